From an optimization exercise on the open Yosys and OpenROAD flow, aimed at small area and a short achievable clock period; shortcuts taken in it are not production practice.
RTL that was checked went through simulation tests only; none was proved equivalent to the original.
The runs stand in the order in which they began. Some may have run side by side, so a run need not build on the results above it, and the first need not be the original design.
The series may have gaps, and a smaller design here may also do less where the tests do not look.
Function not checked in runs 4, 5 and 11: the RTL went through the layout flow alone.
No activity file was given, so power comes from the tool's default toggle rates.

--- flow/design.v ---
`timescale 1ns/1ps
module mac(
    input wire clk,
    input wire rst,
    input wire signed [31:0] in_a,
    input wire signed [31:0] in_b,
    output wire signed [31:0] out_a,
    output wire signed [31:0] out_b,
    output wire signed [63:0] out_c
);
  wire signed [63:0] mul;
  wire signed [63:0] add;
  d_ff_32 d1 (.d(in_a), .clk(clk), .rst(rst), .q(out_a));
  d_ff_32 d2 (.d(in_b), .clk(clk), .rst(rst), .q(out_b));
  assign mul = in_a * in_b;        
  assign add = out_c + mul;        
  d_ff_64 d3 (.d(add), .clk(clk), .rst(rst), .q(out_c));
endmodule
module d_ff_32(
    input wire signed [31:0] d,
    input wire clk,
    input wire rst,
    output reg signed [31:0] q
);
    always @(posedge clk) begin
        if (rst)
            q <= 0;
        else
            q <= d;
    end
endmodule
module d_ff_64(
    input wire signed [63:0] d,
    input wire clk,
    input wire rst,
    output reg signed [63:0] q
);
    always @(posedge clk) begin
        if (rst)
            q <= 0;
        else
            q <= d;
    end
endmodule
`timescale 1ns / 1ps
module systolic_array(
    input [31:0] a1,a2,a3,
    input [31:0] b1,b2,b3,
    input rst, clk,
    output [63:0] c1,c2,c3,c4,c5,c6,c7,c8,c9
    );
    wire [31:0] m1h,m2h,m1v,m2v,m3v,m4h,m4v,m5h,m5v,m6v,m3h,m6h,m7v,m7h,m8h,m8v,m9h,m9v,b2d,b3d,b33d,a2d,a3d,a33d;
    mac m1(.clk(clk),.rst(rst),.in_a(a1),.in_b(b1),.out_a(m1h),.out_b(m1v),.out_c(c1));
    d_ff d1(.d(b2),.clk(clk),.rst(rst),.q(b2d));
    mac m2(.clk(clk),.rst(rst),.in_a(m1h),.in_b(b2d),.out_a(m2h),.out_b(m2v),.out_c(c2));
    d_ff d2(.d(b3),.clk(clk),.rst(rst),.q(b3d));
    d_ff d3(.d(b3d),.clk(clk),.rst(rst),.q(b33d));
    mac m3(.clk(clk),.rst(rst),.in_a(m2h),.in_b(b33d),.out_a(m3h),.out_b(m3v),.out_c(c3));
    d_ff d4(.d(a2),.clk(clk),.rst(rst),.q(a2d));  
    mac m4(.clk(clk),.rst(rst),.in_a(a2d),.in_b(m1v),.out_a(m4h),.out_b(m4v),.out_c(c4));    
    mac m5(.clk(clk),.rst(rst),.in_a(m4h),.in_b(m2v),.out_a(m5h),.out_b(m5v),.out_c(c5));    
    mac m6(.clk(clk),.rst(rst),.in_a(m5h),.in_b(m3v),.out_a(m6h),.out_b(m6v),.out_c(c6)); 
    d_ff d5(.d(a3),.clk(clk),.rst(rst),.q(a3d));  
    d_ff d6(.d(a3d),.clk(clk),.rst(rst),.q(a33d));  
    mac m7(.clk(clk),.rst(rst),.in_a(a33d),.in_b(m4v),.out_a(m7h),.out_b(m7v),.out_c(c7));    
    mac m8(.clk(clk),.rst(rst),.in_a(m7h),.in_b(m5v),.out_a(m8h),.out_b(m8v),.out_c(c8));    
    mac m9(.clk(clk),.rst(rst),.in_a(m8h),.in_b(m6v),.out_a(m9h),.out_b(m9v),.out_c(c9));
endmodule
module d_ff(
    input wire signed [31:0] d,
    input wire clk,
    input wire rst,
    output reg signed [31:0] q
);
    always @(posedge clk) begin
        if (rst)
            q <= 0;
        else
            q <= d;
    end
endmodule
--- flow/run.sh ---
#!/bin/bash
# synth_recipe.tcl (not shown) runs the flow's synth.tcl, then flattens the netlist and writes it again
# the make line also repeats each setting of config.mk as NAME=value (left out here)
make -C /OpenROAD-flow-scripts/flow DESIGN_CONFIG=/design/flow/config.mk WORK_HOME=/design/flow/orfs CLKGATE_MAP_FILE= SYNTH_SCRIPT=/design/flow/synth_recipe.tcl finish
--- flow/config.mk ---
export PLATFORM = sky130hd
export DESIGN_NAME = systolic_array
export DESIGN_NICKNAME = systolic_array
export VERILOG_FILES = /design/flow/design.v
export SDC_FILE = /design/flow/constraint.sdc
export NUM_CORES = 8
export LEC_CHECK = 0
export CAP_MARGIN = 20
export CORE_MARGIN = 2
export CORE_UTILIZATION = 40
export PLACE_DENSITY = 0.6
export SLEW_MARGIN = 20
--- flow/constraint.sdc ---
create_clock -name core_clock -period 12.0 [get_ports {clk}]
set_input_delay 2.4000 -clock core_clock [delete_from_list [all_inputs] [get_ports {clk}]]
set_output_delay 2.4000 -clock core_clock [all_outputs]
set_load 0.01 [all_outputs]
==> flow_summary.yaml, run 1 <==
status:
  outcome: "finished clean"
sta:
  layout_min_cycle_time_ps: 10770
  fin_crit_sh_pct: 89.8
  hold_viol: 0
  slew_violations: 0
  rsz0062_at_grt: "no"
  clock.fmax_ghz: 0.0928
  finClkSkew_ps: 105
  fin_hold_ws_ps: 434
  relSlewSlack_pct: 5.65
  setup_viol: 0
  tightest_slew_ps: 1410
cts:
  clkSinkCount: 1152
  numCtsBuffers: 187
  htree_num_levels: 4
  worstSkewPairLatency_ps: 960
  cts.hold.buffers_added: 0
  postCtsSetupBuffers: 0
  clkTransAtPathRegs_ps: 60
  cts_tree: "yes"
  cts_root_buf: "clkbuf_16"
  cts_buffer_depth: 4
  cts_resized: 0
yosys:
  synth_flop_cell: "dfxtp_1"
  yosys_warnings: 3
  synth_area_um2: 390000
  async_flop_share_pct: 0
  synth_edf_count: 0
  ys_ff_latch: 1152
  synth.distinct_cells: 99
  postSynthAreaPerCell_um2: 9.44
  syn_inst: 41400
  yosysSeqAreaShare_pct: 5.91
job:
  maxCapViolCount: 0
die:
  ios: 770
  num_rows: 362
  die-area_um2: 984000
  start_util_pct: 40.2
  core_area_um2: 972000
  die_x_um: 992
  die_height_um: 992
global_route:
  grt_use_met2_pct: 42.0
  busiest_layer: "met2"
  antenna_found_initial: 131
  grt_pass1_wl_um: 1910000
  grtUsageMet3_pct: 4.49
  grt_use_met1_pct: 32.9
  grt_usage_pct: 25.5
  gr-total-overflow: 0
  grt_pass1_vias: 313000
  grt_max_degree: 185
worst_setup_path:
  path_max_fanout: 18
  worst_setup_path_end_kind: "register"
  path_class: "in2reg"
  cp.arrival_ps: 11540
  worstPathRequired_ps: 12760
  startpoint_type: "input pin"
placement:
  routabilityCongestion: 0.928
  place_hpwl_um: 1000000
  portBuffers: 769
  dp.cells: 53800
cells_and_area:
  fin_cells: 54500
  fin_nets: 54100
  drive_gt1_share_pct: 3.11
  area_growth_pct: 7.59
drt:
  vias_per_cell: 5.02
  drc: 0
  antenna_left: 0
  drt_iter0_drc: 17900
  wirelength_um: 1220000
  wl_per_cell_um: 22.4
  first_pass_iters: 6
  vias: 274000
worst_hold_path:
  holdCritPathClass: "reg2reg"
-- registers in the layout, indices dropped and copies added, names as in the netlist, 64 cells and up --
name     count
m1.d3.q     64
m2.d3.q     64
m3.d3.q     64
m4.d3.q     64
m5.d3.q     64
m6.d3.q     64
m7.d3.q     64
m8.d3.q     64
m9.d3.q     64
-- through the flow --
| step | cell area [um2] | utilization (%) | setup slack, ps | setup TNS (ps) |
|---|---|---|---|---|
| 6_report | 420000 | 43.2 | 1230 | 0 |
| 5_1_grt | 420000 | 43.2 | 1130 | 0 |
| 4_1_cts | 419000 | 43.1 | 1390 | 0 |
| 3_5_place_dp | 412000 | 42.4 | 466 | 0 |
| 3_3_place_gp | 412000 | 42.4 | -24.3 | -24.3 |
| 2_1_floorplan | 390000 | - | 1430 | 0 |
-- cell type report --
class | count | area [um2]
Inverter | 11300 | 42200
Multi-Input combinational cell | 27000 | 318000
Clock inverter | 98 | 1390
Tap cell | 12900 | 16200
Sequential cell | 1152 | 23200
Fill cell | 94300 | 552000
Clock buffer | 242 | 5210
Timing Repair Buffer | 1479 | 13100
Antenna cell | 413 | 1030
-- synthesized netlist by cell type (all sizes together), types with 21 or more instances --
library cell  count  area, um2
dfxtp          1152      23100
nand2b           99        619
inv           11200      42200
ha             1962      24500
nor4             22        144
a31oi            77        500
and3             70        438
fa            10900     218000
nand3           113        566
a41oi            21        184
a21o            343       2570
nand4            91        576
a21boi           22        165
o21ai           331       1660
or3              27        169
mux2             46        518
xnor2           409       3580
a211oi           67        538
nor3            112        561
nor2            945       3550
a21oi           604       3040
o211ai           34        260
clkbuf         1973       7410
nor2b           705       4410
o21bai          118        886
o21a             61        458
and2           4123      25800
nand2          5196      19500
xor2            194       1700
o31ai            40        333
a221oi           21        196
-- layout by cell type, fill, tap and decap left out, types with 112 or more instances in the layout --
master / count
dfxtp_1: 1054
nand3_1: 113
clkdlybuf4s50_1: 765
o21ai_0: 304
ha_1: 1962
xor2_1: 194
nor2b_1: 698
nor2_1: 945
o21bai_1: 118
nand2_1: 5187
fa_1: 10900
a21oi_1: 599
a21o_1: 343
inv_1: 11200
xnor2_1: 409
clkbuf_16: 189
buf_4: 703
diode_2: 413
and2_1: 4123
nor3_1: 112
-- logic make-up (layout without fill, tap and decap cells) --
group,count (synthesis),in the layout,synth area share (%)
AO/OA/AOI/OAI,1905,1905,3.17
flip-flops,1152,1152,5.91
buffers and inverters,13200,13100,12.7
multiplexers,48,48,0.138
adder cells (fa/ha/maj),12900,12900,62.1
other,0,413,0
XOR/XNOR,603,603,1.35
AND/OR/NAND/NOR,11600,11600,14.6
-- critical path: stages --
cell and delay (ps):
clkdlybuf4s50_1 1100, nand2_1 180, fa_1 570, inv_1 50, fa_1 450, fa_1 540
inv_1 60, fa_1 470, fa_1 510, fa_1 540, inv_1 50, fa_1 490
inv_1 60, fa_1 490, inv_1 60, ha_1 380, o2111a_1 270, o2111a_1 360
nor4b_1 170, o311ai_1 850, a21oi_1 310, o31ai_1 700, a41oi_1 230, xor2_1 180
nor2_1 50
-- final timing paths --
kind                                               end                   start  cells after the start  slack [ps]
worst max-delay path            m1.d3.q[52]$_SDFF_PP0_                   b1[8]                     25        1230
worst min-delay path                d6.q[7]$_SDFF_PP0_      d5.q[7]$_SDFF_PP0_                      1         430
worst max register to register  m3.d3.q[58]$_SDFF_PP0_  m2.d1.q[31]$_SDFF_PP0_                     23        2070
worst min register to register      d6.q[7]$_SDFF_PP0_      d5.q[7]$_SDFF_PP0_                      1         430
-- routing by layer --
layer	vias to the layer above	routed length [um]
met5	-	204
met4	32	72500
met3	2164	90000
met2	9661	576000
met1	145000	484000
li1	116000	-
Power of run 1 is not shown: the default activity estimate is doubtful for this run.
==> run 2: too many edits to list; what changed since run 1 <==
flow/design.v: 81 -> 3391 lines; modules unchanged: 0
  mac_pe: new, 1657 lines, not shown
  mac_pe0: new, 1660 lines, shown in part
  fa: new, 4 lines
  booth_enc: new, 5 lines
  booth_enc_m: new, 5 lines
  ha: new, 4 lines
  systolic_array: edited, 23 -> 54 lines
  removed: mac, d_ff_32, d_ff_64, d_ff
==> module mac_pe0 as of run 2, first 43 of 1660 lines <==
module mac_pe0(
  input wire clk,
  input wire rst,
  input wire [31:0] a,
  input wire [31:0] b,
  output wire [63:0] c
);
  reg [232:0] pr;
  reg [63:0] r;
  wire p0, p1, p2;
  booth_enc_m up0(b[1], b[0], 1'b0, ~rst, p0, p1, p2);
  wire p3 = ((p0 & a[0]) | (p1 & 1'b0)) ^ p2;
  wire p4 = ((p0 & a[1]) | (p1 & a[0])) ^ p2;
  wire p5 = ((p0 & a[2]) | (p1 & a[1])) ^ p2;
  wire p6 = ((p0 & a[3]) | (p1 & a[2])) ^ p2;
  wire p7 = ((p0 & a[4]) | (p1 & a[3])) ^ p2;
  wire p8 = ((p0 & a[5]) | (p1 & a[4])) ^ p2;
  wire p9 = ((p0 & a[6]) | (p1 & a[5])) ^ p2;
  wire p10 = ((p0 & a[7]) | (p1 & a[6])) ^ p2;
  wire p11 = ((p0 & a[8]) | (p1 & a[7])) ^ p2;
  wire p12 = ((p0 & a[9]) | (p1 & a[8])) ^ p2;
  wire p13 = ((p0 & a[10]) | (p1 & a[9])) ^ p2;
  wire p14 = ((p0 & a[11]) | (p1 & a[10])) ^ p2;
  wire p15 = ((p0 & a[12]) | (p1 & a[11])) ^ p2;
  wire p16 = ((p0 & a[13]) | (p1 & a[12])) ^ p2;
  wire p17 = ((p0 & a[14]) | (p1 & a[13])) ^ p2;
  wire p18 = ((p0 & a[15]) | (p1 & a[14])) ^ p2;
  wire p19 = ((p0 & a[16]) | (p1 & a[15])) ^ p2;
  wire p20 = ((p0 & a[17]) | (p1 & a[16])) ^ p2;
  wire p21 = ((p0 & a[18]) | (p1 & a[17])) ^ p2;
  wire p22 = ((p0 & a[19]) | (p1 & a[18])) ^ p2;
  wire p23 = ((p0 & a[20]) | (p1 & a[19])) ^ p2;
  wire p24 = ((p0 & a[21]) | (p1 & a[20])) ^ p2;
  wire p25 = ((p0 & a[22]) | (p1 & a[21])) ^ p2;
  wire p26 = ((p0 & a[23]) | (p1 & a[22])) ^ p2;
  wire p27 = ((p0 & a[24]) | (p1 & a[23])) ^ p2;
  wire p28 = ((p0 & a[25]) | (p1 & a[24])) ^ p2;
  wire p29 = ((p0 & a[26]) | (p1 & a[25])) ^ p2;
  wire p30 = ((p0 & a[27]) | (p1 & a[26])) ^ p2;
  wire p31 = ((p0 & a[28]) | (p1 & a[27])) ^ p2;
  wire p32 = ((p0 & a[29]) | (p1 & a[28])) ^ p2;
  wire p33 = ((p0 & a[30]) | (p1 & a[29])) ^ p2;
  wire p34 = ((p0 & a[31]) | (p1 & a[30])) ^ p2;
==> module fa as of run 2 <==
module fa(input wire a, input wire b, input wire c, output wire s, output wire co);
  assign s = a ^ b ^ c;
  assign co = (a & b) | (a & c) | (b & c);
endmodule
==> module booth_enc as of run 2 <==
module booth_enc(input wire b2, input wire b1, input wire b0, output wire one, output wire two, output wire neg);
  assign one = b1 ^ b0;
  assign two = (b2 & ~b1 & ~b0) | (~b2 & b1 & b0);
  assign neg = b2;
endmodule
==> module booth_enc_m as of run 2 <==
module booth_enc_m(input wire b2, input wire b1, input wire b0, input wire en, output wire one, output wire two, output wire neg);
  assign one = (b1 ^ b0) & en;
  assign two = ((b2 & ~b1 & ~b0) | (~b2 & b1 & b0)) & en;
  assign neg = b2 & en;
endmodule
==> module ha as of run 2 <==
module ha(input wire a, input wire b, output wire s, output wire co);
  assign s = a ^ b;
  assign co = a & b;
endmodule
==> module systolic_array as of run 2 <==
module systolic_array(
    input [31:0] a1,a2,a3,
    input [31:0] b1,b2,b3,
    input rst, clk,
    output [63:0] c1,c2,c3,c4,c5,c6,c7,c8,c9
    );
    reg [31:0] a1_1;
    reg [31:0] a1_2;
    reg [31:0] a2_1;
    reg [31:0] a2_2;
    reg [31:0] a2_3;
    reg [31:0] a3_1;
    reg [31:0] a3_2;
    reg [31:0] a3_3;
    reg [31:0] a3_4;
    reg [31:0] b1_1;
    reg [31:0] b1_2;
    reg [31:0] b2_1;
    reg [31:0] b2_2;
    reg [31:0] b2_3;
    reg [31:0] b3_1;
    reg [31:0] b3_2;
    reg [31:0] b3_3;
    reg [31:0] b3_4;
    always @(posedge clk) begin
        a1_1 <= rst ? 32'd0 : a1;
        a1_2 <= rst ? 32'd0 : a1_1;
        a2_1 <= rst ? 32'd0 : a2;
        a2_2 <= rst ? 32'd0 : a2_1;
        a2_3 <= rst ? 32'd0 : a2_2;
        a3_1 <= rst ? 32'd0 : a3;
        a3_2 <= rst ? 32'd0 : a3_1;
        a3_3 <= rst ? 32'd0 : a3_2;
        a3_4 <= rst ? 32'd0 : a3_3;
        b1_1 <= b1;
        b1_2 <= b1_1;
        b2_1 <= b2;
        b2_2 <= b2_1;
        b2_3 <= b2_2;
        b3_1 <= b3;
        b3_2 <= b3_1;
        b3_3 <= b3_2;
        b3_4 <= b3_3;
    end
    mac_pe0 m1(.clk(clk), .rst(rst), .a(a1), .b(b1), .c(c1));
    mac_pe m2(.clk(clk), .rst(rst), .a(a1_1), .b(b2_1), .acc(c2));
    mac_pe m3(.clk(clk), .rst(rst), .a(a1_2), .b(b3_2), .acc(c3));
    mac_pe m4(.clk(clk), .rst(rst), .a(a2_1), .b(b1_1), .acc(c4));
    mac_pe m5(.clk(clk), .rst(rst), .a(a2_2), .b(b2_2), .acc(c5));
    mac_pe m6(.clk(clk), .rst(rst), .a(a2_3), .b(b3_3), .acc(c6));
    mac_pe m7(.clk(clk), .rst(rst), .a(a3_2), .b(b1_2), .acc(c7));
    mac_pe m8(.clk(clk), .rst(rst), .a(a3_3), .b(b2_3), .acc(c8));
    mac_pe m9(.clk(clk), .rst(rst), .a(a3_4), .b(b3_4), .acc(c9));
endmodule
--- a/flow/config.mk
+++ b/flow/config.mk
@@ -12 +12,2 @@
 export SLEW_MARGIN = 20
+export SYNTH_HIERARCHICAL = 1
==> run 2 against run 1 <==
Net effect: fmax up 22%; synthesized area down 34%; critical endpoint is now c1[59]; still clean on timing, DRC and antenna; highest routed layer unchanged; final cell count decreased by 39%.
==> flow_summary.yaml, run 2 <==
yosys:
  synthSimpleGateAreaFrac_pct: 6.27
  ys_ff_latch: 1385
  yosys_warnings: 9
  synth_xor_xnor_area_share_pct: 18.2
  synth_edf_count: 0
  syn_inst: 25700
  synth_top_family_by_area: "adder cells"
  synthAdderAreaFrac_pct: 39.3
  synth_compound_area_share_pct: 19.6
  synth_flop_cell: "dfxtp_1"
  synth_area_leader_cell: "fa_1"
  synth_common_cells: "4761 x xnor2_1, 4464 x a22oi_1, 4375 x fa_1, 2190 x clkbuf_1, 1385 x dfxtp_1"
  synthTopCellsByArea: "fa_1 34%, xnor2_1 16%, a22oi_1 13%"
  yosysSeqAreaShare_pct: 10.8
  synth_area_um2: 256000
  async_flop_share_pct: 0
  postSynthAreaPerCell_um2: 9.94
  synthMuxAreaShare_pct: 0.159
  netlist.area_leader.share_pct: 34.2
  synth.distinct_cells: 101
  yosysMostFrequentCell: "xnor2_1"
worst_setup_path:
  cp.arrival_ps: 6470
  path_max_fanout: 6
  worstPathCellList: "fa_1 -> fa_1 -> fa_1 -> ha_1 -> a21o_1 -> a21oi_1 -> nor2b_1 -> o31ai_1 -> o2111ai_1 -> a21oi_1 -> o21bai_2 -> a21boi_2 -> xnor2_1 -> clkdlybuf4s50_1"
  path_class: "reg2out"
  crit_path_top_delay_cell: "o31ai_1"
  cp.buffers_inverters: 1
  crit_top_cell: "fa_1"
  cpPeakStageDelay_ps: 720
  worst_setup_path_end_kind: "output port"
  cp_top_family: "compound AO/OA/AOI/OAI gates"
  startpoint_type: "register"
  worstPathRequired_ps: 9600
cells_and_area:
  top_register: "m1.pr"
  final_common_cell: "xnor2_1"
  fillers: 60700
  drive_gt1_share_pct: 7.41
  largest_reg_flops: 233
  final_cell_mix: "4761 x xnor2_1, 4464 x a22oi_1, 4375 x fa_1"
  fin_nets: 30200
  area_growth_pct: 8.00
cts:
  clkTransAtPathRegs_ps: 60
  cts_buffer_depth: 4
  clkSinkCount: 1385
  cts.hold.buffers_added: 0
  cts_resized: 0
  worstSkewPairLatency_ps: 1070
  cts_tree: "yes"
  htree_num_levels: 4
  numCtsBuffers: 209
  postCtsSetupBuffers: 0
  cts_root_buf: "clkbuf_16"
global_route:
  grt_max_degree: 74
  grt_usage_pct: 32.6
  antenna_found_initial: 51
  grt_pass1_vias: 228000
  gr-total-overflow: 0
  grt_pass1_wl_um: 1580000
drt:
  wl_per_cell_um: 32.5
  drc: 0
  vias: 215000
  first_pass_iters: 9
  vias_per_cell: 6.47
  antenna_left: 0
  wirelength_um: 1080000
  drt_iter0_drc: 27000
placement:
  routabilityCongestion: 0.969
  portBuffers: 769
  place_hpwl_um: 730000
worst_hold_path:
  holdCritPathClass: "reg2reg"
die:
  die_height_um: 804
  start_util_pct: 40.2
  core_area_um2: 637000
  die-area_um2: 646000
  die_x_um: 804
  ios: 770
  num_rows: 293
sta:
  tightest_slew_ps: 1210
  fin_crit_sh_pct: 73.9
  setup_tns_ps: 0
  hold_viol: 0
  setup_viol: 0
  layout_min_cycle_time_ps: 8870
  relSlewSlack_pct: 19.1
  rsz0062_at_grt: "no"
  clock.fmax_ghz: 0.113
  finClkSkew_ps: 104
  slew_violations: 0
job:
  maxCapViolCount: 0
status:
  outcome: "finished clean"
[run 2: cell types whose count changed in the layout (fill, tap and decap cells not counted), sizes merged, moves of 354 or more]
cell	previous run	this run
ha	1962	1042
diode	413	16
a22oi	5	4464
fa	10890	4375
xor2	194	548
inv	11258	560
xnor2	409	4761
nand2	5196	872
and2	4123	117
[run 2: final timing paths]
check	from	to	slack, ps	cells after the start
setup / recovery	m1.pr[51]$_DFF_P_	c1[59]	3130	14
setup reg to reg	b2_2[7]$_DFF_P_	m5.acc[59]$_SDFF_PP0_	3360	21
hold / removal	b3_1[30]$_DFF_P_	b3_2[30]$_DFF_P_	330	0
hold reg to reg	b3_1[30]$_DFF_P_	b3_2[30]$_DFF_P_	330	0
[run 2: cell families (layout without fill, tap and decap cells)]
logic type / Yosys count / count (layout)
AND/OR/NAND/NOR: 3179 / 3179
other: 9 / 43
buffers and inverters: 3450 / 2433
AO/OA/AOI/OAI: 6938 / 6938
flip-flops: 1385 / 1385
adder cells (fa/ha/maj): 5417 / 5417
XOR/XNOR: 5309 / 5309
multiplexers: 37 / 37
[run 2: per-layer routing]
metal	vias up	part of all wire, %	track usage [%]
met5	-	0.047	0.184
met1	109000	37	41.0
met4	50	7.5	19.9
met2	15600	43	49.2
met3	4040	13	10.1
li1	86200	-	-
[run 2: stage by stage]
step / std cells / cell area [um2] / setup WS [ps] / util, % / hold slack [ps]
2_1_floorplan: 25700 / 256000 / 5360 / - / 310
3_3_place_gp: 32700 / 269000 / 3700 / 42.2 / 311
3_5_place_dp: 32700 / 269000 / 3610 / 42.2 / 312
4_1_cts: 33100 / 276000 / 3210 / 43.4 / 327
5_1_grt: 33100 / 276000 / 3120 / 43.4 / 334
6_report: 33100 / 276000 / 3130 / 43.4 / 326
[run 2: layout make-up]
type	count	area [um2]	share of cell area, %
clock buffer	258	5710	2.07
sequential	1385	28000	10.1
tap	8407	10500	3.81
clock inverter	125	1620	0.587
antenna	16	40.0	0.0145
inverter	543	2040	0.738
timing repair buffer	1507	13300	4.81
multi-input combinational	20900	215000	77.9
[run 2: worst register-to-register path: stages (launching register included)]
cell and delay, ps:
dfxtp_2 710, buf_4 570, nand2_1 170, o22ai_2 440, buf_4 490, a22oi_1 210
xnor2_1 200, fa_1 490, fa_1 550, fa_1 450, fa_1 540, fa_1 420
ha_1 410, a21o_1 240, a21o_1 180, a21oi_1 430, o311ai_1 360, o21a_1 330
o21ai_1 510, o21bai_1 250, a21oi_1 220, mux2_2 360
[run 2: per-module statistics from Yosys (local to each module, per instance)]
module          copies in the design  cell area, um2  flops+latches  cells
systolic_array                     1           13700            576    896
mac_pe0                            1           20200            297   2317
booth_enc_m                       16            38.8              0      6
ha                               377            12.5              0      1
mac_pe                             8           15500             64   2129
fa                              4366            20.0              0      1
booth_enc                        128            38.8              0      5
Power of run 2 is left out: the tool's default activity adds up to more than one toggle a clock period on the data nets, which glitch-free logic cannot reach.
## Run 3: large edit since run 2, in outline
flow/design.v: 3391 -> 3519 lines; modules unchanged: 6
  mac_pe0: edited, 1660 -> 1788 lines, shown in part
==> module mac_pe0, changes in run 3, first 23 of 2182 lines <==
@@ -7,4 +7,8 @@
 );
-  reg [232:0] pr;
-  reg [63:0] r;
+  reg [127:0] st;
+  wire [63:0] f0 = {st[126], st[124], st[122], st[120], st[118], st[116], st[114], st[112], st[110], st[108], st[106], st[104], st[102], st[100], st[98], st[96], st[94], st[92], st[90], st[88], st[86], st[84], st[82], st[80], st[78], st[76], st[74], st[72], st[70], st[68], st[66], st[64], st[62], st[60], st[58], st[56], st[54], st[52], st[50], st[48], st[46], st[44], st[42], st[40], st[38], st[36], st[34], st[32], st[30], st[28], st[26], st[24], st[22], st[20], st[18], st[16], st[14], st[12], st[10], st[8], st[6], st[4], st[2], st[0]};
+  wire [63:0] f1 = {st[127], st[125], st[123], st[121], st[119], st[117], st[115], st[113], st[111], st[109], st[107], st[105], st[103], st[101], st[99], st[97], st[95], st[93], st[91], st[89], st[87], st[85], st[83], st[81], st[79], st[77], st[75], st[73], st[71], st[69], st[67], st[65], st[63], st[61], st[59], st[57], st[55], st[53], st[51], st[49], st[47], st[45], st[43], st[41], st[39], st[37], st[35], st[33], st[31], st[29], st[27], st[25], st[23], st[21], st[19], st[17], st[15], st[13], st[11], st[9], st[7], st[5], st[3], st[1]};
+  assign c = f0 + f1;
+  wire [63:0] fm0 = f0 & {64{~rst}};
+  wire [63:0] fm1 = f1 & {64{~rst}};
   wire p0, p1, p2;
@@ -570,1090 +574,1214 @@
   wire p576, p577;
-  ha up576(.a(p434), .b(p27), .s(p576), .co(p577));
+  ha up576(.a(fm0[20]), .b(fm1[20]), .s(p576), .co(p577));
   wire p578, p579;
-  ha up578(.a(p28), .b(p62), .s(p578), .co(p579));
+  ha up578(.a(fm0[21]), .b(fm1[21]), .s(p578), .co(p579));
   wire p580, p581;
-  fa up580(.a(p470), .b(p29), .c(p63), .s(p580), .co(p581));
+  fa up580(.a(fm0[22]), .b(fm1[22]), .c(p398), .s(p580), .co(p581));
   wire p582, p583;
-  ha up582(.a(p97), .b(p131), .s(p582), .co(p583));
--- a/flow/config.mk
+++ b/flow/config.mk
@@ -11,2 +11,3 @@
 export PLACE_DENSITY = 0.6
+export SETUP_SLACK_MARGIN = 5
 export SLEW_MARGIN = 20
==> run 3 against run 2 <==
Net effect: still clean; final cell count is 0.96% higher; sequential share of layout area is 1.4 points lower; worst hold slack worse by 1.9 ps; flip-flop and latch count is 169 lower; first-iteration DRC count is 14% higher; clock-buffer cell count is 31 lower; synthesized area is 0.77% lower; fmax is 27% higher; via count is 3.0% higher; wire length is 5.7% higher; non-clock buffer count is 408 higher.
==> flow_summary.yaml, run 3 <==
status:
  outcome: "finished clean"
placement:
  place_hpwl_um: 739000
  routabilityCongestion: 0.976
  postPlaceCellArea_um2: 267000
  portBuffers: 769
worst_setup_path:
  path_max_fanout: 19
  cp.arrival_ps: 7870
  cp.depth: 18
  reg2reg_depth: 18
  path_class: "reg2reg"
  cp.buffers_inverters: 1
  cpPeakStageDelay_ps: 770
  startpoint_type: "register"
  cp_top_family: "adder cells"
  crit_path_top_delay_cell: "dfxtp_2"
  worst_setup_path_end_kind: "register"
  worstPathRequired_ps: 12920
  r2r_start: "a3_4[16]$_SDFF_PP0_"
  worstPathCellList: "buf_4 -> a22oi_1 -> xnor2_1 -> fa_1 -> fa_1 -> fa_1 -> fa_1 -> fa_1 -> ha_1 -> a21o_1 -> a21oi_1 -> nor2b_1 -> a311oi_2 -> a21oi_1 -> nor2_1 -> o21bai_1 -> a21oi_1 -> mux2_2"
  rrSetupSlack_ps: 5050
  startpoint: "a3_4[16]$_SDFF_PP0_"
  endpoint: "m9.acc[33]$_SDFF_PP0_"
  rr_endpoint: "m9.acc[33]$_SDFF_PP0_"
  crit_top_cell: "fa_1"
die:
  core_area_um2: 632000
  num_rows: 292
  start_util_pct: 40.2
  die_height_um: 801
  ios: 770
  die-area_um2: 641000
  die_x_um: 801
sta:
  layout_min_cycle_time_ps: 6950
  relSlewSlack_pct: 21.2
  setup_viol: 0
  tightest_slew_ps: 1180
  finClkSkew_ps: 82.0
  hold_viol: 0
  setup_tns_ps: 0
  rsz0062_at_grt: "yes"
  slew_violations: 0
  fin_crit_sh_pct: 57.9
  clock.fmax_ghz: 0.144
cells_and_area:
  fin_nets: 30600
  fillers: 59300
  drive_gt1_share_pct: 10.2
  final_area_um2: 286000
  final_common_cell: "xnor2_1"
  area_growth_pct: 12.6
  final_cell_mix: "4764 x xnor2_1, 4464 x a22oi_1, 4414 x fa_1"
  top_register: "m1.st"
  largest_reg_flops: 128
  fin_util_pct: 45.2
drt:
  wirelength_um: 1140000
  drt_iter0_drc: 30600
  wl_per_cell_um: 34.1
  first_pass_iters: 10
  antenna_left: 0
  vias: 221000
  vias_per_cell: 6.61
  drc: 0
global_route:
  grt_pass1_wl_um: 1620000
  antenna_found_initial: 67
  grt_usage_pct: 33.7
  gr-total-overflow: 0
  grt_pass1_vias: 229000
  grt_max_degree: 144
cts:
  htree_num_levels: 4
  cts_buffer_depth: 4
  cts_tree: "yes"
  clkSinkCount: 1216
  worstSkewPairLatency_ps: 1040
  numCtsBuffers: 189
  cts_root_buf: "clkbuf_16"
  clkTransAtPathRegs_ps: 60
  cts.hold.buffers_added: 0
yosys:
  postSynthAreaPerCell_um2: 9.88
  netlist.area_leader.share_pct: 35.0
  ys_ff_latch: 1216
  yosys_warnings: 9
  syn_inst: 25700
  synth_common_cells: "4778 x xnor2_1, 4465 x a22oi_1, 4435 x fa_1, 2197 x clkbuf_1, 1216 x dfxtp_1"
  synth_flop_cell: "dfxtp_1"
  synthMuxAreaShare_pct: 0.146
  yosysMostFrequentCell: "xnor2_1"
  yosysSeqAreaShare_pct: 9.59
  synthSimpleGateAreaFrac_pct: 6.43
  synth_edf_count: 0
  synthTopCellsByArea: "fa_1 35%, xnor2_1 16%, a22oi_1 13%"
  synth_area_leader_cell: "fa_1"
  async_flop_share_pct: 0
  synth_top_family_by_area: "adder cells"
  synth.distinct_cells: 91
  synth_area_um2: 254000
  synth_compound_area_share_pct: 19.7
  synthAdderAreaFrac_pct: 40.1
  synth_xor_xnor_area_share_pct: 18.3
job:
  maxCapViolCount: 0
worst_hold_path:
  min_path_cells: 0
  holdCritPathClass: "reg2reg"
run 3: cell families after synthesis:
logic type                 after synthesis
AOI/OAI and AO/OA                     6936
adders and majority gates             5482
xor gates and xnor gates              5307
buffers and inverters                 3455
and+or+nand+nor                       3238
DFF                                   1216
muxes                                   34
other                                    9
run 3: layout make-up:
cell class                      instances  area [um2]  area share [%]
Sequential cell                      1216       24900            8.69
Inverter                              548        2060           0.720
Timing Repair Buffer                 1915       22500            7.86
Clock inverter                        121        1640           0.572
Antenna cell                           37        92.6          0.0324
Multi-Input combinational cell      21000      219000            76.6
Clock buffer                          227        5200            1.82
Tap cell                             8379       10500            3.67
run 3: repair_timing:
item,4_1_cts,5_1_grt
pin swaps,40,188
resized for setup,750,647
hold endpoints to repair,0,0
gates cloned,52,94
buffers inserted,77,181
setup endpoints to repair,293,235
run 3: stage by stage:
stage          hold WS [ps]  setup slack [ps]  instances
2_1_floorplan           310              5090      25700
3_3_place_gp            311              3870      32700
3_5_place_dp            314              3850      32700
4_1_cts                 325              4980      33200
5_1_grt                 331              4850      33400
6_report                324              5050      33500
run 3: modules after synthesis, one instance, submodules excluded:
module	cell area (um2)	cells inside	times used	flip-flops and latches
booth_enc	38.8	5	128	0
ha	12.5	1	380	0
mac_pe0	16900	2207	1	128
booth_enc_m	38.8	6	16	0
fa	20.0	1	4426	0
mac_pe	15500	2129	8	64
systolic_array	13700	896	1	576
run 3: routing by layer:
layer | global-route usage [%] | routed length [um] | up-vias
met3 | 10.9 | 154000 | 4721
met4 | 21.1 | 91400 | 66
met5 | 0.364 | 776 | -
met2 | 49.8 | 479000 | 17900
li1 | - | - | 87000
met1 | 42.5 | 414000 | 111000
run 3: how the worst min path moves through the flow:
stage          slack [ps]              from               end
2_1_floorplan         310   b3_1[0]$_DFF_P_   b3_2[0]$_DFF_P_
3_3_place_gp          310  b3_1[11]$_DFF_P_  b3_2[11]$_DFF_P_
3_5_place_dp          310  b3_1[11]$_DFF_P_  b3_2[11]$_DFF_P_
4_1_cts               330   b3_1[5]$_DFF_P_   b3_2[5]$_DFF_P_
5_1_grt               330  b3_1[27]$_DFF_P_  b3_2[27]$_DFF_P_
6_report              320   b3_1[0]$_DFF_P_   b3_2[0]$_DFF_P_
Power of run 3 is left out for the same reason.
--- run 4: outline of the changes from run 3 ---
flow/design.v: 3519 -> 7247 lines; modules unchanged: 4
  mac_pe: edited, 1657 -> 2256 lines, not shown
  mac_pe_f: new, 2256 lines, not shown
  mac_pe0: edited, 1788 -> 2644 lines, shown in part
  fa_g: new, 6 lines
  xor_g: new, 3 lines
  maj_g: new, 3 lines
  pg_aoi: new, 4 lines
  pg_oai: new, 4 lines
  g_aoi: new, 3 lines
  g_oai: new, 3 lines
  systolic_array: edited, 54 -> 45 lines
==> module mac_pe0, changes in run 4, first 42 of 2662 lines <==
@@ -10,3 +10,859 @@
   wire [63:0] f1 = {st[127], st[125], st[123], st[121], st[119], st[117], st[115], st[113], st[111], st[109], st[107], st[105], st[103], st[101], st[99], st[97], st[95], st[93], st[91], st[89], st[87], st[85], st[83], st[81], st[79], st[77], st[75], st[73], st[71], st[69], st[67], st[65], st[63], st[61], st[59], st[57], st[55], st[53], st[51], st[49], st[47], st[45], st[43], st[41], st[39], st[37], st[35], st[33], st[31], st[29], st[27], st[25], st[23], st[21], st[19], st[17], st[15], st[13], st[11], st[9], st[7], st[5], st[3], st[1]};
-  assign c = f0 + f1;
+  wire [63:0] csum;
+  wire qk1 = f0[0] & f1[0];
+  wire qk2 = f0[0] ^ f1[0];
+  wire qk3 = f0[1] & f1[1];
+  wire qk4 = f0[1] ^ f1[1];
+  wire qk5 = f0[2] & f1[2];
+  wire qk6 = f0[2] ^ f1[2];
+  wire qk7 = f0[3] & f1[3];
+  wire qk8 = f0[3] ^ f1[3];
+  wire qk9 = f0[4] & f1[4];
+  wire qk10 = f0[4] ^ f1[4];
+  wire qk11 = f0[5] & f1[5];
+  wire qk12 = f0[5] ^ f1[5];
+  wire qk13 = f0[6] & f1[6];
+  wire qk14 = f0[6] ^ f1[6];
+  wire qk15 = f0[7] & f1[7];
+  wire qk16 = f0[7] ^ f1[7];
+  wire qk17 = f0[8] & f1[8];
+  wire qk18 = f0[8] ^ f1[8];
+  wire qk19 = f0[9] & f1[9];
+  wire qk20 = f0[9] ^ f1[9];
+  wire qk21 = f0[10] & f1[10];
+  wire qk22 = f0[10] ^ f1[10];
+  wire qk23 = f0[11] & f1[11];
+  wire qk24 = f0[11] ^ f1[11];
+  wire qk25 = f0[12] & f1[12];
+  wire qk26 = f0[12] ^ f1[12];
+  wire qk27 = f0[13] & f1[13];
+  wire qk28 = f0[13] ^ f1[13];
+  wire qk29 = f0[14] & f1[14];
+  wire qk30 = f0[14] ^ f1[14];
+  wire qk31 = f0[15] & f1[15];
+  wire qk32 = f0[15] ^ f1[15];
+  wire qk33 = f0[16] & f1[16];
+  wire qk34 = f0[16] ^ f1[16];
+  wire qk35 = f0[17] & f1[17];
+  wire qk36 = f0[17] ^ f1[17];
+  wire qk37 = f0[18] & f1[18];
+  wire qk38 = f0[18] ^ f1[18];
==> module fa_g as of run 4 <==
module fa_g(input wire a, input wire b, input wire c, output wire s, output wire co);
  wire t;
  xor_g x0(a, b, t);
  xor_g x1(t, c, s);
  maj_g m0(a, b, c, co);
endmodule
==> module xor_g as of run 4 <==
module xor_g(input wire a, input wire b, output wire y);
  assign y = a ^ b;
endmodule
==> module maj_g as of run 4 <==
module maj_g(input wire a, input wire b, input wire c, output wire y);
  assign y = (a & b) | (a & c) | (b & c);
endmodule
==> module pg_aoi as of run 4 <==
module pg_aoi(input wire gh, input wire ph, input wire gl, input wire pl, output wire go, output wire po);
  assign go = ~(gh | (ph & gl));
  assign po = ~(ph & pl);
endmodule
==> module pg_oai as of run 4 <==
module pg_oai(input wire gh, input wire ph, input wire gl, input wire pl, output wire go, output wire po);
  assign go = ~(gh & (ph | gl));
  assign po = ~(ph | pl);
endmodule
==> module g_aoi as of run 4 <==
module g_aoi(input wire gh, input wire ph, input wire gl, output wire go);
  assign go = ~(gh | (ph & gl));
endmodule
==> module g_oai as of run 4 <==
module g_oai(input wire gh, input wire ph, input wire gl, output wire go);
  assign go = ~(gh & (ph | gl));
endmodule
==> module systolic_array as of run 4 <==
module systolic_array(
    input [31:0] a1,a2,a3,
    input [31:0] b1,b2,b3,
    input rst, clk,
    output [63:0] c1,c2,c3,c4,c5,c6,c7,c8,c9
    );
    reg [31:0] a1_1;
    reg [31:0] a2_1;
    reg [31:0] a2_2;
    reg [31:0] a3_1;
    reg [31:0] a3_2;
    reg [31:0] a3_3;
    reg [31:0] b1_1;
    reg [31:0] b2_1;
    reg [31:0] b2_2;
    reg [31:0] b3_1;
    reg [31:0] b3_2;
    reg [31:0] b3_3;
    reg rd;
    always @(posedge clk) begin
        rd <= rst;
        a1_1 <= rst ? 32'd0 : a1;
        a2_1 <= rst ? 32'd0 : a2;
        a2_2 <= rst ? 32'd0 : a2_1;
        a3_1 <= rst ? 32'd0 : a3;
        a3_2 <= rst ? 32'd0 : a3_1;
        a3_3 <= rst ? 32'd0 : a3_2;
        b1_1 <= b1;
        b2_1 <= b2;
        b2_2 <= b2_1;
        b3_1 <= b3;
        b3_2 <= b3_1;
        b3_3 <= b3_2;
    end
    wire clr = rst | rd;
    mac_pe0 m1(.clk(clk), .rst(rst), .a(a1), .b(b1), .c(c1));
    mac_pe m2(.clk(clk), .clr(clr), .a(a1), .b(b2), .acc(c2));
    mac_pe m3(.clk(clk), .clr(clr), .a(a1_1), .b(b3_1), .acc(c3));
    mac_pe m4(.clk(clk), .clr(clr), .a(a2), .b(b1), .acc(c4));
    mac_pe m5(.clk(clk), .clr(clr), .a(a2_1), .b(b2_1), .acc(c5));
    mac_pe m6(.clk(clk), .clr(clr), .a(a2_2), .b(b3_2), .acc(c6));
    mac_pe m7(.clk(clk), .clr(clr), .a(a3_1), .b(b1_1), .acc(c7));
    mac_pe m8(.clk(clk), .clr(clr), .a(a3_2), .b(b2_2), .acc(c8));
    mac_pe m9(.clk(clk), .clr(clr), .a(a3_3), .b(b3_3), .acc(c9));
endmodule
removed: flow/run.sh
==> flow/flow/run.sh (new file) <==
#!/bin/bash
set -euo pipefail
MARGIN=6.7
bash standard.sh SETUP_SLACK_MARGIN=$MARGIN finish > standard.log 2>&1
==> flow/standard.sh (new file) <==
#!/bin/bash
# synth_recipe.tcl (not shown) runs the flow's synth.tcl, then flattens the netlist and writes it again
# the make line also repeats each setting of config.mk as NAME=value (left out here)
make -C /OpenROAD-flow-scripts/flow DESIGN_CONFIG=/design/flow/config.mk WORK_HOME=/design/flow/orfs CLKGATE_MAP_FILE= SYNTH_SCRIPT=/design/flow/synth_recipe.tcl "${@:-finish}"
--- a/flow/config.mk
+++ b/flow/config.mk
@@ -11,3 +11,2 @@
 export PLACE_DENSITY = 0.6
-export SETUP_SLACK_MARGIN = 5
 export SLEW_MARGIN = 20
==> run 4 against run 3 <==
Net effect: final cell count increased by 2.5%; critical path depth decreased by 1; clock-buffer cell count increased by 123; synthesized cell count decreased by 2.2%; non-clock buffer count increased by 225; clock skew decreased by 19 ps; flip-flop and latch count increased by 809; sequential share of layout area increased by 4.5 points; final area increased by 8.8%; setup slack improved by 1000 ps; die area increased by 9.2%; via count decreased by 3.7%; critical path type is now in2reg; largest cell class unchanged; highest routed layer unchanged.
==> flow_summary.yaml, run 4 <==
status:
  outcome: "finished clean"
global_route:
  gr-total-overflow: 0
  grt_pass1_vias: 230000
  antenna_found_initial: 72
  grt_pass1_wl_um: 1610000
  grt_usage_pct: 30.8
  grt_max_degree: 120
cells_and_area:
  fillers: 63200
  seq_area_um2: 40900
  drive_gt1_share_pct: 23.8
  multi_input_comb_area_um2: 224000
  final_cell_mix: "4505 x xnor2_1, 3973 x fa_1, 3591 x a22oi_1"
  top_register: "m1.st"
  largest_reg_flops: 128
  fin_nets: 30500
  area_growth_pct: 12.2
  final_common_cell: "xnor2_1"
sta:
  hold_viol: 0
  relSlewSlack_pct: 17.6
  layout_min_cycle_time_ps: 5920
  tightest_slew_ps: 1240
  finClkSkew_ps: 63.2
  setup_viol: 0
  fin_crit_sh_pct: 49.3
  rsz0062_at_grt: "yes"
  setup_tns_ps: 0
  slew_violations: 0
  clock.fmax_ghz: 0.169
die:
  ios: 770
  core_area_um2: 690000
  num_rows: 305
  die_height_um: 837
  die_x_um: 837
  die-area_um2: 700000
  start_util_pct: 40.2
job:
  maxCapViolCount: 0
worst_setup_path:
  path_class: "in2reg"
  r2r_start: "b3_1[17]$_DFF_P_"
  worstPathRequired_ps: 12890
  startpoint_type: "input pin"
  worst_setup_path_end_kind: "register"
  startpoint: "rst"
  cpPeakStageDelay_ps: 580
  worstPathCellList: "buf_16 -> inv_16 -> buf_8 -> buf_6 -> nand4b_1 -> o31ai_4 -> buf_12 -> buf_16 -> buf_12 -> a22oi_2 -> xnor2_2 -> fa_1 -> fa_1 -> fa_2 -> fa_2 -> fa_2 -> fa_2"
  crit_top_cell: "fa_2"
  crit_path_top_delay_cell: "fa_1"
  cp.arrival_ps: 6810
  path_max_fanout: 6
drt:
  antenna_left: 0
  drt_iter0_drc: 24600
  first_pass_iters: 7
  vias_per_cell: 6.21
  wl_per_cell_um: 32.3
  wirelength_um: 1110000
  drc: 0
  vias: 213000
cts:
  cts_tree: "yes"
  worstSkewPairLatency_ps: 1020
  clkSinkCount: 2025
  clkTransAtPathRegs_ps: 70
  cts.hold.buffers_added: 0
  numCtsBuffers: 269
  cts_buffer_depth: 4
  htree_num_levels: 5
  cts_root_buf: "clkbuf_16"
yosys:
  synth_area_um2: 277000
  syn_inst: 25100
  postSynthAreaPerCell_um2: 11.0
  yosys_warnings: 9
  synth_edf_count: 0
  yosysSeqAreaShare_pct: 14.6
  netlist.area_leader.share_pct: 32.0
  synth_flop_cell: "dfxtp_1"
  async_flop_share_pct: 0
  ys_ff_latch: 2025
  synth_area_leader_cell: "fa_1"
  synth.distinct_cells: 30
  synthTopCellsByArea: "fa_1 32%, xnor2_1 15%, dfxtp_1 15%"
  synth_common_cells: "4656 x xnor2_1, 4434 x fa_1, 3716 x a22oi_1, 2025 x dfxtp_1, 1332 x buf_2"
  yosysMostFrequentCell: "xnor2_1"
worst_hold_path:
  holdCritPathClass: "reg2reg"
  min_from: "b3_2[12]$_DFF_P_"
placement:
  portBuffers: 769
  routabilityCongestion: 0.991
  place_hpwl_um: 703000
## run 4: final cells by class
| type | instances | share of cell area, % |
|---|---|---|
| Sequential cell | 2025 | 13.2 |
| Timing Repair inverter | 2 | 0.0105 |
| Clock buffer | 350 | 2.40 |
| Multi-Input combinational cell | 20100 | 72.1 |
| Inverter | 349 | 0.431 |
| Timing Repair Buffer | 2140 | 7.70 |
| Tap cell | 9210 | 3.70 |
| Clock inverter | 128 | 0.486 |
| Antenna cell | 27 | 0.0217 |
## run 4: routing by layer
| layer | share of wire (%) | routed length, um | track usage [%] | up-vias |
|---|---|---|---|---|
| met5 | 0.054 | 595 | 0.339 | - |
| met4 | 7.3 | 81500 | 18.6 | 50 |
| met3 | 12 | 133000 | 9.11 | 4180 |
| met2 | 44 | 484000 | 46.8 | 15300 |
| met1 | 37 | 410000 | 38.6 | 109000 |
| li1 | - | - | - | 84700 |
## run 4: metrics by stage
step,utilization (%),cells,cell area [um2],worst slack (ps),hold WS (ps)
3_5_place_dp,41.3,33100,285000,3830,430
6_report,45.1,34300,311000,6080,432
2_1_floorplan,-,25100,279000,5520,370
5_1_grt,45.1,34300,311000,6100,452
3_3_place_gp,41.3,33100,285000,3920,424
4_1_cts,44.4,34100,307000,6280,442
## run 4: cell families after synthesis
family	count (synthesis)	synth area share (%)
compound gates	6555	19.8
simple gates	2525	3.85
buf+inv	3017	7.56
flops	2025	14.6
xor+xnor	5513	17.5
other cells	9	0.0122
fa+ha+maj	5465	36.7
## run 4: timing repair
action | in CTS | in global routing
setup endpoints to repair | 394 | 340
buffers inserted | 377 | 180
gates cloned | 104 | 16
resized for setup | 1904 | 610
pin swaps | 417 | 429
## run 4: worst paths after layout
kind | endpoint | slack [ps] | cells past startpoint
max | m1.st[69]$_DFF_P_ | 6080 | 17
max reg2reg | m3.pr[70]$_DFF_P_ | 6720 | 12
min reg2reg | b3_3[12]$_DFF_P_ | 430 | 0
min | b3_3[12]$_DFF_P_ | 430 | 0
## run 4: critical path, delay by kind of cell
kind	cells	cell delay [ps]
xor gates and xnor gates	1	150
buffers and inverters	7	890
and+or+nand+nor	1	130
adders and majority gates	6	2850
AOI/OAI and AO/OA	2	310
## run 4: Yosys stat by module, one instance, submodules excluded
module          flops+latches  copies in the design
systolic_array            385                     1
pg_aoi                      0                   723
booth_enc_m                 0                    16
ha                          0                   372
g_oai                       0                   201
fa                          0                  4434
mac_pe                    189                     8
pg_oai                      0                   522
booth_enc                   0                   128
g_aoi                       0                   357
mac_pe0                   128                     1
Power of run 4 is not shown: the default activity estimate is doubtful for this run.
==> inputs of run 5 (changes only) <==
--- a/flow/design.v
+++ b/flow/design.v
@@ -5947,3 +5947,3 @@
   wire p580, p581;
-  fa up580(fm0[22], fm1[22], p398, p580, p581);
+  fa_g up580(fm0[22], fm1[22], p398, p580, p581);
   wire p582, p583;
@@ -5951,3 +5951,3 @@
   wire p584, p585;
-  fa up584(fm0[23], fm1[23], p26, p584, p585);
+  fa_g up584(fm0[23], fm1[23], p26, p584, p585);
   wire p586, p587;
@@ -5955,5 +5955,5 @@
   wire p588, p589;
-  fa up588(fm0[24], fm1[24], p434, p588, p589);
+  fa_g up588(fm0[24], fm1[24], p434, p588, p589);
   wire p590, p591;
-  fa up590(p27, p61, p95, p590, p591);
+  fa_g up590(p27, p61, p95, p590, p591);
   wire p592, p593;
@@ -5961,5 +5961,5 @@
   wire p594, p595;
-  fa up594(fm0[25], fm1[25], p28, p594, p595);
+  fa_g up594(fm0[25], fm1[25], p28, p594, p595);
   wire p596, p597;
-  fa up596(p62, p96, p130, p596, p597);
+  fa_g up596(p62, p96, p130, p596, p597);
   wire p598, p599;
@@ -5967,7 +5967,7 @@
   wire p600, p601;
-  fa up600(fm0[26], fm1[26], p470, p600, p601);
+  fa_g up600(fm0[26], fm1[26], p470, p600, p601);
   wire p602, p603;
-  fa up602(p29, p63, p97, p602, p603);
+  fa_g up602(p29, p63, p97, p602, p603);
   wire p604, p605;
-  fa up604(p131, p165, p199, p604, p605);
+  fa_g up604(p131, p165, p199, p604, p605);
   wire p606, p607;
@@ -5975,7 +5975,7 @@
   wire p608, p609;
-  fa up608(fm0[27], fm1[27], p30, p608, p609);
+  fa_g up608(fm0[27], fm1[27], p30, p608, p609);
   wire p610, p611;
-  fa up610(p64, p98, p132, p610, p611);
+  fa_g up610(p64, p98, p132, p610, p611);
   wire p612, p613;
-  fa up612(p166, p200, p234, p612, p613);
+  fa_g up612(p166, p200, p234, p612, p613);
   wire p614, p615;
@@ -5983,9 +5983,9 @@
   wire p616, p617;
-  fa up616(fm0[28], fm1[28], p506, p616, p617);
+  fa_g up616(fm0[28], fm1[28], p506, p616, p617);
   wire p618, p619;
-  fa up618(p31, p65, p99, p618, p619);
+  fa_g up618(p31, p65, p99, p618, p619);
   wire p620, p621;
-  fa up620(p133, p167, p201, p620, p621);
+  fa_g up620(p133, p167, p201, p620, p621);
   wire p622, p623;
-  fa up622(p235, p269, p303, p622, p623);
+  fa_g up622(p235, p269, p303, p622, p623);
   wire p624, p625;
@@ -5993,9 +5993,9 @@
   wire p626, p627;
-  fa up626(fm0[29], fm1[29], p32, p626, p627);
+  fa_g up626(fm0[29], fm1[29], p32, p626, p627);
   wire p628, p629;
-  fa up628(p66, p100, p134, p628, p629);
+  fa_g up628(p66, p100, p134, p628, p629);
   wire p630, p631;
-  fa up630(p168, p202, p236, p630, p631);
+  fa_g up630(p168, p202, p236, p630, p631);
   wire p632, p633;
-  fa up632(p270, p304, p338, p632, p633);
+  fa_g up632(p270, p304, p338, p632, p633);
   wire p634, p635;
@@ -6003,11 +6003,11 @@
   wire p636, p637;
-  fa up636(fm0[30], fm1[30], p542, p636, p637);
+  fa_g up636(fm0[30], fm1[30], p542, p636, p637);
   wire p638, p639;
-  fa up638(p33, p67, p101, p638, p639);
+  fa_g up638(p33, p67, p101, p638, p639);
   wire p640, p641;
-  fa up640(p135, p169, p203, p640, p641);
+  fa_g up640(p135, p169, p203, p640, p641);
   wire p642, p643;
-  fa up642(p237, p271, p305, p642, p643);
+  fa_g up642(p237, p271, p305, p642, p643);
   wire p644, p645;
-  fa up644(p339, p373, p407, p644, p645);
+  fa_g up644(p339, p373, p407, p644, p645);
   wire p646, p647;
@@ -6015,11 +6015,11 @@
   wire p648, p649;
-  fa up648(fm0[31], fm1[31], p34, p648, p649);
+  fa_g up648(fm0[31], fm1[31], p34, p648, p649);
   wire p650, p651;
-  fa up650(p68, p102, p136, p650, p651);
+  fa_g up650(p68, p102, p136, p650, p651);
   wire p652, p653;
-  fa up652(p170, p204, p238, p652, p653);
+  fa_g up652(p170, p204, p238, p652, p653);
   wire p654, p655;
-  fa up654(p272, p306, p340, p654, p655);
+  fa_g up654(p272, p306, p340, p654, p655);
   wire p656, p657;
-  fa up656(p374, p408, p442, p656, p657);
+  fa_g up656(p374, p408, p442, p656, p657);
   wire p658, p659;
@@ -6029,11 +6029,11 @@
   wire p662, p663;
-  fa up662(p35, p69, p103, p662, p663);
+  fa_g up662(p35, p69, p103, p662, p663);
   wire p664, p665;
-  fa up664(p137, p171, p205, p664, p665);
+  fa_g up664(p137, p171, p205, p664, p665);
   wire p666, p667;
-  fa up666(p239, p273, p307, p666, p667);
+  fa_g up666(p239, p273, p307, p666, p667);
   wire p668, p669;
-  fa up668(p341, p375, p409, p668, p669);
+  fa_g up668(p341, p375, p409, p668, p669);
   wire p670, p671;
-  fa up670(p443, p477, p511, p670, p671);
+  fa_g up670(p443, p477, p511, p670, p671);
   wire p672 = ~(fm0[33] ^ fm1[33]);
@@ -6041,9 +6041,9 @@
   wire p674, p675;
-  fa up674(p70, p104, p138, p674, p675);
+  fa_g up674(p70, p104, p138, p674, p675);
   wire p676, p677;
-  fa up676(p172, p206, p240, p676, p677);
+  fa_g up676(p172, p206, p240, p676, p677);
   wire p678, p679;
-  fa up678(p274, p308, p342, p678, p679);
+  fa_g up678(p274, p308, p342, p678, p679);
   wire p680, p681;
-  fa up680(p376, p410, p444, p680, p681);
+  fa_g up680(p376, p410, p444, p680, p681);
   wire p682, p683;
@@ -6051,11 +6051,11 @@
   wire p684, p685;
-  fa up684(fm0[34], fm1[34], p71, p684, p685);
+  fa_g up684(fm0[34], fm1[34], p71, p684, p685);
   wire p686, p687;
-  fa up686(p105, p139, p173, p686, p687);
+  fa_g up686(p105, p139, p173, p686, p687);
   wire p688, p689;
-  fa up688(p207, p241, p275, p688, p689);
+  fa_g up688(p207, p241, p275, p688, p689);
   wire p690, p691;
-  fa up690(p309, p343, p377, p690, p691);
+  fa_g up690(p309, p343, p377, p690, p691);
   wire p692, p693;
-  fa up692(p411, p445, p479, p692, p693);
+  fa_g up692(p411, p445, p479, p692, p693);
   wire p694 = ~(fm0[35] ^ fm1[35]);
@@ -6063,7 +6063,7 @@
   wire p696, p697;
-  fa up696(p106, p140, p174, p696, p697);
+  fa_g up696(p106, p140, p174, p696, p697);
   wire p698, p699;
-  fa up698(p208, p242, p276, p698, p699);
+  fa_g up698(p208, p242, p276, p698, p699);
   wire p700, p701;
-  fa up700(p310, p344, p378, p700, p701);
+  fa_g up700(p310, p344, p378, p700, p701);
   wire p702, p703;
@@ -6071,9 +6071,9 @@
   wire p704, p705;
-  fa up704(fm0[36], fm1[36], p107, p704, p705);
+  fa_g up704(fm0[36], fm1[36], p107, p704, p705);
   wire p706, p707;
-  fa up706(p141, p175, p209, p706, p707);
+  fa_g up706(p141, p175, p209, p706, p707);
   wire p708, p709;
-  fa up708(p243, p277, p311, p708, p709);
+  fa_g up708(p243, p277, p311, p708, p709);
   wire p710, p711;
-  fa up710(p345, p379, p413, p710, p711);
+  fa_g up710(p345, p379, p413, p710, p711);
   wire p712 = ~(fm0[37] ^ fm1[37]);
@@ -6081,5 +6081,5 @@
   wire p714, p715;
-  fa up714(p142, p176, p210, p714, p715);
+  fa_g up714(p142, p176, p210, p714, p715);
   wire p716, p717;
-  fa up716(p244, p278, p312, p716, p717);
+  fa_g up716(p244, p278, p312, p716, p717);
   wire p718, p719;
@@ -6087,7 +6087,7 @@
   wire p720, p721;
-  fa up720(fm0[38], fm1[38], p143, p720, p721);
+  fa_g up720(fm0[38], fm1[38], p143, p720, p721);
   wire p722, p723;
-  fa up722(p177, p211, p245, p722, p723);
+  fa_g up722(p177, p211, p245, p722, p723);
   wire p724, p725;
-  fa up724(p279, p313, p347, p724, p725);
+  fa_g up724(p279, p313, p347, p724, p725);
   wire p726 = ~(fm0[39] ^ fm1[39]);
@@ -6095,3 +6095,3 @@
   wire p728, p729;
-  fa up728(p178, p212, p246, p728, p729);
+  fa_g up728(p178, p212, p246, p728, p729);
   wire p730, p731;
@@ -6099,5 +6099,5 @@
   wire p732, p733;
-  fa up732(fm0[40], fm1[40], p179, p732, p733);
+  fa_g up732(fm0[40], fm1[40], p179, p732, p733);
   wire p734, p735;
-  fa up734(p213, p247, p281, p734, p735);
+  fa_g up734(p213, p247, p281, p734, p735);
   wire p736 = ~(fm0[41] ^ fm1[41]);
@@ -6107,3 +6107,3 @@
   wire p740, p741;
-  fa up740(fm0[42], fm1[42], p215, p740, p741);
+  fa_g up740(fm0[42], fm1[42], p215, p740, p741);
   wire p742 = ~fm0[43];
@@ -6114,3 +6114,3 @@
   wire p747, p748;
-  fa up747(fm0[14], fm1[14], p254, p747, p748);
+  fa_g up747(fm0[14], fm1[14], p254, p747, p748);
   wire p749, p750;
@@ -6118,3 +6118,3 @@
   wire p751, p752;
-  fa up751(fm0[15], fm1[15], p18, p751, p752);
+  fa_g up751(fm0[15], fm1[15], p18, p751, p752);
   wire p753, p754;
@@ -6122,5 +6122,5 @@
   wire p755, p756;
-  fa up755(fm0[16], fm1[16], p290, p755, p756);
+  fa_g up755(fm0[16], fm1[16], p290, p755, p756);
   wire p757, p758;
-  fa up757(p19, p53, p87, p757, p758);
+  fa_g up757(p19, p53, p87, p757, p758);
   wire p759, p760;
@@ -6128,5 +6128,5 @@
   wire p761, p762;
-  fa up761(fm0[17], fm1[17], p20, p761, p762);
+  fa_g up761(fm0[17], fm1[17], p20, p761, p762);
   wire p763, p764;
-  fa up763(p54, p88, p122, p763, p764);
+  fa_g up763(p54, p88, p122, p763, p764);
   wire p765, p766;
@@ -6134,7 +6134,7 @@
   wire p767, p768;
-  fa up767(fm0[18], fm1[18], p326, p767, p768);
+  fa_g up767(fm0[18], fm1[18], p326, p767, p768);
   wire p769, p770;
-  fa up769(p21, p55, p89, p769, p770);
+  fa_g up769(p21, p55, p89, p769, p770);
   wire p771, p772;
-  fa up771(p123, p157, p191, p771, p772);
+  fa_g up771(p123, p157, p191, p771, p772);
   wire p773, p774;
@@ -6142,7 +6142,7 @@
   wire p775, p776;
-  fa up775(fm0[19], fm1[19], p22, p775, p776);
+  fa_g up775(fm0[19], fm1[19], p22, p775, p776);
   wire p777, p778;
-  fa up777(p56, p90, p124, p777, p778);
+  fa_g up777(p56, p90, p124, p777, p778);
   wire p779, p780;
-  fa up779(p158, p192, p226, p779, p780);
+  fa_g up779(p158, p192, p226, p779, p780);
   wire p781, p782;
@@ -6150,201 +6150,201 @@
   wire p783, p784;
-  fa up783(p576, p362, p23, p783, p784);
+  fa_g up783(p576, p362, p23, p783, p784);
   wire p785, p786;
-  fa up785(p57, p91, p125, p785, p786);
+  fa_g up785(p57, p91, p125, p785, p786);
   wire p787, p788;
-  fa up787(p159, p193, p227, p787, p788);
+  fa_g up787(p159, p193, p227, p787, p788);
   wire p789, p790;
-  fa up789(p261, p295, p329, p789, p790);
+  fa_g up789(p261, p295, p329, p789, p790);
   wire p791, p792;
-  fa up791(p577, p578, p24, p791, p792);
+  fa_g up791(p577, p578, p24, p791, p792);
   wire p793, p794;
-  fa up793(p58, p92, p126, p793, p794);
+  fa_g up793(p58, p92, p126, p793, p794);
   wire p795, p796;
-  fa up795(p160, p194, p228, p795, p796);
+  fa_g up795(p160, p194, p228, p795, p796);
   wire p797, p798;
-  fa up797(p262, p296, p330, p797, p798);
+  fa_g up797(p262, p296, p330, p797, p798);
   wire p799, p800;
-  fa up799(p579, p93, p127, p799, p800);
+  fa_g up799(p579, p93, p127, p799, p800);
   wire p801, p802;
-  fa up801(p161, p195, p229, p801, p802);
+  fa_g up801(p161, p195, p229, p801, p802);
   wire p803, p804;
-  fa up803(p263, p297, p331, p803, p804);
+  fa_g up803(p263, p297, p331, p803, p804);
   wire p805, p806;
-  fa up805(p365, p399, p580, p805, p806);
+  fa_g up805(p365, p399, p580, p805, p806);
   wire p807, p808;
-  fa up807(p128, p162, p196, p807, p808);
+  fa_g up807(p128, p162, p196, p807, p808);
   wire p809, p810;
-  fa up809(p230, p264, p298, p809, p810);
+  fa_g up809(p230, p264, p298, p809, p810);
   wire p811, p812;
-  fa up811(p332, p366, p400, p811, p812);
+  fa_g up811(p332, p366, p400, p811, p812);
   wire p813, p814;
-  fa up813(p581, p583, p586, p813, p814);
+  fa_g up813(p581, p583, p586, p813, p814);
   wire p815, p816;
-  fa up815(p197, p231, p265, p815, p816);
+  fa_g up815(p197, p231, p265, p815, p816);
   wire p817, p818;
-  fa up817(p299, p333, p367, p817, p818);
+  fa_g up817(p299, p333, p367, p817, p818);
   wire p819, p820;
-  fa up819(p401, p435, p587, p819, p820);
+  fa_g up819(p401, p435, p587, p819, p820);
   wire p821, p822;
-  fa up821(p588, p592, p585, p821, p822);
+  fa_g up821(p588, p592, p585, p821, p822);
   wire p823, p824;
-  fa up823(p232, p266, p300, p823, p824);
+  fa_g up823(p232, p266, p300, p823, p824);
   wire p825, p826;
-  fa up825(p334, p368, p402, p825, p826);
+  fa_g up825(p334, p368, p402, p825, p826);
   wire p827, p828;
-  fa up827(p436, p589, p593, p827, p828);
+  fa_g up827(p436, p589, p593, p827, p828);
   wire p829, p830;
-  fa up829(p598, p591, p594, p829, p830);
+  fa_g up829(p598, p591, p594, p829, p830);
   wire p831, p832;
-  fa up831(p301, p335, p369, p831, p832);
+  fa_g up831(p301, p335, p369, p831, p832);
   wire p833, p834;
-  fa up833(p403, p437, p471, p833, p834);
+  fa_g up833(p403, p437, p471, p833, p834);
   wire p835, p836;
-  fa up835(p599, p600, p606, p835, p836);
+  fa_g up835(p599, p600, p606, p835, p836);
   wire p837, p838;
-  fa up837(p595, p597, p602, p837, p838);
+  fa_g up837(p595, p597, p602, p837, p838);
   wire p839, p840;
-  fa up839(p336, p370, p404, p839, p840);
+  fa_g up839(p336, p370, p404, p839, p840);
   wire p841, p842;
-  fa up841(p438, p472, p601, p841, p842);
+  fa_g up841(p438, p472, p601, p841, p842);
   wire p843, p844;
-  fa up843(p607, p614, p603, p843, p844);
+  fa_g up843(p607, p614, p603, p843, p844);
   wire p845, p846;
-  fa up845(p605, p608, p610, p845, p846);
+  fa_g up845(p605, p608, p610, p845, p846);
   wire p847, p848;
-  fa up847(p405, p439, p473, p847, p848);
+  fa_g up847(p405, p439, p473, p847, p848);
   wire p849, p850;
-  fa up849(p507, p615, p616, p849, p850);
+  fa_g up849(p507, p615, p616, p849, p850);
   wire p851, p852;
-  fa up851(p624, p609, p611, p851, p852);
+  fa_g up851(p624, p609, p611, p851, p852);
   wire p853, p854;
-  fa up853(p613, p618, p620, p853, p854);
+  fa_g up853(p613, p618, p620, p853, p854);
   wire p855, p856;
-  fa up855(p440, p474, p508, p855, p856);
+  fa_g up855(p440, p474, p508, p855, p856);
   wire p857, p858;
-  fa up857(p617, p625, p634, p857, p858);
+  fa_g up857(p617, p625, p634, p857, p858);
   wire p859, p860;
-  fa up859(p619, p621, p623, p859, p860);
+  fa_g up859(p619, p621, p623, p859, p860);
   wire p861, p862;
-  fa up861(p626, p628, p630, p861, p862);
+  fa_g up861(p626, p628, p630, p861, p862);
   wire p863, p864;
-  fa up863(p509, p543, p635, p863, p864);
+  fa_g up863(p509, p543, p635, p863, p864);
   wire p865, p866;
-  fa up865(p636, p646, p627, p865, p866);
+  fa_g up865(p636, p646, p627, p865, p866);
   wire p867, p868;
-  fa up867(p629, p631, p633, p867, p868);
+  fa_g up867(p629, p631, p633, p867, p868);
   wire p869, p870;
-  fa up869(p638, p640, p642, p869, p870);
+  fa_g up869(p638, p640, p642, p869, p870);
   wire p871, p872;
-  fa up871(p544, p637, p647, p871, p872);
+  fa_g up871(p544, p637, p647, p871, p872);
   wire p873, p874;
-  fa up873(p658, p639, p641, p873, p874);
+  fa_g up873(p658, p639, p641, p873, p874);
   wire p875, p876;
-  fa up875(p643, p645, p648, p875, p876);
+  fa_g up875(p643, p645, p648, p875, p876);
   wire p877, p878;
-  fa up877(p650, p652, p654, p877, p878);
+  fa_g up877(p650, p652, p654, p877, p878);
   wire p879, p880;
-  fa up879(p660, p545, p659, p879, p880);
+  fa_g up879(p660, p545, p659, p879, p880);
   wire p881, p882;
-  fa up881(p649, p651, p653, p881, p882);
+  fa_g up881(p649, p651, p653, p881, p882);
   wire p883, p884;
-  fa up883(p655, p657, p662, p883, p884);
+  fa_g up883(p655, p657, p662, p883, p884);
   wire p885, p886;
-  fa up885(p664, p666, p668, p885, p886);
+  fa_g up885(p664, p666, p668, p885, p886);
   wire p887, p888;
-  fa up887(p661, p672, p546, p887, p888);
+  fa_g up887(p661, p672, p546, p887, p888);
   wire p889, p890;
-  fa up889(p682, p663, p665, p889, p890);
+  fa_g up889(p682, p663, p665, p889, p890);
   wire p891, p892;
-  fa up891(p667, p669, p671, p891, p892);
+  fa_g up891(p667, p669, p671, p891, p892);
   wire p893, p894;
-  fa up893(p674, p676, p678, p893, p894);
+  fa_g up893(p674, p676, p678, p893, p894);
   wire p895, p896;
-  fa up895(p673, p513, p547, p895, p896);
+  fa_g up895(p673, p513, p547, p895, p896);
   wire p897, p898;
-  fa up897(p683, p675, p677, p897, p898);
+  fa_g up897(p683, p675, p677, p897, p898);
   wire p899, p900;
-  fa up899(p679, p681, p684, p899, p900);
+  fa_g up899(p679, p681, p684, p899, p900);
   wire p901, p902;
-  fa up901(p686, p688, p690, p901, p902);
+  fa_g up901(p686, p688, p690, p901, p902);
   wire p903, p904;
-  fa up903(p694, p480, p514, p903, p904);
+  fa_g up903(p694, p480, p514, p903, p904);
   wire p905, p906;
-  fa up905(p548, p702, p685, p905, p906);
+  fa_g up905(p548, p702, p685, p905, p906);
   wire p907, p908;
-  fa up907(p687, p689, p691, p907, p908);
+  fa_g up907(p687, p689, p691, p907, p908);
   wire p909, p910;
-  fa up909(p693, p696, p698, p909, p910);
+  fa_g up909(p693, p696, p698, p909, p910);
   wire p911, p912;
-  fa up911(p695, p447, p481, p911, p912);
+  fa_g up911(p695, p447, p481, p911, p912);
   wire p913, p914;
-  fa up913(p515, p549, p703, p913, p914);
+  fa_g up913(p515, p549, p703, p913, p914);
   wire p915, p916;
-  fa up915(p697, p699, p701, p915, p916);
+  fa_g up915(p697, p699, p701, p915, p916);
   wire p917, p918;
-  fa up917(p704, p706, p708, p917, p918);
+  fa_g up917(p704, p706, p708, p917, p918);
   wire p919, p920;
-  fa up919(p712, p414, p448, p919, p920);
+  fa_g up919(p712, p414, p448, p919, p920);
   wire p921, p922;
-  fa up921(p482, p516, p550, p921, p922);
+  fa_g up921(p482, p516, p550, p921, p922);
   wire p923, p924;
-  fa up923(p718, p705, p707, p923, p924);
+  fa_g up923(p718, p705, p707, p923, p924);
   wire p925, p926;
-  fa up925(p709, p711, p714, p925, p926);
+  fa_g up925(p709, p711, p714, p925, p926);
   wire p927, p928;
-  fa up927(p713, p381, p415, p927, p928);
+  fa_g up927(p713, p381, p415, p927, p928);
   wire p929, p930;
-  fa up929(p449, p483, p517, p929, p930);
+  fa_g up929(p449, p483, p517, p929, p930);
   wire p931, p932;
-  fa up931(p551, p719, p715, p931, p932);
+  fa_g up931(p551, p719, p715, p931, p932);
   wire p933, p934;
-  fa up933(p717, p720, p722, p933, p934);
+  fa_g up933(p717, p720, p722, p933, p934);
   wire p935, p936;
-  fa up935(p726, p348, p382, p935, p936);
+  fa_g up935(p726, p348, p382, p935, p936);
   wire p937, p938;
-  fa up937(p416, p450, p484, p937, p938);
+  fa_g up937(p416, p450, p484, p937, p938);
   wire p939, p940;
-  fa up939(p518, p552, p730, p939, p940);
+  fa_g up939(p518, p552, p730, p939, p940);
   wire p941, p942;
-  fa up941(p721, p723, p725, p941, p942);
+  fa_g up941(p721, p723, p725, p941, p942);
   wire p943, p944;
-  fa up943(p727, p315, p349, p943, p944);
+  fa_g up943(p727, p315, p349, p943, p944);
   wire p945, p946;
-  fa up945(p383, p417, p451, p945, p946);
+  fa_g up945(p383, p417, p451, p945, p946);
   wire p947, p948;
-  fa up947(p485, p519, p553, p947, p948);
+  fa_g up947(p485, p519, p553, p947, p948);
   wire p949, p950;
-  fa up949(p731, p729, p732, p949, p950);
+  fa_g up949(p731, p729, p732, p949, p950);
   wire p951, p952;
-  fa up951(p736, p282, p316, p951, p952);
+  fa_g up951(p736, p282, p316, p951, p952);
   wire p953, p954;
-  fa up953(p350, p384, p418, p953, p954);
+  fa_g up953(p350, p384, p418, p953, p954);
   wire p955, p956;
-  fa up955(p452, p486, p520, p955, p956);
+  fa_g up955(p452, p486, p520, p955, p956);
   wire p957, p958;
-  fa up957(p554, p738, p733, p957, p958);
+  fa_g up957(p554, p738, p733, p957, p958);
   wire p959, p960;
-  fa up959(p737, p249, p283, p959, p960);
+  fa_g up959(p737, p249, p283, p959, p960);
   wire p961, p962;
-  fa up961(p317, p351, p385, p961, p962);
+  fa_g up961(p317, p351, p385, p961, p962);
   wire p963, p964;
-  fa up963(p419, p453, p487, p963, p964);
+  fa_g up963(p419, p453, p487, p963, p964);
   wire p965, p966;
-  fa up965(p521, p555, p739, p965, p966);
+  fa_g up965(p521, p555, p739, p965, p966);
   wire p967, p968;
-  fa up967(fm1[43], p742, p250, p967, p968);
+  fa_g up967(fm1[43], p742, p250, p967, p968);
   wire p969, p970;
-  fa up969(p284, p318, p352, p969, p970);
+  fa_g up969(p284, p318, p352, p969, p970);
   wire p971, p972;
-  fa up971(p386, p420, p454, p971, p972);
+  fa_g up971(p386, p420, p454, p971, p972);
   wire p973, p974;
-  fa up973(p488, p522, p556, p973, p974);
+  fa_g up973(p488, p522, p556, p973, p974);
   wire p975, p976;
-  fa up975(fm0[44], fm1[44], fm0[43], p975, p976);
+  fa_g up975(fm0[44], fm1[44], fm0[43], p975, p976);
   wire p977, p978;
-  fa up977(p251, p285, p319, p977, p978);
+  fa_g up977(p251, p285, p319, p977, p978);
   wire p979, p980;
-  fa up979(p353, p387, p421, p979, p980);
+  fa_g up979(p353, p387, p421, p979, p980);
   wire p981, p982;
-  fa up981(p455, p489, p523, p981, p982);
+  fa_g up981(p455, p489, p523, p981, p982);
   wire p983 = ~(fm0[45] ^ fm1[45]);
@@ -6352,5 +6352,5 @@
   wire p985, p986;
-  fa up985(p286, p320, p354, p985, p986);
+  fa_g up985(p286, p320, p354, p985, p986);
   wire p987, p988;
-  fa up987(p388, p422, p456, p987, p988);
+  fa_g up987(p388, p422, p456, p987, p988);
   wire p989, p990;
@@ -6358,7 +6358,7 @@
   wire p991, p992;
-  fa up991(fm0[46], fm1[46], p287, p991, p992);
+  fa_g up991(fm0[46], fm1[46], p287, p991, p992);
   wire p993, p994;
-  fa up993(p321, p355, p389, p993, p994);
+  fa_g up993(p321, p355, p389, p993, p994);
   wire p995, p996;
-  fa up995(p423, p457, p491, p995, p996);
+  fa_g up995(p423, p457, p491, p995, p996);
   wire p997 = ~(fm0[47] ^ fm1[47]);
@@ -6366,3 +6366,3 @@
   wire p999, p1000;
-  fa up999(p322, p356, p390, p999, p1000);
+  fa_g up999(p322, p356, p390, p999, p1000);
   wire p1001, p1002;
@@ -6370,5 +6370,5 @@
   wire p1003, p1004;
-  fa up1003(fm0[48], fm1[48], p323, p1003, p1004);
+  fa_g up1003(fm0[48], fm1[48], p323, p1003, p1004);
   wire p1005, p1006;
-  fa up1005(p357, p391, p425, p1005, p1006);
+  fa_g up1005(p357, p391, p425, p1005, p1006);
   wire p1007 = ~(fm0[49] ^ fm1[49]);
@@ -6378,3 +6378,3 @@
   wire p1011, p1012;
-  fa up1011(fm0[50], fm1[50], p359, p1011, p1012);
+  fa_g up1011(fm0[50], fm1[50], p359, p1011, p1012);
   wire p1013 = ~fm0[51];
@@ -6385,3 +6385,3 @@
   wire p1018, p1019;
-  fa up1018(fm0[8], fm1[8], p146, p1018, p1019);
+  fa_g up1018(fm0[8], fm1[8], p146, p1018, p1019);
   wire p1020, p1021;
@@ -6389,3 +6389,3 @@
   wire p1022, p1023;
-  fa up1022(fm0[9], fm1[9], p12, p1022, p1023);
+  fa_g up1022(fm0[9], fm1[9], p12, p1022, p1023);
   wire p1024, p1025;
@@ -6393,5 +6393,5 @@
   wire p1026, p1027;
-  fa up1026(fm0[10], fm1[10], p182, p1026, p1027);
+  fa_g up1026(fm0[10], fm1[10], p182, p1026, p1027);
   wire p1028, p1029;
-  fa up1028(p13, p47, p81, p1028, p1029);
+  fa_g up1028(p13, p47, p81, p1028, p1029);
   wire p1030, p1031;
@@ -6399,5 +6399,5 @@
   wire p1032, p1033;
-  fa up1032(fm0[11], fm1[11], p14, p1032, p1033);
+  fa_g up1032(fm0[11], fm1[11], p14, p1032, p1033);
   wire p1034, p1035;
-  fa up1034(p48, p82, p116, p1034, p1035);
+  fa_g up1034(p48, p82, p116, p1034, p1035);
   wire p1036, p1037;
@@ -6405,247 +6405,247 @@
   wire p1038, p1039;
-  fa up1038(p743, p218, p15, p1038, p1039);
+  fa_g up1038(p743, p218, p15, p1038, p1039);
   wire p1040, p1041;
-  fa up1040(p49, p83, p117, p1040, p1041);
+  fa_g up1040(p49, p83, p117, p1040, p1041);
   wire p1042, p1043;
-  fa up1042(p151, p185, p219, p1042, p1043);
+  fa_g up1042(p151, p185, p219, p1042, p1043);
   wire p1044, p1045;
-  fa up1044(p744, p745, p16, p1044, p1045);
+  fa_g up1044(p744, p745, p16, p1044, p1045);
   wire p1046, p1047;
-  fa up1046(p50, p84, p118, p1046, p1047);
+  fa_g up1046(p50, p84, p118, p1046, p1047);
   wire p1048, p1049;
-  fa up1048(p152, p186, p220, p1048, p1049);
+  fa_g up1048(p152, p186, p220, p1048, p1049);
   wire p1050, p1051;
-  fa up1050(p746, p85, p119, p1050, p1051);
+  fa_g up1050(p746, p85, p119, p1050, p1051);
   wire p1052, p1053;
-  fa up1052(p153, p187, p221, p1052, p1053);
+  fa_g up1052(p153, p187, p221, p1052, p1053);
   wire p1054, p1055;
-  fa up1054(p255, p747, p749, p1054, p1055);
+  fa_g up1054(p255, p747, p749, p1054, p1055);
   wire p1056, p1057;
-  fa up1056(p120, p154, p188, p1056, p1057);
+  fa_g up1056(p120, p154, p188, p1056, p1057);
   wire p1058, p1059;
-  fa up1058(p222, p256, p748, p1058, p1059);
+  fa_g up1058(p222, p256, p748, p1058, p1059);
   wire p1060, p1061;
-  fa up1060(p750, p753, p751, p1060, p1061);
+  fa_g up1060(p750, p753, p751, p1060, p1061);
   wire p1062, p1063;
-  fa up1062(p189, p223, p257, p1062, p1063);
+  fa_g up1062(p189, p223, p257, p1062, p1063);
   wire p1064, p1065;
-  fa up1064(p291, p754, p755, p1064, p1065);
+  fa_g up1064(p291, p754, p755, p1064, p1065);
   wire p1066, p1067;
-  fa up1066(p759, p752, p757, p1066, p1067);
+  fa_g up1066(p759, p752, p757, p1066, p1067);
   wire p1068, p1069;
-  fa up1068(p224, p258, p292, p1068, p1069);
+  fa_g up1068(p224, p258, p292, p1068, p1069);
   wire p1070, p1071;
-  fa up1070(p756, p760, p765, p1070, p1071);
+  fa_g up1070(p756, p760, p765, p1070, p1071);
   wire p1072, p1073;
-  fa up1072(p758, p761, p763, p1072, p1073);
+  fa_g up1072(p758, p761, p763, p1072, p1073);
   wire p1074, p1075;
-  fa up1074(p293, p327, p766, p1074, p1075);
+  fa_g up1074(p293, p327, p766, p1074, p1075);
   wire p1076, p1077;
-  fa up1076(p767, p773, p762, p1076, p1077);
+  fa_g up1076(p767, p773, p762, p1076, p1077);
   wire p1078, p1079;
-  fa up1078(p764, p769, p771, p1078, p1079);
+  fa_g up1078(p764, p769, p771, p1078, p1079);
   wire p1080, p1081;
-  fa up1080(p328, p768, p774, p1080, p1081);
+  fa_g up1080(p328, p768, p774, p1080, p1081);
   wire p1082, p1083;
-  fa up1082(p781, p770, p772, p1082, p1083);
+  fa_g up1082(p781, p770, p772, p1082, p1083);
   wire p1084, p1085;
-  fa up1084(p775, p777, p779, p1084, p1085);
+  fa_g up1084(p775, p777, p779, p1084, p1085);
   wire p1086, p1087;
-  fa up1086(p363, p782, p776, p1086, p1087);
+  fa_g up1086(p363, p782, p776, p1086, p1087);
   wire p1088, p1089;
-  fa up1088(p778, p780, p783, p1088, p1089);
+  fa_g up1088(p778, p780, p783, p1088, p1089);
   wire p1090, p1091;
-  fa up1090(p785, p787, p789, p1090, p1091);
+  fa_g up1090(p785, p787, p789, p1090, p1091);
   wire p1092, p1093;
-  fa up1092(p364, p784, p786, p1092, p1093);
+  fa_g up1092(p364, p784, p786, p1092, p1093);
   wire p1094, p1095;
-  fa up1094(p788, p790, p791, p1094, p1095);
+  fa_g up1094(p788, p790, p791, p1094, p1095);
   wire p1096, p1097;
-  fa up1096(p793, p795, p797, p1096, p1097);
+  fa_g up1096(p793, p795, p797, p1096, p1097);
   wire p1098, p1099;
-  fa up1098(p582, p792, p794, p1098, p1099);
+  fa_g up1098(p582, p792, p794, p1098, p1099);
   wire p1100, p1101;
-  fa up1100(p796, p798, p799, p1100, p1101);
+  fa_g up1100(p796, p798, p799, p1100, p1101);
   wire p1102, p1103;
-  fa up1102(p801, p803, p805, p1102, p1103);
+  fa_g up1102(p801, p803, p805, p1102, p1103);
   wire p1104, p1105;
-  fa up1104(p800, p802, p804, p1104, p1105);
+  fa_g up1104(p800, p802, p804, p1104, p1105);
   wire p1106, p1107;
-  fa up1106(p807, p809, p811, p1106, p1107);
+  fa_g up1106(p807, p809, p811, p1106, p1107);
   wire p1108, p1109;
-  fa up1108(p584, p806, p813, p1108, p1109);
+  fa_g up1108(p584, p806, p813, p1108, p1109);
   wire p1110, p1111;
-  fa up1110(p808, p810, p812, p1110, p1111);
+  fa_g up1110(p808, p810, p812, p1110, p1111);
   wire p1112, p1113;
-  fa up1112(p815, p817, p590, p1112, p1113);
+  fa_g up1112(p815, p817, p590, p1112, p1113);
   wire p1114, p1115;
-  fa up1114(p814, p819, p821, p1114, p1115);
+  fa_g up1114(p814, p819, p821, p1114, p1115);
   wire p1116, p1117;
-  fa up1116(p816, p818, p823, p1116, p1117);
+  fa_g up1116(p816, p818, p823, p1116, p1117);
   wire p1118, p1119;
-  fa up1118(p825, p596, p820, p1118, p1119);
+  fa_g up1118(p825, p596, p820, p1118, p1119);
   wire p1120, p1121;
-  fa up1120(p827, p822, p829, p1120, p1121);
+  fa_g up1120(p827, p822, p829, p1120, p1121);
   wire p1122, p1123;
-  fa up1122(p824, p826, p831, p1122, p1123);
+  fa_g up1122(p824, p826, p831, p1122, p1123);
   wire p1124, p1125;
-  fa up1124(p833, p604, p828, p1124, p1125);
+  fa_g up1124(p833, p604, p828, p1124, p1125);
   wire p1126, p1127;
-  fa up1126(p835, p830, p837, p1126, p1127);
+  fa_g up1126(p835, p830, p837, p1126, p1127);
   wire p1128, p1129;
-  fa up1128(p832, p834, p839, p1128, p1129);
+  fa_g up1128(p832, p834, p839, p1128, p1129);
   wire p1130, p1131;
-  fa up1130(p612, p841, p836, p1130, p1131);
+  fa_g up1130(p612, p841, p836, p1130, p1131);
   wire p1132, p1133;
-  fa up1132(p843, p838, p845, p1132, p1133);
+  fa_g up1132(p843, p838, p845, p1132, p1133);
   wire p1134, p1135;
-  fa up1134(p840, p847, p622, p1134, p1135);
+  fa_g up1134(p840, p847, p622, p1134, p1135);
   wire p1136, p1137;
-  fa up1136(p842, p849, p844, p1136, p1137);
+  fa_g up1136(p842, p849, p844, p1136, p1137);
   wire p1138, p1139;
-  fa up1138(p851, p846, p853, p1138, p1139);
+  fa_g up1138(p851, p846, p853, p1138, p1139);
   wire p1140, p1141;
-  fa up1140(p848, p855, p632, p1140, p1141);
+  fa_g up1140(p848, p855, p632, p1140, p1141);
   wire p1142, p1143;
-  fa up1142(p850, p857, p852, p1142, p1143);
+  fa_g up1142(p850, p857, p852, p1142, p1143);
   wire p1144, p1145;
-  fa up1144(p859, p854, p861, p1144, p1145);
+  fa_g up1144(p859, p854, p861, p1144, p1145);
   wire p1146, p1147;
-  fa up1146(p856, p644, p858, p1146, p1147);
+  fa_g up1146(p856, p644, p858, p1146, p1147);
   wire p1148, p1149;
-  fa up1148(p863, p860, p865, p1148, p1149);
+  fa_g up1148(p863, p860, p865, p1148, p1149);
   wire p1150, p1151;
-  fa up1150(p867, p862, p869, p1150, p1151);
+  fa_g up1150(p867, p862, p869, p1150, p1151);
   wire p1152, p1153;
-  fa up1152(p656, p864, p871, p1152, p1153);
+  fa_g up1152(p656, p864, p871, p1152, p1153);
   wire p1154, p1155;
-  fa up1154(p866, p868, p873, p1154, p1155);
+  fa_g up1154(p866, p868, p873, p1154, p1155);
   wire p1156, p1157;
-  fa up1156(p870, p875, p877, p1156, p1157);
+  fa_g up1156(p870, p875, p877, p1156, p1157);
   wire p1158, p1159;
-  fa up1158(p670, p872, p879, p1158, p1159);
+  fa_g up1158(p670, p872, p879, p1158, p1159);
   wire p1160, p1161;
-  fa up1160(p874, p881, p876, p1160, p1161);
+  fa_g up1160(p874, p881, p876, p1160, p1161);
   wire p1162, p1163;
-  fa up1162(p878, p883, p885, p1162, p1163);
+  fa_g up1162(p878, p883, p885, p1162, p1163);
   wire p1164, p1165;
-  fa up1164(p887, p680, p880, p1164, p1165);
+  fa_g up1164(p887, p680, p880, p1164, p1165);
   wire p1166, p1167;
-  fa up1166(p882, p889, p891, p1166, p1167);
+  fa_g up1166(p882, p889, p891, p1166, p1167);
   wire p1168, p1169;
-  fa up1168(p884, p886, p893, p1168, p1169);
+  fa_g up1168(p884, p886, p893, p1168, p1169);
   wire p1170, p1171;
-  fa up1170(p888, p895, p692, p1170, p1171);
+  fa_g up1170(p888, p895, p692, p1170, p1171);
   wire p1172, p1173;
-  fa up1172(p890, p892, p897, p1172, p1173);
+  fa_g up1172(p890, p892, p897, p1172, p1173);
   wire p1174, p1175;
-  fa up1174(p894, p899, p901, p1174, p1175);
+  fa_g up1174(p894, p899, p901, p1174, p1175);
   wire p1176, p1177;
-  fa up1176(p896, p903, p700, p1176, p1177);
+  fa_g up1176(p896, p903, p700, p1176, p1177);
   wire p1178, p1179;
-  fa up1178(p898, p905, p907, p1178, p1179);
+  fa_g up1178(p898, p905, p907, p1178, p1179);
   wire p1180, p1181;
-  fa up1180(p900, p902, p909, p1180, p1181);
+  fa_g up1180(p900, p902, p909, p1180, p1181);
   wire p1182, p1183;
-  fa up1182(p904, p911, p710, p1182, p1183);
+  fa_g up1182(p904, p911, p710, p1182, p1183);
   wire p1184, p1185;
-  fa up1184(p913, p906, p908, p1184, p1185);
+  fa_g up1184(p913, p906, p908, p1184, p1185);
   wire p1186, p1187;
-  fa up1186(p915, p910, p917, p1186, p1187);
+  fa_g up1186(p915, p910, p917, p1186, p1187);
   wire p1188, p1189;
-  fa up1188(p912, p919, p921, p1188, p1189);
+  fa_g up1188(p912, p919, p921, p1188, p1189);
   wire p1190, p1191;
-  fa up1190(p716, p914, p916, p1190, p1191);
+  fa_g up1190(p716, p914, p916, p1190, p1191);
   wire p1192, p1193;
-  fa up1192(p923, p918, p925, p1192, p1193);
+  fa_g up1192(p923, p918, p925, p1192, p1193);
   wire p1194, p1195;
-  fa up1194(p920, p922, p927, p1194, p1195);
+  fa_g up1194(p920, p922, p927, p1194, p1195);
   wire p1196, p1197;
-  fa up1196(p929, p724, p924, p1196, p1197);
+  fa_g up1196(p929, p724, p924, p1196, p1197);
   wire p1198, p1199;
-  fa up1198(p931, p926, p933, p1198, p1199);
+  fa_g up1198(p931, p926, p933, p1198, p1199);
   wire p1200, p1201;
-  fa up1200(p928, p930, p935, p1200, p1201);
+  fa_g up1200(p928, p930, p935, p1200, p1201);
   wire p1202, p1203;
-  fa up1202(p937, p728, p939, p1202, p1203);
+  fa_g up1202(p937, p728, p939, p1202, p1203);
   wire p1204, p1205;
-  fa up1204(p932, p941, p934, p1204, p1205);
+  fa_g up1204(p932, p941, p934, p1204, p1205);
   wire p1206, p1207;
-  fa up1206(p936, p938, p943, p1206, p1207);
+  fa_g up1206(p936, p938, p943, p1206, p1207);
   wire p1208, p1209;
-  fa up1208(p945, p947, p734, p1208, p1209);
+  fa_g up1208(p945, p947, p734, p1208, p1209);
   wire p1210, p1211;
-  fa up1210(p940, p942, p949, p1210, p1211);
+  fa_g up1210(p940, p942, p949, p1210, p1211);
   wire p1212, p1213;
-  fa up1212(p944, p946, p948, p1212, p1213);
+  fa_g up1212(p944, p946, p948, p1212, p1213);
   wire p1214, p1215;
-  fa up1214(p735, p951, p953, p1214, p1215);
+  fa_g up1214(p735, p951, p953, p1214, p1215);
   wire p1216, p1217;
-  fa up1216(p955, p957, p950, p1216, p1217);
+  fa_g up1216(p955, p957, p950, p1216, p1217);
   wire p1218, p1219;
-  fa up1218(p952, p954, p956, p1218, p1219);
+  fa_g up1218(p952, p954, p956, p1218, p1219);
   wire p1220, p1221;
-  fa up1220(p959, p961, p963, p1220, p1221);
+  fa_g up1220(p959, p961, p963, p1220, p1221);
   wire p1222, p1223;
-  fa up1222(p740, p965, p958, p1222, p1223);
+  fa_g up1222(p740, p965, p958, p1222, p1223);
   wire p1224, p1225;
-  fa up1224(p960, p962, p964, p1224, p1225);
+  fa_g up1224(p960, p962, p964, p1224, p1225);
   wire p1226, p1227;
-  fa up1226(p741, p967, p969, p1226, p1227);
+  fa_g up1226(p741, p967, p969, p1226, p1227);
   wire p1228, p1229;
-  fa up1228(p971, p973, p966, p1228, p1229);
+  fa_g up1228(p971, p973, p966, p1228, p1229);
   wire p1230, p1231;
-  fa up1230(p975, p557, p968, p1230, p1231);
+  fa_g up1230(p975, p557, p968, p1230, p1231);
   wire p1232, p1233;
-  fa up1232(p970, p972, p974, p1232, p1233);
+  fa_g up1232(p970, p972, p974, p1232, p1233);
   wire p1234, p1235;
-  fa up1234(p977, p979, p981, p1234, p1235);
+  fa_g up1234(p977, p979, p981, p1234, p1235);
   wire p1236, p1237;
-  fa up1236(p983, p976, p558, p1236, p1237);
+  fa_g up1236(p983, p976, p558, p1236, p1237);
   wire p1238, p1239;
-  fa up1238(p989, p978, p980, p1238, p1239);
+  fa_g up1238(p989, p978, p980, p1238, p1239);
   wire p1240, p1241;
-  fa up1240(p982, p985, p987, p1240, p1241);
+  fa_g up1240(p982, p985, p987, p1240, p1241);
   wire p1242, p1243;
-  fa up1242(p984, p525, p559, p1242, p1243);
+  fa_g up1242(p984, p525, p559, p1242, p1243);
   wire p1244, p1245;
-  fa up1244(p990, p986, p988, p1244, p1245);
+  fa_g up1244(p990, p986, p988, p1244, p1245);
   wire p1246, p1247;
-  fa up1246(p991, p993, p995, p1246, p1247);
+  fa_g up1246(p991, p993, p995, p1246, p1247);
   wire p1248, p1249;
-  fa up1248(p997, p492, p526, p1248, p1249);
+  fa_g up1248(p997, p492, p526, p1248, p1249);
   wire p1250, p1251;
-  fa up1250(p560, p1001, p992, p1250, p1251);
+  fa_g up1250(p560, p1001, p992, p1250, p1251);
   wire p1252, p1253;
-  fa up1252(p994, p996, p999, p1252, p1253);
+  fa_g up1252(p994, p996, p999, p1252, p1253);
   wire p1254, p1255;
-  fa up1254(p998, p459, p493, p1254, p1255);
+  fa_g up1254(p998, p459, p493, p1254, p1255);
   wire p1256, p1257;
-  fa up1256(p527, p561, p1002, p1256, p1257);
+  fa_g up1256(p527, p561, p1002, p1256, p1257);
   wire p1258, p1259;
-  fa up1258(p1000, p1003, p1005, p1258, p1259);
+  fa_g up1258(p1000, p1003, p1005, p1258, p1259);
   wire p1260, p1261;
-  fa up1260(p1007, p426, p460, p1260, p1261);
+  fa_g up1260(p1007, p426, p460, p1260, p1261);
   wire p1262, p1263;
-  fa up1262(p494, p528, p562, p1262, p1263);
+  fa_g up1262(p494, p528, p562, p1262, p1263);
   wire p1264, p1265;
-  fa up1264(p1009, p1004, p1006, p1264, p1265);
+  fa_g up1264(p1009, p1004, p1006, p1264, p1265);
   wire p1266, p1267;
-  fa up1266(p1008, p393, p427, p1266, p1267);
+  fa_g up1266(p1008, p393, p427, p1266, p1267);
   wire p1268, p1269;
-  fa up1268(p461, p495, p529, p1268, p1269);
+  fa_g up1268(p461, p495, p529, p1268, p1269);
   wire p1270, p1271;
-  fa up1270(p563, p1010, p1011, p1270, p1271);
+  fa_g up1270(p563, p1010, p1011, p1270, p1271);
   wire p1272, p1273;
-  fa up1272(fm1[51], p1013, p394, p1272, p1273);
+  fa_g up1272(fm1[51], p1013, p394, p1272, p1273);
   wire p1274, p1275;
-  fa up1274(p428, p462, p496, p1274, p1275);
+  fa_g up1274(p428, p462, p496, p1274, p1275);
   wire p1276, p1277;
-  fa up1276(p530, p564, p1012, p1276, p1277);
+  fa_g up1276(p530, p564, p1012, p1276, p1277);
   wire p1278, p1279;
-  fa up1278(fm0[52], fm1[52], fm0[51], p1278, p1279);
+  fa_g up1278(fm0[52], fm1[52], fm0[51], p1278, p1279);
   wire p1280, p1281;
-  fa up1280(p395, p429, p463, p1280, p1281);
+  fa_g up1280(p395, p429, p463, p1280, p1281);
   wire p1282, p1283;
-  fa up1282(p497, p531, p565, p1282, p1283);
+  fa_g up1282(p497, p531, p565, p1282, p1283);
   wire p1284 = ~(fm0[53] ^ fm1[53]);
@@ -6653,3 +6653,3 @@
   wire p1286, p1287;
-  fa up1286(p430, p464, p498, p1286, p1287);
+  fa_g up1286(p430, p464, p498, p1286, p1287);
   wire p1288, p1289;
@@ -6657,5 +6657,5 @@
   wire p1290, p1291;
-  fa up1290(fm0[54], fm1[54], p431, p1290, p1291);
+  fa_g up1290(fm0[54], fm1[54], p431, p1290, p1291);
   wire p1292, p1293;
-  fa up1292(p465, p499, p533, p1292, p1293);
+  fa_g up1292(p465, p499, p533, p1292, p1293);
   wire p1294 = ~(fm0[55] ^ fm1[55]);
@@ -6665,3 +6665,3 @@
   wire p1298, p1299;
-  fa up1298(fm0[56], fm1[56], p467, p1298, p1299);
+  fa_g up1298(fm0[56], fm1[56], p467, p1298, p1299);
   wire p1300 = ~fm0[57];
@@ -6672,3 +6672,3 @@
   wire p1305, p1306;
-  fa up1305(fm0[4], fm1[4], p74, p1305, p1306);
+  fa_g up1305(fm0[4], fm1[4], p74, p1305, p1306);
   wire p1307, p1308;
@@ -6676,3 +6676,3 @@
   wire p1309, p1310;
-  fa up1309(fm0[5], fm1[5], p8, p1309, p1310);
+  fa_g up1309(fm0[5], fm1[5], p8, p1309, p1310);
   wire p1311, p1312;
@@ -6680,213 +6680,213 @@
   wire p1313, p1314;
-  fa up1313(p1014, p110, p9, p1313, p1314);
+  fa_g up1313(p1014, p110, p9, p1313, p1314);
   wire p1315, p1316;
-  fa up1315(p43, p77, p111, p1315, p1316);
+  fa_g up1315(p43, p77, p111, p1315, p1316);
   wire p1317, p1318;
-  fa up1317(p1015, p1016, p10, p1317, p1318);
+  fa_g up1317(p1015, p1016, p10, p1317, p1318);
   wire p1319, p1320;
-  fa up1319(p44, p78, p112, p1319, p1320);
+  fa_g up1319(p44, p78, p112, p1319, p1320);
   wire p1321, p1322;
-  fa up1321(p1017, p79, p113, p1321, p1322);
+  fa_g up1321(p1017, p79, p113, p1321, p1322);
   wire p1323, p1324;
-  fa up1323(p147, p1018, p1020, p1323, p1324);
+  fa_g up1323(p147, p1018, p1020, p1323, p1324);
   wire p1325, p1326;
-  fa up1325(p114, p148, p1019, p1325, p1326);
+  fa_g up1325(p114, p148, p1019, p1325, p1326);
   wire p1327, p1328;
-  fa up1327(p1021, p1024, p1022, p1327, p1328);
+  fa_g up1327(p1021, p1024, p1022, p1327, p1328);
   wire p1329, p1330;
-  fa up1329(p183, p1025, p1026, p1329, p1330);
+  fa_g up1329(p183, p1025, p1026, p1329, p1330);
   wire p1331, p1332;
-  fa up1331(p1030, p1023, p1028, p1331, p1332);
+  fa_g up1331(p1030, p1023, p1028, p1331, p1332);
   wire p1333, p1334;
-  fa up1333(p1027, p1031, p1036, p1333, p1334);
+  fa_g up1333(p1027, p1031, p1036, p1333, p1334);
   wire p1335, p1336;
-  fa up1335(p1029, p1032, p1034, p1335, p1336);
+  fa_g up1335(p1029, p1032, p1034, p1335, p1336);
   wire p1337, p1338;
-  fa up1337(p1037, p1033, p1035, p1337, p1338);
+  fa_g up1337(p1037, p1033, p1035, p1337, p1338);
   wire p1339, p1340;
-  fa up1339(p1038, p1040, p1042, p1339, p1340);
+  fa_g up1339(p1038, p1040, p1042, p1339, p1340);
   wire p1341, p1342;
-  fa up1341(p1039, p1041, p1043, p1341, p1342);
+  fa_g up1341(p1039, p1041, p1043, p1341, p1342);
   wire p1343, p1344;
-  fa up1343(p1044, p1046, p1048, p1343, p1344);
+  fa_g up1343(p1044, p1046, p1048, p1343, p1344);
   wire p1345, p1346;
-  fa up1345(p1045, p1047, p1049, p1345, p1346);
+  fa_g up1345(p1045, p1047, p1049, p1345, p1346);
   wire p1347, p1348;
-  fa up1347(p1050, p1052, p1054, p1347, p1348);
+  fa_g up1347(p1050, p1052, p1054, p1347, p1348);
   wire p1349, p1350;
-  fa up1349(p1051, p1053, p1056, p1349, p1350);
+  fa_g up1349(p1051, p1053, p1056, p1349, p1350);
   wire p1351, p1352;
-  fa up1351(p1058, p1055, p1060, p1351, p1352);
+  fa_g up1351(p1058, p1055, p1060, p1351, p1352);
   wire p1353, p1354;
-  fa up1353(p1057, p1062, p1059, p1353, p1354);
+  fa_g up1353(p1057, p1062, p1059, p1353, p1354);
   wire p1355, p1356;
-  fa up1355(p1064, p1061, p1066, p1355, p1356);
+  fa_g up1355(p1064, p1061, p1066, p1355, p1356);
   wire p1357, p1358;
-  fa up1357(p1063, p1068, p1065, p1357, p1358);
+  fa_g up1357(p1063, p1068, p1065, p1357, p1358);
   wire p1359, p1360;
-  fa up1359(p1070, p1067, p1072, p1359, p1360);
+  fa_g up1359(p1070, p1067, p1072, p1359, p1360);
   wire p1361, p1362;
-  fa up1361(p1069, p1071, p1074, p1361, p1362);
+  fa_g up1361(p1069, p1071, p1074, p1361, p1362);
   wire p1363, p1364;
-  fa up1363(p1076, p1073, p1078, p1363, p1364);
+  fa_g up1363(p1076, p1073, p1078, p1363, p1364);
   wire p1365, p1366;
-  fa up1365(p1075, p1080, p1077, p1365, p1366);
+  fa_g up1365(p1075, p1080, p1077, p1365, p1366);
   wire p1367, p1368;
-  fa up1367(p1082, p1079, p1084, p1367, p1368);
+  fa_g up1367(p1082, p1079, p1084, p1367, p1368);
   wire p1369, p1370;
-  fa up1369(p1081, p1083, p1086, p1369, p1370);
+  fa_g up1369(p1081, p1083, p1086, p1369, p1370);
   wire p1371, p1372;
-  fa up1371(p1085, p1088, p1090, p1371, p1372);
+  fa_g up1371(p1085, p1088, p1090, p1371, p1372);
   wire p1373, p1374;
-  fa up1373(p1087, p1092, p1089, p1373, p1374);
+  fa_g up1373(p1087, p1092, p1089, p1373, p1374);
   wire p1375, p1376;
-  fa up1375(p1091, p1094, p1096, p1375, p1376);
+  fa_g up1375(p1091, p1094, p1096, p1375, p1376);
   wire p1377, p1378;
-  fa up1377(p1093, p1098, p1095, p1377, p1378);
+  fa_g up1377(p1093, p1098, p1095, p1377, p1378);
   wire p1379, p1380;
-  fa up1379(p1097, p1100, p1102, p1379, p1380);
+  fa_g up1379(p1097, p1100, p1102, p1379, p1380);
   wire p1381, p1382;
-  fa up1381(p1099, p1104, p1101, p1381, p1382);
+  fa_g up1381(p1099, p1104, p1101, p1381, p1382);
   wire p1383, p1384;
-  fa up1383(p1106, p1103, p1108, p1383, p1384);
+  fa_g up1383(p1106, p1103, p1108, p1383, p1384);
   wire p1385, p1386;
-  fa up1385(p1105, p1110, p1107, p1385, p1386);
+  fa_g up1385(p1105, p1110, p1107, p1385, p1386);
   wire p1387, p1388;
-  fa up1387(p1112, p1109, p1114, p1387, p1388);
+  fa_g up1387(p1112, p1109, p1114, p1387, p1388);
   wire p1389, p1390;
-  fa up1389(p1111, p1113, p1116, p1389, p1390);
+  fa_g up1389(p1111, p1113, p1116, p1389, p1390);
   wire p1391, p1392;
-  fa up1391(p1118, p1115, p1120, p1391, p1392);
+  fa_g up1391(p1118, p1115, p1120, p1391, p1392);
   wire p1393, p1394;
-  fa up1393(p1117, p1122, p1119, p1393, p1394);
+  fa_g up1393(p1117, p1122, p1119, p1393, p1394);
   wire p1395, p1396;
-  fa up1395(p1124, p1121, p1126, p1395, p1396);
+  fa_g up1395(p1124, p1121, p1126, p1395, p1396);
   wire p1397, p1398;
-  fa up1397(p1123, p1128, p1125, p1397, p1398);
+  fa_g up1397(p1123, p1128, p1125, p1397, p1398);
   wire p1399, p1400;
-  fa up1399(p1130, p1127, p1132, p1399, p1400);
+  fa_g up1399(p1130, p1127, p1132, p1399, p1400);
   wire p1401, p1402;
-  fa up1401(p1129, p1134, p1131, p1401, p1402);
+  fa_g up1401(p1129, p1134, p1131, p1401, p1402);
   wire p1403, p1404;
-  fa up1403(p1136, p1133, p1138, p1403, p1404);
+  fa_g up1403(p1136, p1133, p1138, p1403, p1404);
   wire p1405, p1406;
-  fa up1405(p1135, p1140, p1137, p1405, p1406);
+  fa_g up1405(p1135, p1140, p1137, p1405, p1406);
   wire p1407, p1408;
-  fa up1407(p1142, p1139, p1144, p1407, p1408);
+  fa_g up1407(p1142, p1139, p1144, p1407, p1408);
   wire p1409, p1410;
-  fa up1409(p1141, p1146, p1143, p1409, p1410);
+  fa_g up1409(p1141, p1146, p1143, p1409, p1410);
   wire p1411, p1412;
-  fa up1411(p1145, p1148, p1150, p1411, p1412);
+  fa_g up1411(p1145, p1148, p1150, p1411, p1412);
   wire p1413, p1414;
-  fa up1413(p1147, p1152, p1149, p1413, p1414);
+  fa_g up1413(p1147, p1152, p1149, p1413, p1414);
   wire p1415, p1416;
-  fa up1415(p1151, p1154, p1156, p1415, p1416);
+  fa_g up1415(p1151, p1154, p1156, p1415, p1416);
   wire p1417, p1418;
-  fa up1417(p1153, p1158, p1155, p1417, p1418);
+  fa_g up1417(p1153, p1158, p1155, p1417, p1418);
   wire p1419, p1420;
-  fa up1419(p1157, p1160, p1162, p1419, p1420);
+  fa_g up1419(p1157, p1160, p1162, p1419, p1420);
   wire p1421, p1422;
-  fa up1421(p1164, p1159, p1161, p1421, p1422);
+  fa_g up1421(p1164, p1159, p1161, p1421, p1422);
   wire p1423, p1424;
-  fa up1423(p1163, p1166, p1168, p1423, p1424);
+  fa_g up1423(p1163, p1166, p1168, p1423, p1424);
   wire p1425, p1426;
-  fa up1425(p1170, p1165, p1167, p1425, p1426);
+  fa_g up1425(p1170, p1165, p1167, p1425, p1426);
   wire p1427, p1428;
-  fa up1427(p1169, p1172, p1174, p1427, p1428);
+  fa_g up1427(p1169, p1172, p1174, p1427, p1428);
   wire p1429, p1430;
-  fa up1429(p1171, p1176, p1173, p1429, p1430);
+  fa_g up1429(p1171, p1176, p1173, p1429, p1430);
   wire p1431, p1432;
-  fa up1431(p1175, p1178, p1180, p1431, p1432);
+  fa_g up1431(p1175, p1178, p1180, p1431, p1432);
   wire p1433, p1434;
-  fa up1433(p1177, p1182, p1184, p1433, p1434);
+  fa_g up1433(p1177, p1182, p1184, p1433, p1434);
   wire p1435, p1436;
-  fa up1435(p1179, p1181, p1186, p1435, p1436);
+  fa_g up1435(p1179, p1181, p1186, p1435, p1436);
   wire p1437, p1438;
-  fa up1437(p1183, p1188, p1185, p1437, p1438);
+  fa_g up1437(p1183, p1188, p1185, p1437, p1438);
   wire p1439, p1440;
-  fa up1439(p1190, p1187, p1192, p1439, p1440);
+  fa_g up1439(p1190, p1187, p1192, p1439, p1440);
   wire p1441, p1442;
-  fa up1441(p1189, p1194, p1191, p1441, p1442);
+  fa_g up1441(p1189, p1194, p1191, p1441, p1442);
   wire p1443, p1444;
-  fa up1443(p1196, p1193, p1198, p1443, p1444);
+  fa_g up1443(p1196, p1193, p1198, p1443, p1444);
   wire p1445, p1446;
-  fa up1445(p1195, p1200, p1197, p1445, p1446);
+  fa_g up1445(p1195, p1200, p1197, p1445, p1446);
   wire p1447, p1448;
-  fa up1447(p1202, p1199, p1204, p1447, p1448);
+  fa_g up1447(p1202, p1199, p1204, p1447, p1448);
   wire p1449, p1450;
-  fa up1449(p1201, p1206, p1208, p1449, p1450);
+  fa_g up1449(p1201, p1206, p1208, p1449, p1450);
   wire p1451, p1452;
-  fa up1451(p1203, p1205, p1210, p1451, p1452);
+  fa_g up1451(p1203, p1205, p1210, p1451, p1452);
   wire p1453, p1454;
-  fa up1453(p1212, p1207, p1209, p1453, p1454);
+  fa_g up1453(p1212, p1207, p1209, p1453, p1454);
   wire p1455, p1456;
-  fa up1455(p1214, p1211, p1216, p1455, p1456);
+  fa_g up1455(p1214, p1211, p1216, p1455, p1456);
   wire p1457, p1458;
-  fa up1457(p1213, p1218, p1215, p1457, p1458);
+  fa_g up1457(p1213, p1218, p1215, p1457, p1458);
   wire p1459, p1460;
-  fa up1459(p1220, p1222, p1217, p1459, p1460);
+  fa_g up1459(p1220, p1222, p1217, p1459, p1460);
   wire p1461, p1462;
-  fa up1461(p1219, p1224, p1221, p1461, p1462);
+  fa_g up1461(p1219, p1224, p1221, p1461, p1462);
   wire p1463, p1464;
-  fa up1463(p1226, p1228, p1223, p1463, p1464);
+  fa_g up1463(p1226, p1228, p1223, p1463, p1464);
   wire p1465, p1466;
-  fa up1465(p1225, p1230, p1232, p1465, p1466);
+  fa_g up1465(p1225, p1230, p1232, p1465, p1466);
   wire p1467, p1468;
-  fa up1467(p1227, p1234, p1229, p1467, p1468);
+  fa_g up1467(p1227, p1234, p1229, p1467, p1468);
   wire p1469, p1470;
-  fa up1469(p1236, p1231, p1233, p1469, p1470);
+  fa_g up1469(p1236, p1231, p1233, p1469, p1470);
   wire p1471, p1472;
-  fa up1471(p1238, p1235, p1240, p1471, p1472);
+  fa_g up1471(p1238, p1235, p1240, p1471, p1472);
   wire p1473, p1474;
-  fa up1473(p1237, p1242, p1239, p1473, p1474);
+  fa_g up1473(p1237, p1242, p1239, p1473, p1474);
   wire p1475, p1476;
-  fa up1475(p1244, p1241, p1246, p1475, p1476);
+  fa_g up1475(p1244, p1241, p1246, p1475, p1476);
   wire p1477, p1478;
-  fa up1477(p1243, p1248, p1245, p1477, p1478);
+  fa_g up1477(p1243, p1248, p1245, p1477, p1478);
   wire p1479, p1480;
-  fa up1479(p1250, p1247, p1252, p1479, p1480);
+  fa_g up1479(p1250, p1247, p1252, p1479, p1480);
   wire p1481, p1482;
-  fa up1481(p1249, p1254, p1256, p1481, p1482);
+  fa_g up1481(p1249, p1254, p1256, p1481, p1482);
   wire p1483, p1484;
-  fa up1483(p1251, p1253, p1258, p1483, p1484);
+  fa_g up1483(p1251, p1253, p1258, p1483, p1484);
   wire p1485, p1486;
-  fa up1485(p1255, p1260, p1262, p1485, p1486);
+  fa_g up1485(p1255, p1260, p1262, p1485, p1486);
   wire p1487, p1488;
-  fa up1487(p1257, p1264, p1259, p1487, p1488);
+  fa_g up1487(p1257, p1264, p1259, p1487, p1488);
   wire p1489, p1490;
-  fa up1489(p1261, p1263, p1266, p1489, p1490);
+  fa_g up1489(p1261, p1263, p1266, p1489, p1490);
   wire p1491, p1492;
-  fa up1491(p1268, p1265, p1270, p1491, p1492);
+  fa_g up1491(p1268, p1265, p1270, p1491, p1492);
   wire p1493, p1494;
-  fa up1493(p1267, p1269, p1272, p1493, p1494);
+  fa_g up1493(p1267, p1269, p1272, p1493, p1494);
   wire p1495, p1496;
-  fa up1495(p1274, p1276, p1271, p1495, p1496);
+  fa_g up1495(p1274, p1276, p1271, p1495, p1496);
   wire p1497, p1498;
-  fa up1497(p1278, p1273, p1275, p1497, p1498);
+  fa_g up1497(p1278, p1273, p1275, p1497, p1498);
   wire p1499, p1500;
-  fa up1499(p1280, p1282, p1277, p1499, p1500);
+  fa_g up1499(p1280, p1282, p1277, p1499, p1500);
   wire p1501, p1502;
-  fa up1501(p1284, p1279, p1288, p1501, p1502);
+  fa_g up1501(p1284, p1279, p1288, p1501, p1502);
   wire p1503, p1504;
-  fa up1503(p1281, p1283, p1286, p1503, p1504);
+  fa_g up1503(p1281, p1283, p1286, p1503, p1504);
   wire p1505, p1506;
-  fa up1505(p1285, p567, p1289, p1505, p1506);
+  fa_g up1505(p1285, p567, p1289, p1505, p1506);
   wire p1507, p1508;
-  fa up1507(p1287, p1290, p1292, p1507, p1508);
+  fa_g up1507(p1287, p1290, p1292, p1507, p1508);
   wire p1509, p1510;
-  fa up1509(p1294, p534, p568, p1509, p1510);
+  fa_g up1509(p1294, p534, p568, p1509, p1510);
   wire p1511, p1512;
-  fa up1511(p1296, p1291, p1293, p1511, p1512);
+  fa_g up1511(p1296, p1291, p1293, p1511, p1512);
   wire p1513, p1514;
-  fa up1513(p1295, p501, p535, p1513, p1514);
+  fa_g up1513(p1295, p501, p535, p1513, p1514);
   wire p1515, p1516;
-  fa up1515(p569, p1297, p1298, p1515, p1516);
+  fa_g up1515(p569, p1297, p1298, p1515, p1516);
   wire p1517, p1518;
-  fa up1517(fm1[57], p1300, p502, p1517, p1518);
+  fa_g up1517(fm1[57], p1300, p502, p1517, p1518);
   wire p1519, p1520;
-  fa up1519(p536, p570, p1299, p1519, p1520);
+  fa_g up1519(p536, p570, p1299, p1519, p1520);
   wire p1521, p1522;
-  fa up1521(fm0[58], fm1[58], fm0[57], p1521, p1522);
+  fa_g up1521(fm0[58], fm1[58], fm0[57], p1521, p1522);
   wire p1523, p1524;
-  fa up1523(p503, p537, p571, p1523, p1524);
+  fa_g up1523(p503, p537, p571, p1523, p1524);
   wire p1525 = ~(fm0[59] ^ fm1[59]);
@@ -6896,3 +6896,3 @@
   wire p1529, p1530;
-  fa up1529(fm0[60], fm1[60], p539, p1529, p1530);
+  fa_g up1529(fm0[60], fm1[60], p539, p1529, p1530);
   wire p1531 = ~fm0[61];
@@ -6903,123 +6903,123 @@
   wire p1536, p1537;
-  fa up1536(p1301, p38, p5, p1536, p1537);
+  fa_g up1536(p1301, p38, p5, p1536, p1537);
   wire p1538, p1539;
-  fa up1538(p1302, p1303, p6, p1538, p1539);
+  fa_g up1538(p1302, p1303, p6, p1538, p1539);
   wire p1540, p1541;
-  fa up1540(p1304, p75, p1305, p1540, p1541);
+  fa_g up1540(p1304, p75, p1305, p1540, p1541);
   wire p1542, p1543;
-  fa up1542(p1306, p1308, p1311, p1542, p1543);
+  fa_g up1542(p1306, p1308, p1311, p1542, p1543);
   wire p1544, p1545;
-  fa up1544(p1312, p1310, p1313, p1544, p1545);
+  fa_g up1544(p1312, p1310, p1313, p1544, p1545);
   wire p1546, p1547;
-  fa up1546(p1314, p1316, p1317, p1546, p1547);
+  fa_g up1546(p1314, p1316, p1317, p1546, p1547);
   wire p1548, p1549;
-  fa up1548(p1318, p1320, p1321, p1548, p1549);
+  fa_g up1548(p1318, p1320, p1321, p1548, p1549);
   wire p1550, p1551;
-  fa up1550(p1322, p1325, p1324, p1550, p1551);
+  fa_g up1550(p1322, p1325, p1324, p1550, p1551);
   wire p1552, p1553;
-  fa up1552(p1326, p1329, p1328, p1552, p1553);
+  fa_g up1552(p1326, p1329, p1328, p1552, p1553);
   wire p1554, p1555;
-  fa up1554(p1330, p1333, p1332, p1554, p1555);
+  fa_g up1554(p1330, p1333, p1332, p1554, p1555);
   wire p1556, p1557;
-  fa up1556(p1334, p1337, p1336, p1556, p1557);
+  fa_g up1556(p1334, p1337, p1336, p1556, p1557);
   wire p1558, p1559;
-  fa up1558(p1338, p1341, p1340, p1558, p1559);
+  fa_g up1558(p1338, p1341, p1340, p1558, p1559);
   wire p1560, p1561;
-  fa up1560(p1342, p1345, p1344, p1560, p1561);
+  fa_g up1560(p1342, p1345, p1344, p1560, p1561);
   wire p1562, p1563;
-  fa up1562(p1346, p1349, p1348, p1562, p1563);
+  fa_g up1562(p1346, p1349, p1348, p1562, p1563);
   wire p1564, p1565;
-  fa up1564(p1350, p1353, p1352, p1564, p1565);
+  fa_g up1564(p1350, p1353, p1352, p1564, p1565);
   wire p1566, p1567;
-  fa up1566(p1354, p1357, p1356, p1566, p1567);
+  fa_g up1566(p1354, p1357, p1356, p1566, p1567);
   wire p1568, p1569;
-  fa up1568(p1358, p1361, p1360, p1568, p1569);
+  fa_g up1568(p1358, p1361, p1360, p1568, p1569);
   wire p1570, p1571;
-  fa up1570(p1362, p1365, p1364, p1570, p1571);
+  fa_g up1570(p1362, p1365, p1364, p1570, p1571);
   wire p1572, p1573;
-  fa up1572(p1366, p1368, p1369, p1572, p1573);
+  fa_g up1572(p1366, p1368, p1369, p1572, p1573);
   wire p1574, p1575;
-  fa up1574(p1370, p1372, p1373, p1574, p1575);
+  fa_g up1574(p1370, p1372, p1373, p1574, p1575);
   wire p1576, p1577;
-  fa up1576(p1374, p1376, p1377, p1576, p1577);
+  fa_g up1576(p1374, p1376, p1377, p1576, p1577);
   wire p1578, p1579;
-  fa up1578(p1378, p1381, p1380, p1578, p1579);
+  fa_g up1578(p1378, p1381, p1380, p1578, p1579);
   wire p1580, p1581;
-  fa up1580(p1382, p1385, p1384, p1580, p1581);
+  fa_g up1580(p1382, p1385, p1384, p1580, p1581);
   wire p1582, p1583;
-  fa up1582(p1386, p1389, p1388, p1582, p1583);
+  fa_g up1582(p1386, p1389, p1388, p1582, p1583);
   wire p1584, p1585;
-  fa up1584(p1390, p1393, p1392, p1584, p1585);
+  fa_g up1584(p1390, p1393, p1392, p1584, p1585);
   wire p1586, p1587;
-  fa up1586(p1394, p1397, p1396, p1586, p1587);
+  fa_g up1586(p1394, p1397, p1396, p1586, p1587);
   wire p1588, p1589;
-  fa up1588(p1398, p1401, p1400, p1588, p1589);
+  fa_g up1588(p1398, p1401, p1400, p1588, p1589);
   wire p1590, p1591;
-  fa up1590(p1402, p1405, p1404, p1590, p1591);
+  fa_g up1590(p1402, p1405, p1404, p1590, p1591);
   wire p1592, p1593;
-  fa up1592(p1406, p1409, p1408, p1592, p1593);
+  fa_g up1592(p1406, p1409, p1408, p1592, p1593);
   wire p1594, p1595;
-  fa up1594(p1410, p1413, p1412, p1594, p1595);
+  fa_g up1594(p1410, p1413, p1412, p1594, p1595);
   wire p1596, p1597;
-  fa up1596(p1414, p1417, p1416, p1596, p1597);
+  fa_g up1596(p1414, p1417, p1416, p1596, p1597);
   wire p1598, p1599;
-  fa up1598(p1418, p1421, p1420, p1598, p1599);
+  fa_g up1598(p1418, p1421, p1420, p1598, p1599);
   wire p1600, p1601;
-  fa up1600(p1422, p1425, p1424, p1600, p1601);
+  fa_g up1600(p1422, p1425, p1424, p1600, p1601);
   wire p1602, p1603;
-  fa up1602(p1426, p1429, p1428, p1602, p1603);
+  fa_g up1602(p1426, p1429, p1428, p1602, p1603);
   wire p1604, p1605;
-  fa up1604(p1430, p1433, p1432, p1604, p1605);
+  fa_g up1604(p1430, p1433, p1432, p1604, p1605);
   wire p1606, p1607;
-  fa up1606(p1434, p1437, p1436, p1606, p1607);
+  fa_g up1606(p1434, p1437, p1436, p1606, p1607);
   wire p1608, p1609;
-  fa up1608(p1438, p1441, p1440, p1608, p1609);
+  fa_g up1608(p1438, p1441, p1440, p1608, p1609);
   wire p1610, p1611;
-  fa up1610(p1442, p1445, p1444, p1610, p1611);
+  fa_g up1610(p1442, p1445, p1444, p1610, p1611);
   wire p1612, p1613;
-  fa up1612(p1449, p1446, p1448, p1612, p1613);
+  fa_g up1612(p1449, p1446, p1448, p1612, p1613);
   wire p1614, p1615;
-  fa up1614(p1450, p1453, p1452, p1614, p1615);
+  fa_g up1614(p1450, p1453, p1452, p1614, p1615);
   wire p1616, p1617;
-  fa up1616(p1454, p1457, p1456, p1616, p1617);
+  fa_g up1616(p1454, p1457, p1456, p1616, p1617);
   wire p1618, p1619;
-  fa up1618(p1458, p1461, p1460, p1618, p1619);
+  fa_g up1618(p1458, p1461, p1460, p1618, p1619);
   wire p1620, p1621;
-  fa up1620(p1462, p1465, p1467, p1620, p1621);
+  fa_g up1620(p1462, p1465, p1467, p1620, p1621);
   wire p1622, p1623;
-  fa up1622(p1469, p1466, p1471, p1622, p1623);
+  fa_g up1622(p1469, p1466, p1471, p1622, p1623);
   wire p1624, p1625;
-  fa up1624(p1470, p1473, p1472, p1624, p1625);
+  fa_g up1624(p1470, p1473, p1472, p1624, p1625);
   wire p1626, p1627;
-  fa up1626(p1474, p1477, p1476, p1626, p1627);
+  fa_g up1626(p1474, p1477, p1476, p1626, p1627);
   wire p1628, p1629;
-  fa up1628(p1481, p1478, p1480, p1628, p1629);
+  fa_g up1628(p1481, p1478, p1480, p1628, p1629);
   wire p1630, p1631;
-  fa up1630(p1485, p1482, p1484, p1630, p1631);
+  fa_g up1630(p1485, p1482, p1484, p1630, p1631);
   wire p1632, p1633;
-  fa up1632(p1486, p1489, p1488, p1632, p1633);
+  fa_g up1632(p1486, p1489, p1488, p1632, p1633);
   wire p1634, p1635;
-  fa up1634(p1490, p1493, p1492, p1634, p1635);
+  fa_g up1634(p1490, p1493, p1492, p1634, p1635);
   wire p1636, p1637;
-  fa up1636(p1497, p1494, p1499, p1636, p1637);
+  fa_g up1636(p1497, p1494, p1499, p1636, p1637);
   wire p1638, p1639;
-  fa up1638(p1501, p1498, p1503, p1638, p1639);
+  fa_g up1638(p1501, p1498, p1503, p1638, p1639);
   wire p1640, p1641;
-  fa up1640(p1502, p1505, p1504, p1640, p1641);
+  fa_g up1640(p1502, p1505, p1504, p1640, p1641);
   wire p1642, p1643;
-  fa up1642(p1509, p1506, p1511, p1642, p1643);
+  fa_g up1642(p1509, p1506, p1511, p1642, p1643);
   wire p1644, p1645;
-  fa up1644(p1510, p1513, p1512, p1644, p1645);
+  fa_g up1644(p1510, p1513, p1512, p1644, p1645);
   wire p1646, p1647;
-  fa up1646(p1514, p1517, p1519, p1646, p1647);
+  fa_g up1646(p1514, p1517, p1519, p1646, p1647);
   wire p1648, p1649;
-  fa up1648(p1521, p1518, p1523, p1648, p1649);
+  fa_g up1648(p1521, p1518, p1523, p1648, p1649);
   wire p1650, p1651;
-  fa up1650(p1525, p1522, p1527, p1650, p1651);
+  fa_g up1650(p1525, p1522, p1527, p1650, p1651);
   wire p1652, p1653;
-  fa up1652(p1526, p573, p1528, p1652, p1653);
+  fa_g up1652(p1526, p573, p1528, p1652, p1653);
   wire p1654, p1655;
-  fa up1654(fm1[61], p1531, p574, p1654, p1655);
+  fa_g up1654(fm1[61], p1531, p574, p1654, p1655);
   wire p1656, p1657;
-  fa up1656(fm0[62], fm1[62], fm0[61], p1656, p1657);
+  fa_g up1656(fm0[62], fm1[62], fm0[61], p1656, p1657);
   wire p1658 = ~fm0[63];
@@ -7028,125 +7028,125 @@
   wire p1661, p1662;
-  fa up1661(p1533, p1534, p4, p1661, p1662);
+  fa_g up1661(p1533, p1534, p4, p1661, p1662);
   wire p1663, p1664;
-  fa up1663(p1535, p39, p1536, p1663, p1664);
+  fa_g up1663(p1535, p39, p1536, p1663, p1664);
   wire p1665, p1666;
-  fa up1665(p40, p1537, p1538, p1665, p1666);
+  fa_g up1665(p40, p1537, p1538, p1665, p1666);
   wire p1667, p1668;
-  fa up1667(p1307, p1539, p1540, p1667, p1668);
+  fa_g up1667(p1307, p1539, p1540, p1667, p1668);
   wire p1669, p1670;
-  fa up1669(p1309, p1541, p1542, p1669, p1670);
+  fa_g up1669(p1309, p1541, p1542, p1669, p1670);
   wire p1671, p1672;
-  fa up1671(p1315, p1543, p1544, p1671, p1672);
+  fa_g up1671(p1315, p1543, p1544, p1671, p1672);
   wire p1673, p1674;
-  fa up1673(p1319, p1545, p1546, p1673, p1674);
+  fa_g up1673(p1319, p1545, p1546, p1673, p1674);
   wire p1675, p1676;
-  fa up1675(p1323, p1547, p1548, p1675, p1676);
+  fa_g up1675(p1323, p1547, p1548, p1675, p1676);
   wire p1677, p1678;
-  fa up1677(p1549, p1327, p1550, p1677, p1678);
+  fa_g up1677(p1549, p1327, p1550, p1677, p1678);
   wire p1679, p1680;
-  fa up1679(p1331, p1551, p1552, p1679, p1680);
+  fa_g up1679(p1331, p1551, p1552, p1679, p1680);
   wire p1681, p1682;
-  fa up1681(p1335, p1553, p1554, p1681, p1682);
+  fa_g up1681(p1335, p1553, p1554, p1681, p1682);
   wire p1683, p1684;
-  fa up1683(p1339, p1555, p1556, p1683, p1684);
+  fa_g up1683(p1339, p1555, p1556, p1683, p1684);
   wire p1685, p1686;
-  fa up1685(p1343, p1557, p1558, p1685, p1686);
+  fa_g up1685(p1343, p1557, p1558, p1685, p1686);
   wire p1687, p1688;
-  fa up1687(p1347, p1559, p1560, p1687, p1688);
+  fa_g up1687(p1347, p1559, p1560, p1687, p1688);
   wire p1689, p1690;
-  fa up1689(p1561, p1351, p1562, p1689, p1690);
+  fa_g up1689(p1561, p1351, p1562, p1689, p1690);
   wire p1691, p1692;
-  fa up1691(p1355, p1563, p1564, p1691, p1692);
+  fa_g up1691(p1355, p1563, p1564, p1691, p1692);
   wire p1693, p1694;
-  fa up1693(p1359, p1565, p1566, p1693, p1694);
+  fa_g up1693(p1359, p1565, p1566, p1693, p1694);
   wire p1695, p1696;
-  fa up1695(p1363, p1567, p1568, p1695, p1696);
+  fa_g up1695(p1363, p1567, p1568, p1695, p1696);
   wire p1697, p1698;
-  fa up1697(p1367, p1569, p1570, p1697, p1698);
+  fa_g up1697(p1367, p1569, p1570, p1697, p1698);
   wire p1699, p1700;
-  fa up1699(p1371, p1571, p1572, p1699, p1700);
+  fa_g up1699(p1371, p1571, p1572, p1699, p1700);
   wire p1701, p1702;
-  fa up1701(p1375, p1573, p1574, p1701, p1702);
+  fa_g up1701(p1375, p1573, p1574, p1701, p1702);
   wire p1703, p1704;
-  fa up1703(p1379, p1575, p1576, p1703, p1704);
+  fa_g up1703(p1379, p1575, p1576, p1703, p1704);
   wire p1705, p1706;
-  fa up1705(p1383, p1577, p1578, p1705, p1706);
+  fa_g up1705(p1383, p1577, p1578, p1705, p1706);
   wire p1707, p1708;
-  fa up1707(p1387, p1579, p1580, p1707, p1708);
+  fa_g up1707(p1387, p1579, p1580, p1707, p1708);
   wire p1709, p1710;
-  fa up1709(p1391, p1581, p1582, p1709, p1710);
+  fa_g up1709(p1391, p1581, p1582, p1709, p1710);
   wire p1711, p1712;
-  fa up1711(p1395, p1583, p1584, p1711, p1712);
+  fa_g up1711(p1395, p1583, p1584, p1711, p1712);
   wire p1713, p1714;
-  fa up1713(p1399, p1585, p1586, p1713, p1714);
+  fa_g up1713(p1399, p1585, p1586, p1713, p1714);
   wire p1715, p1716;
-  fa up1715(p1403, p1587, p1588, p1715, p1716);
+  fa_g up1715(p1403, p1587, p1588, p1715, p1716);
   wire p1717, p1718;
-  fa up1717(p1407, p1589, p1590, p1717, p1718);
+  fa_g up1717(p1407, p1589, p1590, p1717, p1718);
   wire p1719, p1720;
-  fa up1719(p1411, p1591, p1592, p1719, p1720);
+  fa_g up1719(p1411, p1591, p1592, p1719, p1720);
   wire p1721, p1722;
-  fa up1721(p1415, p1593, p1594, p1721, p1722);
+  fa_g up1721(p1415, p1593, p1594, p1721, p1722);
   wire p1723, p1724;
-  fa up1723(p1419, p1595, p1596, p1723, p1724);
+  fa_g up1723(p1419, p1595, p1596, p1723, p1724);
   wire p1725, p1726;
-  fa up1725(p1423, p1597, p1598, p1725, p1726);
+  fa_g up1725(p1423, p1597, p1598, p1725, p1726);
   wire p1727, p1728;
-  fa up1727(p1427, p1599, p1600, p1727, p1728);
+  fa_g up1727(p1427, p1599, p1600, p1727, p1728);
   wire p1729, p1730;
-  fa up1729(p1431, p1601, p1602, p1729, p1730);
+  fa_g up1729(p1431, p1601, p1602, p1729, p1730);
   wire p1731, p1732;
-  fa up1731(p1435, p1603, p1604, p1731, p1732);
+  fa_g up1731(p1435, p1603, p1604, p1731, p1732);
   wire p1733, p1734;
-  fa up1733(p1439, p1605, p1606, p1733, p1734);
+  fa_g up1733(p1439, p1605, p1606, p1733, p1734);
   wire p1735, p1736;
-  fa up1735(p1443, p1607, p1608, p1735, p1736);
+  fa_g up1735(p1443, p1607, p1608, p1735, p1736);
   wire p1737, p1738;
-  fa up1737(p1447, p1609, p1610, p1737, p1738);
+  fa_g up1737(p1447, p1609, p1610, p1737, p1738);
   wire p1739, p1740;
-  fa up1739(p1451, p1611, p1612, p1739, p1740);
+  fa_g up1739(p1451, p1611, p1612, p1739, p1740);
   wire p1741, p1742;
-  fa up1741(p1455, p1613, p1614, p1741, p1742);
+  fa_g up1741(p1455, p1613, p1614, p1741, p1742);
   wire p1743, p1744;
-  fa up1743(p1459, p1615, p1616, p1743, p1744);
+  fa_g up1743(p1459, p1615, p1616, p1743, p1744);
   wire p1745, p1746;
-  fa up1745(p1463, p1617, p1618, p1745, p1746);
+  fa_g up1745(p1463, p1617, p1618, p1745, p1746);
   wire p1747, p1748;
-  fa up1747(p1464, p1620, p1619, p1747, p1748);
+  fa_g up1747(p1464, p1620, p1619, p1747, p1748);
   wire p1749, p1750;
-  fa up1749(p1468, p1622, p1621, p1749, p1750);
+  fa_g up1749(p1468, p1622, p1621, p1749, p1750);
   wire p1751, p1752;
-  fa up1751(p1475, p1623, p1624, p1751, p1752);
+  fa_g up1751(p1475, p1623, p1624, p1751, p1752);
   wire p1753, p1754;
-  fa up1753(p1479, p1625, p1626, p1753, p1754);
+  fa_g up1753(p1479, p1625, p1626, p1753, p1754);
   wire p1755, p1756;
-  fa up1755(p1483, p1627, p1628, p1755, p1756);
+  fa_g up1755(p1483, p1627, p1628, p1755, p1756);
   wire p1757, p1758;
-  fa up1757(p1487, p1629, p1630, p1757, p1758);
+  fa_g up1757(p1487, p1629, p1630, p1757, p1758);
   wire p1759, p1760;
-  fa up1759(p1491, p1631, p1632, p1759, p1760);
+  fa_g up1759(p1491, p1631, p1632, p1759, p1760);
   wire p1761, p1762;
-  fa up1761(p1495, p1633, p1634, p1761, p1762);
+  fa_g up1761(p1495, p1633, p1634, p1761, p1762);
   wire p1763, p1764;
-  fa up1763(p1496, p1635, p1636, p1763, p1764);
+  fa_g up1763(p1496, p1635, p1636, p1763, p1764);
   wire p1765, p1766;
-  fa up1765(p1500, p1638, p1637, p1765, p1766);
+  fa_g up1765(p1500, p1638, p1637, p1765, p1766);
   wire p1767, p1768;
-  fa up1767(p1507, p1639, p1640, p1767, p1768);
+  fa_g up1767(p1507, p1639, p1640, p1767, p1768);
   wire p1769, p1770;
-  fa up1769(p1508, p1641, p1642, p1769, p1770);
+  fa_g up1769(p1508, p1641, p1642, p1769, p1770);
   wire p1771, p1772;
-  fa up1771(p1515, p1644, p1643, p1771, p1772);
+  fa_g up1771(p1515, p1644, p1643, p1771, p1772);
   wire p1773, p1774;
-  fa up1773(p1516, p1645, p1646, p1773, p1774);
+  fa_g up1773(p1516, p1645, p1646, p1773, p1774);
   wire p1775, p1776;
-  fa up1775(p1520, p1648, p1647, p1775, p1776);
+  fa_g up1775(p1520, p1648, p1647, p1775, p1776);
   wire p1777, p1778;
-  fa up1777(p1524, p1650, p1649, p1777, p1778);
+  fa_g up1777(p1524, p1650, p1649, p1777, p1778);
   wire p1779, p1780;
-  fa up1779(p1529, p1651, p1652, p1779, p1780);
+  fa_g up1779(p1529, p1651, p1652, p1779, p1780);
   wire p1781, p1782;
-  fa up1781(p1530, p1654, p1653, p1781, p1782);
+  fa_g up1781(p1530, p1654, p1653, p1781, p1782);
   wire p1783, p1784;
-  fa up1783(p1656, p575, p1655, p1783, p1784);
+  fa_g up1783(p1656, p575, p1655, p1783, p1784);
   wire p1785 = fm1[63] ^ p1658 ^ p1657;
@@ -7238,5 +7238,5 @@
     mac_pe0 m1(.clk(clk), .rst(rst), .a(a1), .b(b1), .c(c1));
-    mac_pe m2(.clk(clk), .clr(clr), .a(a1), .b(b2), .acc(c2));
+    mac_pe_f m2(.clk(clk), .clr(clr), .a(a1), .b(b2), .acc(c2));
     mac_pe m3(.clk(clk), .clr(clr), .a(a1_1), .b(b3_1), .acc(c3));
-    mac_pe m4(.clk(clk), .clr(clr), .a(a2), .b(b1), .acc(c4));
+    mac_pe_f m4(.clk(clk), .clr(clr), .a(a2), .b(b1), .acc(c4));
     mac_pe m5(.clk(clk), .clr(clr), .a(a2_1), .b(b2_1), .acc(c5));
==> run 5 against run 4 <==
Net effect: synthesized cell count rose by 11%; flip-flop and latch count is the same; setup slack better by 280 ps; worst hold slack better by 30 ps; final cell count up 8.5%; global-route usage decreased by 0.89 points; core utilization shrank 1.2 points; fmax rose by 5.0%; still clean on timing, DRC and antenna; final area increased by 1.8%; clock skew decreased by 0.75 ps; sequential share of layout area down 0.24 points; largest cell class unchanged.
==> flow_summary.yaml, run 5 <==
sta:
  slew_violations: 0
  fin_hold_ws_ps: 462
  hold_viol: 0
  relSlewSlack_pct: 16.9
  layout_min_cycle_time_ps: 5640
  setup_tns_ps: 0
  rsz0062_at_grt: "yes"
  finClkSkew_ps: 62.4
  clock.fmax_ghz: 0.177
  setup_viol: 0
  fin_crit_sh_pct: 47.0
  tightest_slew_ps: 1250
cts:
  clkTransAtPathRegs_ps: 70
  cts_root_buf: "clkbuf_16"
  cts.hold.buffers_added: 0
  numCtsBuffers: 278
  worstSkewPairLatency_ps: 1030
  cts_buffer_depth: 4
  cts_tree: "yes"
  htree_num_levels: 5
  clkSinkCount: 2025
yosys:
  synth_common_cells: "4656 x xnor2_1, 3664 x a22oi_1, 3641 x xor2_1, 3038 x fa_1, 2025 x dfxtp_1"
  yosys_warnings: 10
  yosysMostFrequentCell: "xnor2_1"
  synth_flop_cell: "dfxtp_1"
  syn_inst: 27900
  postSynthAreaPerCell_um2: 10.4
  netlist.area_leader.share_pct: 21.0
  synth_area_leader_cell: "fa_1"
  synth_area_um2: 290000
  synth_edf_count: 0
  ys_ff_latch: 2025
  async_flop_share_pct: 0
  synth.distinct_cells: 31
  yosysSeqAreaShare_pct: 14.0
  synthTopCellsByArea: "fa_1 21%, xnor2_1 14%, dfxtp_1 14%"
drt:
  drt_iter0_drc: 25400
  first_pass_iters: 7
  wl_per_cell_um: 30.9
  drc: 0
  vias_per_cell: 6.10
  wirelength_um: 1150000
  wl_met1_um: 432000
  routed.top_layer: "met5"
  vias: 227000
  wl_met2_um: 498000
  dr_wl_met3_um: 132000
  antenna_left: 0
worst_setup_path:
  rrSetupSlack_ps: 6760
  worst_setup_path_end_kind: "output port"
  path_max_fanout: 3
  worstPathCellList: "ha_4 -> buf_12 -> nand2_8 -> nor2_4 -> nand2_4 -> o21ai_4 -> buf_4 -> inv_1 -> o21ai_1 -> xor2_1 -> buf_2"
  path_class: "reg2out"
  startpoint_type: "register"
  cp.buffers_inverters: 4
  cpPeakStageDelay_ps: 340
  worstPathRequired_ps: 9600
  cp.arrival_ps: 3240
  cp_top_family: "buffers and inverters"
  crit_path_top_delay_cell: "dfxtp_2"
global_route:
  grt_pass1_wl_um: 1640000
  grt_pass1_vias: 239000
  grt_max_degree: 176
  gr-total-overflow: 0
  grt_usage_pct: 29.9
  antenna_found_initial: 87
cells_and_area:
  final_common_cell: "xnor2_1"
  area_growth_pct: 9.37
  final_cell_mix: "4582 x xnor2_1, 3662 x a22oi_1, 3478 x xor2_1"
  drive_gt1_share_pct: 23.3
  top_register: "m1.st"
  fin_nets: 31600
  largest_reg_flops: 128
  fillers: 68100
placement:
  place_hpwl_um: 741000
  routabilityCongestion: 0.951
  portBuffers: 769
die:
  die-area_um2: 731000
  die_x_um: 855
  num_rows: 312
  ios: 770
  start_util_pct: 40.1
  die_height_um: 855
  core_area_um2: 721000
worst_hold_path:
  holdCritPathClass: "reg2reg"
job:
  maxCapViolCount: 0
status:
  outcome: "finished clean"
[run 5: cell count changes in the layout (fill, tap and decap cells not counted), sizes merged, moves of 4 or more]
| cell | change |
|---|---|
| clkdlybuf4s18 | +5 |
| buf | -319 |
| clkdlybuf4s15 | +6 |
| clkinv | +9 |
| fa | -1396 |
| maj3 | +1396 |
| clkdlybuf4s50 | +5 |
| xor2 | +2792 |
| inv | -4 |
| diode | +16 |
| clkbuf | +53 |
| dlymetal6s2s | +10 |
| bufbuf | -44 |
[run 5: routing by layer]
layer | track usage, % | vias to the layer above
met2 | 46.0 | 14900
met1 | 37.0 | 114000
met5 | 0.144 | -
met4 | 18.3 | 50
met3 | 8.45 | 4069
li1 | - | 94100
[run 5: logic make-up (layout without fill, tap and decap cells)]
family,after synthesis,after routing,synth area share (%)
adders and majority gates,5465,5465,30.9
DFF,2025,2025,14.0
buffers and inverters,3017,2695,7.17
xor gates and xnor gates,8305,8305,25.2
and+or+nand+nor,2525,2525,3.68
other,9,70,0.0117
AOI/OAI and AO/OA,6555,6557,19.1
[run 5: final cells by class]
| cell class | count | area [um2] | share of cell area (%) |
|---|---|---|---|
| Antenna cell | 43 | 108 | 0.0340 |
| Clock buffer | 364 | 7760 | 2.45 |
| Tap cell | 9577 | 12000 | 3.78 |
| Clock inverter | 134 | 1640 | 0.517 |
| Timing Repair inverter | 3 | 33.8 | 0.0107 |
| Multi-Input combinational cell | 22900 | 234000 | 74.0 |
| Timing Repair Buffer | 1845 | 18700 | 5.90 |
| Sequential cell | 2025 | 40900 | 12.9 |
| Inverter | 349 | 1370 | 0.432 |
[run 5: Yosys stat by module (local to each module, per instance), excerpt]
module / cells inside / times used / cell area [um2]
mac_pe: 1767 / 6 / 16400
g_oai: 1 / 201 / 5.00
mac_pe_f: 1767 / 2 / 16400
g_aoi: 1 / 357 / 8.76
pg_aoi: 2 / 723 / 12.5
ha: 1 / 372 / 12.5
xor_g: 1 / 2792 / 8.76
mac_pe0: 1784 / 1 / 18500
systolic_array: 599 / 1 / 9020
[run 5: worst register-to-register path, cell delays in order (launching register included)]
cell and delay, ps:
dfxtp_4 600, buf_8 390, nand2_1 170, o22ai_4 330
buf_6 370, a22oi_1 170, xnor2_1 200, fa_1 490
fa_1 610, fa_1 460, fa_1 400, fa_1 510
fa_1 420
[run 5: through the flow]
stage | worst slack (ps) | instances | instance area [um2] | util [%]
final | 6360 | 37200 | 317000 | 43.9
after global routing | 6320 | 37200 | 317000 | 43.9
after CTS | 6470 | 36900 | 312000 | 43.2
after detailed placement | 4640 | 36300 | 297000 | 41.1
after global placement | 4650 | 36300 | 297000 | 41.1
after floorplan | 6180 | 27900 | 290000 | -
[run 5: final timing paths]
kind / startpoint / to / cells past startpoint
worst min-delay path: b3_1[13]$_DFF_P_ / b3_2[13]$_DFF_P_ / 0
worst max register to register: b3_1[5]$_DFF_P_ / m3.pr[62]$_DFF_P_ / 12
worst max-delay path: m1.st[15]$_DFF_P_ / c1[42] / 11
worst min register to register: b3_1[13]$_DFF_P_ / b3_2[13]$_DFF_P_ / 0
[run 5: what timing repair did]
action                                  in CTS  in global routing
gates resized for setup                   1263                520
endpoints found under the setup margin     383                311
pin swaps                                  222                226
buffers inserted                           130                196
gates cloned                                18                 50
Power of run 5 is not shown: the default activity estimate is doubtful for this run.
==> run 6: too many edits to list; what changed since run 5 <==
flow/design.v: 7247 -> 6952 lines; modules unchanged: 11
  mac_pe: edited, 2256 -> 2110 lines, not shown
  mac_pe_f: edited, 2256 -> 2110 lines, not shown
  mac_pe0: edited, 2644 -> 2640 lines, shown in part
  systolic_array: edited, 45 -> 46 lines
==> module mac_pe0 as of run 6, first 28 of 2640 lines <==
module mac_pe0(
  input wire clk,
  input wire rst,
  input wire [31:0] a,
  input wire [31:0] b,
  output wire [63:0] c
);
  reg [127:0] st;
  wire [63:0] p = {st[126], st[124], st[122], st[120], st[118], st[116], st[114], st[112], st[110], st[108], st[106], st[104], st[102], st[100], st[98], st[96], st[94], st[92], st[90], st[88], st[86], st[84], st[82], st[80], st[78], st[76], st[74], st[72], st[70], st[68], st[66], st[64], st[62], st[60], st[58], st[56], st[54], st[52], st[50], st[48], st[46], st[44], st[42], st[40], st[38], st[36], st[34], st[32], st[30], st[28], st[26], st[24], st[22], st[20], st[18], st[16], st[14], st[12], st[10], st[8], st[6], st[4], st[2], st[0]};
  wire [63:0] g = {st[127], st[125], st[123], st[121], st[119], st[117], st[115], st[113], st[111], st[109], st[107], st[105], st[103], st[101], st[99], st[97], st[95], st[93], st[91], st[89], st[87], st[85], st[83], st[81], st[79], st[77], st[75], st[73], st[71], st[69], st[67], st[65], st[63], st[61], st[59], st[57], st[55], st[53], st[51], st[49], st[47], st[45], st[43], st[41], st[39], st[37], st[35], st[33], st[31], st[29], st[27], st[25], st[23], st[21], st[19], st[17], st[15], st[13], st[11], st[9], st[7], st[5], st[3], st[1]};
  wire [63:0] csum;
  wire qk1;
  g_aoi uqk1(g[1], p[1], g[0], qk1);
  wire qk2, qk3;
  pg_aoi uqk2(g[2], p[2], g[1], p[1], qk2, qk3);
  wire qk4, qk5;
  pg_aoi uqk4(g[3], p[3], g[2], p[2], qk4, qk5);
  wire qk6, qk7;
  pg_aoi uqk6(g[4], p[4], g[3], p[3], qk6, qk7);
  wire qk8, qk9;
  pg_aoi uqk8(g[5], p[5], g[4], p[4], qk8, qk9);
  wire qk10, qk11;
  pg_aoi uqk10(g[6], p[6], g[5], p[5], qk10, qk11);
  wire qk12, qk13;
  pg_aoi uqk12(g[7], p[7], g[6], p[6], qk12, qk13);
  wire qk14, qk15;
  pg_aoi uqk14(g[8], p[8], g[7], p[7], qk14, qk15);
  wire qk16, qk17;
==> module systolic_array, changes in run 6 <==
@@ -35,3 +35,4 @@
     wire clr = rst | rd;
-    mac_pe0 m1(.clk(clk), .rst(rst), .a(a1), .b(b1), .c(c1));
+    wire [31:0] a1m = a1 & {32{~rst}};
+    mac_pe0 m1(.clk(clk), .rst(rst), .a(a1m), .b(b1), .c(c1));
     mac_pe_f m2(.clk(clk), .clr(clr), .a(a1), .b(b2), .acc(c2));
--- a/flow/config.mk
+++ b/flow/config.mk
@@ -9,3 +9,3 @@
 export CORE_MARGIN = 2
-export CORE_UTILIZATION = 40
+export CORE_UTILIZATION = 55
 export PLACE_DENSITY = 0.6
==> run 6 against run 5 <==
Net effect: first-iteration DRC count shrank 3.8%; sequential share of layout area is 0.35 points higher; setup slack better by 220 ps; largest cell class unchanged; flip-flop and latch count is 1 lower; non-clock buffer count rose by 220; global-route usage increased by 8.6 points; critical path type is now in2reg.
==> flow_summary.yaml, run 6 <==
status:
  outcome: "finished clean"
global_route:
  grt_pass1_wl_um: 1510000
  grt_pass1_vias: 227000
  grt_usage_pct: 38.5
  gr-total-overflow: 0
  antenna_found_initial: 80
  grt_max_degree: 132
sta:
  layout_min_cycle_time_ps: 5420
  relSlewSlack_pct: 21.0
  hold_viol: 0
  clock.fmax_ghz: 0.184
  rsz0062_at_grt: "yes"
  setup_tns_ps: 0
  tightest_slew_ps: 1180
  finClkSkew_ps: 68.0
  slew_violations: 0
  fin_crit_sh_pct: 45.2
  setup_viol: 0
cells_and_area:
  final_cell_mix: "4492 x xnor2_1, 3746 x a22oi_1, 3426 x xor2_1"
  top_register: "m1.st"
  fillers: 42800
  final_area_um2: 309000
  final_common_cell: "xnor2_1"
  largest_reg_flops: 127
  drive_gt1_share_pct: 22.7
  fin_util_pct: 60.6
  area_growth_pct: 9.57
  fin_nets: 30700
drt:
  antenna_left: 0
  drc: 0
  vias_per_cell: 6.51
  wirelength_um: 1040000
  drt_iter0_drc: 24400
  wl_per_cell_um: 31.2
  vias: 217000
  first_pass_iters: 9
pwr:
  p_sw_uw: 47100
  p_comb_share_pct: 77.4
  ir_drop_v: 0.000288
  power.internal_uw: 48000
  sw_frac_of_total_pct: 49.5
  clkPwrFrac_pct: 9.0
  p_leak_uw: 0.113
  p_seq_share_pct: 13.6
  power_density_nw_per_um2: 308
cts:
  cts_root_buf: "clkbuf_16"
  cts_tree: "yes"
  clkTransAtPathRegs_ps: 60
  worstSkewPairLatency_ps: 990
  cts_buffer_depth: 4
  numCtsBuffers: 266
  htree_num_levels: 5
  clkSinkCount: 2024
  cts.hold.buffers_added: 0
worst_setup_path:
  path_class: "in2reg"
  r2r_start: "b3_1[13]$_DFF_P_"
  cpPeakStageDelay_ps: 380
  path_max_fanout: 8
  crit_path_top_delay_cell: "maj3_2"
  rr_endpoint: "m3.pr[66]$_DFF_P_"
  crit_top_cell: "xor2_1"
  reg2reg_depth: 11
  startpoint_type: "input pin"
  cp.arrival_ps: 6290
  worstPathCellList: "buf_6 -> buf_12 -> nand2b_4 -> o22ai_4 -> buf_12 -> buf_12 -> a22oi_2 -> xnor2_2 -> xor2_1 -> xor2_1 -> xor2_1 -> xor2_1 -> xor2_2 -> maj3_2 -> maj3_2 -> xor2_1 -> xor2_1 -> ha_2"
  worst_setup_path_end_kind: "register"
  rrSetupSlack_ps: 6750
  worstPathRequired_ps: 12860
die:
  start_util_pct: 55.3
  die_height_um: 720
  ios: 770
  die-area_um2: 518000
  core_area_um2: 510000
  num_rows: 262
  die_x_um: 720
yosys:
  yosysMostFrequentCell: "xnor2_1"
  yosysSeqAreaShare_pct: 14.4
  synthTopCellsByArea: "fa_1 22%, xnor2_1 14%, dfxtp_1 14%"
  yosys_warnings: 10
  postSynthAreaPerCell_um2: 10.5
  async_flop_share_pct: 0
  syn_inst: 26800
  ys_ff_latch: 2024
  synth_area_um2: 282000
  synth_common_cells: "4654 x xnor2_1, 3754 x a22oi_1, 3641 x xor2_1, 3038 x fa_1, 2024 x dfxtp_1"
  synth_edf_count: 0
  synth_flop_cell: "dfxtp_1"
  netlist.area_leader.share_pct: 21.6
  synth_area_leader_cell: "fa_1"
  synth.distinct_cells: 31
worst_hold_path:
  min_from: "b3_1[10]$_DFF_P_"
  holdPathEnd: "b3_2[10]$_DFF_P_"
  holdCritPathClass: "reg2reg"
  min_path_cells: 0
job:
  maxCapViolCount: 0
placement:
  place_hpwl_um: 645000
  routabilityCongestion: 0.910
  postPlaceCellArea_um2: 286000
  portBuffers: 769
## run 6: power by group through the flow
stage | clock network (uW) | logic (uW) | registers [uW]
floorplan | 0 | 53400 | 12100
global placement | 0 | 69200 | 13000
detailed placement | 0 | 70300 | 13000
CTS | 8700 | 71900 | 12900
global route | 8930 | 81500 | 13200
finish | 8510 | 73600 | 12900
## run 6: repair_timing
item	in CTS	in global routing
buffers inserted	200	306
cloned	62	41
gates resized for setup	1061	660
setup endpoints to repair	687	302
pin swaps	182	401
## run 6: cells by family (layout without fill, tap and decap cells)
family / after synthesis / count (layout) / share of synthesized area [%]
other: 9 / 82 / 0.0120
AOI/OAI and AO/OA: 5979 / 5979 / 17.7
xor gates and xnor gates: 8304 / 8304 / 25.8
buffers and inverters: 3020 / 2870 / 7.35
and+or+nand+nor: 1964 / 1965 / 3.07
DFF: 2024 / 2024 / 14.4
adders and majority gates: 5463 / 5463 / 31.7
## run 6: per-layer routing
layer  GRT usage [%]  share of wire, %  routed length, um  vias to the layer above
li1                -                 -                  -                    90300
met1            47.7                37             386000                   109000
met2            59.2                44             455000                    14100
met3            10.0                11             118000                     3912
met4            25.2               7.8              81100                       42
met5           0.481             0.058                607                        -
## run 6: how the worst max path moves through the flow
| stage | cells past startpoint | to | from | slack [ps] |
|---|---|---|---|---|
| global route | 18 | m1.st[72]$_DFF_P_ | b1[12] | 6450 |
| finish | 18 | m1.st[72]$_DFF_P_ | b1[12] | 6580 |
| CTS | 8 | c1[35] | m1.st[58]$_DFF_P_ | 6440 |
| global placement | 16 | m4.pr[74]$_DFF_P_ | b1[5] | 4450 |
| floorplan | 17 | m1.st[64]$_DFF_P_ | rst | 6190 |
| detailed placement | 16 | m4.pr[78]$_DFF_P_ | b1[5] | 4400 |
## run 6: per-stage QoR
step / instances / setup slack [ps] / hold slack, ps / power, uW
finish: 33400 / 6580 / 440 / 95000
global route: 33400 / 6450 / 446 / 104000
CTS: 33000 / 6440 / 445 / 93600
detailed placement: 32300 / 4400 / 434 / 83200
global placement: 32300 / 4450 / 433 / 82100
floorplan: 26800 / 6190 / 370 / 65500
## run 6: modules after synthesis (local to each module, per instance), a selection
module,flops+latches,times used
mac_pe0,127,1
mac_pe,189,6
mac_pe_f,189,2
booth_enc,0,144
fa,0,3038
ha,0,371
pg_oai,0,234
pg_aoi,0,435
g_aoi,0,357
xor_g,0,2790
g_oai,0,201
## run 6: layout make-up
type                       count  area, um2  share of cell area [%]
clock buffer                 352       7420                    2.40
inverter                     332       1250                   0.403
antenna                       55        138                  0.0445
sequential                  2024      41000                    13.3
multi-input combinational  21700     227000                    73.3
clock inverter               121       1760                   0.569
timing repair buffer        2065      22400                    7.26
tap                         6732       8420                    2.73
## run 6: critical path, delay by kind of cell
family / cells / cell delay, ps
adder cells (fa/ha/maj): 3 / 1020
buffers and inverters: 4 / 570
AND/OR/NAND/NOR: 1 / 150
AO/OA/AOI/OAI: 2 / 300
XOR/XNOR: 8 / 1830
==> inputs of run 7 (changes only) <==
--- a/flow/design.v
+++ b/flow/design.v
@@ -2111,3 +2111,3 @@
 endmodule
-module mac_pe_f(
+module mac_pe1(
   input wire clk,
@@ -2118,3 +2118,3 @@
 );
-  reg [124:0] pr;
+  reg [180:0] pr;
   wire n0, n1, n2;
@@ -2684,3 +2684,3 @@
   wire n580, n581;
-  fa_g un580(n470, n29, n63, n580, n581);
+  fa un580(n470, n29, n63, n580, n581);
   wire n582, n583;
@@ -2688,3 +2688,3 @@
   wire n584, n585;
-  fa_g un584(n30, n64, n98, n584, n585);
+  fa un584(n30, n64, n98, n584, n585);
   wire n586, n587;
@@ -2692,5 +2692,5 @@
   wire n588, n589;
-  fa_g un588(n506, n31, n65, n588, n589);
+  fa un588(n506, n31, n65, n588, n589);
   wire n590, n591;
-  fa_g un590(n99, n133, n167, n590, n591);
+  fa un590(n99, n133, n167, n590, n591);
   wire n592, n593;
@@ -2698,5 +2698,5 @@
   wire n594, n595;
-  fa_g un594(n32, n66, n100, n594, n595);
+  fa un594(n32, n66, n100, n594, n595);
   wire n596, n597;
-  fa_g un596(n134, n168, n202, n596, n597);
+  fa un596(n134, n168, n202, n596, n597);
   wire n598, n599;
@@ -2704,7 +2704,7 @@
   wire n600, n601;
-  fa_g un600(n542, n33, n67, n600, n601);
+  fa un600(n542, n33, n67, n600, n601);
   wire n602, n603;
-  fa_g un602(n101, n135, n169, n602, n603);
+  fa un602(n101, n135, n169, n602, n603);
   wire n604, n605;
-  fa_g un604(n203, n237, n271, n604, n605);
+  fa un604(n203, n237, n271, n604, n605);
   wire n606, n607;
@@ -2712,7 +2712,7 @@
   wire n608, n609;
-  fa_g un608(n34, n68, n102, n608, n609);
+  fa un608(n34, n68, n102, n608, n609);
   wire n610, n611;
-  fa_g un610(n136, n170, n204, n610, n611);
+  fa un610(n136, n170, n204, n610, n611);
   wire n612, n613;
-  fa_g un612(n238, n272, n306, n612, n613);
+  fa un612(n238, n272, n306, n612, n613);
   wire n614, n615;
@@ -2722,7 +2722,7 @@
   wire n618, n619;
-  fa_g un618(n103, n137, n171, n618, n619);
+  fa un618(n103, n137, n171, n618, n619);
   wire n620, n621;
-  fa_g un620(n205, n239, n273, n620, n621);
+  fa un620(n205, n239, n273, n620, n621);
   wire n622, n623;
-  fa_g un622(n307, n341, n375, n622, n623);
+  fa un622(n307, n341, n375, n622, n623);
   wire n624 = ~(n70 ^ n104);
@@ -2730,5 +2730,5 @@
   wire n626, n627;
-  fa_g un626(n138, n172, n206, n626, n627);
+  fa un626(n138, n172, n206, n626, n627);
   wire n628, n629;
-  fa_g un628(n240, n274, n308, n628, n629);
+  fa un628(n240, n274, n308, n628, n629);
   wire n630, n631;
@@ -2736,7 +2736,7 @@
   wire n632, n633;
-  fa_g un632(n71, n105, n139, n632, n633);
+  fa un632(n71, n105, n139, n632, n633);
   wire n634, n635;
-  fa_g un634(n173, n207, n241, n634, n635);
+  fa un634(n173, n207, n241, n634, n635);
   wire n636, n637;
-  fa_g un636(n275, n309, n343, n636, n637);
+  fa un636(n275, n309, n343, n636, n637);
   wire n638 = ~(n106 ^ n140);
@@ -2744,3 +2744,3 @@
   wire n640, n641;
-  fa_g un640(n174, n208, n242, n640, n641);
+  fa un640(n174, n208, n242, n640, n641);
   wire n642, n643;
@@ -2748,5 +2748,5 @@
   wire n644, n645;
-  fa_g un644(n107, n141, n175, n644, n645);
+  fa un644(n107, n141, n175, n644, n645);
   wire n646, n647;
-  fa_g un646(n209, n243, n277, n646, n647);
+  fa un646(n209, n243, n277, n646, n647);
   wire n648 = ~(n142 ^ n176);
@@ -2756,3 +2756,3 @@
   wire n652, n653;
-  fa_g un652(n143, n177, n211, n652, n653);
+  fa un652(n143, n177, n211, n652, n653);
   wire n654 = ~n178;
@@ -2763,3 +2763,3 @@
   wire n659, n660;
-  fa_g un659(n326, n21, n55, n659, n660);
+  fa un659(n326, n21, n55, n659, n660);
   wire n661, n662;
@@ -2767,3 +2767,3 @@
   wire n663, n664;
-  fa_g un663(n22, n56, n90, n663, n664);
+  fa un663(n22, n56, n90, n663, n664);
   wire n665, n666;
@@ -2771,5 +2771,5 @@
   wire n667, n668;
-  fa_g un667(n362, n23, n57, n667, n668);
+  fa un667(n362, n23, n57, n667, n668);
   wire n669, n670;
-  fa_g un669(n91, n125, n159, n669, n670);
+  fa un669(n91, n125, n159, n669, n670);
   wire n671, n672;
@@ -2777,5 +2777,5 @@
   wire n673, n674;
-  fa_g un673(n24, n58, n92, n673, n674);
+  fa un673(n24, n58, n92, n673, n674);
   wire n675, n676;
-  fa_g un675(n126, n160, n194, n675, n676);
+  fa un675(n126, n160, n194, n675, n676);
   wire n677, n678;
@@ -2783,7 +2783,7 @@
   wire n679, n680;
-  fa_g un679(n398, n25, n59, n679, n680);
+  fa un679(n398, n25, n59, n679, n680);
   wire n681, n682;
-  fa_g un681(n93, n127, n161, n681, n682);
+  fa un681(n93, n127, n161, n681, n682);
   wire n683, n684;
-  fa_g un683(n195, n229, n263, n683, n684);
+  fa un683(n195, n229, n263, n683, n684);
   wire n685, n686;
@@ -2791,7 +2791,7 @@
   wire n687, n688;
-  fa_g un687(n26, n60, n94, n687, n688);
+  fa un687(n26, n60, n94, n687, n688);
   wire n689, n690;
-  fa_g un689(n128, n162, n196, n689, n690);
+  fa un689(n128, n162, n196, n689, n690);
   wire n691, n692;
-  fa_g un691(n230, n264, n298, n691, n692);
+  fa un691(n230, n264, n298, n691, n692);
   wire n693, n694;
@@ -2799,137 +2799,137 @@
   wire n695, n696;
-  fa_g un695(n61, n95, n129, n695, n696);
+  fa un695(n61, n95, n129, n695, n696);
   wire n697, n698;
-  fa_g un697(n163, n197, n231, n697, n698);
+  fa un697(n163, n197, n231, n697, n698);
   wire n699, n700;
-  fa_g un699(n265, n299, n333, n699, n700);
+  fa un699(n265, n299, n333, n699, n700);
   wire n701, n702;
-  fa_g un701(n367, n401, n435, n701, n702);
+  fa un701(n367, n401, n435, n701, n702);
   wire n703, n704;
-  fa_g un703(n96, n130, n164, n703, n704);
+  fa un703(n96, n130, n164, n703, n704);
   wire n705, n706;
-  fa_g un705(n198, n232, n266, n705, n706);
+  fa un705(n198, n232, n266, n705, n706);
   wire n707, n708;
-  fa_g un707(n300, n334, n368, n707, n708);
+  fa un707(n300, n334, n368, n707, n708);
   wire n709, n710;
-  fa_g un709(n402, n436, n577, n709, n710);
+  fa un709(n402, n436, n577, n709, n710);
   wire n711, n712;
-  fa_g un711(n165, n199, n233, n711, n712);
+  fa un711(n165, n199, n233, n711, n712);
   wire n713, n714;
-  fa_g un713(n267, n301, n335, n713, n714);
+  fa un713(n267, n301, n335, n713, n714);
   wire n715, n716;
-  fa_g un715(n369, n403, n437, n715, n716);
+  fa un715(n369, n403, n437, n715, n716);
   wire n717, n718;
-  fa_g un717(n471, n579, n582, n717, n718);
+  fa un717(n471, n579, n582, n717, n718);
   wire n719, n720;
-  fa_g un719(n200, n234, n268, n719, n720);
+  fa un719(n200, n234, n268, n719, n720);
   wire n721, n722;
-  fa_g un721(n302, n336, n370, n721, n722);
+  fa un721(n302, n336, n370, n721, n722);
   wire n723, n724;
-  fa_g un723(n404, n438, n472, n723, n724);
+  fa un723(n404, n438, n472, n723, n724);
   wire n725, n726;
-  fa_g un725(n583, n586, n581, n725, n726);
+  fa un725(n583, n586, n581, n725, n726);
   wire n727, n728;
-  fa_g un727(n269, n303, n337, n727, n728);
+  fa un727(n269, n303, n337, n727, n728);
   wire n729, n730;
-  fa_g un729(n371, n405, n439, n729, n730);
+  fa un729(n371, n405, n439, n729, n730);
   wire n731, n732;
-  fa_g un731(n473, n507, n587, n731, n732);
+  fa un731(n473, n507, n587, n731, n732);
   wire n733, n734;
-  fa_g un733(n592, n585, n588, n733, n734);
+  fa un733(n592, n585, n588, n733, n734);
   wire n735, n736;
-  fa_g un735(n304, n338, n372, n735, n736);
+  fa un735(n304, n338, n372, n735, n736);
   wire n737, n738;
-  fa_g un737(n406, n440, n474, n737, n738);
+  fa un737(n406, n440, n474, n737, n738);
   wire n739, n740;
-  fa_g un739(n508, n593, n598, n739, n740);
+  fa un739(n508, n593, n598, n739, n740);
   wire n741, n742;
-  fa_g un741(n589, n591, n594, n741, n742);
+  fa un741(n589, n591, n594, n741, n742);
   wire n743, n744;
-  fa_g un743(n373, n407, n441, n743, n744);
+  fa un743(n373, n407, n441, n743, n744);
   wire n745, n746;
-  fa_g un745(n475, n509, n543, n745, n746);
+  fa un745(n475, n509, n543, n745, n746);
   wire n747, n748;
-  fa_g un747(n599, n606, n595, n747, n748);
+  fa un747(n599, n606, n595, n747, n748);
   wire n749, n750;
-  fa_g un749(n597, n600, n602, n749, n750);
+  fa un749(n597, n600, n602, n749, n750);
   wire n751, n752;
-  fa_g un751(n408, n442, n476, n751, n752);
+  fa un751(n408, n442, n476, n751, n752);
   wire n753, n754;
-  fa_g un753(n510, n544, n607, n753, n754);
+  fa un753(n510, n544, n607, n753, n754);
   wire n755, n756;
-  fa_g un755(n614, n601, n603, n755, n756);
+  fa un755(n614, n601, n603, n755, n756);
   wire n757, n758;
-  fa_g un757(n605, n608, n610, n757, n758);
+  fa un757(n605, n608, n610, n757, n758);
   wire n759, n760;
-  fa_g un759(n409, n443, n477, n759, n760);
+  fa un759(n409, n443, n477, n759, n760);
   wire n761, n762;
-  fa_g un761(n511, n545, n615, n761, n762);
+  fa un761(n511, n545, n615, n761, n762);
   wire n763, n764;
-  fa_g un763(n609, n611, n613, n763, n764);
+  fa un763(n609, n611, n613, n763, n764);
   wire n765, n766;
-  fa_g un765(n616, n618, n620, n765, n766);
+  fa un765(n616, n618, n620, n765, n766);
   wire n767, n768;
-  fa_g un767(n410, n444, n478, n767, n768);
+  fa un767(n410, n444, n478, n767, n768);
   wire n769, n770;
-  fa_g un769(n512, n546, n630, n769, n770);
+  fa un769(n512, n546, n630, n769, n770);
   wire n771, n772;
-  fa_g un771(n617, n619, n621, n771, n772);
+  fa un771(n617, n619, n621, n771, n772);
   wire n773, n774;
-  fa_g un773(n623, n624, n626, n773, n774);
+  fa un773(n623, n624, n626, n773, n774);
   wire n775, n776;
-  fa_g un775(n377, n411, n445, n775, n776);
+  fa un775(n377, n411, n445, n775, n776);
   wire n777, n778;
-  fa_g un777(n479, n513, n547, n777, n778);
+  fa un777(n479, n513, n547, n777, n778);
   wire n779, n780;
-  fa_g un779(n631, n625, n627, n779, n780);
+  fa un779(n631, n625, n627, n779, n780);
   wire n781, n782;
-  fa_g un781(n629, n632, n634, n781, n782);
+  fa un781(n629, n632, n634, n781, n782);
   wire n783, n784;
-  fa_g un783(n344, n378, n412, n783, n784);
+  fa un783(n344, n378, n412, n783, n784);
   wire n785, n786;
-  fa_g un785(n446, n480, n514, n785, n786);
+  fa un785(n446, n480, n514, n785, n786);
   wire n787, n788;
-  fa_g un787(n548, n642, n633, n787, n788);
+  fa un787(n548, n642, n633, n787, n788);
   wire n789, n790;
-  fa_g un789(n635, n637, n638, n789, n790);
+  fa un789(n635, n637, n638, n789, n790);
   wire n791, n792;
-  fa_g un791(n311, n345, n379, n791, n792);
+  fa un791(n311, n345, n379, n791, n792);
   wire n793, n794;
-  fa_g un793(n413, n447, n481, n793, n794);
+  fa un793(n413, n447, n481, n793, n794);
   wire n795, n796;
-  fa_g un795(n515, n549, n643, n795, n796);
+  fa un795(n515, n549, n643, n795, n796);
   wire n797, n798;
-  fa_g un797(n639, n641, n644, n797, n798);
+  fa un797(n639, n641, n644, n797, n798);
   wire n799, n800;
-  fa_g un799(n278, n312, n346, n799, n800);
+  fa un799(n278, n312, n346, n799, n800);
   wire n801, n802;
-  fa_g un801(n380, n414, n448, n801, n802);
+  fa un801(n380, n414, n448, n801, n802);
   wire n803, n804;
-  fa_g un803(n482, n516, n550, n803, n804);
+  fa un803(n482, n516, n550, n803, n804);
   wire n805, n806;
-  fa_g un805(n650, n645, n647, n805, n806);
+  fa un805(n650, n645, n647, n805, n806);
   wire n807, n808;
-  fa_g un807(n245, n279, n313, n807, n808);
+  fa un807(n245, n279, n313, n807, n808);
   wire n809, n810;
-  fa_g un809(n347, n381, n415, n809, n810);
+  fa un809(n347, n381, n415, n809, n810);
   wire n811, n812;
-  fa_g un811(n449, n483, n517, n811, n812);
+  fa un811(n449, n483, n517, n811, n812);
   wire n813, n814;
-  fa_g un813(n551, n651, n649, n813, n814);
+  fa un813(n551, n651, n649, n813, n814);
   wire n815, n816;
-  fa_g un815(n212, n246, n280, n815, n816);
+  fa un815(n212, n246, n280, n815, n816);
   wire n817, n818;
-  fa_g un817(n314, n348, n382, n817, n818);
+  fa un817(n314, n348, n382, n817, n818);
   wire n819, n820;
-  fa_g un819(n416, n450, n484, n819, n820);
+  fa un819(n416, n450, n484, n819, n820);
   wire n821, n822;
-  fa_g un821(n518, n552, n654, n821, n822);
+  fa un821(n518, n552, n654, n821, n822);
   wire n823, n824;
-  fa_g un823(n179, n213, n247, n823, n824);
+  fa un823(n179, n213, n247, n823, n824);
   wire n825, n826;
-  fa_g un825(n281, n315, n349, n825, n826);
+  fa un825(n281, n315, n349, n825, n826);
   wire n827, n828;
-  fa_g un827(n383, n417, n451, n827, n828);
+  fa un827(n383, n417, n451, n827, n828);
   wire n829, n830;
-  fa_g un829(n485, n519, n553, n829, n830);
+  fa un829(n485, n519, n553, n829, n830);
   wire n831 = ~(n214 ^ n248);
@@ -2937,5 +2937,5 @@
   wire n833, n834;
-  fa_g un833(n282, n316, n350, n833, n834);
+  fa un833(n282, n316, n350, n833, n834);
   wire n835, n836;
-  fa_g un835(n384, n418, n452, n835, n836);
+  fa un835(n384, n418, n452, n835, n836);
   wire n837, n838;
@@ -2943,7 +2943,7 @@
   wire n839, n840;
-  fa_g un839(n215, n249, n283, n839, n840);
+  fa un839(n215, n249, n283, n839, n840);
   wire n841, n842;
-  fa_g un841(n317, n351, n385, n841, n842);
+  fa un841(n317, n351, n385, n841, n842);
   wire n843, n844;
-  fa_g un843(n419, n453, n487, n843, n844);
+  fa un843(n419, n453, n487, n843, n844);
   wire n845 = ~(n250 ^ n284);
@@ -2951,3 +2951,3 @@
   wire n847, n848;
-  fa_g un847(n318, n352, n386, n847, n848);
+  fa un847(n318, n352, n386, n847, n848);
   wire n849, n850;
@@ -2955,5 +2955,5 @@
   wire n851, n852;
-  fa_g un851(n251, n285, n319, n851, n852);
+  fa un851(n251, n285, n319, n851, n852);
   wire n853, n854;
-  fa_g un853(n353, n387, n421, n853, n854);
+  fa un853(n353, n387, n421, n853, n854);
   wire n855 = ~(n286 ^ n320);
@@ -2963,3 +2963,3 @@
   wire n859, n860;
-  fa_g un859(n287, n321, n355, n859, n860);
+  fa un859(n287, n321, n355, n859, n860);
   wire n861 = ~n322;
@@ -2970,3 +2970,3 @@
   wire n866, n867;
-  fa_g un866(n218, n15, n49, n866, n867);
+  fa un866(n218, n15, n49, n866, n867);
   wire n868, n869;
@@ -2974,3 +2974,3 @@
   wire n870, n871;
-  fa_g un870(n16, n50, n84, n870, n871);
+  fa un870(n16, n50, n84, n870, n871);
   wire n872, n873;
@@ -2978,5 +2978,5 @@
   wire n874, n875;
-  fa_g un874(n254, n17, n51, n874, n875);
+  fa un874(n254, n17, n51, n874, n875);
   wire n876, n877;
-  fa_g un876(n85, n119, n153, n876, n877);
+  fa un876(n85, n119, n153, n876, n877);
   wire n878, n879;
@@ -2984,5 +2984,5 @@
   wire n880, n881;
-  fa_g un880(n18, n52, n86, n880, n881);
+  fa un880(n18, n52, n86, n880, n881);
   wire n882, n883;
-  fa_g un882(n120, n154, n188, n882, n883);
+  fa un882(n120, n154, n188, n882, n883);
   wire n884, n885;
@@ -2990,199 +2990,199 @@
   wire n886, n887;
-  fa_g un886(n53, n87, n121, n886, n887);
+  fa un886(n53, n87, n121, n886, n887);
   wire n888, n889;
-  fa_g un888(n155, n189, n223, n888, n889);
+  fa un888(n155, n189, n223, n888, n889);
   wire n890, n891;
-  fa_g un890(n257, n291, n655, n890, n891);
+  fa un890(n257, n291, n655, n890, n891);
   wire n892, n893;
-  fa_g un892(n88, n122, n156, n892, n893);
+  fa un892(n88, n122, n156, n892, n893);
   wire n894, n895;
-  fa_g un894(n190, n224, n258, n894, n895);
+  fa un894(n190, n224, n258, n894, n895);
   wire n896, n897;
-  fa_g un896(n292, n656, n657, n896, n897);
+  fa un896(n292, n656, n657, n896, n897);
   wire n898, n899;
-  fa_g un898(n157, n191, n225, n898, n899);
+  fa un898(n157, n191, n225, n898, n899);
   wire n900, n901;
-  fa_g un900(n259, n293, n327, n900, n901);
+  fa un900(n259, n293, n327, n900, n901);
   wire n902, n903;
-  fa_g un902(n658, n661, n659, n902, n903);
+  fa un902(n658, n661, n659, n902, n903);
   wire n904, n905;
-  fa_g un904(n192, n226, n260, n904, n905);
+  fa un904(n192, n226, n260, n904, n905);
   wire n906, n907;
-  fa_g un906(n294, n328, n662, n906, n907);
+  fa un906(n294, n328, n662, n906, n907);
   wire n908, n909;
-  fa_g un908(n665, n660, n663, n908, n909);
+  fa un908(n665, n660, n663, n908, n909);
   wire n910, n911;
-  fa_g un910(n261, n295, n329, n910, n911);
+  fa un910(n261, n295, n329, n910, n911);
   wire n912, n913;
-  fa_g un912(n363, n666, n671, n912, n913);
+  fa un912(n363, n666, n671, n912, n913);
   wire n914, n915;
-  fa_g un914(n664, n667, n669, n914, n915);
+  fa un914(n664, n667, n669, n914, n915);
   wire n916, n917;
-  fa_g un916(n296, n330, n364, n916, n917);
+  fa un916(n296, n330, n364, n916, n917);
   wire n918, n919;
-  fa_g un918(n672, n677, n668, n918, n919);
+  fa un918(n672, n677, n668, n918, n919);
   wire n920, n921;
-  fa_g un920(n670, n673, n675, n920, n921);
+  fa un920(n670, n673, n675, n920, n921);
   wire n922, n923;
-  fa_g un922(n365, n399, n678, n922, n923);
+  fa un922(n365, n399, n678, n922, n923);
   wire n924, n925;
-  fa_g un924(n685, n674, n676, n924, n925);
+  fa un924(n685, n674, n676, n924, n925);
   wire n926, n927;
-  fa_g un926(n679, n681, n683, n926, n927);
+  fa un926(n679, n681, n683, n926, n927);
   wire n928, n929;
-  fa_g un928(n400, n686, n693, n928, n929);
+  fa un928(n400, n686, n693, n928, n929);
   wire n930, n931;
-  fa_g un930(n680, n682, n684, n930, n931);
+  fa un930(n680, n682, n684, n930, n931);
   wire n932, n933;
-  fa_g un932(n687, n689, n691, n932, n933);
+  fa un932(n687, n689, n691, n932, n933);
   wire n934, n935;
-  fa_g un934(n694, n576, n688, n934, n935);
+  fa un934(n694, n576, n688, n934, n935);
   wire n936, n937;
-  fa_g un936(n690, n692, n695, n936, n937);
+  fa un936(n690, n692, n695, n936, n937);
   wire n938, n939;
-  fa_g un938(n697, n699, n701, n938, n939);
+  fa un938(n697, n699, n701, n938, n939);
   wire n940, n941;
-  fa_g un940(n578, n696, n698, n940, n941);
+  fa un940(n578, n696, n698, n940, n941);
   wire n942, n943;
-  fa_g un942(n700, n702, n703, n942, n943);
+  fa un942(n700, n702, n703, n942, n943);
   wire n944, n945;
-  fa_g un944(n705, n707, n709, n944, n945);
+  fa un944(n705, n707, n709, n944, n945);
   wire n946, n947;
-  fa_g un946(n704, n706, n708, n946, n947);
+  fa un946(n704, n706, n708, n946, n947);
   wire n948, n949;
-  fa_g un948(n711, n713, n715, n948, n949);
+  fa un948(n711, n713, n715, n948, n949);
   wire n950, n951;
-  fa_g un950(n580, n710, n717, n950, n951);
+  fa un950(n580, n710, n717, n950, n951);
   wire n952, n953;
-  fa_g un952(n712, n714, n716, n952, n953);
+  fa un952(n712, n714, n716, n952, n953);
   wire n954, n955;
-  fa_g un954(n719, n721, n723, n954, n955);
+  fa un954(n719, n721, n723, n954, n955);
   wire n956, n957;
-  fa_g un956(n584, n718, n725, n956, n957);
+  fa un956(n584, n718, n725, n956, n957);
   wire n958, n959;
-  fa_g un958(n720, n722, n724, n958, n959);
+  fa un958(n720, n722, n724, n958, n959);
   wire n960, n961;
-  fa_g un960(n727, n729, n590, n960, n961);
+  fa un960(n727, n729, n590, n960, n961);
   wire n962, n963;
-  fa_g un962(n731, n726, n733, n962, n963);
+  fa un962(n731, n726, n733, n962, n963);
   wire n964, n965;
-  fa_g un964(n728, n730, n735, n964, n965);
+  fa un964(n728, n730, n735, n964, n965);
   wire n966, n967;
-  fa_g un966(n737, n596, n732, n966, n967);
+  fa un966(n737, n596, n732, n966, n967);
   wire n968, n969;
-  fa_g un968(n739, n734, n741, n968, n969);
+  fa un968(n739, n734, n741, n968, n969);
   wire n970, n971;
-  fa_g un970(n736, n738, n743, n970, n971);
+  fa un970(n736, n738, n743, n970, n971);
   wire n972, n973;
-  fa_g un972(n745, n604, n740, n972, n973);
+  fa un972(n745, n604, n740, n972, n973);
   wire n974, n975;
-  fa_g un974(n747, n742, n749, n974, n975);
+  fa un974(n747, n742, n749, n974, n975);
   wire n976, n977;
-  fa_g un976(n744, n746, n751, n976, n977);
+  fa un976(n744, n746, n751, n976, n977);
   wire n978, n979;
-  fa_g un978(n612, n753, n748, n978, n979);
+  fa un978(n612, n753, n748, n978, n979);
   wire n980, n981;
-  fa_g un980(n755, n750, n757, n980, n981);
+  fa un980(n755, n750, n757, n980, n981);
   wire n982, n983;
-  fa_g un982(n752, n759, n622, n982, n983);
+  fa un982(n752, n759, n622, n982, n983);
   wire n984, n985;
-  fa_g un984(n754, n761, n756, n984, n985);
+  fa un984(n754, n761, n756, n984, n985);
   wire n986, n987;
-  fa_g un986(n763, n758, n765, n986, n987);
+  fa un986(n763, n758, n765, n986, n987);
   wire n988, n989;
-  fa_g un988(n760, n767, n628, n988, n989);
+  fa un988(n760, n767, n628, n988, n989);
   wire n990, n991;
-  fa_g un990(n762, n769, n764, n990, n991);
+  fa un990(n762, n769, n764, n990, n991);
   wire n992, n993;
-  fa_g un992(n771, n766, n773, n992, n993);
+  fa un992(n771, n766, n773, n992, n993);
   wire n994, n995;
-  fa_g un994(n768, n775, n777, n994, n995);
+  fa un994(n768, n775, n777, n994, n995);
   wire n996, n997;
-  fa_g un996(n636, n770, n772, n996, n997);
+  fa un996(n636, n770, n772, n996, n997);
   wire n998, n999;
-  fa_g un998(n779, n774, n781, n998, n999);
+  fa un998(n779, n774, n781, n998, n999);
   wire n1000, n1001;
-  fa_g un1000(n776, n778, n783, n1000, n1001);
+  fa un1000(n776, n778, n783, n1000, n1001);
   wire n1002, n1003;
-  fa_g un1002(n785, n640, n780, n1002, n1003);
+  fa un1002(n785, n640, n780, n1002, n1003);
   wire n1004, n1005;
-  fa_g un1004(n787, n782, n789, n1004, n1005);
+  fa un1004(n787, n782, n789, n1004, n1005);
   wire n1006, n1007;
-  fa_g un1006(n784, n786, n791, n1006, n1007);
+  fa un1006(n784, n786, n791, n1006, n1007);
   wire n1008, n1009;
-  fa_g un1008(n793, n646, n795, n1008, n1009);
+  fa un1008(n793, n646, n795, n1008, n1009);
   wire n1010, n1011;
-  fa_g un1010(n788, n790, n797, n1010, n1011);
+  fa un1010(n788, n790, n797, n1010, n1011);
   wire n1012, n1013;
-  fa_g un1012(n792, n794, n799, n1012, n1013);
+  fa un1012(n792, n794, n799, n1012, n1013);
   wire n1014, n1015;
-  fa_g un1014(n801, n803, n648, n1014, n1015);
+  fa un1014(n801, n803, n648, n1014, n1015);
   wire n1016, n1017;
-  fa_g un1016(n796, n805, n798, n1016, n1017);
+  fa un1016(n796, n805, n798, n1016, n1017);
   wire n1018, n1019;
-  fa_g un1018(n800, n802, n804, n1018, n1019);
+  fa un1018(n800, n802, n804, n1018, n1019);
   wire n1020, n1021;
-  fa_g un1020(n807, n809, n811, n1020, n1021);
+  fa un1020(n807, n809, n811, n1020, n1021);
   wire n1022, n1023;
-  fa_g un1022(n652, n806, n813, n1022, n1023);
+  fa un1022(n652, n806, n813, n1022, n1023);
   wire n1024, n1025;
-  fa_g un1024(n808, n810, n812, n1024, n1025);
+  fa un1024(n808, n810, n812, n1024, n1025);
   wire n1026, n1027;
-  fa_g un1026(n653, n815, n817, n1026, n1027);
+  fa un1026(n653, n815, n817, n1026, n1027);
   wire n1028, n1029;
-  fa_g un1028(n819, n821, n814, n1028, n1029);
+  fa un1028(n819, n821, n814, n1028, n1029);
   wire n1030, n1031;
-  fa_g un1030(n178, n816, n818, n1030, n1031);
+  fa un1030(n178, n816, n818, n1030, n1031);
   wire n1032, n1033;
-  fa_g un1032(n820, n823, n825, n1032, n1033);
+  fa un1032(n820, n823, n825, n1032, n1033);
   wire n1034, n1035;
-  fa_g un1034(n827, n829, n822, n1034, n1035);
+  fa un1034(n827, n829, n822, n1034, n1035);
   wire n1036, n1037;
-  fa_g un1036(n554, n837, n824, n1036, n1037);
+  fa un1036(n554, n837, n824, n1036, n1037);
   wire n1038, n1039;
-  fa_g un1038(n826, n828, n830, n1038, n1039);
+  fa un1038(n826, n828, n830, n1038, n1039);
   wire n1040, n1041;
-  fa_g un1040(n831, n833, n835, n1040, n1041);
+  fa un1040(n831, n833, n835, n1040, n1041);
   wire n1042, n1043;
-  fa_g un1042(n521, n555, n838, n1042, n1043);
+  fa un1042(n521, n555, n838, n1042, n1043);
   wire n1044, n1045;
-  fa_g un1044(n832, n834, n836, n1044, n1045);
+  fa un1044(n832, n834, n836, n1044, n1045);
   wire n1046, n1047;
-  fa_g un1046(n839, n841, n843, n1046, n1047);
+  fa un1046(n839, n841, n843, n1046, n1047);
   wire n1048, n1049;
-  fa_g un1048(n488, n522, n556, n1048, n1049);
+  fa un1048(n488, n522, n556, n1048, n1049);
   wire n1050, n1051;
-  fa_g un1050(n849, n840, n842, n1050, n1051);
+  fa un1050(n849, n840, n842, n1050, n1051);
   wire n1052, n1053;
-  fa_g un1052(n844, n845, n847, n1052, n1053);
+  fa un1052(n844, n845, n847, n1052, n1053);
   wire n1054, n1055;
-  fa_g un1054(n455, n489, n523, n1054, n1055);
+  fa un1054(n455, n489, n523, n1054, n1055);
   wire n1056, n1057;
-  fa_g un1056(n557, n850, n846, n1056, n1057);
+  fa un1056(n557, n850, n846, n1056, n1057);
   wire n1058, n1059;
-  fa_g un1058(n848, n851, n853, n1058, n1059);
+  fa un1058(n848, n851, n853, n1058, n1059);
   wire n1060, n1061;
-  fa_g un1060(n422, n456, n490, n1060, n1061);
+  fa un1060(n422, n456, n490, n1060, n1061);
   wire n1062, n1063;
-  fa_g un1062(n524, n558, n857, n1062, n1063);
+  fa un1062(n524, n558, n857, n1062, n1063);
   wire n1064, n1065;
-  fa_g un1064(n852, n854, n855, n1064, n1065);
+  fa un1064(n852, n854, n855, n1064, n1065);
   wire n1066, n1067;
-  fa_g un1066(n389, n423, n457, n1066, n1067);
+  fa un1066(n389, n423, n457, n1066, n1067);
   wire n1068, n1069;
-  fa_g un1068(n491, n525, n559, n1068, n1069);
+  fa un1068(n491, n525, n559, n1068, n1069);
   wire n1070, n1071;
-  fa_g un1070(n858, n856, n859, n1070, n1071);
+  fa un1070(n858, n856, n859, n1070, n1071);
   wire n1072, n1073;
-  fa_g un1072(n356, n390, n424, n1072, n1073);
+  fa un1072(n356, n390, n424, n1072, n1073);
   wire n1074, n1075;
-  fa_g un1074(n458, n492, n526, n1074, n1075);
+  fa un1074(n458, n492, n526, n1074, n1075);
   wire n1076, n1077;
-  fa_g un1076(n560, n861, n860, n1076, n1077);
+  fa un1076(n560, n861, n860, n1076, n1077);
   wire n1078, n1079;
-  fa_g un1078(n323, n357, n391, n1078, n1079);
+  fa un1078(n323, n357, n391, n1078, n1079);
   wire n1080, n1081;
-  fa_g un1080(n425, n459, n493, n1080, n1081);
+  fa un1080(n425, n459, n493, n1080, n1081);
   wire n1082, n1083;
-  fa_g un1082(n527, n561, n322, n1082, n1083);
+  fa un1082(n527, n561, n322, n1082, n1083);
   wire n1084 = ~(n358 ^ n392);
@@ -3190,3 +3190,3 @@
   wire n1086, n1087;
-  fa_g un1086(n426, n460, n494, n1086, n1087);
+  fa un1086(n426, n460, n494, n1086, n1087);
   wire n1088, n1089;
@@ -3194,5 +3194,5 @@
   wire n1090, n1091;
-  fa_g un1090(n359, n393, n427, n1090, n1091);
+  fa un1090(n359, n393, n427, n1090, n1091);
   wire n1092, n1093;
-  fa_g un1092(n461, n495, n529, n1092, n1093);
+  fa un1092(n461, n495, n529, n1092, n1093);
   wire n1094 = ~(n394 ^ n428);
@@ -3202,3 +3202,3 @@
   wire n1098, n1099;
-  fa_g un1098(n395, n429, n463, n1098, n1099);
+  fa un1098(n395, n429, n463, n1098, n1099);
   wire n1100 = ~n430;
@@ -3209,3 +3209,3 @@
   wire n1105, n1106;
-  fa_g un1105(n146, n11, n45, n1105, n1106);
+  fa un1105(n146, n11, n45, n1105, n1106);
   wire n1107, n1108;
@@ -3213,3 +3213,3 @@
   wire n1109, n1110;
-  fa_g un1109(n12, n46, n80, n1109, n1110);
+  fa un1109(n12, n46, n80, n1109, n1110);
   wire n1111, n1112;
@@ -3217,181 +3217,181 @@
   wire n1113, n1114;
-  fa_g un1113(n47, n81, n115, n1113, n1114);
+  fa un1113(n47, n81, n115, n1113, n1114);
   wire n1115, n1116;
-  fa_g un1115(n149, n183, n862, n1115, n1116);
+  fa un1115(n149, n183, n862, n1115, n1116);
   wire n1117, n1118;
-  fa_g un1117(n82, n116, n150, n1117, n1118);
+  fa un1117(n82, n116, n150, n1117, n1118);
   wire n1119, n1120;
-  fa_g un1119(n184, n863, n864, n1119, n1120);
+  fa un1119(n184, n863, n864, n1119, n1120);
   wire n1121, n1122;
-  fa_g un1121(n151, n185, n219, n1121, n1122);
+  fa un1121(n151, n185, n219, n1121, n1122);
   wire n1123, n1124;
-  fa_g un1123(n865, n868, n866, n1123, n1124);
+  fa un1123(n865, n868, n866, n1123, n1124);
   wire n1125, n1126;
-  fa_g un1125(n186, n220, n869, n1125, n1126);
+  fa un1125(n186, n220, n869, n1125, n1126);
   wire n1127, n1128;
-  fa_g un1127(n872, n867, n870, n1127, n1128);
+  fa un1127(n872, n867, n870, n1127, n1128);
   wire n1129, n1130;
-  fa_g un1129(n255, n873, n878, n1129, n1130);
+  fa un1129(n255, n873, n878, n1129, n1130);
   wire n1131, n1132;
-  fa_g un1131(n871, n874, n876, n1131, n1132);
+  fa un1131(n871, n874, n876, n1131, n1132);
   wire n1133, n1134;
-  fa_g un1133(n879, n884, n875, n1133, n1134);
+  fa un1133(n879, n884, n875, n1133, n1134);
   wire n1135, n1136;
-  fa_g un1135(n877, n880, n882, n1135, n1136);
+  fa un1135(n877, n880, n882, n1135, n1136);
   wire n1137, n1138;
-  fa_g un1137(n885, n881, n883, n1137, n1138);
+  fa un1137(n885, n881, n883, n1137, n1138);
   wire n1139, n1140;
-  fa_g un1139(n886, n888, n890, n1139, n1140);
+  fa un1139(n886, n888, n890, n1139, n1140);
   wire n1141, n1142;
-  fa_g un1141(n887, n889, n892, n1141, n1142);
+  fa un1141(n887, n889, n892, n1141, n1142);
   wire n1143, n1144;
-  fa_g un1143(n894, n891, n896, n1143, n1144);
+  fa un1143(n894, n891, n896, n1143, n1144);
   wire n1145, n1146;
-  fa_g un1145(n893, n895, n898, n1145, n1146);
+  fa un1145(n893, n895, n898, n1145, n1146);
   wire n1147, n1148;
-  fa_g un1147(n900, n897, n902, n1147, n1148);
+  fa un1147(n900, n897, n902, n1147, n1148);
   wire n1149, n1150;
-  fa_g un1149(n899, n901, n904, n1149, n1150);
+  fa un1149(n899, n901, n904, n1149, n1150);
   wire n1151, n1152;
-  fa_g un1151(n906, n903, n908, n1151, n1152);
+  fa un1151(n906, n903, n908, n1151, n1152);
   wire n1153, n1154;
-  fa_g un1153(n905, n910, n907, n1153, n1154);
+  fa un1153(n905, n910, n907, n1153, n1154);
   wire n1155, n1156;
-  fa_g un1155(n912, n909, n914, n1155, n1156);
+  fa un1155(n912, n909, n914, n1155, n1156);
   wire n1157, n1158;
-  fa_g un1157(n911, n916, n913, n1157, n1158);
+  fa un1157(n911, n916, n913, n1157, n1158);
   wire n1159, n1160;
-  fa_g un1159(n918, n915, n920, n1159, n1160);
+  fa un1159(n918, n915, n920, n1159, n1160);
   wire n1161, n1162;
-  fa_g un1161(n917, n922, n919, n1161, n1162);
+  fa un1161(n917, n922, n919, n1161, n1162);
   wire n1163, n1164;
-  fa_g un1163(n924, n921, n926, n1163, n1164);
+  fa un1163(n924, n921, n926, n1163, n1164);
   wire n1165, n1166;
-  fa_g un1165(n923, n928, n925, n1165, n1166);
+  fa un1165(n923, n928, n925, n1165, n1166);
   wire n1167, n1168;
-  fa_g un1167(n930, n927, n932, n1167, n1168);
+  fa un1167(n930, n927, n932, n1167, n1168);
   wire n1169, n1170;
-  fa_g un1169(n929, n931, n934, n1169, n1170);
+  fa un1169(n929, n931, n934, n1169, n1170);
   wire n1171, n1172;
-  fa_g un1171(n933, n936, n938, n1171, n1172);
+  fa un1171(n933, n936, n938, n1171, n1172);
   wire n1173, n1174;
-  fa_g un1173(n935, n940, n937, n1173, n1174);
+  fa un1173(n935, n940, n937, n1173, n1174);
   wire n1175, n1176;
-  fa_g un1175(n939, n942, n944, n1175, n1176);
+  fa un1175(n939, n942, n944, n1175, n1176);
   wire n1177, n1178;
-  fa_g un1177(n941, n946, n943, n1177, n1178);
+  fa un1177(n941, n946, n943, n1177, n1178);
   wire n1179, n1180;
-  fa_g un1179(n948, n945, n950, n1179, n1180);
+  fa un1179(n948, n945, n950, n1179, n1180);
   wire n1181, n1182;
-  fa_g un1181(n947, n952, n949, n1181, n1182);
+  fa un1181(n947, n952, n949, n1181, n1182);
   wire n1183, n1184;
-  fa_g un1183(n954, n951, n956, n1183, n1184);
+  fa un1183(n954, n951, n956, n1183, n1184);
   wire n1185, n1186;
-  fa_g un1185(n953, n958, n955, n1185, n1186);
+  fa un1185(n953, n958, n955, n1185, n1186);
   wire n1187, n1188;
-  fa_g un1187(n960, n957, n962, n1187, n1188);
+  fa un1187(n960, n957, n962, n1187, n1188);
   wire n1189, n1190;
-  fa_g un1189(n959, n961, n964, n1189, n1190);
+  fa un1189(n959, n961, n964, n1189, n1190);
   wire n1191, n1192;
-  fa_g un1191(n966, n963, n968, n1191, n1192);
+  fa un1191(n966, n963, n968, n1191, n1192);
   wire n1193, n1194;
-  fa_g un1193(n965, n970, n967, n1193, n1194);
+  fa un1193(n965, n970, n967, n1193, n1194);
   wire n1195, n1196;
-  fa_g un1195(n972, n969, n974, n1195, n1196);
+  fa un1195(n972, n969, n974, n1195, n1196);
   wire n1197, n1198;
-  fa_g un1197(n971, n976, n973, n1197, n1198);
+  fa un1197(n971, n976, n973, n1197, n1198);
   wire n1199, n1200;
-  fa_g un1199(n978, n975, n980, n1199, n1200);
+  fa un1199(n978, n975, n980, n1199, n1200);
   wire n1201, n1202;
-  fa_g un1201(n977, n982, n979, n1201, n1202);
+  fa un1201(n977, n982, n979, n1201, n1202);
   wire n1203, n1204;
-  fa_g un1203(n984, n981, n986, n1203, n1204);
+  fa un1203(n984, n981, n986, n1203, n1204);
   wire n1205, n1206;
-  fa_g un1205(n983, n988, n985, n1205, n1206);
+  fa un1205(n983, n988, n985, n1205, n1206);
   wire n1207, n1208;
-  fa_g un1207(n990, n987, n992, n1207, n1208);
+  fa un1207(n990, n987, n992, n1207, n1208);
   wire n1209, n1210;
-  fa_g un1209(n989, n994, n991, n1209, n1210);
+  fa un1209(n989, n994, n991, n1209, n1210);
   wire n1211, n1212;
-  fa_g un1211(n996, n993, n998, n1211, n1212);
+  fa un1211(n996, n993, n998, n1211, n1212);
   wire n1213, n1214;
-  fa_g un1213(n995, n1000, n997, n1213, n1214);
+  fa un1213(n995, n1000, n997, n1213, n1214);
   wire n1215, n1216;
-  fa_g un1215(n1002, n999, n1004, n1215, n1216);
+  fa un1215(n1002, n999, n1004, n1215, n1216);
   wire n1217, n1218;
-  fa_g un1217(n1001, n1006, n1008, n1217, n1218);
+  fa un1217(n1001, n1006, n1008, n1217, n1218);
   wire n1219, n1220;
-  fa_g un1219(n1003, n1005, n1010, n1219, n1220);
+  fa un1219(n1003, n1005, n1010, n1219, n1220);
   wire n1221, n1222;
-  fa_g un1221(n1007, n1012, n1014, n1221, n1222);
+  fa un1221(n1007, n1012, n1014, n1221, n1222);
   wire n1223, n1224;
-  fa_g un1223(n1009, n1011, n1016, n1223, n1224);
+  fa un1223(n1009, n1011, n1016, n1223, n1224);
   wire n1225, n1226;
-  fa_g un1225(n1018, n1013, n1015, n1225, n1226);
+  fa un1225(n1018, n1013, n1015, n1225, n1226);
   wire n1227, n1228;
-  fa_g un1227(n1020, n1017, n1022, n1227, n1228);
+  fa un1227(n1020, n1017, n1022, n1227, n1228);
   wire n1229, n1230;
-  fa_g un1229(n1019, n1024, n1021, n1229, n1230);
+  fa un1229(n1019, n1024, n1021, n1229, n1230);
   wire n1231, n1232;
-  fa_g un1231(n1026, n1028, n1023, n1231, n1232);
+  fa un1231(n1026, n1028, n1023, n1231, n1232);
   wire n1233, n1234;
-  fa_g un1233(n1025, n1030, n1027, n1233, n1234);
+  fa un1233(n1025, n1030, n1027, n1233, n1234);
   wire n1235, n1236;
-  fa_g un1235(n1032, n1034, n1029, n1235, n1236);
+  fa un1235(n1032, n1034, n1029, n1235, n1236);
   wire n1237, n1238;
-  fa_g un1237(n1031, n1036, n1038, n1237, n1238);
+  fa un1237(n1031, n1036, n1038, n1237, n1238);
   wire n1239, n1240;
-  fa_g un1239(n1033, n1040, n1035, n1239, n1240);
+  fa un1239(n1033, n1040, n1035, n1239, n1240);
   wire n1241, n1242;
-  fa_g un1241(n1042, n1037, n1039, n1241, n1242);
+  fa un1241(n1042, n1037, n1039, n1241, n1242);
   wire n1243, n1244;
-  fa_g un1243(n1044, n1041, n1046, n1243, n1244);
+  fa un1243(n1044, n1041, n1046, n1243, n1244);
   wire n1245, n1246;
-  fa_g un1245(n1048, n1043, n1045, n1245, n1246);
+  fa un1245(n1048, n1043, n1045, n1245, n1246);
   wire n1247, n1248;
-  fa_g un1247(n1050, n1047, n1052, n1247, n1248);
+  fa un1247(n1050, n1047, n1052, n1247, n1248);
   wire n1249, n1250;
-  fa_g un1249(n1049, n1054, n1051, n1249, n1250);
+  fa un1249(n1049, n1054, n1051, n1249, n1250);
   wire n1251, n1252;
-  fa_g un1251(n1056, n1053, n1058, n1251, n1252);
+  fa un1251(n1056, n1053, n1058, n1251, n1252);
   wire n1253, n1254;
-  fa_g un1253(n1055, n1060, n1062, n1253, n1254);
+  fa un1253(n1055, n1060, n1062, n1253, n1254);
   wire n1255, n1256;
-  fa_g un1255(n1057, n1059, n1064, n1255, n1256);
+  fa un1255(n1057, n1059, n1064, n1255, n1256);
   wire n1257, n1258;
-  fa_g un1257(n1061, n1066, n1068, n1257, n1258);
+  fa un1257(n1061, n1066, n1068, n1257, n1258);
   wire n1259, n1260;
-  fa_g un1259(n1063, n1065, n1070, n1259, n1260);
+  fa un1259(n1063, n1065, n1070, n1259, n1260);
   wire n1261, n1262;
-  fa_g un1261(n1067, n1069, n1072, n1261, n1262);
+  fa un1261(n1067, n1069, n1072, n1261, n1262);
   wire n1263, n1264;
-  fa_g un1263(n1074, n1076, n1071, n1263, n1264);
+  fa un1263(n1074, n1076, n1071, n1263, n1264);
   wire n1265, n1266;
-  fa_g un1265(n1073, n1075, n1078, n1265, n1266);
+  fa un1265(n1073, n1075, n1078, n1265, n1266);
   wire n1267, n1268;
-  fa_g un1267(n1080, n1082, n1077, n1267, n1268);
+  fa un1267(n1080, n1082, n1077, n1267, n1268);
   wire n1269, n1270;
-  fa_g un1269(n1088, n1079, n1081, n1269, n1270);
+  fa un1269(n1088, n1079, n1081, n1269, n1270);
   wire n1271, n1272;
-  fa_g un1271(n1084, n1086, n1083, n1271, n1272);
+  fa un1271(n1084, n1086, n1083, n1271, n1272);
   wire n1273, n1274;
-  fa_g un1273(n563, n1089, n1085, n1273, n1274);
+  fa un1273(n563, n1089, n1085, n1273, n1274);
   wire n1275, n1276;
-  fa_g un1275(n1087, n1090, n1092, n1275, n1276);
+  fa un1275(n1087, n1090, n1092, n1275, n1276);
   wire n1277, n1278;
-  fa_g un1277(n530, n564, n1096, n1277, n1278);
+  fa un1277(n530, n564, n1096, n1277, n1278);
   wire n1279, n1280;
-  fa_g un1279(n1091, n1093, n1094, n1279, n1280);
+  fa un1279(n1091, n1093, n1094, n1279, n1280);
   wire n1281, n1282;
-  fa_g un1281(n497, n531, n565, n1281, n1282);
+  fa un1281(n497, n531, n565, n1281, n1282);
   wire n1283, n1284;
-  fa_g un1283(n1097, n1095, n1098, n1283, n1284);
+  fa un1283(n1097, n1095, n1098, n1283, n1284);
   wire n1285, n1286;
-  fa_g un1285(n464, n498, n532, n1285, n1286);
+  fa un1285(n464, n498, n532, n1285, n1286);
   wire n1287, n1288;
-  fa_g un1287(n566, n1100, n1099, n1287, n1288);
+  fa un1287(n566, n1100, n1099, n1287, n1288);
   wire n1289, n1290;
-  fa_g un1289(n431, n465, n499, n1289, n1290);
+  fa un1289(n431, n465, n499, n1289, n1290);
   wire n1291, n1292;
-  fa_g un1291(n533, n567, n430, n1291, n1292);
+  fa un1291(n533, n567, n430, n1291, n1292);
   wire n1293 = ~(n466 ^ n500);
@@ -3401,3 +3401,3 @@
   wire n1297, n1298;
-  fa_g un1297(n467, n501, n535, n1297, n1298);
+  fa un1297(n467, n501, n535, n1297, n1298);
   wire n1299 = ~n502;
@@ -3408,484 +3408,484 @@
   wire n1304, n1305;
-  fa_g un1304(n43, n77, n111, n1304, n1305);
+  fa un1304(n43, n77, n111, n1304, n1305);
   wire n1306, n1307;
-  fa_g un1306(n78, n112, n1102, n1306, n1307);
+  fa un1306(n78, n112, n1102, n1306, n1307);
   wire n1308, n1309;
-  fa_g un1308(n147, n1104, n1107, n1308, n1309);
+  fa un1308(n147, n1104, n1107, n1308, n1309);
   wire n1310, n1311;
-  fa_g un1310(n1108, n1111, n1106, n1310, n1311);
+  fa un1310(n1108, n1111, n1106, n1310, n1311);
   wire n1312, n1313;
-  fa_g un1312(n1112, n1110, n1113, n1312, n1313);
+  fa un1312(n1112, n1110, n1113, n1312, n1313);
   wire n1314, n1315;
-  fa_g un1314(n1114, n1117, n1116, n1314, n1315);
+  fa un1314(n1114, n1117, n1116, n1314, n1315);
   wire n1316, n1317;
-  fa_g un1316(n1118, n1121, n1120, n1316, n1317);
+  fa un1316(n1118, n1121, n1120, n1316, n1317);
   wire n1318, n1319;
-  fa_g un1318(n1122, n1125, n1124, n1318, n1319);
+  fa un1318(n1122, n1125, n1124, n1318, n1319);
   wire n1320, n1321;
-  fa_g un1320(n1126, n1129, n1128, n1320, n1321);
+  fa un1320(n1126, n1129, n1128, n1320, n1321);
   wire n1322, n1323;
-  fa_g un1322(n1130, n1133, n1132, n1322, n1323);
+  fa un1322(n1130, n1133, n1132, n1322, n1323);
   wire n1324, n1325;
-  fa_g un1324(n1134, n1137, n1136, n1324, n1325);
+  fa un1324(n1134, n1137, n1136, n1324, n1325);
   wire n1326, n1327;
-  fa_g un1326(n1138, n1141, n1140, n1326, n1327);
+  fa un1326(n1138, n1141, n1140, n1326, n1327);
   wire n1328, n1329;
-  fa_g un1328(n1142, n1145, n1144, n1328, n1329);
+  fa un1328(n1142, n1145, n1144, n1328, n1329);
   wire n1330, n1331;
-  fa_g un1330(n1146, n1149, n1148, n1330, n1331);
+  fa un1330(n1146, n1149, n1148, n1330, n1331);
   wire n1332, n1333;
-  fa_g un1332(n1150, n1153, n1152, n1332, n1333);
+  fa un1332(n1150, n1153, n1152, n1332, n1333);
   wire n1334, n1335;
-  fa_g un1334(n1154, n1157, n1156, n1334, n1335);
+  fa un1334(n1154, n1157, n1156, n1334, n1335);
   wire n1336, n1337;
-  fa_g un1336(n1158, n1161, n1160, n1336, n1337);
+  fa un1336(n1158, n1161, n1160, n1336, n1337);
   wire n1338, n1339;
-  fa_g un1338(n1162, n1165, n1164, n1338, n1339);
+  fa un1338(n1162, n1165, n1164, n1338, n1339);
   wire n1340, n1341;
-  fa_g un1340(n1166, n1168, n1169, n1340, n1341);
+  fa un1340(n1166, n1168, n1169, n1340, n1341);
   wire n1342, n1343;
-  fa_g un1342(n1170, n1172, n1173, n1342, n1343);
+  fa un1342(n1170, n1172, n1173, n1342, n1343);
   wire n1344, n1345;
-  fa_g un1344(n1174, n1177, n1176, n1344, n1345);
+  fa un1344(n1174, n1177, n1176, n1344, n1345);
   wire n1346, n1347;
-  fa_g un1346(n1178, n1181, n1180, n1346, n1347);
+  fa un1346(n1178, n1181, n1180, n1346, n1347);
   wire n1348, n1349;
-  fa_g un1348(n1182, n1185, n1184, n1348, n1349);
+  fa un1348(n1182, n1185, n1184, n1348, n1349);
   wire n1350, n1351;
-  fa_g un1350(n1186, n1189, n1188, n1350, n1351);
+  fa un1350(n1186, n1189, n1188, n1350, n1351);
   wire n1352, n1353;
-  fa_g un1352(n1190, n1193, n1192, n1352, n1353);
+  fa un1352(n1190, n1193, n1192, n1352, n1353);
   wire n1354, n1355;
-  fa_g un1354(n1194, n1197, n1196, n1354, n1355);
+  fa un1354(n1194, n1197, n1196, n1354, n1355);
   wire n1356, n1357;
-  fa_g un1356(n1198, n1201, n1200, n1356, n1357);
+  fa un1356(n1198, n1201, n1200, n1356, n1357);
   wire n1358, n1359;
-  fa_g un1358(n1202, n1205, n1204, n1358, n1359);
+  fa un1358(n1202, n1205, n1204, n1358, n1359);
   wire n1360, n1361;
-  fa_g un1360(n1206, n1209, n1208, n1360, n1361);
+  fa un1360(n1206, n1209, n1208, n1360, n1361);
   wire n1362, n1363;
-  fa_g un1362(n1210, n1213, n1212, n1362, n1363);
+  fa un1362(n1210, n1213, n1212, n1362, n1363);
   wire n1364, n1365;
-  fa_g un1364(n1214, n1217, n1216, n1364, n1365);
+  fa un1364(n1214, n1217, n1216, n1364, n1365);
   wire n1366, n1367;
-  fa_g un1366(n1221, n1218, n1220, n1366, n1367);
+  fa un1366(n1221, n1218, n1220, n1366, n1367);
   wire n1368, n1369;
-  fa_g un1368(n1222, n1225, n1224, n1368, n1369);
+  fa un1368(n1222, n1225, n1224, n1368, n1369);
   wire n1370, n1371;
-  fa_g un1370(n1226, n1229, n1228, n1370, n1371);
+  fa un1370(n1226, n1229, n1228, n1370, n1371);
   wire n1372, n1373;
-  fa_g un1372(n1230, n1233, n1232, n1372, n1373);
+  fa un1372(n1230, n1233, n1232, n1372, n1373);
   wire n1374, n1375;
-  fa_g un1374(n1234, n1237, n1239, n1374, n1375);
+  fa un1374(n1234, n1237, n1239, n1374, n1375);
   wire n1376, n1377;
-  fa_g un1376(n1241, n1238, n1243, n1376, n1377);
+  fa un1376(n1241, n1238, n1243, n1376, n1377);
   wire n1378, n1379;
-  fa_g un1378(n1242, n1245, n1244, n1378, n1379);
+  fa un1378(n1242, n1245, n1244, n1378, n1379);
   wire n1380, n1381;
-  fa_g un1380(n1246, n1249, n1248, n1380, n1381);
+  fa un1380(n1246, n1249, n1248, n1380, n1381);
   wire n1382, n1383;
-  fa_g un1382(n1250, n1253, n1252, n1382, n1383);
+  fa un1382(n1250, n1253, n1252, n1382, n1383);
   wire n1384, n1385;
-  fa_g un1384(n1257, n1254, n1256, n1384, n1385);
+  fa un1384(n1257, n1254, n1256, n1384, n1385);
   wire n1386, n1387;
-  fa_g un1386(n1258, n1261, n1260, n1386, n1387);
+  fa un1386(n1258, n1261, n1260, n1386, n1387);
   wire n1388, n1389;
-  fa_g un1388(n1262, n1265, n1267, n1388, n1389);
+  fa un1388(n1262, n1265, n1267, n1388, n1389);
   wire n1390, n1391;
-  fa_g un1390(n1269, n1266, n1271, n1390, n1391);
+  fa un1390(n1269, n1266, n1271, n1390, n1391);
   wire n1392, n1393;
-  fa_g un1392(n1270, n1273, n1275, n1392, n1393);
+  fa un1392(n1270, n1273, n1275, n1392, n1393);
   wire n1394, n1395;
-  fa_g un1394(n1277, n1274, n1276, n1394, n1395);
+  fa un1394(n1277, n1274, n1276, n1394, n1395);
   wire n1396, n1397;
-  fa_g un1396(n1281, n1278, n1280, n1396, n1397);
+  fa un1396(n1281, n1278, n1280, n1396, n1397);
   wire n1398, n1399;
-  fa_g un1398(n1282, n1285, n1287, n1398, n1399);
+  fa un1398(n1282, n1285, n1287, n1398, n1399);
   wire n1400, n1401;
-  fa_g un1400(n1286, n1289, n1291, n1400, n1401);
+  fa un1400(n1286, n1289, n1291, n1400, n1401);
   wire n1402, n1403;
-  fa_g un1402(n1295, n1290, n1293, n1402, n1403);
+  fa un1402(n1295, n1290, n1293, n1402, n1403);
   wire n1404, n1405;
-  fa_g un1404(n569, n1296, n1294, n1404, n1405);
+  fa un1404(n569, n1296, n1294, n1404, n1405);
   wire n1406, n1407;
-  fa_g un1406(n536, n570, n1299, n1406, n1407);
+  fa un1406(n536, n570, n1299, n1406, n1407);
   wire n1408, n1409;
-  fa_g un1408(n503, n537, n571, n1408, n1409);
+  fa un1408(n503, n537, n571, n1408, n1409);
   wire n1410 = ~n538;
-  wire n1411, n1412;
-  ha un1411(n38, n5, n1411, n1412);
-  wire n1413, n1414;
-  ha un1413(n6, n40, n1413, n1414);
-  wire n1415, n1416;
-  fa_g un1415(n41, n75, n1300, n1415, n1416);
-  wire n1417, n1418;
-  fa_g un1417(n76, n1301, n1302, n1417, n1418);
-  wire n1419, n1420;
-  fa_g un1419(n1303, n1101, n1304, n1419, n1420);
-  wire n1421, n1422;
-  fa_g un1421(n1103, n1305, n1306, n1421, n1422);
-  wire n1423, n1424;
-  fa_g un1423(n1105, n1307, n1308, n1423, n1424);
-  wire n1425, n1426;
-  fa_g un1425(n1109, n1309, n1310, n1425, n1426);
-  wire n1427, n1428;
-  fa_g un1427(n1115, n1311, n1312, n1427, n1428);
-  wire n1429, n1430;
-  fa_g un1429(n1119, n1313, n1314, n1429, n1430);
-  wire n1431, n1432;
-  fa_g un1431(n1123, n1315, n1316, n1431, n1432);
-  wire n1433, n1434;
-  fa_g un1433(n1127, n1317, n1318, n1433, n1434);
-  wire n1435, n1436;
-  fa_g un1435(n1131, n1319, n1320, n1435, n1436);
-  wire n1437, n1438;
-  fa_g un1437(n1135, n1321, n1322, n1437, n1438);
-  wire n1439, n1440;
-  fa_g un1439(n1139, n1323, n1324, n1439, n1440);
-  wire n1441, n1442;
-  fa_g un1441(n1143, n1325, n1326, n1441, n1442);
-  wire n1443, n1444;
-  fa_g un1443(n1147, n1327, n1328, n1443, n1444);
-  wire n1445, n1446;
-  fa_g un1445(n1151, n1329, n1330, n1445, n1446);
-  wire n1447, n1448;
-  fa_g un1447(n1155, n1331, n1332, n1447, n1448);
-  wire n1449, n1450;
-  fa_g un1449(n1159, n1333, n1334, n1449, n1450);
-  wire n1451, n1452;
-  fa_g un1451(n1163, n1335, n1336, n1451, n1452);
-  wire n1453, n1454;
-  fa_g un1453(n1167, n1337, n1338, n1453, n1454);
-  wire n1455, n1456;
-  fa_g un1455(n1171, n1339, n1340, n1455, n1456);
-  wire n1457, n1458;
-  fa_g un1457(n1175, n1341, n1342, n1457, n1458);
-  wire n1459, n1460;
-  fa_g un1459(n1179, n1343, n1344, n1459, n1460);
-  wire n1461, n1462;
-  fa_g un1461(n1183, n1345, n1346, n1461, n1462);
-  wire n1463, n1464;
-  fa_g un1463(n1187, n1347, n1348, n1463, n1464);
-  wire n1465, n1466;
-  fa_g un1465(n1191, n1349, n1350, n1465, n1466);
-  wire n1467, n1468;
-  fa_g un1467(n1195, n1351, n1352, n1467, n1468);
-  wire n1469, n1470;
-  fa_g un1469(n1199, n1353, n1354, n1469, n1470);
-  wire n1471, n1472;
-  fa_g un1471(n1203, n1355, n1356, n1471, n1472);
-  wire n1473, n1474;
-  fa_g un1473(n1207, n1357, n1358, n1473, n1474);
-  wire n1475, n1476;
-  fa_g un1475(n1211, n1359, n1360, n1475, n1476);
-  wire n1477, n1478;
-  fa_g un1477(n1215, n1361, n1362, n1477, n1478);
-  wire n1479, n1480;
-  fa_g un1479(n1219, n1363, n1364, n1479, n1480);
-  wire n1481, n1482;
-  fa_g un1481(n1223, n1365, n1366, n1481, n1482);
-  wire n1483, n1484;
-  fa_g un1483(n1227, n1367, n1368, n1483, n1484);
-  wire n1485, n1486;
-  fa_g un1485(n1231, n1369, n1370, n1485, n1486);
-  wire n1487, n1488;
-  fa_g un1487(n1235, n1371, n1372, n1487, n1488);
-  wire n1489, n1490;
-  fa_g un1489(n1236, n1374, n1373, n1489, n1490);
-  wire n1491, n1492;
-  fa_g un1491(n1240, n1376, n1375, n1491, n1492);
-  wire n1493, n1494;
-  fa_g un1493(n1247, n1377, n1378, n1493, n1494);
-  wire n1495, n1496;
-  fa_g un1495(n1251, n1379, n1380, n1495, n1496);
-  wire n1497, n1498;
-  fa_g un1497(n1255, n1381, n1382, n1497, n1498);
-  wire n1499, n1500;
-  fa_g un1499(n1259, n1383, n1384, n1499, n1500);
-  wire n1501, n1502;
-  fa_g un1501(n1263, n1385, n1386, n1501, n1502);
-  wire n1503, n1504;
-  fa_g un1503(n1264, n1387, n1388, n1503, n1504);
-  wire n1505, n1506;
-  fa_g un1505(n1268, n1390, n1389, n1505, n1506);
-  wire n1507, n1508;
-  fa_g un1507(n1272, n1392, n1391, n1507, n1508);
-  wire n1509, n1510;
-  fa_g un1509(n1279, n1393, n1394, n1509, n1510);
-  wire n1511, n1512;
-  fa_g un1511(n1283, n1395, n1396, n1511, n1512);
-  wire n1513, n1514;
-  fa_g un1513(n1284, n1397, n1398, n1513, n1514);
-  wire n1515, n1516;
-  fa_g un1515(n1288, n1400, n1399, n1515, n1516);
-  wire n1517, n1518;
-  fa_g un1517(n1292, n1402, n1401, n1517, n1518);
-  wire n1519, n1520;
-  fa_g un1519(n1297, n1404, n1403, n1519, n1520);
-  wire n1521, n1522;
-  fa_g un1521(n1298, n1406, n1405, n1521, n1522);
-  wire n1523, n1524;
-  fa_g un1523(n502, n1408, n1407, n1523, n1524);
-  wire n1525, n1526;
-  fa_g un1525(n572, n1410, n1409, n1525, n1526);
-  wire n1527, n1528;
-  fa_g un1527(n539, n573, n538, n1527, n1528);
-  wire n1529 = ~n574;
-  wire [124:0] pr_d = {n575, n574, n1529, n1528, n1527, n1526, n1525, n1524, n1523, n1522, n1521, n1520, n1519, n1518, n1517, n1516, n1515, n1514, n1513, n1512, n1511, n1510, n1509, n1508, n1507, n1506, n1505, n1504, n1503, n1502, n1501, n1500, n1499, n1498, n1497, n1496, n1495, n1494, n1493, n1492, n1491, n1490, n1489, n1488, n1487, n1486, n1485, n1484, n1483, n1482, n1481, n1480, n1479, n1478, n1477, n1476, n1475, n1474, n1473, n1472, n1471, n1470, n1469, n1468, n1467, n1466, n1465, n1464, n1463, n1462, n1461, n1460, n1459, n1458, n1457, n1456, n1455, n1454, n1453, n1452, n1451, n1450, n1449, n1448, n1447, n1446, n1445, n1444, n1443, n1442, n1441, n1440, n1439, n1438, n1437, n1436, n1435, n1434, n1433, n1432, n1431, n1430, n1429, n1428, n1427, n1426, n1425, n1424, n1423, n1422, n1421, n1420, n1419, n1418, n1417, n1416, n1415, n1414, n1413, n1412, n39, n1411, n4, n3, n2};
+  wire [180:0] pr_d = {n575, n574, n573, n539, n538, n572, n1410, n1409, n502, n1408, n1407, n1298, n1406, n1405, n1297, n1404, n1403, n1292, n1402, n1401, n1288, n1400, n1399, n1284, n1398, n1397, n1283, n1396, n1395, n1279, n1394, n1393, n1272, n1392, n1391, n1268, n1390, n1389, n1264, n1388, n1387, n1263, n1386, n1385, n1259, n1384, n1383, n1255, n1382, n1381, n1251, n1380, n1379, n1247, n1378, n1377, n1240, n1376, n1375, n1236, n1374, n1373, n1235, n1372, n1371, n1231, n1370, n1369, n1227, n1368, n1367, n1223, n1366, n1365, n1219, n1364, n1363, n1215, n1362, n1361, n1211, n1360, n1359, n1207, n1358, n1357, n1203, n1356, n1355, n1199, n1354, n1353, n1195, n1352, n1351, n1191, n1350, n1349, n1187, n1348, n1347, n1183, n1346, n1345, n1179, n1344, n1343, n1175, n1342, n1341, n1171, n1340, n1339, n1167, n1338, n1337, n1163, n1336, n1335, n1159, n1334, n1333, n1155, n1332, n1331, n1151, n1330, n1329, n1147, n1328, n1327, n1143, n1326, n1325, n1139, n1324, n1323, n1135, n1322, n1321, n1131, n1320, n1319, n1127, n1318, n1317, n1123, n1316, n1315, n1119, n1314, n1313, n1115, n1312, n1311, n1109, n1310, n1309, n1105, n1308, n1307, n1103, n1306, n1305, n1101, n1304, n1303, n76, n1302, n1301, n75, n41, n1300, n40, n6, n39, n5, n38, n4, n3, n2};
   wire q0, q1;
-  ha uq0(pr[0], pr[1], q0, q1);
+  ha uq0(pr[3], pr[4], q0, q1);
   wire q2, q3;
-  ha uq2(pr[2], acc[1], q2, q3);
+  ha uq2(pr[6], pr[7], q2, q3);
   wire q4, q5;
-  fa uq4(pr[3], pr[4], acc[2], q4, q5);
+  fa uq4(pr[8], pr[9], pr[10], q4, q5);
   wire q6, q7;
-  fa uq6(pr[5], pr[6], acc[3], q6, q7);
+  fa uq6(pr[11], pr[12], pr[13], q6, q7);
   wire q8, q9;
-  fa uq8(pr[7], pr[8], acc[4], q8, q9);
+  fa uq8(pr[14], pr[15], pr[16], q8, q9);
   wire q10, q11;
-  fa uq10(pr[9], pr[10], acc[5], q10, q11);
+  fa uq10(pr[17], pr[18], pr[19], q10, q11);
   wire q12, q13;
-  fa uq12(pr[11], pr[12], acc[6], q12, q13);
+  fa uq12(pr[20], pr[21], pr[22], q12, q13);
   wire q14, q15;
-  fa uq14(pr[13], pr[14], acc[7], q14, q15);
+  fa uq14(pr[23], pr[24], pr[25], q14, q15);
   wire q16, q17;
-  fa uq16(pr[15], pr[16], acc[8], q16, q17);
+  fa uq16(pr[26], pr[27], pr[28], q16, q17);
   wire q18, q19;
-  fa uq18(pr[17], pr[18], acc[9], q18, q19);
+  fa uq18(pr[29], pr[30], pr[31], q18, q19);
   wire q20, q21;
-  fa uq20(pr[19], pr[20], acc[10], q20, q21);
+  fa uq20(pr[32], pr[33], pr[34], q20, q21);
   wire q22, q23;
-  fa uq22(pr[21], pr[22], acc[11], q22, q23);
+  fa uq22(pr[35], pr[36], pr[37], q22, q23);
   wire q24, q25;
-  fa uq24(pr[23], pr[24], acc[12], q24, q25);
+  fa uq24(pr[38], pr[39], pr[40], q24, q25);
   wire q26, q27;
-  fa uq26(pr[25], pr[26], acc[13], q26, q27);
+  fa uq26(pr[41], pr[42], pr[43], q26, q27);
   wire q28, q29;
-  fa uq28(pr[27], pr[28], acc[14], q28, q29);
+  fa uq28(pr[44], pr[45], pr[46], q28, q29);
   wire q30, q31;
-  fa uq30(pr[29], pr[30], acc[15], q30, q31);
+  fa uq30(pr[47], pr[48], pr[49], q30, q31);
   wire q32, q33;
-  fa uq32(pr[31], pr[32], acc[16], q32, q33);
+  fa uq32(pr[50], pr[51], pr[52], q32, q33);
   wire q34, q35;
-  fa uq34(pr[33], pr[34], acc[17], q34, q35);
+  fa uq34(pr[53], pr[54], pr[55], q34, q35);
   wire q36, q37;
-  fa uq36(pr[35], pr[36], acc[18], q36, q37);
+  fa uq36(pr[56], pr[57], pr[58], q36, q37);
   wire q38, q39;
-  fa uq38(pr[37], pr[38], acc[19], q38, q39);
+  fa uq38(pr[59], pr[60], pr[61], q38, q39);
   wire q40, q41;
-  fa uq40(pr[39], pr[40], acc[20], q40, q41);
+  fa uq40(pr[62], pr[63], pr[64], q40, q41);
   wire q42, q43;
-  fa uq42(pr[41], pr[42], acc[21], q42, q43);
+  fa uq42(pr[65], pr[66], pr[67], q42, q43);
   wire q44, q45;
-  fa uq44(pr[43], pr[44], acc[22], q44, q45);
+  fa uq44(pr[68], pr[69], pr[70], q44, q45);
   wire q46, q47;
-  fa uq46(pr[45], pr[46], acc[23], q46, q47);
+  fa uq46(pr[71], pr[72], pr[73], q46, q47);
   wire q48, q49;
-  fa uq48(pr[47], pr[48], acc[24], q48, q49);
+  fa uq48(pr[74], pr[75], pr[76], q48, q49);
   wire q50, q51;
-  fa uq50(pr[49], pr[50], acc[25], q50, q51);
+  fa uq50(pr[77], pr[78], pr[79], q50, q51);
   wire q52, q53;
-  fa uq52(pr[51], pr[52], acc[26], q52, q53);
+  fa uq52(pr[80], pr[81], pr[82], q52, q53);
   wire q54, q55;
-  fa uq54(pr[53], pr[54], acc[27], q54, q55);
+  fa uq54(pr[83], pr[84], pr[85], q54, q55);
   wire q56, q57;
-  fa uq56(pr[55], pr[56], acc[28], q56, q57);
+  fa uq56(pr[86], pr[87], pr[88], q56, q57);
   wire q58, q59;
-  fa uq58(pr[57], pr[58], acc[29], q58, q59);
+  fa uq58(pr[89], pr[90], pr[91], q58, q59);
   wire q60, q61;
-  fa uq60(pr[59], pr[60], acc[30], q60, q61);
+  fa uq60(pr[92], pr[93], pr[94], q60, q61);
   wire q62, q63;
-  fa uq62(pr[61], pr[62], acc[31], q62, q63);
+  fa uq62(pr[95], pr[96], pr[97], q62, q63);
   wire q64, q65;
-  fa uq64(pr[63], pr[64], acc[32], q64, q65);
+  fa uq64(pr[98], pr[99], pr[100], q64, q65);
   wire q66, q67;
-  fa uq66(pr[65], pr[66], acc[33], q66, q67);
+  fa uq66(pr[101], pr[102], pr[103], q66, q67);
   wire q68, q69;
-  fa uq68(pr[67], pr[68], acc[34], q68, q69);
+  fa uq68(pr[104], pr[105], pr[106], q68, q69);
   wire q70, q71;
-  fa uq70(pr[69], pr[70], acc[35], q70, q71);
+  fa uq70(pr[107], pr[108], pr[109], q70, q71);
   wire q72, q73;
-  fa uq72(pr[71], pr[72], acc[36], q72, q73);
+  fa uq72(pr[110], pr[111], pr[112], q72, q73);
   wire q74, q75;
-  fa uq74(pr[73], pr[74], acc[37], q74, q75);
+  fa uq74(pr[113], pr[114], pr[115], q74, q75);
   wire q76, q77;
-  fa uq76(pr[75], pr[76], acc[38], q76, q77);
+  fa uq76(pr[116], pr[117], pr[118], q76, q77);
   wire q78, q79;
-  fa uq78(pr[77], pr[78], acc[39], q78, q79);
+  fa uq78(pr[119], pr[120], pr[121], q78, q79);
   wire q80, q81;
-  fa uq80(pr[79], pr[80], acc[40], q80, q81);
+  fa uq80(pr[122], pr[123], pr[124], q80, q81);
   wire q82, q83;
-  fa uq82(pr[81], pr[82], acc[41], q82, q83);
+  fa uq82(pr[125], pr[126], pr[127], q82, q83);
   wire q84, q85;
-  fa uq84(pr[83], pr[84], acc[42], q84, q85);
+  fa uq84(pr[128], pr[129], pr[130], q84, q85);
   wire q86, q87;
-  fa uq86(pr[85], pr[86], acc[43], q86, q87);
+  fa uq86(pr[131], pr[132], pr[133], q86, q87);
   wire q88, q89;
-  fa uq88(pr[87], pr[88], acc[44], q88, q89);
+  fa uq88(pr[134], pr[135], pr[136], q88, q89);
   wire q90, q91;
-  fa uq90(pr[89], pr[90], acc[45], q90, q91);
+  fa uq90(pr[137], pr[138], pr[139], q90, q91);
   wire q92, q93;
-  fa uq92(pr[91], pr[92], acc[46], q92, q93);
+  fa uq92(pr[140], pr[141], pr[142], q92, q93);
   wire q94, q95;
-  fa uq94(pr[93], pr[94], acc[47], q94, q95);
+  fa uq94(pr[143], pr[144], pr[145], q94, q95);
   wire q96, q97;
-  fa uq96(pr[95], pr[96], acc[48], q96, q97);
+  fa uq96(pr[146], pr[147], pr[148], q96, q97);
   wire q98, q99;
-  fa uq98(pr[97], pr[98], acc[49], q98, q99);
+  fa uq98(pr[149], pr[150], pr[151], q98, q99);
   wire q100, q101;
-  fa uq100(pr[99], pr[100], acc[50], q100, q101);
+  fa uq100(pr[152], pr[153], pr[154], q100, q101);
   wire q102, q103;
-  fa uq102(pr[101], pr[102], acc[51], q102, q103);
+  fa uq102(pr[155], pr[156], pr[157], q102, q103);
   wire q104, q105;
-  fa uq104(pr[103], pr[104], acc[52], q104, q105);
+  fa uq104(pr[158], pr[159], pr[160], q104, q105);
   wire q106, q107;
-  fa uq106(pr[105], pr[106], acc[53], q106, q107);
+  fa uq106(pr[161], pr[162], pr[163], q106, q107);
   wire q108, q109;
-  fa uq108(pr[107], pr[108], acc[54], q108, q109);
+  fa uq108(pr[164], pr[165], pr[166], q108, q109);
   wire q110, q111;
-  fa uq110(pr[109], pr[110], acc[55], q110, q111);
+  fa uq110(pr[167], pr[168], pr[169], q110, q111);
   wire q112, q113;
-  fa uq112(pr[111], pr[112], acc[56], q112, q113);
+  fa uq112(pr[170], pr[171], pr[172], q112, q113);
   wire q114, q115;
-  fa uq114(pr[113], pr[114], acc[57], q114, q115);
+  fa uq114(pr[173], pr[174], pr[175], q114, q115);
   wire q116, q117;
-  fa uq116(pr[115], pr[116], acc[58], q116, q117);
-  wire q118, q119;
-  fa uq118(pr[117], pr[118], acc[59], q118, q119);
-  wire q120, q121;
-  fa uq120(pr[119], pr[120], acc[60], q120, q121);
-  wire q122, q123;
-  fa uq122(pr[121], pr[122], acc[61], q122, q123);
-  wire q124, q125;
-  fa uq124(pr[123], pr[124], acc[62], q124, q125);
-  wire q126 = ~acc[63];
+  fa uq116(pr[176], pr[177], pr[178], q116, q117);
+  wire q118 = ~pr[179];
+  wire q119, q120;
+  ha uq119(pr[0], pr[1], q119, q120);
+  wire q121, q122;
+  ha uq121(pr[2], acc[1], q121, q122);
+  wire q123, q124;
+  fa uq123(pr[5], acc[2], q0, q123, q124);
+  wire q125, q126;
+  fa uq125(acc[3], q1, q2, q125, q126);
+  wire q127, q128;
+  fa uq127(acc[4], q3, q4, q127, q128);
+  wire q129, q130;
+  fa uq129(acc[5], q5, q6, q129, q130);
+  wire q131, q132;
+  fa uq131(acc[6], q7, q8, q131, q132);
+  wire q133, q134;
+  fa uq133(acc[7], q9, q10, q133, q134);
+  wire q135, q136;
+  fa uq135(acc[8], q11, q12, q135, q136);
+  wire q137, q138;
+  fa uq137(acc[9], q13, q14, q137, q138);
+  wire q139, q140;
+  fa uq139(acc[10], q15, q16, q139, q140);
+  wire q141, q142;
+  fa uq141(acc[11], q17, q18, q141, q142);
+  wire q143, q144;
+  fa uq143(acc[12], q19, q20, q143, q144);
+  wire q145, q146;
+  fa uq145(acc[13], q21, q22, q145, q146);
+  wire q147, q148;
+  fa uq147(acc[14], q23, q24, q147, q148);
+  wire q149, q150;
+  fa uq149(acc[15], q25, q26, q149, q150);
+  wire q151, q152;
+  fa uq151(acc[16], q27, q28, q151, q152);
+  wire q153, q154;
+  fa uq153(acc[17], q29, q30, q153, q154);
+  wire q155, q156;
+  fa uq155(acc[18], q31, q32, q155, q156);
+  wire q157, q158;
+  fa uq157(acc[19], q33, q34, q157, q158);
+  wire q159, q160;
+  fa uq159(acc[20], q35, q36, q159, q160);
+  wire q161, q162;
+  fa uq161(acc[21], q37, q38, q161, q162);
+  wire q163, q164;
+  fa uq163(acc[22], q39, q40, q163, q164);
+  wire q165, q166;
+  fa uq165(acc[23], q41, q42, q165, q166);
+  wire q167, q168;
+  fa uq167(acc[24], q43, q44, q167, q168);
+  wire q169, q170;
+  fa uq169(acc[25], q45, q46, q169, q170);
+  wire q171, q172;
+  fa uq171(acc[26], q47, q48, q171, q172);
+  wire q173, q174;
+  fa uq173(acc[27], q49, q50, q173, q174);
+  wire q175, q176;
+  fa uq175(acc[28], q51, q52, q175, q176);
+  wire q177, q178;
+  fa uq177(acc[29], q53, q54, q177, q178);
+  wire q179, q180;
+  fa uq179(acc[30], q55, q56, q179, q180);
+  wire q181, q182;
+  fa uq181(acc[31], q57, q58, q181, q182);
+  wire q183, q184;
+  fa uq183(acc[32], q59, q60, q183, q184);
+  wire q185, q186;
+  fa uq185(acc[33], q61, q62, q185, q186);
+  wire q187, q188;
+  fa uq187(acc[34], q63, q64, q187, q188);
+  wire q189, q190;
+  fa uq189(acc[35], q65, q66, q189, q190);
+  wire q191, q192;
+  fa uq191(acc[36], q67, q68, q191, q192);
+  wire q193, q194;
+  fa uq193(acc[37], q69, q70, q193, q194);
+  wire q195, q196;
+  fa uq195(acc[38], q71, q72, q195, q196);
+  wire q197, q198;
+  fa uq197(acc[39], q73, q74, q197, q198);
+  wire q199, q200;
+  fa uq199(acc[40], q75, q76, q199, q200);
+  wire q201, q202;
+  fa uq201(acc[41], q77, q78, q201, q202);
+  wire q203, q204;
+  fa uq203(acc[42], q79, q80, q203, q204);
+  wire q205, q206;
+  fa uq205(acc[43], q81, q82, q205, q206);
+  wire q207, q208;
+  fa uq207(acc[44], q83, q84, q207, q208);
+  wire q209, q210;
+  fa uq209(acc[45], q85, q86, q209, q210);
+  wire q211, q212;
+  fa uq211(acc[46], q87, q88, q211, q212);
+  wire q213, q214;
+  fa uq213(acc[47], q89, q90, q213, q214);
+  wire q215, q216;
+  fa uq215(acc[48], q91, q92, q215, q216);
+  wire q217, q218;
+  fa uq217(acc[49], q93, q94, q217, q218);
+  wire q219, q220;
+  fa uq219(acc[50], q95, q96, q219, q220);
+  wire q221, q222;
+  fa uq221(acc[51], q97, q98, q221, q222);
+  wire q223, q224;
+  fa uq223(acc[52], q99, q100, q223, q224);
+  wire q225, q226;
+  fa uq225(acc[53], q101, q102, q225, q226);
+  wire q227, q228;
+  fa uq227(acc[54], q103, q104, q227, q228);
+  wire q229, q230;
+  fa uq229(acc[55], q105, q106, q229, q230);
+  wire q231, q232;
+  fa uq231(acc[56], q107, q108, q231, q232);
+  wire q233, q234;
+  fa uq233(acc[57], q109, q110, q233, q234);
+  wire q235, q236;
+  fa uq235(acc[58], q111, q112, q235, q236);
+  wire q237, q238;
+  fa uq237(acc[59], q113, q114, q237, q238);
+  wire q239, q240;
+  fa uq239(acc[60], q115, q116, q239, q240);
+  wire q241, q242;
+  fa uq241(acc[61], q118, q117, q241, q242);
+  wire q243, q244;
+  fa uq243(pr[180], acc[62], pr[179], q243, q244);
+  wire q245 = ~acc[63];
   wire [63:0] sum;
-  wire qk1 = q0 & acc[0];
-  wire qk2 = q0 ^ acc[0];
-  wire qk3 = q1 & q2;
-  wire qk4 = q1 ^ q2;
-  wire qk5 = q3 & q4;
-  wire qk6 = q3 ^ q4;
-  wire qk7 = q5 & q6;
-  wire qk8 = q5 ^ q6;
-  wire qk9 = q7 & q8;
-  wire qk10 = q7 ^ q8;
-  wire qk11 = q9 & q10;
-  wire qk12 = q9 ^ q10;
-  wire qk13 = q11 & q12;
-  wire qk14 = q11 ^ q12;
-  wire qk15 = q13 & q14;
-  wire qk16 = q13 ^ q14;
-  wire qk17 = q15 & q16;
-  wire qk18 = q15 ^ q16;
-  wire qk19 = q17 & q18;
-  wire qk20 = q17 ^ q18;
-  wire qk21 = q19 & q20;
-  wire qk22 = q19 ^ q20;
-  wire qk23 = q21 & q22;
-  wire qk24 = q21 ^ q22;
-  wire qk25 = q23 & q24;
-  wire qk26 = q23 ^ q24;
-  wire qk27 = q25 & q26;
-  wire qk28 = q25 ^ q26;
-  wire qk29 = q27 & q28;
-  wire qk30 = q27 ^ q28;
-  wire qk31 = q29 & q30;
-  wire qk32 = q29 ^ q30;
-  wire qk33 = q31 & q32;
-  wire qk34 = q31 ^ q32;
-  wire qk35 = q33 & q34;
-  wire qk36 = q33 ^ q34;
-  wire qk37 = q35 & q36;
-  wire qk38 = q35 ^ q36;
-  wire qk39 = q37 & q38;
-  wire qk40 = q37 ^ q38;
-  wire qk41 = q39 & q40;
-  wire qk42 = q39 ^ q40;
-  wire qk43 = q41 & q42;
-  wire qk44 = q41 ^ q42;
-  wire qk45 = q43 & q44;
-  wire qk46 = q43 ^ q44;
-  wire qk47 = q45 & q46;
-  wire qk48 = q45 ^ q46;
-  wire qk49 = q47 & q48;
-  wire qk50 = q47 ^ q48;
-  wire qk51 = q49 & q50;
-  wire qk52 = q49 ^ q50;
-  wire qk53 = q51 & q52;
-  wire qk54 = q51 ^ q52;
-  wire qk55 = q53 & q54;
-  wire qk56 = q53 ^ q54;
-  wire qk57 = q55 & q56;
-  wire qk58 = q55 ^ q56;
-  wire qk59 = q57 & q58;
-  wire qk60 = q57 ^ q58;
-  wire qk61 = q59 & q60;
-  wire qk62 = q59 ^ q60;
-  wire qk63 = q61 & q62;
-  wire qk64 = q61 ^ q62;
-  wire qk65 = q63 & q64;
-  wire qk66 = q63 ^ q64;
-  wire qk67 = q65 & q66;
-  wire qk68 = q65 ^ q66;
-  wire qk69 = q67 & q68;
-  wire qk70 = q67 ^ q68;
-  wire qk71 = q69 & q70;
-  wire qk72 = q69 ^ q70;
-  wire qk73 = q71 & q72;
-  wire qk74 = q71 ^ q72;
-  wire qk75 = q73 & q74;
-  wire qk76 = q73 ^ q74;
-  wire qk77 = q75 & q76;
-  wire qk78 = q75 ^ q76;
-  wire qk79 = q77 & q78;
-  wire qk80 = q77 ^ q78;
-  wire qk81 = q79 & q80;
-  wire qk82 = q79 ^ q80;
-  wire qk83 = q81 & q82;
-  wire qk84 = q81 ^ q82;
-  wire qk85 = q83 & q84;
-  wire qk86 = q83 ^ q84;
-  wire qk87 = q85 & q86;
-  wire qk88 = q85 ^ q86;
-  wire qk89 = q87 & q88;
-  wire qk90 = q87 ^ q88;
-  wire qk91 = q89 & q90;
-  wire qk92 = q89 ^ q90;
-  wire qk93 = q91 & q92;
-  wire qk94 = q91 ^ q92;
-  wire qk95 = q93 & q94;
-  wire qk96 = q93 ^ q94;
-  wire qk97 = q95 & q96;
-  wire qk98 = q95 ^ q96;
-  wire qk99 = q97 & q98;
-  wire qk100 = q97 ^ q98;
-  wire qk101 = q99 & q100;
-  wire qk102 = q99 ^ q100;
-  wire qk103 = q101 & q102;
-  wire qk104 = q101 ^ q102;
-  wire qk105 = q103 & q104;
-  wire qk106 = q103 ^ q104;
-  wire qk107 = q105 & q106;
-  wire qk108 = q105 ^ q106;
-  wire qk109 = q107 & q108;
-  wire qk110 = q107 ^ q108;
-  wire qk111 = q109 & q110;
-  wire qk112 = q109 ^ q110;
-  wire qk113 = q111 & q112;
-  wire qk114 = q111 ^ q112;
-  wire qk115 = q113 & q114;
-  wire qk116 = q113 ^ q114;
-  wire qk117 = q115 & q116;
-  wire qk118 = q115 ^ q116;
-  wire qk119 = q117 & q118;
-  wire qk120 = q117 ^ q118;
-  wire qk121 = q119 & q120;
-  wire qk122 = q119 ^ q120;
-  wire qk123 = q121 & q122;
-  wire qk124 = q121 ^ q122;
-  wire qk125 = q123 & q124;
-  wire qk126 = q123 ^ q124;
-  wire qk127 = q125 & q126;
-  wire qk128 = q125 ^ q126;
+  wire qk1 = q119 & acc[0];
+  wire qk2 = q119 ^ acc[0];
+  wire qk3 = q120 & q121;
+  wire qk4 = q120 ^ q121;
+  wire qk5 = q122 & q123;
+  wire qk6 = q122 ^ q123;
+  wire qk7 = q124 & q125;
+  wire qk8 = q124 ^ q125;
+  wire qk9 = q126 & q127;
+  wire qk10 = q126 ^ q127;
+  wire qk11 = q128 & q129;
+  wire qk12 = q128 ^ q129;
+  wire qk13 = q130 & q131;
+  wire qk14 = q130 ^ q131;
+  wire qk15 = q132 & q133;
+  wire qk16 = q132 ^ q133;
+  wire qk17 = q134 & q135;
+  wire qk18 = q134 ^ q135;
+  wire qk19 = q136 & q137;
+  wire qk20 = q136 ^ q137;
+  wire qk21 = q138 & q139;
+  wire qk22 = q138 ^ q139;
+  wire qk23 = q140 & q141;
+  wire qk24 = q140 ^ q141;
+  wire qk25 = q142 & q143;
+  wire qk26 = q142 ^ q143;
+  wire qk27 = q144 & q145;
+  wire qk28 = q144 ^ q145;
+  wire qk29 = q146 & q147;
+  wire qk30 = q146 ^ q147;
+  wire qk31 = q148 & q149;
+  wire qk32 = q148 ^ q149;
+  wire qk33 = q150 & q151;
+  wire qk34 = q150 ^ q151;
+  wire qk35 = q152 & q153;
+  wire qk36 = q152 ^ q153;
+  wire qk37 = q154 & q155;
+  wire qk38 = q154 ^ q155;
+  wire qk39 = q156 & q157;
+  wire qk40 = q156 ^ q157;
+  wire qk41 = q158 & q159;
+  wire qk42 = q158 ^ q159;
+  wire qk43 = q160 & q161;
+  wire qk44 = q160 ^ q161;
+  wire qk45 = q162 & q163;
+  wire qk46 = q162 ^ q163;
+  wire qk47 = q164 & q165;
+  wire qk48 = q164 ^ q165;
+  wire qk49 = q166 & q167;
+  wire qk50 = q166 ^ q167;
+  wire qk51 = q168 & q169;
+  wire qk52 = q168 ^ q169;
+  wire qk53 = q170 & q171;
+  wire qk54 = q170 ^ q171;
+  wire qk55 = q172 & q173;
+  wire qk56 = q172 ^ q173;
+  wire qk57 = q174 & q175;
+  wire qk58 = q174 ^ q175;
+  wire qk59 = q176 & q177;
+  wire qk60 = q176 ^ q177;
+  wire qk61 = q178 & q179;
+  wire qk62 = q178 ^ q179;
+  wire qk63 = q180 & q181;
+  wire qk64 = q180 ^ q181;
+  wire qk65 = q182 & q183;
+  wire qk66 = q182 ^ q183;
+  wire qk67 = q184 & q185;
+  wire qk68 = q184 ^ q185;
+  wire qk69 = q186 & q187;
+  wire qk70 = q186 ^ q187;
+  wire qk71 = q188 & q189;
+  wire qk72 = q188 ^ q189;
+  wire qk73 = q190 & q191;
+  wire qk74 = q190 ^ q191;
+  wire qk75 = q192 & q193;
+  wire qk76 = q192 ^ q193;
+  wire qk77 = q194 & q195;
+  wire qk78 = q194 ^ q195;
+  wire qk79 = q196 & q197;
+  wire qk80 = q196 ^ q197;
+  wire qk81 = q198 & q199;
+  wire qk82 = q198 ^ q199;
+  wire qk83 = q200 & q201;
+  wire qk84 = q200 ^ q201;
+  wire qk85 = q202 & q203;
+  wire qk86 = q202 ^ q203;
+  wire qk87 = q204 & q205;
+  wire qk88 = q204 ^ q205;
+  wire qk89 = q206 & q207;
+  wire qk90 = q206 ^ q207;
+  wire qk91 = q208 & q209;
+  wire qk92 = q208 ^ q209;
+  wire qk93 = q210 & q211;
+  wire qk94 = q210 ^ q211;
+  wire qk95 = q212 & q213;
+  wire qk96 = q212 ^ q213;
+  wire qk97 = q214 & q215;
+  wire qk98 = q214 ^ q215;
+  wire qk99 = q216 & q217;
+  wire qk100 = q216 ^ q217;
+  wire qk101 = q218 & q219;
+  wire qk102 = q218 ^ q219;
+  wire qk103 = q220 & q221;
+  wire qk104 = q220 ^ q221;
+  wire qk105 = q222 & q223;
+  wire qk106 = q222 ^ q223;
+  wire qk107 = q224 & q225;
+  wire qk108 = q224 ^ q225;
+  wire qk109 = q226 & q227;
+  wire qk110 = q226 ^ q227;
+  wire qk111 = q228 & q229;
+  wire qk112 = q228 ^ q229;
+  wire qk113 = q230 & q231;
+  wire qk114 = q230 ^ q231;
+  wire qk115 = q232 & q233;
+  wire qk116 = q232 ^ q233;
+  wire qk117 = q234 & q235;
+  wire qk118 = q234 ^ q235;
+  wire qk119 = q236 & q237;
+  wire qk120 = q236 ^ q237;
+  wire qk121 = q238 & q239;
+  wire qk122 = q238 ^ q239;
+  wire qk123 = q240 & q241;
+  wire qk124 = q240 ^ q241;
+  wire qk125 = q242 & q243;
+  wire qk126 = q242 ^ q243;
+  wire qk127 = q244 & q245;
+  wire qk128 = q244 ^ q245;
   wire qk129;
@@ -6924,11 +6924,11 @@
     reg [31:0] b3_3;
-    reg rd;
+    reg [4:1] rh;
     always @(posedge clk) begin
-        rd <= rst;
-        a1_1 <= rst ? 32'd0 : a1;
-        a2_1 <= rst ? 32'd0 : a2;
-        a2_2 <= rst ? 32'd0 : a2_1;
-        a3_1 <= rst ? 32'd0 : a3;
-        a3_2 <= rst ? 32'd0 : a3_1;
-        a3_3 <= rst ? 32'd0 : a3_2;
+        rh <= {rh[3:1], rst};
+        a1_1 <= a1;
+        a2_1 <= a2;
+        a2_2 <= a2_1;
+        a3_1 <= a3;
+        a3_2 <= a3_1;
+        a3_3 <= a3_2;
         b1_1 <= b1;
@@ -6940,13 +6940,16 @@
     end
-    wire clr = rst | rd;
+    wire clr1 = rst | rh[1];
+    wire clr2 = clr1 | rh[2];
+    wire clr3 = clr2 | rh[3];
+    wire clr4 = clr3 | rh[4];
     wire [31:0] a1m = a1 & {32{~rst}};
     mac_pe0 m1(.clk(clk), .rst(rst), .a(a1m), .b(b1), .c(c1));
-    mac_pe_f m2(.clk(clk), .clr(clr), .a(a1), .b(b2), .acc(c2));
-    mac_pe m3(.clk(clk), .clr(clr), .a(a1_1), .b(b3_1), .acc(c3));
-    mac_pe_f m4(.clk(clk), .clr(clr), .a(a2), .b(b1), .acc(c4));
-    mac_pe m5(.clk(clk), .clr(clr), .a(a2_1), .b(b2_1), .acc(c5));
-    mac_pe m6(.clk(clk), .clr(clr), .a(a2_2), .b(b3_2), .acc(c6));
-    mac_pe m7(.clk(clk), .clr(clr), .a(a3_1), .b(b1_1), .acc(c7));
-    mac_pe m8(.clk(clk), .clr(clr), .a(a3_2), .b(b2_2), .acc(c8));
-    mac_pe m9(.clk(clk), .clr(clr), .a(a3_3), .b(b3_3), .acc(c9));
+    mac_pe1 m2(.clk(clk), .clr(clr1), .a(a1), .b(b2), .acc(c2));
+    mac_pe m3(.clk(clk), .clr(clr2), .a(a1_1), .b(b3_1), .acc(c3));
+    mac_pe1 m4(.clk(clk), .clr(clr1), .a(a2), .b(b1), .acc(c4));
+    mac_pe m5(.clk(clk), .clr(clr2), .a(a2_1), .b(b2_1), .acc(c5));
+    mac_pe m6(.clk(clk), .clr(clr3), .a(a2_2), .b(b3_2), .acc(c6));
+    mac_pe m7(.clk(clk), .clr(clr2), .a(a3_1), .b(b1_1), .acc(c7));
+    mac_pe m8(.clk(clk), .clr(clr3), .a(a3_2), .b(b2_2), .acc(c8));
+    mac_pe m9(.clk(clk), .clr(clr4), .a(a3_3), .b(b3_3), .acc(c9));
 endmodule
--- a/flow/config.mk
+++ b/flow/config.mk
@@ -10,2 +10,3 @@
 export CORE_UTILIZATION = 55
+export CTS_BUF_LIST = sky130_fd_sc_hd__clkbuf_4 sky130_fd_sc_hd__clkbuf_8
 export PLACE_DENSITY = 0.6
==> run 7 against run 6 <==
Net effect: register-to-register slack got worse by 80 ps; global-route usage grew 0.95 points; via count down 5.1%; core utilization shrank 0.73 points; sequential share of layout area rose by 1.3 points; first-iteration DRC count shrank 4.9%; largest cell class unchanged; highest routed layer unchanged.
==> flow_summary.yaml, run 7 <==
drt:
  vias_per_cell: 6.54
  wirelength_um: 1030000
  drc: 0
  antenna_left: 0
  vias: 206000
  wl_per_cell_um: 32.6
  drt_iter0_drc: 23200
  first_pass_iters: 9
placement:
  routabilityCongestion: 0.931
  place_hpwl_um: 656000
  dp_slack_ps: 4230
  portBuffers: 769
sta:
  relSlewSlack_pct: 13.5
  layout_min_cycle_time_ps: 5540
  setup_viol: 0
  fin_crit_sh_pct: 46.2
  setup_tns_ps: 0
  slew_violations: 0
  clock.fmax_ghz: 0.180
  worst_slack_ps: 6460
  finClkSkew_ps: 154
  hold_viol: 0
  rsz0062_at_grt: "yes"
  tightest_slew_ps: 1300
yosys:
  syn_inst: 25000
  postSynthAreaPerCell_um2: 11.0
  synthTopCellsByArea: "fa_1 28%, dfxtp_1 16%, xnor2_1 15%"
  synth_common_cells: "4654 x xnor2_1, 3888 x fa_1, 3804 x a22oi_1, 2139 x dfxtp_1, 1939 x xor2_1"
  synth_area_leader_cell: "fa_1"
  synth_area_um2: 275000
  synth_edf_count: 0
  synth.distinct_cells: 34
  yosysMostFrequentCell: "xnor2_1"
  netlist.area_leader.share_pct: 28.3
  async_flop_share_pct: 0
  yosysSeqAreaShare_pct: 15.6
  yosys_warnings: 10
  ys_ff_latch: 2139
  synth_flop_cell: "dfxtp_1"
worst_setup_path:
  path_class: "reg2out"
  cp_top_family: "compound AO/OA/AOI/OAI gates"
  path_max_fanout: 5
  crit_path_top_delay_cell: "dfxtp_4"
  worst_setup_path_end_kind: "output port"
  cp.arrival_ps: 3140
  cp.buffers_inverters: 5
  reg2reg_depth: 11
  rrSetupSlack_ps: 6670
  r2r_start: "b2_1[10]$_DFF_P_"
  worstPathRequired_ps: 9600
  cpPeakStageDelay_ps: 390
  rr_endpoint: "m5.pr[72]$_DFF_P_"
  crit_top_cell: "buf_6"
  startpoint_type: "register"
  worstPathCellList: "a21oi_4 -> buf_6 -> o21ai_4 -> a21oi_4 -> buf_6 -> o21ai_4 -> a21oi_4 -> buf_6 -> buf_6 -> xnor2_2 -> buf_2"
cts:
  cts_buffer_depth: 4
  clkSinkCount: 2139
  cts_root_buf: "clkbuf_8"
  worstSkewPairLatency_ps: 1250
  clkTransAtPathRegs_ps: 70
  htree_num_levels: 5
  cts_tree: "yes"
  cts.hold.buffers_added: 0
  numCtsBuffers: 400
die:
  num_rows: 259
  die-area_um2: 506000
  core_area_um2: 498000
  die_height_um: 711
  die_x_um: 711
  start_util_pct: 55.3
  ios: 770
cells_and_area:
  final_common_cell: "xnor2_1"
  fin_nets: 29700
  top_regs: "m2.pr: 181 flops, m4.pr: 181 flops, m1.st: 127 flops"
  drive_gt1_share_pct: 21.0
  area_growth_pct: 8.39
  final_cell_mix: "4584 x xnor2_1, 3794 x fa_1, 3761 x a22oi_1"
worst_hold_path:
  holdCritPathClass: "reg2reg"
  min_path_cells: 0
  min_from: "b3_2[3]$_DFF_P_"
  holdPathEnd: "b3_3[3]$_DFF_P_"
job:
  maxCapViolCount: 0
global_route:
  gr-total-overflow: 0
  grt_usage_pct: 39.5
  grt_max_degree: 77
  grt_pass1_wl_um: 1490000
  grt_pass1_vias: 217000
  antenna_found_initial: 69
status:
  outcome: "finished clean"
==> run 7: cell types whose count changed after synthesis, sizes merged, moves of 2 or more <==
cell / before / now
buf: 2660 / 2629
maj3: 1395 / 545
xor2: 3641 / 1939
dfxtp: 2024 / 2139
nor2b: 310 / 115
and2b: 18 / 21
inv: 332 / 334
fa: 3038 / 3888
clkbuf: 28 / 37
==> run 7: layout make-up <==
| cell class | count | area (um2) |
|---|---|---|
| Clock inverter | 117 | 1560 |
| Tap cell | 6655 | 8330 |
| Multi-Input combinational cell | 19800 | 217000 |
| Fill cell | 41700 | 200000 |
| Timing Repair Buffer | 1815 | 18600 |
| Inverter | 334 | 1250 |
| Clock buffer | 610 | 7710 |
| Antenna cell | 50 | 125 |
| Sequential cell | 2139 | 43300 |
==> run 7: cell families (layout without fill, tap and decap cells) <==
group / after synthesis / after routing / synth area share, %
AND/OR/NAND/NOR: 1775 / 1776 / 2.72
XOR/XNOR: 6602 / 6602 / 21.1
AO/OA/AOI/OAI: 5979 / 5981 / 18.0
flip-flops: 2139 / 2139 / 15.6
buffers and inverters: 3000 / 2876 / 7.46
other: 9 / 77 / 0.0123
adder cells (fa/ha/maj): 5463 / 5463 / 35.2
==> run 7: metal layers <==
layer  track usage (%)  routed length (um)  up-vias
li1                  -                   -    83900
met4              26.9               86800       26
met3              11.9              124000     3643
met5             0.264                 320        -
met1              49.0              378000   105000
met2              59.1              441000    14200
==> run 7: Yosys stat by module (local to each module, per instance), excerpt <==
module          area (um2)  flip-flops and latches  cells
mac_pe               16400                     189   1767
xor_g                 8.76                       0      1
pg_oai                12.5                       0      2
booth_enc             38.8                       0      5
systolic_array        8010                     388    427
fa                    20.0                       0      1
g_oai                 5.00                       0      1
ha                    12.5                       0      1
g_aoi                 8.76                       0      1
==> run 7: worst reg2reg max path: stages, from the launching register on <==
cell and delay [ps]:
dfxtp_1 1040, nand2_1 160, o22ai_2 150, buf_4 520
a22oi_1 220, xnor2_1 190, fa_1 450, fa_1 570
fa_1 430, fa_1 400, fa_1 590, fa_1 440
==> run 7: what timing repair did <==
| action | 4_1_cts | 5_1_grt |
|---|---|---|
| resized for setup | 1071 | 513 |
| pin swaps | 128 | 139 |
| gates cloned | 14 | 42 |
| setup endpoints to repair | 430 | 256 |
| buffers inserted | 108 | 172 |
==> run 7: worst max path at each step <==
stage | startpoint | end | slack, ps | depth (start not counted)
final | m1.st[18]$_DFF_P_ | c1[28] | 6460 | 11
after global routing | m1.st[10]$_DFF_P_ | c1[50] | 6420 | 9
after CTS | m1.st[18]$_DFF_P_ | c1[60] | 6430 | 10
after detailed placement | b1[7] | m4.pr[96]$_DFF_P_ | 4230 | 11
after global placement | b1[21] | m1.st[68]$_DFF_P_ | 4180 | 17
after floorplan | b1[2] | m1.st[64]$_DFF_P_ | 6350 | 15
==> run 7: stage by stage <==
step | cell area [um2] | util (%) | instances | hold WS (ps)
after floorplan | 277000 | - | 25000 | 332
after global placement | 280000 | 56.2 | 30500 | 357
after detailed placement | 280000 | 56.2 | 30500 | 358
after CTS | 294000 | 59.0 | 31300 | 371
after global routing | 298000 | 59.9 | 31500 | 373
final | 298000 | 59.9 | 31600 | 368
Power of run 7 is not shown: the default activity estimate is doubtful for this run.
==> inputs of run 8 (changes only) <==
--- a/flow/config.mk
+++ b/flow/config.mk
@@ -10,3 +10,2 @@
 export CORE_UTILIZATION = 55
-export CTS_BUF_LIST = sky130_fd_sc_hd__clkbuf_4 sky130_fd_sc_hd__clkbuf_8
 export PLACE_DENSITY = 0.6
==> run 8 against run 7 <==
Net effect: fmax down 0.57%; first-iteration DRC count up 7.8%; final area up 2.1%; setup slack worse by 32 ps; global-route usage up 0.73 points; worst hold slack better by 3.0 ps; non-clock buffer count up 350; critical endpoint is now c1[51]; largest cell class unchanged; highest routed layer unchanged.
==> flow_summary.yaml, run 8 <==
sta:
  hold_viol: 0
  setup_tns_ps: 0
  fin_crit_sh_pct: 46.4
  relSlewSlack_pct: 13.6
  setup_viol: 0
  layout_min_cycle_time_ps: 5570
  clock.fmax_ghz: 0.179
  tightest_slew_ps: 1290
  finClkSkew_ps: 56.7
  slew_violations: 0
  rsz0062_at_grt: "yes"
global_route:
  grt_pass1_vias: 218000
  antenna_found_initial: 84
  grt_usage_pct: 40.2
  grt_pass1_wl_um: 1510000
  grt_max_degree: 77
  gr-total-overflow: 0
drt:
  drc: 0
  wirelength_um: 1060000
  wl_per_cell_um: 33.4
  vias_per_cell: 6.59
  first_pass_iters: 9
  vias: 209000
  antenna_left: 0
  drt_iter0_drc: 25000
yosys:
  synth_edf_count: 0
  yosysSeqAreaShare_pct: 15.6
  synth.distinct_cells: 34
  postSynthAreaPerCell_um2: 11.0
  syn_inst: 25000
  synthTopCellsByArea: "fa_1 28%, dfxtp_1 16%, xnor2_1 15%"
  yosys_warnings: 10
  ys_ff_latch: 2139
  synth_flop_cell: "dfxtp_1"
  async_flop_share_pct: 0
  synth_common_cells: "4654 x xnor2_1, 3888 x fa_1, 3804 x a22oi_1, 2139 x dfxtp_1, 1939 x xor2_1"
  netlist.area_leader.share_pct: 28.3
  yosysMostFrequentCell: "xnor2_1"
  synth_area_um2: 275000
  synth_area_leader_cell: "fa_1"
worst_setup_path:
  path_max_fanout: 5
  startpoint_type: "register"
  worstPathRequired_ps: 9600
  path_class: "reg2out"
  worst_setup_path_end_kind: "output port"
  cp.arrival_ps: 3170
cts:
  clkSinkCount: 2139
  numCtsBuffers: 274
  cts_root_buf: "clkbuf_16"
  clkTransAtPathRegs_ps: 60
  worstSkewPairLatency_ps: 1030
  htree_num_levels: 5
  cts_tree: "yes"
  cts_buffer_depth: 4
die:
  core_area_um2: 498000
  num_rows: 259
  die-area_um2: 506000
  start_util_pct: 55.3
  die_height_um: 711
  ios: 770
  die_x_um: 711
cells_and_area:
  top_regs: "m2.pr: 181 flops, m4.pr: 181 flops, m1.st: 127 flops"
  final_area_um2: 304000
  final_common_cell: "xnor2_1"
  final_cell_mix: "4535 x xnor2_1, 3794 x fa_1, 3756 x a22oi_1"
  fin_nets: 29900
  drive_gt1_share_pct: 21.4
  area_growth_pct: 10.6
status:
  outcome: "finished clean"
placement:
  portBuffers: 769
  place_hpwl_um: 656000
  routabilityCongestion: 0.931
  postPlaceCellArea_um2: 280000
job:
  maxCapViolCount: 0
worst_hold_path:
  holdCritPathClass: "reg2reg"
## run 8: changes by cell type in the layout (fill, tap and decap cells not counted), sizes merged, moves of 3 or more
cell | previous run | this run
clkbuf | 688 | 476
clkinv | 57 | 64
buf | 1097 | 1351
dlymetal6s2s | 6 | 15
dlygate4sd2 | 4 | 29
bufbuf | 11 | 49
bufinv | 30 | 27
inv | 351 | 355
diode | 50 | 58
clkdlybuf4s18 | 3 | 0
## run 8: final cells by class
| class | instances | area (um2) |
|---|---|---|
| multi-input cells | 19800 | 218000 |
| fillers | 40900 | 194000 |
| flip-flops and latches | 2139 | 43300 |
| repair buffers | 2165 | 23900 |
| well taps | 6655 | 8330 |
| clock buffers | 371 | 7880 |
| clock inverters | 124 | 1750 |
| inverters | 334 | 1260 |
| diodes | 58 | 145 |
## run 8: cell families (layout without fill, tap and decap cells)
kind of cell,after synthesis,count (layout),share of synthesized area (%)
and+or+nand+nor,1775,1776,2.72
xor gates and xnor gates,6602,6602,21.1
DFF,2139,2139,15.6
other,9,85,0.0123
adders and majority gates,5463,5463,35.2
AOI/OAI and AO/OA,5979,5981,18.0
buffers and inverters,3000,2994,7.46
## run 8: modules after synthesis, one instance, submodules excluded, a selection
module	copies in the design	area (um2)
mac_pe	6	16400
ha	371	12.5
booth_enc	144	38.8
g_aoi	357	8.76
pg_aoi	435	12.5
mac_pe1	2	17300
g_oai	201	5.00
maj_g	545	11.3
systolic_array	1	8010
fa	3888	20.0
pg_oai	234	12.5
xor_g	1090	8.76
mac_pe0	1	18100
## run 8: worst max-delay path: stages (launching register included)
cell	delay, ps
dfxtp_4	450
nand2_2	160
nor2_4	200
nand2_2	150
o21ai_4	210
a21oi_4	70
o21ai_2	190
xor2_1	160
clkdlybuf4s50_1	550
## run 8: metal layers
metal  wire length [um]  track usage [%]  part of all wire, %  vias to the layer above
li1                   -                -                    -                    84300
met1             382000             49.6                   36                   106000
met2             450000             59.7                   42                    15000
met3             135000             12.7                   13                     3943
met4              92700             28.1                  8.7                       39
met5                452            0.349                0.043                        -
## run 8: timing repair
item / in CTS / in global routing
hold buffers: 0 / 0
setup buffers: 193 / 372
cloned: 64 / 57
endpoints found under the setup margin: 449 / 262
gates resized for setup: 1033 / 621
pin swaps: 100 / 349
## run 8: path summary, 6_finish.rpt
kind | slack [ps] | endpoint | start | cells after the start
setup reg to reg | 6680 | m5.pr[76]$_DFF_P_ | b2_1[25]$_DFF_P_ | 11
hold reg to reg | 370 | rh[3]$_DFF_P_ | rh[2]$_DFF_P_ | 0
setup / recovery | 6430 | c1[51] | m1.st[30]$_DFF_P_ | 8
hold / removal | 370 | rh[3]$_DFF_P_ | rh[2]$_DFF_P_ | 0
## run 8: stage by stage
step,std cells,setup WS (ps),hold WS (ps),utilization (%)
final,31700,6430,371,61.1
after global routing,31700,6400,383,61.1
after CTS,31200,6430,369,59.7
after detailed placement,30500,4230,358,56.2
after global placement,30500,4180,357,56.2
after floorplan,25000,6350,332,-
Power of run 8 is not shown: the default activity estimate is doubtful for this run.
==> inputs of run 9 (changes only) <==
--- a/flow/design.v
+++ b/flow/design.v
@@ -4960,4 +4960,4 @@
   assign c = csum;
-  wire [63:0] fm0 = p & {64{~rst}};
-  wire [63:0] fm1 = {g[62:0], 1'b0} & {64{~rst}};
+  wire [63:0] fm0 = p;
+  wire [63:0] fm1 = {g[62:0], 1'b0};
   wire p0, p1, p2;
@@ -6858,3 +6858,4 @@
   always @(posedge clk) begin
-    st <= st_d;
+    if (rst) st <= 128'd0;
+    else st <= st_d;
   end
@@ -6944,4 +6945,3 @@
     wire clr4 = clr3 | rh[4];
-    wire [31:0] a1m = a1 & {32{~rst}};
-    mac_pe0 m1(.clk(clk), .rst(rst), .a(a1m), .b(b1), .c(c1));
+    mac_pe0 m1(.clk(clk), .rst(rst), .a(a1), .b(b1), .c(c1));
     mac_pe1 m2(.clk(clk), .clr(clr1), .a(a1), .b(b2), .acc(c2));
==> flow/flow/run.sh (replaced) <==
#!/bin/bash
set -euo pipefail
MARGIN=6.7
bash standard.sh SETUP_SLACK_MARGIN=$MARGIN \
  "BUFFER_PORTS_ARGS=-buffer_cell sky130_fd_sc_hd__buf_2" \
  "CTS_ARGS=-sink_clustering_enable -repair_clock_nets -buf_list {sky130_fd_sc_hd__clkbuf_4 sky130_fd_sc_hd__clkbuf_8} -dont_use_dummy_load" \
  finish > standard.log 2>&1
--- a/flow/config.mk
+++ b/flow/config.mk
@@ -10,2 +10,3 @@
 export CORE_UTILIZATION = 55
+export CTS_BUF_LIST = sky130_fd_sc_hd__clkbuf_4 sky130_fd_sc_hd__clkbuf_8
 export PLACE_DENSITY = 0.6
==> run 9 against run 8 <==
Net effect: sequential share of layout area increased by 0.73 points; non-clock buffer count shrank 352; wire length decreased by 4.1%; register-to-register slack better by 60 ps; final area fell by 4.8%; setup slack got worse by 97 ps; global-route usage shrank 0.80 points; still clean on timing, DRC and antenna; fmax fell by 1.7%; synthesized cell count about the same; first-iteration DRC count fell by 3.7%.
==> flow_summary.yaml, run 9 <==
global_route:
  grt_pass1_wl_um: 1470000
  antenna_found_initial: 79
  grt_pass1_vias: 218000
  grt_usage_pct: 39.4
  grt_max_degree: 107
  gr-total-overflow: 0
yosys:
  ys_ff_latch: 2139
  synth_common_cells: "4655 x xnor2_1, 4061 x a22oi_1, 3888 x fa_1, 2139 x dfxtp_1, 1939 x xor2_1"
  synth_flop_cell: "dfxtp_1"
  synth_edf_count: 0
  synth_area_um2: 273000
  yosysSeqAreaShare_pct: 15.7
  syn_inst: 25000
  yosysMostFrequentCell: "xnor2_1"
  synthTopCellsByArea: "fa_1 28%, dfxtp_1 16%, xnor2_1 15%"
  synth_area_leader_cell: "fa_1"
  synth.distinct_cells: 31
  async_flop_share_pct: 0
  postSynthAreaPerCell_um2: 10.9
  netlist.area_leader.share_pct: 28.5
  yosys_warnings: 10
cts:
  htree_num_levels: 5
  clkSinkCount: 2139
  cts_buffer_depth: 4
  worstSkewPairLatency_ps: 1350
  clkTransAtPathRegs_ps: 50
  cts_root_buf: "clkbuf_8"
  cts.hold.buffers_added: 0
  cts_tree: "yes"
  numCtsBuffers: 404
die:
  num_rows: 258
  core_area_um2: 494000
  die-area_um2: 503000
  start_util_pct: 55.3
  die_height_um: 709
  ios: 770
  die_x_um: 709
drt:
  wl_met2_um: 435000
  routed.top_layer: "met5"
  vias_per_cell: 6.60
  antenna_left: 0
  drc: 0
  wl_met1_um: 370000
  wl_per_cell_um: 32.6
  vias: 206000
  wirelength_um: 1020000
  first_pass_iters: 9
  drt_iter0_drc: 24100
  dr_wl_met3_um: 130000
sta:
  clock.fmax_ghz: 0.176
  fin_crit_sh_pct: 47.2
  setup_viol: 0
  tightest_slew_ps: 1270
  finClkSkew_ps: 214
  setup_tns_ps: 0
  slew_violations: 0
  rsz0062_at_grt: "yes"
  relSlewSlack_pct: 15.1
  hold_viol: 0
  layout_min_cycle_time_ps: 5670
worst_hold_path:
  holdCritPathClass: "reg2reg"
worst_setup_path:
  worstPathRequired_ps: 9600
  cpPeakStageDelay_ps: 410
  worst_setup_path_end_kind: "output port"
  startpoint_type: "register"
  crit_top_cell: "a21oi_4"
  path_class: "reg2out"
  worstPathCellList: "a21oi_4 -> o21ai_4 -> a21oi_4 -> o21ai_2 -> buf_4 -> a21oi_2 -> o21ai_1 -> xor2_1 -> buf_2"
  crit_path_top_delay_cell: "dfxtp_4"
  path_max_fanout: 5
  cp.arrival_ps: 3270
cells_and_area:
  final_cell_mix: "4586 x xnor2_1, 4004 x a22oi_1, 3794 x fa_1"
  drive_gt1_share_pct: 21.3
  fin_nets: 29600
  final_common_cell: "xnor2_1"
  top_regs: "m2.pr: 181 flops, m4.pr: 181 flops, m1.st: 127 flops"
  area_growth_pct: 6.07
placement:
  routabilityCongestion: 0.938
  place_hpwl_um: 648000
  portBuffers: 769
job:
  maxCapViolCount: 0
status:
  outcome: "finished clean"
-- run 9: cell types whose count changed in the layout (fill, tap and decap cells not counted), sizes merged, moves of 15 or more --
cell / before / now
bufinv: 27 / 0
dlymetal6s2s: 15 / 0
clkbuf: 476 / 448
nand2b: 172 / 144
dlygate4sd2: 29 / 0
diode: 58 / 35
clkdlybuf4s50: 612 / 0
clkinv: 64 / 0
buf: 1351 / 1747
bufbuf: 49 / 22
-- run 9: path summary, 6_finish.rpt --
kind,from,to,slack (ps),cells past startpoint
hold reg to reg,b3_1[20]$_DFF_P_,b3_2[20]$_DFF_P_,340,0
setup reg to reg,b2_1[19]$_DFF_P_,m5.pr[68]$_DFF_P_,6740,12
hold / removal,b3_1[20]$_DFF_P_,b3_2[20]$_DFF_P_,340,0
setup / recovery,m1.st[34]$_SDFF_PP0_,c1[34],6330,9
-- run 9: metal layers --
metal  up-vias  global-route usage [%]
li1      83500                       -
met1    104000                    49.3
met2     14400                    58.9
met3      3677                    12.4
met4        66                    25.3
met5         -                   0.135
-- run 9: through the flow --
step	hold WS, ps	util (%)	cell area, um2	setup slack (ps)	cells
final	343	58.6	290000	6330	31200
after global routing	369	58.6	290000	6280	31200
after CTS	354	57.6	285000	6410	30900
after detailed placement	354	55.6	275000	4170	30400
after global placement	339	55.6	275000	4180	30400
after floorplan	332	-	275000	6270	25000
-- run 9: worst max-delay path: cells and delay by family (launching register included) --
kind	cells	cell delay (ps)
XOR/XNOR	1	290
flip-flops	1	410
buffers and inverters	2	340
AO/OA/AOI/OAI	6	1010
-- run 9: area by class of cell --
class | count | area [um2]
multi-input combinational | 19800 | 216000
fill | 42200 | 204000
sequential | 2139 | 43300
timing repair buffer | 1813 | 15400
tap | 6630 | 8300
clock buffer | 404 | 5560
inverter | 358 | 1340
antenna | 35 | 87.6
-- run 9: Yosys stat by module (local to each module, per instance), excerpt --
module,flip-flops and latches,cell area (um2),cells inside
booth_enc,0,38.8,5
fa,0,20.0,1
g_aoi,0,8.76,1
g_oai,0,5.00,1
ha,0,12.5,1
mac_pe,189,16400,1767
mac_pe0,127,16300,1807
mac_pe1,245,17300,1823
maj_g,0,11.3,1
pg_aoi,0,12.5,2
pg_oai,0,12.5,2
systolic_array,388,7800,392
xor_g,0,8.76,1
-- run 9: logic make-up after synthesis --
| logic type | after synthesis | synth area share (%) |
|---|---|---|
| xor gates and xnor gates | 6602 | 21.2 |
| DFF | 2139 | 15.7 |
| other | 9 | 0.0124 |
| buffers and inverters | 3021 | 7.36 |
| AOI/OAI and AO/OA | 5979 | 17.7 |
| adders and majority gates | 5463 | 35.4 |
| and+or+nand+nor | 1744 | 2.66 |
-- run 9: what timing repair did --
| action | in CTS | in global routing |
|---|---|---|
| resized for setup | 654 | 512 |
| buffers inserted | 107 | 226 |
| endpoints found under the setup margin | 464 | 289 |
| gates cloned | 26 | 31 |
| pin swaps | 83 | 268 |
Power of run 9 is not shown: the default activity estimate is doubtful for this run.
==> inputs of run 10 (changes only) <==
==> flow/flow/run.sh (replaced) <==
#!/bin/bash
set -euo pipefail
MARGIN=6.7
bash standard.sh SETUP_SLACK_MARGIN=$MARGIN "BUFFER_PORTS_ARGS=-buffer_cell sky130_fd_sc_hd__buf_2" finish > standard.log 2>&1
==> run 10 against run 9 <==
Net effect: core utilization grew 0.58 points; synthesized area did not move; setup slack better by 53 ps; clock-buffer cell count up 198; final area up 0.99%; die area unchanged; critical path depth down 1; flip-flop and latch count is the same; still clean on timing, DRC and antenna; largest cell class unchanged.
==> flow_summary.yaml, run 10 <==
status:
  outcome: "finished clean"
drt:
  wirelength_um: 1010000
  wl_per_cell_um: 32.2
  first_pass_iters: 8
  vias: 206000
  drc: 0
  drt_iter0_drc: 23700
  vias_per_cell: 6.53
  antenna_left: 0
cts:
  cts.hold.buffers_added: 0
  cts_buffer_depth: 4
  numCtsBuffers: 404
  clkSinkCount: 2139
  worstSkewPairLatency_ps: 1330
  cts_tree: "yes"
  htree_num_levels: 5
  cts_root_buf: "clkbuf_8"
  clkTransAtPathRegs_ps: 60
sta:
  hold_viol: 0
  slew_violations: 0
  finClkSkew_ps: 158
  setup_tns_ps: 0
  rsz0062_at_grt: "yes"
  fin_crit_sh_pct: 46.8
  setup_viol: 0
  relSlewSlack_pct: 17.7
  clock.fmax_ghz: 0.178
  tightest_slew_ps: 1230
  fin_hold_ws_ps: 363
  layout_min_cycle_time_ps: 5620
cells_and_area:
  final_common_cell: "xnor2_1"
  fillers: 41900
  top_regs: "m2.pr: 181 flops, m4.pr: 181 flops, m1.st: 127 flops"
  seq_area_um2: 43300
  final_cell_mix: "4593 x xnor2_1, 4007 x a22oi_1, 3794 x fa_1"
  area_growth_pct: 7.12
  multi_input_comb_area_um2: 215000
  fin_nets: 29600
  drive_gt1_share_pct: 22.1
worst_setup_path:
  worstPathRequired_ps: 9600
  reg2reg_depth: 12
  worst_setup_path_end_kind: "output port"
  rrSetupSlack_ps: 6720
  rr_endpoint: "m3.pr[68]$_DFF_P_"
  r2r_start: "b3_1[19]$_DFF_P_"
  cp.arrival_ps: 3220
  startpoint_type: "register"
  endpoint: "c1[50]"
  startpoint: "m1.st[34]$_SDFF_PP0_"
  path_class: "reg2out"
  path_max_fanout: 5
global_route:
  gr-total-overflow: 0
  grt_pass1_wl_um: 1470000
  grt_max_degree: 107
  antenna_found_initial: 75
  grt_usage_pct: 39.3
  grt_pass1_vias: 218000
placement:
  place_hpwl_um: 648000
  portBuffers: 769
  routabilityCongestion: 0.938
die:
  ios: 770
  num_rows: 258
  start_util_pct: 55.3
  die_x_um: 709
  core_area_um2: 494000
  die-area_um2: 503000
  die_height_um: 709
yosys:
  synth_edf_count: 0
  synthTopCellsByArea: "fa_1 28%, dfxtp_1 16%, xnor2_1 15%"
  async_flop_share_pct: 0
  synth_flop_cell: "dfxtp_1"
  synth_common_cells: "4655 x xnor2_1, 4061 x a22oi_1, 3888 x fa_1, 2139 x dfxtp_1, 1939 x xor2_1"
  syn_inst: 25000
  ys_ff_latch: 2139
  synth_area_leader_cell: "fa_1"
  yosys_warnings: 10
  netlist.area_leader.share_pct: 28.5
  yosysSeqAreaShare_pct: 15.7
  synth_area_um2: 273000
  postSynthAreaPerCell_um2: 10.9
  yosysMostFrequentCell: "xnor2_1"
  synth.distinct_cells: 31
worst_hold_path:
  holdCritPathClass: "reg2reg"
job:
  maxCapViolCount: 0
[run 10: how the worst min path moves through the flow]
stage | start | end | slack (ps) | cells after the start
after CTS | rh[3]$_DFF_P_ | rh[4]$_DFF_P_ | 370 | 0
after global placement | rh[3]$_DFF_P_ | rh[4]$_DFF_P_ | 340 | 0
after floorplan | rh[3]$_DFF_P_ | rh[4]$_DFF_P_ | 330 | 0
final | a3_1[21]$_DFF_P_ | a3_2[21]$_DFF_P_ | 360 | 0
after global routing | rh[3]$_DFF_P_ | rh[4]$_DFF_P_ | 370 | 0
after detailed placement | a3_1[21]$_DFF_P_ | a3_2[21]$_DFF_P_ | 350 | 0
[run 10: routing by layer]
layer / global-route usage [%] / routed length (um) / up-vias
li1: - / - / 83700
met1: 49.2 / 371000 / 104000
met2: 59.0 / 433000 / 14200
met3: 12.3 / 128000 / 3679
met4: 24.8 / 79700 / 56
met5: 0.135 / 495 / -
[run 10: Yosys stat by module (local to each module, per instance), a selection]
module,cells inside,flops+latches
pg_aoi,2,0
mac_pe1,1823,245
maj_g,1,0
g_oai,1,0
fa,1,0
systolic_array,392,388
[run 10: logic make-up after synthesis]
group	count (synthesis)	synth area share, %
xor gates and xnor gates	6602	21.2
AOI/OAI and AO/OA	5979	17.7
adders and majority gates	5463	35.4
buffers and inverters	3021	7.36
DFF	2139	15.7
and+or+nand+nor	1744	2.66
other	9	0.0124
[run 10: timing repair]
item                       4_1_cts  5_1_grt
gates resized for setup        653      414
pin swaps                       90      190
setup endpoints to repair      457      282
buffers inserted                96      174
hold endpoints to repair         0        0
cloned                          19       30
[run 10: area by class of cell]
cell class	instances	share of cell area, %
Timing Repair Buffer	1743	4.94
Sequential cell	2139	14.8
Clock buffer	602	2.66
Antenna cell	40	0.0342
Tap cell	6630	2.83
Clock inverter	148	0.672
Multi-Input combinational cell	19800	73.6
Inverter	358	0.460
[run 10: metrics by stage]
step	worst slack (ps)	instances	instance area, um2	utilization [%]
after detailed placement	4170	30400	275000	55.6
after CTS	6410	31200	288000	58.3
after floorplan	6270	25000	275000	-
final	6380	31500	293000	59.2
after global routing	6350	31500	293000	59.2
after global placement	4180	30400	275000	55.6
[run 10: worst max-delay path, stage by stage, from the launching register on]
cell and delay, ps:
dfxtp_4 410, a21oi_4 340, o21ai_4 150, a21oi_4 210
o21ai_2 110, a21oi_4 230, o21ai_2 100, xor2_1 250
buf_2 190
Power of run 10 is not shown: the default activity estimate is doubtful for this run.
--- run 11: outline of the changes from run 10 ---
flow/design.v: 6955 -> 6992 lines; modules unchanged: 13
  mac_pe1: edited, 2110 -> 2110 lines, not shown
  mac_pe0: edited, 2641 -> 2673 lines, shown in part
  booth_enc_1: new, 5 lines
==> module mac_pe0 as of run 11, first 28 of 2673 lines <==
module mac_pe0(
  input wire clk,
  input wire rst,
  input wire [31:0] a,
  input wire [31:0] b,
  output wire [63:0] c
);
  reg [127:0] st;
  wire [63:0] p = {st[126], st[124], st[122], st[120], st[118], st[116], st[114], st[112], st[110], st[108], st[106], st[104], st[102], st[100], st[98], st[96], st[94], st[92], st[90], st[88], st[86], st[84], st[82], st[80], st[78], st[76], st[74], st[72], st[70], st[68], st[66], st[64], st[62], st[60], st[58], st[56], st[54], st[52], st[50], st[48], st[46], st[44], st[42], st[40], st[38], st[36], st[34], st[32], st[30], st[28], st[26], st[24], st[22], st[20], st[18], st[16], st[14], st[12], st[10], st[8], st[6], st[4], st[2], st[0]};
  wire [63:0] g = {st[127], st[125], st[123], st[121], st[119], st[117], st[115], st[113], st[111], st[109], st[107], st[105], st[103], st[101], st[99], st[97], st[95], st[93], st[91], st[89], st[87], st[85], st[83], st[81], st[79], st[77], st[75], st[73], st[71], st[69], st[67], st[65], st[63], st[61], st[59], st[57], st[55], st[53], st[51], st[49], st[47], st[45], st[43], st[41], st[39], st[37], st[35], st[33], st[31], st[29], st[27], st[25], st[23], st[21], st[19], st[17], st[15], st[13], st[11], st[9], st[7], st[5], st[3], st[1]};
  wire [63:0] csum;
  wire qk1;
  g_aoi uqk1(g[1], p[1], g[0], qk1);
  wire qk2, qk3;
  pg_aoi uqk2(g[2], p[2], g[1], p[1], qk2, qk3);
  wire qk4, qk5;
  pg_aoi uqk4(g[3], p[3], g[2], p[2], qk4, qk5);
  wire qk6, qk7;
  pg_aoi uqk6(g[4], p[4], g[3], p[3], qk6, qk7);
  wire qk8, qk9;
  pg_aoi uqk8(g[5], p[5], g[4], p[4], qk8, qk9);
  wire qk10, qk11;
  pg_aoi uqk10(g[6], p[6], g[5], p[5], qk10, qk11);
  wire qk12, qk13;
  pg_aoi uqk12(g[7], p[7], g[6], p[6], qk12, qk13);
  wire qk14, qk15;
  pg_aoi uqk14(g[8], p[8], g[7], p[7], qk14, qk15);
  wire qk16, qk17;
==> module booth_enc_1 as of run 11 <==
module booth_enc_1(input wire b2, input wire b1, input wire b0, output wire one, output wire two, output wire neg);
  assign one = b1 ^ b0;
  assign two = (b2 & ~b1 & ~b0) | (~b2 & b1 & b0);
  assign neg = b2;
endmodule
==> run 11 against run 10 <==
Net effect: sequential share of layout area grew 0.63 points; clock skew fell by 24 ps; critical path depth grew 1; non-clock buffer count fell by 6; core utilization is 0.55 points lower; largest cell class unchanged.
==> flow_summary.yaml, run 11 <==
placement:
  routabilityCongestion: 0.952
  portBuffers: 769
  dp_slack_ps: 4210
  place_hpwl_um: 653000
cts:
  htree_num_levels: 5
  cts_root_buf: "clkbuf_8"
  clkSinkCount: 2243
  numCtsBuffers: 418
  cts_tree: "yes"
  worstSkewPairLatency_ps: 1250
  clkTransAtPathRegs_ps: 60
  cts_buffer_depth: 4
die:
  die_height_um: 714
  core_area_um2: 502000
  die_x_um: 714
  num_rows: 260
  ios: 770
  start_util_pct: 55.2
  die-area_um2: 509000
worst_setup_path:
  cp.arrival_ps: 3140
  crit_path_top_delay_cell: "dfxtp_4"
  reg2reg_depth: 12
  worst_setup_path_end_kind: "output port"
  path_class: "reg2out"
  path_max_fanout: 4
  cpPeakStageDelay_ps: 400
  cp.depth: 9
  startpoint_type: "register"
  cp.buffers_inverters: 2
  rrSetupSlack_ps: 6700
  worstPathRequired_ps: 9600
  worstPathCellList: "a21oi_4 -> o21ai_2 -> a21oi_2 -> o21ai_2 -> buf_4 -> a21oi_2 -> o21ai_1 -> xor2_1 -> buf_2"
  cp_top_family: "compound AO/OA/AOI/OAI gates"
cells_and_area:
  area_growth_pct: 6.26
  final_cell_mix: "4596 x xnor2_1, 3911 x a22oi_1, 3888 x fa_1"
  fin_nets: 29800
  final_common_cell: "xnor2_1"
  top_regs: "m2.pr: 233 flops, m4.pr: 233 flops, m1.st: 127 flops"
  drive_gt1_share_pct: 22.1
global_route:
  grt_pass1_wl_um: 1480000
  grt_max_degree: 69
  grt_usage_pct: 38.8
  antenna_found_initial: 84
  grt_pass1_vias: 218000
  gr-total-overflow: 0
yosys:
  ys_ff_latch: 2243
  async_flop_share_pct: 0
  syn_inst: 25100
  netlist.area_leader.share_pct: 28.1
  yosysMostFrequentCell: "xnor2_1"
  synthSimpleGateAreaFrac_pct: 2.68
  yosys_warnings: 10
  synth_area_um2: 277000
  synth_common_cells: "4655 x xnor2_1, 3917 x a22oi_1, 3888 x fa_1, 2243 x dfxtp_1, 1953 x xor2_1"
  synth_top_family_by_area: "adder cells"
  synth_xor_xnor_area_share_pct: 21.0
  yosysSeqAreaShare_pct: 16.2
  synth_compound_area_share_pct: 17.8
  synthMuxAreaShare_pct: 0
  synth.distinct_cells: 31
  synth_area_leader_cell: "fa_1"
  postSynthAreaPerCell_um2: 11.0
  synthAdderAreaFrac_pct: 35.0
  synth_flop_cell: "dfxtp_1"
  synthTopCellsByArea: "fa_1 28%, dfxtp_1 16%, xnor2_1 15%"
  synth_edf_count: 0
drt:
  vias_per_cell: 6.49
  drc: 0
  wl_per_cell_um: 31.9
  wl_met1_um: 374000
  antenna_left: 0
  wl_met2_um: 433000
  first_pass_iters: 12
  vias: 206000
  routed.top_layer: "met5"
  drt_iter0_drc: 23700
  dr_wl_met3_um: 120000
  wirelength_um: 1010000
sta:
  setup_viol: 0
  hold_viol: 0
  finClkSkew_ps: 133
  layout_min_cycle_time_ps: 5540
  rsz0062_at_grt: "yes"
  setup_tns_ps: 0
  clock.fmax_ghz: 0.180
  worst_slack_ps: 6460
  slew_violations: 0
  tightest_slew_ps: 1220
  relSlewSlack_pct: 18.9
  fin_crit_sh_pct: 46.2
  fin_hold_ws_ps: 366
worst_hold_path:
  holdCritPathClass: "reg2reg"
  min_path_cells: 0
status:
  outcome: "finished clean"
job:
  maxCapViolCount: 0
run 11: cell types whose count changed in the layout (fill, tap and decap cells not counted), sizes merged, moves of 7 or more:
cell and change:
buf +13, dfxtp +104, clkinv +7, nand2 +16, xor2 +14, bufinv -7, bufbuf -9, o22ai +16
diode +8, nand2b +16
run 11: metrics by stage:
| step | util [%] | area (um2) | std cells |
|---|---|---|---|
| 2_1_floorplan | - | 278000 | 25100 |
| 6_report | 58.7 | 294000 | 31700 |
| 3_3_place_gp | 55.3 | 278000 | 30600 |
| 3_5_place_dp | 55.3 | 278000 | 30600 |
| 4_1_cts | 58.1 | 291000 | 31500 |
| 5_1_grt | 58.7 | 294000 | 31700 |
run 11: cells by family (layout without fill, tap and decap cells):
| logic type | after synthesis | count (layout) |
|---|---|---|
| XOR/XNOR | 6616 | 6616 |
| AO/OA/AOI/OAI | 5995 | 5998 |
| adder cells (fa/ha/maj) | 5463 | 5463 |
| buffers and inverters | 3023 | 2855 |
| flip-flops | 2243 | 2243 |
| AND/OR/NAND/NOR | 1776 | 1776 |
| other | 9 | 78 |
run 11: layout make-up:
type	instances	area (um2)
Antenna cell	48	120
Clock buffer	615	7930
Clock inverter	143	1640
Fill cell	42700	207000
Inverter	360	1350
Multi-Input combinational cell	19900	216000
Sequential cell	2243	45400
Tap cell	6681	8360
Timing Repair Buffer	1737	13600
run 11: what timing repair did:
item | CTS | global route
pin swaps | 102 | 91
hold buffers | 0 | 0
gates cloned | 10 | 19
resized for setup | 605 | 368
endpoints found under the setup margin | 426 | 292
buffers inserted | 165 | 108
run 11: per-layer routing:
layer	vias to the layer above	global-route usage [%]
li1	84200	-
met3	3622	11.4
met4	65	26.7
met1	104000	48.4
met2	13900	58.0
met5	-	0.170
run 11: modules after synthesis (local to each module, per instance), a selection:
module | flip-flops and latches | cells inside
mac_pe1 | 297 | 1875
mac_pe | 189 | 1767
systolic_array | 388 | 392
booth_enc | 0 | 5
fa | 0 | 1
ha | 0 | 1
maj_g | 0 | 1
xor_g | 0 | 1
g_oai | 0 | 1
run 11: final timing paths:
kind	from	endpoint
max reg2reg	b2_2[11]$_DFF_P_	m8.pr[70]$_DFF_P_
min reg2reg	b3_2[17]$_DFF_P_	b3_3[17]$_DFF_P_
max	m1.st[33]$_SDFF_PP0_	c1[40]
min	b3_2[17]$_DFF_P_	b3_3[17]$_DFF_P_
Power of run 11 is not shown: the default activity estimate is doubtful for this run.
==> inputs of run 12 (changes only) <==
--- a/flow/design.v
+++ b/flow/design.v
@@ -2118,3 +2118,3 @@
 );
-  reg [232:0] pr;
+  reg [180:0] pr;
   wire n0, n1, n2;
@@ -3403,489 +3403,489 @@
   wire n1299 = ~n502;
-  wire [232:0] pr_d = {n575, n574, n573, n539, n572, n538, n571, n537, n503, n502, n570, n536, n1299, n1298, n569, n1297, n1296, n1294, n1295, n1293, n1292, n1290, n1291, n1289, n1288, n1286, n1287, n1285, n1284, n1282, n1283, n1281, n1280, n1278, n1279, n1277, n1276, n1274, n1275, n1273, n1272, n1270, n1271, n1269, n1268, n1266, n1267, n1265, n1264, n1262, n1263, n1261, n1260, n1258, n1259, n1257, n1256, n1254, n1255, n1253, n1252, n1250, n1251, n1249, n1248, n1246, n1247, n1245, n1244, n1242, n1243, n1241, n1240, n1238, n1239, n1237, n1236, n1234, n1235, n1233, n1232, n1230, n1231, n1229, n1228, n1226, n1227, n1225, n1224, n1222, n1223, n1221, n1220, n1218, n1219, n1217, n1216, n1214, n1215, n1213, n1212, n1210, n1211, n1209, n1208, n1206, n1207, n1205, n1204, n1202, n1203, n1201, n1200, n1198, n1199, n1197, n1196, n1194, n1195, n1193, n1192, n1190, n1191, n1189, n1188, n1186, n1187, n1185, n1184, n1182, n1183, n1181, n1180, n1178, n1179, n1177, n1176, n1174, n1175, n1173, n1172, n1170, n1171, n1169, n1168, n1166, n1167, n1165, n1164, n1162, n1163, n1161, n1160, n1158, n1159, n1157, n1156, n1154, n1155, n1153, n1152, n1150, n1151, n1149, n1148, n1146, n1147, n1145, n1144, n1142, n1143, n1141, n1140, n1138, n1139, n1137, n1136, n1134, n1135, n1133, n1132, n1130, n1131, n1129, n1128, n1126, n1127, n1125, n1124, n1122, n1123, n1121, n1120, n1118, n1119, n1117, n1116, n1114, n1115, n1113, n1112, n1110, n1111, n1109, n1108, n1106, n147, n1107, n1105, n1104, n112, n78, n1103, n1102, n111, n77, n43, n1101, n76, n42, n8, n75, n41, n7, n74, n40, n6, n39, n5, n38, n4, n3, n2};
+  wire n1300, n1301;
+  ha un1300(n74, n7, n1300, n1301);
+  wire n1302, n1303;
+  ha un1302(n8, n42, n1302, n1303);
+  wire n1304, n1305;
+  fa un1304(n43, n77, n111, n1304, n1305);
+  wire n1306, n1307;
+  fa un1306(n78, n112, n1102, n1306, n1307);
+  wire n1308, n1309;
+  fa un1308(n147, n1104, n1107, n1308, n1309);
+  wire n1310, n1311;
+  fa un1310(n1108, n1111, n1106, n1310, n1311);
+  wire n1312, n1313;
+  fa un1312(n1112, n1110, n1113, n1312, n1313);
+  wire n1314, n1315;
+  fa un1314(n1114, n1117, n1116, n1314, n1315);
+  wire n1316, n1317;
+  fa un1316(n1118, n1121, n1120, n1316, n1317);
+  wire n1318, n1319;
+  fa un1318(n1122, n1125, n1124, n1318, n1319);
+  wire n1320, n1321;
+  fa un1320(n1126, n1129, n1128, n1320, n1321);
+  wire n1322, n1323;
+  fa un1322(n1130, n1133, n1132, n1322, n1323);
+  wire n1324, n1325;
+  fa un1324(n1134, n1137, n1136, n1324, n1325);
+  wire n1326, n1327;
+  fa un1326(n1138, n1141, n1140, n1326, n1327);
+  wire n1328, n1329;
+  fa un1328(n1142, n1145, n1144, n1328, n1329);
+  wire n1330, n1331;
+  fa un1330(n1146, n1149, n1148, n1330, n1331);
+  wire n1332, n1333;
+  fa un1332(n1150, n1153, n1152, n1332, n1333);
+  wire n1334, n1335;
+  fa un1334(n1154, n1157, n1156, n1334, n1335);
+  wire n1336, n1337;
+  fa un1336(n1158, n1161, n1160, n1336, n1337);
+  wire n1338, n1339;
+  fa un1338(n1162, n1165, n1164, n1338, n1339);
+  wire n1340, n1341;
+  fa un1340(n1166, n1168, n1169, n1340, n1341);
+  wire n1342, n1343;
+  fa un1342(n1170, n1172, n1173, n1342, n1343);
+  wire n1344, n1345;
+  fa un1344(n1174, n1177, n1176, n1344, n1345);
+  wire n1346, n1347;
+  fa un1346(n1178, n1181, n1180, n1346, n1347);
+  wire n1348, n1349;
+  fa un1348(n1182, n1185, n1184, n1348, n1349);
+  wire n1350, n1351;
+  fa un1350(n1186, n1189, n1188, n1350, n1351);
+  wire n1352, n1353;
+  fa un1352(n1190, n1193, n1192, n1352, n1353);
+  wire n1354, n1355;
+  fa un1354(n1194, n1197, n1196, n1354, n1355);
+  wire n1356, n1357;
+  fa un1356(n1198, n1201, n1200, n1356, n1357);
+  wire n1358, n1359;
+  fa un1358(n1202, n1205, n1204, n1358, n1359);
+  wire n1360, n1361;
+  fa un1360(n1206, n1209, n1208, n1360, n1361);
+  wire n1362, n1363;
+  fa un1362(n1210, n1213, n1212, n1362, n1363);
+  wire n1364, n1365;
+  fa un1364(n1214, n1217, n1216, n1364, n1365);
+  wire n1366, n1367;
+  fa un1366(n1221, n1218, n1220, n1366, n1367);
+  wire n1368, n1369;
+  fa un1368(n1222, n1225, n1224, n1368, n1369);
+  wire n1370, n1371;
+  fa un1370(n1226, n1229, n1228, n1370, n1371);
+  wire n1372, n1373;
+  fa un1372(n1230, n1233, n1232, n1372, n1373);
+  wire n1374, n1375;
+  fa un1374(n1234, n1237, n1239, n1374, n1375);
+  wire n1376, n1377;
+  fa un1376(n1241, n1238, n1243, n1376, n1377);
+  wire n1378, n1379;
+  fa un1378(n1242, n1245, n1244, n1378, n1379);
+  wire n1380, n1381;
+  fa un1380(n1246, n1249, n1248, n1380, n1381);
+  wire n1382, n1383;
+  fa un1382(n1250, n1253, n1252, n1382, n1383);
+  wire n1384, n1385;
+  fa un1384(n1257, n1254, n1256, n1384, n1385);
+  wire n1386, n1387;
+  fa un1386(n1258, n1261, n1260, n1386, n1387);
+  wire n1388, n1389;
+  fa un1388(n1262, n1265, n1267, n1388, n1389);
+  wire n1390, n1391;
+  fa un1390(n1269, n1266, n1271, n1390, n1391);
+  wire n1392, n1393;
+  fa un1392(n1270, n1273, n1275, n1392, n1393);
+  wire n1394, n1395;
+  fa un1394(n1277, n1274, n1276, n1394, n1395);
+  wire n1396, n1397;
+  fa un1396(n1281, n1278, n1280, n1396, n1397);
+  wire n1398, n1399;
+  fa un1398(n1282, n1285, n1287, n1398, n1399);
+  wire n1400, n1401;
+  fa un1400(n1286, n1289, n1291, n1400, n1401);
+  wire n1402, n1403;
+  fa un1402(n1295, n1290, n1293, n1402, n1403);
+  wire n1404, n1405;
+  fa un1404(n569, n1296, n1294, n1404, n1405);
+  wire n1406, n1407;
+  fa un1406(n536, n570, n1299, n1406, n1407);
+  wire n1408, n1409;
+  fa un1408(n503, n537, n571, n1408, n1409);
+  wire n1410 = ~n538;
+  wire [180:0] pr_d = {n575, n574, n573, n539, n538, n572, n1410, n1409, n502, n1408, n1407, n1298, n1406, n1405, n1297, n1404, n1403, n1292, n1402, n1401, n1288, n1400, n1399, n1284, n1398, n1397, n1283, n1396, n1395, n1279, n1394, n1393, n1272, n1392, n1391, n1268, n1390, n1389, n1264, n1388, n1387, n1263, n1386, n1385, n1259, n1384, n1383, n1255, n1382, n1381, n1251, n1380, n1379, n1247, n1378, n1377, n1240, n1376, n1375, n1236, n1374, n1373, n1235, n1372, n1371, n1231, n1370, n1369, n1227, n1368, n1367, n1223, n1366, n1365, n1219, n1364, n1363, n1215, n1362, n1361, n1211, n1360, n1359, n1207, n1358, n1357, n1203, n1356, n1355, n1199, n1354, n1353, n1195, n1352, n1351, n1191, n1350, n1349, n1187, n1348, n1347, n1183, n1346, n1345, n1179, n1344, n1343, n1175, n1342, n1341, n1171, n1340, n1339, n1167, n1338, n1337, n1163, n1336, n1335, n1159, n1334, n1333, n1155, n1332, n1331, n1151, n1330, n1329, n1147, n1328, n1327, n1143, n1326, n1325, n1139, n1324, n1323, n1135, n1322, n1321, n1131, n1320, n1319, n1127, n1318, n1317, n1123, n1316, n1315, n1119, n1314, n1313, n1115, n1312, n1311, n1109, n1310, n1309, n1105, n1308, n1307, n1103, n1306, n1305, n1101, n1304, n1303, n76, n1302, n1301, n75, n41, n1300, n40, n6, n39, n5, n38, n4, n3, n2};
   wire q0, q1;
-  ha uq0(pr[8], pr[9], q0, q1);
+  ha uq0(pr[3], pr[4], q0, q1);
   wire q2, q3;
-  ha uq2(pr[12], pr[13], q2, q3);
+  ha uq2(pr[6], pr[7], q2, q3);
   wire q4, q5;
-  fa uq4(pr[15], pr[16], pr[17], q4, q5);
+  fa uq4(pr[8], pr[9], pr[10], q4, q5);
   wire q6, q7;
-  fa uq6(pr[19], pr[20], pr[21], q6, q7);
+  fa uq6(pr[11], pr[12], pr[13], q6, q7);
   wire q8, q9;
-  fa uq8(pr[23], pr[24], pr[25], q8, q9);
+  fa uq8(pr[14], pr[15], pr[16], q8, q9);
   wire q10, q11;
-  fa uq10(pr[27], pr[28], pr[29], q10, q11);
+  fa uq10(pr[17], pr[18], pr[19], q10, q11);
   wire q12, q13;
-  fa uq12(pr[31], pr[32], pr[33], q12, q13);
+  fa uq12(pr[20], pr[21], pr[22], q12, q13);
   wire q14, q15;
-  fa uq14(pr[35], pr[36], pr[37], q14, q15);
+  fa uq14(pr[23], pr[24], pr[25], q14, q15);
   wire q16, q17;
-  fa uq16(pr[39], pr[40], pr[41], q16, q17);
+  fa uq16(pr[26], pr[27], pr[28], q16, q17);
   wire q18, q19;
-  fa uq18(pr[43], pr[44], pr[45], q18, q19);
+  fa uq18(pr[29], pr[30], pr[31], q18, q19);
   wire q20, q21;
-  fa uq20(pr[47], pr[48], pr[49], q20, q21);
+  fa uq20(pr[32], pr[33], pr[34], q20, q21);
   wire q22, q23;
-  fa uq22(pr[51], pr[52], pr[53], q22, q23);
+  fa uq22(pr[35], pr[36], pr[37], q22, q23);
   wire q24, q25;
-  fa uq24(pr[55], pr[56], pr[57], q24, q25);
+  fa uq24(pr[38], pr[39], pr[40], q24, q25);
   wire q26, q27;
-  fa uq26(pr[59], pr[60], pr[61], q26, q27);
+  fa uq26(pr[41], pr[42], pr[43], q26, q27);
   wire q28, q29;
-  fa uq28(pr[63], pr[64], pr[65], q28, q29);
+  fa uq28(pr[44], pr[45], pr[46], q28, q29);
   wire q30, q31;
-  fa uq30(pr[67], pr[68], pr[69], q30, q31);
+  fa uq30(pr[47], pr[48], pr[49], q30, q31);
   wire q32, q33;
-  fa uq32(pr[71], pr[72], pr[73], q32, q33);
+  fa uq32(pr[50], pr[51], pr[52], q32, q33);
   wire q34, q35;
-  fa uq34(pr[75], pr[76], pr[77], q34, q35);
+  fa uq34(pr[53], pr[54], pr[55], q34, q35);
   wire q36, q37;
-  fa uq36(pr[79], pr[80], pr[81], q36, q37);
+  fa uq36(pr[56], pr[57], pr[58], q36, q37);
   wire q38, q39;
-  fa uq38(pr[83], pr[84], pr[85], q38, q39);
+  fa uq38(pr[59], pr[60], pr[61], q38, q39);
   wire q40, q41;
-  fa uq40(pr[87], pr[88], pr[89], q40, q41);
+  fa uq40(pr[62], pr[63], pr[64], q40, q41);
   wire q42, q43;
-  fa uq42(pr[91], pr[92], pr[93], q42, q43);
+  fa uq42(pr[65], pr[66], pr[67], q42, q43);
   wire q44, q45;
-  fa uq44(pr[95], pr[96], pr[97], q44, q45);
+  fa uq44(pr[68], pr[69], pr[70], q44, q45);
   wire q46, q47;
-  fa uq46(pr[99], pr[100], pr[101], q46, q47);
+  fa uq46(pr[71], pr[72], pr[73], q46, q47);
   wire q48, q49;
-  fa uq48(pr[103], pr[104], pr[105], q48, q49);
+  fa uq48(pr[74], pr[75], pr[76], q48, q49);
   wire q50, q51;
-  fa uq50(pr[107], pr[108], pr[109], q50, q51);
+  fa uq50(pr[77], pr[78], pr[79], q50, q51);
   wire q52, q53;
-  fa uq52(pr[111], pr[112], pr[113], q52, q53);
+  fa uq52(pr[80], pr[81], pr[82], q52, q53);
   wire q54, q55;
-  fa uq54(pr[115], pr[116], pr[117], q54, q55);
+  fa uq54(pr[83], pr[84], pr[85], q54, q55);
   wire q56, q57;
-  fa uq56(pr[119], pr[120], pr[121], q56, q57);
+  fa uq56(pr[86], pr[87], pr[88], q56, q57);
   wire q58, q59;
-  fa uq58(pr[123], pr[124], pr[125], q58, q59);
+  fa uq58(pr[89], pr[90], pr[91], q58, q59);
   wire q60, q61;
-  fa uq60(pr[127], pr[128], pr[129], q60, q61);
+  fa uq60(pr[92], pr[93], pr[94], q60, q61);
   wire q62, q63;
-  fa uq62(pr[131], pr[132], pr[133], q62, q63);
+  fa uq62(pr[95], pr[96], pr[97], q62, q63);
   wire q64, q65;
-  fa uq64(pr[135], pr[136], pr[137], q64, q65);
+  fa uq64(pr[98], pr[99], pr[100], q64, q65);
   wire q66, q67;
-  fa uq66(pr[139], pr[140], pr[141], q66, q67);
+  fa uq66(pr[101], pr[102], pr[103], q66, q67);
   wire q68, q69;
-  fa uq68(pr[143], pr[144], pr[145], q68, q69);
+  fa uq68(pr[104], pr[105], pr[106], q68, q69);
   wire q70, q71;
-  fa uq70(pr[147], pr[148], pr[149], q70, q71);
+  fa uq70(pr[107], pr[108], pr[109], q70, q71);
   wire q72, q73;
-  fa uq72(pr[151], pr[152], pr[153], q72, q73);
+  fa uq72(pr[110], pr[111], pr[112], q72, q73);
   wire q74, q75;
-  fa uq74(pr[155], pr[156], pr[157], q74, q75);
+  fa uq74(pr[113], pr[114], pr[115], q74, q75);
   wire q76, q77;
-  fa uq76(pr[159], pr[160], pr[161], q76, q77);
+  fa uq76(pr[116], pr[117], pr[118], q76, q77);
   wire q78, q79;
-  fa uq78(pr[163], pr[164], pr[165], q78, q79);
+  fa uq78(pr[119], pr[120], pr[121], q78, q79);
   wire q80, q81;
-  fa uq80(pr[167], pr[168], pr[169], q80, q81);
+  fa uq80(pr[122], pr[123], pr[124], q80, q81);
   wire q82, q83;
-  fa uq82(pr[171], pr[172], pr[173], q82, q83);
+  fa uq82(pr[125], pr[126], pr[127], q82, q83);
   wire q84, q85;
-  fa uq84(pr[175], pr[176], pr[177], q84, q85);
+  fa uq84(pr[128], pr[129], pr[130], q84, q85);
   wire q86, q87;
-  fa uq86(pr[179], pr[180], pr[181], q86, q87);
+  fa uq86(pr[131], pr[132], pr[133], q86, q87);
   wire q88, q89;
-  fa uq88(pr[183], pr[184], pr[185], q88, q89);
+  fa uq88(pr[134], pr[135], pr[136], q88, q89);
   wire q90, q91;
-  fa uq90(pr[187], pr[188], pr[189], q90, q91);
+  fa uq90(pr[137], pr[138], pr[139], q90, q91);
   wire q92, q93;
-  fa uq92(pr[191], pr[192], pr[193], q92, q93);
+  fa uq92(pr[140], pr[141], pr[142], q92, q93);
   wire q94, q95;
-  fa uq94(pr[195], pr[196], pr[197], q94, q95);
+  fa uq94(pr[143], pr[144], pr[145], q94, q95);
   wire q96, q97;
-  fa uq96(pr[199], pr[200], pr[201], q96, q97);
+  fa uq96(pr[146], pr[147], pr[148], q96, q97);
   wire q98, q99;
-  fa uq98(pr[203], pr[204], pr[205], q98, q99);
+  fa uq98(pr[149], pr[150], pr[151], q98, q99);
   wire q100, q101;
-  fa uq100(pr[207], pr[208], pr[209], q100, q101);
+  fa uq100(pr[152], pr[153], pr[154], q100, q101);
   wire q102, q103;
-  fa uq102(pr[211], pr[212], pr[213], q102, q103);
+  fa uq102(pr[155], pr[156], pr[157], q102, q103);
   wire q104, q105;
-  fa uq104(pr[215], pr[216], pr[217], q104, q105);
+  fa uq104(pr[158], pr[159], pr[160], q104, q105);
   wire q106, q107;
-  fa uq106(pr[219], pr[220], pr[221], q106, q107);
+  fa uq106(pr[161], pr[162], pr[163], q106, q107);
   wire q108, q109;
-  fa uq108(pr[223], pr[224], pr[225], q108, q109);
-  wire q110 = ~pr[227];
-  wire q111, q112;
-  ha uq111(pr[3], pr[4], q111, q112);
-  wire q113, q114;
-  ha uq113(pr[6], pr[7], q113, q114);
-  wire q115, q116;
-  fa uq115(pr[10], pr[11], acc[4], q115, q116);
-  wire q117, q118;
-  fa uq117(pr[14], acc[5], q1, q117, q118);
+  fa uq108(pr[164], pr[165], pr[166], q108, q109);
+  wire q110, q111;
+  fa uq110(pr[167], pr[168], pr[169], q110, q111);
+  wire q112, q113;
+  fa uq112(pr[170], pr[171], pr[172], q112, q113);
+  wire q114, q115;
+  fa uq114(pr[173], pr[174], pr[175], q114, q115);
+  wire q116, q117;
+  fa uq116(pr[176], pr[177], pr[178], q116, q117);
+  wire q118 = ~pr[179];
   wire q119, q120;
-  fa uq119(pr[18], acc[6], q3, q119, q120);
+  ha uq119(pr[0], pr[1], q119, q120);
   wire q121, q122;
-  fa uq121(pr[22], acc[7], q5, q121, q122);
+  ha uq121(pr[2], acc[1], q121, q122);
   wire q123, q124;
-  fa uq123(pr[26], acc[8], q7, q123, q124);
+  fa uq123(pr[5], acc[2], q0, q123, q124);
   wire q125, q126;
-  fa uq125(pr[30], acc[9], q9, q125, q126);
+  fa uq125(acc[3], q1, q2, q125, q126);
   wire q127, q128;
-  fa uq127(pr[34], acc[10], q11, q127, q128);
+  fa uq127(acc[4], q3, q4, q127, q128);
   wire q129, q130;
-  fa uq129(pr[38], acc[11], q13, q129, q130);
+  fa uq129(acc[5], q5, q6, q129, q130);
   wire q131, q132;
-  fa uq131(pr[42], acc[12], q15, q131, q132);
+  fa uq131(acc[6], q7, q8, q131, q132);
   wire q133, q134;
-  fa uq133(pr[46], acc[13], q17, q133, q134);
+  fa uq133(acc[7], q9, q10, q133, q134);
   wire q135, q136;
-  fa uq135(pr[50], acc[14], q19, q135, q136);
+  fa uq135(acc[8], q11, q12, q135, q136);
   wire q137, q138;
-  fa uq137(pr[54], acc[15], q21, q137, q138);
+  fa uq137(acc[9], q13, q14, q137, q138);
   wire q139, q140;
-  fa uq139(pr[58], acc[16], q23, q139, q140);
+  fa uq139(acc[10], q15, q16, q139, q140);
   wire q141, q142;
-  fa uq141(pr[62], acc[17], q25, q141, q142);
+  fa uq141(acc[11], q17, q18, q141, q142);
   wire q143, q144;
-  fa uq143(pr[66], acc[18], q27, q143, q144);
+  fa uq143(acc[12], q19, q20, q143, q144);
   wire q145, q146;
-  fa uq145(pr[70], acc[19], q29, q145, q146);
+  fa uq145(acc[13], q21, q22, q145, q146);
   wire q147, q148;
-  fa uq147(pr[74], acc[20], q31, q147, q148);
+  fa uq147(acc[14], q23, q24, q147, q148);
   wire q149, q150;
-  fa uq149(pr[78], acc[21], q33, q149, q150);
+  fa uq149(acc[15], q25, q26, q149, q150);
   wire q151, q152;
-  fa uq151(pr[82], acc[22], q35, q151, q152);
+  fa uq151(acc[16], q27, q28, q151, q152);
   wire q153, q154;
-  fa uq153(pr[86], acc[23], q37, q153, q154);
+  fa uq153(acc[17], q29, q30, q153, q154);
   wire q155, q156;
-  fa uq155(pr[90], acc[24], q39, q155, q156);
+  fa uq155(acc[18], q31, q32, q155, q156);
   wire q157, q158;
-  fa uq157(pr[94], acc[25], q41, q157, q158);
+  fa uq157(acc[19], q33, q34, q157, q158);
   wire q159, q160;
-  fa uq159(pr[98], acc[26], q43, q159, q160);
+  fa uq159(acc[20], q35, q36, q159, q160);
   wire q161, q162;
-  fa uq161(pr[102], acc[27], q45, q161, q162);
+  fa uq161(acc[21], q37, q38, q161, q162);
   wire q163, q164;
-  fa uq163(pr[106], acc[28], q47, q163, q164);
+  fa uq163(acc[22], q39, q40, q163, q164);
   wire q165, q166;
-  fa uq165(pr[110], acc[29], q49, q165, q166);
+  fa uq165(acc[23], q41, q42, q165, q166);
   wire q167, q168;
-  fa uq167(pr[114], acc[30], q51, q167, q168);
+  fa uq167(acc[24], q43, q44, q167, q168);
   wire q169, q170;
-  fa uq169(pr[118], acc[31], q53, q169, q170);
+  fa uq169(acc[25], q45, q46, q169, q170);
   wire q171, q172;
-  fa uq171(pr[122], acc[32], q55, q171, q172);
+  fa uq171(acc[26], q47, q48, q171, q172);
   wire q173, q174;
-  fa uq173(pr[126], acc[33], q57, q173, q174);
+  fa uq173(acc[27], q49, q50, q173, q174);
   wire q175, q176;
-  fa uq175(pr[130], acc[34], q59, q175, q176);
+  fa uq175(acc[28], q51, q52, q175, q176);
   wire q177, q178;
-  fa uq177(pr[134], acc[35], q61, q177, q178);
+  fa uq177(acc[29], q53, q54, q177, q178);
   wire q179, q180;
-  fa uq179(pr[138], acc[36], q63, q179, q180);
+  fa uq179(acc[30], q55, q56, q179, q180);
   wire q181, q182;
-  fa uq181(pr[142], acc[37], q65, q181, q182);
+  fa uq181(acc[31], q57, q58, q181, q182);
   wire q183, q184;
-  fa uq183(pr[146], acc[38], q67, q183, q184);
+  fa uq183(acc[32], q59, q60, q183, q184);
   wire q185, q186;
-  fa uq185(pr[150], acc[39], q69, q185, q186);
+  fa uq185(acc[33], q61, q62, q185, q186);
   wire q187, q188;
-  fa uq187(pr[154], acc[40], q71, q187, q188);
+  fa uq187(acc[34], q63, q64, q187, q188);
   wire q189, q190;
-  fa uq189(pr[158], acc[41], q73, q189, q190);
+  fa uq189(acc[35], q65, q66, q189, q190);
   wire q191, q192;
-  fa uq191(pr[162], acc[42], q75, q191, q192);
+  fa uq191(acc[36], q67, q68, q191, q192);
   wire q193, q194;
-  fa uq193(pr[166], acc[43], q77, q193, q194);
+  fa uq193(acc[37], q69, q70, q193, q194);
   wire q195, q196;
-  fa uq195(pr[170], acc[44], q79, q195, q196);
+  fa uq195(acc[38], q71, q72, q195, q196);
   wire q197, q198;
-  fa uq197(pr[174], acc[45], q81, q197, q198);
+  fa uq197(acc[39], q73, q74, q197, q198);
   wire q199, q200;
-  fa uq199(pr[178], acc[46], q83, q199, q200);
+  fa uq199(acc[40], q75, q76, q199, q200);
   wire q201, q202;
-  fa uq201(pr[182], acc[47], q85, q201, q202);
+  fa uq201(acc[41], q77, q78, q201, q202);
   wire q203, q204;
-  fa uq203(pr[186], acc[48], q87, q203, q204);
+  fa uq203(acc[42], q79, q80, q203, q204);
   wire q205, q206;
-  fa uq205(pr[190], acc[49], q89, q205, q206);
+  fa uq205(acc[43], q81, q82, q205, q206);
   wire q207, q208;
-  fa uq207(pr[194], acc[50], q91, q207, q208);
+  fa uq207(acc[44], q83, q84, q207, q208);
   wire q209, q210;
-  fa uq209(pr[198], acc[51], q93, q209, q210);
+  fa uq209(acc[45], q85, q86, q209, q210);
   wire q211, q212;
-  fa uq211(pr[202], acc[52], q95, q211, q212);
+  fa uq211(acc[46], q87, q88, q211, q212);
   wire q213, q214;
-  fa uq213(pr[206], acc[53], q97, q213, q214);
+  fa uq213(acc[47], q89, q90, q213, q214);
   wire q215, q216;
-  fa uq215(pr[210], acc[54], q99, q215, q216);
+  fa uq215(acc[48], q91, q92, q215, q216);
   wire q217, q218;
-  fa uq217(pr[214], acc[55], q101, q217, q218);
+  fa uq217(acc[49], q93, q94, q217, q218);
   wire q219, q220;
-  fa uq219(pr[218], acc[56], q103, q219, q220);
+  fa uq219(acc[50], q95, q96, q219, q220);
   wire q221, q222;
-  fa uq221(pr[222], acc[57], q105, q221, q222);
+  fa uq221(acc[51], q97, q98, q221, q222);
   wire q223, q224;
-  fa uq223(pr[226], acc[58], q107, q223, q224);
+  fa uq223(acc[52], q99, q100, q223, q224);
   wire q225, q226;
-  fa uq225(pr[228], acc[59], q110, q225, q226);
+  fa uq225(acc[53], q101, q102, q225, q226);
   wire q227, q228;
-  fa uq227(pr[229], pr[230], acc[60], q227, q228);
-  wire q229 = ~pr[231];
-  wire q230, q231;
-  ha uq230(pr[0], pr[1], q230, q231);
-  wire q232, q233;
-  ha uq232(pr[2], acc[1], q232, q233);
-  wire q234, q235;
-  fa uq234(pr[5], acc[2], q111, q234, q235);
-  wire q236, q237;
-  fa uq236(acc[3], q112, q113, q236, q237);
-  wire q238, q239;
-  fa uq238(q114, q0, q115, q238, q239);
-  wire q240, q241;
-  fa uq240(q2, q116, q117, q240, q241);
-  wire q242, q243;
-  fa uq242(q4, q118, q119, q242, q243);
-  wire q244, q245;
-  fa uq244(q6, q120, q121, q244, q245);
-  wire q246, q247;
-  fa uq246(q8, q122, q123, q246, q247);
-  wire q248, q249;
-  fa uq248(q10, q124, q125, q248, q249);
-  wire q250, q251;
-  fa uq250(q12, q126, q127, q250, q251);
-  wire q252, q253;
-  fa uq252(q14, q128, q129, q252, q253);
-  wire q254, q255;
-  fa uq254(q16, q130, q131, q254, q255);
-  wire q256, q257;
-  fa uq256(q18, q132, q133, q256, q257);
-  wire q258, q259;
-  fa uq258(q20, q134, q135, q258, q259);
-  wire q260, q261;
-  fa uq260(q22, q136, q137, q260, q261);
-  wire q262, q263;
-  fa uq262(q24, q138, q139, q262, q263);
-  wire q264, q265;
-  fa uq264(q26, q140, q141, q264, q265);
-  wire q266, q267;
-  fa uq266(q28, q142, q143, q266, q267);
-  wire q268, q269;
-  fa uq268(q30, q144, q145, q268, q269);
-  wire q270, q271;
-  fa uq270(q32, q146, q147, q270, q271);
-  wire q272, q273;
-  fa uq272(q34, q148, q149, q272, q273);
-  wire q274, q275;
-  fa uq274(q36, q150, q151, q274, q275);
-  wire q276, q277;
-  fa uq276(q38, q152, q153, q276, q277);
-  wire q278, q279;
-  fa uq278(q40, q154, q155, q278, q279);
-  wire q280, q281;
-  fa uq280(q42, q156, q157, q280, q281);
-  wire q282, q283;
-  fa uq282(q44, q158, q159, q282, q283);
-  wire q284, q285;
-  fa uq284(q46, q160, q161, q284, q285);
-  wire q286, q287;
-  fa uq286(q48, q162, q163, q286, q287);
-  wire q288, q289;
-  fa uq288(q50, q164, q165, q288, q289);
-  wire q290, q291;
-  fa uq290(q52, q166, q167, q290, q291);
-  wire q292, q293;
-  fa uq292(q54, q168, q169, q292, q293);
-  wire q294, q295;
-  fa uq294(q56, q170, q171, q294, q295);
-  wire q296, q297;
-  fa uq296(q58, q172, q173, q296, q297);
-  wire q298, q299;
-  fa uq298(q60, q174, q175, q298, q299);
-  wire q300, q301;
-  fa uq300(q62, q176, q177, q300, q301);
-  wire q302, q303;
-  fa uq302(q64, q178, q179, q302, q303);
-  wire q304, q305;
-  fa uq304(q66, q180, q181, q304, q305);
-  wire q306, q307;
-  fa uq306(q68, q182, q183, q306, q307);
-  wire q308, q309;
-  fa uq308(q70, q184, q185, q308, q309);
-  wire q310, q311;
-  fa uq310(q72, q186, q187, q310, q311);
-  wire q312, q313;
-  fa uq312(q74, q188, q189, q312, q313);
-  wire q314, q315;
-  fa uq314(q76, q190, q191, q314, q315);
-  wire q316, q317;
-  fa uq316(q78, q192, q193, q316, q317);
-  wire q318, q319;
-  fa uq318(q80, q194, q195, q318, q319);
-  wire q320, q321;
-  fa uq320(q82, q196, q197, q320, q321);
-  wire q322, q323;
-  fa uq322(q84, q198, q199, q322, q323);
-  wire q324, q325;
-  fa uq324(q86, q200, q201, q324, q325);
-  wire q326, q327;
-  fa uq326(q88, q202, q203, q326, q327);
-  wire q328, q329;
-  fa uq328(q90, q204, q205, q328, q329);
-  wire q330, q331;
-  fa uq330(q92, q206, q207, q330, q331);
-  wire q332, q333;
-  fa uq332(q94, q208, q209, q332, q333);
-  wire q334, q335;
-  fa uq334(q96, q210, q211, q334, q335);
-  wire q336, q337;
-  fa uq336(q98, q212, q213, q336, q337);
-  wire q338, q339;
-  fa uq338(q100, q214, q215, q338, q339);
-  wire q340, q341;
-  fa uq340(q102, q216, q217, q340, q341);
-  wire q342, q343;
-  fa uq342(q104, q218, q219, q342, q343);
-  wire q344, q345;
-  fa uq344(q106, q220, q221, q344, q345);
-  wire q346, q347;
-  fa uq346(q108, q222, q223, q346, q347);
-  wire q348, q349;
-  fa uq348(q109, q225, q224, q348, q349);
-  wire q350, q351;
-  fa uq350(pr[227], q227, q226, q350, q351);
-  wire q352, q353;
-  fa uq352(acc[61], q229, q228, q352, q353);
-  wire q354, q355;
-  fa uq354(pr[232], acc[62], pr[231], q354, q355);
-  wire q356 = ~acc[63];
+  fa uq227(acc[54], q103, q104, q227, q228);
+  wire q229, q230;
+  fa uq229(acc[55], q105, q106, q229, q230);
+  wire q231, q232;
+  fa uq231(acc[56], q107, q108, q231, q232);
+  wire q233, q234;
+  fa uq233(acc[57], q109, q110, q233, q234);
+  wire q235, q236;
+  fa uq235(acc[58], q111, q112, q235, q236);
+  wire q237, q238;
+  fa uq237(acc[59], q113, q114, q237, q238);
+  wire q239, q240;
+  fa uq239(acc[60], q115, q116, q239, q240);
+  wire q241, q242;
+  fa uq241(acc[61], q118, q117, q241, q242);
+  wire q243, q244;
+  fa uq243(pr[180], acc[62], pr[179], q243, q244);
+  wire q245 = ~acc[63];
   wire [63:0] sum;
-  wire qk1 = q230 & acc[0];
-  wire qk2 = q230 ^ acc[0];
-  wire qk3 = q231 & q232;
-  wire qk4 = q231 ^ q232;
-  wire qk5 = q233 & q234;
-  wire qk6 = q233 ^ q234;
-  wire qk7 = q235 & q236;
-  wire qk8 = q235 ^ q236;
-  wire qk9 = q237 & q238;
-  wire qk10 = q237 ^ q238;
-  wire qk11 = q239 & q240;
-  wire qk12 = q239 ^ q240;
-  wire qk13 = q241 & q242;
-  wire qk14 = q241 ^ q242;
-  wire qk15 = q243 & q244;
-  wire qk16 = q243 ^ q244;
-  wire qk17 = q245 & q246;
-  wire qk18 = q245 ^ q246;
-  wire qk19 = q247 & q248;
-  wire qk20 = q247 ^ q248;
-  wire qk21 = q249 & q250;
-  wire qk22 = q249 ^ q250;
-  wire qk23 = q251 & q252;
-  wire qk24 = q251 ^ q252;
-  wire qk25 = q253 & q254;
-  wire qk26 = q253 ^ q254;
-  wire qk27 = q255 & q256;
-  wire qk28 = q255 ^ q256;
-  wire qk29 = q257 & q258;
-  wire qk30 = q257 ^ q258;
-  wire qk31 = q259 & q260;
-  wire qk32 = q259 ^ q260;
-  wire qk33 = q261 & q262;
-  wire qk34 = q261 ^ q262;
-  wire qk35 = q263 & q264;
-  wire qk36 = q263 ^ q264;
-  wire qk37 = q265 & q266;
-  wire qk38 = q265 ^ q266;
-  wire qk39 = q267 & q268;
-  wire qk40 = q267 ^ q268;
-  wire qk41 = q269 & q270;
-  wire qk42 = q269 ^ q270;
-  wire qk43 = q271 & q272;
-  wire qk44 = q271 ^ q272;
-  wire qk45 = q273 & q274;
-  wire qk46 = q273 ^ q274;
-  wire qk47 = q275 & q276;
-  wire qk48 = q275 ^ q276;
-  wire qk49 = q277 & q278;
-  wire qk50 = q277 ^ q278;
-  wire qk51 = q279 & q280;
-  wire qk52 = q279 ^ q280;
-  wire qk53 = q281 & q282;
-  wire qk54 = q281 ^ q282;
-  wire qk55 = q283 & q284;
-  wire qk56 = q283 ^ q284;
-  wire qk57 = q285 & q286;
-  wire qk58 = q285 ^ q286;
-  wire qk59 = q287 & q288;
-  wire qk60 = q287 ^ q288;
-  wire qk61 = q289 & q290;
-  wire qk62 = q289 ^ q290;
-  wire qk63 = q291 & q292;
-  wire qk64 = q291 ^ q292;
-  wire qk65 = q293 & q294;
-  wire qk66 = q293 ^ q294;
-  wire qk67 = q295 & q296;
-  wire qk68 = q295 ^ q296;
-  wire qk69 = q297 & q298;
-  wire qk70 = q297 ^ q298;
-  wire qk71 = q299 & q300;
-  wire qk72 = q299 ^ q300;
-  wire qk73 = q301 & q302;
-  wire qk74 = q301 ^ q302;
-  wire qk75 = q303 & q304;
-  wire qk76 = q303 ^ q304;
-  wire qk77 = q305 & q306;
-  wire qk78 = q305 ^ q306;
-  wire qk79 = q307 & q308;
-  wire qk80 = q307 ^ q308;
-  wire qk81 = q309 & q310;
-  wire qk82 = q309 ^ q310;
-  wire qk83 = q311 & q312;
-  wire qk84 = q311 ^ q312;
-  wire qk85 = q313 & q314;
-  wire qk86 = q313 ^ q314;
-  wire qk87 = q315 & q316;
-  wire qk88 = q315 ^ q316;
-  wire qk89 = q317 & q318;
-  wire qk90 = q317 ^ q318;
-  wire qk91 = q319 & q320;
-  wire qk92 = q319 ^ q320;
-  wire qk93 = q321 & q322;
-  wire qk94 = q321 ^ q322;
-  wire qk95 = q323 & q324;
-  wire qk96 = q323 ^ q324;
-  wire qk97 = q325 & q326;
-  wire qk98 = q325 ^ q326;
-  wire qk99 = q327 & q328;
-  wire qk100 = q327 ^ q328;
-  wire qk101 = q329 & q330;
-  wire qk102 = q329 ^ q330;
-  wire qk103 = q331 & q332;
-  wire qk104 = q331 ^ q332;
-  wire qk105 = q333 & q334;
-  wire qk106 = q333 ^ q334;
-  wire qk107 = q335 & q336;
-  wire qk108 = q335 ^ q336;
-  wire qk109 = q337 & q338;
-  wire qk110 = q337 ^ q338;
-  wire qk111 = q339 & q340;
-  wire qk112 = q339 ^ q340;
-  wire qk113 = q341 & q342;
-  wire qk114 = q341 ^ q342;
-  wire qk115 = q343 & q344;
-  wire qk116 = q343 ^ q344;
-  wire qk117 = q345 & q346;
-  wire qk118 = q345 ^ q346;
-  wire qk119 = q347 & q348;
-  wire qk120 = q347 ^ q348;
-  wire qk121 = q349 & q350;
-  wire qk122 = q349 ^ q350;
-  wire qk123 = q351 & q352;
-  wire qk124 = q351 ^ q352;
-  wire qk125 = q353 & q354;
-  wire qk126 = q353 ^ q354;
-  wire qk127 = q355 & q356;
-  wire qk128 = q355 ^ q356;
+  wire qk1 = q119 & acc[0];
+  wire qk2 = q119 ^ acc[0];
+  wire qk3 = q120 & q121;
+  wire qk4 = q120 ^ q121;
+  wire qk5 = q122 & q123;
+  wire qk6 = q122 ^ q123;
+  wire qk7 = q124 & q125;
+  wire qk8 = q124 ^ q125;
+  wire qk9 = q126 & q127;
+  wire qk10 = q126 ^ q127;
+  wire qk11 = q128 & q129;
+  wire qk12 = q128 ^ q129;
+  wire qk13 = q130 & q131;
+  wire qk14 = q130 ^ q131;
+  wire qk15 = q132 & q133;
+  wire qk16 = q132 ^ q133;
+  wire qk17 = q134 & q135;
+  wire qk18 = q134 ^ q135;
+  wire qk19 = q136 & q137;
+  wire qk20 = q136 ^ q137;
+  wire qk21 = q138 & q139;
+  wire qk22 = q138 ^ q139;
+  wire qk23 = q140 & q141;
+  wire qk24 = q140 ^ q141;
+  wire qk25 = q142 & q143;
+  wire qk26 = q142 ^ q143;
+  wire qk27 = q144 & q145;
+  wire qk28 = q144 ^ q145;
+  wire qk29 = q146 & q147;
+  wire qk30 = q146 ^ q147;
+  wire qk31 = q148 & q149;
+  wire qk32 = q148 ^ q149;
+  wire qk33 = q150 & q151;
+  wire qk34 = q150 ^ q151;
+  wire qk35 = q152 & q153;
+  wire qk36 = q152 ^ q153;
+  wire qk37 = q154 & q155;
+  wire qk38 = q154 ^ q155;
+  wire qk39 = q156 & q157;
+  wire qk40 = q156 ^ q157;
+  wire qk41 = q158 & q159;
+  wire qk42 = q158 ^ q159;
+  wire qk43 = q160 & q161;
+  wire qk44 = q160 ^ q161;
+  wire qk45 = q162 & q163;
+  wire qk46 = q162 ^ q163;
+  wire qk47 = q164 & q165;
+  wire qk48 = q164 ^ q165;
+  wire qk49 = q166 & q167;
+  wire qk50 = q166 ^ q167;
+  wire qk51 = q168 & q169;
+  wire qk52 = q168 ^ q169;
+  wire qk53 = q170 & q171;
+  wire qk54 = q170 ^ q171;
+  wire qk55 = q172 & q173;
+  wire qk56 = q172 ^ q173;
+  wire qk57 = q174 & q175;
+  wire qk58 = q174 ^ q175;
+  wire qk59 = q176 & q177;
+  wire qk60 = q176 ^ q177;
+  wire qk61 = q178 & q179;
+  wire qk62 = q178 ^ q179;
+  wire qk63 = q180 & q181;
+  wire qk64 = q180 ^ q181;
+  wire qk65 = q182 & q183;
+  wire qk66 = q182 ^ q183;
+  wire qk67 = q184 & q185;
+  wire qk68 = q184 ^ q185;
+  wire qk69 = q186 & q187;
+  wire qk70 = q186 ^ q187;
+  wire qk71 = q188 & q189;
+  wire qk72 = q188 ^ q189;
+  wire qk73 = q190 & q191;
+  wire qk74 = q190 ^ q191;
+  wire qk75 = q192 & q193;
+  wire qk76 = q192 ^ q193;
+  wire qk77 = q194 & q195;
+  wire qk78 = q194 ^ q195;
+  wire qk79 = q196 & q197;
+  wire qk80 = q196 ^ q197;
+  wire qk81 = q198 & q199;
+  wire qk82 = q198 ^ q199;
+  wire qk83 = q200 & q201;
+  wire qk84 = q200 ^ q201;
+  wire qk85 = q202 & q203;
+  wire qk86 = q202 ^ q203;
+  wire qk87 = q204 & q205;
+  wire qk88 = q204 ^ q205;
+  wire qk89 = q206 & q207;
+  wire qk90 = q206 ^ q207;
+  wire qk91 = q208 & q209;
+  wire qk92 = q208 ^ q209;
+  wire qk93 = q210 & q211;
+  wire qk94 = q210 ^ q211;
+  wire qk95 = q212 & q213;
+  wire qk96 = q212 ^ q213;
+  wire qk97 = q214 & q215;
+  wire qk98 = q214 ^ q215;
+  wire qk99 = q216 & q217;
+  wire qk100 = q216 ^ q217;
+  wire qk101 = q218 & q219;
+  wire qk102 = q218 ^ q219;
+  wire qk103 = q220 & q221;
+  wire qk104 = q220 ^ q221;
+  wire qk105 = q222 & q223;
+  wire qk106 = q222 ^ q223;
+  wire qk107 = q224 & q225;
+  wire qk108 = q224 ^ q225;
+  wire qk109 = q226 & q227;
+  wire qk110 = q226 ^ q227;
+  wire qk111 = q228 & q229;
+  wire qk112 = q228 ^ q229;
+  wire qk113 = q230 & q231;
+  wire qk114 = q230 ^ q231;
+  wire qk115 = q232 & q233;
+  wire qk116 = q232 ^ q233;
+  wire qk117 = q234 & q235;
+  wire qk118 = q234 ^ q235;
+  wire qk119 = q236 & q237;
+  wire qk120 = q236 ^ q237;
+  wire qk121 = q238 & q239;
+  wire qk122 = q238 ^ q239;
+  wire qk123 = q240 & q241;
+  wire qk124 = q240 ^ q241;
+  wire qk125 = q242 & q243;
+  wire qk126 = q242 ^ q243;
+  wire qk127 = q244 & q245;
+  wire qk128 = q244 ^ q245;
   wire qk129;
==> run 12 against run 11 <==
Net effect: critical endpoint is now c1[34]; critical path depth is the same; fmax shrank 0.64%; core utilization grew 0.24 points; clock-buffer cell count shrank 11; via count shrank 0.39%; still clean on timing, DRC and antenna; clock skew shrank 20 ps.
==> flow_summary.yaml, run 12 <==
worst_setup_path:
  path_max_fanout: 5
  worst_setup_path_end_kind: "output port"
  worstPathRequired_ps: 9600
  crit_top_cell: "nand2_4"
  startpoint_type: "register"
  cp_top_family: "simple AND/OR/NAND/NOR gates"
  cp.buffers_inverters: 2
  crit_path_top_delay_cell: "dfxtp_4"
  cp.arrival_ps: 3180
  cpPeakStageDelay_ps: 470
  path_class: "reg2out"
  worstPathCellList: "nand2_4 -> nor2_4 -> nand2_4 -> o21ai_4 -> buf_6 -> a21oi_2 -> o21ai_2 -> xor2_1 -> buf_2"
yosys:
  yosys_warnings: 10
  syn_inst: 25000
  synth_compound_area_share_pct: 17.9
  netlist.area_leader.share_pct: 28.3
  synthSimpleGateAreaFrac_pct: 2.70
  postSynthAreaPerCell_um2: 11.0
  synth_xor_xnor_area_share_pct: 21.1
  yosysSeqAreaShare_pct: 15.6
  synthTopCellsByArea: "fa_1 28%, dfxtp_1 16%, xnor2_1 15%"
  synth_flop_cell: "dfxtp_1"
  synth_area_leader_cell: "fa_1"
  synthAdderAreaFrac_pct: 35.2
  synthMuxAreaShare_pct: 0
  synth_top_family_by_area: "adder cells"
  yosysMostFrequentCell: "xnor2_1"
  synth_common_cells: "4655 x xnor2_1, 3888 x fa_1, 3881 x a22oi_1, 2139 x dfxtp_1, 1955 x xor2_1"
  ys_ff_latch: 2139
  synth_area_um2: 275000
  synth.distinct_cells: 31
  async_flop_share_pct: 0
  synth_edf_count: 0
global_route:
  grt_pass1_wl_um: 1470000
  grt_max_degree: 81
  antenna_found_initial: 80
  gr-total-overflow: 0
  grt_usage_pct: 38.7
  grt_pass1_vias: 217000
sta:
  layout_min_cycle_time_ps: 5580
  rsz0062_at_grt: "yes"
  setup_viol: 0
  relSlewSlack_pct: 18.3
  slew_violations: 0
  finClkSkew_ps: 113
  fin_crit_sh_pct: 46.5
  setup_tns_ps: 0
  tightest_slew_ps: 1230
  clock.fmax_ghz: 0.179
  hold_viol: 0
cells_and_area:
  drive_gt1_share_pct: 22.8
  fin_nets: 29600
  top_regs: "m2.pr: 181 flops, m4.pr: 181 flops, m1.st: 127 flops"
  fillers: 42300
  final_common_cell: "xnor2_1"
  final_cell_mix: "4596 x xnor2_1, 3841 x a22oi_1, 3794 x fa_1"
  area_growth_pct: 6.62
drt:
  drt_iter0_drc: 23400
  vias_per_cell: 6.50
  drc: 0
  antenna_left: 0
  vias: 205000
  wirelength_um: 1000000
  wl_per_cell_um: 31.8
  first_pass_iters: 7
die:
  ios: 770
  num_rows: 259
  start_util_pct: 55.3
  core_area_um2: 498000
  die_height_um: 711
  die_x_um: 711
  die-area_um2: 506000
cts:
  htree_num_levels: 5
  worstSkewPairLatency_ps: 1260
  cts_root_buf: "clkbuf_8"
  numCtsBuffers: 408
  cts_buffer_depth: 4
  clkSinkCount: 2139
  cts_tree: "yes"
  cts.hold.buffers_added: 0
  clkTransAtPathRegs_ps: 60
worst_hold_path:
  holdCritPathClass: "reg2reg"
placement:
  portBuffers: 769
  place_hpwl_um: 651000
  routabilityCongestion: 0.933
status:
  outcome: "finished clean"
job:
  maxCapViolCount: 0
run 12: changes by cell type in the layout (fill, tap and decap cells not counted), sizes merged, moves of 4 or more:
cell and delta:
inv -5, diode -8, buf -12, clkbuf -7, bufinv +4, dfxtp -104
clkinv -17
run 12: Yosys stat by module (local to each module, per instance), a selection:
module | area [um2] | flops+latches
g_aoi | 8.76 | 0
xor_g | 8.76 | 0
booth_enc_1 | 38.8 | 0
mac_pe | 16400 | 189
pg_aoi | 12.5 | 0
booth_enc | 38.8 | 0
run 12: per-layer routing:
metal | global-route usage, % | share of wire [%]
met5 | 0 | 0.036
met4 | 25.9 | 7.9
met3 | 11.5 | 12
met2 | 57.5 | 43
met1 | 48.8 | 37
run 12: timing repair:
item                       CTS  global route
setup endpoints to repair  413           289
buffers inserted           141           126
gates resized for setup    628           435
pin swaps                   97            97
cloned                       9            21
run 12: worst paths after layout:
check	from	end	slack [ps]	depth (start not counted)
max	m1.st[30]$_SDFF_PP0_	c1[34]	6420	9
min	b3_2[15]$_DFF_P_	b3_3[15]$_DFF_P_	360	0
max reg2reg	b3_2[13]$_DFF_P_	m6.pr[70]$_DFF_P_	6740	12
min reg2reg	b3_2[15]$_DFF_P_	b3_3[15]$_DFF_P_	360	0
run 12: kinds of logic (layout without fill, tap and decap cells):
family / count (synthesis) / after routing
AOI/OAI and AO/OA: 5995 / 5998
xor gates and xnor gates: 6618 / 6619
adders and majority gates: 5463 / 5463
buffers and inverters: 3021 / 2817
DFF: 2139 / 2139
other: 9 / 70
and+or+nand+nor: 1776 / 1776
run 12: final cells by class:
cell class / instances / area (um2) / area share (%)
antenna: 40 / 100 / 0.0341
clock buffer: 604 / 7690 / 2.62
clock inverter: 127 / 1630 / 0.556
inverter: 358 / 1350 / 0.459
multi-input combinational: 19900 / 217000 / 74.0
sequential: 2139 / 43300 / 14.8
tap: 6655 / 8330 / 2.84
timing repair buffer: 1728 / 13700 / 4.69
run 12: worst reg2reg max path, delay by kind of cell, from the launching register on:
kind / cells / cell delay, ps
compound gates: 2 / 410
flops: 1 / 500
xor+xnor: 1 / 240
fa+ha+maj: 6 / 2860
buf+inv: 2 / 960
simple gates: 1 / 130
run 12: through the flow:
step | hold slack (ps) | cells | utilization, % | worst slack, ps | area, um2
floorplan | 332 | 25000 | - | 6240 | 277000
global placement | 334 | 30500 | 55.5 | 4230 | 276000
finish | 357 | 31500 | 58.9 | 6420 | 293000
CTS | 357 | 31400 | 58.2 | 6480 | 290000
global route | 364 | 31500 | 58.9 | 6420 | 293000
detailed placement | 334 | 30500 | 55.5 | 4230 | 276000
Power of run 12 is not shown: the default activity estimate is doubtful for this run.
==> inputs of run 13 (changes only) <==
==> flow/flow/run.sh (replaced) <==
#!/bin/bash
set -euo pipefail
MARGIN=6.8
bash standard.sh SETUP_SLACK_MARGIN=$MARGIN "BUFFER_PORTS_ARGS=-buffer_cell sky130_fd_sc_hd__buf_2" finish > standard.log 2>&1
==> run 13 against run 12 <==
Net effect: flip-flop and latch count is the same; first-iteration DRC count grew 2.8%; fmax grew 1.2%; critical path depth shrank 1; core utilization grew 0.52 points; largest cell class unchanged.
==> flow_summary.yaml, run 13 <==
yosys:
  ys_ff_latch: 2139
  synthMuxAreaShare_pct: 0
  postSynthAreaPerCell_um2: 11.0
  netlist.area_leader.share_pct: 28.3
  synthTopCellsByArea: "fa_1 28%, dfxtp_1 16%, xnor2_1 15%"
  synth_flop_cell: "dfxtp_1"
  yosysSeqAreaShare_pct: 15.6
  yosysMostFrequentCell: "xnor2_1"
  synthAdderAreaFrac_pct: 35.2
  syn_inst: 25000
  synth_area_um2: 275000
  synthSimpleGateAreaFrac_pct: 2.70
  synth_compound_area_share_pct: 17.9
  yosys_warnings: 10
  synth_top_family_by_area: "adder cells"
  async_flop_share_pct: 0
  synth_common_cells: "4655 x xnor2_1, 3888 x fa_1, 3881 x a22oi_1, 2139 x dfxtp_1, 1955 x xor2_1"
  synth_xor_xnor_area_share_pct: 21.1
  synth_edf_count: 0
  synth.distinct_cells: 31
  synth_area_leader_cell: "fa_1"
cells_and_area:
  final_common_cell: "xnor2_1"
  fillers: 41900
  final_cell_mix: "4561 x xnor2_1, 3834 x a22oi_1, 3790 x fa_1"
  multi_input_comb_area_um2: 218000
  area_growth_pct: 7.55
  seq_area_um2: 43400
  top_regs: "m2.pr: 181 flops, m4.pr: 181 flops, m1.st: 127 flops"
  fin_nets: 29800
  drive_gt1_share_pct: 23.6
die:
  die_x_um: 711
  num_rows: 259
  die-area_um2: 506000
  start_util_pct: 55.3
  core_area_um2: 498000
  die_height_um: 711
  ios: 770
worst_setup_path:
  cp_top_family: "simple AND/OR/NAND/NOR gates"
  startpoint_type: "register"
  cp.arrival_ps: 3110
  path_max_fanout: 5
  cpPeakStageDelay_ps: 470
  reg2reg_depth: 11
  cp.depth: 8
  worstPathCellList: "nand2_4 -> nor2_4 -> nand2_2 -> o21ai_4 -> buf_4 -> buf_6 -> xor2_2 -> buf_2"
  path_class: "reg2out"
  crit_path_top_delay_cell: "dfxtp_4"
  worst_setup_path_end_kind: "output port"
  cp.buffers_inverters: 3
  worstPathRequired_ps: 9600
global_route:
  antenna_found_initial: 73
  grt_pass1_wl_um: 1470000
  grt_max_degree: 80
  grt_usage_pct: 38.8
  grt_pass1_vias: 218000
  gr-total-overflow: 0
cts:
  clkTransAtPathRegs_ps: 90
  numCtsBuffers: 406
  cts.hold.buffers_added: 0
  cts_tree: "yes"
  cts_buffer_depth: 4
  clkSinkCount: 2139
  cts_root_buf: "clkbuf_8"
  worstSkewPairLatency_ps: 1350
  htree_num_levels: 5
sta:
  setup_tns_ps: 0
  hold_viol: 0
  rsz0062_at_grt: "yes"
  relSlewSlack_pct: 18.9
  layout_min_cycle_time_ps: 5510
  fin_crit_sh_pct: 45.9
  clock.fmax_ghz: 0.181
  tightest_slew_ps: 1220
  finClkSkew_ps: 119
  slew_violations: 0
  setup_viol: 0
drt:
  wl_per_cell_um: 31.8
  wirelength_um: 1010000
  drc: 0
  antenna_left: 0
  vias_per_cell: 6.51
  first_pass_iters: 9
  drt_iter0_drc: 24000
  vias: 206000
status:
  outcome: "finished clean"
placement:
  portBuffers: 769
  place_hpwl_um: 648000
  routabilityCongestion: 0.947
worst_hold_path:
  holdCritPathClass: "reg2reg"
  min_path_cells: 0
job:
  maxCapViolCount: 0
==> run 13: repair_timing <==
action	4_1_cts	5_1_grt
endpoints found under the hold margin	0	0
endpoints found under the setup margin	515	304
buffers inserted	199	193
cloned	23	18
pin swaps	129	222
resized for setup	773	501
==> run 13: cell families after synthesis <==
| group | count (synthesis) |
|---|---|
| buf+inv | 3021 |
| other cells | 9 |
| xor+xnor | 6618 |
| compound gates | 5995 |
| fa+ha+maj | 5463 |
| flops | 2139 |
| simple gates | 1776 |
==> run 13: cell type report <==
| cell class | instances | area share (%) |
|---|---|---|
| clock inverters | 151 | 0.630 |
| repair buffers | 1847 | 5.22 |
| multi-input cells | 19900 | 73.6 |
| well taps | 6655 | 2.81 |
| inverters | 358 | 0.454 |
| diodes | 60 | 0.0507 |
| flip-flops and latches | 2139 | 14.7 |
| clock buffers | 589 | 2.54 |
==> run 13: worst register-to-register path, cell delays in order, from the launching register on <==
cell and delay, ps:
dfxtp_4 740, nand2_1 210, o22ai_4 140, buf_4 520, a22oi_1 220, xnor2_1 200
fa_1 470, fa_1 580, fa_1 450, fa_1 460, fa_1 530, fa_1 500
==> run 13: modules after synthesis (local to each module, per instance), a selection <==
module / cells inside / area (um2) / times used / flops+latches
mac_pe0: 1791 / 17500 / 1 / 127
mac_pe1: 1823 / 17300 / 2 / 245
booth_enc_1: 5 / 38.8 / 16 / 0
g_oai: 1 / 5.00 / 201 / 0
systolic_array: 392 / 7800 / 1 / 388
g_aoi: 1 / 8.76 / 357 / 0
fa: 1 / 20.0 / 3888 / 0
ha: 1 / 12.5 / 371 / 0
booth_enc: 5 / 38.8 / 144 / 0
pg_oai: 2 / 12.5 / 234 / 0
mac_pe: 1767 / 16400 / 6 / 189
==> run 13: final timing paths <==
check                                           from  slack (ps)           endpoint
worst min register to register       b3_2[9]$_DFF_P_         340    b3_3[9]$_DFF_P_
worst max-delay path            m1.st[28]$_SDFF_PP0_        6490             c1[16]
worst min-delay path                 b3_2[9]$_DFF_P_         340    b3_3[9]$_DFF_P_
worst max register to register      b2_2[11]$_DFF_P_        6810  m8.pr[70]$_DFF_P_
==> run 13: per-layer routing <==
| layer | track usage (%) | share of wire [%] | wire length [um] | vias to the layer above |
|---|---|---|---|---|
| met5 | 0.0660 | 0.023 | 232 | - |
| met4 | 25.2 | 7.9 | 80000 | 34 |
| met3 | 11.8 | 12 | 123000 | 3653 |
| met2 | 58.3 | 43 | 433000 | 13900 |
| met1 | 48.6 | 37 | 372000 | 104000 |
| li1 | - | - | - | 84200 |
==> run 13: stage by stage <==
| stage | util [%] | instances | instance area [um2] | hold WS, ps | setup slack (ps) |
|---|---|---|---|---|---|
| 2_1_floorplan | - | 25000 | 277000 | 332 | 6240 |
| 3_3_place_gp | 55.5 | 30500 | 276000 | 345 | 4170 |
| 3_5_place_dp | 55.5 | 30500 | 276000 | 351 | 4200 |
| 4_1_cts | 58.5 | 31400 | 291000 | 331 | 6490 |
| 5_1_grt | 59.4 | 31600 | 296000 | 358 | 6420 |
| 6_report | 59.4 | 31700 | 296000 | 337 | 6490 |
Power of run 13 is not shown: the default activity estimate is doubtful for this run.
==> inputs of run 14 (changes only) <==
==> flow/flow/run.sh (replaced) <==
#!/bin/bash
set -euo pipefail
MARGIN=6.6
bash standard.sh SETUP_SLACK_MARGIN=$MARGIN "BUFFER_PORTS_ARGS=-buffer_cell sky130_fd_sc_hd__buf_2" finish > standard.log 2>&1
==> run 14 against run 13 <==
Net effect: still clean; final area fell by 1.2%; non-clock buffer count fell by 163; clock skew rose by 8.4 ps; flip-flop and latch count did not move; largest cell class unchanged.
==> flow_summary.yaml, run 14 <==
worst_setup_path:
  rr_endpoint: "m3.pr[62]$_DFF_P_"
  worstPathCellList: "a21oi_4 -> o21ai_4 -> a21oi_4 -> buf_6 -> o21ai_4 -> a21oi_4 -> o21ai_4 -> xor2_2 -> buf_2"
  reg2reg_depth: 10
  rrSetupSlack_ps: 6590
  worstPathRequired_ps: 9600
  r2r_start: "b3_1[0]$_DFF_P_"
  startpoint_type: "register"
  cpPeakStageDelay_ps: 410
  path_max_fanout: 5
  worst_setup_path_end_kind: "output port"
  cp.arrival_ps: 3100
  path_class: "reg2out"
  crit_path_top_delay_cell: "dfxtp_4"
drt:
  drc: 0
  antenna_left: 0
  wirelength_um: 999000
  first_pass_iters: 10
  vias_per_cell: 6.50
  wl_per_cell_um: 31.7
  vias: 205000
  drt_iter0_drc: 22600
sta:
  slew_violations: 0
  rsz0062_at_grt: "yes"
  setup_tns_ps: 0
  setup_viol: 0
  hold_viol: 0
  fin_crit_sh_pct: 45.9
  finClkSkew_ps: 128
  clock.fmax_ghz: 0.182
  layout_min_cycle_time_ps: 5500
  relSlewSlack_pct: 19.0
  tightest_slew_ps: 1220
cells_and_area:
  final_cell_mix: "4606 x xnor2_1, 3860 x a22oi_1, 3846 x fa_1"
  seq_area_um2: 43300
  top_regs: "m2.pr: 181 flops, m4.pr: 181 flops, m1.st: 127 flops"
  multi_input_comb_area_um2: 217000
  drive_gt1_share_pct: 22.3
  final_common_cell: "xnor2_1"
  fin_nets: 29600
  area_growth_pct: 6.22
  fillers: 42400
global_route:
  antenna_found_initial: 97
  grt_use_met1_pct: 48.3
  grtUsageMet3_pct: 11.0
  grt_pass1_vias: 216000
  grt_max_degree: 86
  grt_use_met2_pct: 57.6
  gr-total-overflow: 0
  grt_usage_pct: 38.4
  grt_pass1_wl_um: 1460000
  busiest_layer: "met2"
die:
  die-area_um2: 506000
  die_x_um: 711
  start_util_pct: 55.3
  ios: 770
  core_area_um2: 498000
  num_rows: 259
  die_height_um: 711
yosys:
  yosysMostFrequentCell: "xnor2_1"
  postSynthAreaPerCell_um2: 11.0
  synth_flop_cell: "dfxtp_1"
  yosys_warnings: 10
  synth_area_um2: 275000
  netlist.area_leader.share_pct: 28.3
  synth.distinct_cells: 31
  synthSimpleGateAreaFrac_pct: 2.70
  ys_ff_latch: 2139
  synth_edf_count: 0
  synth_xor_xnor_area_share_pct: 21.1
  yosysSeqAreaShare_pct: 15.6
  syn_inst: 25000
  synth_common_cells: "4655 x xnor2_1, 3888 x fa_1, 3881 x a22oi_1, 2139 x dfxtp_1, 1955 x xor2_1"
  synth_compound_area_share_pct: 17.9
  synth_area_leader_cell: "fa_1"
  synth_top_family_by_area: "adder cells"
  synthAdderAreaFrac_pct: 35.2
  async_flop_share_pct: 0
  synthTopCellsByArea: "fa_1 28%, dfxtp_1 16%, xnor2_1 15%"
  synthMuxAreaShare_pct: 0
cts:
  numCtsBuffers: 402
  htree_num_levels: 5
  cts_tree: "yes"
  clkTransAtPathRegs_ps: 60
  worstSkewPairLatency_ps: 1310
  cts_buffer_depth: 4
  clkSinkCount: 2139
  cts_root_buf: "clkbuf_8"
worst_hold_path:
  min_path_cells: 0
  holdCritPathClass: "reg2reg"
  holdPathEnd: "a3_3[21]$_DFF_P_"
  min_from: "a3_2[21]$_DFF_P_"
job:
  maxCapViolCount: 0
placement:
  place_hpwl_um: 652000
  portBuffers: 769
  routabilityCongestion: 0.928
status:
  outcome: "finished clean"
[run 14: cell counts after synthesis]
No cell type changed its count.
[run 14: final cells by class]
class / instances / area share [%]
tap: 6655 / 2.85
antenna: 62 / 0.0531
multi-input combinational: 19900 / 74.2
clock buffer: 602 / 2.60
sequential: 2139 / 14.8
timing repair buffer: 1684 / 4.42
clock inverter: 128 / 0.586
inverter: 358 / 0.461
[run 14: worst max-delay path, delay by kind of cell, from the launching register on]
kind | cells | cell delay, ps
DFF | 1 | 410
xor gates and xnor gates | 1 | 190
AOI/OAI and AO/OA | 6 | 930
buffers and inverters | 2 | 300
[run 14: worst max path at each step]
stage / startpoint / endpoint / slack, ps / cells past startpoint
final: m1.st[34]$_SDFF_PP0_ / c1[50] / 6500 / 9
after global routing: m1.st[34]$_SDFF_PP0_ / c1[33] / 6430 / 8
after CTS: m1.st[1]$_SDFF_PP0_ / c1[56] / 6430 / 8
after detailed placement: b1[13] / m1.st[76]$_SDFF_PP0_ / 4200 / 17
after global placement: b1[13] / m1.st[72]$_SDFF_PP0_ / 4190 / 17
after floorplan: b1[6] / m1.st[66]$_SDFF_PP0_ / 6240 / 16
[run 14: repair_timing]
item                                    CTS  global route
setup buffers                           116           106
gates cloned                              7            22
pin swaps                                73           109
hold buffers                              0             0
endpoints found under the hold margin     0             0
endpoints found under the setup margin  409           232
resized for setup                       605           404
[run 14: cell families (layout without fill, tap and decap cells)]
kind of cell    after synthesis  after routing
flops                      2139           2139
simple gates               1776           1776
xor+xnor                   6618           6618
fa+ha+maj                  5463           5463
compound gates             5995           5997
buf+inv                    3021           2772
other cells                   9             92
[run 14: Yosys stat by module, one instance, submodules excluded, excerpt]
module,times used,area [um2],cells
ha,371,12.5,1
booth_enc,144,38.8,5
pg_oai,234,12.5,2
mac_pe1,2,17300,1823
mac_pe0,1,17500,1791
g_oai,201,5.00,1
g_aoi,357,8.76,1
systolic_array,1,7800,392
[run 14: per-stage QoR]
stage | instance area (um2) | hold slack (ps) | util (%) | setup WS, ps | cells
finish | 292000 | 345 | 58.7 | 6500 | 31500
global route | 292000 | 351 | 58.7 | 6430 | 31500
CTS | 289000 | 345 | 58.0 | 6430 | 31300
detailed placement | 276000 | 337 | 55.4 | 4200 | 30500
global placement | 276000 | 334 | 55.4 | 4190 | 30500
floorplan | 276000 | 332 | - | 6240 | 25000
[run 14: layer usage]
| layer | share of wire (%) | vias to the layer above |
|---|---|---|
| met4 | 7.9 | 56 |
| met2 | 43 | 13700 |
| met5 | 0.057 | - |
| li1 | - | 83800 |
| met3 | 12 | 3512 |
| met1 | 37 | 104000 |
Power of run 14 is not shown: the default activity estimate is doubtful for this run.
==> inputs of run 15 (changes only) <==
==> flow/flow/run.sh (replaced) <==
#!/bin/bash
set -euo pipefail
MARGIN=6.6
bash standard.sh SETUP_SLACK_MARGIN=$MARGIN TNS_END_PERCENT=10 "BUFFER_PORTS_ARGS=-buffer_cell sky130_fd_sc_hd__buf_2" finish > standard.log 2>&1
==> run 15 against run 14 <==
Net effect: synthesized area unchanged; synthesized cell count unchanged; largest cell class unchanged; flip-flop and latch count unchanged.
==> flow_summary.yaml, run 15 <==
cts:
  worstSkewPairLatency_ps: 1280
  cts.hold.buffers_added: 0
  numCtsBuffers: 392
  cts_buffer_depth: 4
  cts_root_buf: "clkbuf_8"
  cts_tree: "yes"
  clkSinkCount: 2139
  htree_num_levels: 5
  clkTransAtPathRegs_ps: 60
drt:
  wl_per_cell_um: 31.9
  drt_iter0_drc: 22800
  vias_per_cell: 6.49
  drc: 0
  vias: 204000
  antenna_left: 0
  wirelength_um: 1000000
  first_pass_iters: 7
global_route:
  grt_usage_pct: 38.9
  grt_pass1_vias: 217000
  gr-total-overflow: 0
  grt_max_degree: 147
  grt_pass1_wl_um: 1470000
  antenna_found_initial: 106
cells_and_area:
  final_cell_mix: "4621 x xnor2_1, 3888 x fa_1, 3879 x a22oi_1"
  area_growth_pct: 5.20
  fin_nets: 29500
  final_common_cell: "xnor2_1"
  seq_area_um2: 43300
  fillers: 42800
  multi_input_comb_area_um2: 215000
  top_regs: "m2.pr: 181 flops, m4.pr: 181 flops, m1.st: 127 flops"
  drive_gt1_share_pct: 21.2
placement:
  portBuffers: 769
  place_hpwl_um: 657000
  routabilityCongestion: 0.937
yosys:
  netlist.area_leader.share_pct: 28.3
  synth.distinct_cells: 31
  synth_common_cells: "4655 x xnor2_1, 3888 x fa_1, 3881 x a22oi_1, 2139 x dfxtp_1, 1955 x xor2_1"
  yosysSeqAreaShare_pct: 15.6
  synth_flop_cell: "dfxtp_1"
  yosysMostFrequentCell: "xnor2_1"
  synth_area_um2: 275000
  syn_inst: 25000
  ys_ff_latch: 2139
  synth_edf_count: 0
  postSynthAreaPerCell_um2: 11.0
  synthTopCellsByArea: "fa_1 28%, dfxtp_1 16%, xnor2_1 15%"
  synth_area_leader_cell: "fa_1"
  yosys_warnings: 10
  async_flop_share_pct: 0
die:
  start_util_pct: 55.3
  die-area_um2: 506000
  core_area_um2: 498000
  num_rows: 259
  die_x_um: 711
  die_height_um: 711
  ios: 770
sta:
  layout_min_cycle_time_ps: 5610
  setup_tns_ps: 0
  finClkSkew_ps: 111
  clock.fmax_ghz: 0.178
  hold_viol: 0
  setup_viol: 0
  rsz0062_at_grt: "yes"
  slew_violations: 0
  fin_crit_sh_pct: 46.8
  relSlewSlack_pct: 17.3
  tightest_slew_ps: 1240
job:
  maxCapViolCount: 0
worst_setup_path:
  startpoint_type: "register"
  reg2reg_depth: 10
  path_class: "reg2reg"
  worstPathRequired_ps: 13080
  worst_setup_path_end_kind: "register"
  cp.arrival_ps: 6700
  path_max_fanout: 33
worst_hold_path:
  min_path_cells: 0
  holdCritPathClass: "reg2reg"
status:
  outcome: "finished clean"
## run 15: final timing paths
kind,slack (ps),endpoint,start
setup / recovery,6390,m5.pr[76]$_DFF_P_,b2_1[27]$_DFF_P_
hold reg to reg,320,rh[4]$_DFF_P_,rh[3]$_DFF_P_
hold / removal,320,rh[4]$_DFF_P_,rh[3]$_DFF_P_
setup reg to reg,6390,m5.pr[76]$_DFF_P_,b2_1[27]$_DFF_P_
## run 15: per-layer routing
metal  share of wire, %  vias to the layer above  wire length, um  global-route usage [%]
met5              0.039                        -              387                   0.141
met3                 12                     3491           119000                    11.7
met2                 43                    13400           430000                    58.5
met4                8.0                       48            80600                    25.4
met1                 37                   103000           374000                    48.8
li1                   -                    83700                -                       -
## run 15: area by class of cell
type | count | share of cell area, %
Antenna cell | 52 | 0.0450
Multi-Input combinational cell | 19900 | 74.2
Inverter | 358 | 0.464
Timing Repair Buffer | 1654 | 4.28
Tap cell | 6655 | 2.88
Sequential cell | 2139 | 14.9
Clock buffer | 561 | 2.50
Clock inverter | 146 | 0.639
## run 15: kinds of logic (layout without fill, tap and decap cells)
group | after synthesis | in the layout | share of synthesized area (%)
flops | 2139 | 2139 | 15.6
other cells | 9 | 82 | 0.0123
xor+xnor | 6618 | 6618 | 21.1
fa+ha+maj | 5463 | 5463 | 35.2
buf+inv | 3021 | 2719 | 7.45
compound gates | 5995 | 5995 | 17.9
simple gates | 1776 | 1776 | 2.70
## run 15: per-stage QoR
| stage | cells | util (%) | setup WS, ps | hold WS (ps) | instance area [um2] |
|---|---|---|---|---|---|
| detailed placement | 30500 | 55.3 | 4250 | 339 | 275000 |
| floorplan | 25000 | - | 6240 | 332 | 275000 |
| finish | 31400 | 58.1 | 6390 | 323 | 289000 |
| CTS | 31300 | 57.7 | 6450 | 333 | 287000 |
| global route | 31400 | 58.1 | 6390 | 352 | 289000 |
| global placement | 30500 | 55.3 | 4250 | 335 | 275000 |
## run 15: worst max-delay path, stage by stage (launching register included)
cell and delay (ps):
dfxtp_2 1130, buf_4 580, xor2_2 160, buf_4 500
a22oi_1 170, xnor2_1 190, fa_1 540, fa_1 550
fa_1 450, fa_1 480, fa_1 710
## run 15: repair_timing
item	4_1_cts	5_1_grt
setup buffers	101	58
gates cloned	4	14
resized for setup	432	273
endpoints found under the hold margin	0	0
endpoints found under the setup margin	328	308
pin swaps	52	27
## run 15: per-module statistics from Yosys, one instance, submodules excluded, a selection
module	flops+latches	area, um2	copies in the design
mac_pe0	127	17500	1
mac_pe1	245	17300	2
mac_pe	189	16400	6
systolic_array	388	7800	1
booth_enc	0	38.8	144
booth_enc_1	0	38.8	16
fa	0	20.0	3888
ha	0	12.5	371
pg_aoi	0	12.5	435
pg_oai	0	12.5	234
maj_g	0	11.3	545
g_aoi	0	8.76	357
xor_g	0	8.76	1090
g_oai	0	5.00	201
Power of run 15 is not shown: the default activity estimate is doubtful for this run.

[afterwards: timing with drivers on the ports]
In the flow no input, the clock included, has a driving cell. The finished layouts below were timed again as built, in two steps.
Step 1 assumes that a clkbuf_16 drives the clock port and a buf_2 every other input.
Step 2 adds t to the input delays and takes it off the output delays; t is the mean of the earliest and latest rising clock arrival at the registers after step 1. Input paths then give back, and output paths get back, about the clock's delay inside the block.
Slacks: ideal / step 1 / step 2; pairs: ideal / step 1.
run | t (ns) | setup WS [ns] | worst hold slack (ns) | clock arrival spread, ns | cell pins on the clock port's net
run 1 | 1.065 | 1.225 / 1.325 / 0.261 | 0.434 / 0.434 / 0.434 | 0.107 / 0.107 | 1
run 2 | 1.148 | 3.135 / 3.004 / 3.359 | 0.326 / 0.326 / 0.326 | 0.111 / 0.111 | 1
run 3 | 1.140 | 5.047 / 4.946 / 4.036 | 0.324 / 0.324 / 0.324 | 0.100 / 0.100 | 1
run 4 | 1.127 | 6.079 / 5.842 / 4.715 | 0.432 / 0.432 / 0.432 | 0.089 / 0.090 | 1
run 5 | 1.137 | 6.358 / 6.215 / 5.481 | 0.462 / 0.462 / 0.462 | 0.073 / 0.073 | 1
run 6 | 1.108 | 6.575 / 6.375 / 5.267 | 0.440 / 0.440 / 0.440 | 0.082 / 0.082 | 1
run 7 | 1.319 | 6.460 / 6.327 / 5.322 | 0.368 / 0.368 / 0.368 | 0.183 / 0.183 | 1
run 8 | 1.134 | 6.428 / 6.294 / 5.315 | 0.371 / 0.371 / 0.371 | 0.063 / 0.063 | 1
run 9 | 1.377 | 6.330 / 6.188 / 5.102 | 0.343 / 0.343 / 0.343 | 0.223 / 0.222 | 1
run 10 | 1.384 | 6.383 / 6.252 / 5.133 | 0.363 / 0.363 / 0.363 | 0.158 / 0.159 | 1
run 11 | 1.331 | 6.459 / 6.317 / 5.329 | 0.366 / 0.366 / 0.366 | 0.136 / 0.136 | 1
run 12 | 1.336 | 6.423 / 6.294 / 5.244 | 0.357 / 0.357 / 0.357 | 0.122 / 0.122 | 1
run 13 | 1.391 | 6.488 / 6.363 / 5.262 | 0.337 / 0.337 / 0.337 | 0.160 / 0.160 | 1
run 14 | 1.380 | 6.497 / 6.368 / 5.187 | 0.345 / 0.345 / 0.345 | 0.139 / 0.140 | 1
run 15 | 1.357 | 6.385 / 6.315 / 5.182 | 0.323 / 0.323 / 0.323 | 0.126 / 0.126 | 1
After both steps setup and hold are still met in every run listed. For run 4, which loses most, drivers alone change the setup slack by -0.237 ns; drivers and shift together by -1.364 ns.
